What follows belongs to an exercise in optimizing a design on an open flow for small area; a production flow would make more cautious choices.
At most, simulation tests tie the RTL to the original design; equivalence was not proved.
Runs are listed by start time; runs that overlapped did not see each other's results, and the first one shown may already differ from the original design.
The series may have gaps, and a smaller design here may also do less where the tests do not look.
No functional check of the RTL was part of runs 2, 15 and 17.
Power figures rest on the tool's default switching activity, not on a simulated workload.

===== flow/design.v =====
`timescale 1ns / 1ps
module rgb2YCbCr #(
parameter pix_per_clock = 4,
parameter data_width    = 8
)
(
input wire clk_in                                   ,
input wire reset                                    ,
input wire[(data_width*pix_per_clock*3)-1 :0] rdata ,
input wire rlast                                    ,
output reg rready                                   ,
input wire ruser                                    ,
input wire rvalid                                   ,
output reg[(data_width*pix_per_clock*3)-1 :0] tdata ,
output reg tlast                                    ,
input wire tready                                   ,
output reg tuser                                    ,
output reg tvalid                                   
);
localparam para_0183_10b = 10'd47;  
localparam para_0614_10b = 10'd157;
localparam para_0062_10b = 10'd16;
localparam para_0101_10b = 10'd26;
localparam para_0338_10b = 10'd86;
localparam para_0439_10b = 10'd112;
localparam para_0399_10b = 10'd102;
localparam para_0040_10b = 10'd10;
localparam para_16_18b   = 18'd4096;
localparam para_128_18b  = 18'd32768;
wire[pix_per_clock-1:0] sign_cb;
wire[pix_per_clock-1:0] sign_cr;
wire[data_width-1:0] R[pix_per_clock-1:0];
wire[data_width-1:0] G[pix_per_clock-1:0];
wire[data_width-1:0] B[pix_per_clock-1:0];
reg[data_width+9:0] M0[pix_per_clock-1:0];
reg[data_width+9:0] M1[pix_per_clock-1:0];
reg[data_width+9:0] M2[pix_per_clock-1:0];
reg[data_width+9:0] M3[pix_per_clock-1:0];
reg[data_width+9:0] M4[pix_per_clock-1:0];
reg[data_width+9:0] M5[pix_per_clock-1:0];
reg[data_width+9:0] M6[pix_per_clock-1:0];
reg[data_width+9:0] M7[pix_per_clock-1:0];
reg[data_width+9:0] M8[pix_per_clock-1:0];
reg[data_width+9:0] A0[pix_per_clock-1:0];
reg[data_width+9:0] A1[pix_per_clock-1:0];
reg[data_width+9:0] A2[pix_per_clock-1:0];  
reg[data_width+9:0] A3[pix_per_clock-1:0];
reg[data_width+9:0] A4[pix_per_clock-1:0];
reg[data_width+9:0] A5[pix_per_clock-1:0];
reg[data_width+9:0] Y[pix_per_clock-1:0];
reg[data_width+9:0] Cb[pix_per_clock-1:0];
reg[data_width+9:0] Cr[pix_per_clock-1:0];
genvar i;
generate 
    for (i = 1; i < (pix_per_clock + 1); i = i + 1)
    begin
        assign R[i-1] = rdata[(data_width*3*i-1)              -: data_width];
        assign G[i-1] = rdata[(data_width*3*i-1-data_width)   -: data_width];
        assign B[i-1] = rdata[(data_width*3*i-1-2*data_width) -: data_width];
    end
endgenerate
generate
    for (i = 0; i < pix_per_clock; i = i + 1)
    begin:convert
        always @ (posedge clk_in)
        begin
            M0[i] <= para_0183_10b * R[i];
            M1[i] <= para_0614_10b * G[i];
            M2[i] <= para_0062_10b * B[i];
            M3[i] <= para_0101_10b * R[i];
            M4[i] <= para_0338_10b * G[i];
            M5[i] <= para_0439_10b * B[i];
            M6[i] <= para_0439_10b * R[i];
            M7[i] <= para_0399_10b * G[i];
            M8[i] <= para_0040_10b * B[i];
        end
        always @ (posedge clk_in)
        begin
            A0[i] <= M0[i] + M1[i];
            A1[i] <= M2[i] + para_16_18b;
            A2[i] <= M5[i] + para_128_18b;
            A3[i] <= M3[i] + M4[i];
            A4[i] <= M6[i] + para_128_18b;
            A5[i] <= M7[i] + M8[i];
        end
        assign sign_cb[i] = (A2[i] >= A3[i]);
        assign sign_cr[i] = (A4[i] >= A5[i]);
        always @ (posedge clk_in)
        begin
            Y[i]    <= A0[i] + A1[i];
            Cb[i]   <= sign_cb[i] ? (A2[i] - A3[i]) : 18'd0;
            Cr[i]   <= sign_cr[i] ? (A4[i] - A5[i]) : 18'd0;
        end
    end
endgenerate
generate
    for (i = 1; i < (pix_per_clock + 1); i = i + 1)
    begin
        always @ (posedge clk_in)
        begin
            tdata[(data_width*3*i-1)              -: data_width] <= Cr[i-1][data_width+9:8];
            tdata[(data_width*3*i-1-data_width)   -: data_width] <= Cb[i-1][data_width+9:8];
            tdata[(data_width*3*i-1-2*data_width) -: data_width] <= Y[i-1][data_width+9:8];
        end
    end
endgenerate
reg     rlast_dly1;
reg     rlast_dly2;
reg     rlast_dly3;
reg     ruser_dly1;
reg     ruser_dly2;
reg     ruser_dly3;
reg     rvalid_dly1;
reg     rvalid_dly2;
reg     rvalid_dly3;
always @ (posedge clk_in)
begin
    rlast_dly1  <= rlast;
    rlast_dly2  <= rlast_dly1;
    rlast_dly3  <= rlast_dly2;
    ruser_dly1  <= ruser;
    ruser_dly2  <= ruser_dly1;
    ruser_dly3  <= ruser_dly2;
    rvalid_dly1 <= rvalid;
    rvalid_dly2 <= rvalid_dly1;
    rvalid_dly3 <= rvalid_dly2;
end
always @ (posedge clk_in)
begin
    tlast   <= rlast_dly3  ;
    rready  <= tready ;
    tuser   <= ruser_dly3  ;
    tvalid  <= rvalid_dly3 ;
end
endmodule

===== flow/run.sh =====
#!/bin/bash
# synth_recipe.tcl (not shown) runs the flow's synth.tcl, then flattens the netlist and writes it again
# the make line also repeats each setting of config.mk as NAME=value (left out here)
make -C /OpenROAD-flow-scripts/flow DESIGN_CONFIG=/design/flow/config.mk WORK_HOME=/design/flow/orfs CLKGATE_MAP_FILE= SYNTH_SCRIPT=/design/flow/synth_recipe.tcl finish

===== flow/config.mk =====
export PLATFORM = sky130hd
export DESIGN_NAME = rgb2YCbCr
export DESIGN_NICKNAME = rgb2YCbCr
export VERILOG_FILES = /design/flow/design.v
export SDC_FILE = /design/flow/constraint.sdc
export NUM_CORES = 4
export LEC_CHECK = 0
export CAP_MARGIN = 20
export CORE_MARGIN = 2
export CORE_UTILIZATION = 40
export SLEW_MARGIN = 20

===== flow/constraint.sdc =====
create_clock -name core_clock -period 5.0 [get_ports {clk_in}]
set_input_delay 1.0000 -clock core_clock [delete_from_list [all_inputs] [get_ports {clk_in}]]
set_output_delay 1.0000 -clock core_clock [all_outputs]
set_load 0.01 [all_outputs]

==> flow_metrics.py, run 1 <==
metrics = {
    "timing": {
        "period_minus_slack_ps": 4598,
        "slew_headroom_pct": 44.57,
        "worst_pin_slew_ps": 810.4,
        "drv_slew": 0,
        "fin_crit_sh_pct": 91.95,
        "fin_worst_skew_ps": 22.27,
        "hold_viol": 0,
        "rsz0062_at_grt": "false",
        "fmaxAchievable_mhz": 217.5,
        "setup_viol": 0,
    },
    "cts": {
        "clock_latency_ps": 690,
        "clk_pin_slew_worst_paths_ps": 60,
        "ctsResizeCount": 0,
        "htreeDepth": 3,
        "cts_tree": "yes",
        "cts_setup_buffers": 0,
        "root_buffer": "clkbuf_16",
        "clockBufferDepth": 3,
        "cts.hold.buffers_added": 0,
        "clkSinkCount": 889,
        "numCtsBuffers": 98,
    },
    "drt": {
        "postRouteAntennaNets": 0,
        "viasPerCell": 4.685,
        "vias": 33294,
        "dr.pass1.iters": 5,
        "routed_wl_um": 100200,
        "drc": 0,
        "dr.first_iter.drc_count": 1212,
        "routedWlPerCell_um": 14.11,
    },
    "worst_setup_path": {
        "cp.arrival_ps": 5210,
        "crit_chain": "clkdlybuf4s50_1 > inv_1 > fa_1 > inv_1 > ha_1 > inv_1 > fa_1 > inv_1 > ha_1 > a21o_1 > a21oi_1 > nand2b_1 > a21boi_0 > o41ai_1 > or4b_2 > o211ai_1",
        "slowest_delay_ps": 620,
        "startpoint_type": "primary input",
        "path_class": "primary input to register",
        "crit_top_cell": "inv_1",
        "slowest_stage": "or4b_2",
        "cp.required_ps": 5610,
        "end_kind": "register",
        "path_delay_family": "adder cells",
        "cp_max_fo": 2,
        "worst-path-buf-inv": 5,
    },
    "placement": {
        "dpl-instance-area_mm2": 0.05577,
        "dp_cells": 6918,
        "portBuffers": 200,
        "dp_hpwl_um": 82460,
        "finalWeightedCongestion": 0.8611,
    },
    "yosys": {
        "synth-edff-count": 0,
        "ys_warn_count": 19,
        "yosys_most_used_dff": "dfxtp_1",
        "avgSynthCellArea_um2": 10.30,
        "synth_fp_nets": 6144,
        "synthCells": 4876,
        "synth_area_mm2": 0.05025,
        "yosysSeqAreaShare_pct": 35.42,
        "ys_seq_elements": 889,
        "synth_cell_types": 77,
        "async_flop_share_pct": 0,
        "synth_top_area_cell": "dfxtp_1",
        "synth_top_cell_area_share_pct": 35.42,
        "synthTopCellsByArea": "dfxtp_1 (35%), ha_1 (23%), fa_1 (10%)",
    },
    "die": {
        "start_util_pct": 40.17,
        "io_pins": 202,
        "die_height_um": 358.4,
        "dieArea_mm2": 0.1285,
        "die_x_um": 358.4,
        "num_rows": 130,
        "coreArea_mm2": 0.1251,
    },
    "power_and_ir_drop": {
        "vdd_drop_max_mv": 0.4381,
        "p_leak_nw": 29.01,
        "powerDensity_mw_per_mm2": 599.3,
    },
    "outcome": {
        "status": "no timing/DRC/antenna violations",
    },
    "layout": {
        "fin_area_mm2": 0.05933,
        "nets": 6636,
        "drive_gt1_share_pct": 7.650,
        "area_delta_synth_final_pct": 18.08,
        "final_cell_count_no_fill": 7106,
    },
    "grt": {
        "overflow": 0,
        "grt_pass1_wl_um": 165200,
        "grt_usage_pct": 15.92,
        "antenna_found_initial": 5,
        "grt_max_degree": 15,
        "grt_pass1_vias": 33159,
    },
    "run": {
        "max-cap-violations": 0,
    },
    "worst_hold_path": {
        "holdCritPathClass": "register to register",
    },
}
==> synth_stat cells, types with 39 or more instances <==
master and count:
a21o_1 85, ha_1 905, and3_1 40, nor3_1 71
a21oi_1 254, o21a_1 62, xnor2_1 309, o21ai_0 152
nor2_1 239, dfxtp_1 889, nand3_1 56, nor2b_1 68
xor2_1 91, nand2_1 111, a21boi_0 41, inv_1 824
or3_1 39, fa_1 261
==> flip-flops by register name, indices dropped and copies added, names as in the netlist, 36 cells and up <==
register  count
M8           36
M3           44
A4           44
M0           56
A3           56
A0           52
M1           64
M4           44
M5           40
A2           40
tdata        96
M7           52
A5           60
==> worst register-to-register path, cell delays in order (launching register included) <==
cell and delay (ps):
dfxtp_1 340, ha_1 280, nor4b_1 540, o22ai_1 220, o221ai_1 440, a221o_1 290, a21boi_1 180, nor2_1 490
==> cell families (layout without fill, tap and decap cells) <==
family	after synthesis	after routing	share of synthesized area, %
fa+ha+maj	1166	1166	32.93
flops	889	889	35.42
compound gates	830	830	10.78
buf+inv	828	1403	6.185
simple gates	755	755	7.547
xor+xnor	400	400	6.972
mux	8	8	0.1643
other cells	0	5	0
==> cell usage in the layout, fill, tap and decap left out, drive strengths merged, types with 56 or more instances in the layout <==
cell type        n
clkdlybuf4s50  200
nand3           56
nor2b           68
dfxtp          889
a21o            86
inv            829
buf            196
xor2            91
a21oi          255
nor2           239
clkbuf         136
fa             261
nor3            72
o21ai          153
ha             905
xnor2          309
o21a            62
nand2          111
==> through the flow <==
stage | setup slack (ps) | TNS (ps) | power, mW | util, % | hold slack [ps]
final | 402.5 | 0 | 35.56 | 47.43 | 317.1
after global routing | 285.1 | 0 | 38.73 | 47.43 | 326.4
after CTS | 496.5 | 0 | 36.11 | 47.42 | 315.6
after detailed placement | -188.7 | -935.1 | 28.13 | 44.59 | 312.1
after global placement | -176.7 | -661.4 | 27.89 | 44.59 | 309.8
after floorplan | 438.8 | 0 | 23.25 | - | 309.6
==> layer usage <==
layer | vias up | global-route usage (%) | wire, um
met5 | - | 0 | 0
met4 | 0 | 4.703 | 2238
met3 | 127 | 2.320 | 3041
met2 | 356 | 26.45 | 45790
met1 | 15428 | 21.39 | 49170
li1 | 17383 | - | -
==> worst paths after layout <==
| path | start | to | slack, ps | depth (start not counted) |
|---|---|---|---|---|
| setup / recovery | rdata[42] | M0[1][12] | 400 | 16 |
| setup reg to reg | A1[1][4] | Cb[1][10] | 2060 | 7 |
| hold / removal | Y[0][12] | tdata[4] | 320 | 0 |
| hold reg to reg | Y[0][12] | tdata[4] | 320 | 0 |
==> area by class of cell <==
type / instances / area (um2)
Multi-Input combinational cell: 3159 / 29340
Inverter: 824 / 3093
Sequential cell: 889 / 17800
Clock buffer: 136 / 2855
Timing Repair Buffer: 396 / 3473
Antenna cell: 5 / 12.51
Tap cell: 1650 / 2064
Clock inverter: 47 / 694.4
Fill cell: 11637 / 65750
==> where the power goes <==
group | total (mW) | internal [mW] | leakage [nW] | switching, mW
Combinational | 16.7 | 8.10 | 19.8 | 8.65
Clock | 7.66 | 4.69 | 1.73 | 2.97
Sequential | 11.2 | 10.1 | 7.49 | 1.02
Total | 35.6 | 22.9 | 29.0 | 12.6
==> inputs of run 2 (changes only) <==
==> flow/design.v (replaced) <==
`timescale 1ns / 1ps
module rgb2YCbCr #(
parameter pix_per_clock = 4,
parameter data_width    = 8
)
(
input wire clk_in,
input wire reset,
input wire [(data_width*pix_per_clock*3)-1:0] rdata,
input wire rlast,
output reg rready,
input wire ruser,
input wire rvalid,
output reg [(data_width*pix_per_clock*3)-1:0] tdata,
output reg tlast,
input wire tready,
output reg tuser,
output reg tvalid
);
reg [95:0] pix_d1, pix_d2;
reg [7:0] g_d3 [0:3];
reg [8:0] u_d3 [0:3];
reg [8:0] v_d3 [0:3];
always @(posedge clk_in) begin
    pix_d1 <= rdata;
    pix_d2 <= pix_d1;
end
genvar i;
generate for (i = 0; i < 4; i = i + 1) begin : px
    wire [7:0] r = pix_d2[24*i+16 +: 8];
    wire [7:0] g = pix_d2[24*i+8  +: 8];
    wire [7:0] b = pix_d2[24*i    +: 8];
    wire [8:0] u, v;
    wire [7:0] y, cb, cr;
    rgb2ycc_diff du (.a(r), .g(g), .d(u));
    rgb2ycc_diff dv (.a(b), .g(g), .d(v));
    always @(posedge clk_in) begin
        g_d3[i] <= g;
        u_d3[i] <= u;
        v_d3[i] <= v;
    end
    rgb2ycc_sum cs (.g(g_d3[i]), .u(u_d3[i]), .v(v_d3[i]), .y(y), .cb(cb), .cr(cr));
    always @(posedge clk_in)
        tdata[24*i +: 24] <= {cr, cb, y};
end endgenerate
reg rlast_d1, rlast_d2, rlast_d3;
reg ruser_d1, ruser_d2, ruser_d3;
reg rvalid_d1, rvalid_d2, rvalid_d3;
always @(posedge clk_in) begin
    rlast_d1  <= rlast;  rlast_d2  <= rlast_d1;  rlast_d3  <= rlast_d2;  tlast  <= rlast_d3;
    ruser_d1  <= ruser;  ruser_d2  <= ruser_d1;  ruser_d3  <= ruser_d2;  tuser  <= ruser_d3;
    rvalid_d1 <= rvalid; rvalid_d2 <= rvalid_d1; rvalid_d3 <= rvalid_d2; tvalid <= rvalid_d3;
    rready    <= tready;
end
endmodule
module rgb2ycc_diff (input wire [7:0] a, input wire [7:0] g, output wire [8:0] d);
  wire [8:0] c;
  assign c[0] = 1'b1;
  genvar k;
  generate for (k = 0; k < 8; k = k + 1) begin : bit_
    assign d[k]   = a[k] ^ ~g[k] ^ c[k];
    assign c[k+1] = (a[k] & ~g[k]) | (c[k] & (a[k] ^ ~g[k]));
  end endgenerate
  assign d[8] = c[8];
endmodule
module rgb2ycc_sum (input wire [7:0] g, input wire [8:0] u, input wire [8:0] v,
  output wire [7:0] y, output wire [7:0] cb, output wire [7:0] cr);
  wire n1;
  wire n2;
  wire n3;
  wire n4;
  wire n5;
  wire n6;
  wire n7;
  wire n8;
  wire n9;
  wire n10;
  wire n11;
  wire n12;
  wire n13;
  wire n14;
  wire n15;
  wire n16;
  wire n17;
  wire n18;
  wire n19;
  wire n20;
  wire n21;
  wire n22;
  wire n23;
  wire n24;
  wire n25;
  wire n26;
  wire n27;
  wire n28;
  wire n29;
  wire n30;
  wire n31;
  wire n32;
  wire n33;
  wire n34;
  wire n35;
  wire n36;
  wire n37;
  wire n38;
  wire n39;
  wire n40;
  wire n41;
  wire n42;
  wire n43;
  wire n44;
  wire n45;
  wire n46;
  wire n47;
  wire n48;
  wire n49;
  wire n50;
  wire n51;
  wire n52;
  wire n53;
  wire n54;
  wire n55;
  wire n56;
  wire n57;
  wire n58;
  wire n59;
  wire n60;
  wire n61;
  wire n62;
  wire n63;
  wire n64;
  wire n65;
  wire n66;
  wire n67;
  wire n68;
  wire n69;
  wire n70;
  wire n71;
  wire n72;
  wire n73;
  wire n74;
  wire n75;
  wire n76;
  wire n77;
  wire n78;
  wire n79;
  wire n80;
  wire n81;
  wire n82;
  wire n83;
  wire n84;
  wire n85;
  wire n86;
  wire n87;
  wire n88;
  wire n89;
  wire n90;
  wire n91;
  wire n92;
  wire n93;
  wire n94;
  wire n95;
  wire n96;
  wire n97;
  wire n98;
  wire n99;
  wire n100;
  wire n101;
  wire n102;
  wire n103;
  wire n104;
  wire n105;
  wire n106;
  wire n107;
  wire n108;
  wire n109;
  wire n110;
  wire n111;
  wire n112;
  wire n113;
  wire n114;
  wire n115;
  wire n116;
  wire n117;
  wire n118;
  wire n119;
  wire n120;
  wire n121;
  wire n122;
  wire n123;
  wire n124;
  wire n125;
  wire n126;
  wire n127;
  wire n128;
  wire n129;
  wire n130;
  wire n131;
  wire n132;
  wire n133;
  wire n134;
  wire n135;
  wire n136;
  wire n137;
  wire n138;
  wire n139;
  wire n140;
  wire n141;
  wire n142;
  wire n143;
  wire n144;
  wire n145;
  wire n146;
  wire n147;
  wire n148;
  wire n149;
  wire n150;
  wire n151;
  wire n152;
  wire n153;
  wire n154;
  wire n155;
  wire n156;
  wire n157;
  wire n158;
  wire n159;
  wire n160;
  wire n161;
  wire n162;
  wire n163;
  wire n164;
  wire n165;
  wire n166;
  wire n167;
  wire n168;
  wire n169;
  wire n170;
  wire n171;
  wire n172;
  wire n173;
  wire n174;
  wire n175;
  wire n176;
  wire n177;
  wire n178;
  wire n179;
  wire n180;
  wire n181;
  wire n182;
  wire n183;
  wire n184;
  wire n185;
  wire n186;
  wire n187;
  wire n188;
  wire n189;
  wire n190;
  wire n191;
  wire n192;
  wire n193;
  wire n194;
  wire n195;
  wire n196;
  wire n197;
  wire n198;
  wire n199;
  wire n200;
  wire n201;
  wire n202;
  wire n203;
  wire n204;
  wire n205;
  wire n206;
  wire n207;
  wire n208;
  wire n209;
  wire n210;
  wire n211;
  wire n212;
  wire n213;
  wire n214;
  wire n215;
  wire n216;
  wire n217;
  wire n218;
  wire n219;
  wire n220;
  wire n221;
  wire n222;
  wire n223;
  wire n224;
  wire n225;
  wire n226;
  wire n227;
  wire n228;
  wire n229;
  wire n230;
  wire n231;
  wire n232;
  wire n233;
  wire n234;
  wire n235;
  wire n236;
  wire n237;
  wire n238;
  wire n239;
  wire n240;
  wire n241;
  wire n242;
  wire n243;
  wire n244;
  wire n245;
  wire n246;
  wire n247;
  wire n248;
  wire n249;
  wire n250;
  wire n251;
  wire n252;
  wire n253;
  wire n254;
  wire n255;
  wire n256;
  assign n1 = ~u[1] & ~u[0];
  assign n2 = ~g[0] | ~u[2];
  assign n3 = ~(~g[0] ^ ~u[2]);
  assign n4 = n3 & n1;
  assign n5 = ~g[1] ^ ~u[3] ^ n2;
  assign n6 = (~g[1] & ~u[3]) | (n2 & (~g[1] ^ ~u[3]));
  assign n7 = n4 & n5;
  assign n8 = ~g[2] | ~u[4];
  assign n9 = ~(~g[2] ^ ~u[4]);
  assign n10 = ~u[0] ^ v[0] ^ n9;
  assign n11 = (~u[0] & v[0]) | (n9 & (~u[0] ^ v[0]));
  assign n12 = (n10 & n6) | (n7 & (n10 | n6));
  assign n13 = ~g[3] | ~g[0];
  assign n14 = ~(~g[3] ^ ~g[0]);
  assign n15 = ~u[5] ^ ~u[1] ^ v[1];
  assign n16 = (~u[5] & ~u[1]) | (v[1] & (~u[5] ^ ~u[1]));
  assign n17 = n14 ^ n8 ^ n15;
  assign n18 = (n14 & n8) | (n15 & (n14 ^ n8));
  assign n19 = (n11 & n17) | (n12 & (n11 | n17));
  assign n20 = ~g[4] ^ ~g[1] ^ ~u[6];
  assign n21 = (~g[4] & ~g[1]) | (~u[6] & (~g[4] ^ ~g[1]));
  assign n22 = ~u[2] ^ u[0] ^ v[2];
  assign n23 = (~u[2] & u[0]) | (v[2] & (~u[2] ^ u[0]));
  assign n24 = n13 ^ n16 ^ n20;
  assign n25 = (n13 & n16) | (n20 & (n13 ^ n16));
  assign n26 = n22 ^ n18 ^ n24;
  assign n27 = (n22 & n18) | (n24 & (n22 ^ n18));
  assign n28 = n26 & n19;
  assign n29 = ~g[5] ^ ~g[2] ^ ~u[7];
  assign n30 = (~g[5] & ~g[2]) | (~u[7] & (~g[5] ^ ~g[2]));
  assign n31 = ~u[3] ^ u[1] ^ v[3];
  assign n32 = (~u[3] & u[1]) | (v[3] & (~u[3] ^ u[1]));
  assign n33 = n21 ^ n23 ^ n29;
  assign n34 = (n21 & n23) | (n29 & (n21 ^ n23));
  assign n35 = n31 ^ n25 ^ n33;
  assign n36 = (n31 & n25) | (n33 & (n31 ^ n25));
  assign n37 = (n27 & n35) | (n28 & (n27 | n35));
  assign n38 = ~g[6] | ~g[3];
  assign n39 = ~(~g[6] ^ ~g[3]);
  assign n40 = g[0] ^ ~u[8] ^ ~u[4];
  assign n41 = (g[0] & ~u[8]) | (~u[4] & (g[0] ^ ~u[8]));
  assign n42 = u[2] ^ v[4] ^ n39;
  assign n43 = (u[2] & v[4]) | (n39 & (u[2] ^ v[4]));
  assign n44 = n30 ^ n32 ^ n40;
  assign n45 = (n30 & n32) | (n40 & (n30 ^ n32));
  assign n46 = n42 ^ n34 ^ n44;
  assign n47 = (n42 & n34) | (n44 & (n42 ^ n34));
  assign n48 = n36 ^ n46 ^ n37;
  assign n49 = (n36 & n46) | (n37 & (n36 ^ n46));
  assign n50 = ~g[7] | ~g[4];
  assign n51 = ~(~g[7] ^ ~g[4]);
  assign n52 = g[1] ^ ~u[5] ^ u[3];
  assign n53 = (g[1] & ~u[5]) | (u[3] & (g[1] ^ ~u[5]));
  assign n54 = v[5] ^ n51 ^ n38;
  assign n55 = (v[5] & n51) | (n38 & (v[5] ^ n51));
  assign n56 = n41 ^ n52 ^ n43;
  assign n57 = (n41 & n52) | (n43 & (n41 ^ n52));
  assign n58 = n54 ^ n45 ^ n56;
  assign n59 = (n54 & n45) | (n56 & (n54 ^ n45));
  assign n60 = n47 ^ n58 ^ n49;
  assign n61 = (n47 & n58) | (n49 & (n47 ^ n58));
  assign n62 = ~g[5] ^ g[2] ^ ~u[6];
  assign n63 = (~g[5] & g[2]) | (~u[6] & (~g[5] ^ g[2]));
  assign n64 = u[4] ^ v[6] ^ n50;
  assign n65 = (u[4] & v[6]) | (n50 & (u[4] ^ v[6]));
  assign n66 = n53 ^ n62 ^ n55;
  assign n67 = (n53 & n62) | (n55 & (n53 ^ n62));
  assign n68 = n64 ^ n57 ^ n66;
  assign n69 = (n64 & n57) | (n66 & (n64 ^ n57));
  assign n70 = n59 ^ n68 ^ n61;
  assign n71 = (n59 & n68) | (n61 & (n59 ^ n68));
  assign n72 = ~g[6] | g[3];
  assign n73 = ~(~g[6] ^ g[3]);
  assign n74 = ~u[7] ^ u[5] ^ v[7];
  assign n75 = (~u[7] & u[5]) | (v[7] & (~u[7] ^ u[5]));
  assign n76 = n73 ^ n63 ^ n74;
  assign n77 = (n73 & n63) | (n74 & (n73 ^ n63));
  assign n78 = n65 ^ n76 ^ n67;
  assign n79 = (n65 & n76) | (n67 & (n65 ^ n76));
  assign n80 = n69 ^ n78 ^ n71;
  assign n81 = (n69 & n78) | (n71 & (n69 ^ n78));
  assign n82 = ~g[7] ^ g[4] ^ ~u[8];
  assign n83 = (~g[7] & g[4]) | (~u[8] & (~g[7] ^ g[4]));
  assign n84 = u[6] ^ v[8] ^ n72;
  assign n85 = (u[6] & v[8]) | (n72 & (u[6] ^ v[8]));
  assign n86 = n75 ^ n82 ^ n84;
  assign n87 = (n75 & n82) | (n84 & (n75 ^ n82));
  assign n88 = n77 ^ n86 ^ n79;
  assign n89 = (n77 & n86) | (n79 & (n77 ^ n86));
  assign n90 = n88 ^ n81;
  assign n91 = n88 & n81;
  assign n92 = g[5] ^ u[7] ^ n83;
  assign n93 = (g[5] & u[7]) | (n83 & (g[5] ^ u[7]));
  assign n94 = n85 ^ n92 ^ n87;
  assign n95 = (n85 & n92) | (n87 & (n85 ^ n92));
  assign n96 = n94 ^ n89 ^ n91;
  assign n97 = (n94 & n89) | (n91 & (n94 ^ n89));
  assign n98 = g[6] ^ u[8] ^ n93;
  assign n99 = (g[6] & u[8]) | (n93 & (g[6] ^ u[8]));
  assign n100 = n98 ^ n95 ^ n97;
  assign n101 = (n98 & n95) | (n97 & (n98 ^ n95));
  assign n102 = g[7] | n99;
  assign n103 = ~(g[7] ^ n99);
  assign n104 = n103 ^ n101;
  assign n105 = ~u[1] & ~u[0];
  assign n106 = ~u[2] | ~u[0];
  assign n107 = ~(~u[2] ^ ~u[0]);
  assign n108 = n107 & n105;
  assign n109 = ~u[3] ^ ~u[1] ^ ~u[0];
  assign n110 = (~u[3] & ~u[1]) | (~u[0] & (~u[3] ^ ~u[1]));
  assign n111 = ~v[0] ^ n106 ^ n108;
  assign n112 = (~v[0] & n106) | (n108 & (~v[0] ^ n106));
  assign n113 = n109 & n111;
  assign n114 = ~u[4] | ~u[2];
  assign n115 = ~(~u[4] ^ ~u[2]);
  assign n116 = ~u[1] ^ ~v[1] ^ n115;
  assign n117 = (~u[1] & ~v[1]) | (n115 & (~u[1] ^ ~v[1]));
  assign n118 = n110 ^ n116 ^ n112;
  assign n119 = (n110 & n116) | (n112 & (n110 ^ n116));
  assign n120 = n113 & n118;
  assign n121 = ~u[5] ^ ~u[3] ^ ~u[2];
  assign n122 = (~u[5] & ~u[3]) | (~u[2] & (~u[5] ^ ~u[3]));
  assign n123 = ~v[2] ^ n114 ^ n121;
  assign n124 = (~v[2] & n114) | (n121 & (~v[2] ^ n114));
  assign n125 = n117 ^ n123 ^ n119;
  assign n126 = (n117 & n123) | (n119 & (n117 ^ n123));
  assign n127 = n120 & n125;
  assign n128 = ~u[6] ^ ~u[4] ^ ~u[3];
  assign n129 = (~u[6] & ~u[4]) | (~u[3] & (~u[6] ^ ~u[4]));
  assign n130 = ~v[3] ^ v[0] ^ n122;
  assign n131 = (~v[3] & v[0]) | (n122 & (~v[3] ^ v[0]));
  assign n132 = n128 ^ n124 ^ n130;
  assign n133 = (n128 & n124) | (n130 & (n128 ^ n124));
  assign n134 = (n132 & n126) | (n127 & (n132 | n126));
  assign n135 = ~u[7] ^ ~u[5] ^ ~u[4];
  assign n136 = (~u[7] & ~u[5]) | (~u[4] & (~u[7] ^ ~u[5]));
  assign n137 = ~v[4] ^ v[1] ^ n129;
  assign n138 = (~v[4] & v[1]) | (n129 & (~v[4] ^ v[1]));
  assign n139 = n135 ^ n131 ^ n137;
  assign n140 = (n135 & n131) | (n137 & (n135 ^ n131));
  assign n141 = n133 ^ n139 ^ n134;
  assign n142 = (n133 & n139) | (n134 & (n133 ^ n139));
  assign n143 = ~u[8] | ~u[6];
  assign n144 = ~(~u[8] ^ ~u[6]);
  assign n145 = ~u[5] ^ ~v[5] ^ v[2];
  assign n146 = (~u[5] & ~v[5]) | (v[2] & (~u[5] ^ ~v[5]));
  assign n147 = n144 ^ n136 ^ n145;
  assign n148 = (n144 & n136) | (n145 & (n144 ^ n136));
  assign n149 = n138 ^ n147 ^ n140;
  assign n150 = (n138 & n147) | (n140 & (n138 ^ n147));
  assign n151 = n149 ^ n142;
  assign n152 = n149 & n142;
  assign n153 = ~u[7] | ~u[6];
  assign n154 = ~(~u[7] ^ ~u[6]);
  assign n155 = ~v[6] ^ v[3] ^ n154;
  assign n156 = (~v[6] & v[3]) | (n154 & (~v[6] ^ v[3]));
  assign n157 = n143 ^ n146 ^ n155;
  assign n158 = (n143 & n146) | (n155 & (n143 ^ n146));
  assign n159 = n148 ^ n157 ^ n150;
  assign n160 = (n148 & n157) | (n150 & (n148 ^ n157));
  assign n161 = n159 ^ n152;
  assign n162 = n159 & n152;
  assign n163 = ~u[8] ^ ~u[7] ^ ~v[7];
  assign n164 = (~u[8] & ~u[7]) | (~v[7] & (~u[8] ^ ~u[7]));
  assign n165 = v[4] ^ n153 ^ n163;
  assign n166 = (v[4] & n153) | (n163 & (v[4] ^ n153));
  assign n167 = n156 ^ n165 ^ n158;
  assign n168 = (n156 & n165) | (n158 & (n156 ^ n165));
  assign n169 = n167 ^ n160 ^ n162;
  assign n170 = (n167 & n160) | (n162 & (n167 ^ n160));
  assign n171 = ~u[8] | ~v[8];
  assign n172 = ~(~u[8] ^ ~v[8]);
  assign n173 = v[5] ^ n172 ^ n164;
  assign n174 = (v[5] & n172) | (n164 & (v[5] ^ n172));
  assign n175 = n166 ^ n173 ^ n168;
  assign n176 = (n166 & n173) | (n168 & (n166 ^ n173));
  assign n177 = n175 ^ n170;
  assign n178 = n175 & n170;
  assign n179 = v[6] ^ n171 ^ n174;
  assign n180 = (v[6] & n171) | (n174 & (v[6] ^ n171));
  assign n181 = n179 ^ n176 ^ n178;
  assign n182 = (n179 & n176) | (n178 & (n179 ^ n176));
  assign n183 = v[7] | n180;
  assign n184 = ~(v[7] ^ n180);
  assign n185 = n184 ^ n182;
  assign n186 = n184 & n182;
  assign n187 = v[8] | n183;
  assign n188 = ~(v[8] ^ n183);
  assign n189 = n188 ^ n186;
  assign n190 = ~v[1] & ~v[0];
  assign n191 = ~v[2] | ~v[0];
  assign n192 = ~(~v[2] ^ ~v[0]);
  assign n193 = n192 & n190;
  assign n194 = ~u[0] | ~v[3];
  assign n195 = ~(~u[0] ^ ~v[3]);
  assign n196 = ~v[1] ^ n195 ^ n191;
  assign n197 = (~v[1] & n195) | (n191 & (~v[1] ^ n195));
  assign n198 = n193 & n196;
  assign n199 = ~u[1] ^ ~v[4] ^ ~v[2];
  assign n200 = (~u[1] & ~v[4]) | (~v[2] & (~u[1] ^ ~v[4]));
  assign n201 = n194 ^ n199 ^ n197;
  assign n202 = (n194 & n199) | (n197 & (n194 ^ n199));
  assign n203 = n198 & n201;
  assign n204 = ~u[2] ^ ~v[5] ^ ~v[3];
  assign n205 = (~u[2] & ~v[5]) | (~v[3] & (~u[2] ^ ~v[5]));
  assign n206 = n200 ^ n204 ^ n202;
  assign n207 = (n200 & n204) | (n202 & (n200 ^ n204));
  assign n208 = n203 & n206;
  assign n209 = ~u[3] ^ u[0] ^ ~v[6];
  assign n210 = (~u[3] & u[0]) | (~v[6] & (~u[3] ^ u[0]));
  assign n211 = ~v[4] ^ n205 ^ n209;
  assign n212 = (~v[4] & n205) | (n209 & (~v[4] ^ n205));
  assign n213 = (n211 & n207) | (n208 & (n211 | n207));
  assign n214 = ~u[4] ^ u[1] ^ ~v[7];
  assign n215 = (~u[4] & u[1]) | (~v[7] & (~u[4] ^ u[1]));
  assign n216 = ~v[5] ^ n210 ^ n214;
  assign n217 = (~v[5] & n210) | (n214 & (~v[5] ^ n210));
  assign n218 = n212 ^ n216 ^ n213;
  assign n219 = (n212 & n216) | (n213 & (n212 ^ n216));
  assign n220 = ~u[5] | u[2];
  assign n221 = ~(~u[5] ^ u[2]);
  assign n222 = ~v[8] ^ ~v[6] ^ n221;
  assign n223 = (~v[8] & ~v[6]) | (n221 & (~v[8] ^ ~v[6]));
  assign n224 = n215 ^ n222 ^ n217;
  assign n225 = (n215 & n222) | (n217 & (n215 ^ n222));
  assign n226 = n224 ^ n219;
  assign n227 = n224 & n219;
  assign n228 = ~u[6] | u[3];
  assign n229 = ~(~u[6] ^ u[3]);
  assign n230 = ~v[7] ^ n229 ^ n220;
  assign n231 = (~v[7] & n229) | (n220 & (~v[7] ^ n229));
  assign n232 = n223 ^ n230 ^ n225;
  assign n233 = (n223 & n230) | (n225 & (n223 ^ n230));
  assign n234 = n232 ^ n227;
  assign n235 = n232 & n227;
  assign n236 = ~u[7] ^ u[4] ^ ~v[8];
  assign n237 = (~u[7] & u[4]) | (~v[8] & (~u[7] ^ u[4]));
  assign n238 = n228 ^ n236 ^ n231;
  assign n239 = (n228 & n236) | (n231 & (n228 ^ n236));
  assign n240 = n238 ^ n233 ^ n235;
  assign n241 = (n238 & n233) | (n235 & (n238 ^ n233));
  assign n242 = ~u[8] ^ u[5] ^ n237;
  assign n243 = (~u[8] & u[5]) | (n237 & (~u[8] ^ u[5]));
  assign n244 = n242 ^ n239 ^ n241;
  assign n245 = (n242 & n239) | (n241 & (n242 ^ n239));
  assign n246 = u[6] | n243;
  assign n247 = ~(u[6] ^ n243);
  assign n248 = n247 ^ n245;
  assign n249 = n247 & n245;
  assign n250 = u[7] | n246;
  assign n251 = ~(u[7] ^ n246);
  assign n252 = n251 ^ n249;
  assign n253 = n251 & n249;
  assign n254 = u[8] | n250;
  assign n255 = ~(u[8] ^ n250);
  assign n256 = n255 ^ n253;
  assign y[0] = n48;
  assign y[1] = n60;
  assign y[2] = n70;
  assign y[3] = n80;
  assign y[4] = n90;
  assign y[5] = n96;
  assign y[6] = n100;
  assign y[7] = n104;
  assign cb[0] = n141;
  assign cb[1] = n151;
  assign cb[2] = n161;
  assign cb[3] = n169;
  assign cb[4] = n177;
  assign cb[5] = n181;
  assign cb[6] = n185;
  assign cb[7] = n189;
  assign cr[0] = n218;
  assign cr[1] = n226;
  assign cr[2] = n234;
  assign cr[3] = n240;
  assign cr[4] = n244;
  assign cr[5] = n248;
  assign cr[6] = n252;
  assign cr[7] = n256;
endmodule
==> flow_metrics.py, run 2 <==
metrics = {
    "yosys": {
        "synth_fp_nets": 2202,
        "post-synth-top-count-cell": "inv_1",
        "ys_warn_count": 7,
        "ys_seq_elements": 405,
        "synthTopCellsByArea": "dfxtp_1 (40%), fa_1 (40%), inv_1 (10%)",
        "avgSynthCellArea_um2": 13.01,
        "synthCells": 1572,
        "async_flop_share_pct": 0,
        "synth_cell_types": 25,
        "synth_top_area_cell": "dfxtp_1",
        "yosys_most_used_dff": "dfxtp_1",
        "synth_area_mm2": 0.02045,
        "synth_commonest_cells": "inv_1 (558), dfxtp_1 (405), fa_1 (404)",
        "synth-edff-count": 0,
        "synth_top_cell_area_share_pct": 39.64,
        "yosysSeqAreaShare_pct": 39.64,
    },
    "timing": {
        "rsz0062_at_grt": "true",
        "period_minus_slack_ps": 5056,
        "slew_headroom_pct": 74.77,
        "fmaxAchievable_mhz": 197.8,
        "drv_slew": 0,
        "fin_crit_sh_pct": 101.1,
        "setup_viol": 1,
        "worst_pin_slew_ps": 378.0,
        "fin_worst_skew_ps": 16.19,
        "setup_ws_ps": -55.74,
        "hold_viol": 0,
    },
    "layout": {
        "largest_registers": "pix_d1 (96), pix_d2 (96), tdata (96)",
        "regArea_mm2": 0.008132,
        "insertedDiodeCount": 0,
        "n_fill_cell": 4367,
        "multiInputGateArea_mm2": 0.01039,
        "layout_common_cells": "inv_1 (551), dfxtp_1 (392), fa_1 (380), clkdlybuf4s50_1 (200), ha_1 (117)",
        "area_delta_synth_final_pct": 25.78,
        "final_common_cell": "inv_1",
        "drive_gt1_share_pct": 12.29,
        "fin_area_mm2": 0.02573,
        "nets": 2551,
    },
    "cts": {
        "clock_latency_ps": 560,
        "clk_pin_slew_worst_paths_ps": 60,
        "numCtsBuffers": 42,
        "cts_tree": "yes",
        "clkSinkCount": 405,
        "root_buffer": "clkbuf_16",
        "htreeDepth": 2,
        "clockBufferDepth": 3,
    },
    "grt": {
        "grt_max_degree": 15,
        "overflow": 0,
        "grt_pass1_vias": 12575,
        "grt_usage_pct": 15.09,
        "antenna_found_initial": 0,
        "grt_pass1_wl_um": 62810,
    },
    "die": {
        "dieArea_mm2": 0.05296,
        "die_x_um": 230.1,
        "coreArea_mm2": 0.05027,
        "num_rows": 82,
        "start_util_pct": 40.68,
        "io_pins": 202,
        "die_height_um": 230.1,
    },
    "worst_setup_path": {
        "path_class": "register to register",
        "cp_max_fo": 2,
        "end_kind": "register",
        "slowest_delay_ps": 530,
        "crit_chain": "inv_2 > fa_1 > inv_1 > fa_1 > fa_1 > a221o_1 > o32ai_1 > maj3_2 > fa_2 > fa_2 > fa_2 > fa_2 > ha_2 > fa_2 > fa_2 > xor2_1 > xnor2_1",
        "startpoint_type": "register",
        "critPathLaunch": "g_d3[2][1]",
        "cp.required_ps": 5440,
        "ff2ff_path_depth": 17,
        "crit_top_cell": "fa_2",
        "r2r_start": "g_d3[2][1]",
        "cp.arrival_ps": 5500,
        "slowest_stage": "fa_1",
    },
    "placement": {
        "post-place-ws_ps": -173.8,
        "dp_hpwl_um": 31100,
        "portBuffers": 200,
        "dpl-instance-area_mm2": 0.02410,
        "finalWeightedCongestion": 0.8495,
    },
    "run": {
        "max-cap-violations": 0,
    },
    "drt": {
        "dr.first_iter.drc_count": 261,
        "viasPerCell": 4.106,
        "dr.pass1.iters": 4,
        "drc": 0,
        "routed_wl_um": 37070,
        "vias": 10779,
        "routedWlPerCell_um": 14.12,
        "postRouteAntennaNets": 0,
    },
    "power_and_ir_drop": {
        "powerDensity_mw_per_mm2": 641.4,
        "p_leak_nw": 12.44,
        "vdd_drop_max_mv": 0.4474,
    },
    "worst_hold_path": {
        "min_from": "pix_d1[22]",
        "whs_path_depth": 0,
        "holdCritPathClass": "register to register",
    },
    "outcome": {
        "violations": "setup timing",
        "status": "finished with violations",
    },
}
run 2: area by class of cell:
| type | instances | share of cell area, % |
|---|---|---|
| clock buffer | 57 | 4.713 |
| clock inverter | 19 | 0.9533 |
| inverter | 558 | 8.156 |
| multi-input combinational | 609 | 40.38 |
| sequential | 405 | 31.61 |
| tap | 672 | 3.268 |
| timing repair buffer | 305 | 10.92 |
run 2: worst paths after layout:
path                            slack [ps]    endpoint
worst min-delay path                   320  pix_d2[22]
worst max register to register         -60   tdata[55]
worst min register to register         320  pix_d2[22]
worst max-delay path                   -60   tdata[55]
run 2: metal layers:
layer / share of wire [%] / GRT usage, % / wire, um / vias to the layer above
li1: - / - / - / 5082
met1: 43 / 19.02 / 15790 / 5472
met2: 51 / 26.38 / 19090 / 176
met3: 3.9 / 2.691 / 1436 / 49
met4: 2.0 / 4.657 / 757 / 0
met5: 0 / 0 / 0 / -
run 2: power by group:
group	switching [mW]	internal, mW
Clock	1.28	1.97
Combinational	4.51	4.33
Sequential	0.320	4.10
Total	6.11	10.4
run 2: stage by stage:
step	setup TNS, ps	hold WS [ps]	utilization, %	cells	power [mW]
finish	-55.74	318.8	51.17	2625	16.50
global route	-554.6	316.8	51.17	2625	18.49
CTS	-86.26	323.3	50.89	2622	16.82
detailed placement	-566.4	312.1	47.94	2546	13.35
global placement	-283.9	309.6	47.94	2546	13.22
floorplan	-23.42	309.6	-	1572	9.957
run 2: cell families after synthesis:
kind of cell | synth area share [%]
AO/OA/AOI/OAI | 0.5261
XOR/XNOR | 1.028
adder cells (fa/ha/maj) | 47.57
buffers and inverters | 10.24
flip-flops | 39.64
AND/OR/NAND/NOR | 0.9970
run 2: timing repair:
| action | 4_1_cts | 5_1_grt |
|---|---|---|
| hold buffers | 0 | 0 |
| setup endpoints to repair | 7 | 12 |
| setup buffers | 0 | 3 |
| pin swaps | 6 | 8 |
| resized for setup | 12 | 29 |
run 2: critical path: cells and delay by family, from the launching register on:
family                   cells  cell delay, ps
XOR/XNOR                     2             280
flip-flops                   1             330
buffers and inverters        2             110
AO/OA/AOI/OAI                2             190
adder cells (fa/ha/maj)     11            4040
==> inputs of run 3 (changes only) <==
==> flow/design.v (replaced) <==
`timescale 1ns / 1ps
module rgb2YCbCr #(
parameter pix_per_clock = 4,
parameter data_width    = 8
)
(
input wire clk_in,
input wire reset,
input wire [(data_width*pix_per_clock*3)-1:0] rdata,
input wire rlast,
output reg rready,
input wire ruser,
input wire rvalid,
output reg [(data_width*pix_per_clock*3)-1:0] tdata,
output reg tlast,
input wire tready,
output reg tuser,
output reg tvalid
);
reg [95:0] pix_d1, pix_d2;
reg [7:0] g_d3 [0:3];
reg [8:0] u_d3 [0:3];
reg [8:0] v_d3 [0:3];
always @(posedge clk_in) begin
    pix_d1 <= rdata;
    pix_d2 <= pix_d1;
end
genvar i;
generate for (i = 0; i < 4; i = i + 1) begin : px
    wire [7:0] r = pix_d2[24*i+16 +: 8];
    wire [7:0] g = pix_d2[24*i+8  +: 8];
    wire [7:0] b = pix_d2[24*i    +: 8];
    wire [8:0] u, v;
    wire [7:0] y, cb, cr;
    rgb2ycc_diff du (.a(r), .g(g), .d(u));
    rgb2ycc_diff dv (.a(b), .g(g), .d(v));
    always @(posedge clk_in) begin
        g_d3[i] <= g;
        u_d3[i] <= u;
        v_d3[i] <= v;
    end
    rgb2ycc_sum cs (.g(g_d3[i]), .u(u_d3[i]), .v(v_d3[i]), .y(y), .cb(cb), .cr(cr));
    always @(posedge clk_in)
        tdata[24*i +: 24] <= {cr, cb, y};
end endgenerate
reg rlast_d1, rlast_d2, rlast_d3;
reg ruser_d1, ruser_d2, ruser_d3;
reg rvalid_d1, rvalid_d2, rvalid_d3;
always @(posedge clk_in) begin
    rlast_d1  <= rlast;  rlast_d2  <= rlast_d1;  rlast_d3  <= rlast_d2;  tlast  <= rlast_d3;
    ruser_d1  <= ruser;  ruser_d2  <= ruser_d1;  ruser_d3  <= ruser_d2;  tuser  <= ruser_d3;
    rvalid_d1 <= rvalid; rvalid_d2 <= rvalid_d1; rvalid_d3 <= rvalid_d2; tvalid <= rvalid_d3;
    rready    <= tready;
end
endmodule
module rgb2ycc_diff (input wire [7:0] a, input wire [7:0] g, output wire [8:0] d);
  wire [8:0] c;
  assign c[0] = 1'b1;
  genvar k;
  generate for (k = 0; k < 8; k = k + 1) begin : bit_
    wire gn = ~g[k];
    rgb2ycc_fa f (.a(a[k]), .b(gn), .c(c[k]), .s(d[k]), .co(c[k+1]));
  end endgenerate
  assign d[8] = c[8];
endmodule
module rgb2ycc_fa (input wire a, input wire b, input wire c, output wire s, output wire co);
  assign s  = a ^ b ^ c;
  assign co = (a & b) | (c & (a ^ b));
endmodule
module rgb2ycc_ha (input wire a, input wire b, output wire s, output wire co);
  assign s  = a ^ b;
  assign co = a & b;
endmodule
module rgb2ycc_sum (input wire [7:0] g, input wire [8:0] u, input wire [8:0] v,
  output wire [7:0] y, output wire [7:0] cb, output wire [7:0] cr);
  wire n1;
  wire n2;
  wire n3;
  wire n4;
  wire n5;
  wire n6;
  wire n7;
  wire n8;
  wire n9;
  wire n10;
  wire n11;
  wire n12;
  wire n13;
  wire n14;
  wire n15;
  wire n16;
  wire n17;
  wire n18;
  wire n19;
  wire n20;
  wire n21;
  wire n22;
  wire n23;
  wire n24;
  wire n25;
  wire n26;
  wire n27;
  wire n28;
  wire n29;
  wire n30;
  wire n31;
  wire n32;
  wire n33;
  wire n34;
  wire n35;
  wire n36;
  wire n37;
  wire n38;
  wire n39;
  wire n40;
  wire n41;
  wire n42;
  wire n43;
  wire n44;
  wire n45;
  wire n46;
  wire n47;
  wire n48;
  wire n49;
  wire n50;
  wire n51;
  wire n52;
  wire n53;
  wire n54;
  wire n55;
  wire n56;
  wire n57;
  wire n58;
  wire n59;
  wire n60;
  wire n61;
  wire n62;
  wire n63;
  wire n64;
  wire n65;
  wire n66;
  wire n67;
  wire n68;
  wire n69;
  wire n70;
  wire n71;
  wire n72;
  wire n73;
  wire n74;
  wire n75;
  wire n76;
  wire n77;
  wire n78;
  wire n79;
  wire n80;
  wire n81;
  wire n82;
  wire n83;
  wire n84;
  wire n85;
  wire n86;
  wire n87;
  wire n88;
  wire n89;
  wire n90;
  wire n91;
  wire n92;
  wire n93;
  wire n94;
  wire n95;
  wire n96;
  wire n97;
  wire n98;
  wire n99;
  wire n100;
  wire n101;
  wire n102;
  wire n103;
  wire n104;
  wire n105;
  wire n106;
  wire n107;
  wire n108;
  wire n109;
  wire n110;
  wire n111;
  wire n112;
  wire n113;
  wire n114;
  wire n115;
  wire n116;
  wire n117;
  wire n118;
  wire n119;
  wire n120;
  wire n121;
  wire n122;
  wire n123;
  wire n124;
  wire n125;
  wire n126;
  wire n127;
  wire n128;
  wire n129;
  wire n130;
  wire n131;
  wire n132;
  wire n133;
  wire n134;
  wire n135;
  wire n136;
  wire n137;
  wire n138;
  wire n139;
  wire n140;
  wire n141;
  wire n142;
  wire n143;
  wire n144;
  wire n145;
  wire n146;
  wire n147;
  wire n148;
  wire n149;
  wire n150;
  wire n151;
  wire n152;
  wire n153;
  wire n154;
  wire n155;
  wire n156;
  wire n157;
  wire n158;
  wire n159;
  wire n160;
  wire n161;
  wire n162;
  wire n163;
  wire n164;
  wire n165;
  wire n166;
  wire n167;
  wire n168;
  wire n169;
  wire n170;
  wire n171;
  wire n172;
  wire n173;
  wire n174;
  wire n175;
  wire n176;
  wire n177;
  wire n178;
  wire n179;
  wire n180;
  wire n181;
  wire n182;
  wire n183;
  wire n184;
  wire n185;
  wire n186;
  wire n187;
  wire n188;
  wire n189;
  wire n190;
  wire n191;
  wire n192;
  wire n193;
  wire n194;
  wire n195;
  wire n196;
  wire n197;
  wire n198;
  wire n199;
  wire n200;
  wire n201;
  wire n202;
  wire n203;
  wire n204;
  wire n205;
  wire n206;
  wire n207;
  wire n208;
  wire n209;
  wire n210;
  wire n211;
  wire n212;
  wire n213;
  wire n214;
  wire n215;
  wire n216;
  wire n217;
  wire n218;
  wire n219;
  wire n220;
  wire n221;
  wire n222;
  wire n223;
  wire n224;
  wire n225;
  wire n226;
  wire n227;
  wire n228;
  wire n229;
  wire n230;
  wire n231;
  wire n232;
  wire n233;
  wire n234;
  wire n235;
  wire n236;
  wire n237;
  wire n238;
  wire n239;
  wire n240;
  wire n241;
  wire n242;
  wire n243;
  wire n244;
  wire n245;
  wire n246;
  wire n247;
  wire n248;
  wire n249;
  wire n250;
  wire n251;
  wire n252;
  wire n253;
  wire n254;
  wire n255;
  wire n256;
  assign n1 = ~u[1] & ~u[0];
  assign n2 = ~g[0] | ~u[2];
  assign n3 = ~(~g[0] ^ ~u[2]);
  assign n4 = n3 & n1;
  rgb2ycc_fa fa_n5 (.a(~g[1]), .b(~u[3]), .c(n2), .s(n5), .co(n6));
  assign n7 = n4 & n5;
  assign n8 = ~g[2] | ~u[4];
  assign n9 = ~(~g[2] ^ ~u[4]);
  rgb2ycc_fa fa_n10 (.a(~u[0]), .b(v[0]), .c(n9), .s(n10), .co(n11));
  assign n12 = (n10 & n6) | (n7 & (n10 | n6));
  assign n13 = ~g[3] | ~g[0];
  assign n14 = ~(~g[3] ^ ~g[0]);
  rgb2ycc_fa fa_n15 (.a(~u[5]), .b(~u[1]), .c(v[1]), .s(n15), .co(n16));
  rgb2ycc_fa fa_n17 (.a(n14), .b(n8), .c(n15), .s(n17), .co(n18));
  assign n19 = (n11 & n17) | (n12 & (n11 | n17));
  rgb2ycc_fa fa_n20 (.a(~g[4]), .b(~g[1]), .c(~u[6]), .s(n20), .co(n21));
  rgb2ycc_fa fa_n22 (.a(~u[2]), .b(u[0]), .c(v[2]), .s(n22), .co(n23));
  rgb2ycc_fa fa_n24 (.a(n13), .b(n16), .c(n20), .s(n24), .co(n25));
  rgb2ycc_fa fa_n26 (.a(n22), .b(n18), .c(n24), .s(n26), .co(n27));
  assign n28 = n26 & n19;
  rgb2ycc_fa fa_n29 (.a(~g[5]), .b(~g[2]), .c(~u[7]), .s(n29), .co(n30));
  rgb2ycc_fa fa_n31 (.a(~u[3]), .b(u[1]), .c(v[3]), .s(n31), .co(n32));
  rgb2ycc_fa fa_n33 (.a(n21), .b(n23), .c(n29), .s(n33), .co(n34));
  rgb2ycc_fa fa_n35 (.a(n31), .b(n25), .c(n33), .s(n35), .co(n36));
  assign n37 = (n27 & n35) | (n28 & (n27 | n35));
  assign n38 = ~g[6] | ~g[3];
  assign n39 = ~(~g[6] ^ ~g[3]);
  rgb2ycc_fa fa_n40 (.a(g[0]), .b(~u[8]), .c(~u[4]), .s(n40), .co(n41));
  rgb2ycc_fa fa_n42 (.a(u[2]), .b(v[4]), .c(n39), .s(n42), .co(n43));
  rgb2ycc_fa fa_n44 (.a(n30), .b(n32), .c(n40), .s(n44), .co(n45));
  rgb2ycc_fa fa_n46 (.a(n42), .b(n34), .c(n44), .s(n46), .co(n47));
  rgb2ycc_fa fa_n48 (.a(n36), .b(n46), .c(n37), .s(n48), .co(n49));
  assign n50 = ~g[7] | ~g[4];
  assign n51 = ~(~g[7] ^ ~g[4]);
  rgb2ycc_fa fa_n52 (.a(g[1]), .b(~u[5]), .c(u[3]), .s(n52), .co(n53));
  rgb2ycc_fa fa_n54 (.a(v[5]), .b(n51), .c(n38), .s(n54), .co(n55));
  rgb2ycc_fa fa_n56 (.a(n41), .b(n52), .c(n43), .s(n56), .co(n57));
  rgb2ycc_fa fa_n58 (.a(n54), .b(n45), .c(n56), .s(n58), .co(n59));
  rgb2ycc_fa fa_n60 (.a(n47), .b(n58), .c(n49), .s(n60), .co(n61));
  rgb2ycc_fa fa_n62 (.a(~g[5]), .b(g[2]), .c(~u[6]), .s(n62), .co(n63));
  rgb2ycc_fa fa_n64 (.a(u[4]), .b(v[6]), .c(n50), .s(n64), .co(n65));
  rgb2ycc_fa fa_n66 (.a(n53), .b(n62), .c(n55), .s(n66), .co(n67));
  rgb2ycc_fa fa_n68 (.a(n64), .b(n57), .c(n66), .s(n68), .co(n69));
  rgb2ycc_fa fa_n70 (.a(n59), .b(n68), .c(n61), .s(n70), .co(n71));
  assign n72 = ~g[6] | g[3];
  assign n73 = ~(~g[6] ^ g[3]);
  rgb2ycc_fa fa_n74 (.a(~u[7]), .b(u[5]), .c(v[7]), .s(n74), .co(n75));
  rgb2ycc_fa fa_n76 (.a(n73), .b(n63), .c(n74), .s(n76), .co(n77));
  rgb2ycc_fa fa_n78 (.a(n65), .b(n76), .c(n67), .s(n78), .co(n79));
  rgb2ycc_fa fa_n80 (.a(n69), .b(n78), .c(n71), .s(n80), .co(n81));
  rgb2ycc_fa fa_n82 (.a(~g[7]), .b(g[4]), .c(~u[8]), .s(n82), .co(n83));
  rgb2ycc_fa fa_n84 (.a(u[6]), .b(v[8]), .c(n72), .s(n84), .co(n85));
  rgb2ycc_fa fa_n86 (.a(n75), .b(n82), .c(n84), .s(n86), .co(n87));
  rgb2ycc_fa fa_n88 (.a(n77), .b(n86), .c(n79), .s(n88), .co(n89));
  rgb2ycc_ha ha_n90 (.a(n88), .b(n81), .s(n90), .co(n91));
  rgb2ycc_fa fa_n92 (.a(g[5]), .b(u[7]), .c(n83), .s(n92), .co(n93));
  rgb2ycc_fa fa_n94 (.a(n85), .b(n92), .c(n87), .s(n94), .co(n95));
  rgb2ycc_fa fa_n96 (.a(n94), .b(n89), .c(n91), .s(n96), .co(n97));
  rgb2ycc_fa fa_n98 (.a(g[6]), .b(u[8]), .c(n93), .s(n98), .co(n99));
  rgb2ycc_fa fa_n100 (.a(n98), .b(n95), .c(n97), .s(n100), .co(n101));
  assign n102 = g[7] | n99;
  assign n103 = ~(g[7] ^ n99);
  assign n104 = n103 ^ n101;
  assign n105 = ~u[1] & ~u[0];
  assign n106 = ~u[2] | ~u[0];
  assign n107 = ~(~u[2] ^ ~u[0]);
  assign n108 = n107 & n105;
  rgb2ycc_fa fa_n109 (.a(~u[3]), .b(~u[1]), .c(~u[0]), .s(n109), .co(n110));
  rgb2ycc_fa fa_n111 (.a(~v[0]), .b(n106), .c(n108), .s(n111), .co(n112));
  assign n113 = n109 & n111;
  assign n114 = ~u[4] | ~u[2];
  assign n115 = ~(~u[4] ^ ~u[2]);
  rgb2ycc_fa fa_n116 (.a(~u[1]), .b(~v[1]), .c(n115), .s(n116), .co(n117));
  rgb2ycc_fa fa_n118 (.a(n110), .b(n116), .c(n112), .s(n118), .co(n119));
  assign n120 = n113 & n118;
  rgb2ycc_fa fa_n121 (.a(~u[5]), .b(~u[3]), .c(~u[2]), .s(n121), .co(n122));
  rgb2ycc_fa fa_n123 (.a(~v[2]), .b(n114), .c(n121), .s(n123), .co(n124));
  rgb2ycc_fa fa_n125 (.a(n117), .b(n123), .c(n119), .s(n125), .co(n126));
  assign n127 = n120 & n125;
  rgb2ycc_fa fa_n128 (.a(~u[6]), .b(~u[4]), .c(~u[3]), .s(n128), .co(n129));
  rgb2ycc_fa fa_n130 (.a(~v[3]), .b(v[0]), .c(n122), .s(n130), .co(n131));
  rgb2ycc_fa fa_n132 (.a(n128), .b(n124), .c(n130), .s(n132), .co(n133));
  assign n134 = (n132 & n126) | (n127 & (n132 | n126));
  rgb2ycc_fa fa_n135 (.a(~u[7]), .b(~u[5]), .c(~u[4]), .s(n135), .co(n136));
  rgb2ycc_fa fa_n137 (.a(~v[4]), .b(v[1]), .c(n129), .s(n137), .co(n138));
  rgb2ycc_fa fa_n139 (.a(n135), .b(n131), .c(n137), .s(n139), .co(n140));
  rgb2ycc_fa fa_n141 (.a(n133), .b(n139), .c(n134), .s(n141), .co(n142));
  assign n143 = ~u[8] | ~u[6];
  assign n144 = ~(~u[8] ^ ~u[6]);
  rgb2ycc_fa fa_n145 (.a(~u[5]), .b(~v[5]), .c(v[2]), .s(n145), .co(n146));
  rgb2ycc_fa fa_n147 (.a(n144), .b(n136), .c(n145), .s(n147), .co(n148));
  rgb2ycc_fa fa_n149 (.a(n138), .b(n147), .c(n140), .s(n149), .co(n150));
  rgb2ycc_ha ha_n151 (.a(n149), .b(n142), .s(n151), .co(n152));
  assign n153 = ~u[7] | ~u[6];
  assign n154 = ~(~u[7] ^ ~u[6]);
  rgb2ycc_fa fa_n155 (.a(~v[6]), .b(v[3]), .c(n154), .s(n155), .co(n156));
  rgb2ycc_fa fa_n157 (.a(n143), .b(n146), .c(n155), .s(n157), .co(n158));
  rgb2ycc_fa fa_n159 (.a(n148), .b(n157), .c(n150), .s(n159), .co(n160));
  rgb2ycc_ha ha_n161 (.a(n159), .b(n152), .s(n161), .co(n162));
  rgb2ycc_fa fa_n163 (.a(~u[8]), .b(~u[7]), .c(~v[7]), .s(n163), .co(n164));
  rgb2ycc_fa fa_n165 (.a(v[4]), .b(n153), .c(n163), .s(n165), .co(n166));
  rgb2ycc_fa fa_n167 (.a(n156), .b(n165), .c(n158), .s(n167), .co(n168));
  rgb2ycc_fa fa_n169 (.a(n167), .b(n160), .c(n162), .s(n169), .co(n170));
  assign n171 = ~u[8] | ~v[8];
  assign n172 = ~(~u[8] ^ ~v[8]);
  rgb2ycc_fa fa_n173 (.a(v[5]), .b(n172), .c(n164), .s(n173), .co(n174));
  rgb2ycc_fa fa_n175 (.a(n166), .b(n173), .c(n168), .s(n175), .co(n176));
  rgb2ycc_ha ha_n177 (.a(n175), .b(n170), .s(n177), .co(n178));
  rgb2ycc_fa fa_n179 (.a(v[6]), .b(n171), .c(n174), .s(n179), .co(n180));
  rgb2ycc_fa fa_n181 (.a(n179), .b(n176), .c(n178), .s(n181), .co(n182));
  assign n183 = v[7] | n180;
  assign n184 = ~(v[7] ^ n180);
  rgb2ycc_ha ha_n185 (.a(n184), .b(n182), .s(n185), .co(n186));
  assign n187 = v[8] | n183;
  assign n188 = ~(v[8] ^ n183);
  assign n189 = n188 ^ n186;
  assign n190 = ~v[1] & ~v[0];
  assign n191 = ~v[2] | ~v[0];
  assign n192 = ~(~v[2] ^ ~v[0]);
  assign n193 = n192 & n190;
  assign n194 = ~u[0] | ~v[3];
  assign n195 = ~(~u[0] ^ ~v[3]);
  rgb2ycc_fa fa_n196 (.a(~v[1]), .b(n195), .c(n191), .s(n196), .co(n197));
  assign n198 = n193 & n196;
  rgb2ycc_fa fa_n199 (.a(~u[1]), .b(~v[4]), .c(~v[2]), .s(n199), .co(n200));
  rgb2ycc_fa fa_n201 (.a(n194), .b(n199), .c(n197), .s(n201), .co(n202));
  assign n203 = n198 & n201;
  rgb2ycc_fa fa_n204 (.a(~u[2]), .b(~v[5]), .c(~v[3]), .s(n204), .co(n205));
  rgb2ycc_fa fa_n206 (.a(n200), .b(n204), .c(n202), .s(n206), .co(n207));
  assign n208 = n203 & n206;
  rgb2ycc_fa fa_n209 (.a(~u[3]), .b(u[0]), .c(~v[6]), .s(n209), .co(n210));
  rgb2ycc_fa fa_n211 (.a(~v[4]), .b(n205), .c(n209), .s(n211), .co(n212));
  assign n213 = (n211 & n207) | (n208 & (n211 | n207));
  rgb2ycc_fa fa_n214 (.a(~u[4]), .b(u[1]), .c(~v[7]), .s(n214), .co(n215));
  rgb2ycc_fa fa_n216 (.a(~v[5]), .b(n210), .c(n214), .s(n216), .co(n217));
  rgb2ycc_fa fa_n218 (.a(n212), .b(n216), .c(n213), .s(n218), .co(n219));
  assign n220 = ~u[5] | u[2];
  assign n221 = ~(~u[5] ^ u[2]);
  rgb2ycc_fa fa_n222 (.a(~v[8]), .b(~v[6]), .c(n221), .s(n222), .co(n223));
  rgb2ycc_fa fa_n224 (.a(n215), .b(n222), .c(n217), .s(n224), .co(n225));
  rgb2ycc_ha ha_n226 (.a(n224), .b(n219), .s(n226), .co(n227));
  assign n228 = ~u[6] | u[3];
  assign n229 = ~(~u[6] ^ u[3]);
  rgb2ycc_fa fa_n230 (.a(~v[7]), .b(n229), .c(n220), .s(n230), .co(n231));
  rgb2ycc_fa fa_n232 (.a(n223), .b(n230), .c(n225), .s(n232), .co(n233));
  rgb2ycc_ha ha_n234 (.a(n232), .b(n227), .s(n234), .co(n235));
  rgb2ycc_fa fa_n236 (.a(~u[7]), .b(u[4]), .c(~v[8]), .s(n236), .co(n237));
  rgb2ycc_fa fa_n238 (.a(n228), .b(n236), .c(n231), .s(n238), .co(n239));
  rgb2ycc_fa fa_n240 (.a(n238), .b(n233), .c(n235), .s(n240), .co(n241));
  rgb2ycc_fa fa_n242 (.a(~u[8]), .b(u[5]), .c(n237), .s(n242), .co(n243));
  rgb2ycc_fa fa_n244 (.a(n242), .b(n239), .c(n241), .s(n244), .co(n245));
  assign n246 = u[6] | n243;
  assign n247 = ~(u[6] ^ n243);
  rgb2ycc_ha ha_n248 (.a(n247), .b(n245), .s(n248), .co(n249));
  assign n250 = u[7] | n246;
  assign n251 = ~(u[7] ^ n246);
  rgb2ycc_ha ha_n252 (.a(n251), .b(n249), .s(n252), .co(n253));
  assign n254 = u[8] | n250;
  assign n255 = ~(u[8] ^ n250);
  assign n256 = n255 ^ n253;
  assign y[0] = n48;
  assign y[1] = n60;
  assign y[2] = n70;
  assign y[3] = n80;
  assign y[4] = n90;
  assign y[5] = n96;
  assign y[6] = n100;
  assign y[7] = n104;
  assign cb[0] = n141;
  assign cb[1] = n151;
  assign cb[2] = n161;
  assign cb[3] = n169;
  assign cb[4] = n177;
  assign cb[5] = n181;
  assign cb[6] = n185;
  assign cb[7] = n189;
  assign cr[0] = n218;
  assign cr[1] = n226;
  assign cr[2] = n234;
  assign cr[3] = n240;
  assign cr[4] = n244;
  assign cr[5] = n248;
  assign cr[6] = n252;
  assign cr[7] = n256;
endmodule
--- a/flow/config.mk
+++ b/flow/config.mk
@@ -9,3 +9,5 @@
 export CORE_MARGIN = 2
 export CORE_UTILIZATION = 40
 export SLEW_MARGIN = 20
+export SYNTH_HIERARCHICAL = 1
+export SYNTH_MINIMUM_KEEP_SIZE = 0
==> flow_metrics.py, run 3 <==
metrics = {
    "cts": {
        "clock_latency_ps": 550,
        "cts.hold.buffers_added": 0,
        "htreeDepth": 2,
        "numCtsBuffers": 42,
        "clkSinkCount": 405,
        "clk_pin_slew_worst_paths_ps": 60,
        "cts_tree": "yes",
        "clockBufferDepth": 3,
        "root_buffer": "clkbuf_16",
    },
    "worst_setup_path": {
        "slowest_delay_ps": 560,
        "cp_max_fo": 3,
        "cp.arrival_ps": 5380,
        "ff2ff_path_depth": 15,
        "startpoint_type": "register",
        "r2r_start": "u_d3[1][7]",
        "cp.required_ps": 5430,
        "end_kind": "register",
        "crit_chain": "inv_4 > fa_1 > fa_1 > fa_1 > o2111ai_1 > nand3_2 > fa_2 > fa_2 > fa_2 > fa_2 > ha_4 > fa_2 > fa_2 > xnor2_2 > xnor2_1",
        "reg2reg_slack_ps": 50,
        "path_class": "register to register",
        "reg2reg_to": "tdata[31]",
        "slowest_stage": "fa_1",
        "critPathLaunch": "u_d3[1][7]",
        "crit_top_cell": "fa_2",
    },
    "drt": {
        "dr.pass1.iters": 5,
        "dr.first_iter.drc_count": 225,
        "drt-met1-wl_um": 14410,
        "drc": 0,
        "routed-wl-met2_um": 18360,
        "wl_met3_um": 1368,
        "vias": 9874,
        "postRouteAntennaNets": 0,
        "viasPerCell": 4.180,
        "routedWlPerCell_um": 14.90,
        "topRoutingLayerUsed": "met4",
        "routed_wl_um": 35190,
    },
    "grt": {
        "grt_pass1_vias": 11794,
        "antenna_found_initial": 0,
        "grt_max_degree": 15,
        "overflow": 0,
        "grt_usage_pct": 14.43,
        "grt_pass1_wl_um": 58730,
    },
    "worst_hold_path": {
        "hold_end": "pix_d2[47]",
        "whs_path_depth": 0,
        "min_from": "pix_d1[47]",
        "holdCritPathClass": "register to register",
    },
    "placement": {
        "dp_cells": 2282,
        "dp_hpwl_um": 29760,
        "dpl-instance-area_mm2": 0.02319,
        "post-place-ws_ps": -91.61,
        "portBuffers": 200,
        "finalWeightedCongestion": 0.8369,
    },
    "layout": {
        "nets": 2281,
        "final_common_cell": "fa_1",
        "drive_gt1_share_pct": 18.99,
        "fin_area_mm2": 0.02493,
        "final_cell_count_no_fill": 2362,
        "largest_registers": "pix_d1 (96), pix_d2 (96), tdata (96)",
        "n_fill_cell": 4405,
        "area_delta_synth_final_pct": 23.38,
        "insertedDiodeCount": 0,
        "layout_common_cells": "fa_1 (372), dfxtp_1 (363), inv_1 (256), clkdlybuf4s50_1 (200), buf_4 (112)",
    },
    "yosys": {
        "async_flop_share_pct": 0,
        "ys_seq_elements": 405,
        "yosys_most_used_dff": "dfxtp_1",
        "synthTopCellsByArea": "fa_1 (41%), dfxtp_1 (40%), ha_1 (6.7%)",
        "synth_commonest_cells": "fa_1 (412), dfxtp_1 (405), inv_1 (284)",
        "ys_warn_count": 13,
        "yosysSeqAreaShare_pct": 40.13,
        "synth_top_area_cell": "fa_1",
        "synth_cell_types": 17,
        "avgSynthCellArea_um2": 14.38,
        "synth_top_cell_area_share_pct": 40.82,
        "synth_area_mm2": 0.02020,
        "synth_fp_nets": 2027,
        "synthCells": 1405,
        "post-synth-top-count-cell": "fa_1",
        "synth-edff-count": 0,
    },
    "run": {
        "max-cap-violations": 0,
    },
    "die": {
        "start_util_pct": 40.44,
        "coreArea_mm2": 0.04997,
        "num_rows": 82,
        "dieArea_mm2": 0.05232,
        "io_pins": 202,
        "die_x_um": 228.7,
        "die_height_um": 228.7,
    },
    "timing": {
        "hold_viol": 0,
        "fin_crit_sh_pct": 98.97,
        "fmaxAchievable_mhz": 202.1,
        "fin_setup_tns_ps": 0,
        "period_minus_slack_ps": 4949,
        "whs_ps": 322.7,
        "drv_slew": 0,
        "fin_worst_skew_ps": 10.39,
        "setup_viol": 0,
        "setup_ws_ps": 51.30,
        "rsz0062_at_grt": "true",
    },
    "power_and_ir_drop": {
        "powerDensity_mw_per_mm2": 686.6,
        "vdd_drop_max_mv": 0.3561,
        "p_leak_nw": 10.85,
    },
    "outcome": {
        "status": "no timing/DRC/antenna violations",
    },
}
run 3: cell types whose count changed in the layout (fill, tap and decap cells not counted), moves of 16 or more:
cell     change
dfxtp_1     -29
dfxtp_2     +26
fa_2        +16
ha_1        -17
inv_1      -295
inv_2       +17
run 3: final cells by class:
type	instances	area, um2	area share [%]
Multi-Input combinational cell	612	10490	42.08
Sequential cell	405	8175	32.80
Timing Repair Buffer	314	2883	11.56
Clock buffer	60	1260	5.054
Inverter	284	1080	4.332
Tap cell	672	840.8	3.373
Clock inverter	15	198.9	0.7981
run 3: worst max path at each step:
| stage | end | slack [ps] | depth (start not counted) |
|---|---|---|---|
| floorplan | tdata[31] | 30 | 16 |
| global placement | tdata[7] | -50 | 15 |
| detailed placement | tdata[55] | -90 | 15 |
| CTS | tdata[39] | 4 | 16 |
| global route | tdata[31] | -170 | 15 |
| finish | tdata[31] | 50 | 15 |
run 3: repair_timing:
item / in CTS / in global routing
pin swaps: 17 / 33
setup endpoints to repair: 7 / 12
resized for setup: 21 / 55
buffers inserted: 0 / 5
run 3: worst max-delay path, delay by kind of cell (launching register included):
kind / cells / cell delay [ps]
AO/OA/AOI/OAI: 1 / 240
flip-flops: 1 / 350
XOR/XNOR: 2 / 260
buffers and inverters: 1 / 40
adder cells (fa/ha/maj): 10 / 3820
AND/OR/NAND/NOR: 1 / 110
run 3: where the power goes:
group	internal [mW]	switching [mW]
clock	1.96	1.24
sequential	4.12	0.320
combinational	4.87	4.60
total	11.0	6.16
run 3: cell families after synthesis:
| logic type | count (synthesis) | synth area share (%) |
|---|---|---|
| adders and majority gates | 528 | 47.91 |
| DFF | 405 | 40.13 |
| buffers and inverters | 388 | 9.140 |
| and+or+nand+nor | 40 | 1.139 |
| xor gates and xnor gates | 24 | 1.040 |
| AOI/OAI and AO/OA | 12 | 0.4954 |
| other | 8 | 0.1486 |
run 3: routing by layer:
metal | GRT usage, % | vias up
met4 | 5.699 | 0
li1 | - | 4553
met2 | 25.66 | 189
met5 | 0 | -
met3 | 2.408 | 66
met1 | 17.45 | 5066
run 3: modules after synthesis (local to each module, per instance):
module        flops+latches  times used  cells
rgb2ycc_diff              0           8     10
rgb2ycc_fa                0         412      1
rgb2YCbCr               405           1    405
rgb2ycc_ha                0          36      1
rgb2ycc_sum               0           4    118
run 3: stage by stage:
step / util [%] / power, mW
6_report: 49.89 / 17.12
5_1_grt: 49.89 / 18.95
4_1_cts: 49.49 / 17.37
3_5_place_dp: 46.42 / 13.84
3_3_place_gp: 46.42 / 13.75
2_1_floorplan: - / 13.67
==> inputs of run 4 (changes only) <==
==> flow/design.v (replaced) <==
`timescale 1ns / 1ps
module rgb2YCbCr #(
parameter pix_per_clock = 4,
parameter data_width    = 8
)
(
input wire clk_in,
input wire reset,
input wire [(data_width*pix_per_clock*3)-1:0] rdata,
input wire rlast,
output reg rready,
input wire ruser,
input wire rvalid,
output reg [(data_width*pix_per_clock*3)-1:0] tdata,
output reg tlast,
input wire tready,
output reg tuser,
output reg tvalid
);
reg [95:0] pix_d1, pix_d2;
reg [7:0] g_d3 [0:3];
reg [8:0] u_d3 [0:3];
reg [8:0] v_d3 [0:3];
always @(posedge clk_in) begin
    pix_d1 <= rdata;
    pix_d2 <= pix_d1;
end
genvar i;
generate for (i = 0; i < 4; i = i + 1) begin : px
    wire [7:0] r = pix_d2[24*i+16 +: 8];
    wire [7:0] g = pix_d2[24*i+8  +: 8];
    wire [7:0] b = pix_d2[24*i    +: 8];
    wire [7:0] gn = ~g;
    wire [8:0] u, v;
    wire [7:0] y, cb, cr;
    rgb2ycc_diff_u du (.a(r), .g(g), .gn(gn), .d(u));
    rgb2ycc_diff_v dv (.a(b), .g(g), .gn(gn), .d(v));
    always @(posedge clk_in) begin
        g_d3[i] <= g;
        u_d3[i] <= u;
        v_d3[i] <= v;
    end
    rgb2ycc_sum cs (.g(g_d3[i]), .u(u_d3[i]), .v(v_d3[i]), .y(y), .cb(cb), .cr(cr));
    always @(posedge clk_in)
        tdata[24*i +: 24] <= {cr, cb, y};
end endgenerate
reg rlast_d1, rlast_d2, rlast_d3;
reg ruser_d1, ruser_d2, ruser_d3;
reg rvalid_d1, rvalid_d2, rvalid_d3;
always @(posedge clk_in) begin
    rlast_d1  <= rlast;  rlast_d2  <= rlast_d1;  rlast_d3  <= rlast_d2;  tlast  <= rlast_d3;
    ruser_d1  <= ruser;  ruser_d2  <= ruser_d1;  ruser_d3  <= ruser_d2;  tuser  <= ruser_d3;
    rvalid_d1 <= rvalid; rvalid_d2 <= rvalid_d1; rvalid_d3 <= rvalid_d2; tvalid <= rvalid_d3;
    rready    <= tready;
end
endmodule
module rgb2ycc_fa (input wire a, input wire b, input wire c, output wire s, output wire co);
  assign s  = a ^ b ^ c;
  assign co = (a & b) | (c & (a ^ b));
endmodule
module rgb2ycc_ha (input wire a, input wire b, output wire s, output wire co);
  assign s  = a ^ b;
  assign co = a & b;
endmodule
module rgb2ycc_maj (input wire a, input wire b, input wire c, output wire co);
  assign co = (a & b) | (c & (a | b));
endmodule
module rgb2ycc_xor (input wire a, input wire b, output wire s);
  assign s = a ^ b;
endmodule
module rgb2ycc_xnor (input wire a, input wire b, output wire s);
  assign s = ~(a ^ b);
endmodule
module rgb2ycc_or (input wire a, input wire b, output wire co);
  assign co = a | b;
endmodule
module rgb2ycc_and (input wire a, input wire b, output wire co);
  assign co = a & b;
endmodule
module rgb2ycc_diff_u (input wire [7:0] a, input wire [7:0] g, input wire [7:0] gn, output wire [8:0] d);
  wire [7:0] an = ~a;
  wire [8:0] c;
  rgb2ycc_ha   h0 (.a(a[0]), .b(gn[0]), .s(d[0]), .co(c[1]));
  genvar k;
  generate for (k = 1; k < 8; k = k + 1) begin : bit_
    rgb2ycc_fa f (.a(a[k]), .b(gn[k]), .c(c[k]), .s(d[k]), .co(c[k+1]));
  end endgenerate
  assign d[8] = c[8];
endmodule
module rgb2ycc_diff_v (input wire [7:0] a, input wire [7:0] g, input wire [7:0] gn, output wire [8:0] d);
  wire [7:0] an = ~a;
  wire [8:0] c;
  rgb2ycc_ha   h0 (.a(a[0]), .b(gn[0]), .s(d[0]), .co(c[1]));
  genvar k;
  generate for (k = 1; k < 8; k = k + 1) begin : bit_
    rgb2ycc_fa f (.a(a[k]), .b(gn[k]), .c(c[k]), .s(d[k]), .co(c[k+1]));
  end endgenerate
  assign d[8] = c[8];
endmodule
module rgb2ycc_sum (input wire [7:0] g, input wire [8:0] u, input wire [8:0] v,
  output wire [7:0] y, output wire [7:0] cb, output wire [7:0] cr);
  wire [7:0] g_n = ~g;
  wire [8:0] u_n = ~u;
  wire [8:0] v_n = ~v;
  wire n1;
  wire n2;
  wire n3, n4;
  wire n5;
  wire n6;
  wire n7;
  wire n8, n9;
  wire n10, n11;
  wire n12;
  wire n13;
  wire n14;
  wire n15, n16;
  wire n17, n18;
  wire n19, n20;
  wire n21;
  wire n22, n23;
  wire n24, n25;
  wire n26, n27;
  wire n28, n29;
  wire n30;
  wire n31;
  wire n32;
  wire n33, n34;
  wire n35, n36;
  wire n37, n38;
  wire n39, n40;
  wire n41, n42;
  wire n43;
  wire n44;
  wire n45, n46;
  wire n47, n48;
  wire n49, n50;
  wire n51, n52;
  wire n53, n54;
  wire n55, n56;
  wire n57, n58;
  wire n59, n60;
  wire n61, n62;
  wire n63, n64;
  wire n65;
  wire n66;
  wire n67, n68;
  wire n69, n70;
  wire n71, n72;
  wire n73, n74;
  wire n75, n76;
  wire n77, n78;
  wire n79, n80;
  wire n81, n82;
  wire n83, n84;
  wire n85;
  wire n86;
  wire n87, n88;
  wire n89, n90;
  wire n91, n92;
  wire n93, n94;
  wire n95, n96;
  wire n97;
  wire n98;
  wire n99;
  wire n100, n101;
  wire n102;
  wire n103, n104;
  wire n105, n106;
  wire n107;
  wire n108, n109;
  wire n110, n111;
  wire n112;
  wire n113;
  wire n114;
  wire n115, n116;
  wire n117, n118;
  wire n119;
  wire n120, n121;
  wire n122, n123;
  wire n124, n125;
  wire n126, n127;
  wire n128;
  wire n129;
  wire n130, n131;
  wire n132, n133;
  wire n134, n135;
  wire n136, n137;
  wire n138;
  wire n139;
  wire n140, n141;
  wire n142, n143;
  wire n144, n145;
  wire n146, n147;
  wire n148, n149;
  wire n150, n151;
  wire n152, n153;
  wire n154, n155;
  wire n156, n157;
  wire n158, n159;
  wire n160, n161;
  wire n162, n163;
  wire n164, n165;
  wire n166;
  wire n167;
  wire n168, n169;
  wire n170;
  wire n171;
  wire n172;
  wire n173, n174;
  wire n175;
  wire n176, n177;
  wire n178;
  wire n179, n180;
  wire n181;
  wire n182;
  wire n183;
  wire n184, n185;
  wire n186;
  wire n187, n188;
  wire n189, n190;
  wire n191, n192;
  wire n193;
  wire n194;
  wire n195, n196;
  wire n197, n198;
  wire n199, n200;
  wire n201;
  wire n202;
  wire n203, n204;
  wire n205, n206;
  wire n207, n208;
  wire n209, n210;
  wire n211, n212;
  wire n213, n214;
  wire n215, n216;
  wire n217, n218;
  wire n219;
  wire n220;
  wire n221, n222;
  wire n223;
  wire n224;
  wire n225, n226;
  wire n227;
  wire n228;
  rgb2ycc_or  cn1 (.a(g_n[0]), .b(u_n[2]), .co(n1));
  rgb2ycc_maj cn2 (.a(g_n[1]), .b(u_n[3]), .c(n1), .co(n2));
  rgb2ycc_fa  cn3 (.a(g_n[2]), .b(u_n[4]), .c(u[0]), .s(n3), .co(n4));
  rgb2ycc_maj cn5 (.a(v[0]), .b(n3), .c(n2), .co(n5));
  rgb2ycc_or  cn6 (.a(g_n[3]), .b(g_n[0]), .co(n6));
  rgb2ycc_xnor cn7 (.a(g_n[3]), .b(g_n[0]), .s(n7));
  rgb2ycc_fa  cn8 (.a(u_n[5]), .b(u[1]), .c(u[0]), .s(n8), .co(n9));
  rgb2ycc_fa  cn10 (.a(v[1]), .b(n7), .c(n4), .s(n10), .co(n11));
  rgb2ycc_maj cn12 (.a(n8), .b(n10), .c(n5), .co(n12));
  rgb2ycc_or  cn13 (.a(g_n[4]), .b(g_n[1]), .co(n13));
  rgb2ycc_xnor cn14 (.a(g_n[4]), .b(g_n[1]), .s(n14));
  rgb2ycc_fa  cn15 (.a(u_n[6]), .b(u[2]), .c(u[1]), .s(n15), .co(n16));
  rgb2ycc_fa  cn17 (.a(v[2]), .b(n14), .c(n6), .s(n17), .co(n18));
  rgb2ycc_fa  cn19 (.a(n9), .b(n15), .c(n17), .s(n19), .co(n20));
  rgb2ycc_maj cn21 (.a(n11), .b(n19), .c(n12), .co(n21));
  rgb2ycc_fa  cn22 (.a(g_n[5]), .b(g_n[2]), .c(u_n[7]), .s(n22), .co(n23));
  rgb2ycc_fa  cn24 (.a(u[3]), .b(u[2]), .c(v[3]), .s(n24), .co(n25));
  rgb2ycc_fa  cn26 (.a(n13), .b(n16), .c(n22), .s(n26), .co(n27));
  rgb2ycc_fa  cn28 (.a(n24), .b(n18), .c(n26), .s(n28), .co(n29));
  rgb2ycc_maj cn30 (.a(n20), .b(n28), .c(n21), .co(n30));
  rgb2ycc_or  cn31 (.a(g_n[6]), .b(g_n[3]), .co(n31));
  rgb2ycc_xnor cn32 (.a(g_n[6]), .b(g_n[3]), .s(n32));
  rgb2ycc_fa  cn33 (.a(g[0]), .b(u_n[8]), .c(u[4]), .s(n33), .co(n34));
  rgb2ycc_fa  cn35 (.a(u[3]), .b(v[4]), .c(n32), .s(n35), .co(n36));
  rgb2ycc_fa  cn37 (.a(n23), .b(n25), .c(n33), .s(n37), .co(n38));
  rgb2ycc_fa  cn39 (.a(n35), .b(n27), .c(n37), .s(n39), .co(n40));
  rgb2ycc_fa  cn41 (.a(n29), .b(n39), .c(n30), .s(n41), .co(n42));
  rgb2ycc_or  cn43 (.a(g_n[7]), .b(g_n[4]), .co(n43));
  rgb2ycc_xnor cn44 (.a(g_n[7]), .b(g_n[4]), .s(n44));
  rgb2ycc_fa  cn45 (.a(g[1]), .b(u[5]), .c(u[4]), .s(n45), .co(n46));
  rgb2ycc_fa  cn47 (.a(v[5]), .b(n44), .c(n31), .s(n47), .co(n48));
  rgb2ycc_fa  cn49 (.a(n34), .b(n45), .c(n36), .s(n49), .co(n50));
  rgb2ycc_fa  cn51 (.a(n47), .b(n38), .c(n49), .s(n51), .co(n52));
  rgb2ycc_fa  cn53 (.a(n40), .b(n51), .c(n42), .s(n53), .co(n54));
  rgb2ycc_fa  cn55 (.a(g_n[5]), .b(g[2]), .c(u[6]), .s(n55), .co(n56));
  rgb2ycc_fa  cn57 (.a(u[5]), .b(v[6]), .c(n43), .s(n57), .co(n58));
  rgb2ycc_fa  cn59 (.a(n46), .b(n55), .c(n48), .s(n59), .co(n60));
  rgb2ycc_fa  cn61 (.a(n57), .b(n50), .c(n59), .s(n61), .co(n62));
  rgb2ycc_fa  cn63 (.a(n52), .b(n61), .c(n54), .s(n63), .co(n64));
  rgb2ycc_or  cn65 (.a(g_n[6]), .b(g[3]), .co(n65));
  rgb2ycc_xnor cn66 (.a(g_n[6]), .b(g[3]), .s(n66));
  rgb2ycc_fa  cn67 (.a(u[7]), .b(u[6]), .c(v[7]), .s(n67), .co(n68));
  rgb2ycc_fa  cn69 (.a(n66), .b(n56), .c(n67), .s(n69), .co(n70));
  rgb2ycc_fa  cn71 (.a(n58), .b(n69), .c(n60), .s(n71), .co(n72));
  rgb2ycc_fa  cn73 (.a(n62), .b(n71), .c(n64), .s(n73), .co(n74));
  rgb2ycc_fa  cn75 (.a(g_n[7]), .b(g[4]), .c(u[8]), .s(n75), .co(n76));
  rgb2ycc_fa  cn77 (.a(u[7]), .b(v[8]), .c(n65), .s(n77), .co(n78));
  rgb2ycc_fa  cn79 (.a(n68), .b(n75), .c(n77), .s(n79), .co(n80));
  rgb2ycc_fa  cn81 (.a(n70), .b(n79), .c(n72), .s(n81), .co(n82));
  rgb2ycc_ha  cn83 (.a(n81), .b(n74), .s(n83), .co(n84));
  rgb2ycc_or  cn85 (.a(g[5]), .b(u[8]), .co(n85));
  rgb2ycc_xnor cn86 (.a(g[5]), .b(u[8]), .s(n86));
  rgb2ycc_fa  cn87 (.a(n86), .b(n76), .c(n78), .s(n87), .co(n88));
  rgb2ycc_fa  cn89 (.a(n80), .b(n87), .c(n82), .s(n89), .co(n90));
  rgb2ycc_ha  cn91 (.a(n89), .b(n84), .s(n91), .co(n92));
  rgb2ycc_fa  cn93 (.a(g[6]), .b(n85), .c(n88), .s(n93), .co(n94));
  rgb2ycc_fa  cn95 (.a(n93), .b(n90), .c(n92), .s(n95), .co(n96));
  rgb2ycc_xnor cn97 (.a(g[7]), .b(n94), .s(n97));
  rgb2ycc_xor cn98 (.a(n97), .b(n96), .s(n98));
  rgb2ycc_or  cn99 (.a(u_n[2]), .b(u[0]), .co(n99));
  rgb2ycc_fa  cn100 (.a(u_n[3]), .b(u[1]), .c(v_n[0]), .s(n100), .co(n101));
  rgb2ycc_and cn102 (.a(n99), .b(n100), .co(n102));
  rgb2ycc_fa  cn103 (.a(u_n[4]), .b(u[2]), .c(u_n[0]), .s(n103), .co(n104));
  rgb2ycc_fa  cn105 (.a(v_n[1]), .b(n101), .c(n103), .s(n105), .co(n106));
  rgb2ycc_and cn107 (.a(n102), .b(n105), .co(n107));
  rgb2ycc_fa  cn108 (.a(u_n[5]), .b(u[3]), .c(u_n[1]), .s(n108), .co(n109));
  rgb2ycc_fa  cn110 (.a(v_n[2]), .b(n104), .c(n108), .s(n110), .co(n111));
  rgb2ycc_maj cn112 (.a(n106), .b(n110), .c(n107), .co(n112));
  rgb2ycc_or  cn113 (.a(u_n[6]), .b(u[4]), .co(n113));
  rgb2ycc_xnor cn114 (.a(u_n[6]), .b(u[4]), .s(n114));
  rgb2ycc_fa  cn115 (.a(u_n[2]), .b(v_n[3]), .c(v[0]), .s(n115), .co(n116));
  rgb2ycc_fa  cn117 (.a(n114), .b(n109), .c(n115), .s(n117), .co(n118));
  rgb2ycc_maj cn119 (.a(n111), .b(n117), .c(n112), .co(n119));
  rgb2ycc_fa  cn120 (.a(u_n[7]), .b(u[5]), .c(u_n[3]), .s(n120), .co(n121));
  rgb2ycc_fa  cn122 (.a(v_n[4]), .b(v[1]), .c(n113), .s(n122), .co(n123));
  rgb2ycc_fa  cn124 (.a(n116), .b(n120), .c(n122), .s(n124), .co(n125));
  rgb2ycc_fa  cn126 (.a(n118), .b(n124), .c(n119), .s(n126), .co(n127));
  rgb2ycc_or  cn128 (.a(u_n[8]), .b(u[6]), .co(n128));
  rgb2ycc_xnor cn129 (.a(u_n[8]), .b(u[6]), .s(n129));
  rgb2ycc_fa  cn130 (.a(u_n[4]), .b(v_n[5]), .c(v[2]), .s(n130), .co(n131));
  rgb2ycc_fa  cn132 (.a(n129), .b(n121), .c(n130), .s(n132), .co(n133));
  rgb2ycc_fa  cn134 (.a(n123), .b(n132), .c(n125), .s(n134), .co(n135));
  rgb2ycc_ha  cn136 (.a(n134), .b(n127), .s(n136), .co(n137));
  rgb2ycc_or  cn138 (.a(u[7]), .b(u_n[5]), .co(n138));
  rgb2ycc_xnor cn139 (.a(u[7]), .b(u_n[5]), .s(n139));
  rgb2ycc_fa  cn140 (.a(v_n[6]), .b(v[3]), .c(n139), .s(n140), .co(n141));
  rgb2ycc_fa  cn142 (.a(n128), .b(n131), .c(n140), .s(n142), .co(n143));
  rgb2ycc_fa  cn144 (.a(n133), .b(n142), .c(n135), .s(n144), .co(n145));
  rgb2ycc_ha  cn146 (.a(n144), .b(n137), .s(n146), .co(n147));
  rgb2ycc_fa  cn148 (.a(u[8]), .b(u_n[6]), .c(v_n[7]), .s(n148), .co(n149));
  rgb2ycc_fa  cn150 (.a(v[4]), .b(n138), .c(n148), .s(n150), .co(n151));
  rgb2ycc_fa  cn152 (.a(n141), .b(n150), .c(n143), .s(n152), .co(n153));
  rgb2ycc_fa  cn154 (.a(n152), .b(n145), .c(n147), .s(n154), .co(n155));
  rgb2ycc_fa  cn156 (.a(u_n[7]), .b(v_n[8]), .c(v[5]), .s(n156), .co(n157));
  rgb2ycc_fa  cn158 (.a(n149), .b(n156), .c(n151), .s(n158), .co(n159));
  rgb2ycc_fa  cn160 (.a(n158), .b(n153), .c(n155), .s(n160), .co(n161));
  rgb2ycc_fa  cn162 (.a(u_n[8]), .b(v[6]), .c(n157), .s(n162), .co(n163));
  rgb2ycc_fa  cn164 (.a(n162), .b(n159), .c(n161), .s(n164), .co(n165));
  rgb2ycc_or  cn166 (.a(v[7]), .b(n163), .co(n166));
  rgb2ycc_xnor cn167 (.a(v[7]), .b(n163), .s(n167));
  rgb2ycc_ha  cn168 (.a(n167), .b(n165), .s(n168), .co(n169));
  rgb2ycc_xnor cn170 (.a(v[8]), .b(n166), .s(n170));
  rgb2ycc_xor cn171 (.a(n170), .b(n169), .s(n171));
  rgb2ycc_and cn172 (.a(v_n[2]), .b(v_n[0]), .co(n172));
  rgb2ycc_fa  cn173 (.a(u_n[0]), .b(v_n[3]), .c(v_n[1]), .s(n173), .co(n174));
  rgb2ycc_and cn175 (.a(n172), .b(n173), .co(n175));
  rgb2ycc_fa  cn176 (.a(u_n[1]), .b(v_n[4]), .c(v_n[2]), .s(n176), .co(n177));
  rgb2ycc_maj cn178 (.a(n174), .b(n176), .c(n175), .co(n178));
  rgb2ycc_fa  cn179 (.a(u_n[2]), .b(v_n[5]), .c(v_n[3]), .s(n179), .co(n180));
  rgb2ycc_maj cn181 (.a(n177), .b(n179), .c(n178), .co(n181));
  rgb2ycc_or  cn182 (.a(u_n[3]), .b(u[0]), .co(n182));
  rgb2ycc_xnor cn183 (.a(u_n[3]), .b(u[0]), .s(n183));
  rgb2ycc_fa  cn184 (.a(v_n[6]), .b(v_n[4]), .c(n183), .s(n184), .co(n185));
  rgb2ycc_maj cn186 (.a(n180), .b(n184), .c(n181), .co(n186));
  rgb2ycc_fa  cn187 (.a(u_n[4]), .b(u[1]), .c(v_n[7]), .s(n187), .co(n188));
  rgb2ycc_fa  cn189 (.a(v_n[5]), .b(n182), .c(n187), .s(n189), .co(n190));
  rgb2ycc_fa  cn191 (.a(n185), .b(n189), .c(n186), .s(n191), .co(n192));
  rgb2ycc_or  cn193 (.a(u_n[5]), .b(u[2]), .co(n193));
  rgb2ycc_xnor cn194 (.a(u_n[5]), .b(u[2]), .s(n194));
  rgb2ycc_fa  cn195 (.a(v_n[8]), .b(v_n[6]), .c(n194), .s(n195), .co(n196));
  rgb2ycc_fa  cn197 (.a(n188), .b(n195), .c(n190), .s(n197), .co(n198));
  rgb2ycc_ha  cn199 (.a(n197), .b(n192), .s(n199), .co(n200));
  rgb2ycc_or  cn201 (.a(u_n[6]), .b(u[3]), .co(n201));
  rgb2ycc_xnor cn202 (.a(u_n[6]), .b(u[3]), .s(n202));
  rgb2ycc_fa  cn203 (.a(v_n[7]), .b(n202), .c(n193), .s(n203), .co(n204));
  rgb2ycc_fa  cn205 (.a(n196), .b(n203), .c(n198), .s(n205), .co(n206));
  rgb2ycc_ha  cn207 (.a(n205), .b(n200), .s(n207), .co(n208));
  rgb2ycc_fa  cn209 (.a(u_n[7]), .b(u[4]), .c(v_n[8]), .s(n209), .co(n210));
  rgb2ycc_fa  cn211 (.a(n201), .b(n209), .c(n204), .s(n211), .co(n212));
  rgb2ycc_fa  cn213 (.a(n211), .b(n206), .c(n208), .s(n213), .co(n214));
  rgb2ycc_fa  cn215 (.a(u_n[8]), .b(u[5]), .c(n210), .s(n215), .co(n216));
  rgb2ycc_fa  cn217 (.a(n215), .b(n212), .c(n214), .s(n217), .co(n218));
  rgb2ycc_or  cn219 (.a(u[6]), .b(n216), .co(n219));
  rgb2ycc_xnor cn220 (.a(u[6]), .b(n216), .s(n220));
  rgb2ycc_ha  cn221 (.a(n220), .b(n218), .s(n221), .co(n222));
  rgb2ycc_or  cn223 (.a(u[7]), .b(n219), .co(n223));
  rgb2ycc_xnor cn224 (.a(u[7]), .b(n219), .s(n224));
  rgb2ycc_ha  cn225 (.a(n224), .b(n222), .s(n225), .co(n226));
  rgb2ycc_xnor cn227 (.a(u[8]), .b(n223), .s(n227));
  rgb2ycc_xor cn228 (.a(n227), .b(n226), .s(n228));
  assign y[0] = n41;
  assign y[1] = n53;
  assign y[2] = n63;
  assign y[3] = n73;
  assign y[4] = n83;
  assign y[5] = n91;
  assign y[6] = n95;
  assign y[7] = n98;
  assign cb[0] = n126;
  assign cb[1] = n136;
  assign cb[2] = n146;
  assign cb[3] = n154;
  assign cb[4] = n160;
  assign cb[5] = n164;
  assign cb[6] = n168;
  assign cb[7] = n171;
  assign cr[0] = n191;
  assign cr[1] = n199;
  assign cr[2] = n207;
  assign cr[3] = n213;
  assign cr[4] = n217;
  assign cr[5] = n221;
  assign cr[6] = n225;
  assign cr[7] = n228;
endmodule
==> flow_metrics.py, run 4 <==
metrics = {
    "outcome": {
        "status": "no timing/DRC/antenna violations",
    },
    "timing": {
        "worst_pin_slew_ps": 371.6,
        "fin_worst_skew_ps": 10.78,
        "drv_slew": 0,
        "setup_viol": 0,
        "fin_crit_sh_pct": 97.18,
        "fin_setup_tns_ps": 0,
        "setup_ws_ps": 140.9,
        "slew_headroom_pct": 75.19,
        "period_minus_slack_ps": 4859,
        "hold_viol": 0,
        "fmaxAchievable_mhz": 205.8,
    },
    "grt": {
        "antenna_found_initial": 1,
        "grt_pass1_vias": 10490,
        "overflow": 0,
        "grt_max_degree": 15,
        "grt_usage_pct": 13.78,
        "grt_pass1_wl_um": 52990,
    },
    "power_and_ir_drop": {
        "p_leak_nw": 9.448,
        "internal_power_mw": 9.994,
        "powerDensity_mw_per_mm2": 661.3,
        "clkPwrFrac_pct": 21.1,
        "p_sw_mw": 5.202,
        "vdd_drop_max_mv": 0.3582,
        "p_seq_share_pct": 28.9,
        "netSwitchingFraction_pct": 34.23,
        "comb_power_share_pct": 50.0,
    },
    "yosys": {
        "ys_warn_count": 13,
        "synthTopCellsByArea": "dfxtp_1 (42%), fa_1 (39%), buf_4 (4.1%)",
        "post-synth-top-count-cell": "dfxtp_1",
        "synth_commonest_cells": "dfxtp_1 (405), fa_1 (372), inv_1 (136)",
        "async_flop_share_pct": 0,
        "yosys_most_used_dff": "dfxtp_1",
        "ys_seq_elements": 405,
        "yosysSeqAreaShare_pct": 42.43,
        "synth_top_cell_area_share_pct": 42.43,
        "synth_fp_nets": 1787,
        "avgSynthCellArea_um2": 15.06,
        "synth_top_area_cell": "dfxtp_1",
        "synth_area_mm2": 0.01911,
        "synth_cell_types": 10,
        "synth-edff-count": 0,
        "synthCells": 1269,
    },
    "cts": {
        "cts.hold.buffers_added": 0,
        "clk_pin_slew_worst_paths_ps": 60,
        "clockBufferDepth": 3,
        "root_buffer": "clkbuf_16",
        "cts_tree": "yes",
        "htreeDepth": 2,
        "clkSinkCount": 405,
        "numCtsBuffers": 42,
        "clock_latency_ps": 540,
    },
    "worst_setup_path": {
        "r2r_start": "g_d3[0][0]",
        "cp.required_ps": 5430,
        "reg2reg_to": "tdata[7]",
        "ff2ff_path_depth": 14,
        "cp_max_fo": 3,
        "cp.arrival_ps": 5290,
        "startpoint_type": "register",
        "path_class": "register to register",
        "end_kind": "register",
        "reg2reg_slack_ps": 140,
    },
    "worst_hold_path": {
        "hold_end": "pix_d2[66]",
        "whs_path_depth": 0,
        "holdCritPathClass": "register to register",
        "min_from": "pix_d1[66]",
    },
    "die": {
        "num_rows": 80,
        "start_util_pct": 40.27,
        "coreArea_mm2": 0.04745,
        "die_x_um": 222.6,
        "io_pins": 202,
        "dieArea_mm2": 0.04954,
        "die_height_um": 222.6,
    },
    "placement": {
        "dpl-instance-area_mm2": 0.02148,
        "portBuffers": 200,
        "post-place-ws_ps": 52.24,
        "dp_cells": 2031,
        "dp_hpwl_um": 26840,
        "finalWeightedCongestion": 0.8264,
    },
    "layout": {
        "layout_common_cells": "dfxtp_1 (395), fa_1 (368), clkdlybuf4s50_1 (200), inv_1 (126), xnor2_1 (69)",
        "nets": 1978,
        "utilization_pct": 48.43,
        "area_delta_synth_final_pct": 20.25,
        "fin_area_mm2": 0.02298,
        "insertedDiodeCount": 0,
        "final_cell_count_no_fill": 2105,
        "drive_gt1_share_pct": 12.48,
        "final_common_cell": "dfxtp_1",
        "largest_registers": "pix_d1 (96), pix_d2 (96), tdata (96)",
    },
    "drt": {
        "vias": 8855,
        "routedWlPerCell_um": 15.22,
        "routed_wl_um": 32030,
        "dr.first_iter.drc_count": 209,
        "postRouteAntennaNets": 0,
        "drc": 0,
        "viasPerCell": 4.207,
        "dr.pass1.iters": 4,
    },
    "run": {
        "max-cap-violations": 0,
    },
}
[run 4: timing repair]
item / 4_1_cts / 5_1_grt
setup endpoints to repair: 0 / 5
setup buffers: 0 / 0
gates resized for setup: 0 / 24
[run 4: power by group through the flow]
stage          logic (mW)  clock network, mW  registers, mW
4_1_cts              7.93               3.33           4.41
3_3_place_gp         7.83                  0           4.46
3_5_place_dp         7.86                  0           4.48
6_report             7.60               3.21           4.39
2_1_floorplan        7.97                  0           4.68
5_1_grt              8.87               3.45           4.46
[run 4: layer usage]
layer,wire (um),vias to the layer above,global-route usage (%)
met5,13,-,0
met4,639,2,3.659
met3,1443,45,3.240
met2,16710,165,24.33
met1,13230,4558,16.93
li1,-,4085,-
[run 4: layout make-up]
| cell class | count | area (um2) |
|---|---|---|
| Inverter | 136 | 513.0 |
| Fill cell | 4146 | 24470 |
| Multi-Input combinational cell | 624 | 9742 |
| Tap cell | 615 | 769.5 |
| Sequential cell | 405 | 8120 |
| Clock inverter | 18 | 254.0 |
| Timing Repair Buffer | 251 | 2385 |
| Clock buffer | 56 | 1195 |
[run 4: kinds of logic after synthesis]
logic type,synth area share [%]
fa+ha+maj,44.21
flops,42.43
buf+inv,6.757
xor+xnor,3.850
simple gates,2.750
[run 4: worst max-delay path by stage]
stage / from / endpoint / slack (ps)
after floorplan: u_d3[1][2] / tdata[31] / 1
after global placement: g_d3[2][3] / tdata[55] / 90
after CTS: g_d3[2][3] / tdata[55] / 30
after global routing: g_d3[0][0] / tdata[7] / -20
final: g_d3[0][0] / tdata[7] / 140
after detailed placement: g_d3[0][2] / tdata[7] / 50
[run 4: critical path, cell delays in order, from the launching register on]
cell and delay [ps]:
dfxtp_1 370, inv_1 100, or2_1 250, fa_1 500, fa_1 420, maj3_2 320, maj3_2 320, fa_1 380
fa_1 390, fa_1 390, fa_1 370, ha_1 190, ha_1 200, fa_1 370, xor2_1 170
[run 4: metrics by stage]
step	hold slack, ps	total power, mW
after floorplan	309.6	12.65
after global placement	310.4	12.29
after detailed placement	312.1	12.33
after CTS	321.1	15.67
after global routing	326.2	16.79
final	320.6	15.20
[run 4: per-module statistics from Yosys, one instance, submodules excluded, a selection]
| module | cell area (um2) | flops+latches | times used |
|---|---|---|---|
| rgb2ycc_or | 6.256 | 0 | 68 |
| rgb2ycc_ha | 12.51 | 0 | 44 |
| rgb2ycc_sum | 277.8 | 0 | 4 |
| rgb2YCbCr | 8228 | 405 | 1 |
| rgb2ycc_and | 6.256 | 0 | 16 |
| rgb2ycc_maj | 11.26 | 0 | 40 |
| rgb2ycc_xor | 8.758 | 0 | 12 |
| rgb2ycc_xnor | 8.758 | 0 | 72 |
==> inputs of run 5 (changes only) <==
--- a/flow/config.mk
+++ b/flow/config.mk
@@ -8,6 +8,8 @@
 export CAP_MARGIN = 20
 export CORE_MARGIN = 2
 export CORE_UTILIZATION = 40
+export CTS_BUF_LIST = sky130_fd_sc_hd__clkbuf_4
+export CTS_CLUSTER_SIZE = 30
 export SLEW_MARGIN = 20
 export SYNTH_HIERARCHICAL = 1
 export SYNTH_MINIMUM_KEEP_SIZE = 0
==> flow_metrics.py, run 5 <==
metrics = {
    "outcome": {
        "status": "no timing/DRC/antenna violations",
    },
    "placement": {
        "dpl-instance-area_mm2": 0.02148,
        "finalWeightedCongestion": 0.8264,
        "dp_cells": 2031,
        "post-place-ws_ps": 52.24,
        "dp_hpwl_um": 26840,
        "portBuffers": 200,
    },
    "cts": {
        "htreeDepth": 3,
        "cts_setup_buffers": 0,
        "cts_tree": "yes",
        "clockBufferDepth": 3,
        "root_buffer": "clkbuf_4",
        "ctsResizeCount": 0,
        "numCtsBuffers": 101,
        "clock_latency_ps": 860,
        "clk_pin_slew_worst_paths_ps": 70,
        "clkSinkCount": 405,
        "cts.hold.buffers_added": 0,
    },
    "timing": {
        "setup_viol": 0,
        "whs_ps": 301.3,
        "drv_slew": 0,
        "fin_worst_skew_ps": 68.50,
        "hold_viol": 0,
        "rsz0062_at_grt": "false",
        "fmaxAchievable_mhz": 205.9,
        "slew_headroom_pct": 75.37,
        "period_minus_slack_ps": 4856,
        "fin_setup_tns_ps": 0,
        "setup_ws_ps": 144.1,
        "fin_crit_sh_pct": 97.12,
        "worst_pin_slew_ps": 369.0,
    },
    "drt": {
        "dr.pass1.iters": 4,
        "dr.first_iter.drc_count": 179,
        "vias": 9187,
        "routedWlPerCell_um": 14.74,
        "postRouteAntennaNets": 0,
        "viasPerCell": 4.151,
        "drc": 0,
        "routed_wl_um": 32630,
    },
    "yosys": {
        "synth_commonest_cells": "dfxtp_1 (405), fa_1 (372), inv_1 (136)",
        "synthTopCellsByArea": "dfxtp_1 (42%), fa_1 (39%), buf_4 (4.1%)",
        "synth_top_cell_area_share_pct": 42.43,
        "synth_top_area_cell": "dfxtp_1",
        "synth-edff-count": 0,
        "post-synth-top-count-cell": "dfxtp_1",
        "yosys_most_used_dff": "dfxtp_1",
        "synth_area_mm2": 0.01911,
        "synth_fp_nets": 1787,
        "yosysSeqAreaShare_pct": 42.43,
        "ys_seq_elements": 405,
        "synth_cell_types": 10,
        "async_flop_share_pct": 0,
        "ys_warn_count": 13,
        "avgSynthCellArea_um2": 15.06,
        "synthCells": 1269,
    },
    "worst_setup_path": {
        "ff2ff_path_depth": 14,
        "startpoint_type": "register",
        "cp.arrival_ps": 5580,
        "reg2reg_to": "tdata[55]",
        "reg2reg_slack_ps": 140,
        "cp.required_ps": 5730,
        "path_class": "register to register",
        "r2r_start": "g_d3[2][3]",
        "cp_max_fo": 4,
        "end_kind": "register",
    },
    "power_and_ir_drop": {
        "p_seq_share_pct": 29.8,
        "netSwitchingFraction_pct": 35.68,
        "internal_power_mw": 9.467,
        "comb_power_share_pct": 51.6,
        "finalPower_mw": 14.72,
        "powerDensity_mw_per_mm2": 644.6,
        "p_sw_mw": 5.251,
        "p_leak_nw": 9.490,
        "clkPwrFrac_pct": 18.6,
        "vdd_drop_max_mv": 0.3070,
    },
    "layout": {
        "area_delta_synth_final_pct": 19.48,
        "regArea_mm2": 0.008118,
        "n_fill_cell": 4227,
        "largest_registers": "pix_d1 (96), pix_d2 (96), tdata (96)",
        "utilization_pct": 48.12,
        "multiInputGateArea_mm2": 0.009734,
        "layout_common_cells": "dfxtp_1 (397), fa_1 (368), clkdlybuf4s50_1 (200), clkbuf_4 (141), inv_1 (126)",
        "drive_gt1_share_pct": 17.02,
        "fin_area_mm2": 0.02283,
        "final_common_cell": "dfxtp_1",
        "final_cell_count_no_fill": 2213,
        "nets": 2037,
    },
    "die": {
        "io_pins": 202,
        "num_rows": 80,
        "die_x_um": 222.6,
        "start_util_pct": 40.27,
        "coreArea_mm2": 0.04745,
        "dieArea_mm2": 0.04954,
        "die_height_um": 222.6,
    },
    "worst_hold_path": {
        "whs_path_depth": 0,
        "holdCritPathClass": "register to register",
        "hold_end": "g_d3[1][0]",
        "min_from": "pix_d2[32]",
    },
    "grt": {
        "use_met3_pct": 3.756,
        "use_met1_pct": 16.77,
        "grtUsageMet2_pct": 24.26,
        "grt_pass1_vias": 10933,
        "grt_usage_pct": 14.17,
        "grt_pass1_wl_um": 53940,
        "antenna_found_initial": 3,
        "grt_max_degree": 16,
        "grt.busiest_layer": "met2",
        "overflow": 0,
    },
    "run": {
        "max-cap-violations": 0,
    },
}
## run 5: worst max path at each step
stage	start	endpoint	depth (start not counted)
3_3_place_gp	g_d3[2][3]	tdata[55]	14
5_1_grt	u_d3[0][2]	tdata[7]	15
2_1_floorplan	u_d3[1][2]	tdata[31]	16
3_5_place_dp	g_d3[0][2]	tdata[7]	14
6_report	g_d3[2][3]	tdata[55]	14
4_1_cts	g_d3[0][2]	tdata[7]	14
## run 5: power by group through the flow
stage               Combinational (mW)  Clock, mW  Sequential, mW
finish                            7.59       2.74            4.38
detailed placement                7.86          0            4.48
global route                      8.87       3.05            4.46
floorplan                         7.97          0            4.68
CTS                               7.93       2.89            4.41
global placement                  7.83          0            4.46
## run 5: critical path: stages, from the launching register on
cell and delay [ps]:
dfxtp_2 350, inv_1 100, or2_1 230, fa_1 510
fa_1 430, maj3_2 320, maj3_2 310, fa_1 390
fa_1 400, fa_1 390, fa_1 400, ha_1 200
ha_1 190, fa_1 380, xor2_1 170
## run 5: kinds of logic after synthesis
family / after synthesis / synth area share [%]
simple gates: 84 / 2.750
flops: 405 / 42.43
buf+inv: 240 / 6.757
fa+ha+maj: 456 / 44.21
xor+xnor: 84 / 3.850
## run 5: routing by layer
| metal | wire, um | share of wire (%) |
|---|---|---|
| met1 | 13290 | 41 |
| met3 | 1544 | 4.7 |
| met2 | 17020 | 52 |
| met5 | 13 | 0.040 |
| met4 | 755 | 2.3 |
## run 5: layout make-up
type / instances / share of cell area, %
clock buffers: 141 / 4.636
diodes: 6 / 0.06576
well taps: 615 / 3.370
multi-input cells: 624 / 42.64
clock inverters: 35 / 1.052
flip-flops and latches: 405 / 35.56
inverters: 136 / 2.236
repair buffers: 251 / 10.45
## run 5: modules after synthesis, one instance, submodules excluded
module | times used | cells inside | area [um2] | flops+latches
rgb2ycc_xnor | 72 | 1 | 8.758 | 0
rgb2ycc_ha | 44 | 1 | 12.51 | 0
rgb2ycc_diff_u | 4 | 1 | 7.507 | 0
rgb2ycc_maj | 40 | 1 | 11.26 | 0
rgb2YCbCr | 1 | 437 | 8228 | 405
rgb2ycc_sum | 4 | 50 | 277.8 | 0
rgb2ycc_or | 68 | 1 | 6.256 | 0
rgb2ycc_xor | 12 | 1 | 8.758 | 0
rgb2ycc_diff_v | 4 | 1 | 7.507 | 0
rgb2ycc_fa | 372 | 1 | 20.02 | 0
rgb2ycc_and | 16 | 1 | 6.256 | 0
==> inputs of run 6 (changes only) <==
==> flow/flow/run.sh (new file) <==
#!/bin/bash
# Standard layout (standard.sh, unchanged synthesis and floorplan) with two
# knobs passed through the environment:
#  - ports are buffered with the smallest buffer (buf_1) instead of the default choice;
#  - clock tree synthesis clusters more sinks per buffer and adds no dummy loads.
set -euo pipefail
cd "$(dirname "$0")/.."
export BUFFER_PORTS_ARGS="-buffer_cell sky130_fd_sc_hd__buf_1"
export CTS_ARGS="-sink_clustering_enable -repair_clock_nets -dont_use_dummy_load -sink_clustering_size 30 -buf_list sky130_fd_sc_hd__clkbuf_4"
bash standard.sh > standard.log 2>&1
==> flow/standard.sh (new file) <==
#!/bin/bash
# synth_recipe.tcl (not shown) runs the flow's synth.tcl, then flattens the netlist and writes it again
# the make line also repeats each setting of config.mk as NAME=value (left out here)
make -C /OpenROAD-flow-scripts/flow DESIGN_CONFIG=/design/flow/config.mk WORK_HOME=/design/flow/orfs CLKGATE_MAP_FILE= SYNTH_SCRIPT=/design/flow/synth_recipe.tcl "${@:-finish}"
--- a/flow/config.mk
+++ b/flow/config.mk
@@ -8,8 +8,6 @@
 export CAP_MARGIN = 20
 export CORE_MARGIN = 2
 export CORE_UTILIZATION = 40
-export CTS_BUF_LIST = sky130_fd_sc_hd__clkbuf_4
-export CTS_CLUSTER_SIZE = 30
 export SLEW_MARGIN = 20
 export SYNTH_HIERARCHICAL = 1
 export SYNTH_MINIMUM_KEEP_SIZE = 0
removed: flow/run.sh
==> flow_metrics.py, run 6 <==
metrics = {
    "timing": {
        "fmaxAchievable_mhz": 206.3,
        "setup_viol": 0,
        "worst_pin_slew_ps": 363.6,
        "slew_headroom_pct": 75.73,
        "setup_ws_ps": 152.3,
        "drv_slew": 0,
        "fin_worst_skew_ps": 52.12,
        "fin_crit_sh_pct": 96.95,
        "period_minus_slack_ps": 4848,
        "hold_viol": 0,
        "whs_ps": 287.3,
    },
    "die": {
        "die_height_um": 222.6,
        "coreArea_mm2": 0.04745,
        "die_x_um": 222.6,
        "io_pins": 202,
        "num_rows": 80,
        "start_util_pct": 40.27,
        "dieArea_mm2": 0.04954,
    },
    "layout": {
        "final_common_cell": "dfxtp_1",
        "largest_registers": "pix_d1 (96), pix_d2 (96), tdata (96)",
        "area_delta_synth_final_pct": 10.05,
        "drive_gt1_share_pct": 14.66,
        "nets": 2034,
        "n_fill_cell": 4427,
        "regArea_mm2": 0.008128,
        "multiInputGateArea_mm2": 0.009744,
        "layout_common_cells": "dfxtp_1 (389), fa_1 (367), buf_1 (200), inv_1 (127), clkbuf_4 (98)",
    },
    "yosys": {
        "synthCells": 1269,
        "synth_commonest_cells": "dfxtp_1 (405), fa_1 (372), inv_1 (136)",
        "synth_fp_nets": 1787,
        "yosys_most_used_dff": "dfxtp_1",
        "synth_top_area_cell": "dfxtp_1",
        "synthTopCellsByArea": "dfxtp_1 (42%), fa_1 (39%), buf_4 (4.1%)",
        "synth_top_cell_area_share_pct": 42.43,
        "ys_seq_elements": 405,
        "ys_warn_count": 13,
        "avgSynthCellArea_um2": 15.06,
        "yosysSeqAreaShare_pct": 42.43,
        "synth-edff-count": 0,
        "synth_area_mm2": 0.01911,
        "synth_cell_types": 10,
        "post-synth-top-count-cell": "dfxtp_1",
        "async_flop_share_pct": 0,
    },
    "worst_hold_path": {
        "holdCritPathClass": "primary input to register",
        "whs_path_depth": 1,
        "hold_end": "pix_d1[26]",
        "min_from": "rdata[26]",
    },
    "worst_setup_path": {
        "r2r_start": "g_d3[1][3]",
        "reg2reg_to": "tdata[31]",
        "startpoint_type": "register",
        "cp_max_fo": 3,
        "path_class": "register to register",
        "cp.required_ps": 5680,
        "end_kind": "register",
        "cp.arrival_ps": 5520,
        "reg2reg_slack_ps": 150,
        "ff2ff_path_depth": 14,
    },
    "power_and_ir_drop": {
        "p_seq_share_pct": 32.8,
        "powerDensity_mw_per_mm2": 635.5,
        "finalPower_mw": 13.36,
        "vdd_drop_max_mv": 0.2958,
        "comb_power_share_pct": 52.7,
        "p_sw_mw": 5.026,
        "clkPwrFrac_pct": 14.5,
        "p_leak_nw": 8.636,
        "internal_power_mw": 8.338,
        "netSwitchingFraction_pct": 37.61,
    },
    "drt": {
        "dr.pass1.iters": 4,
        "vias": 9069,
        "drc": 0,
        "dr.first_iter.drc_count": 204,
        "postRouteAntennaNets": 0,
        "viasPerCell": 4.256,
        "routedWlPerCell_um": 14.87,
        "routed_wl_um": 31700,
    },
    "placement": {
        "finalWeightedCongestion": 0.8549,
        "post-place-ws_ps": 69.47,
        "portBuffers": 200,
        "dp_hpwl_um": 26660,
    },
    "grt": {
        "grt_max_degree": 16,
        "grt_pass1_wl_um": 53100,
        "overflow": 0,
        "grt_usage_pct": 13.89,
        "grt_pass1_vias": 10915,
        "antenna_found_initial": 2,
    },
    "cts": {
        "clkSinkCount": 405,
        "numCtsBuffers": 98,
        "clock_latency_ps": 800,
        "clk_pin_slew_worst_paths_ps": 60,
        "root_buffer": "clkbuf_4",
        "clockBufferDepth": 3,
        "htreeDepth": 3,
        "cts_setup_buffers": 0,
        "cts_tree": "yes",
    },
    "run": {
        "max-cap-violations": 0,
    },
    "outcome": {
        "status": "no timing/DRC/antenna violations",
    },
}
run 6: cell counts after synthesis:
Identical to the previous run, type by type.
run 6: kinds of logic (layout without fill, tap and decap cells):
kind of cell | Yosys count | count (layout) | synth area share [%]
and+or+nand+nor | 84 | 84 | 2.750
other | 0 | 2 | 0
DFF | 405 | 405 | 42.43
adders and majority gates | 456 | 456 | 44.21
buffers and inverters | 240 | 485 | 6.757
xor gates and xnor gates | 84 | 84 | 3.850
run 6: repair_timing:
item	in CTS	in global routing
setup endpoints to repair	0	5
hold buffers	0	0
gates resized for setup	0	30
run 6: stage by stage:
stage / cell area [um2] / std cells / TNS (ps) / util [%]
after floorplan: 19110 / 1269 / 0 / -
after global placement: 20230 / 2031 / 0 / 42.64
after detailed placement: 20230 / 2031 / 0 / 42.64
after CTS: 20970 / 2129 / 0 / 44.19
after global routing: 21030 / 2131 / -8.334 / 44.32
final: 21030 / 2131 / 0 / 44.32
run 6: metal layers:
metal | global-route usage [%] | share of wire (%) | vias up
met5 | 0 | 0 | -
met4 | 6.408 | 2.6 | 0
met3 | 3.769 | 4.8 | 56
met2 | 23.54 | 52 | 204
met1 | 16.49 | 41 | 4624
li1 | - | - | 4185
run 6: layout make-up:
class	count	area share (%)
multi-input combinational	624	46.34
antenna	2	0.02380
tap	615	3.659
timing repair buffer	251	5.391
clock buffer	98	3.499
inverter	136	2.439
sequential	405	38.65
run 6: power groups by stage:
stage / logic, mW / registers (mW) / clock network, mW
final: 7.05 / 4.38 / 1.93
after global routing: 8.33 / 4.45 / 2.22
after floorplan: 7.97 / 4.68 / 0
after CTS: 7.37 / 4.40 / 2.08
after global placement: 7.24 / 4.46 / 0
after detailed placement: 7.30 / 4.47 / 0
run 6: critical path, stage by stage, from the launching register on:
cell	delay (ps)
dfxtp_1	410
inv_1	80
or2_1	230
fa_1	510
fa_1	430
maj3_2	320
maj3_2	320
fa_1	380
fa_1	400
fa_2	350
fa_1	390
ha_1	200
ha_1	190
fa_1	370
xor2_1	160
run 6: modules after synthesis, one instance, submodules excluded, excerpt:
module          cell area, um2  copies in the design  flip-flops and latches
rgb2ycc_and              6.256                    16                       0
rgb2ycc_xor              8.758                    12                       0
rgb2ycc_sum              277.8                     4                       0
rgb2YCbCr                 8228                     1                     405
rgb2ycc_diff_v           7.507                     4                       0
rgb2ycc_diff_u           7.507                     4                       0
rgb2ycc_xnor             8.758                    72                       0
rgb2ycc_ha               12.51                    44                       0
rgb2ycc_maj              11.26                    40                       0
run 6: how the worst max path moves through the flow:
stage                           from         to  slack, ps  depth (start not counted)
after detailed placement  g_d3[1][2]  tdata[31]         70                         14
final                     g_d3[1][3]  tdata[31]        150                         14
after floorplan           u_d3[1][2]  tdata[31]          1                         16
after global routing      g_d3[2][1]  tdata[55]         -8                         14
after CTS                 g_d3[0][2]   tdata[7]         50                         14
after global placement    g_d3[1][4]  tdata[31]         90                         14
==> inputs of run 7 (changes only) <==
--- a/flow/flow/run.sh
+++ b/flow/flow/run.sh
@@ -6,5 +6,5 @@
 set -euo pipefail
 cd "$(dirname "$0")/.."
 export BUFFER_PORTS_ARGS="-buffer_cell sky130_fd_sc_hd__buf_1"
-export CTS_ARGS="-sink_clustering_enable -repair_clock_nets -dont_use_dummy_load -sink_clustering_size 30 -buf_list sky130_fd_sc_hd__clkbuf_4"
+export CTS_ARGS="-sink_clustering_enable -repair_clock_nets -dont_use_dummy_load -sink_clustering_size 35 -sink_clustering_max_diameter 80 -buf_list sky130_fd_sc_hd__clkbuf_16"
 bash standard.sh > standard.log 2>&1
==> flow_metrics.py, run 7 <==
metrics = {
    "layout": {
        "insertedDiodeCount": 0,
        "final_common_cell": "dfxtp_1",
        "drive_gt1_share_pct": 10.08,
        "largest_registers": "pix_d1 (96), pix_d2 (96), tdata (96)",
        "nets": 1958,
        "area_delta_synth_final_pct": 8.977,
        "layout_common_cells": "dfxtp_1 (387), fa_1 (366), buf_1 (200), inv_1 (131), xnor2_1 (69)",
    },
    "timing": {
        "fin_worst_skew_ps": 52.63,
        "drv_slew": 0,
        "hold_viol": 0,
        "fin_setup_tns_ps": 0,
        "slew_headroom_pct": 75.77,
        "fin_crit_sh_pct": 96.84,
        "worst_pin_slew_ps": 363.0,
        "rsz0062_at_grt": "false",
        "period_minus_slack_ps": 4842,
        "whs_ps": 304.3,
        "setup_viol": 0,
        "fmaxAchievable_mhz": 206.5,
    },
    "worst_setup_path": {
        "crit_chain": "inv_1 > or2_1 > fa_1 > fa_1 > maj3_2 > maj3_2 > fa_1 > fa_1 > fa_1 > fa_1 > ha_1 > ha_1 > fa_1 > xor2_1",
        "slowest_delay_ps": 500,
        "path_class": "register to register",
        "startpoint_type": "register",
        "path_delay_family": "adder cells",
        "worst-path-buf-inv": 1,
        "cp.required_ps": 5440,
        "end_kind": "register",
        "slowest_stage": "fa_1",
        "cp_max_fo": 3,
        "crit_top_cell": "fa_1",
        "cp.arrival_ps": 5290,
    },
    "power_and_ir_drop": {
        "vdd_drop_max_mv": 0.3851,
        "powerDensity_mw_per_mm2": 629.0,
        "comb_power_share_pct": 53.8,
        "netSwitchingFraction_pct": 37.37,
        "p_sw_mw": 4.894,
        "internal_power_mw": 8.204,
        "clkPwrFrac_pct": 12.8,
        "p_leak_nw": 8.452,
        "p_seq_share_pct": 33.4,
    },
    "yosys": {
        "synth_cell_types": 10,
        "synth-edff-count": 0,
        "ys_seq_elements": 405,
        "async_flop_share_pct": 0,
        "avgSynthCellArea_um2": 15.06,
        "synthCells": 1269,
        "synthTopCellsByArea": "dfxtp_1 (42%), fa_1 (39%), buf_4 (4.1%)",
        "post-synth-top-count-cell": "dfxtp_1",
        "ys_warn_count": 13,
        "synth_commonest_cells": "dfxtp_1 (405), fa_1 (372), inv_1 (136)",
        "synth_top_cell_area_share_pct": 42.43,
        "synth_top_area_cell": "dfxtp_1",
        "synth_fp_nets": 1787,
        "synth_area_mm2": 0.01911,
        "yosysSeqAreaShare_pct": 42.43,
        "yosys_most_used_dff": "dfxtp_1",
    },
    "grt": {
        "grt_usage_pct": 13.14,
        "antenna_found_initial": 1,
        "grt_max_degree": 36,
        "overflow": 0,
        "grt_pass1_wl_um": 51270,
        "grt_pass1_vias": 10192,
    },
    "die": {
        "start_util_pct": 40.27,
        "dieArea_mm2": 0.04954,
        "die_height_um": 222.6,
        "die_x_um": 222.6,
        "coreArea_mm2": 0.04745,
        "io_pins": 202,
        "num_rows": 80,
    },
    "outcome": {
        "status": "no timing/DRC/antenna violations",
    },
    "drt": {
        "routed_wl_um": 30800,
        "routedWlPerCell_um": 15.00,
        "postRouteAntennaNets": 0,
        "dr.pass1.iters": 4,
        "dr.first_iter.drc_count": 242,
        "viasPerCell": 4.223,
        "drc": 0,
        "vias": 8670,
    },
    "placement": {
        "portBuffers": 200,
        "dp_hpwl_um": 26660,
        "finalWeightedCongestion": 0.8549,
    },
    "cts": {
        "clock_latency_ps": 550,
        "clockBufferDepth": 3,
        "cts_tree": "yes",
        "clkSinkCount": 405,
        "htreeDepth": 1,
        "numCtsBuffers": 21,
        "clk_pin_slew_worst_paths_ps": 110,
        "root_buffer": "clkbuf_16",
        "cts.hold.buffers_added": 0,
    },
    "run": {
        "max-cap-violations": 0,
    },
    "worst_hold_path": {
        "holdCritPathClass": "register to register",
    },
}
-- run 7: cell counts after synthesis --
Identical to the previous run, type by type.
-- run 7: metrics by stage --
stage	std cells	worst slack [ps]	power, mW	util (%)	area [um2]
3_5_place_dp	2031	69.47	11.77	42.64	20230
3_3_place_gp	2031	89.25	11.70	42.64	20230
6_report	2053	158.1	13.10	43.89	20820
2_1_floorplan	1269	0.9668	12.65	-	19110
5_1_grt	2053	8.438	14.66	43.89	20820
4_1_cts	2052	1.587	13.54	43.75	20760
-- run 7: metal layers --
layer	track usage, %	part of all wire (%)	wire length [um]
met5	0	0	0
met4	3.053	2.2	663
met3	2.182	3.6	1113
met2	23.31	52	15960
met1	16.83	42	13060
-- run 7: repair_timing --
item                       in CTS  in global routing
gates resized for setup         0                 28
buffers inserted                0                  1
setup endpoints to repair       0                  7
-- run 7: final cells by class --
cell class                 count  area (um2)
inverter                     136       510.5
sequential                   405        8130
timing repair buffer         252        1141
fill                        4393       26620
clock buffer                  21       525.5
tap                          615       769.5
multi-input combinational    624        9747
-- run 7: final timing paths --
kind | from | to | slack (ps) | depth (start not counted)
worst min register to register | pix_d2[14] | g_d3[0][6] | 300 | 0
worst min-delay path | pix_d2[14] | g_d3[0][6] | 300 | 0
worst max-delay path | g_d3[2][0] | tdata[55] | 160 | 14
worst max register to register | g_d3[2][0] | tdata[55] | 160 | 14
-- run 7: logic make-up after synthesis --
logic type / count (synthesis) / share of synthesized area (%)
adders and majority gates: 456 / 44.21
DFF: 405 / 42.43
and+or+nand+nor: 84 / 2.750
xor gates and xnor gates: 84 / 3.850
buffers and inverters: 240 / 6.757
-- run 7: worst reg2reg max path: stages (launching register included) --
cell and delay (ps):
dfxtp_1 380, inv_1 90, or2_1 240, fa_1 500, fa_1 410, maj3_2 320, maj3_2 320, fa_1 380
fa_1 400, fa_1 390, fa_1 390, ha_1 200, ha_1 190, fa_1 370, xor2_1 170
-- run 7: power groups by stage --
stage	Sequential [mW]	Combinational, mW	Clock, mW
after floorplan	4.68	7.97	0
after global placement	4.46	7.24	0
after detailed placement	4.47	7.30	0
after CTS	4.40	7.37	1.77
after global routing	4.45	8.34	1.87
final	4.37	7.05	1.67
-- run 7: per-module statistics from Yosys (local to each module, per instance), a selection --
module	flip-flops and latches	times used
rgb2ycc_xor	0	12
rgb2YCbCr	405	1
rgb2ycc_and	0	16
rgb2ycc_or	0	68
rgb2ycc_ha	0	44
rgb2ycc_sum	0	4
rgb2ycc_xnor	0	72
rgb2ycc_diff_u	0	4
==> inputs of run 8 (changes only) <==
--- a/flow/flow/run.sh
+++ b/flow/flow/run.sh
@@ -6,5 +6,5 @@
 set -euo pipefail
 cd "$(dirname "$0")/.."
 export BUFFER_PORTS_ARGS="-buffer_cell sky130_fd_sc_hd__buf_1"
-export CTS_ARGS="-sink_clustering_enable -repair_clock_nets -dont_use_dummy_load -sink_clustering_size 35 -sink_clustering_max_diameter 80 -buf_list sky130_fd_sc_hd__clkbuf_16"
+export CTS_ARGS="-sink_clustering_enable -repair_clock_nets -dont_use_dummy_load -sink_clustering_size 20 -sink_clustering_max_diameter 60 -buf_list sky130_fd_sc_hd__clkbuf_8"
 bash standard.sh > standard.log 2>&1
==> flow_metrics.py, run 8 <==
metrics = {
    "outcome": {
        "status": "no timing/DRC/antenna violations",
    },
    "drt": {
        "routed_wl_um": 31150,
        "routedWlPerCell_um": 15.09,
        "dr.pass1.iters": 4,
        "viasPerCell": 4.251,
        "dr.first_iter.drc_count": 190,
        "postRouteAntennaNets": 0,
        "drc": 0,
        "vias": 8774,
    },
    "yosys": {
        "synth_top_cell_area_share_pct": 42.43,
        "ys_seq_elements": 405,
        "synth_top_area_cell": "dfxtp_1",
        "yosys_most_used_dff": "dfxtp_1",
        "synth_cell_types": 10,
        "post-synth-top-count-cell": "dfxtp_1",
        "yosysSeqAreaShare_pct": 42.43,
        "avgSynthCellArea_um2": 15.06,
        "synth_area_mm2": 0.01911,
        "synthCells": 1269,
        "synthTopCellsByArea": "dfxtp_1 (42%), fa_1 (39%), buf_4 (4.1%)",
        "synth_fp_nets": 1787,
        "async_flop_share_pct": 0,
        "synth-edff-count": 0,
        "ys_warn_count": 13,
        "synth_commonest_cells": "dfxtp_1 (405), fa_1 (372), inv_1 (136)",
    },
    "cts": {
        "root_buffer": "clkbuf_8",
        "htreeDepth": 1,
        "clock_latency_ps": 650,
        "clk_pin_slew_worst_paths_ps": 110,
        "clkSinkCount": 405,
        "numCtsBuffers": 31,
        "cts_tree": "yes",
        "clockBufferDepth": 3,
    },
    "grt": {
        "grtUsageMet2_pct": 23.39,
        "antenna_found_initial": 1,
        "grt_pass1_wl_um": 51590,
        "grt_pass1_vias": 10278,
        "grt_max_degree": 21,
        "overflow": 0,
        "grt.busiest_layer": "met2",
        "use_met3_pct": 2.248,
        "use_met1_pct": 16.82,
        "grt_usage_pct": 13.19,
    },
    "worst_hold_path": {
        "min_from": "pix_d1[94]",
        "holdCritPathClass": "register to register",
    },
    "worst_setup_path": {
        "end_kind": "register",
        "cp.arrival_ps": 5350,
        "r2r_start": "g_d3[1][3]",
        "cp_max_fo": 3,
        "path_class": "register to register",
        "critPathLaunch": "g_d3[1][3]",
        "startpoint_type": "register",
        "cp.required_ps": 5500,
    },
    "timing": {
        "fin_setup_tns_ps": 0,
        "rsz0062_at_grt": "false",
        "slew_headroom_pct": 75.77,
        "setup_viol": 0,
        "whs_ps": 273.8,
        "drv_slew": 0,
        "period_minus_slack_ps": 4845,
        "fmaxAchievable_mhz": 206.4,
        "hold_viol": 0,
        "worst_pin_slew_ps": 363.1,
        "fin_crit_sh_pct": 96.91,
        "fin_worst_skew_ps": 75.10,
    },
    "layout": {
        "fin_area_mm2": 0.02074,
        "area_delta_synth_final_pct": 8.532,
        "insertedDiodeCount": 0,
        "layout_common_cells": "dfxtp_1 (388), fa_1 (366), buf_1 (200), inv_1 (128)",
        "final_common_cell": "dfxtp_1",
        "nets": 1969,
        "utilization_pct": 43.71,
        "largest_registers": "pix_d1 (96), pix_d2 (96), tdata (96)",
        "drive_gt1_share_pct": 10.97,
    },
    "die": {
        "num_rows": 80,
        "die_height_um": 222.6,
        "dieArea_mm2": 0.04954,
        "die_x_um": 222.6,
        "start_util_pct": 40.27,
        "io_pins": 202,
        "coreArea_mm2": 0.04745,
    },
    "placement": {
        "dpl-instance-area_mm2": 0.02023,
        "dp_hpwl_um": 26660,
        "portBuffers": 200,
        "finalWeightedCongestion": 0.8549,
    },
    "power_and_ir_drop": {
        "finalPower_mw": 12.91,
        "p_leak_nw": 8.424,
        "powerDensity_mw_per_mm2": 622.6,
        "vdd_drop_max_mv": 0.3324,
    },
    "run": {
        "max-cap-violations": 0,
    },
}
-- run 8: cell count changes in the layout (fill, tap and decap cells not counted), sizes merged --
cell / before / now
buf: 252 / 253
clkbuf: 21 / 31
-- run 8: worst max-delay path, stage by stage, from the launching register on --
cell     delay (ps)
dfxtp_1         420
inv_1            80
or2_1           230
fa_1            510
fa_1            420
maj3_2          320
maj3_2          320
fa_1            380
fa_1            400
fa_2            350
fa_1            380
ha_1            200
ha_1            200
fa_1            370
xor2_1          160
-- run 8: final timing paths --
path / cells past startpoint / to / slack [ps]
max: 14 / tdata[31] / 150
min: 0 / pix_d2[94] / 270
max reg2reg: 14 / tdata[31] / 150
min reg2reg: 0 / pix_d2[94] / 270
-- run 8: per-layer routing --
metal / part of all wire, % / vias to the layer above / wire (um)
met5: 0 / - / 0
met4: 2.3 / 0 / 729
met3: 4.1 / 47 / 1292
met2: 52 / 173 / 16100
met1: 42 / 4535 / 13030
li1: - / 4019 / -
-- run 8: through the flow --
step,std cells,setup WS (ps)
after floorplan,1269,0.9668
after global placement,2031,89.25
after detailed placement,2031,69.47
after CTS,2062,16.11
after global routing,2064,9.027
final,2064,154.6
-- run 8: cells by family (layout without fill, tap and decap cells) --
| logic type | count (synthesis) | after routing | share of synthesized area, % |
|---|---|---|---|
| XOR/XNOR | 84 | 84 | 3.850 |
| buffers and inverters | 240 | 420 | 6.757 |
| flip-flops | 405 | 405 | 42.43 |
| adder cells (fa/ha/maj) | 456 | 456 | 44.21 |
| AND/OR/NAND/NOR | 84 | 84 | 2.750 |
-- run 8: area by class of cell --
cell class,count,area (um2)
Inverter,136,510.5
Multi-Input combinational cell,624,9754
Clock buffer,31,426.7
Sequential cell,405,8129
Tap cell,615,769.5
Fill cell,4400,26710
Timing Repair Buffer,253,1149
-- run 8: timing repair --
action                                  4_1_cts  5_1_grt
hold buffers                                  0        0
setup buffers                                 0        2
endpoints found under the setup margin        0        5
gates resized for setup                       0       31
-- run 8: per-module statistics from Yosys, one instance, submodules excluded --
module,cells inside,flip-flops and latches,copies in the design,area [um2]
rgb2ycc_and,1,0,16,6.256
rgb2ycc_ha,1,0,44,12.51
rgb2ycc_or,1,0,68,6.256
rgb2ycc_maj,1,0,40,11.26
rgb2YCbCr,437,405,1,8228
rgb2ycc_diff_v,1,0,4,7.507
rgb2ycc_xor,1,0,12,8.758
rgb2ycc_sum,50,0,4,277.8
rgb2ycc_xnor,1,0,72,8.758
rgb2ycc_diff_u,1,0,4,7.507
rgb2ycc_fa,1,0,372,20.02
-- run 8: power by group --
group / total, mW / internal (mW) / switching (mW)
clock: 1.48 / 0.549 / 0.931
combinational: 7.06 / 3.37 / 3.68
sequential: 4.37 / 4.08 / 0.293
total: 12.9 / 8.00 / 4.91
==> inputs of run 9 (changes only) <==
--- a/flow/config.mk
+++ b/flow/config.mk
@@ -7,7 +7,7 @@
 export LEC_CHECK = 0
 export CAP_MARGIN = 20
 export CORE_MARGIN = 2
-export CORE_UTILIZATION = 40
+export CORE_UTILIZATION = 60
 export SLEW_MARGIN = 20
 export SYNTH_HIERARCHICAL = 1
 export SYNTH_MINIMUM_KEEP_SIZE = 0
==> flow_metrics.py, run 9 <==
metrics = {
    "outcome": {
        "status": "no timing/DRC/antenna violations",
    },
    "yosys": {
        "avgSynthCellArea_um2": 15.06,
        "yosys_most_used_dff": "dfxtp_1",
        "synth_top_cell_area_share_pct": 42.43,
        "synthCells": 1269,
        "synth_area_mm2": 0.01911,
        "synthTopCellsByArea": "dfxtp_1 (42%), fa_1 (39%), buf_4 (4.1%)",
        "synth_cell_types": 10,
        "synth_commonest_cells": "dfxtp_1 (405), fa_1 (372), inv_1 (136)",
        "synth-edff-count": 0,
        "synth_top_area_cell": "dfxtp_1",
        "async_flop_share_pct": 0,
        "ys_warn_count": 13,
        "ys_seq_elements": 405,
        "synth_fp_nets": 1787,
        "yosysSeqAreaShare_pct": 42.43,
        "post-synth-top-count-cell": "dfxtp_1",
    },
    "layout": {
        "layout_common_cells": "dfxtp_1 (383), fa_1 (366), buf_1 (200), inv_1 (131), xnor2_1 (69)",
        "n_fill_cell": 2419,
        "nets": 1962,
        "final_cell_count_no_fill": 1846,
        "fin_area_mm2": 0.02041,
        "largest_registers": "pix_d1 (96), pix_d2 (96), tdata (96)",
        "regArea_mm2": 0.008135,
        "drive_gt1_share_pct": 10.61,
        "area_delta_synth_final_pct": 6.816,
        "utilization_pct": 64.85,
        "final_common_cell": "dfxtp_1",
        "multiInputGateArea_mm2": 0.009747,
    },
    "power_and_ir_drop": {
        "powerDensity_mw_per_mm2": 620.9,
        "finalPower_mw": 12.67,
        "p_leak_nw": 8.383,
        "vdd_drop_max_mv": 0.3869,
    },
    "timing": {
        "fin_crit_sh_pct": 96.80,
        "setup_viol": 0,
        "worst_pin_slew_ps": 380.8,
        "fin_worst_skew_ps": 58.07,
        "slew_headroom_pct": 74.58,
        "fin_setup_tns_ps": 0,
        "period_minus_slack_ps": 4840,
        "setup_ws_ps": 160.0,
        "fmaxAchievable_mhz": 206.6,
        "rsz0062_at_grt": "false",
        "whs_ps": 309.0,
        "drv_slew": 0,
        "hold_viol": 0,
    },
    "grt": {
        "overflow": 0,
        "grt_pass1_wl_um": 48360,
        "grt_pass1_vias": 9835,
        "grt_max_degree": 21,
        "grt_usage_pct": 19.02,
        "antenna_found_initial": 3,
    },
    "die": {
        "io_pins": 202,
        "die_x_um": 182.5,
        "start_util_pct": 60.71,
        "die_height_um": 182.5,
        "num_rows": 65,
        "coreArea_mm2": 0.03147,
        "dieArea_mm2": 0.03329,
    },
    "drt": {
        "routedWlPerCell_um": 15.90,
        "dr.first_iter.drc_count": 230,
        "viasPerCell": 4.598,
        "routed_wl_um": 29340,
        "postRouteAntennaNets": 0,
        "drc": 0,
        "vias": 8488,
        "dr.pass1.iters": 4,
    },
    "cts": {
        "clock_latency_ps": 610,
        "htreeDepth": 1,
        "cts_tree": "yes",
        "cts.hold.buffers_added": 0,
        "clk_pin_slew_worst_paths_ps": 110,
        "root_buffer": "clkbuf_8",
        "clockBufferDepth": 3,
        "numCtsBuffers": 29,
        "clkSinkCount": 405,
    },
    "worst_hold_path": {
        "whs_path_depth": 0,
        "hold_end": "pix_d2[86]",
        "min_from": "pix_d1[86]",
        "holdCritPathClass": "register to register",
    },
    "worst_setup_path": {
        "startpoint_type": "register",
        "r2r_start": "g_d3[2][2]",
        "reg2reg_to": "tdata[55]",
        "slowest_delay_ps": 450,
        "cp_max_fo": 2,
        "cp.arrival_ps": 5320,
        "reg2reg_slack_ps": 160,
        "slowest_stage": "fa_1",
        "path_class": "register to register",
        "crit_top_cell": "fa_1",
        "cp.required_ps": 5480,
        "end_kind": "register",
        "ff2ff_path_depth": 14,
        "crit_chain": "inv_1 > fa_1 > fa_1 > maj3_2 > maj3_2 > maj3_2 > fa_1 > fa_1 > fa_1 > fa_2 > ha_1 > ha_1 > fa_1 > xor2_1",
    },
    "placement": {
        "dp_cells": 1814,
        "dp_hpwl_um": 24980,
        "dpl-instance-area_mm2": 0.01993,
        "portBuffers": 200,
        "post-place-ws_ps": 44.99,
        "finalWeightedCongestion": 0.8177,
    },
    "run": {
        "max-cap-violations": 0,
    },
}
[run 9: cell counts after synthesis]
Identical to the previous run, type by type.
[run 9: critical path: cells and delay by family, from the launching register on]
kind	cells	cell delay (ps)
buf+inv	1	90
xor+xnor	1	170
flops	1	350
fa+ha+maj	12	4090
[run 9: modules after synthesis, one instance, submodules excluded, a selection]
module	flip-flops and latches	copies in the design	cells	area, um2
rgb2ycc_diff_v	0	4	1	7.507
rgb2ycc_xnor	0	72	1	8.758
rgb2YCbCr	405	1	437	8228
rgb2ycc_xor	0	12	1	8.758
rgb2ycc_sum	0	4	50	277.8
rgb2ycc_and	0	16	1	6.256
rgb2ycc_maj	0	40	1	11.26
rgb2ycc_diff_u	0	4	1	7.507
rgb2ycc_ha	0	44	1	12.51
[run 9: logic make-up (layout without fill, tap and decap cells)]
| kind of cell | count (synthesis) | after routing | share of synthesized area, % |
|---|---|---|---|
| xor gates and xnor gates | 84 | 84 | 3.850 |
| other | 0 | 2 | 0 |
| buffers and inverters | 240 | 413 | 6.757 |
| DFF | 405 | 405 | 42.43 |
| adders and majority gates | 456 | 456 | 44.21 |
| and+or+nand+nor | 84 | 84 | 2.750 |
[run 9: where the power goes]
group,leakage [nW],internal (mW),switching (mW)
registers,3.42,4.08,0.284
clock network,0.209,0.515,0.902
logic,4.76,3.31,3.58
[run 9: cell type report]
class                           instances  share of cell area, %
Clock buffer                           29                  1.955
Multi-Input combinational cell        624                  47.75
Sequential cell                       405                  39.86
Timing Repair Buffer                  248                  5.444
Antenna cell                            2                0.02452
Tap cell                              402                  2.464
Inverter                              136                  2.501
[run 9: metal layers]
metal	track usage [%]	share of wire [%]	wire [um]	vias up
met5	0	0.044	13	-
met4	6.452	3.5	1026	2
met3	2.834	3.2	937	52
met2	34.37	53	15420	149
met1	23.53	41	11940	4279
li1	-	-	-	4006
[run 9: how the worst max path moves through the flow]
stage | from | endpoint | slack, ps | cells past startpoint
6_report | g_d3[2][2] | tdata[55] | 160 | 14
2_1_floorplan | u_d3[1][2] | tdata[31] | 1 | 16
3_3_place_gp | g_d3[1][2] | tdata[31] | 80 | 14
3_5_place_dp | g_d3[1][2] | tdata[31] | 40 | 14
4_1_cts | g_d3[0][2] | tdata[7] | 3 | 14
5_1_grt | g_d3[0][2] | tdata[7] | 9 | 14
[run 9: timing repair]
item	4_1_cts	5_1_grt
buffers inserted	0	1
resized for setup	0	32
endpoints found under the setup margin	0	7
==> inputs of run 10 (changes only) <==
--- a/flow/flow/run.sh
+++ b/flow/flow/run.sh
@@ -6,5 +6,5 @@
 set -euo pipefail
 cd "$(dirname "$0")/.."
 export BUFFER_PORTS_ARGS="-buffer_cell sky130_fd_sc_hd__buf_1"
-export CTS_ARGS="-sink_clustering_enable -repair_clock_nets -dont_use_dummy_load -sink_clustering_size 20 -sink_clustering_max_diameter 60 -buf_list sky130_fd_sc_hd__clkbuf_8"
+export CTS_ARGS="-sink_clustering_enable -repair_clock_nets -dont_use_dummy_load -sink_clustering_size 20 -sink_clustering_max_diameter 60 -buf_list {sky130_fd_sc_hd__clkbuf_4 sky130_fd_sc_hd__clkbuf_8}"
 bash standard.sh > standard.log 2>&1
--- a/flow/config.mk
+++ b/flow/config.mk
@@ -7,7 +7,7 @@
 export LEC_CHECK = 0
 export CAP_MARGIN = 20
 export CORE_MARGIN = 2
-export CORE_UTILIZATION = 60
+export CORE_UTILIZATION = 40
 export SLEW_MARGIN = 20
 export SYNTH_HIERARCHICAL = 1
 export SYNTH_MINIMUM_KEEP_SIZE = 0
==> flow_metrics.py, run 10 <==
metrics = {
    "outcome": {
        "status": "no timing/DRC/antenna violations",
    },
    "worst_setup_path": {
        "startpoint_type": "register",
        "path_class": "register to register",
        "end_kind": "register",
        "cp.arrival_ps": 5350,
        "cp_max_fo": 3,
        "cp.required_ps": 5500,
    },
    "run": {
        "max-cap-violations": 0,
    },
    "cts": {
        "clock_latency_ps": 650,
        "clockBufferDepth": 3,
        "clkSinkCount": 405,
        "cts.hold.buffers_added": 0,
        "cts_tree": "yes",
        "root_buffer": "clkbuf_8",
        "clk_pin_slew_worst_paths_ps": 110,
        "htreeDepth": 1,
        "numCtsBuffers": 31,
    },
    "yosys": {
        "post-synth-top-count-cell": "dfxtp_1",
        "synth_cell_types": 10,
        "synth_commonest_cells": "dfxtp_1 (405), fa_1 (372), inv_1 (136)",
        "synth-edff-count": 0,
        "synth_top_cell_area_share_pct": 42.43,
        "async_flop_share_pct": 0,
        "synthCells": 1269,
        "synthTopCellsByArea": "dfxtp_1 (42%), fa_1 (39%), buf_4 (4.1%)",
        "yosys_most_used_dff": "dfxtp_1",
        "avgSynthCellArea_um2": 15.06,
        "yosysSeqAreaShare_pct": 42.43,
        "synth_area_mm2": 0.01911,
        "synth_fp_nets": 1787,
        "ys_seq_elements": 405,
        "synth_top_area_cell": "dfxtp_1",
        "ys_warn_count": 13,
    },
    "power_and_ir_drop": {
        "internal_power_mw": 8.002,
        "vdd_drop_max_mv": 0.3324,
        "p_seq_share_pct": 33.9,
        "comb_power_share_pct": 54.7,
        "p_sw_mw": 4.909,
        "clkPwrFrac_pct": 11.5,
        "p_leak_nw": 8.424,
        "netSwitchingFraction_pct": 38.02,
        "powerDensity_mw_per_mm2": 622.6,
    },
    "grt": {
        "antenna_found_initial": 1,
        "grt_max_degree": 21,
        "grt_pass1_vias": 10278,
        "overflow": 0,
        "grt_pass1_wl_um": 51590,
        "grt_usage_pct": 13.19,
    },
    "layout": {
        "insertedDiodeCount": 0,
        "n_fill_cell": 4400,
        "final_common_cell": "dfxtp_1",
        "largest_registers": "pix_d1 (96), pix_d2 (96), tdata (96)",
        "drive_gt1_share_pct": 10.97,
        "area_delta_synth_final_pct": 8.532,
        "nets": 1969,
        "layout_common_cells": "dfxtp_1 (388), fa_1 (366), buf_1 (200), inv_1 (128)",
    },
    "drt": {
        "viasPerCell": 4.251,
        "routed_wl_um": 31150,
        "routedWlPerCell_um": 15.09,
        "drc": 0,
        "postRouteAntennaNets": 0,
        "vias": 8774,
        "dr.first_iter.drc_count": 190,
        "dr.pass1.iters": 4,
    },
    "timing": {
        "fin_worst_skew_ps": 75.10,
        "fmaxAchievable_mhz": 206.4,
        "period_minus_slack_ps": 4845,
        "drv_slew": 0,
        "worst_pin_slew_ps": 363.1,
        "fin_setup_tns_ps": 0,
        "whs_ps": 273.8,
        "rsz0062_at_grt": "false",
        "hold_viol": 0,
        "fin_crit_sh_pct": 96.91,
        "slew_headroom_pct": 75.77,
        "setup_viol": 0,
    },
    "die": {
        "die_height_um": 222.6,
        "num_rows": 80,
        "die_x_um": 222.6,
        "io_pins": 202,
        "coreArea_mm2": 0.04745,
        "start_util_pct": 40.27,
        "dieArea_mm2": 0.04954,
    },
    "placement": {
        "dp_hpwl_um": 26660,
        "finalWeightedCongestion": 0.8549,
        "portBuffers": 200,
    },
    "worst_hold_path": {
        "holdCritPathClass": "register to register",
    },
}
==> run 10: final timing paths <==
check                   from    endpoint  slack [ps]  cells past startpoint
setup reg to reg  g_d3[1][3]   tdata[31]         150                     14
hold / removal    pix_d1[94]  pix_d2[94]         270                      0
hold reg to reg   pix_d1[94]  pix_d2[94]         270                      0
setup / recovery  g_d3[1][3]   tdata[31]         150                     14
==> run 10: worst max-delay path, cell delays in order, from the launching register on <==
cell and delay [ps]:
dfxtp_1 420, inv_1 80, or2_1 230, fa_1 510, fa_1 420, maj3_2 320, maj3_2 320, fa_1 380
fa_1 400, fa_2 350, fa_1 380, ha_1 200, ha_1 200, fa_1 370, xor2_1 160
==> run 10: cell families (layout without fill, tap and decap cells) <==
family | after synthesis | count (layout) | synth area share (%)
adder cells (fa/ha/maj) | 456 | 456 | 44.21
flip-flops | 405 | 405 | 42.43
AND/OR/NAND/NOR | 84 | 84 | 2.750
buffers and inverters | 240 | 420 | 6.757
XOR/XNOR | 84 | 84 | 3.850
==> run 10: modules after synthesis (local to each module, per instance), a selection <==
module	cell area, um2	times used	cells inside	flip-flops and latches
rgb2YCbCr	8228	1	437	405
rgb2ycc_and	6.256	16	1	0
rgb2ycc_diff_v	7.507	4	1	0
rgb2ycc_fa	20.02	372	1	0
rgb2ycc_ha	12.51	44	1	0
rgb2ycc_maj	11.26	40	1	0
rgb2ycc_or	6.256	68	1	0
rgb2ycc_sum	277.8	4	50	0
rgb2ycc_xor	8.758	12	1	0
==> run 10: repair_timing <==
action | 4_1_cts | 5_1_grt
endpoints found under the hold margin | 0 | 0
gates resized for setup | 0 | 31
buffers inserted | 0 | 2
setup endpoints to repair | 0 | 5
==> run 10: cell type report <==
| class | instances | area, um2 | area share, % |
|---|---|---|---|
| repair buffers | 253 | 1149 | 5.538 |
| multi-input cells | 624 | 9754 | 47.03 |
| flip-flops and latches | 405 | 8129 | 39.20 |
| inverters | 136 | 510.5 | 2.462 |
| clock buffers | 31 | 426.7 | 2.057 |
| well taps | 615 | 769.5 | 3.710 |
==> run 10: routing by layer <==
| layer | up-vias | global-route usage [%] | wire, um |
|---|---|---|---|
| li1 | 4019 | - | - |
| met1 | 4535 | 16.82 | 13030 |
| met2 | 173 | 23.39 | 16100 |
| met3 | 47 | 2.248 | 1292 |
| met4 | 0 | 3.226 | 729 |
| met5 | - | 0 | 0 |
==> run 10: metrics by stage <==
stage / utilization (%) / cell area (um2) / cells / power, mW / setup slack, ps
finish: 43.71 / 20740 / 2064 / 12.91 / 154.6
global placement: 42.64 / 20230 / 2031 / 11.70 / 89.25
detailed placement: 42.64 / 20230 / 2031 / 11.77 / 69.47
floorplan: - / 19110 / 1269 / 12.65 / 0.9668
global route: 43.71 / 20740 / 2064 / 14.46 / 9.027
CTS: 43.54 / 20660 / 2062 / 13.33 / 16.11
==> run 10: power by group through the flow <==
stage / combinational, mW / clock [mW] / sequential [mW]
after floorplan: 7.97 / 0 / 4.68
after global placement: 7.24 / 0 / 4.46
after detailed placement: 7.30 / 0 / 4.47
after CTS: 7.37 / 1.57 / 4.40
after global routing: 8.34 / 1.67 / 4.44
final: 7.06 / 1.48 / 4.37
==> inputs of run 11 (changes only) <==
--- a/flow/flow/run.sh
+++ b/flow/flow/run.sh
@@ -6,5 +6,6 @@
 set -euo pipefail
 cd "$(dirname "$0")/.."
 export BUFFER_PORTS_ARGS="-buffer_cell sky130_fd_sc_hd__buf_1"
-export CTS_ARGS="-sink_clustering_enable -repair_clock_nets -dont_use_dummy_load -sink_clustering_size 20 -sink_clustering_max_diameter 60 -buf_list {sky130_fd_sc_hd__clkbuf_4 sky130_fd_sc_hd__clkbuf_8}"
+export GPL_KEEP_OVERFLOW=0
+export CTS_ARGS="-sink_clustering_enable -repair_clock_nets -dont_use_dummy_load -sink_clustering_size 20 -sink_clustering_max_diameter 60 -buf_list sky130_fd_sc_hd__clkbuf_8"
 bash standard.sh > standard.log 2>&1
==> flow_metrics.py, run 11 <==
metrics = {
    "die": {
        "dieArea_mm2": 0.04954,
        "num_rows": 80,
        "coreArea_mm2": 0.04745,
        "die_x_um": 222.6,
        "start_util_pct": 40.27,
        "die_height_um": 222.6,
        "io_pins": 202,
    },
    "worst_setup_path": {
        "cp.arrival_ps": 5400,
        "cp_max_fo": 4,
        "path_class": "register to register",
        "worst-path-buf-inv": 1,
        "path_delay_family": "adder cells",
        "end_kind": "register",
        "cp.required_ps": 5540,
        "slowest_stage": "fa_1",
        "crit_top_cell": "fa_1",
        "crit_chain": "inv_2 > fa_1 > fa_1 > maj3_2 > maj3_2 > maj3_2 > fa_1 > fa_2 > fa_1 > fa_1 > ha_1 > ha_1 > fa_1 > xor2_1",
        "startpoint_type": "register",
        "slowest_delay_ps": 440,
    },
    "placement": {
        "portBuffers": 200,
        "dpl-instance-area_mm2": 0.01985,
        "finalWeightedCongestion": 0.8131,
        "dp_hpwl_um": 25730,
    },
    "drt": {
        "dr.first_iter.drc_count": 210,
        "viasPerCell": 4.230,
        "routedWlPerCell_um": 14.86,
        "vias": 8785,
        "routed_wl_um": 30860,
        "postRouteAntennaNets": 0,
        "drc": 0,
        "dr.pass1.iters": 6,
    },
    "timing": {
        "period_minus_slack_ps": 4866,
        "worst_pin_slew_ps": 376.4,
        "drv_slew": 0,
        "fmaxAchievable_mhz": 205.5,
        "fin_crit_sh_pct": 97.32,
        "fin_setup_tns_ps": 0,
        "setup_viol": 0,
        "slew_headroom_pct": 74.87,
        "fin_worst_skew_ps": 65.29,
        "hold_viol": 0,
        "whs_ps": 267.3,
    },
    "power_and_ir_drop": {
        "p_leak_nw": 8.401,
        "comb_power_share_pct": 54.1,
        "finalPower_mw": 12.98,
        "p_sw_mw": 4.910,
        "powerDensity_mw_per_mm2": 617.8,
        "netSwitchingFraction_pct": 37.84,
        "vdd_drop_max_mv": 0.3155,
        "clkPwrFrac_pct": 11.4,
        "p_seq_share_pct": 34.5,
        "internal_power_mw": 8.066,
    },
    "yosys": {
        "synth_top_area_cell": "dfxtp_1",
        "post-synth-top-count-cell": "dfxtp_1",
        "synth-edff-count": 0,
        "avgSynthCellArea_um2": 15.06,
        "synth_top_cell_area_share_pct": 42.43,
        "synthCells": 1269,
        "synth_area_mm2": 0.01911,
        "yosysSeqAreaShare_pct": 42.43,
        "ys_warn_count": 13,
        "synthTopCellsByArea": "dfxtp_1 (42%), fa_1 (39%), buf_4 (4.1%)",
        "synth_cell_types": 10,
        "synth_fp_nets": 1787,
        "async_flop_share_pct": 0,
        "ys_seq_elements": 405,
        "synth_commonest_cells": "dfxtp_1 (405), fa_1 (372), inv_1 (136)",
        "yosys_most_used_dff": "dfxtp_1",
    },
    "grt": {
        "grt_pass1_wl_um": 50470,
        "grt_usage_pct": 12.85,
        "grt_pass1_vias": 10136,
        "antenna_found_initial": 1,
        "grt_max_degree": 21,
        "overflow": 0,
    },
    "worst_hold_path": {
        "holdCritPathClass": "register to register",
    },
    "run": {
        "max-cap-violations": 0,
    },
    "cts": {
        "numCtsBuffers": 31,
        "htreeDepth": 1,
        "clockBufferDepth": 3,
        "root_buffer": "clkbuf_8",
        "clock_latency_ps": 640,
        "cts_tree": "yes",
        "clkSinkCount": 405,
        "clk_pin_slew_worst_paths_ps": 110,
        "cts.hold.buffers_added": 0,
    },
    "layout": {
        "regArea_mm2": 0.008227,
        "fin_area_mm2": 0.02100,
        "n_fill_cell": 4434,
        "insertedDiodeCount": 0,
        "utilization_pct": 44.27,
        "final_common_cell": "fa_1",
        "area_delta_synth_final_pct": 9.913,
        "drive_gt1_share_pct": 14.98,
        "multiInputGateArea_mm2": 0.009754,
        "largest_registers": "pix_d1 (96), pix_d2 (96), tdata (96)",
        "layout_common_cells": "fa_1 (363), dfxtp_1 (358), buf_1 (200), inv_1 (113), xnor2_1 (69)",
        "nets": 1982,
    },
    "outcome": {
        "status": "no timing/DRC/antenna violations",
    },
}
## run 11: final timing paths
kind,cells past startpoint,start,endpoint,slack (ps)
setup / recovery,14,u_d3[2][4],tdata[55],130
hold / removal,0,pix_d1[67],pix_d2[67],270
setup reg to reg,14,u_d3[2][4],tdata[55],130
hold reg to reg,0,pix_d1[67],pix_d2[67],270
## run 11: repair_timing
action,4_1_cts,5_1_grt
hold endpoints to repair,0,0
buffers inserted,11,55
pin swaps,0,0
gates resized for setup,56,48
setup endpoints to repair,10,9
## run 11: layout make-up
class                           count  area share (%)
Clock buffer                       31           2.031
Timing Repair Buffer              266           5.934
Tap cell                          615           3.664
Sequential cell                   405           39.17
Multi-Input combinational cell    624           46.44
Inverter                          136           2.758
## run 11: cells by family after synthesis
kind of cell / count (synthesis) / synth area share (%)
buf+inv: 240 / 6.757
simple gates: 84 / 2.750
fa+ha+maj: 456 / 44.21
flops: 405 / 42.43
xor+xnor: 84 / 3.850
## run 11: per-module statistics from Yosys (local to each module, per instance)
module / cells inside / copies in the design
rgb2ycc_diff_v: 1 / 4
rgb2ycc_ha: 1 / 44
rgb2ycc_maj: 1 / 40
rgb2ycc_fa: 1 / 372
rgb2ycc_and: 1 / 16
rgb2YCbCr: 437 / 1
rgb2ycc_diff_u: 1 / 4
rgb2ycc_sum: 50 / 4
rgb2ycc_xnor: 1 / 72
rgb2ycc_xor: 1 / 12
rgb2ycc_or: 1 / 68
## run 11: worst reg2reg max path: stages (launching register included)
cell,delay (ps)
dfxtp_4,380
inv_2,90
fa_1,420
fa_1,440
maj3_2,320
maj3_2,320
maj3_2,320
fa_1,400
fa_2,360
fa_1,390
fa_1,380
ha_1,200
ha_1,200
fa_1,380
xor2_1,170
## run 11: per-stage QoR
step | worst slack (ps) | std cells
2_1_floorplan | 0.9668 | 1269
3_3_place_gp | -270.4 | 1980
3_5_place_dp | -294.4 | 1980
4_1_cts | 0.4343 | 2022
5_1_grt | -6.829 | 2077
6_report | 133.8 | 2077
## run 11: power groups by stage
stage               Combinational (mW)  Sequential (mW)  Clock [mW]
finish                            7.03             4.47        1.48
global route                      8.28             4.55        1.69
CTS                               7.16             4.53        1.59
detailed placement                7.02             4.59           0
global placement                  7.03             4.58           0
floorplan                         7.97             4.68           0
## run 11: per-layer routing
metal | routed length (um) | global-route usage (%) | vias up
li1 | - | - | 4052
met1 | 12880 | 16.00 | 4525
met2 | 16030 | 22.92 | 163
met3 | 1285 | 2.156 | 45
met4 | 655 | 3.767 | 0
met5 | 0 | 0 | -
==> inputs of run 12 (changes only) <==
--- a/flow/config.mk
+++ b/flow/config.mk
@@ -7,7 +7,7 @@
 export LEC_CHECK = 0
 export CAP_MARGIN = 20
 export CORE_MARGIN = 2
-export CORE_UTILIZATION = 40
+export CORE_UTILIZATION = 60
 export SLEW_MARGIN = 20
 export SYNTH_HIERARCHICAL = 1
 export SYNTH_MINIMUM_KEEP_SIZE = 0
==> flow_metrics.py, run 12 <==
metrics = {
    "worst_setup_path": {
        "path_class": "register to register",
        "ff2ff_path_depth": 14,
        "end_kind": "register",
        "cp.arrival_ps": 5340,
        "cp_max_fo": 5,
        "startpoint_type": "register",
        "slowest_stage": "fa_1",
        "path_delay_family": "adder cells",
        "cp.required_ps": 5480,
        "slowest_delay_ps": 570,
        "worst-path-buf-inv": 2,
        "crit_cells": 14,
        "crit_top_cell": "fa_1",
        "crit_chain": "clkinvlp_4 > buf_4 > fa_1 > fa_1 > maj3_2 > maj3_2 > fa_1 > ha_1 > ha_1 > fa_1 > fa_1 > fa_1 > ha_1 > xor2_1",
    },
    "cts": {
        "cts.hold.buffers_added": 0,
        "clkSinkCount": 405,
        "numCtsBuffers": 29,
        "clk_pin_slew_worst_paths_ps": 110,
        "cts_tree": "yes",
        "htreeDepth": 1,
        "root_buffer": "clkbuf_8",
        "clockBufferDepth": 3,
        "clock_latency_ps": 610,
    },
    "drt": {
        "dr.first_iter.drc_count": 219,
        "routed_wl_um": 29080,
        "drc": 0,
        "postRouteAntennaNets": 0,
        "dr.pass1.iters": 4,
        "vias": 8580,
        "routedWlPerCell_um": 15.79,
        "viasPerCell": 4.661,
    },
    "yosys": {
        "post-synth-top-count-cell": "dfxtp_1",
        "synthTopCellsByArea": "dfxtp_1 (42%), fa_1 (39%), buf_4 (4.1%)",
        "yosys_most_used_dff": "dfxtp_1",
        "synth_commonest_cells": "dfxtp_1 (405), fa_1 (372), inv_1 (136)",
        "synth_top_area_cell": "dfxtp_1",
        "synth_top_cell_area_share_pct": 42.43,
        "avgSynthCellArea_um2": 15.06,
        "async_flop_share_pct": 0,
        "synth-edff-count": 0,
        "ys_warn_count": 13,
        "synth_cell_types": 10,
        "yosysSeqAreaShare_pct": 42.43,
        "synth_fp_nets": 1787,
        "ys_seq_elements": 405,
        "synthCells": 1269,
        "synth_area_mm2": 0.01911,
    },
    "timing": {
        "fmaxAchievable_mhz": 205.8,
        "period_minus_slack_ps": 4860,
        "fin_worst_skew_ps": 49.27,
        "slew_headroom_pct": 76.45,
        "hold_viol": 0,
        "drv_slew": 0,
        "setup_viol": 0,
        "worst_pin_slew_ps": 352.8,
        "rsz0062_at_grt": "false",
        "fin_crit_sh_pct": 97.20,
        "whs_ps": 305.0,
    },
    "power_and_ir_drop": {
        "vdd_drop_max_mv": 0.3386,
        "powerDensity_mw_per_mm2": 619.9,
        "finalPower_mw": 12.72,
        "p_leak_nw": 8.292,
    },
    "die": {
        "coreArea_mm2": 0.03147,
        "start_util_pct": 60.71,
        "num_rows": 65,
        "dieArea_mm2": 0.03329,
        "io_pins": 202,
        "die_x_um": 182.5,
        "die_height_um": 182.5,
    },
    "worst_hold_path": {
        "whs_path_depth": 0,
        "holdCritPathClass": "register to register",
    },
    "layout": {
        "final_cell_count_no_fill": 1841,
        "final_common_cell": "fa_1",
        "n_fill_cell": 2419,
        "area_delta_synth_final_pct": 7.412,
        "layout_common_cells": "fa_1 (367), dfxtp_1 (364), buf_1 (200), inv_1 (112)",
        "drive_gt1_share_pct": 13.00,
        "largest_registers": "pix_d1 (96), pix_d2 (96), tdata (96)",
        "nets": 1958,
    },
    "placement": {
        "dp_cells": 1767,
        "dp_hpwl_um": 24270,
        "finalWeightedCongestion": 0.8106,
        "portBuffers": 200,
    },
    "outcome": {
        "status": "no timing/DRC/antenna violations",
    },
    "grt": {
        "grt.busiest_layer": "met2",
        "use_met1_pct": 22.24,
        "grt_pass1_vias": 9777,
        "antenna_found_initial": 2,
        "grtUsageMet2_pct": 33.89,
        "grt_max_degree": 21,
        "use_met3_pct": 2.993,
        "grt_usage_pct": 18.55,
        "grt_pass1_wl_um": 47740,
        "overflow": 0,
    },
    "run": {
        "max-cap-violations": 0,
    },
}
-- run 12: cell count changes in the layout (fill, tap and decap cells not counted), moves of 2 or more --
| cell | change |
|---|---|
| dfxtp_4 | -3 |
| dfxtp_2 | -3 |
| dfxtp_1 | +6 |
| inv_2 | +2 |
| fa_2 | -4 |
| fa_1 | +4 |
| buf_4 | -22 |
| clkbuf_8 | -2 |
-- run 12: final timing paths --
kind              startpoint    endpoint  slack, ps
setup reg to reg  u_d3[1][5]   tdata[39]        140
hold reg to reg   pix_d1[86]  pix_d2[86]        300
setup / recovery  u_d3[1][5]   tdata[39]        140
hold / removal    pix_d1[86]  pix_d2[86]        300
-- run 12: metrics by stage --
step / worst slack, ps / cell area [um2] / utilization, % / TNS (ps)
detailed placement: -269.6 / 19580 / 62.21 / -1536
global placement: -256.8 / 19580 / 62.21 / -1361
finish: 139.9 / 20520 / 65.21 / 0
CTS: 0.5440 / 20150 / 64.02 / 0
global route: 9.750 / 20520 / 65.20 / 0
floorplan: 0.9668 / 19110 / - / 0
-- run 12: kinds of logic after synthesis --
kind of cell             count (synthesis)  share of synthesized area, %
flip-flops                             405                         42.43
AND/OR/NAND/NOR                         84                         2.750
adder cells (fa/ha/maj)                456                         44.21
buffers and inverters                  240                         6.757
XOR/XNOR                                84                         3.850
-- run 12: metal layers --
| layer | up-vias | part of all wire [%] |
|---|---|---|
| met5 | - | 0.034 |
| met4 | 2 | 3.8 |
| met3 | 58 | 3.8 |
| met2 | 173 | 54 |
| met1 | 4343 | 39 |
| li1 | 4004 | - |
-- run 12: cell type report --
| class | instances | area, um2 | share of cell area (%) |
|---|---|---|---|
| Multi-Input combinational cell | 624 | 9752 | 47.51 |
| Sequential cell | 405 | 8212 | 40.01 |
| Inverter | 136 | 575.6 | 2.804 |
| Timing Repair Buffer | 244 | 1081 | 5.267 |
| Clock buffer | 29 | 399.1 | 1.945 |
| Antenna cell | 1 | 2.502 | 0.01219 |
| Tap cell | 402 | 503.0 | 2.451 |
-- run 12: what timing repair did --
item | CTS | global route
endpoints found under the setup margin | 9 | 7
resized for setup | 45 | 48
cloned | 0 | 0
buffers inserted | 10 | 34
-- run 12: power by group --
| part | leakage, nW | internal (mW) | switching [mW] |
|---|---|---|---|
| registers | 3.42 | 4.10 | 0.369 |
| clock network | 0.209 | 0.516 | 0.906 |
| logic | 4.66 | 3.33 | 3.50 |
-- run 12: Yosys stat by module (local to each module, per instance) --
module,cells inside,cell area (um2),flip-flops and latches,times used
rgb2ycc_xnor,1,8.758,0,72
rgb2ycc_diff_u,1,7.507,0,4
rgb2ycc_xor,1,8.758,0,12
rgb2ycc_maj,1,11.26,0,40
rgb2ycc_and,1,6.256,0,16
rgb2ycc_fa,1,20.02,0,372
rgb2ycc_diff_v,1,7.507,0,4
rgb2YCbCr,437,8228,405,1
rgb2ycc_ha,1,12.51,0,44
rgb2ycc_or,1,6.256,0,68
rgb2ycc_sum,50,277.8,0,4
==> inputs of run 13 (changes only) <==
==> flow/flow/run.sh (replaced) <==
#!/bin/bash
# Standard layout (standard.sh, unchanged synthesis and floorplan) with two
# knobs passed through the environment:
#  - ports are buffered with the smallest buffer (buf_1) instead of the default choice;
#  - clock tree synthesis uses clkbuf_8 on clusters of up to 20 sinks and adds no dummy loads.
set -euo pipefail
cd "$(dirname "$0")/.."
export BUFFER_PORTS_ARGS="-buffer_cell sky130_fd_sc_hd__buf_1"
export CTS_ARGS="-sink_clustering_enable -repair_clock_nets -dont_use_dummy_load -sink_clustering_size 20 -sink_clustering_max_diameter 60 -buf_list sky130_fd_sc_hd__clkbuf_8"
bash standard.sh > standard.log 2>&1
==> flow_metrics.py, run 13 <==
metrics = {
    "outcome": {
        "status": "no timing/DRC/antenna violations",
    },
    "drt": {
        "routed_wl_um": 29340,
        "routedWlPerCell_um": 15.90,
        "vias": 8488,
        "drc": 0,
        "dr.pass1.iters": 4,
        "postRouteAntennaNets": 0,
        "viasPerCell": 4.598,
        "dr.first_iter.drc_count": 230,
    },
    "cts": {
        "cts_tree": "yes",
        "numCtsBuffers": 29,
        "clkSinkCount": 405,
        "root_buffer": "clkbuf_8",
        "clock_latency_ps": 610,
        "clockBufferDepth": 3,
        "htreeDepth": 1,
        "clk_pin_slew_worst_paths_ps": 110,
    },
    "timing": {
        "worst_pin_slew_ps": 380.8,
        "fmaxAchievable_mhz": 206.6,
        "setup_viol": 0,
        "slew_headroom_pct": 74.58,
        "fin_setup_tns_ps": 0,
        "rsz0062_at_grt": "false",
        "fin_crit_sh_pct": 96.80,
        "period_minus_slack_ps": 4840,
        "drv_slew": 0,
        "hold_viol": 0,
        "fin_worst_skew_ps": 58.07,
    },
    "layout": {
        "largest_registers": "pix_d1 (96), pix_d2 (96), tdata (96)",
        "fin_area_mm2": 0.02041,
        "n_fill_cell": 2419,
        "multiInputGateArea_mm2": 0.009747,
        "regArea_mm2": 0.008135,
        "drive_gt1_share_pct": 10.61,
        "nets": 1962,
        "layout_common_cells": "dfxtp_1 (383), fa_1 (366), buf_1 (200), inv_1 (131), xnor2_1 (69)",
        "final_common_cell": "dfxtp_1",
        "area_delta_synth_final_pct": 6.816,
    },
    "placement": {
        "finalWeightedCongestion": 0.8177,
        "dp_hpwl_um": 24980,
        "portBuffers": 200,
        "dpl-instance-area_mm2": 0.01993,
    },
    "yosys": {
        "ys_warn_count": 13,
        "synth_fp_nets": 1787,
        "synthTopCellsByArea": "dfxtp_1 (42%), fa_1 (39%), buf_4 (4.1%)",
        "ys_seq_elements": 405,
        "synth_area_mm2": 0.01911,
        "synth_commonest_cells": "dfxtp_1 (405), fa_1 (372), inv_1 (136)",
        "yosysSeqAreaShare_pct": 42.43,
        "synth-edff-count": 0,
        "post-synth-top-count-cell": "dfxtp_1",
        "synth_top_area_cell": "dfxtp_1",
        "synth_cell_types": 10,
        "avgSynthCellArea_um2": 15.06,
        "async_flop_share_pct": 0,
        "yosys_most_used_dff": "dfxtp_1",
        "synth_top_cell_area_share_pct": 42.43,
        "synthCells": 1269,
    },
    "power_and_ir_drop": {
        "p_sw_mw": 4.764,
        "clkPwrFrac_pct": 11.2,
        "comb_power_share_pct": 54.4,
        "netSwitchingFraction_pct": 37.59,
        "p_leak_nw": 8.383,
        "internal_power_mw": 7.910,
        "vdd_drop_max_mv": 0.3869,
        "powerDensity_mw_per_mm2": 620.9,
        "p_seq_share_pct": 34.4,
    },
    "run": {
        "max-cap-violations": 0,
    },
    "grt": {
        "overflow": 0,
        "grt_pass1_vias": 9835,
        "grt.busiest_layer": "met2",
        "grt_max_degree": 21,
        "grt_usage_pct": 19.02,
        "grt_pass1_wl_um": 48360,
        "use_met3_pct": 2.834,
        "use_met1_pct": 23.53,
        "grtUsageMet2_pct": 34.37,
        "antenna_found_initial": 3,
    },
    "worst_hold_path": {
        "holdCritPathClass": "register to register",
    },
    "worst_setup_path": {
        "cp.required_ps": 5480,
        "slowest_delay_ps": 450,
        "end_kind": "register",
        "crit_chain": "inv_1 > fa_1 > fa_1 > maj3_2 > maj3_2 > maj3_2 > fa_1 > fa_1 > fa_1 > fa_2 > ha_1 > ha_1 > fa_1 > xor2_1",
        "cp.arrival_ps": 5320,
        "path_class": "register to register",
        "cp_max_fo": 2,
        "startpoint_type": "register",
        "slowest_stage": "fa_1",
        "crit_top_cell": "fa_1",
    },
    "die": {
        "die_x_um": 182.5,
        "start_util_pct": 60.71,
        "num_rows": 65,
        "die_height_um": 182.5,
        "dieArea_mm2": 0.03329,
        "coreArea_mm2": 0.03147,
        "io_pins": 202,
    },
}
[run 13: cell count changes in the layout (fill, tap and decap cells not counted), moves of 2 or more]
cell        delta
dfxtp_4       -21
clkinvlp_4    -16
inv_1         +19
inv_4          -2
dfxtp_1       +19
dfxtp_2        +2
buf_4          +4
[run 13: logic make-up after synthesis]
logic type | after synthesis | synth area share, %
adders and majority gates | 456 | 44.21
DFF | 405 | 42.43
buffers and inverters | 240 | 6.757
xor gates and xnor gates | 84 | 3.850
and+or+nand+nor | 84 | 2.750
[run 13: critical path: cells and delay by family (launching register included)]
family	cells	cell delay (ps)
xor+xnor	1	170
fa+ha+maj	12	4090
buf+inv	1	90
flops	1	350
[run 13: what timing repair did]
| item | 4_1_cts | 5_1_grt |
|---|---|---|
| endpoints found under the setup margin | 0 | 7 |
| resized for setup | 0 | 32 |
| setup buffers | 0 | 1 |
| hold buffers | 0 | 0 |
[run 13: path summary, 6_finish.rpt]
kind	endpoint	slack, ps	cells past startpoint	start
setup reg to reg	tdata[55]	160	14	g_d3[2][2]
hold / removal	pix_d2[86]	310	0	pix_d1[86]
setup / recovery	tdata[55]	160	14	g_d3[2][2]
hold reg to reg	pix_d2[86]	310	0	pix_d1[86]
[run 13: per-stage QoR]
stage	setup WS [ps]	hold slack (ps)	utilization (%)	power, mW	instances
floorplan	0.9668	309.6	-	12.65	1269
global placement	75.97	309.6	63.34	11.44	1814
detailed placement	44.99	312.1	63.34	11.58	1814
CTS	2.923	296.3	64.60	13.06	1843
global route	8.683	313.5	64.85	14.26	1846
finish	160.0	309.0	64.85	12.67	1846
[run 13: modules after synthesis, one instance, submodules excluded]
| module | cells inside | flip-flops and latches | times used |
|---|---|---|---|
| rgb2YCbCr | 437 | 405 | 1 |
| rgb2ycc_and | 1 | 0 | 16 |
| rgb2ycc_diff_u | 1 | 0 | 4 |
| rgb2ycc_diff_v | 1 | 0 | 4 |
| rgb2ycc_fa | 1 | 0 | 372 |
| rgb2ycc_ha | 1 | 0 | 44 |
| rgb2ycc_maj | 1 | 0 | 40 |
| rgb2ycc_or | 1 | 0 | 68 |
| rgb2ycc_sum | 50 | 0 | 4 |
| rgb2ycc_xnor | 1 | 0 | 72 |
| rgb2ycc_xor | 1 | 0 | 12 |
[run 13: area by class of cell]
type / instances / share of cell area (%)
antenna: 2 / 0.02452
clock buffer: 29 / 1.955
inverter: 136 / 2.501
multi-input combinational: 624 / 47.75
sequential: 405 / 39.86
tap: 402 / 2.464
timing repair buffer: 248 / 5.444
[run 13: power by group through the flow]
| stage | clock [mW] | sequential (mW) | combinational (mW) |
|---|---|---|---|
| after floorplan | 0 | 4.68 | 7.97 |
| after global placement | 0 | 4.44 | 7.00 |
| after detailed placement | 0 | 4.45 | 7.13 |
| after CTS | 1.50 | 4.38 | 7.18 |
| after global routing | 1.61 | 4.43 | 8.22 |
| final | 1.42 | 4.36 | 6.89 |
[run 13: metal layers]
metal	wire, um	share of wire [%]
met4	1026	3.5
met3	937	3.2
met1	11940	41
met5	13	0.044
met2	15420	53
==> inputs of run 14 (changes only) <==
--- a/flow/flow/run.sh
+++ b/flow/flow/run.sh
@@ -6,5 +6,5 @@
 set -euo pipefail
 cd "$(dirname "$0")/.."
 export BUFFER_PORTS_ARGS="-buffer_cell sky130_fd_sc_hd__buf_1"
-export CTS_ARGS="-sink_clustering_enable -repair_clock_nets -dont_use_dummy_load -sink_clustering_size 20 -sink_clustering_max_diameter 60 -buf_list sky130_fd_sc_hd__clkbuf_8"
+export CTS_ARGS="-sink_clustering_enable -repair_clock_nets -dont_use_dummy_load -sink_clustering_size 10 -sink_clustering_max_diameter 40 -buf_list sky130_fd_sc_hd__clkbuf_4"
 bash standard.sh > standard.log 2>&1
==> flow_metrics.py, run 14 <==
metrics = {
    "outcome": {
        "status": "no timing/DRC/antenna violations",
    },
    "yosys": {
        "ys_seq_elements": 405,
        "ys_warn_count": 13,
        "synth_compound_area_share_pct": 0,
        "async_flop_share_pct": 0,
        "synthCells": 1269,
        "yosys_most_used_dff": "dfxtp_1",
        "avgSynthCellArea_um2": 15.06,
        "post-synth-top-count-cell": "dfxtp_1",
        "synth_cell_types": 10,
        "synth_top_area_cell": "dfxtp_1",
        "synth.area.mux_share_pct": 0,
        "synth_commonest_cells": "dfxtp_1 (405), fa_1 (372), inv_1 (136)",
        "synth_top_family_by_area": "adder cells",
        "synth_top_cell_area_share_pct": 42.43,
        "synthAdderAreaFrac_pct": 44.21,
        "synth-xor-area-share_pct": 3.850,
        "yosysSeqAreaShare_pct": 42.43,
        "yosys.area_share.simple_pct": 2.750,
        "synth_fp_nets": 1787,
        "synthTopCellsByArea": "dfxtp_1 (42%), fa_1 (39%), buf_4 (4.1%)",
        "synth-edff-count": 0,
        "synth_area_mm2": 0.01911,
    },
    "placement": {
        "dp_hpwl_um": 24980,
        "dpl-instance-area_mm2": 0.01993,
        "portBuffers": 200,
        "finalWeightedCongestion": 0.8177,
    },
    "grt": {
        "antenna_found_initial": 3,
        "overflow": 0,
        "use_met1_pct": 23.49,
        "grt_pass1_vias": 10077,
        "grtUsageMet2_pct": 34.56,
        "grt_usage_pct": 19.50,
        "grt_pass1_wl_um": 49020,
        "grt.busiest_layer": "met2",
        "use_met3_pct": 3.333,
        "grt_max_degree": 13,
    },
    "timing": {
        "slew_headroom_pct": 74.63,
        "drv_slew": 0,
        "rsz0062_at_grt": "false",
        "fmaxAchievable_mhz": 204.9,
        "period_minus_slack_ps": 4880,
        "hold_viol": 0,
        "setup_viol": 0,
        "fin_worst_skew_ps": 66.88,
        "worst_pin_slew_ps": 380.1,
        "fin_setup_tns_ps": 0,
        "fin_crit_sh_pct": 97.60,
    },
    "cts": {
        "clock_latency_ps": 750,
        "htreeDepth": 2,
        "root_buffer": "clkbuf_4",
        "clkSinkCount": 405,
        "numCtsBuffers": 52,
        "clockBufferDepth": 3,
        "clk_pin_slew_worst_paths_ps": 90,
        "cts_tree": "yes",
    },
    "power_and_ir_drop": {
        "p_leak_nw": 8.404,
        "vdd_drop_max_mv": 0.3336,
        "powerDensity_mw_per_mm2": 622.0,
    },
    "worst_setup_path": {
        "ff2ff_path_depth": 14,
        "cp.required_ps": 5640,
        "crit_top_cell": "fa_1",
        "startpoint_type": "register",
        "end_kind": "register",
        "path_class": "register to register",
        "cp.arrival_ps": 5520,
        "slowest_delay_ps": 460,
        "cp_max_fo": 2,
        "crit_chain": "inv_1 > fa_1 > fa_1 > maj3_2 > maj3_2 > maj3_2 > fa_1 > fa_1 > fa_1 > fa_1 > ha_1 > ha_1 > fa_1 > xor2_1",
        "slowest_stage": "fa_1",
    },
    "drt": {
        "drc": 0,
        "dr.pass1.iters": 4,
        "postRouteAntennaNets": 0,
        "routed_wl_um": 29650,
        "viasPerCell": 4.635,
        "dr.first_iter.drc_count": 237,
        "routedWlPerCell_um": 15.87,
        "vias": 8662,
    },
    "run": {
        "max-cap-violations": 0,
    },
    "die": {
        "num_rows": 65,
        "start_util_pct": 60.71,
        "dieArea_mm2": 0.03329,
        "io_pins": 202,
        "coreArea_mm2": 0.03147,
        "die_height_um": 182.5,
        "die_x_um": 182.5,
    },
    "worst_hold_path": {
        "whs_path_depth": 0,
        "holdCritPathClass": "register to register",
    },
    "layout": {
        "layout_common_cells": "dfxtp_1 (389), fa_1 (369), buf_1 (200), inv_1 (130), xnor2_1 (70)",
        "utilization_pct": 64.73,
        "fin_area_mm2": 0.02037,
        "largest_registers": "pix_d1 (96), pix_d2 (96), tdata (96)",
        "drive_gt1_share_pct": 11.34,
        "nets": 1984,
        "final_common_cell": "dfxtp_1",
        "area_delta_synth_final_pct": 6.626,
    },
}
==> run 14: cell counts after synthesis <==
Identical to the previous run, type by type.
==> run 14: cell families (layout without fill, tap and decap cells) <==
family                     after synthesis  after routing
and+or+nand+nor                         84             84
xor gates and xnor gates                84             84
buffers and inverters                  240            435
other                                    0              3
adders and majority gates              456            456
DFF                                    405            405
==> run 14: worst paths after layout <==
check | from | end | slack, ps
worst max-delay path | g_d3[3][2] | tdata[79] | 120
worst min-delay path | pix_d1[61] | pix_d2[61] | 290
worst max register to register | g_d3[3][2] | tdata[79] | 120
worst min register to register | pix_d1[61] | pix_d2[61] | 290
==> run 14: timing repair <==
action	CTS	global route
setup endpoints to repair	0	7
hold buffers	0	0
buffers inserted	0	0
resized for setup	0	23
==> run 14: worst max-delay path, delay by kind of cell (launching register included) <==
family	cells	cell delay, ps
adder cells (fa/ha/maj)	12	4170
XOR/XNOR	1	180
buffers and inverters	1	90
flip-flops	1	350
==> run 14: through the flow <==
stage,total power [mW],std cells,worst slack [ps],hold slack [ps]
after floorplan,12.65,1269,0.9668,309.6
after global placement,11.44,1814,75.97,309.6
after detailed placement,11.58,1814,44.99,312.1
after CTS,13.06,1866,12.07,213.6
after global routing,14.28,1869,0.9748,230.0
final,12.67,1869,120.2,292.1
==> run 14: final cells by class <==
type                            count  area (um2)
Clock buffer                       52       390.4
Tap cell                          402       503.0
Antenna cell                        3       7.507
Inverter                          136       510.5
Timing Repair Buffer              247        1104
Multi-Input combinational cell    624        9732
Fill cell                        2447       11100
Sequential cell                   405        8128
==> run 14: power breakdown <==
part	switching (mW)	internal, mW	total (mW)
sequential	0.285	4.08	4.36
combinational	3.59	3.31	6.90
clock	0.930	0.475	1.41
total	4.81	7.87	12.7
==> run 14: modules after synthesis, one instance, submodules excluded, excerpt <==
| module | flip-flops and latches | copies in the design | area, um2 |
|---|---|---|---|
| rgb2YCbCr | 405 | 1 | 8228 |
| rgb2ycc_sum | 0 | 4 | 277.8 |
| rgb2ycc_ha | 0 | 44 | 12.51 |
| rgb2ycc_maj | 0 | 40 | 11.26 |
| rgb2ycc_xor | 0 | 12 | 8.758 |
| rgb2ycc_diff_v | 0 | 4 | 7.507 |
| rgb2ycc_and | 0 | 16 | 6.256 |
| rgb2ycc_or | 0 | 68 | 6.256 |
==> run 14: routing by layer <==
| layer | wire [um] | vias to the layer above |
|---|---|---|
| met5 | 0 | - |
| met4 | 1023 | 0 |
| met3 | 1060 | 60 |
| met2 | 15660 | 179 |
| met1 | 11910 | 4350 |
| li1 | - | 4073 |
==> inputs of run 15 (changes only) <==
--- a/flow/design.v
+++ b/flow/design.v
@@ -106,13 +106,11 @@
   wire n2;
   wire n3, n4;
   wire n5;
-  wire n6;
-  wire n7;
+  wire n6, n7;
   wire n8, n9;
   wire n10, n11;
   wire n12;
-  wire n13;
-  wire n14;
+  wire n13, n14;
   wire n15, n16;
   wire n17, n18;
   wire n19, n20;
@@ -122,15 +120,13 @@
   wire n26, n27;
   wire n28, n29;
   wire n30;
-  wire n31;
-  wire n32;
+  wire n31, n32;
   wire n33, n34;
   wire n35, n36;
   wire n37, n38;
   wire n39, n40;
   wire n41, n42;
-  wire n43;
-  wire n44;
+  wire n43, n44;
   wire n45, n46;
   wire n47, n48;
   wire n49, n50;
@@ -141,13 +137,13 @@
   wire n59, n60;
   wire n61, n62;
   wire n63, n64;
-  wire n65;
-  wire n66;
+  wire n65, n66;
   wire n67, n68;
   wire n69, n70;
   wire n71, n72;
   wire n73, n74;
-  wire n75, n76;
+  wire n75;
+  wire n76;
   wire n77, n78;
   wire n79, n80;
   wire n81, n82;
@@ -242,64 +238,60 @@
   wire n225, n226;
   wire n227;
   wire n228;
-  rgb2ycc_or  cn1 (.a(g_n[0]), .b(u_n[2]), .co(n1));
-  rgb2ycc_maj cn2 (.a(g_n[1]), .b(u_n[3]), .c(n1), .co(n2));
-  rgb2ycc_fa  cn3 (.a(g_n[2]), .b(u_n[4]), .c(u[0]), .s(n3), .co(n4));
-  rgb2ycc_maj cn5 (.a(v[0]), .b(n3), .c(n2), .co(n5));
-  rgb2ycc_or  cn6 (.a(g_n[3]), .b(g_n[0]), .co(n6));
-  rgb2ycc_xnor cn7 (.a(g_n[3]), .b(g_n[0]), .s(n7));
-  rgb2ycc_fa  cn8 (.a(u_n[5]), .b(u[1]), .c(u[0]), .s(n8), .co(n9));
-  rgb2ycc_fa  cn10 (.a(v[1]), .b(n7), .c(n4), .s(n10), .co(n11));
-  rgb2ycc_maj cn12 (.a(n8), .b(n10), .c(n5), .co(n12));
-  rgb2ycc_or  cn13 (.a(g_n[4]), .b(g_n[1]), .co(n13));
-  rgb2ycc_xnor cn14 (.a(g_n[4]), .b(g_n[1]), .s(n14));
-  rgb2ycc_fa  cn15 (.a(u_n[6]), .b(u[2]), .c(u[1]), .s(n15), .co(n16));
-  rgb2ycc_fa  cn17 (.a(v[2]), .b(n14), .c(n6), .s(n17), .co(n18));
-  rgb2ycc_fa  cn19 (.a(n9), .b(n15), .c(n17), .s(n19), .co(n20));
-  rgb2ycc_maj cn21 (.a(n11), .b(n19), .c(n12), .co(n21));
-  rgb2ycc_fa  cn22 (.a(g_n[5]), .b(g_n[2]), .c(u_n[7]), .s(n22), .co(n23));
-  rgb2ycc_fa  cn24 (.a(u[3]), .b(u[2]), .c(v[3]), .s(n24), .co(n25));
-  rgb2ycc_fa  cn26 (.a(n13), .b(n16), .c(n22), .s(n26), .co(n27));
+  rgb2ycc_and cn1 (.a(g[0]), .b(u[2]), .co(n1));
+  rgb2ycc_maj cn2 (.a(g[1]), .b(u[3]), .c(n1), .co(n2));
+  rgb2ycc_fa  cn3 (.a(g[2]), .b(u[4]), .c(u_n[0]), .s(n3), .co(n4));
+  rgb2ycc_maj cn5 (.a(v_n[0]), .b(n3), .c(n2), .co(n5));
+  rgb2ycc_fa  cn6 (.a(g[3]), .b(g[0]), .c(u[5]), .s(n6), .co(n7));
+  rgb2ycc_fa  cn8 (.a(u_n[1]), .b(u_n[0]), .c(v_n[1]), .s(n8), .co(n9));
+  rgb2ycc_fa  cn10 (.a(n4), .b(n6), .c(n8), .s(n10), .co(n11));
+  rgb2ycc_and cn12 (.a(n5), .b(n10), .co(n12));
+  rgb2ycc_fa  cn13 (.a(g[4]), .b(g[1]), .c(u[6]), .s(n13), .co(n14));
+  rgb2ycc_fa  cn15 (.a(u_n[2]), .b(u_n[1]), .c(v_n[2]), .s(n15), .co(n16));
+  rgb2ycc_fa  cn17 (.a(n7), .b(n9), .c(n13), .s(n17), .co(n18));
+  rgb2ycc_fa  cn19 (.a(n15), .b(n11), .c(n17), .s(n19), .co(n20));
+  rgb2ycc_and cn21 (.a(n12), .b(n19), .co(n21));
+  rgb2ycc_fa  cn22 (.a(g[5]), .b(g[2]), .c(u[7]), .s(n22), .co(n23));
+  rgb2ycc_fa  cn24 (.a(u_n[3]), .b(u_n[2]), .c(v_n[3]), .s(n24), .co(n25));
+  rgb2ycc_fa  cn26 (.a(n14), .b(n16), .c(n22), .s(n26), .co(n27));
   rgb2ycc_fa  cn28 (.a(n24), .b(n18), .c(n26), .s(n28), .co(n29));
   rgb2ycc_maj cn30 (.a(n20), .b(n28), .c(n21), .co(n30));
-  rgb2ycc_or  cn31 (.a(g_n[6]), .b(g_n[3]), .co(n31));
-  rgb2ycc_xnor cn32 (.a(g_n[6]), .b(g_n[3]), .s(n32));
-  rgb2ycc_fa  cn33 (.a(g[0]), .b(u_n[8]), .c(u[4]), .s(n33), .co(n34));
-  rgb2ycc_fa  cn35 (.a(u[3]), .b(v[4]), .c(n32), .s(n35), .co(n36));
-  rgb2ycc_fa  cn37 (.a(n23), .b(n25), .c(n33), .s(n37), .co(n38));
-  rgb2ycc_fa  cn39 (.a(n35), .b(n27), .c(n37), .s(n39), .co(n40));
-  rgb2ycc_fa  cn41 (.a(n29), .b(n39), .c(n30), .s(n41), .co(n42));
-  rgb2ycc_or  cn43 (.a(g_n[7]), .b(g_n[4]), .co(n43));
-  rgb2ycc_xnor cn44 (.a(g_n[7]), .b(g_n[4]), .s(n44));
-  rgb2ycc_fa  cn45 (.a(g[1]), .b(u[5]), .c(u[4]), .s(n45), .co(n46));
-  rgb2ycc_fa  cn47 (.a(v[5]), .b(n44), .c(n31), .s(n47), .co(n48));
-  rgb2ycc_fa  cn49 (.a(n34), .b(n45), .c(n36), .s(n49), .co(n50));
-  rgb2ycc_fa  cn51 (.a(n47), .b(n38), .c(n49), .s(n51), .co(n52));
-  rgb2ycc_fa  cn53 (.a(n40), .b(n51), .c(n42), .s(n53), .co(n54));
-  rgb2ycc_fa  cn55 (.a(g_n[5]), .b(g[2]), .c(u[6]), .s(n55), .co(n56));
-  rgb2ycc_fa  cn57 (.a(u[5]), .b(v[6]), .c(n43), .s(n57), .co(n58));
-  rgb2ycc_fa  cn59 (.a(n46), .b(n55), .c(n48), .s(n59), .co(n60));
-  rgb2ycc_fa  cn61 (.a(n57), .b(n50), .c(n59), .s(n61), .co(n62));
-  rgb2ycc_fa  cn63 (.a(n52), .b(n61), .c(n54), .s(n63), .co(n64));
-  rgb2ycc_or  cn65 (.a(g_n[6]), .b(g[3]), .co(n65));
-  rgb2ycc_xnor cn66 (.a(g_n[6]), .b(g[3]), .s(n66));
-  rgb2ycc_fa  cn67 (.a(u[7]), .b(u[6]), .c(v[7]), .s(n67), .co(n68));
-  rgb2ycc_fa  cn69 (.a(n66), .b(n56), .c(n67), .s(n69), .co(n70));
-  rgb2ycc_fa  cn71 (.a(n58), .b(n69), .c(n60), .s(n71), .co(n72));
-  rgb2ycc_fa  cn73 (.a(n62), .b(n71), .c(n64), .s(n73), .co(n74));
-  rgb2ycc_fa  cn75 (.a(g_n[7]), .b(g[4]), .c(u[8]), .s(n75), .co(n76));
-  rgb2ycc_fa  cn77 (.a(u[7]), .b(v[8]), .c(n65), .s(n77), .co(n78));
-  rgb2ycc_fa  cn79 (.a(n68), .b(n75), .c(n77), .s(n79), .co(n80));
-  rgb2ycc_fa  cn81 (.a(n70), .b(n79), .c(n72), .s(n81), .co(n82));
-  rgb2ycc_ha  cn83 (.a(n81), .b(n74), .s(n83), .co(n84));
-  rgb2ycc_or  cn85 (.a(g[5]), .b(u[8]), .co(n85));
-  rgb2ycc_xnor cn86 (.a(g[5]), .b(u[8]), .s(n86));
-  rgb2ycc_fa  cn87 (.a(n86), .b(n76), .c(n78), .s(n87), .co(n88));
+  rgb2ycc_fa  cn31 (.a(g[6]), .b(g[3]), .c(g_n[0]), .s(n31), .co(n32));
+  rgb2ycc_fa  cn33 (.a(u[8]), .b(u_n[4]), .c(u_n[3]), .s(n33), .co(n34));
+  rgb2ycc_fa  cn35 (.a(v_n[4]), .b(n31), .c(n23), .s(n35), .co(n36));
+  rgb2ycc_fa  cn37 (.a(n25), .b(n33), .c(n27), .s(n37), .co(n38));
+  rgb2ycc_fa  cn39 (.a(n35), .b(n29), .c(n37), .s(n39), .co(n40));
+  rgb2ycc_ha  cn41 (.a(n39), .b(n30), .s(n41), .co(n42));
+  rgb2ycc_fa  cn43 (.a(g[7]), .b(g[4]), .c(g_n[1]), .s(n43), .co(n44));
+  rgb2ycc_fa  cn45 (.a(u_n[5]), .b(u_n[4]), .c(v_n[5]), .s(n45), .co(n46));
+  rgb2ycc_fa  cn47 (.a(n32), .b(n43), .c(n34), .s(n47), .co(n48));
+  rgb2ycc_fa  cn49 (.a(n45), .b(n36), .c(n47), .s(n49), .co(n50));
+  rgb2ycc_fa  cn51 (.a(n38), .b(n49), .c(n40), .s(n51), .co(n52));
+  rgb2ycc_ha  cn53 (.a(n42), .b(n51), .s(n53), .co(n54));
+  rgb2ycc_fa  cn55 (.a(g[5]), .b(g_n[2]), .c(u_n[6]), .s(n55), .co(n56));
+  rgb2ycc_fa  cn57 (.a(u_n[5]), .b(v_n[6]), .c(n44), .s(n57), .co(n58));
+  rgb2ycc_fa  cn59 (.a(n46), .b(n55), .c(n57), .s(n59), .co(n60));
+  rgb2ycc_fa  cn61 (.a(n48), .b(n59), .c(n50), .s(n61), .co(n62));
+  rgb2ycc_fa  cn63 (.a(n61), .b(n52), .c(n54), .s(n63), .co(n64));
+  rgb2ycc_fa  cn65 (.a(g[6]), .b(g_n[3]), .c(u_n[7]), .s(n65), .co(n66));
+  rgb2ycc_fa  cn67 (.a(u_n[6]), .b(v_n[7]), .c(n56), .s(n67), .co(n68));
+  rgb2ycc_fa  cn69 (.a(n65), .b(n58), .c(n67), .s(n69), .co(n70));
+  rgb2ycc_fa  cn71 (.a(n60), .b(n69), .c(n62), .s(n71), .co(n72));
+  rgb2ycc_ha  cn73 (.a(n71), .b(n64), .s(n73), .co(n74));
+  rgb2ycc_or  cn75 (.a(g[7]), .b(g_n[4]), .co(n75));
+  rgb2ycc_xnor cn76 (.a(g[7]), .b(g_n[4]), .s(n76));
+  rgb2ycc_fa  cn77 (.a(u_n[8]), .b(u_n[7]), .c(v_n[8]), .s(n77), .co(n78));
+  rgb2ycc_fa  cn79 (.a(n76), .b(n66), .c(n77), .s(n79), .co(n80));
+  rgb2ycc_fa  cn81 (.a(n68), .b(n79), .c(n70), .s(n81), .co(n82));
+  rgb2ycc_fa  cn83 (.a(n81), .b(n72), .c(n74), .s(n83), .co(n84));
+  rgb2ycc_or  cn85 (.a(g_n[5]), .b(u_n[8]), .co(n85));
+  rgb2ycc_xnor cn86 (.a(g_n[5]), .b(u_n[8]), .s(n86));
+  rgb2ycc_fa  cn87 (.a(n75), .b(n86), .c(n78), .s(n87), .co(n88));
   rgb2ycc_fa  cn89 (.a(n80), .b(n87), .c(n82), .s(n89), .co(n90));
   rgb2ycc_ha  cn91 (.a(n89), .b(n84), .s(n91), .co(n92));
-  rgb2ycc_fa  cn93 (.a(g[6]), .b(n85), .c(n88), .s(n93), .co(n94));
+  rgb2ycc_fa  cn93 (.a(g_n[6]), .b(n85), .c(n88), .s(n93), .co(n94));
   rgb2ycc_fa  cn95 (.a(n93), .b(n90), .c(n92), .s(n95), .co(n96));
-  rgb2ycc_xnor cn97 (.a(g[7]), .b(n94), .s(n97));
+  rgb2ycc_xnor cn97 (.a(g_n[7]), .b(n94), .s(n97));
   rgb2ycc_xor cn98 (.a(n97), .b(n96), .s(n98));
   rgb2ycc_or  cn99 (.a(u_n[2]), .b(u[0]), .co(n99));
   rgb2ycc_fa  cn100 (.a(u_n[3]), .b(u[1]), .c(v_n[0]), .s(n100), .co(n101));
@@ -382,14 +374,14 @@
   rgb2ycc_ha  cn225 (.a(n224), .b(n222), .s(n225), .co(n226));
   rgb2ycc_xnor cn227 (.a(u[8]), .b(n223), .s(n227));
   rgb2ycc_xor cn228 (.a(n227), .b(n226), .s(n228));
-  assign y[0] = n41;
-  assign y[1] = n53;
-  assign y[2] = n63;
-  assign y[3] = n73;
-  assign y[4] = n83;
-  assign y[5] = n91;
-  assign y[6] = n95;
-  assign y[7] = n98;
+  assign y[0] = ~n41;
+  assign y[1] = ~n53;
+  assign y[2] = ~n63;
+  assign y[3] = ~n73;
+  assign y[4] = ~n83;
+  assign y[5] = ~n91;
+  assign y[6] = ~n95;
+  assign y[7] = ~n98;
   assign cb[0] = n126;
   assign cb[1] = n136;
   assign cb[2] = n146;
--- a/flow/flow/run.sh
+++ b/flow/flow/run.sh
@@ -6,5 +6,5 @@
 set -euo pipefail
 cd "$(dirname "$0")/.."
 export BUFFER_PORTS_ARGS="-buffer_cell sky130_fd_sc_hd__buf_1"
-export CTS_ARGS="-sink_clustering_enable -repair_clock_nets -dont_use_dummy_load -sink_clustering_size 10 -sink_clustering_max_diameter 40 -buf_list sky130_fd_sc_hd__clkbuf_4"
+export CTS_ARGS="-sink_clustering_enable -repair_clock_nets -dont_use_dummy_load -sink_clustering_size 20 -sink_clustering_max_diameter 60 -buf_list sky130_fd_sc_hd__clkbuf_8"
 bash standard.sh > standard.log 2>&1
==> flow_metrics.py, run 15 <==
metrics = {
    "outcome": {
        "status": "no timing/DRC/antenna violations",
    },
    "worst_setup_path": {
        "slowest_delay_ps": 440,
        "end_kind": "register",
        "cp.required_ps": 5480,
        "cp.arrival_ps": 5270,
        "path_class": "register to register",
        "crit_top_cell": "fa_1",
        "startpoint_type": "register",
        "path_delay_family": "adder cells",
        "cp_max_fo": 4,
        "crit_chain": "inv_1 > fa_1 > fa_1 > fa_1 > fa_1 > fa_1 > ha_1 > fa_1 > ha_1 > fa_1 > ha_1 > fa_1 > xor2_1 > inv_1",
        "worst-path-buf-inv": 2,
        "slowest_stage": "fa_1",
    },
    "cts": {
        "root_buffer": "clkbuf_8",
        "cts_tree": "yes",
        "numCtsBuffers": 29,
        "cts.hold.buffers_added": 0,
        "cts_setup_buffers": 0,
        "clock_latency_ps": 610,
        "clockBufferDepth": 3,
        "clkSinkCount": 405,
        "clk_pin_slew_worst_paths_ps": 110,
        "htreeDepth": 1,
    },
    "drt": {
        "drc": 0,
        "viasPerCell": 4.654,
        "routedWlPerCell_um": 16.59,
        "routed_wl_um": 30870,
        "dr.first_iter.drc_count": 215,
        "vias": 8661,
        "dr.pass1.iters": 5,
        "postRouteAntennaNets": 0,
    },
    "grt": {
        "grt_max_degree": 21,
        "use_met1_pct": 26.66,
        "antenna_found_initial": 0,
        "use_met3_pct": 2.748,
        "overflow": 0,
        "grtUsageMet2_pct": 37.10,
        "grt.busiest_layer": "met2",
        "grt_usage_pct": 20.54,
        "grt_pass1_vias": 10227,
        "grt_pass1_wl_um": 51740,
    },
    "power_and_ir_drop": {
        "vdd_drop_max_mv": 0.4556,
        "powerDensity_mw_per_mm2": 650.8,
        "p_leak_nw": 8.649,
    },
    "timing": {
        "drv_slew": 0,
        "fin_setup_tns_ps": 0,
        "fin_worst_skew_ps": 64.49,
        "fin_crit_sh_pct": 95.81,
        "hold_viol": 0,
        "rsz0062_at_grt": "false",
        "worst_pin_slew_ps": 411.7,
        "setup_viol": 0,
        "fmaxAchievable_mhz": 208.8,
        "period_minus_slack_ps": 4790,
        "slew_headroom_pct": 72.52,
        "setup_ws_ps": 209.7,
    },
    "die": {
        "die_x_um": 181.8,
        "io_pins": 202,
        "coreArea_mm2": 0.03131,
        "start_util_pct": 60.58,
        "dieArea_mm2": 0.03305,
        "num_rows": 65,
        "die_height_um": 181.8,
    },
    "yosys": {
        "synth_top_area_cell": "dfxtp_1",
        "synth_commonest_cells": "dfxtp_1 (405), fa_1 (380), inv_1 (168)",
        "synth_area_mm2": 0.01897,
        "synth-edff-count": 0,
        "ys_warn_count": 13,
        "yosys_most_used_dff": "dfxtp_1",
        "async_flop_share_pct": 0,
        "post-synth-top-count-cell": "dfxtp_1",
        "yosysSeqAreaShare_pct": 42.74,
        "ys_seq_elements": 405,
        "synth_cell_types": 10,
        "synth_top_cell_area_share_pct": 42.74,
        "avgSynthCellArea_um2": 15.14,
        "synth_fp_nets": 1787,
        "synthCells": 1253,
        "synthTopCellsByArea": "dfxtp_1 (43%), fa_1 (40%), ha_1 (3.4%)",
    },
    "layout": {
        "nets": 1994,
        "area_delta_synth_final_pct": 7.797,
        "final_cell_count_no_fill": 1861,
        "layout_common_cells": "dfxtp_1 (402), fa_1 (380), buf_1 (200), inv_1 (167), xnor2_1 (56)",
        "largest_registers": "pix_d1 (96), pix_d2 (96), tdata (96)",
        "drive_gt1_share_pct": 7.750,
        "final_common_cell": "dfxtp_1",
        "fin_area_mm2": 0.02045,
        "utilization_pct": 65.30,
    },
    "placement": {
        "finalWeightedCongestion": 0.8888,
        "dp_hpwl_um": 26370,
        "portBuffers": 200,
        "dp_cells": 1831,
        "dpl-instance-area_mm2": 0.02004,
        "post-place-ws_ps": 159.5,
    },
    "run": {
        "max-cap-violations": 0,
    },
    "worst_hold_path": {
        "holdCritPathClass": "register to register",
    },
}
-- run 15: what timing repair did --
item,in CTS,in global routing
setup endpoints to repair,0,3
resized for setup,0,4
hold endpoints to repair,0,0
-- run 15: final cells by class --
| type | count | area [um2] |
|---|---|---|
| Antenna cell | 1 | 2.502 |
| Clock buffer | 29 | 399.1 |
| Fill cell | 2392 | 10860 |
| Inverter | 168 | 630.6 |
| Multi-Input combinational cell | 608 | 9689 |
| Sequential cell | 405 | 8112 |
| Tap cell | 402 | 503.0 |
| Timing Repair Buffer | 248 | 1111 |
-- run 15: stage by stage --
| stage | hold WS [ps] | total power [mW] |
|---|---|---|
| after floorplan | 309.6 | 11.79 |
| after global placement | 309.7 | 12.01 |
| after detailed placement | 312.1 | 12.19 |
| after CTS | 272.3 | 13.71 |
| after global routing | 258.6 | 15.05 |
| final | 269.3 | 13.31 |
-- run 15: cell families (layout without fill, tap and decap cells) --
family / after synthesis / count (layout) / share of synthesized area, %
simple gates: 76 / 76 / 2.507
fa+ha+maj: 464 / 464 / 45.44
flops: 405 / 405 / 42.74
buf+inv: 240 / 445 / 6.174
xor+xnor: 68 / 68 / 3.140
other cells: 0 / 1 / 0
-- run 15: where the power goes --
part	switching [mW]	internal [mW]
registers	0.287	4.09
logic	3.96	3.53
clock network	0.917	0.516
-- run 15: final timing paths --
| path | from | endpoint | slack [ps] | cells after the start |
|---|---|---|---|---|
| max reg2reg | u_d3[0][0] | tdata[7] | 210 | 14 |
| min reg2reg | pix_d1[3] | pix_d2[3] | 270 | 0 |
| min | pix_d1[3] | pix_d2[3] | 270 | 0 |
| max | u_d3[0][0] | tdata[7] | 210 | 14 |
-- run 15: modules after synthesis, one instance, submodules excluded, a selection --
| module | area, um2 | cells |
|---|---|---|
| rgb2YCbCr | 8228 | 437 |
| rgb2ycc_ha | 12.51 | 1 |
| rgb2ycc_maj | 11.26 | 1 |
| rgb2ycc_or | 6.256 | 1 |
| rgb2ycc_sum | 247.7 | 50 |
| rgb2ycc_xor | 8.758 | 1 |
-- run 15: layer usage --
metal,part of all wire [%],wire length (um),vias up
li1,-,-,4029
met1,41,12620,4420
met2,53,16320,173
met3,3.9,1211,39
met4,2.3,711,0
met5,0,0,-
==> inputs of run 16 (changes only) <==
==> flow/design.v: back to that of run 4 <==
--- a/flow/config.mk
+++ b/flow/config.mk
@@ -8,6 +8,7 @@
 export CAP_MARGIN = 20
 export CORE_MARGIN = 2
 export CORE_UTILIZATION = 60
+export GPL_TIMING_DRIVEN = 0
 export SLEW_MARGIN = 20
 export SYNTH_HIERARCHICAL = 1
 export SYNTH_MINIMUM_KEEP_SIZE = 0
==> flow_metrics.py, run 16 <==
metrics = {
    "worst_setup_path": {
        "cp.required_ps": 5510,
        "cp_max_fo": 4,
        "path_class": "register to register",
        "cp.arrival_ps": 5370,
        "reg2reg_slack_ps": 140,
        "critPathLaunch": "u_d3[1][2]",
        "reg2reg_to": "tdata[31]",
        "ff2ff_path_depth": 16,
        "end_kind": "register",
        "startpoint_type": "register",
        "r2r_start": "u_d3[1][2]",
        "worstSetupEndpoint": "tdata[31]",
    },
    "yosys": {
        "yosysSeqAreaShare_pct": 42.43,
        "synth_area_mm2": 0.01911,
        "ys_warn_count": 13,
        "synth_commonest_cells": "dfxtp_1 (405), fa_1 (372), inv_1 (136)",
        "ys_seq_elements": 405,
        "yosys_most_used_dff": "dfxtp_1",
        "synthCells": 1269,
        "post-synth-top-count-cell": "dfxtp_1",
        "synth-edff-count": 0,
        "synth_fp_nets": 1787,
        "synth_top_area_cell": "dfxtp_1",
        "avgSynthCellArea_um2": 15.06,
        "synth_top_cell_area_share_pct": 42.43,
        "synth_cell_types": 10,
        "async_flop_share_pct": 0,
        "synthTopCellsByArea": "dfxtp_1 (42%), fa_1 (39%), buf_4 (4.1%)",
    },
    "power_and_ir_drop": {
        "vdd_drop_max_mv": 0.4615,
        "p_leak_nw": 8.898,
        "powerDensity_mw_per_mm2": 756.3,
    },
    "drt": {
        "drc": 0,
        "postRouteAntennaNets": 0,
        "viasPerCell": 4.599,
        "vias": 9055,
        "dr.first_iter.drc_count": 210,
        "routedWlPerCell_um": 14.86,
        "dr.pass1.iters": 6,
        "routed_wl_um": 29260,
    },
    "grt": {
        "grt_pass1_vias": 10077,
        "grt_max_degree": 21,
        "grt_pass1_wl_um": 48560,
        "antenna_found_initial": 2,
        "overflow": 0,
        "grt_usage_pct": 18.90,
    },
    "cts": {
        "cts_tree": "yes",
        "clk_pin_slew_worst_paths_ps": 110,
        "cts.hold.buffers_added": 0,
        "root_buffer": "clkbuf_8",
        "clkSinkCount": 405,
        "numCtsBuffers": 29,
        "clock_latency_ps": 600,
        "clockBufferDepth": 3,
        "htreeDepth": 1,
    },
    "timing": {
        "fmaxAchievable_mhz": 206.0,
        "hold_viol": 0,
        "setup_viol": 0,
        "slew_headroom_pct": 76.09,
        "whs_ps": 263.5,
        "rsz0062_at_grt": "true",
        "period_minus_slack_ps": 4855,
        "setup_ws_ps": 144.8,
        "fin_crit_sh_pct": 97.10,
        "worst_pin_slew_ps": 358.2,
        "drv_slew": 0,
        "fin_worst_skew_ps": 56.11,
    },
    "placement": {
        "finalWeightedCongestion": 0.8375,
        "dp_hpwl_um": 24430,
        "portBuffers": 200,
        "dpl-instance-area_mm2": 0.02036,
        "post-place-ws_ps": -381.2,
    },
    "outcome": {
        "status": "no timing/DRC/antenna violations",
    },
    "die": {
        "io_pins": 202,
        "die_x_um": 182.5,
        "die_height_um": 182.5,
        "num_rows": 65,
        "coreArea_mm2": 0.03147,
        "start_util_pct": 60.71,
        "dieArea_mm2": 0.03329,
    },
    "worst_hold_path": {
        "whs_path_depth": 0,
        "holdCritPathClass": "register to register",
    },
    "layout": {
        "layout_common_cells": "fa_1 (356), dfxtp_1 (352), buf_1 (200), buf_4 (172), inv_1 (112)",
        "final_common_cell": "fa_1",
        "nets": 2086,
        "fin_area_mm2": 0.02153,
        "largest_registers": "pix_d1 (96), pix_d2 (96), tdata (96)",
        "drive_gt1_share_pct": 21.58,
        "area_delta_synth_final_pct": 12.68,
    },
    "run": {
        "max-cap-violations": 0,
    },
}
==> run 16: worst max-delay path, cell delays in order (launching register included) <==
cell	delay, ps
dfxtp_4	380
clkinvlp_4	100
or2_1	240
maj3_2	310
maj3_2	310
maj3_2	310
maj3_2	320
maj3_2	320
fa_2	360
fa_2	350
fa_2	350
fa_1	370
ha_1	190
ha_1	190
fa_1	370
xor2_1	170
buf_4	130
==> run 16: cell type report <==
type	count	area [um2]
tap	402	503.0
timing repair buffer	268	1261
inverter	136	570.5
fill	2311	9943
antenna	1	2.502
buffer	104	780.7
sequential	405	8234
clock buffer	29	399.1
multi-input combinational	624	9779
==> run 16: what timing repair did <==
action	CTS	global route
endpoints found under the setup margin	13	13
buffers inserted	30	38
resized for setup	80	37
==> run 16: per-module statistics from Yosys, one instance, submodules excluded <==
module          cells  area [um2]
rgb2ycc_diff_u      1       7.507
rgb2YCbCr         437        8228
rgb2ycc_maj         1       11.26
rgb2ycc_diff_v      1       7.507
rgb2ycc_or          1       6.256
rgb2ycc_xor         1       8.758
rgb2ycc_xnor        1       8.758
rgb2ycc_fa          1       20.02
rgb2ycc_and         1       6.256
rgb2ycc_ha          1       12.51
rgb2ycc_sum        50       277.8
==> run 16: worst min-delay path by stage <==
stage	slack, ps	to	startpoint
4_1_cts	260	pix_d2[79]	pix_d1[79]
3_3_place_gp	310	rvalid_d2	rvalid_d1
5_1_grt	260	pix_d2[79]	pix_d1[79]
6_report	260	pix_d2[79]	pix_d1[79]
3_5_place_dp	310	pix_d2[15]	pix_d1[15]
2_1_floorplan	310	pix_d2[0]	pix_d1[0]
==> run 16: power breakdown <==
part / total (mW) / switching [mW] / leakage, nW / internal (mW)
Combinational: 10.4 / 4.16 / 5.26 / 6.27
Sequential: 4.45 / 0.337 / 3.43 / 4.11
Clock: 1.41 / 0.895 / 0.209 / 0.516
==> run 16: per-stage QoR <==
stage	std cells	total power, mW	util [%]	setup TNS (ps)
3_3_place_gp	1871	14.76	64.69	-2370
5_1_grt	1969	18.02	68.41	-15.15
6_report	1969	16.28	68.41	0
3_5_place_dp	1871	14.91	64.69	-2480
2_1_floorplan	1269	12.65	-	0
4_1_cts	1930	16.52	67.22	-16.48
==> run 16: kinds of logic (layout without fill, tap and decap cells) <==
kind of cell             Yosys count  after routing  share of synthesized area (%)
other                              0              1                              0
adder cells (fa/ha/maj)          456            456                          44.21
buffers and inverters            240            537                          6.757
XOR/XNOR                          84             84                          3.850
flip-flops                       405            405                          42.43
AND/OR/NAND/NOR                   84             84                          2.750
==> run 16: layer usage <==
| layer | global-route usage, % | wire length, um | part of all wire, % |
|---|---|---|---|
| met5 | 0 | 13 | 0.044 |
| met4 | 5.387 | 690 | 2.4 |
| met3 | 2.954 | 1165 | 4.0 |
| met2 | 34.95 | 16010 | 55 |
| met1 | 23.01 | 11380 | 39 |
==> inputs of run 17 (changes only) <==
==> flow/design.v: back to that of run 15 <==
==> flow_metrics.py, run 17 <==
metrics = {
    "outcome": {
        "status": "no timing/DRC/antenna violations",
    },
    "timing": {
        "whs_ps": 246.5,
        "rsz0062_at_grt": "true",
        "worst_pin_slew_ps": 406.5,
        "period_minus_slack_ps": 4870,
        "fin_crit_sh_pct": 97.39,
        "drv_slew": 0,
        "fin_worst_skew_ps": 64.26,
        "fin_setup_tns_ps": 0,
        "hold_viol": 0,
        "slew_headroom_pct": 72.87,
        "fmaxAchievable_mhz": 205.4,
        "setup_viol": 0,
    },
    "worst_setup_path": {
        "cp.arrival_ps": 5380,
        "reg2reg_slack_ps": 130,
        "critPathLaunch": "u_d3[0][4]",
        "r2r_start": "u_d3[0][4]",
        "reg2reg_to": "tdata[15]",
        "startpoint_type": "register",
        "cp.required_ps": 5510,
        "cp_max_fo": 5,
        "end_kind": "register",
        "path_class": "register to register",
        "ff2ff_path_depth": 15,
    },
    "cts": {
        "numCtsBuffers": 28,
        "root_buffer": "clkbuf_8",
        "clockBufferDepth": 3,
        "cts_tree": "yes",
        "clock_latency_ps": 600,
        "htreeDepth": 1,
        "cts.hold.buffers_added": 0,
        "clk_pin_slew_worst_paths_ps": 110,
        "clkSinkCount": 405,
    },
    "layout": {
        "fin_area_mm2": 0.02086,
        "nets": 2039,
        "area_delta_synth_final_pct": 9.967,
        "largest_registers": "pix_d1 (96), pix_d2 (96), tdata (96)",
        "final_common_cell": "dfxtp_1",
        "final_cell_count_no_fill": 1905,
        "n_fill_cell": 2388,
        "insertedDiodeCount": 0,
        "drive_gt1_share_pct": 13.04,
        "layout_common_cells": "dfxtp_1 (383), fa_1 (379), buf_1 (200), inv_1 (149), buf_4 (94)",
    },
    "yosys": {
        "synthCells": 1253,
        "synth_fp_nets": 1787,
        "synth_top_cell_area_share_pct": 42.74,
        "yosys_most_used_dff": "dfxtp_1",
        "post-synth-top-count-cell": "dfxtp_1",
        "synth_cell_types": 10,
        "synthTopCellsByArea": "dfxtp_1 (43%), fa_1 (40%), ha_1 (3.4%)",
        "synth_area_mm2": 0.01897,
        "async_flop_share_pct": 0,
        "ys_seq_elements": 405,
        "synth_commonest_cells": "dfxtp_1 (405), fa_1 (380), inv_1 (168)",
        "synth_top_area_cell": "dfxtp_1",
        "avgSynthCellArea_um2": 15.14,
        "synth-edff-count": 0,
        "ys_warn_count": 13,
        "yosysSeqAreaShare_pct": 42.74,
    },
    "drt": {
        "routedWlPerCell_um": 16.07,
        "postRouteAntennaNets": 0,
        "vias": 8879,
        "routed_wl_um": 30610,
        "viasPerCell": 4.661,
        "dr.first_iter.drc_count": 296,
        "drc": 0,
        "dr.pass1.iters": 4,
    },
    "die": {
        "dieArea_mm2": 0.03305,
        "start_util_pct": 60.58,
        "die_height_um": 181.8,
        "die_x_um": 181.8,
        "io_pins": 202,
        "num_rows": 65,
        "coreArea_mm2": 0.03131,
    },
    "grt": {
        "grt_max_degree": 21,
        "grt_pass1_vias": 10075,
        "antenna_found_initial": 0,
        "overflow": 0,
        "grt_usage_pct": 19.96,
        "grt_pass1_wl_um": 50450,
    },
    "worst_hold_path": {
        "min_from": "pix_d1[19]",
        "hold_end": "pix_d2[19]",
        "holdCritPathClass": "register to register",
        "whs_path_depth": 0,
    },
    "placement": {
        "dp_hpwl_um": 25480,
        "finalWeightedCongestion": 0.8307,
        "dp_cells": 1855,
        "portBuffers": 200,
        "dpl-instance-area_mm2": 0.02022,
    },
    "power_and_ir_drop": {
        "p_leak_nw": 8.800,
        "vdd_drop_max_mv": 0.4709,
        "powerDensity_mw_per_mm2": 735.7,
    },
    "run": {
        "max-cap-violations": 0,
    },
}
## run 17: layer usage
metal  up-vias  share of wire, %  wire length [um]  global-route usage, %
met3        42               3.5              1079                  2.607
met1      4540                43             13140                  26.98
met5         -                 0                 0                      0
met2       177                51             15590                  34.47
li1       4120                 -                 -                      -
met4         0               2.6               797                  5.398
## run 17: report_power, final
part           total (mW)  switching [mW]  internal (mW)
combinational        9.48            4.27           5.21
sequential           4.46           0.354           4.11
clock                1.41           0.907          0.500
## run 17: repair_timing
| action | in CTS | in global routing |
|---|---|---|
| setup buffers | 4 | 18 |
| endpoints found under the setup margin | 12 | 15 |
| resized for setup | 17 | 31 |
## run 17: worst max-delay path: stages (launching register included)
cell        delay [ps]
dfxtp_4            430
clkinvlp_4         130
fa_1               560
fa_1               400
and2_1             150
maj3_2             310
maj3_2             320
fa_1               370
ha_1               200
ha_1               200
fa_1               400
fa_1               390
fa_1               380
ha_1               200
xor2_1             170
buf_4              140
## run 17: final cells by class
type                       count  area [um2]  share of cell area [%]
buffer                        72       540.5                   2.591
clock buffer                  28       385.4                   1.848
inverter                     168       671.9                   3.221
multi-input combinational    608        9692                   46.46
sequential                   405        8150                   39.07
tap                          402       503.0                   2.411
timing repair buffer         222       915.9                   4.391
## run 17: cell families (layout without fill, tap and decap cells)
group,count (synthesis),in the layout,share of synthesized area [%]
flip-flops,405,405,42.74
adder cells (fa/ha/maj),464,464,45.44
XOR/XNOR,68,68,3.140
AND/OR/NAND/NOR,76,76,2.507
buffers and inverters,240,490,6.174
## run 17: stage by stage
step	utilization (%)	setup slack, ps	power [mW]
final	66.62	130.4	15.35
after global routing	66.62	-29.95	17.23
after CTS	65.99	-38.22	15.65
after detailed placement	64.58	-186.5	14.12
after global placement	64.58	-161.3	14.01
after floorplan	-	263.5	11.79
## run 17: how the worst max path moves through the flow
stage	cells after the start	slack [ps]	end
5_1_grt	14	-30	tdata[55]
3_5_place_dp	15	-190	tdata[63]
2_1_floorplan	15	260	tdata[15]
6_report	15	130	tdata[15]
4_1_cts	14	-40	tdata[15]
3_3_place_gp	15	-160	tdata[63]
## run 17: modules after synthesis, one instance, submodules excluded
module          times used  cells  flops+latches  cell area [um2]
rgb2YCbCr                1    437            405             8228
rgb2ycc_and             28      1              0            6.256
rgb2ycc_diff_u           4      1              0            7.507
rgb2ycc_diff_v           4      1              0            7.507
rgb2ycc_fa             380      1              0            20.02
rgb2ycc_ha              52      1              0            12.51
rgb2ycc_maj             32      1              0            11.26
rgb2ycc_or              48      1              0            6.256
rgb2ycc_sum              4     50              0            247.7
rgb2ycc_xnor            56      1              0            8.758
rgb2ycc_xor             12      1              0            8.758
==> inputs of run 18 (changes only) <==
==> flow/design.v: back to that of run 4 <==
--- a/flow/config.mk
+++ b/flow/config.mk
@@ -8,7 +8,7 @@
 export CAP_MARGIN = 20
 export CORE_MARGIN = 2
 export CORE_UTILIZATION = 60
-export GPL_TIMING_DRIVEN = 0
+export PLACE_DENSITY = 0.75
 export SLEW_MARGIN = 20
 export SYNTH_HIERARCHICAL = 1
 export SYNTH_MINIMUM_KEEP_SIZE = 0
==> flow_metrics.py, run 18 <==
metrics = {
    "worst_setup_path": {
        "worst-path-buf-inv": 1,
        "critPathLaunch": "g_d3[0][5]",
        "slowest_delay_ps": 570,
        "path_class": "register to register",
        "slowest_stage": "fa_1",
        "cp_max_fo": 3,
        "reg2reg_slack_ps": 130,
        "startpoint_type": "register",
        "cp.arrival_ps": 5360,
        "path_delay_family": "adder cells",
        "cp.required_ps": 5490,
        "r2r_start": "g_d3[0][5]",
        "end_kind": "register",
        "crit_top_cell": "fa_1",
        "crit_chain": "inv_1 > fa_1 > fa_1 > fa_1 > maj3_2 > fa_1 > fa_1 > fa_1 > fa_1 > ha_1 > ha_1 > fa_1 > xor2_1",
    },
    "yosys": {
        "synth_commonest_cells": "dfxtp_1 (405), fa_1 (372), inv_1 (136)",
        "synth_top_area_cell": "dfxtp_1",
        "ys_warn_count": 13,
        "synth-edff-count": 0,
        "synthCells": 1269,
        "async_flop_share_pct": 0,
        "yosysSeqAreaShare_pct": 42.43,
        "synthTopCellsByArea": "dfxtp_1 (42%), fa_1 (39%), buf_4 (4.1%)",
        "avgSynthCellArea_um2": 15.06,
        "ys_seq_elements": 405,
        "yosys_most_used_dff": "dfxtp_1",
        "synth_cell_types": 10,
        "synth_top_cell_area_share_pct": 42.43,
        "synth_fp_nets": 1787,
        "post-synth-top-count-cell": "dfxtp_1",
        "synth_area_mm2": 0.01911,
    },
    "timing": {
        "fin_worst_skew_ps": 64.70,
        "rsz0062_at_grt": "true",
        "setup_ws_ps": 131.3,
        "fin_crit_sh_pct": 97.37,
        "whs_ps": 285.8,
        "hold_viol": 0,
        "period_minus_slack_ps": 4869,
        "drv_slew": 0,
        "worst_pin_slew_ps": 356.8,
        "slew_headroom_pct": 76.18,
        "fmaxAchievable_mhz": 205.4,
        "setup_viol": 0,
    },
    "cts": {
        "clockBufferDepth": 3,
        "htreeDepth": 1,
        "root_buffer": "clkbuf_8",
        "clk_pin_slew_worst_paths_ps": 110,
        "numCtsBuffers": 28,
        "cts.hold.buffers_added": 0,
        "clkSinkCount": 405,
        "cts_tree": "yes",
        "clock_latency_ps": 610,
    },
    "placement": {
        "post-place-ws_ps": 48.80,
        "dp_hpwl_um": 25260,
        "portBuffers": 200,
        "finalWeightedCongestion": 0.8689,
        "dp_cells": 1813,
    },
    "layout": {
        "largest_registers": "pix_d1 (96), pix_d2 (96), tdata (96)",
        "final_common_cell": "dfxtp_1",
        "nets": 1963,
        "utilization_pct": 64.86,
        "area_delta_synth_final_pct": 6.829,
        "insertedDiodeCount": 0,
        "drive_gt1_share_pct": 10.81,
        "layout_common_cells": "dfxtp_1 (384), fa_1 (366), buf_1 (200), inv_1 (129)",
        "final_cell_count_no_fill": 1845,
    },
    "die": {
        "start_util_pct": 60.71,
        "dieArea_mm2": 0.03329,
        "die_height_um": 182.5,
        "die_x_um": 182.5,
        "io_pins": 202,
        "coreArea_mm2": 0.03147,
        "num_rows": 65,
    },
    "grt": {
        "grt_max_degree": 21,
        "overflow": 0,
        "antenna_found_initial": 0,
        "grt_usage_pct": 19.33,
        "grt_pass1_wl_um": 49810,
        "grt_pass1_vias": 10381,
    },
    "drt": {
        "routed_wl_um": 29730,
        "dr.pass1.iters": 4,
        "vias": 8682,
        "postRouteAntennaNets": 0,
        "viasPerCell": 4.706,
        "drc": 0,
        "routedWlPerCell_um": 16.11,
        "dr.first_iter.drc_count": 261,
    },
    "worst_hold_path": {
        "min_from": "pix_d1[50]",
        "holdCritPathClass": "register to register",
    },
    "power_and_ir_drop": {
        "powerDensity_mw_per_mm2": 624.6,
        "vdd_drop_max_mv": 0.4205,
        "p_leak_nw": 8.389,
    },
    "outcome": {
        "status": "no timing/DRC/antenna violations",
    },
    "run": {
        "max-cap-violations": 0,
    },
}
==> run 18: changes by cell type in the layout (fill, tap and decap cells not counted), sizes merged <==
cell / before / now
inv: 157 / 136
xnor2: 56 / 72
clkinvlp: 11 / 0
and2: 28 / 16
ha: 52 / 44
or2: 48 / 68
maj3: 32 / 40
fa: 380 / 372
buf: 294 / 250
==> run 18: cells by family (layout without fill, tap and decap cells) <==
logic type                 Yosys count  after routing  share of synthesized area (%)
xor gates and xnor gates            84             84                          3.850
adders and majority gates          456            456                          44.21
buffers and inverters              240            414                          6.757
DFF                                405            405                          42.43
and+or+nand+nor                     84             84                          2.750
==> run 18: through the flow <==
stage / area [um2] / power [mW] / TNS, ps
after floorplan: 19110 / 12.65 / 0
after global placement: 19930 / 11.28 / 0
after detailed placement: 19930 / 11.54 / 0
after CTS: 20310 / 13.04 / 0
after global routing: 20410 / 14.23 / -6.239
final: 20410 / 12.75 / 0
==> run 18: cell type report <==
| class | count | area (um2) |
|---|---|---|
| fillers | 2294 | 11060 |
| multi-input cells | 624 | 9754 |
| flip-flops and latches | 405 | 8134 |
| repair buffers | 250 | 1126 |
| inverters | 136 | 510.5 |
| well taps | 402 | 503.0 |
| clock buffers | 28 | 385.4 |
==> run 18: modules after synthesis (local to each module, per instance) <==
module	cells inside	cell area (um2)	copies in the design	flip-flops and latches
rgb2ycc_sum	50	277.8	4	0
rgb2ycc_xor	1	8.758	12	0
rgb2ycc_maj	1	11.26	40	0
rgb2ycc_diff_v	1	7.507	4	0
rgb2ycc_ha	1	12.51	44	0
rgb2ycc_xnor	1	8.758	72	0
rgb2ycc_diff_u	1	7.507	4	0
rgb2ycc_and	1	6.256	16	0
rgb2ycc_or	1	6.256	68	0
rgb2YCbCr	437	8228	1	405
rgb2ycc_fa	1	20.02	372	0
==> run 18: path summary, 6_finish.rpt <==
| path | depth (start not counted) | endpoint |
|---|---|---|
| worst max-delay path | 13 | tdata[7] |
| worst min-delay path | 0 | pix_d2[50] |
| worst max register to register | 13 | tdata[7] |
| worst min register to register | 0 | pix_d2[50] |
==> run 18: layer usage <==
metal / up-vias / track usage [%] / share of wire [%]
li1: 4010 / - / -
met1: 4469 / 23.56 / 40
met2: 160 / 35.97 / 55
met3: 43 / 2.814 / 3.7
met4: 0 / 5.323 / 2.0
met5: - / 0 / 0
==> run 18: report_power, final <==
part	switching, mW	internal (mW)	leakage (nW)	total, mW
registers	0.285	4.08	3.42	4.37
clock network	0.896	0.499	0.201	1.40
logic	3.64	3.35	4.77	6.99
==> run 18: repair_timing <==
item,in CTS,in global routing
setup endpoints to repair,1,7
gates resized for setup,1,33
setup buffers,0,4
hold endpoints to repair,0,0
==> inputs of run 19 (changes only) <==
--- a/flow/flow/run.sh
+++ b/flow/flow/run.sh
@@ -6,5 +6,5 @@
 set -euo pipefail
 cd "$(dirname "$0")/.."
 export BUFFER_PORTS_ARGS="-buffer_cell sky130_fd_sc_hd__buf_1"
-export CTS_ARGS="-sink_clustering_enable -repair_clock_nets -dont_use_dummy_load -sink_clustering_size 20 -sink_clustering_max_diameter 60 -buf_list sky130_fd_sc_hd__clkbuf_8"
+export CTS_ARGS="-sink_clustering_enable -repair_clock_nets -dont_use_dummy_load -sink_clustering_size 10 -sink_clustering_max_diameter 40 -buf_list sky130_fd_sc_hd__clkbuf_4"
 bash standard.sh > standard.log 2>&1
--- a/flow/config.mk
+++ b/flow/config.mk
@@ -7,8 +7,7 @@
 export LEC_CHECK = 0
 export CAP_MARGIN = 20
 export CORE_MARGIN = 2
-export CORE_UTILIZATION = 60
-export PLACE_DENSITY = 0.75
+export CORE_UTILIZATION = 75
 export SLEW_MARGIN = 20
 export SYNTH_HIERARCHICAL = 1
 export SYNTH_MINIMUM_KEEP_SIZE = 0
==> flow_metrics.py, run 19 <==
metrics = {
    "timing": {
        "fin_setup_tns_ps": 0,
        "fin_crit_sh_pct": 97.60,
        "worst_pin_slew_ps": 354.6,
        "period_minus_slack_ps": 4880,
        "hold_viol": 0,
        "fin_worst_skew_ps": 54.24,
        "setup_viol": 0,
        "whs_ps": 307.5,
        "fmaxAchievable_mhz": 204.9,
        "setup_ws_ps": 119.8,
        "drv_slew": 0,
        "slew_headroom_pct": 76.33,
    },
    "worst_setup_path": {
        "crit_top_cell": "fa_1",
        "end_kind": "register",
        "slowest_stage": "fa_1",
        "ff2ff_path_depth": 13,
        "cp_max_fo": 3,
        "cp.required_ps": 5550,
        "startpoint_type": "register",
        "path_class": "register to register",
        "cp.arrival_ps": 5430,
        "crit_chain": "inv_1 > fa_1 > fa_1 > fa_1 > maj3_2 > fa_1 > fa_2 > fa_1 > fa_2 > ha_1 > ha_1 > fa_1 > xor2_1",
        "slowest_delay_ps": 560,
    },
    "placement": {
        "dpl-instance-area_mm2": 0.01984,
        "portBuffers": 200,
        "post-place-ws_ps": -24.06,
        "finalWeightedCongestion": 0.8557,
        "dp_hpwl_um": 26560,
    },
    "drt": {
        "routed_wl_um": 31220,
        "routedWlPerCell_um": 17.38,
        "dr.pass1.iters": 4,
        "drc": 0,
        "vias": 9024,
        "dr.first_iter.drc_count": 303,
        "postRouteAntennaNets": 0,
        "viasPerCell": 5.024,
    },
    "die": {
        "start_util_pct": 76.10,
        "die_height_um": 163.6,
        "num_rows": 58,
        "io_pins": 202,
        "coreArea_mm2": 0.02511,
        "dieArea_mm2": 0.02677,
        "die_x_um": 163.6,
    },
    "grt": {
        "overflow": 0,
        "grt_max_degree": 13,
        "grt_usage_pct": 25.15,
        "grt_pass1_wl_um": 50690,
        "antenna_found_initial": 4,
        "grt_pass1_vias": 10639,
    },
    "cts": {
        "clock_latency_ps": 660,
        "clockBufferDepth": 3,
        "htreeDepth": 2,
        "cts_tree": "yes",
        "numCtsBuffers": 51,
        "cts.hold.buffers_added": 0,
        "clkSinkCount": 405,
        "clk_pin_slew_worst_paths_ps": 90,
        "root_buffer": "clkbuf_4",
        "cts_setup_buffers": 0,
    },
    "yosys": {
        "async_flop_share_pct": 0,
        "synth_fp_nets": 1787,
        "synth.area.mux_share_pct": 0,
        "ys_seq_elements": 405,
        "synth_compound_area_share_pct": 0,
        "yosys.area_share.simple_pct": 2.750,
        "synthCells": 1269,
        "synth_top_family_by_area": "adder cells",
        "synth_top_area_cell": "dfxtp_1",
        "ys_warn_count": 13,
        "post-synth-top-count-cell": "dfxtp_1",
        "synth_commonest_cells": "dfxtp_1 (405), fa_1 (372), inv_1 (136)",
        "synthAdderAreaFrac_pct": 44.21,
        "synth-edff-count": 0,
        "synth-xor-area-share_pct": 3.850,
        "synthTopCellsByArea": "dfxtp_1 (42%), fa_1 (39%), buf_4 (4.1%)",
        "synth_top_cell_area_share_pct": 42.43,
        "synth_area_mm2": 0.01911,
        "yosysSeqAreaShare_pct": 42.43,
        "synth_cell_types": 10,
        "yosys_most_used_dff": "dfxtp_1",
        "avgSynthCellArea_um2": 15.06,
    },
    "power_and_ir_drop": {
        "internal_power_mw": 7.936,
        "netSwitchingFraction_pct": 38.18,
        "powerDensity_mw_per_mm2": 632.2,
        "finalPower_mw": 12.84,
        "comb_power_share_pct": 55.2,
        "vdd_drop_max_mv": 0.4341,
        "p_seq_share_pct": 34.0,
        "clkPwrFrac_pct": 10.8,
        "p_sw_mw": 4.900,
        "p_leak_nw": 8.400,
    },
    "layout": {
        "fin_area_mm2": 0.02030,
        "final_common_cell": "dfxtp_1",
        "area_delta_synth_final_pct": 6.260,
        "nets": 1982,
        "layout_common_cells": "dfxtp_1 (387), fa_1 (363), buf_1 (200), inv_1 (129)",
        "drive_gt1_share_pct": 11.97,
        "largest_registers": "pix_d1 (96), pix_d2 (96), tdata (96)",
    },
    "run": {
        "max-cap-violations": 0,
    },
    "outcome": {
        "status": "no timing/DRC/antenna violations",
    },
    "worst_hold_path": {
        "whs_path_depth": 0,
        "holdCritPathClass": "register to register",
    },
}
==> run 19: per-module statistics from Yosys (local to each module, per instance) <==
module,cells inside,copies in the design,flip-flops and latches,area [um2]
rgb2YCbCr,437,1,405,8228
rgb2ycc_diff_u,1,4,0,7.507
rgb2ycc_xor,1,12,0,8.758
rgb2ycc_sum,50,4,0,277.8
rgb2ycc_diff_v,1,4,0,7.507
rgb2ycc_fa,1,372,0,20.02
rgb2ycc_maj,1,40,0,11.26
rgb2ycc_and,1,16,0,6.256
rgb2ycc_ha,1,44,0,12.51
rgb2ycc_or,1,68,0,6.256
rgb2ycc_xnor,1,72,0,8.758
==> run 19: cell families (layout without fill, tap and decap cells) <==
family | Yosys count | in the layout
xor+xnor | 84 | 84
fa+ha+maj | 456 | 456
buf+inv | 240 | 433
flops | 405 | 405
other cells | 0 | 4
simple gates | 84 | 84
==> run 19: cell type report <==
class | count | area (um2)
diodes | 4 | 10.01
clock buffers | 51 | 382.9
fillers | 1456 | 4805
inverters | 136 | 510.5
multi-input cells | 624 | 9762
flip-flops and latches | 405 | 8130
well taps | 330 | 412.9
repair buffers | 246 | 1096
==> run 19: worst max-delay path, delay by kind of cell, from the launching register on <==
family     cells  cell delay, ps
xor+xnor       1             180
fa+ha+maj     11            4080
buf+inv        1             120
flops          1             400
==> run 19: final timing paths <==
| kind | startpoint | to | slack [ps] |
|---|---|---|---|
| hold / removal | pix_d1[68] | pix_d2[68] | 310 |
| setup / recovery | g_d3[0][5] | tdata[7] | 120 |
| hold reg to reg | pix_d1[68] | pix_d2[68] | 310 |
| setup reg to reg | g_d3[0][5] | tdata[7] | 120 |
==> run 19: power by group through the flow <==
stage,Combinational (mW),Clock [mW],Sequential [mW]
finish,7.08,1.39,4.36
detailed placement,7.22,0,4.45
CTS,7.27,1.45,4.37
global route,8.23,1.59,4.43
floorplan,7.97,0,4.68
global placement,6.82,0,4.42
==> run 19: repair_timing <==
action	4_1_cts	5_1_grt
setup endpoints to repair	2	5
gates resized for setup	8	26
pin swaps	0	0
==> run 19: through the flow <==
stage / util [%] / std cells
floorplan: - / 1269
global placement: 79.00 / 1741
detailed placement: 79.00 / 1741
CTS: 80.58 / 1792
global route: 80.87 / 1796
finish: 80.87 / 1796
==> run 19: layer usage <==
metal	part of all wire (%)	GRT usage, %	routed length, um
met1	36	28.33	11350
met2	57	47.67	17640
met3	3.6	3.758	1128
met4	3.5	10.13	1096
met5	0	0	0
==> inputs of run 20 (changes only) <==
--- a/flow/flow/run.sh
+++ b/flow/flow/run.sh
@@ -6,5 +6,5 @@
 set -euo pipefail
 cd "$(dirname "$0")/.."
 export BUFFER_PORTS_ARGS="-buffer_cell sky130_fd_sc_hd__buf_1"
-export CTS_ARGS="-sink_clustering_enable -repair_clock_nets -dont_use_dummy_load -sink_clustering_size 10 -sink_clustering_max_diameter 40 -buf_list sky130_fd_sc_hd__clkbuf_4"
+export CTS_ARGS="-sink_clustering_enable -repair_clock_nets -dont_use_dummy_load -sink_clustering_size 12 -sink_clustering_max_diameter 45 -buf_list sky130_fd_sc_hd__clkbuf_4"
 bash standard.sh > standard.log 2>&1
==> flow_metrics.py, run 20 <==
metrics = {
    "grt": {
        "grt_usage_pct": 24.71,
        "overflow": 0,
        "grt_pass1_vias": 10487,
        "grt_max_degree": 13,
        "antenna_found_initial": 3,
        "grt_pass1_wl_um": 49850,
    },
    "worst_setup_path": {
        "cp.required_ps": 5540,
        "ff2ff_path_depth": 14,
        "startpoint_type": "register",
        "cp.arrival_ps": 5410,
        "path_class": "register to register",
        "r2r_start": "g_d3[1][2]",
        "cp_max_fo": 2,
        "reg2reg_to": "tdata[31]",
        "path_delay_family": "adder cells",
        "crit_chain": "inv_1 > fa_1 > fa_1 > maj3_2 > maj3_2 > maj3_2 > fa_1 > fa_2 > fa_1 > fa_1 > ha_1 > ha_1 > fa_2 > xor2_1",
        "crit_cells": 14,
        "worst-path-buf-inv": 1,
        "reg2reg_slack_ps": 120,
        "slowest_delay_ps": 450,
        "crit_top_cell": "fa_1",
        "slowest_stage": "fa_1",
        "end_kind": "register",
    },
    "drt": {
        "viasPerCell": 4.973,
        "dr.pass1.iters": 4,
        "routedWlPerCell_um": 17.19,
        "vias": 8892,
        "dr.first_iter.drc_count": 329,
        "routed_wl_um": 30730,
        "drc": 0,
        "postRouteAntennaNets": 0,
    },
    "layout": {
        "n_fill_cell": 1470,
        "final_cell_count_no_fill": 1788,
        "drive_gt1_share_pct": 11.13,
        "final_common_cell": "dfxtp_1",
        "layout_common_cells": "dfxtp_1 (388), fa_1 (365), buf_1 (200), inv_1 (130), xnor2_1 (70)",
        "nets": 1975,
        "largest_registers": "pix_d1 (96), pix_d2 (96), tdata (96)",
        "fin_area_mm2": 0.02023,
        "area_delta_synth_final_pct": 5.861,
    },
    "timing": {
        "fin_crit_sh_pct": 97.56,
        "drv_slew": 0,
        "slew_headroom_pct": 76.32,
        "rsz0062_at_grt": "false",
        "period_minus_slack_ps": 4878,
        "fin_worst_skew_ps": 53.99,
        "whs_ps": 313.9,
        "setup_ws_ps": 121.9,
        "hold_viol": 0,
        "worst_pin_slew_ps": 354.6,
        "fmaxAchievable_mhz": 205.0,
        "setup_viol": 0,
    },
    "cts": {
        "htreeDepth": 2,
        "root_buffer": "clkbuf_4",
        "numCtsBuffers": 42,
        "clock_latency_ps": 650,
        "clk_pin_slew_worst_paths_ps": 120,
        "clockBufferDepth": 3,
        "cts_tree": "yes",
        "clkSinkCount": 405,
    },
    "worst_hold_path": {
        "whs_path_depth": 0,
        "min_from": "rvalid_d1",
        "hold_end": "rvalid_d2",
        "holdCritPathClass": "register to register",
    },
    "yosys": {
        "synth_fp_nets": 1787,
        "synth_top_cell_area_share_pct": 42.43,
        "yosys_most_used_dff": "dfxtp_1",
        "post-synth-top-count-cell": "dfxtp_1",
        "synth_top_area_cell": "dfxtp_1",
        "ys_warn_count": 13,
        "synthTopCellsByArea": "dfxtp_1 (42%), fa_1 (39%), buf_4 (4.1%)",
        "yosysSeqAreaShare_pct": 42.43,
        "avgSynthCellArea_um2": 15.06,
        "ys_seq_elements": 405,
        "synth_commonest_cells": "dfxtp_1 (405), fa_1 (372), inv_1 (136)",
        "async_flop_share_pct": 0,
        "synthCells": 1269,
        "synth-edff-count": 0,
        "synth_area_mm2": 0.01911,
        "synth_cell_types": 10,
    },
    "power_and_ir_drop": {
        "powerDensity_mw_per_mm2": 628.9,
        "p_leak_nw": 8.360,
        "netSwitchingFraction_pct": 38.27,
        "internal_power_mw": 7.853,
        "p_seq_share_pct": 34.3,
        "comb_power_share_pct": 55.7,
        "clkPwrFrac_pct": 10.0,
        "vdd_drop_max_mv": 0.4321,
        "p_sw_mw": 4.869,
    },
    "outcome": {
        "status": "no timing/DRC/antenna violations",
    },
    "run": {
        "max-cap-violations": 0,
    },
    "die": {
        "die_height_um": 163.6,
        "io_pins": 202,
        "dieArea_mm2": 0.02677,
        "die_x_um": 163.6,
        "start_util_pct": 76.10,
        "num_rows": 58,
        "coreArea_mm2": 0.02511,
    },
    "placement": {
        "dpl-instance-area_mm2": 0.01984,
        "dp_cells": 1741,
        "portBuffers": 200,
        "post-place-ws_ps": -24.06,
        "finalWeightedCongestion": 0.8557,
        "dp_hpwl_um": 26560,
    },
}
[run 20: worst max-delay path by stage]
| stage | from | to | slack, ps |
|---|---|---|---|
| 6_report | g_d3[1][2] | tdata[31] | 120 |
| 5_1_grt | g_d3[1][1] | tdata[31] | 6 |
| 4_1_cts | g_d3[1][2] | tdata[31] | 10 |
| 3_5_place_dp | g_d3[1][2] | tdata[31] | -20 |
| 3_3_place_gp | g_d3[0][2] | tdata[7] | 70 |
| 2_1_floorplan | u_d3[1][2] | tdata[31] | 1 |
[run 20: timing repair]
item,4_1_cts,5_1_grt
setup endpoints to repair,2,4
gates resized for setup,6,22
setup buffers,0,2
hold buffers,0,0
[run 20: worst reg2reg max path: cells and delay by family, from the launching register on]
| family | cells | cell delay [ps] |
|---|---|---|
| xor gates and xnor gates | 1 | 180 |
| adders and majority gates | 12 | 4130 |
| buffers and inverters | 1 | 100 |
| DFF | 1 | 360 |
[run 20: kinds of logic (layout without fill, tap and decap cells)]
logic type,Yosys count,count (layout),share of synthesized area (%)
DFF,405,405,42.43
buffers and inverters,240,426,6.757
other,0,3,0
and+or+nand+nor,84,84,2.750
adders and majority gates,456,456,44.21
xor gates and xnor gates,84,84,3.850
[run 20: stage by stage]
step	TNS, ps	utilization [%]	total power [mW]
CTS	0	80.29	12.97
finish	0	80.56	12.72
floorplan	0	-	12.65
global placement	0	79.00	11.24
detailed placement	-35.41	79.00	11.67
global route	0	80.56	14.12
[run 20: final cells by class]
class                   count  area (um2)  area share [%]
multi-input cells         624        9742           48.16
flip-flops and latches    405        8129           40.19
repair buffers            248        1111           5.493
inverters                 136       510.5           2.524
well taps                 330       412.9           2.041
clock buffers              42       315.3           1.559
diodes                      3       7.507         0.03711
[run 20: power by group through the flow]
stage	logic [mW]	clock network, mW	registers [mW]
finish	7.09	1.28	4.36
floorplan	7.97	0	4.68
CTS	7.27	1.34	4.37
global route	8.23	1.47	4.43
global placement	6.82	0	4.42
detailed placement	7.22	0	4.45
[run 20: metal layers]
layer  GRT usage [%]  vias up  share of wire (%)
met1           28.18     4575                 37
li1                -     4046                  -
met3           3.504       69                3.4
met4           9.609        0                3.5
met2           46.77      202                 56
met5               0        -                  0
[run 20: Yosys stat by module, one instance, submodules excluded]
module,flip-flops and latches,cells,copies in the design
rgb2YCbCr,405,437,1
rgb2ycc_sum,0,50,4
rgb2ycc_fa,0,1,372
rgb2ycc_ha,0,1,44
rgb2ycc_maj,0,1,40
rgb2ycc_xnor,0,1,72
rgb2ycc_xor,0,1,12
rgb2ycc_diff_u,0,1,4
rgb2ycc_diff_v,0,1,4
rgb2ycc_and,0,1,16
rgb2ycc_or,0,1,68
==> inputs of run 21 (changes only) <==
--- a/flow/flow/run.sh
+++ b/flow/flow/run.sh
@@ -6,5 +6,5 @@
 set -euo pipefail
 cd "$(dirname "$0")/.."
 export BUFFER_PORTS_ARGS="-buffer_cell sky130_fd_sc_hd__buf_1"
-export CTS_ARGS="-sink_clustering_enable -repair_clock_nets -dont_use_dummy_load -sink_clustering_size 12 -sink_clustering_max_diameter 45 -buf_list sky130_fd_sc_hd__clkbuf_4"
+export CTS_ARGS="-sink_clustering_enable -repair_clock_nets -dont_use_dummy_load -sink_clustering_size 20 -sink_clustering_max_diameter 60 -buf_list sky130_fd_sc_hd__clkbuf_8"
 bash standard.sh > standard.log 2>&1
==> flow_metrics.py, run 21 <==
metrics = {
    "outcome": {
        "status": "no timing/DRC/antenna violations",
    },
    "yosys": {
        "synth_top_area_cell": "dfxtp_1",
        "yosysSeqAreaShare_pct": 42.43,
        "yosys_most_used_dff": "dfxtp_1",
        "synth_fp_nets": 1787,
        "avgSynthCellArea_um2": 15.06,
        "synthTopCellsByArea": "dfxtp_1 (42%), fa_1 (39%), buf_4 (4.1%)",
        "post-synth-top-count-cell": "dfxtp_1",
        "ys_seq_elements": 405,
        "synth_area_mm2": 0.01911,
        "async_flop_share_pct": 0,
        "synth-edff-count": 0,
        "synth_commonest_cells": "dfxtp_1 (405), fa_1 (372), inv_1 (136)",
        "synth_top_cell_area_share_pct": 42.43,
        "ys_warn_count": 13,
        "synthCells": 1269,
        "synth_cell_types": 10,
    },
    "layout": {
        "n_fill_cell": 1452,
        "area_delta_synth_final_pct": 6.116,
        "layout_common_cells": "dfxtp_1 (388), fa_1 (364), buf_1 (200), inv_1 (129), xnor2_1 (70)",
        "regArea_mm2": 0.008129,
        "drive_gt1_share_pct": 10.28,
        "multiInputGateArea_mm2": 0.009744,
        "largest_registers": "pix_d1 (96), pix_d2 (96), tdata (96)",
        "nets": 1959,
        "final_cell_count_no_fill": 1771,
        "final_common_cell": "dfxtp_1",
    },
    "worst_setup_path": {
        "reg2reg_to": "tdata[31]",
        "worstSetupEndpoint": "tdata[31]",
        "cp.required_ps": 5480,
        "end_kind": "register",
        "cp.arrival_ps": 5340,
        "r2r_start": "g_d3[1][1]",
        "path_class": "register to register",
        "reg2reg_slack_ps": 140,
        "startpoint_type": "register",
        "cp_max_fo": 3,
        "ff2ff_path_depth": 14,
        "critPathLaunch": "g_d3[1][1]",
    },
    "power_and_ir_drop": {
        "finalPower_mw": 12.81,
        "vdd_drop_max_mv": 0.4171,
        "powerDensity_mw_per_mm2": 631.6,
        "p_leak_nw": 8.354,
    },
    "run": {
        "max-cap-violations": 0,
    },
    "cts": {
        "clk_pin_slew_worst_paths_ps": 110,
        "htreeDepth": 1,
        "root_buffer": "clkbuf_8",
        "clkSinkCount": 405,
        "clock_latency_ps": 580,
        "numCtsBuffers": 27,
        "clockBufferDepth": 3,
        "cts.hold.buffers_added": 0,
        "cts_tree": "yes",
    },
    "timing": {
        "period_minus_slack_ps": 4859,
        "setup_viol": 0,
        "worst_pin_slew_ps": 349.3,
        "fin_crit_sh_pct": 97.19,
        "fin_setup_tns_ps": 0,
        "fin_worst_skew_ps": 41.12,
        "drv_slew": 0,
        "whs_ps": 294.2,
        "slew_headroom_pct": 76.68,
        "hold_viol": 0,
        "setup_ws_ps": 140.6,
        "fmaxAchievable_mhz": 205.8,
    },
    "grt": {
        "grt_max_degree": 21,
        "grt_usage_pct": 24.45,
        "grt_pass1_wl_um": 49490,
        "grt_pass1_vias": 10337,
        "antenna_found_initial": 2,
        "overflow": 0,
    },
    "die": {
        "start_util_pct": 76.10,
        "coreArea_mm2": 0.02511,
        "io_pins": 202,
        "dieArea_mm2": 0.02677,
        "die_x_um": 163.6,
        "die_height_um": 163.6,
        "num_rows": 58,
    },
    "drt": {
        "dr.first_iter.drc_count": 327,
        "vias": 8824,
        "viasPerCell": 4.982,
        "drc": 0,
        "postRouteAntennaNets": 0,
        "routed_wl_um": 30540,
        "dr.pass1.iters": 4,
        "routedWlPerCell_um": 17.24,
    },
    "worst_hold_path": {
        "holdCritPathClass": "register to register",
        "min_from": "pix_d1[79]",
    },
    "placement": {
        "dp_cells": 1741,
        "post-place-ws_ps": -24.06,
        "portBuffers": 200,
        "dp_hpwl_um": 26560,
        "finalWeightedCongestion": 0.8557,
    },
}
## run 21: cell counts after synthesis
Identical to the previous run, type by type.
## run 21: final cells by class
class / instances / share of cell area (%)
diodes: 2 / 0.02468
well taps: 330 / 2.036
repair buffers: 247 / 5.442
flip-flops and latches: 405 / 40.09
inverters: 136 / 2.518
multi-input cells: 624 / 48.06
clock buffers: 27 / 1.833
## run 21: kinds of logic after synthesis
kind of cell,Yosys count,share of synthesized area (%)
adder cells (fa/ha/maj),456,44.21
flip-flops,405,42.43
buffers and inverters,240,6.757
XOR/XNOR,84,3.850
AND/OR/NAND/NOR,84,2.750
## run 21: how the worst min path moves through the flow
stage / end / depth (start not counted)
floorplan: pix_d2[0] / 0
global placement: pix_d2[37] / 0
detailed placement: pix_d2[15] / 0
CTS: pix_d2[79] / 0
global route: rvalid_d2 / 0
finish: pix_d2[79] / 0
## run 21: what timing repair did
action	CTS	global route
gates resized for setup	7	23
buffers inserted	0	1
setup endpoints to repair	2	5
## run 21: where the power goes
part / internal (mW) / total [mW] / switching, mW
Combinational: 3.39 / 7.08 / 3.69
Sequential: 4.08 / 4.36 / 0.281
Clock: 0.483 / 1.36 / 0.881
Total: 7.95 / 12.8 / 4.86
## run 21: layer usage
metal	up-vias	wire length [um]	track usage, %
li1	4006	-	-
met1	4566	11250	28.43
met2	190	17250	46.37
met3	62	1091	2.946
met4	0	943	8.931
met5	-	0	0
## run 21: per-stage QoR
step                area, um2  util [%]
floorplan               19110         -
global placement        19840     79.00
detailed placement      19840     79.00
CTS                     20220     80.53
global route            20280     80.76
finish                  20280     80.76
## run 21: critical path, cell delays in order, from the launching register on
cell and delay [ps]:
dfxtp_1 390, inv_1 100, xnor2_1 230, fa_1 470
fa_1 440, maj3_2 320, maj3_2 320, fa_1 400
fa_2 350, fa_1 380, fa_1 390, ha_1 210
ha_1 210, fa_2 360, xor2_1 180
## run 21: Yosys stat by module (local to each module, per instance), a selection
module | times used | cells | cell area, um2
rgb2ycc_ha | 44 | 1 | 12.51
rgb2YCbCr | 1 | 437 | 8228
rgb2ycc_diff_u | 4 | 1 | 7.507
rgb2ycc_diff_v | 4 | 1 | 7.507
rgb2ycc_sum | 4 | 50 | 277.8
rgb2ycc_xor | 12 | 1 | 8.758
rgb2ycc_and | 16 | 1 | 6.256
==> inputs of run 22 (changes only) <==
--- a/flow/design.v
+++ b/flow/design.v
@@ -77,6 +77,12 @@
 module rgb2ycc_and (input wire a, input wire b, output wire co);
   assign co = a & b;
 endmodule
+module rgb2ycc_nand (input wire a, input wire b, output wire co);
+  assign co = ~(a & b);
+endmodule
+module rgb2ycc_nor (input wire a, input wire b, output wire co);
+  assign co = ~(a | b);
+endmodule
 module rgb2ycc_diff_u (input wire [7:0] a, input wire [7:0] g, input wire [7:0] gn, output wire [8:0] d);
   wire [7:0] an = ~a;
   wire [8:0] c;
@@ -242,16 +248,16 @@
   wire n225, n226;
   wire n227;
   wire n228;
-  rgb2ycc_or  cn1 (.a(g_n[0]), .b(u_n[2]), .co(n1));
+  rgb2ycc_nand cn1 (.a(g[0]), .b(u[2]), .co(n1));
   rgb2ycc_maj cn2 (.a(g_n[1]), .b(u_n[3]), .c(n1), .co(n2));
   rgb2ycc_fa  cn3 (.a(g_n[2]), .b(u_n[4]), .c(u[0]), .s(n3), .co(n4));
   rgb2ycc_maj cn5 (.a(v[0]), .b(n3), .c(n2), .co(n5));
-  rgb2ycc_or  cn6 (.a(g_n[3]), .b(g_n[0]), .co(n6));
+  rgb2ycc_nand cn6 (.a(g[3]), .b(g[0]), .co(n6));
   rgb2ycc_xnor cn7 (.a(g_n[3]), .b(g_n[0]), .s(n7));
   rgb2ycc_fa  cn8 (.a(u_n[5]), .b(u[1]), .c(u[0]), .s(n8), .co(n9));
   rgb2ycc_fa  cn10 (.a(v[1]), .b(n7), .c(n4), .s(n10), .co(n11));
   rgb2ycc_maj cn12 (.a(n8), .b(n10), .c(n5), .co(n12));
-  rgb2ycc_or  cn13 (.a(g_n[4]), .b(g_n[1]), .co(n13));
+  rgb2ycc_nand cn13 (.a(g[4]), .b(g[1]), .co(n13));
   rgb2ycc_xnor cn14 (.a(g_n[4]), .b(g_n[1]), .s(n14));
   rgb2ycc_fa  cn15 (.a(u_n[6]), .b(u[2]), .c(u[1]), .s(n15), .co(n16));
   rgb2ycc_fa  cn17 (.a(v[2]), .b(n14), .c(n6), .s(n17), .co(n18));
@@ -262,14 +268,14 @@
   rgb2ycc_fa  cn26 (.a(n13), .b(n16), .c(n22), .s(n26), .co(n27));
   rgb2ycc_fa  cn28 (.a(n24), .b(n18), .c(n26), .s(n28), .co(n29));
   rgb2ycc_maj cn30 (.a(n20), .b(n28), .c(n21), .co(n30));
-  rgb2ycc_or  cn31 (.a(g_n[6]), .b(g_n[3]), .co(n31));
+  rgb2ycc_nand cn31 (.a(g[6]), .b(g[3]), .co(n31));
   rgb2ycc_xnor cn32 (.a(g_n[6]), .b(g_n[3]), .s(n32));
   rgb2ycc_fa  cn33 (.a(g[0]), .b(u_n[8]), .c(u[4]), .s(n33), .co(n34));
   rgb2ycc_fa  cn35 (.a(u[3]), .b(v[4]), .c(n32), .s(n35), .co(n36));
   rgb2ycc_fa  cn37 (.a(n23), .b(n25), .c(n33), .s(n37), .co(n38));
   rgb2ycc_fa  cn39 (.a(n35), .b(n27), .c(n37), .s(n39), .co(n40));
   rgb2ycc_fa  cn41 (.a(n29), .b(n39), .c(n30), .s(n41), .co(n42));
-  rgb2ycc_or  cn43 (.a(g_n[7]), .b(g_n[4]), .co(n43));
+  rgb2ycc_nand cn43 (.a(g[7]), .b(g[4]), .co(n43));
   rgb2ycc_xnor cn44 (.a(g_n[7]), .b(g_n[4]), .s(n44));
   rgb2ycc_fa  cn45 (.a(g[1]), .b(u[5]), .c(u[4]), .s(n45), .co(n46));
   rgb2ycc_fa  cn47 (.a(v[5]), .b(n44), .c(n31), .s(n47), .co(n48));
@@ -281,7 +287,7 @@
   rgb2ycc_fa  cn59 (.a(n46), .b(n55), .c(n48), .s(n59), .co(n60));
   rgb2ycc_fa  cn61 (.a(n57), .b(n50), .c(n59), .s(n61), .co(n62));
   rgb2ycc_fa  cn63 (.a(n52), .b(n61), .c(n54), .s(n63), .co(n64));
-  rgb2ycc_or  cn65 (.a(g_n[6]), .b(g[3]), .co(n65));
+  rgb2ycc_nand cn65 (.a(g[6]), .b(g_n[3]), .co(n65));
   rgb2ycc_xnor cn66 (.a(g_n[6]), .b(g[3]), .s(n66));
   rgb2ycc_fa  cn67 (.a(u[7]), .b(u[6]), .c(v[7]), .s(n67), .co(n68));
   rgb2ycc_fa  cn69 (.a(n66), .b(n56), .c(n67), .s(n69), .co(n70));
@@ -292,7 +298,7 @@
   rgb2ycc_fa  cn79 (.a(n68), .b(n75), .c(n77), .s(n79), .co(n80));
   rgb2ycc_fa  cn81 (.a(n70), .b(n79), .c(n72), .s(n81), .co(n82));
   rgb2ycc_ha  cn83 (.a(n81), .b(n74), .s(n83), .co(n84));
-  rgb2ycc_or  cn85 (.a(g[5]), .b(u[8]), .co(n85));
+  rgb2ycc_nand cn85 (.a(g_n[5]), .b(u_n[8]), .co(n85));
   rgb2ycc_xnor cn86 (.a(g[5]), .b(u[8]), .s(n86));
   rgb2ycc_fa  cn87 (.a(n86), .b(n76), .c(n78), .s(n87), .co(n88));
   rgb2ycc_fa  cn89 (.a(n80), .b(n87), .c(n82), .s(n89), .co(n90));
@@ -301,7 +307,7 @@
   rgb2ycc_fa  cn95 (.a(n93), .b(n90), .c(n92), .s(n95), .co(n96));
   rgb2ycc_xnor cn97 (.a(g[7]), .b(n94), .s(n97));
   rgb2ycc_xor cn98 (.a(n97), .b(n96), .s(n98));
-  rgb2ycc_or  cn99 (.a(u_n[2]), .b(u[0]), .co(n99));
+  rgb2ycc_nand cn99 (.a(u[2]), .b(u_n[0]), .co(n99));
   rgb2ycc_fa  cn100 (.a(u_n[3]), .b(u[1]), .c(v_n[0]), .s(n100), .co(n101));
   rgb2ycc_and cn102 (.a(n99), .b(n100), .co(n102));
   rgb2ycc_fa  cn103 (.a(u_n[4]), .b(u[2]), .c(u_n[0]), .s(n103), .co(n104));
@@ -310,7 +316,7 @@
   rgb2ycc_fa  cn108 (.a(u_n[5]), .b(u[3]), .c(u_n[1]), .s(n108), .co(n109));
   rgb2ycc_fa  cn110 (.a(v_n[2]), .b(n104), .c(n108), .s(n110), .co(n111));
   rgb2ycc_maj cn112 (.a(n106), .b(n110), .c(n107), .co(n112));
-  rgb2ycc_or  cn113 (.a(u_n[6]), .b(u[4]), .co(n113));
+  rgb2ycc_nand cn113 (.a(u[6]), .b(u_n[4]), .co(n113));
   rgb2ycc_xnor cn114 (.a(u_n[6]), .b(u[4]), .s(n114));
   rgb2ycc_fa  cn115 (.a(u_n[2]), .b(v_n[3]), .c(v[0]), .s(n115), .co(n116));
   rgb2ycc_fa  cn117 (.a(n114), .b(n109), .c(n115), .s(n117), .co(n118));
@@ -319,13 +325,13 @@
   rgb2ycc_fa  cn122 (.a(v_n[4]), .b(v[1]), .c(n113), .s(n122), .co(n123));
   rgb2ycc_fa  cn124 (.a(n116), .b(n120), .c(n122), .s(n124), .co(n125));
   rgb2ycc_fa  cn126 (.a(n118), .b(n124), .c(n119), .s(n126), .co(n127));
-  rgb2ycc_or  cn128 (.a(u_n[8]), .b(u[6]), .co(n128));
+  rgb2ycc_nand cn128 (.a(u[8]), .b(u_n[6]), .co(n128));
   rgb2ycc_xnor cn129 (.a(u_n[8]), .b(u[6]), .s(n129));
   rgb2ycc_fa  cn130 (.a(u_n[4]), .b(v_n[5]), .c(v[2]), .s(n130), .co(n131));
   rgb2ycc_fa  cn132 (.a(n129), .b(n121), .c(n130), .s(n132), .co(n133));
   rgb2ycc_fa  cn134 (.a(n123), .b(n132), .c(n125), .s(n134), .co(n135));
   rgb2ycc_ha  cn136 (.a(n134), .b(n127), .s(n136), .co(n137));
-  rgb2ycc_or  cn138 (.a(u[7]), .b(u_n[5]), .co(n138));
+  rgb2ycc_nand cn138 (.a(u_n[7]), .b(u[5]), .co(n138));
   rgb2ycc_xnor cn139 (.a(u[7]), .b(u_n[5]), .s(n139));
   rgb2ycc_fa  cn140 (.a(v_n[6]), .b(v[3]), .c(n139), .s(n140), .co(n141));
   rgb2ycc_fa  cn142 (.a(n128), .b(n131), .c(n140), .s(n142), .co(n143));
@@ -345,26 +351,26 @@
   rgb2ycc_ha  cn168 (.a(n167), .b(n165), .s(n168), .co(n169));
   rgb2ycc_xnor cn170 (.a(v[8]), .b(n166), .s(n170));
   rgb2ycc_xor cn171 (.a(n170), .b(n169), .s(n171));
-  rgb2ycc_and cn172 (.a(v_n[2]), .b(v_n[0]), .co(n172));
+  rgb2ycc_nor cn172 (.a(v[2]), .b(v[0]), .co(n172));
   rgb2ycc_fa  cn173 (.a(u_n[0]), .b(v_n[3]), .c(v_n[1]), .s(n173), .co(n174));
   rgb2ycc_and cn175 (.a(n172), .b(n173), .co(n175));
   rgb2ycc_fa  cn176 (.a(u_n[1]), .b(v_n[4]), .c(v_n[2]), .s(n176), .co(n177));
   rgb2ycc_maj cn178 (.a(n174), .b(n176), .c(n175), .co(n178));
   rgb2ycc_fa  cn179 (.a(u_n[2]), .b(v_n[5]), .c(v_n[3]), .s(n179), .co(n180));
   rgb2ycc_maj cn181 (.a(n177), .b(n179), .c(n178), .co(n181));
-  rgb2ycc_or  cn182 (.a(u_n[3]), .b(u[0]), .co(n182));
+  rgb2ycc_nand cn182 (.a(u[3]), .b(u_n[0]), .co(n182));
   rgb2ycc_xnor cn183 (.a(u_n[3]), .b(u[0]), .s(n183));
   rgb2ycc_fa  cn184 (.a(v_n[6]), .b(v_n[4]), .c(n183), .s(n184), .co(n185));
   rgb2ycc_maj cn186 (.a(n180), .b(n184), .c(n181), .co(n186));
   rgb2ycc_fa  cn187 (.a(u_n[4]), .b(u[1]), .c(v_n[7]), .s(n187), .co(n188));
   rgb2ycc_fa  cn189 (.a(v_n[5]), .b(n182), .c(n187), .s(n189), .co(n190));
   rgb2ycc_fa  cn191 (.a(n185), .b(n189), .c(n186), .s(n191), .co(n192));
-  rgb2ycc_or  cn193 (.a(u_n[5]), .b(u[2]), .co(n193));
+  rgb2ycc_nand cn193 (.a(u[5]), .b(u_n[2]), .co(n193));
   rgb2ycc_xnor cn194 (.a(u_n[5]), .b(u[2]), .s(n194));
   rgb2ycc_fa  cn195 (.a(v_n[8]), .b(v_n[6]), .c(n194), .s(n195), .co(n196));
   rgb2ycc_fa  cn197 (.a(n188), .b(n195), .c(n190), .s(n197), .co(n198));
   rgb2ycc_ha  cn199 (.a(n197), .b(n192), .s(n199), .co(n200));
-  rgb2ycc_or  cn201 (.a(u_n[6]), .b(u[3]), .co(n201));
+  rgb2ycc_nand cn201 (.a(u[6]), .b(u_n[3]), .co(n201));
   rgb2ycc_xnor cn202 (.a(u_n[6]), .b(u[3]), .s(n202));
   rgb2ycc_fa  cn203 (.a(v_n[7]), .b(n202), .c(n193), .s(n203), .co(n204));
   rgb2ycc_fa  cn205 (.a(n196), .b(n203), .c(n198), .s(n205), .co(n206));
==> flow_metrics.py, run 22 <==
metrics = {
    "outcome": {
        "status": "no timing/DRC/antenna violations",
    },
    "die": {
        "coreArea_mm2": 0.02496,
        "start_util_pct": 75.94,
        "die_x_um": 163.0,
        "die_height_um": 163.0,
        "io_pins": 202,
        "dieArea_mm2": 0.02657,
        "num_rows": 58,
    },
    "timing": {
        "rsz0062_at_grt": "false",
        "drv_slew": 0,
        "fin_worst_skew_ps": 36.14,
        "fmaxAchievable_mhz": 206.5,
        "worst_pin_slew_ps": 342.0,
        "fin_crit_sh_pct": 96.86,
        "hold_viol": 0,
        "slew_headroom_pct": 77.17,
        "fin_setup_tns_ps": 0,
        "period_minus_slack_ps": 4843,
        "setup_viol": 0,
        "setup_ws_ps": 156.8,
    },
    "placement": {
        "post-place-ws_ps": 17.71,
        "finalWeightedCongestion": 0.8726,
        "dp_hpwl_um": 26160,
        "portBuffers": 200,
        "dp_cells": 1747,
    },
    "layout": {
        "drive_gt1_share_pct": 9.286,
        "area_delta_synth_final_pct": 6.131,
        "largest_registers": "pix_d1 (96), pix_d2 (96), tdata (96)",
        "nets": 1963,
        "final_common_cell": "dfxtp_1",
        "utilization_pct": 80.60,
        "layout_common_cells": "dfxtp_1 (400), fa_1 (366), buf_1 (200), inv_1 (132), xnor2_1 (71)",
        "n_fill_cell": 1438,
        "final_cell_count_no_fill": 1774,
    },
    "yosys": {
        "ys_warn_count": 13,
        "synth-edff-count": 0,
        "ys_seq_elements": 405,
        "post-synth-top-count-cell": "dfxtp_1",
        "synth_fp_nets": 1787,
        "async_flop_share_pct": 0,
        "synth_commonest_cells": "dfxtp_1 (405), fa_1 (372), inv_1 (136)",
        "synth_top_cell_area_share_pct": 42.77,
        "synth_area_mm2": 0.01896,
        "synth_top_area_cell": "dfxtp_1",
        "yosys_most_used_dff": "dfxtp_1",
        "avgSynthCellArea_um2": 14.94,
        "synth_cell_types": 12,
        "yosysSeqAreaShare_pct": 42.77,
        "synthTopCellsByArea": "dfxtp_1 (43%), fa_1 (39%), buf_4 (4.1%)",
        "synthCells": 1269,
    },
    "grt": {
        "overflow": 0,
        "grt_pass1_wl_um": 51550,
        "grt_max_degree": 21,
        "grt_pass1_vias": 10653,
        "grt_usage_pct": 25.70,
        "antenna_found_initial": 1,
    },
    "worst_setup_path": {
        "path_class": "register to register",
        "critPathLaunch": "g_d3[0][2]",
        "cp.arrival_ps": 5290,
        "cp.required_ps": 5440,
        "startpoint_type": "register",
        "end_kind": "register",
        "cp_max_fo": 2,
        "r2r_start": "g_d3[0][2]",
    },
    "cts": {
        "cts_tree": "yes",
        "clock_latency_ps": 590,
        "clockBufferDepth": 3,
        "numCtsBuffers": 26,
        "clk_pin_slew_worst_paths_ps": 110,
        "htreeDepth": 1,
        "root_buffer": "clkbuf_8",
        "clkSinkCount": 405,
        "cts_setup_buffers": 0,
    },
    "power_and_ir_drop": {
        "vdd_drop_max_mv": 0.4211,
        "finalPower_mw": 12.67,
        "p_leak_nw": 8.383,
        "powerDensity_mw_per_mm2": 629.5,
    },
    "drt": {
        "viasPerCell": 5.036,
        "vias": 8933,
        "routedWlPerCell_um": 17.80,
        "postRouteAntennaNets": 0,
        "dr.first_iter.drc_count": 381,
        "dr.pass1.iters": 4,
        "routed_wl_um": 31590,
        "drc": 0,
    },
    "worst_hold_path": {
        "min_from": "pix_d1[53]",
        "holdCritPathClass": "register to register",
    },
    "run": {
        "max-cap-violations": 0,
    },
}
## run 22: final timing paths
check,slack [ps],depth (start not counted),end
worst max-delay path,160,14,tdata[7]
worst min register to register,290,0,pix_d2[53]
worst min-delay path,290,0,pix_d2[53]
worst max register to register,160,14,tdata[7]
## run 22: cell type report
cell class | count | area, um2 | area share (%)
multi-input cells | 624 | 9582 | 47.62
flip-flops and latches | 405 | 8114 | 40.33
repair buffers | 252 | 1141 | 5.671
inverters | 136 | 510.5 | 2.537
well taps | 330 | 412.9 | 2.052
clock buffers | 26 | 357.8 | 1.778
diodes | 1 | 2.502 | 0.01244
## run 22: critical path, cell delays in order, from the launching register on
cell,delay (ps)
dfxtp_2,360
inv_1,90
fa_1,440
fa_1,440
maj3_2,320
maj3_2,320
maj3_2,320
fa_1,380
fa_2,350
fa_1,380
fa_1,370
ha_1,190
ha_1,190
fa_1,370
xor2_1,170
## run 22: timing repair
action                     CTS  global route
setup endpoints to repair    0             6
hold endpoints to repair     0             0
gates resized for setup      0            12
hold buffers                 0             0
## run 22: per-layer routing
layer / vias up / GRT usage, % / part of all wire [%]
met2: 232 / 48.25 / 56
met1: 4621 / 30.01 / 36
met3: 72 / 3.412 / 3.8
li1: 4008 / - / -
met5: - / 0 / 0
met4: 0 / 9.855 / 4.0
## run 22: kinds of logic (layout without fill, tap and decap cells)
family	Yosys count	after routing	share of synthesized area, %
flip-flops	405	405	42.77
other	0	1	0
AND/OR/NAND/NOR	84	84	1.980
XOR/XNOR	84	84	3.881
buffers and inverters	240	414	6.811
adder cells (fa/ha/maj)	456	456	44.56
## run 22: modules after synthesis, one instance, submodules excluded
module / cells inside / flip-flops and latches
rgb2ycc_maj: 1 / 0
rgb2ycc_xor: 1 / 0
rgb2ycc_nor: 1 / 0
rgb2ycc_diff_u: 1 / 0
rgb2ycc_xnor: 1 / 0
rgb2ycc_nand: 1 / 0
rgb2ycc_fa: 1 / 0
rgb2YCbCr: 437 / 405
rgb2ycc_ha: 1 / 0
rgb2ycc_or: 1 / 0
rgb2ycc_diff_v: 1 / 0
rgb2ycc_sum: 50 / 0
rgb2ycc_and: 1 / 0
## run 22: power by group
part / internal (mW) / switching (mW)
clock network: 0.466 / 0.900
registers: 4.08 / 0.299
logic: 3.32 / 3.61
total: 7.86 / 4.80
## run 22: stage by stage
stage	hold slack (ps)	cell area, um2
CTS	294.8	20090
global placement	309.7	19730
global route	299.9	20120
finish	288.2	20120
floorplan	309.6	18960
detailed placement	312.1	19730
==> inputs of run 23 (changes only) <==
==> flow/flow/run.sh (replaced) <==
#!/bin/bash
# Standard layout (standard.sh, unchanged synthesis and floorplan) with two
# knobs passed through the environment:
#  - ports are buffered with the smallest buffer (buf_1) instead of the default choice;
#  - clock tree synthesis uses clkbuf_4 on clusters of up to 10 sinks and adds no dummy loads.
set -euo pipefail
cd "$(dirname "$0")/.."
export BUFFER_PORTS_ARGS="-buffer_cell sky130_fd_sc_hd__buf_1"
export CTS_ARGS="-sink_clustering_enable -repair_clock_nets -dont_use_dummy_load -sink_clustering_size 10 -sink_clustering_max_diameter 40 -buf_list sky130_fd_sc_hd__clkbuf_4"
bash standard.sh > standard.log 2>&1
--- a/flow/config.mk
+++ b/flow/config.mk
@@ -7,7 +7,7 @@
 export LEC_CHECK = 0
 export CAP_MARGIN = 20
 export CORE_MARGIN = 2
-export CORE_UTILIZATION = 75
+export CORE_UTILIZATION = 85
 export SLEW_MARGIN = 20
 export SYNTH_HIERARCHICAL = 1
 export SYNTH_MINIMUM_KEEP_SIZE = 0
==> flow_metrics.py, run 23 <==
metrics = {
    "placement": {
        "finalWeightedCongestion": 0.8811,
        "dp_hpwl_um": 30210,
        "portBuffers": 200,
    },
    "timing": {
        "fin_worst_skew_ps": 68.60,
        "worst_pin_slew_ps": 515.2,
        "period_minus_slack_ps": 5189,
        "drv_slew": 0,
        "setup_viol": 3,
        "slew_headroom_pct": 65.60,
        "setup_ws_ps": -189.4,
        "fmaxAchievable_mhz": 192.7,
        "hold_viol": 0,
        "fin_setup_tns_ps": -331.8,
        "fin_crit_sh_pct": 103.8,
    },
    "cts": {
        "clockBufferDepth": 3,
        "root_buffer": "clkbuf_4",
        "cts_tree": "yes",
        "clkSinkCount": 405,
        "clk_pin_slew_worst_paths_ps": 100,
        "numCtsBuffers": 49,
        "htreeDepth": 2,
        "clock_latency_ps": 700,
    },
    "drt": {
        "routedWlPerCell_um": 28.87,
        "postRouteAntennaNets": 0,
        "routed_wl_um": 50460,
        "dr.first_iter.drc_count": 996,
        "drc": 0,
        "vias": 10890,
        "dr.pass1.iters": 5,
        "viasPerCell": 6.230,
    },
    "yosys": {
        "synthTopCellsByArea": "dfxtp_1 (43%), fa_1 (39%), buf_4 (4.1%)",
        "synth_top_area_cell": "dfxtp_1",
        "synth_commonest_cells": "dfxtp_1 (405), fa_1 (372), inv_1 (136)",
        "yosysSeqAreaShare_pct": 42.77,
        "synth_top_family_by_area": "adder cells",
        "synth_fp_nets": 1787,
        "post-synth-top-count-cell": "dfxtp_1",
        "avgSynthCellArea_um2": 14.94,
        "yosys_most_used_dff": "dfxtp_1",
        "synth_cell_types": 12,
        "synthCells": 1269,
        "ys_seq_elements": 405,
        "synth_compound_area_share_pct": 0,
        "synth_top_cell_area_share_pct": 42.77,
        "synth_area_mm2": 0.01896,
        "ys_warn_count": 13,
        "synthAdderAreaFrac_pct": 44.56,
        "synth.area.mux_share_pct": 0,
        "async_flop_share_pct": 0,
        "synth-xor-area-share_pct": 3.881,
        "synth-edff-count": 0,
        "yosys.area_share.simple_pct": 1.980,
    },
    "worst_setup_path": {
        "cp.required_ps": 5580,
        "cp_max_fo": 3,
        "critPathLaunch": "g_d3[2][1]",
        "crit_chain": "inv_1 > xnor2_2 > fa_1 > fa_1 > maj3_2 > maj3_2 > fa_1 > fa_1 > fa_1 > fa_2 > ha_1 > ha_1 > fa_2 > xor2_1",
        "cp.arrival_ps": 5770,
        "crit_top_cell": "fa_1",
        "path_class": "register to register",
        "slowest_stage": "fa_1",
        "end_kind": "register",
        "reg2reg_to": "tdata[55]",
        "startpoint_type": "register",
        "slowest_delay_ps": 520,
        "r2r_start": "g_d3[2][1]",
        "reg2reg_slack_ps": -190,
        "ff2ff_path_depth": 14,
    },
    "die": {
        "die_x_um": 153.3,
        "die_height_um": 153.3,
        "io_pins": 202,
        "num_rows": 54,
        "coreArea_mm2": 0.02189,
        "dieArea_mm2": 0.02351,
        "start_util_pct": 86.60,
    },
    "worst_hold_path": {
        "whs_path_depth": 0,
        "holdCritPathClass": "register to register",
        "min_from": "pix_d1[60]",
        "hold_end": "pix_d2[60]",
    },
    "grt": {
        "grt_max_degree": 13,
        "grt_usage_pct": 42.24,
        "antenna_found_initial": 3,
        "overflow": 0,
        "grt_pass1_vias": 12797,
        "grt_pass1_wl_um": 72220,
    },
    "layout": {
        "regArea_mm2": 0.008139,
        "n_fill_cell": 656,
        "final_common_cell": "dfxtp_1",
        "multiInputGateArea_mm2": 0.009679,
        "layout_common_cells": "dfxtp_1 (382), fa_1 (350), buf_1 (200), inv_1 (127), xnor2_1 (64)",
        "largest_registers": "pix_d1 (96), pix_d2 (96), tdata (96)",
        "area_delta_synth_final_pct": 6.474,
        "nets": 1984,
        "drive_gt1_share_pct": 13.87,
    },
    "outcome": {
        "violations": "setup timing",
        "status": "finished with violations",
    },
    "power_and_ir_drop": {
        "p_leak_nw": 8.428,
        "finalPower_mw": 14.37,
        "powerDensity_mw_per_mm2": 712.1,
        "vdd_drop_max_mv": 0.4976,
    },
    "run": {
        "max-cap-violations": 0,
    },
}
-- run 23: cell counts after synthesis --
No cell type changed its count.
-- run 23: where the power goes --
part           switching, mW  internal (mW)
clock network           1.03          0.451
registers              0.355           4.08
logic                   4.64           3.82
-- run 23: layout make-up --
class | count | area share [%]
Inverter | 136 | 2.541
Sequential cell | 405 | 40.32
Clock buffer | 49 | 1.822
Tap cell | 280 | 1.736
Antenna cell | 4 | 0.04959
Multi-Input combinational cell | 624 | 47.95
Timing Repair Buffer | 250 | 5.579
-- run 23: logic make-up after synthesis --
logic type / count (synthesis)
flip-flops: 405
buffers and inverters: 240
XOR/XNOR: 84
adder cells (fa/ha/maj): 456
AND/OR/NAND/NOR: 84
-- run 23: worst max path at each step --
stage                      endpoint  cells past startpoint  slack [ps]
after CTS                 tdata[31]                     14           3
after global placement    tdata[79]                     14         110
final                     tdata[55]                     14        -190
after detailed placement  tdata[31]                     14         -40
after floorplan           tdata[31]                     14          10
after global routing      tdata[55]                     14        -210
-- run 23: routing by layer --
metal | vias to the layer above | share of wire [%] | global-route usage, %
met1 | 5431 | 29 | 44.51
li1 | 4070 | - | -
met5 | - | 0 | 0
met4 | 0 | 11 | 31.98
met3 | 414 | 8.5 | 9.073
met2 | 975 | 52 | 74.17
-- run 23: stage by stage --
stage | cell area, um2 | cells | hold WS, ps | util, % | setup WS [ps]
after floorplan | 18960 | 1269 | 309.6 | - | 11.74
after global placement | 19640 | 1693 | 309.7 | 89.71 | 111.5
after detailed placement | 19640 | 1693 | 312.1 | 89.71 | -37.73
after CTS | 20080 | 1742 | 292.4 | 91.72 | 2.825
after global routing | 20190 | 1748 | 302.0 | 92.21 | -207.0
final | 20190 | 1748 | 311.0 | 92.21 | -189.4
-- run 23: repair_timing --
item	4_1_cts	5_1_grt
buffers inserted	0	2
pin swaps	2	8
hold buffers	0	0
resized for setup	27	35
endpoints found under the setup margin	6	9
-- run 23: per-module statistics from Yosys (local to each module, per instance), excerpt --
module / flops+latches / cells inside / area [um2]
rgb2YCbCr: 405 / 437 / 8228
rgb2ycc_fa: 0 / 1 / 20.02
rgb2ycc_maj: 0 / 1 / 11.26
rgb2ycc_xnor: 0 / 1 / 8.758
rgb2ycc_xor: 0 / 1 / 8.758
rgb2ycc_diff_u: 0 / 1 / 7.507
rgb2ycc_diff_v: 0 / 1 / 7.507
rgb2ycc_and: 0 / 1 / 6.256
rgb2ycc_nand: 0 / 1 / 3.754
-- run 23: worst max-delay path: cells and delay by family, from the launching register on --
| family | cells | cell delay, ps |
|---|---|---|
| XOR/XNOR | 2 | 510 |
| buffers and inverters | 1 | 130 |
| flip-flops | 1 | 390 |
| adder cells (fa/ha/maj) | 11 | 4030 |
==> inputs of run 24 (changes only) <==
--- a/flow/config.mk
+++ b/flow/config.mk
@@ -7,7 +7,8 @@
 export LEC_CHECK = 0
 export CAP_MARGIN = 20
 export CORE_MARGIN = 2
-export CORE_UTILIZATION = 85
+export CORE_UTILIZATION = 75
+export GPL_ROUTABILITY_DRIVEN = 0
 export SLEW_MARGIN = 20
 export SYNTH_HIERARCHICAL = 1
 export SYNTH_MINIMUM_KEEP_SIZE = 0
==> flow_metrics.py, run 24 <==
metrics = {
    "timing": {
        "fin_setup_tns_ps": 0,
        "hold_viol": 0,
        "slew_headroom_pct": 76.85,
        "drv_slew": 0,
        "fin_crit_sh_pct": 96.51,
        "period_minus_slack_ps": 4826,
        "setup_viol": 0,
        "rsz0062_at_grt": "false",
        "worst_pin_slew_ps": 346.8,
        "fin_worst_skew_ps": 40.32,
        "fmaxAchievable_mhz": 207.2,
    },
    "yosys": {
        "synth-edff-count": 0,
        "synthCells": 1269,
        "async_flop_share_pct": 0,
        "yosys_most_used_dff": "dfxtp_1",
        "synthTopCellsByArea": "dfxtp_1 (43%), fa_1 (39%), buf_4 (4.1%)",
        "post-synth-top-count-cell": "dfxtp_1",
        "ys_warn_count": 13,
        "ys_seq_elements": 405,
        "synth_top_area_cell": "dfxtp_1",
        "synth_commonest_cells": "dfxtp_1 (405), fa_1 (372), inv_1 (136)",
        "avgSynthCellArea_um2": 14.94,
        "yosysSeqAreaShare_pct": 42.77,
        "synth_cell_types": 12,
        "synth_area_mm2": 0.01896,
        "synth_fp_nets": 1787,
        "synth_top_cell_area_share_pct": 42.77,
    },
    "drt": {
        "topRoutingLayerUsed": "met4",
        "routed_wl_um": 31140,
        "vias": 9029,
        "drc": 0,
        "dr.first_iter.drc_count": 358,
        "dr.pass1.iters": 4,
        "postRouteAntennaNets": 0,
        "drt-met1-wl_um": 11430,
        "viasPerCell": 5.022,
        "routed-wl-met2_um": 17340,
        "wl_met3_um": 1255,
        "routedWlPerCell_um": 17.32,
    },
    "cts": {
        "root_buffer": "clkbuf_4",
        "clockBufferDepth": 3,
        "clk_pin_slew_worst_paths_ps": 90,
        "clock_latency_ps": 690,
        "cts_setup_buffers": 0,
        "cts_tree": "yes",
        "clkSinkCount": 405,
        "htreeDepth": 2,
        "numCtsBuffers": 49,
    },
    "power_and_ir_drop": {
        "vdd_drop_max_mv": 0.4191,
        "p_leak_nw": 8.420,
        "powerDensity_mw_per_mm2": 630.2,
    },
    "worst_setup_path": {
        "cp.arrival_ps": 5380,
        "crit_chain": "inv_1 > fa_1 > fa_1 > maj3_2 > maj3_2 > maj3_2 > fa_2 > fa_1 > fa_2 > fa_1 > ha_1 > ha_1 > fa_1 > xor2_1",
        "slowest_stage": "fa_1",
        "crit_top_cell": "fa_1",
        "r2r_start": "g_d3[1][2]",
        "slowest_delay_ps": 450,
        "cp_max_fo": 2,
        "critPathLaunch": "g_d3[1][2]",
        "startpoint_type": "register",
        "cp.required_ps": 5560,
        "path_class": "register to register",
        "end_kind": "register",
    },
    "run": {
        "max-cap-violations": 0,
    },
    "grt": {
        "antenna_found_initial": 2,
        "grt_pass1_wl_um": 51120,
        "grt_usage_pct": 25.55,
        "grt_max_degree": 14,
        "grt_pass1_vias": 10785,
        "overflow": 0,
    },
    "layout": {
        "drive_gt1_share_pct": 10.85,
        "area_delta_synth_final_pct": 6.217,
        "n_fill_cell": 1447,
        "largest_registers": "pix_d1 (96), pix_d2 (96), tdata (96)",
        "final_common_cell": "dfxtp_1",
        "regArea_mm2": 0.008115,
        "multiInputGateArea_mm2": 0.009584,
        "layout_common_cells": "dfxtp_1 (399), fa_1 (365), buf_1 (200), inv_1 (132), xnor2_1 (71)",
        "nets": 1986,
        "utilization_pct": 80.66,
    },
    "placement": {
        "portBuffers": 200,
        "dp_hpwl_um": 26160,
    },
    "die": {
        "die_x_um": 163.0,
        "dieArea_mm2": 0.02657,
        "io_pins": 202,
        "coreArea_mm2": 0.02496,
        "num_rows": 58,
        "die_height_um": 163.0,
        "start_util_pct": 75.94,
    },
    "worst_hold_path": {
        "min_from": "rlast_d2",
        "holdCritPathClass": "register to register",
    },
    "outcome": {
        "status": "no timing/DRC/antenna violations",
    },
}
run 24: cell counts after synthesis:
Identical to the previous run, type by type.
run 24: path summary, 6_finish.rpt:
kind / endpoint / cells after the start / slack, ps
worst max-delay path: tdata[31] / 14 / 170
worst min-delay path: rlast_d3 / 0 / 290
worst max register to register: tdata[31] / 14 / 170
worst min register to register: rlast_d3 / 0 / 290
run 24: metrics by stage:
stage	area [um2]	cells	hold WS [ps]	worst slack, ps	power [mW]
after global placement	19730	1747	309.7	105.1	11.17
final	20140	1798	290.5	174.3	12.69
after global routing	20140	1798	293.3	36.81	14.07
after floorplan	18960	1269	309.6	11.74	12.64
after detailed placement	19730	1747	312.1	17.71	11.48
after CTS	20100	1796	288.4	17.84	12.88
run 24: layout make-up:
cell class                 count  share of cell area [%]
inverter                     136                   2.535
timing repair buffer         252                   5.667
clock buffer                  49                   1.827
sequential                   405                   40.30
tap                          330                   2.050
antenna                        2                 0.02485
multi-input combinational    624                   47.60
run 24: cell families (layout without fill, tap and decap cells):
group	count (synthesis)	count (layout)	share of synthesized area (%)
xor gates and xnor gates	84	84	3.881
buffers and inverters	240	437	6.811
and+or+nand+nor	84	84	1.980
DFF	405	405	42.77
other	0	2	0
adders and majority gates	456	456	44.56
run 24: repair_timing:
action | 4_1_cts | 5_1_grt
hold buffers | 0 | 0
resized for setup | 0 | 14
setup endpoints to repair | 0 | 4
run 24: report_power, final:
group | switching, mW | internal, mW
registers | 0.297 | 4.08
clock network | 0.920 | 0.450
logic | 3.61 | 3.33
total | 4.83 | 7.86
run 24: Yosys stat by module (local to each module, per instance), a selection:
module | flip-flops and latches | cell area, um2 | cells
rgb2ycc_and | 0 | 6.256 | 1
rgb2ycc_maj | 0 | 11.26 | 1
rgb2ycc_nor | 0 | 3.754 | 1
rgb2ycc_diff_v | 0 | 7.507 | 1
rgb2ycc_ha | 0 | 12.51 | 1
rgb2ycc_nand | 0 | 3.754 | 1
rgb2ycc_sum | 0 | 277.8 | 50
rgb2ycc_xor | 0 | 8.758 | 1
rgb2ycc_fa | 0 | 20.02 | 1
rgb2YCbCr | 405 | 8228 | 437
rgb2ycc_xnor | 0 | 8.758 | 1
run 24: metal layers:
layer | global-route usage (%) | vias to the layer above
met5 | 0 | -
met3 | 4.100 | 78
li1 | - | 4076
met2 | 47.36 | 232
met1 | 29.58 | 4643
met4 | 10.50 | 0
run 24: critical path, delay by kind of cell (launching register included):
family	cells	cell delay [ps]
XOR/XNOR	1	170
buffers and inverters	1	90
flip-flops	1	360
adder cells (fa/ha/maj)	12	4090
==> inputs of run 25 (changes only) <==
--- a/flow/config.mk
+++ b/flow/config.mk
@@ -8,7 +8,6 @@
 export CAP_MARGIN = 20
 export CORE_MARGIN = 2
 export CORE_UTILIZATION = 75
-export GPL_ROUTABILITY_DRIVEN = 0
 export SLEW_MARGIN = 20
 export SYNTH_HIERARCHICAL = 1
 export SYNTH_MINIMUM_KEEP_SIZE = 0
==> flow_metrics.py, run 25 <==
metrics = {
    "yosys": {
        "synthTopCellsByArea": "dfxtp_1 (43%), fa_1 (39%), buf_4 (4.1%)",
        "yosysSeqAreaShare_pct": 42.77,
        "yosys_most_used_dff": "dfxtp_1",
        "ys_seq_elements": 405,
        "async_flop_share_pct": 0,
        "synthCells": 1269,
        "synth_compound_area_share_pct": 0,
        "avgSynthCellArea_um2": 14.94,
        "ys_warn_count": 13,
        "synth-xor-area-share_pct": 3.881,
        "post-synth-top-count-cell": "dfxtp_1",
        "synth_cell_types": 12,
        "yosys.area_share.simple_pct": 1.980,
        "synth_top_area_cell": "dfxtp_1",
        "synth.area.mux_share_pct": 0,
        "synth-edff-count": 0,
        "synthAdderAreaFrac_pct": 44.56,
        "synth_top_family_by_area": "adder cells",
        "synth_fp_nets": 1787,
        "synth_top_cell_area_share_pct": 42.77,
        "synth_area_mm2": 0.01896,
        "synth_commonest_cells": "dfxtp_1 (405), fa_1 (372), inv_1 (136)",
    },
    "layout": {
        "largest_registers": "pix_d1 (96), pix_d2 (96), tdata (96)",
        "n_fill_cell": 1447,
        "utilization_pct": 80.66,
        "layout_common_cells": "dfxtp_1 (399), fa_1 (365), buf_1 (200), inv_1 (132), xnor2_1 (71)",
        "final_common_cell": "dfxtp_1",
        "fin_area_mm2": 0.02014,
        "nets": 1986,
        "area_delta_synth_final_pct": 6.217,
        "drive_gt1_share_pct": 10.85,
    },
    "grt": {
        "grt_pass1_vias": 10785,
        "grt_max_degree": 14,
        "overflow": 0,
        "grt_pass1_wl_um": 51120,
        "grt_usage_pct": 25.55,
        "antenna_found_initial": 2,
    },
    "die": {
        "io_pins": 202,
        "dieArea_mm2": 0.02657,
        "start_util_pct": 75.94,
        "die_x_um": 163.0,
        "coreArea_mm2": 0.02496,
        "die_height_um": 163.0,
        "num_rows": 58,
    },
    "cts": {
        "cts_tree": "yes",
        "htreeDepth": 2,
        "clk_pin_slew_worst_paths_ps": 90,
        "clockBufferDepth": 3,
        "numCtsBuffers": 49,
        "clock_latency_ps": 690,
        "cts.hold.buffers_added": 0,
        "cts_setup_buffers": 0,
        "clkSinkCount": 405,
        "ctsResizeCount": 0,
        "root_buffer": "clkbuf_4",
    },
    "timing": {
        "hold_viol": 0,
        "setup_viol": 0,
        "fin_crit_sh_pct": 96.51,
        "drv_slew": 0,
        "slew_headroom_pct": 76.85,
        "fmaxAchievable_mhz": 207.2,
        "rsz0062_at_grt": "false",
        "period_minus_slack_ps": 4826,
        "worst_pin_slew_ps": 346.8,
        "fin_setup_tns_ps": 0,
        "fin_worst_skew_ps": 40.32,
    },
    "power_and_ir_drop": {
        "p_leak_nw": 8.420,
        "vdd_drop_max_mv": 0.4191,
        "powerDensity_mw_per_mm2": 630.2,
    },
    "worst_setup_path": {
        "cp_max_fo": 2,
        "path_class": "register to register",
        "cp.arrival_ps": 5380,
        "cp.required_ps": 5560,
        "end_kind": "register",
        "startpoint_type": "register",
    },
    "worst_hold_path": {
        "holdCritPathClass": "register to register",
    },
    "placement": {
        "finalWeightedCongestion": 0.8726,
        "portBuffers": 200,
        "dpl-instance-area_mm2": 0.01973,
        "dp_hpwl_um": 26160,
    },
    "drt": {
        "vias": 9029,
        "viasPerCell": 5.022,
        "drc": 0,
        "routedWlPerCell_um": 17.32,
        "dr.pass1.iters": 4,
        "routed_wl_um": 31140,
        "dr.first_iter.drc_count": 358,
        "postRouteAntennaNets": 0,
    },
    "outcome": {
        "status": "no timing/DRC/antenna violations",
    },
    "run": {
        "max-cap-violations": 0,
    },
}
## run 25: cell counts in the layout (fill, tap and decap cells not counted)
No cell type changed its count.
## run 25: cell families (layout without fill, tap and decap cells)
| logic type | count (synthesis) | in the layout |
|---|---|---|
| adders and majority gates | 456 | 456 |
| other | 0 | 2 |
| and+or+nand+nor | 84 | 84 |
| DFF | 405 | 405 |
| xor gates and xnor gates | 84 | 84 |
| buffers and inverters | 240 | 437 |
## run 25: stage by stage
stage | setup WS [ps] | hold WS [ps] | power [mW] | std cells
after floorplan | 11.74 | 309.6 | 12.64 | 1269
after global placement | 105.1 | 309.7 | 11.17 | 1747
after detailed placement | 17.71 | 312.1 | 11.48 | 1747
after CTS | 17.84 | 288.4 | 12.88 | 1796
after global routing | 36.81 | 293.3 | 14.07 | 1798
final | 174.3 | 290.5 | 12.69 | 1798
## run 25: per-module statistics from Yosys (local to each module, per instance), a selection
module / flops+latches / cells
rgb2ycc_diff_u: 0 / 1
rgb2ycc_diff_v: 0 / 1
rgb2ycc_ha: 0 / 1
rgb2ycc_maj: 0 / 1
rgb2ycc_nand: 0 / 1
rgb2ycc_or: 0 / 1
rgb2ycc_xor: 0 / 1
## run 25: cell type report
class	count	area (um2)	area share [%]
antenna	2	5.005	0.02485
timing repair buffer	252	1141	5.667
clock buffer	49	367.9	1.827
tap	330	412.9	2.050
sequential	405	8115	40.30
multi-input combinational	624	9584	47.60
inverter	136	510.5	2.535
## run 25: worst paths after layout
kind               from         to  slack (ps)  depth (start not counted)
max          g_d3[1][2]  tdata[31]         170                         14
min            rlast_d2   rlast_d3         290                          0
max reg2reg  g_d3[1][2]  tdata[31]         170                         14
min reg2reg    rlast_d2   rlast_d3         290                          0
## run 25: where the power goes
group / leakage [nW] / switching [mW] / internal [mW] / total [mW]
Combinational: 4.78 / 3.61 / 3.33 / 6.95
Sequential: 3.42 / 0.297 / 4.08 / 4.37
Clock: 0.225 / 0.920 / 0.450 / 1.37
Total: 8.42 / 4.83 / 7.86 / 12.7
## run 25: critical path, stage by stage, from the launching register on
cell	delay (ps)
dfxtp_2	360
inv_1	90
fa_1	450
fa_1	450
maj3_2	320
maj3_2	310
maj3_2	320
fa_2	350
fa_1	410
fa_2	350
fa_1	370
ha_1	190
ha_1	190
fa_1	380
xor2_1	170
## run 25: layer usage
metal | part of all wire [%] | GRT usage (%) | routed length (um)
met4 | 3.6 | 10.50 | 1116
met3 | 4.0 | 4.100 | 1255
met5 | 0 | 0 | 0
met2 | 56 | 47.36 | 17340
met1 | 37 | 29.58 | 11430
==> inputs of run 26 (changes only) <==
--- a/flow/flow/run.sh
+++ b/flow/flow/run.sh
@@ -6,5 +6,6 @@
 set -euo pipefail
 cd "$(dirname "$0")/.."
 export BUFFER_PORTS_ARGS="-buffer_cell sky130_fd_sc_hd__buf_1"
+export GLOBAL_PLACEMENT_ARGS="-timing_driven_repair_tns_end_percent 0"
 export CTS_ARGS="-sink_clustering_enable -repair_clock_nets -dont_use_dummy_load -sink_clustering_size 10 -sink_clustering_max_diameter 40 -buf_list sky130_fd_sc_hd__clkbuf_4"
 bash standard.sh > standard.log 2>&1
==> flow_metrics.py, run 26 <==
metrics = {
    "layout": {
        "area_delta_synth_final_pct": 6.217,
        "final_common_cell": "dfxtp_1",
        "multiInputGateArea_mm2": 0.009584,
        "n_fill_cell": 1447,
        "final_cell_count_no_fill": 1798,
        "largest_registers": "pix_d1 (96), pix_d2 (96), tdata (96)",
        "drive_gt1_share_pct": 10.85,
        "utilization_pct": 80.66,
        "layout_common_cells": "dfxtp_1 (399), fa_1 (365), buf_1 (200), inv_1 (132), xnor2_1 (71)",
        "nets": 1986,
        "regArea_mm2": 0.008115,
    },
    "cts": {
        "clockBufferDepth": 3,
        "clk_pin_slew_worst_paths_ps": 90,
        "ctsResizeCount": 0,
        "root_buffer": "clkbuf_4",
        "numCtsBuffers": 49,
        "htreeDepth": 2,
        "cts_setup_buffers": 0,
        "clkSinkCount": 405,
        "clock_latency_ps": 690,
        "cts.hold.buffers_added": 0,
        "cts_tree": "yes",
    },
    "yosys": {
        "yosysSeqAreaShare_pct": 42.77,
        "synth_area_mm2": 0.01896,
        "synth_fp_nets": 1787,
        "synth_top_cell_area_share_pct": 42.77,
        "synthTopCellsByArea": "dfxtp_1 (43%), fa_1 (39%), buf_4 (4.1%)",
        "yosys_most_used_dff": "dfxtp_1",
        "ys_seq_elements": 405,
        "synth-edff-count": 0,
        "synthCells": 1269,
        "synth_top_area_cell": "dfxtp_1",
        "post-synth-top-count-cell": "dfxtp_1",
        "async_flop_share_pct": 0,
        "avgSynthCellArea_um2": 14.94,
        "ys_warn_count": 13,
        "synth_cell_types": 12,
        "synth_commonest_cells": "dfxtp_1 (405), fa_1 (372), inv_1 (136)",
    },
    "grt": {
        "grt_pass1_wl_um": 51120,
        "grt_max_degree": 14,
        "overflow": 0,
        "grt_usage_pct": 25.55,
        "grt_pass1_vias": 10785,
        "antenna_found_initial": 2,
    },
    "worst_setup_path": {
        "cp.arrival_ps": 5380,
        "end_kind": "register",
        "slowest_stage": "fa_1",
        "path_delay_family": "adder cells",
        "slowest_delay_ps": 450,
        "cp_max_fo": 2,
        "reg2reg_slack_ps": 170,
        "path_class": "register to register",
        "crit_top_cell": "fa_1",
        "cp.required_ps": 5560,
        "startpoint_type": "register",
        "crit_chain": "inv_1 > fa_1 > fa_1 > maj3_2 > maj3_2 > maj3_2 > fa_2 > fa_1 > fa_2 > fa_1 > ha_1 > ha_1 > fa_1 > xor2_1",
        "worst-path-buf-inv": 1,
    },
    "drt": {
        "vias": 9029,
        "routed_wl_um": 31140,
        "dr.first_iter.drc_count": 358,
        "postRouteAntennaNets": 0,
        "drc": 0,
        "routedWlPerCell_um": 17.32,
        "dr.pass1.iters": 4,
        "viasPerCell": 5.022,
    },
    "placement": {
        "dp_cells": 1747,
        "dp_hpwl_um": 26160,
        "finalWeightedCongestion": 0.8726,
        "portBuffers": 200,
        "post-place-ws_ps": 17.71,
    },
    "die": {
        "num_rows": 58,
        "coreArea_mm2": 0.02496,
        "dieArea_mm2": 0.02657,
        "io_pins": 202,
        "die_height_um": 163.0,
        "start_util_pct": 75.94,
        "die_x_um": 163.0,
    },
    "power_and_ir_drop": {
        "vdd_drop_max_mv": 0.4191,
        "p_leak_nw": 8.420,
        "finalPower_mw": 12.69,
        "powerDensity_mw_per_mm2": 630.2,
    },
    "timing": {
        "fin_setup_tns_ps": 0,
        "period_minus_slack_ps": 4826,
        "fmaxAchievable_mhz": 207.2,
        "setup_ws_ps": 174.3,
        "fin_crit_sh_pct": 96.51,
        "rsz0062_at_grt": "false",
        "setup_viol": 0,
        "fin_worst_skew_ps": 40.32,
        "worst_pin_slew_ps": 346.8,
        "hold_viol": 0,
        "slew_headroom_pct": 76.85,
        "drv_slew": 0,
    },
    "worst_hold_path": {
        "holdCritPathClass": "register to register",
    },
    "run": {
        "max-cap-violations": 0,
    },
    "outcome": {
        "status": "no timing/DRC/antenna violations",
    },
}
==> run 26: cell counts after synthesis <==
Identical to the previous run, type by type.
==> run 26: metal layers <==
layer	vias to the layer above	track usage [%]	routed length (um)
li1	4076	-	-
met5	-	0	0
met2	232	47.36	17340
met3	78	4.100	1255
met1	4643	29.58	11430
met4	0	10.50	1116
==> run 26: worst reg2reg max path, stage by stage, from the launching register on <==
cell     delay [ps]
dfxtp_2         360
inv_1            90
fa_1            450
fa_1            450
maj3_2          320
maj3_2          310
maj3_2          320
fa_2            350
fa_1            410
fa_2            350
fa_1            370
ha_1            190
ha_1            190
fa_1            380
xor2_1          170
==> run 26: layout make-up <==
cell class	count	area share, %
multi-input combinational	624	47.60
tap	330	2.050
inverter	136	2.535
sequential	405	40.30
timing repair buffer	252	5.667
antenna	2	0.02485
clock buffer	49	1.827
==> run 26: metrics by stage <==
stage / hold WS (ps) / instance area [um2]
finish: 290.5 / 20140
global route: 293.3 / 20140
CTS: 288.4 / 20100
detailed placement: 312.1 / 19730
global placement: 309.7 / 19730
floorplan: 309.6 / 18960
==> run 26: worst paths after layout <==
kind,end,depth (start not counted),from
worst min-delay path,rlast_d3,0,rlast_d2
worst max register to register,tdata[31],14,g_d3[1][2]
worst min register to register,rlast_d3,0,rlast_d2
worst max-delay path,tdata[31],14,g_d3[1][2]
==> run 26: cells by family after synthesis <==
family,count (synthesis),share of synthesized area [%]
flops,405,42.77
buf+inv,240,6.811
simple gates,84,1.980
xor+xnor,84,3.881
fa+ha+maj,456,44.56
==> run 26: power by group <==
| part | total [mW] | internal (mW) | switching (mW) |
|---|---|---|---|
| Sequential | 4.37 | 4.08 | 0.297 |
| Clock | 1.37 | 0.450 | 0.920 |
| Combinational | 6.95 | 3.33 | 3.61 |
| Total | 12.7 | 7.86 | 4.83 |
==> run 26: per-module statistics from Yosys, one instance, submodules excluded, a selection <==
module          flops+latches  times used
rgb2YCbCr                 405           1
rgb2ycc_and                 0          12
rgb2ycc_diff_u              0           4
rgb2ycc_diff_v              0           4
rgb2ycc_nor                 0           4
rgb2ycc_or                  0          12
rgb2ycc_sum                 0           4
rgb2ycc_xor                 0          12
==> inputs of run 27 (changes only) <==
--- a/flow/flow/run.sh
+++ b/flow/flow/run.sh
@@ -6,6 +6,5 @@
 set -euo pipefail
 cd "$(dirname "$0")/.."
 export BUFFER_PORTS_ARGS="-buffer_cell sky130_fd_sc_hd__buf_1"
-export GLOBAL_PLACEMENT_ARGS="-timing_driven_repair_tns_end_percent 0"
 export CTS_ARGS="-sink_clustering_enable -repair_clock_nets -dont_use_dummy_load -sink_clustering_size 10 -sink_clustering_max_diameter 40 -buf_list sky130_fd_sc_hd__clkbuf_4"
 bash standard.sh > standard.log 2>&1
--- a/flow/config.mk
+++ b/flow/config.mk
@@ -5,9 +5,9 @@
 export SDC_FILE = /design/flow/constraint.sdc
 export NUM_CORES = 4
 export LEC_CHECK = 0
-export CAP_MARGIN = 20
+export CAP_MARGIN = 0
 export CORE_MARGIN = 2
 export CORE_UTILIZATION = 75
-export SLEW_MARGIN = 20
+export SLEW_MARGIN = 0
 export SYNTH_HIERARCHICAL = 1
 export SYNTH_MINIMUM_KEEP_SIZE = 0
==> flow_metrics.py, run 27 <==
metrics = {
    "worst_setup_path": {
        "end_kind": "register",
        "r2r_start": "g_d3[1][2]",
        "crit_chain": "inv_1 > fa_1 > fa_1 > maj3_2 > maj3_2 > maj3_2 > fa_2 > fa_1 > fa_2 > fa_1 > ha_1 > ha_1 > fa_1 > xor2_1",
        "path_class": "register to register",
        "worst-path-buf-inv": 1,
        "reg2reg_to": "tdata[31]",
        "ff2ff_path_depth": 14,
        "startpoint_type": "register",
        "cp.arrival_ps": 5380,
        "reg2reg_slack_ps": 170,
        "crit_top_cell": "fa_1",
        "path_delay_family": "adder cells",
        "cp_max_fo": 2,
        "slowest_stage": "fa_1",
        "slowest_delay_ps": 450,
        "cp.required_ps": 5560,
    },
    "timing": {
        "hold_viol": 0,
        "period_minus_slack_ps": 4826,
        "fmaxAchievable_mhz": 207.2,
        "fin_worst_skew_ps": 40.32,
        "rsz0062_at_grt": "false",
        "fin_setup_tns_ps": 0,
        "setup_viol": 0,
        "slew_headroom_pct": 76.85,
        "worst_pin_slew_ps": 346.8,
        "fin_crit_sh_pct": 96.51,
        "setup_ws_ps": 174.3,
        "drv_slew": 0,
    },
    "placement": {
        "finalWeightedCongestion": 0.8726,
        "portBuffers": 200,
        "post-place-ws_ps": 17.71,
        "dp_hpwl_um": 26160,
    },
    "layout": {
        "final_common_cell": "dfxtp_1",
        "utilization_pct": 80.66,
        "area_delta_synth_final_pct": 6.217,
        "largest_registers": "pix_d1 (96), pix_d2 (96), tdata (96)",
        "drive_gt1_share_pct": 10.85,
        "layout_common_cells": "dfxtp_1 (399), fa_1 (365), buf_1 (200), inv_1 (132), xnor2_1 (71)",
        "nets": 1986,
    },
    "die": {
        "num_rows": 58,
        "coreArea_mm2": 0.02496,
        "die_x_um": 163.0,
        "dieArea_mm2": 0.02657,
        "die_height_um": 163.0,
        "start_util_pct": 75.94,
        "io_pins": 202,
    },
    "yosys": {
        "synth_top_family_by_area": "adder cells",
        "synth_top_area_cell": "dfxtp_1",
        "ys_warn_count": 13,
        "yosys_most_used_dff": "dfxtp_1",
        "async_flop_share_pct": 0,
        "post-synth-top-count-cell": "dfxtp_1",
        "synth_fp_nets": 1787,
        "synthAdderAreaFrac_pct": 44.56,
        "synth-edff-count": 0,
        "yosysSeqAreaShare_pct": 42.77,
        "avgSynthCellArea_um2": 14.94,
        "synth-xor-area-share_pct": 3.881,
        "synth_cell_types": 12,
        "synthCells": 1269,
        "synthTopCellsByArea": "dfxtp_1 (43%), fa_1 (39%), buf_4 (4.1%)",
        "yosys.area_share.simple_pct": 1.980,
        "synth_top_cell_area_share_pct": 42.77,
        "synth.area.mux_share_pct": 0,
        "synth_compound_area_share_pct": 0,
        "ys_seq_elements": 405,
        "synth_area_mm2": 0.01896,
        "synth_commonest_cells": "dfxtp_1 (405), fa_1 (372), inv_1 (136)",
    },
    "grt": {
        "grt_pass1_wl_um": 51120,
        "antenna_found_initial": 2,
        "overflow": 0,
        "grt_max_degree": 14,
        "grt_pass1_vias": 10785,
        "grt_usage_pct": 25.55,
    },
    "worst_hold_path": {
        "holdCritPathClass": "register to register",
        "min_from": "rlast_d2",
        "hold_end": "rlast_d3",
        "whs_path_depth": 0,
    },
    "drt": {
        "viasPerCell": 5.022,
        "routed_wl_um": 31140,
        "postRouteAntennaNets": 0,
        "dr.pass1.iters": 4,
        "routedWlPerCell_um": 17.32,
        "drc": 0,
        "dr.first_iter.drc_count": 358,
        "vias": 9029,
    },
    "cts": {
        "numCtsBuffers": 49,
        "cts.hold.buffers_added": 0,
        "clkSinkCount": 405,
        "clock_latency_ps": 690,
        "root_buffer": "clkbuf_4",
        "cts_tree": "yes",
        "clockBufferDepth": 3,
        "htreeDepth": 2,
        "clk_pin_slew_worst_paths_ps": 90,
    },
    "run": {
        "max-cap-violations": 0,
    },
    "power_and_ir_drop": {
        "powerDensity_mw_per_mm2": 630.2,
        "p_leak_nw": 8.420,
        "vdd_drop_max_mv": 0.4191,
    },
    "outcome": {
        "status": "no timing/DRC/antenna violations",
    },
}
-- run 27: per-module statistics from Yosys, one instance, submodules excluded, excerpt --
module,times used,area [um2]
rgb2ycc_sum,4,277.8
rgb2YCbCr,1,8228
rgb2ycc_diff_u,4,7.507
rgb2ycc_nand,56,3.754
rgb2ycc_xnor,72,8.758
rgb2ycc_maj,40,11.26
-- run 27: worst max path at each step --
stage,start,endpoint,cells after the start
after floorplan,u_d3[1][6],tdata[31],14
after global placement,g_d3[3][2],tdata[79],14
after detailed placement,g_d3[2][2],tdata[55],14
after CTS,g_d3[1][2],tdata[31],14
after global routing,g_d3[2][2],tdata[55],14
final,g_d3[1][2],tdata[31],14
-- run 27: per-layer routing --
metal,GRT usage (%),wire length (um),vias to the layer above
met5,0,0,-
met4,10.50,1116,0
met3,4.100,1255,78
met2,47.36,17340,232
met1,29.58,11430,4643
li1,-,-,4076
-- run 27: area by class of cell --
type / count / area (um2)
multi-input cells: 624 / 9584
well taps: 330 / 412.9
repair buffers: 252 / 1141
flip-flops and latches: 405 / 8115
diodes: 2 / 5.005
clock buffers: 49 / 367.9
fillers: 1447 / 4827
inverters: 136 / 510.5
-- run 27: cell families (layout without fill, tap and decap cells) --
family / Yosys count / count (layout)
buffers and inverters: 240 / 437
other: 0 / 2
and+or+nand+nor: 84 / 84
adders and majority gates: 456 / 456
xor gates and xnor gates: 84 / 84
DFF: 405 / 405
-- run 27: what timing repair did --
action,in CTS,in global routing
endpoints found under the setup margin,0,4
buffers inserted,0,0
endpoints found under the hold margin,0,0
resized for setup,0,14
-- run 27: through the flow --
step	power [mW]	instance area, um2	std cells	hold slack [ps]
after floorplan	12.64	18960	1269	309.6
after global placement	11.17	19730	1747	309.7
after detailed placement	11.48	19730	1747	312.1
after CTS	12.88	20100	1796	288.4
after global routing	14.07	20140	1798	293.3
final	12.69	20140	1798	290.5
-- run 27: worst reg2reg max path: stages (launching register included) --
cell and delay [ps]:
dfxtp_2 360, inv_1 90, fa_1 450, fa_1 450, maj3_2 320, maj3_2 310, maj3_2 320, fa_2 350
fa_1 410, fa_2 350, fa_1 370, ha_1 190, ha_1 190, fa_1 380, xor2_1 170
-- run 27: report_power, final --
group          leakage (nW)  internal, mW  switching, mW  total, mW
Clock                 0.225         0.450          0.920       1.37
Sequential             3.42          4.08          0.297       4.37
Combinational          4.78          3.33           3.61       6.95
==> inputs of run 28 (changes only) <==
--- a/flow/flow/run.sh
+++ b/flow/flow/run.sh
@@ -6,5 +6,6 @@
 set -euo pipefail
 cd "$(dirname "$0")/.."
 export BUFFER_PORTS_ARGS="-buffer_cell sky130_fd_sc_hd__buf_1"
+export GPL_KEEP_OVERFLOW=0.3
 export CTS_ARGS="-sink_clustering_enable -repair_clock_nets -dont_use_dummy_load -sink_clustering_size 10 -sink_clustering_max_diameter 40 -buf_list sky130_fd_sc_hd__clkbuf_4"
 bash standard.sh > standard.log 2>&1
--- a/flow/config.mk
+++ b/flow/config.mk
@@ -5,9 +5,9 @@
 export SDC_FILE = /design/flow/constraint.sdc
 export NUM_CORES = 4
 export LEC_CHECK = 0
-export CAP_MARGIN = 0
+export CAP_MARGIN = 20
 export CORE_MARGIN = 2
 export CORE_UTILIZATION = 75
-export SLEW_MARGIN = 0
+export SLEW_MARGIN = 20
 export SYNTH_HIERARCHICAL = 1
 export SYNTH_MINIMUM_KEEP_SIZE = 0
==> flow_metrics.py, run 28 <==
metrics = {
    "drt": {
        "drc": 0,
        "dr.pass1.iters": 4,
        "dr.first_iter.drc_count": 356,
        "routedWlPerCell_um": 17.17,
        "viasPerCell": 4.974,
        "routed_wl_um": 31050,
        "vias": 8998,
        "postRouteAntennaNets": 0,
    },
    "layout": {
        "fin_area_mm2": 0.02022,
        "final_common_cell": "dfxtp_1",
        "largest_registers": "pix_d1 (96), pix_d2 (96), tdata (96)",
        "nets": 1995,
        "layout_common_cells": "dfxtp_1 (398), fa_1 (365), buf_1 (200), inv_1 (131), xnor2_1 (70)",
        "n_fill_cell": 1441,
        "area_delta_synth_final_pct": 6.646,
        "drive_gt1_share_pct": 11.59,
        "final_cell_count_no_fill": 1809,
    },
    "cts": {
        "clock_latency_ps": 660,
        "clockBufferDepth": 3,
        "htreeDepth": 2,
        "clkSinkCount": 405,
        "cts_tree": "yes",
        "numCtsBuffers": 51,
        "root_buffer": "clkbuf_4",
        "clk_pin_slew_worst_paths_ps": 100,
        "cts.hold.buffers_added": 0,
    },
    "worst_hold_path": {
        "whs_path_depth": 0,
        "hold_end": "pix_d2[60]",
        "holdCritPathClass": "register to register",
        "min_from": "pix_d1[60]",
    },
    "die": {
        "die_height_um": 163.0,
        "dieArea_mm2": 0.02657,
        "num_rows": 58,
        "io_pins": 202,
        "die_x_um": 163.0,
        "start_util_pct": 75.94,
        "coreArea_mm2": 0.02496,
    },
    "grt": {
        "grt_max_degree": 14,
        "grt_usage_pct": 25.47,
        "grt_pass1_wl_um": 51250,
        "overflow": 0,
        "antenna_found_initial": 4,
        "grt_pass1_vias": 10546,
    },
    "worst_setup_path": {
        "cp.required_ps": 5560,
        "ff2ff_path_depth": 14,
        "path_class": "register to register",
        "reg2reg_to": "tdata[31]",
        "cp_max_fo": 2,
        "cp.arrival_ps": 5420,
        "startpoint_type": "register",
        "r2r_start": "g_d3[1][2]",
        "reg2reg_slack_ps": 140,
        "end_kind": "register",
    },
    "timing": {
        "setup_viol": 0,
        "rsz0062_at_grt": "false",
        "slew_headroom_pct": 74.57,
        "hold_viol": 0,
        "drv_slew": 0,
        "period_minus_slack_ps": 4861,
        "whs_ps": 283.6,
        "fmaxAchievable_mhz": 205.7,
        "fin_setup_tns_ps": 0,
        "worst_pin_slew_ps": 380.9,
        "fin_worst_skew_ps": 56.13,
        "fin_crit_sh_pct": 97.21,
    },
    "yosys": {
        "yosysSeqAreaShare_pct": 42.77,
        "ys_warn_count": 13,
        "synthTopCellsByArea": "dfxtp_1 (43%), fa_1 (39%), buf_4 (4.1%)",
        "synth-edff-count": 0,
        "synth_area_mm2": 0.01896,
        "ys_seq_elements": 405,
        "synth_cell_types": 12,
        "synth_top_cell_area_share_pct": 42.77,
        "async_flop_share_pct": 0,
        "synth_fp_nets": 1787,
        "avgSynthCellArea_um2": 14.94,
        "yosys_most_used_dff": "dfxtp_1",
        "synth_top_area_cell": "dfxtp_1",
        "post-synth-top-count-cell": "dfxtp_1",
        "synth_commonest_cells": "dfxtp_1 (405), fa_1 (372), inv_1 (136)",
        "synthCells": 1269,
    },
    "placement": {
        "dpl-instance-area_mm2": 0.01978,
        "finalWeightedCongestion": 0.8584,
        "portBuffers": 200,
        "dp_hpwl_um": 26290,
        "dp_cells": 1754,
    },
    "power_and_ir_drop": {
        "powerDensity_mw_per_mm2": 628.3,
        "comb_power_share_pct": 54.7,
        "vdd_drop_max_mv": 0.4724,
        "p_sw_mw": 4.833,
        "p_seq_share_pct": 34.4,
        "internal_power_mw": 7.870,
        "p_leak_nw": 8.468,
        "finalPower_mw": 12.70,
        "clkPwrFrac_pct": 10.9,
        "netSwitchingFraction_pct": 38.05,
    },
    "run": {
        "max-cap-violations": 0,
    },
    "outcome": {
        "status": "no timing/DRC/antenna violations",
    },
}
[run 28: power groups by stage]
stage	Sequential [mW]	Combinational [mW]	Clock [mW]
floorplan	4.69	7.95	0
global placement	4.43	6.78	0
detailed placement	4.45	7.08	0
CTS	4.37	7.11	1.45
global route	4.44	8.12	1.58
finish	4.36	6.95	1.39
[run 28: metal layers]
layer / vias to the layer above / GRT usage, % / part of all wire [%]
li1: 4103 / - / -
met1: 4578 / 30.72 / 38
met2: 232 / 46.32 / 55
met3: 85 / 3.514 / 3.5
met4: 0 / 10.54 / 4.0
met5: - / 0 / 0
[run 28: Yosys stat by module (local to each module, per instance), a selection]
module	flip-flops and latches	cells inside	times used	cell area, um2
rgb2ycc_nor	0	1	4	3.754
rgb2ycc_xnor	0	1	72	8.758
rgb2ycc_diff_u	0	1	4	7.507
rgb2ycc_nand	0	1	56	3.754
rgb2ycc_sum	0	50	4	277.8
rgb2ycc_ha	0	1	44	12.51
rgb2ycc_maj	0	1	40	11.26
rgb2ycc_fa	0	1	372	20.02
rgb2YCbCr	405	437	1	8228
rgb2ycc_or	0	1	12	6.256
rgb2ycc_diff_v	0	1	4	7.507
[run 28: worst max-delay path, stage by stage (launching register included)]
cell     delay (ps)
dfxtp_2         360
inv_1            90
fa_1            450
fa_1            440
maj3_2          320
maj3_2          310
maj3_2          320
fa_1            390
fa_1            400
fa_2            350
fa_1            370
ha_1            190
ha_1            210
fa_1            380
xor2_1          160
[run 28: worst max path at each step]
stage,endpoint,start,slack (ps)
after floorplan,tdata[31],u_d3[1][6],10
after global placement,tdata[55],g_d3[2][2],120
after detailed placement,tdata[55],g_d3[2][2],40
after CTS,tdata[79],g_d3[3][2],20
after global routing,tdata[79],g_d3[3][2],10
final,tdata[31],g_d3[1][2],140
[run 28: per-stage QoR]
step	util (%)	worst slack [ps]
2_1_floorplan	-	11.74
3_3_place_gp	79.25	117.3
3_5_place_dp	79.25	41.92
4_1_cts	80.78	18.58
5_1_grt	80.99	9.520
6_report	80.99	139.3
[run 28: area by class of cell]
cell class                      instances  area [um2]  share of cell area (%)
Antenna cell                            4       10.01                 0.04951
Clock buffer                           51       382.9                   1.894
Inverter                              136       510.5                   2.525
Multi-Input combinational cell        624        9592                   47.44
Sequential cell                       405        8117                   40.14
Tap cell                              330       412.9                   2.042
Timing Repair Buffer                  259        1194                   5.904
[run 28: kinds of logic (layout without fill, tap and decap cells)]
logic type | after synthesis | after routing | synth area share (%)
xor+xnor | 84 | 84 | 3.881
buf+inv | 240 | 446 | 6.811
flops | 405 | 405 | 42.77
simple gates | 84 | 84 | 1.980
other cells | 0 | 4 | 0
fa+ha+maj | 456 | 456 | 44.56
[run 28: repair_timing]
action / in CTS / in global routing
hold endpoints to repair: 0 / 0
setup endpoints to repair: 0 / 5
setup buffers: 0 / 0
gates resized for setup: 0 / 17
==> inputs of run 29 (changes only) <==
--- a/flow/flow/run.sh
+++ b/flow/flow/run.sh
@@ -6,6 +6,5 @@
 set -euo pipefail
 cd "$(dirname "$0")/.."
 export BUFFER_PORTS_ARGS="-buffer_cell sky130_fd_sc_hd__buf_1"
-export GPL_KEEP_OVERFLOW=0.3
 export CTS_ARGS="-sink_clustering_enable -repair_clock_nets -dont_use_dummy_load -sink_clustering_size 10 -sink_clustering_max_diameter 40 -buf_list sky130_fd_sc_hd__clkbuf_4"
 bash standard.sh > standard.log 2>&1
--- a/flow/config.mk
+++ b/flow/config.mk
@@ -7,7 +7,7 @@
 export LEC_CHECK = 0
 export CAP_MARGIN = 20
 export CORE_MARGIN = 2
-export CORE_UTILIZATION = 75
+export CORE_UTILIZATION = 80
 export SLEW_MARGIN = 20
 export SYNTH_HIERARCHICAL = 1
 export SYNTH_MINIMUM_KEEP_SIZE = 0
==> flow_metrics.py, run 29 <==
metrics = {
    "layout": {
        "final_common_cell": "dfxtp_1",
        "n_fill_cell": 1112,
        "area_delta_synth_final_pct": 6.224,
        "drive_gt1_share_pct": 10.99,
        "largest_registers": "pix_d1 (96), pix_d2 (96), tdata (96)",
        "layout_common_cells": "dfxtp_1 (399), fa_1 (365), buf_1 (200), inv_1 (132), xnor2_1 (68)",
        "final_cell_count_no_fill": 1786,
        "nets": 1985,
    },
    "worst_hold_path": {
        "hold_end": "pix_d2[89]",
        "whs_path_depth": 0,
        "min_from": "pix_d1[89]",
        "holdCritPathClass": "register to register",
    },
    "cts": {
        "htreeDepth": 2,
        "cts_tree": "yes",
        "numCtsBuffers": 48,
        "clk_pin_slew_worst_paths_ps": 110,
        "cts.hold.buffers_added": 0,
        "clockBufferDepth": 3,
        "clkSinkCount": 405,
        "clock_latency_ps": 700,
        "root_buffer": "clkbuf_4",
    },
    "yosys": {
        "synth_top_cell_area_share_pct": 42.77,
        "ys_seq_elements": 405,
        "synthTopCellsByArea": "dfxtp_1 (43%), fa_1 (39%), buf_4 (4.1%)",
        "synth_cell_types": 12,
        "synth_fp_nets": 1787,
        "synth_top_area_cell": "dfxtp_1",
        "synth_area_mm2": 0.01896,
        "post-synth-top-count-cell": "dfxtp_1",
        "synth-edff-count": 0,
        "yosysSeqAreaShare_pct": 42.77,
        "synth_commonest_cells": "dfxtp_1 (405), fa_1 (372), inv_1 (136)",
        "async_flop_share_pct": 0,
        "yosys_most_used_dff": "dfxtp_1",
        "avgSynthCellArea_um2": 14.94,
        "ys_warn_count": 13,
        "synthCells": 1269,
    },
    "drt": {
        "dr.pass1.iters": 5,
        "dr.first_iter.drc_count": 396,
        "routed_wl_um": 35470,
        "viasPerCell": 5.232,
        "postRouteAntennaNets": 0,
        "vias": 9344,
        "routedWlPerCell_um": 19.86,
        "drc": 0,
    },
    "outcome": {
        "status": "finished with violations",
        "violations": "setup timing",
    },
    "grt": {
        "antenna_found_initial": 1,
        "grt_pass1_vias": 11059,
        "overflow": 0,
        "grt_pass1_wl_um": 52760,
        "grt_max_degree": 13,
        "grt_usage_pct": 28.46,
    },
    "timing": {
        "hold_viol": 0,
        "fmaxAchievable_mhz": 199.7,
        "period_minus_slack_ps": 5008,
        "drv_slew": 0,
        "fin_crit_sh_pct": 100.2,
        "setup_ws_ps": -7.662,
        "fin_worst_skew_ps": 77.74,
        "slew_headroom_pct": 76.44,
        "worst_pin_slew_ps": 350.9,
        "setup_viol": 1,
    },
    "worst_setup_path": {
        "startpoint_type": "register",
        "reg2reg_to": "tdata[7]",
        "cp.arrival_ps": 5560,
        "reg2reg_slack_ps": -8,
        "cp_max_fo": 3,
        "ff2ff_path_depth": 14,
        "path_class": "register to register",
        "r2r_start": "g_d3[0][1]",
        "end_kind": "register",
        "cp.required_ps": 5550,
    },
    "placement": {
        "post-place-ws_ps": -48.76,
        "portBuffers": 200,
        "dp_hpwl_um": 28150,
        "dp_cells": 1735,
        "finalWeightedCongestion": 0.8858,
    },
    "run": {
        "max-cap-violations": 0,
    },
    "die": {
        "die_height_um": 157.9,
        "io_pins": 202,
        "start_util_pct": 81.01,
        "coreArea_mm2": 0.02340,
        "die_x_um": 157.9,
        "num_rows": 56,
        "dieArea_mm2": 0.02495,
    },
    "power_and_ir_drop": {
        "vdd_drop_max_mv": 0.3872,
        "finalPower_mw": 13.01,
        "p_leak_nw": 8.433,
        "powerDensity_mw_per_mm2": 646.2,
    },
}
==> run 29: cell counts after synthesis <==
No cell type changed its count.
==> run 29: logic make-up (layout without fill, tap and decap cells) <==
group,Yosys count,count (layout),share of synthesized area [%]
fa+ha+maj,456,456,44.56
flops,405,405,42.77
buf+inv,240,436,6.811
xor+xnor,84,84,3.881
simple gates,84,84,1.980
other cells,0,2,0
==> run 29: per-stage QoR <==
step / hold slack (ps) / utilization [%] / area, um2 / TNS (ps)
floorplan: 309.6 / - / 18960 / 0
global placement: 309.8 / 84.22 / 19710 / 0
detailed placement: 312.1 / 84.22 / 19710 / -80.05
CTS: 298.9 / 85.83 / 20090 / 0
global route: 304.7 / 86.04 / 20140 / -109.1
finish: 307.4 / 86.05 / 20140 / -7.662
==> run 29: where the power goes <==
group | internal (mW) | switching, mW | total (mW)
Clock | 0.442 | 0.928 | 1.37
Sequential | 4.08 | 0.303 | 4.38
Combinational | 3.42 | 3.84 | 7.26
==> run 29: routing by layer <==
| layer | GRT usage, % | vias up | wire length (um) |
|---|---|---|---|
| met4 | 10.85 | 0 | 1405 |
| met3 | 5.092 | 102 | 1644 |
| met1 | 31.39 | 4825 | 12140 |
| li1 | - | 4074 | - |
| met2 | 54.45 | 343 | 20270 |
| met5 | 0 | - | 0 |
==> run 29: timing repair <==
| action | CTS | global route |
|---|---|---|
| pin swaps | 1 | 0 |
| cloned | 0 | 0 |
| gates resized for setup | 5 | 12 |
| endpoints found under the setup margin | 2 | 5 |
| buffers inserted | 0 | 1 |
==> run 29: per-module statistics from Yosys (local to each module, per instance) <==
module,area [um2],flip-flops and latches,cells inside,times used
rgb2YCbCr,8228,405,437,1
rgb2ycc_diff_v,7.507,0,1,4
rgb2ycc_or,6.256,0,1,12
rgb2ycc_nand,3.754,0,1,56
rgb2ycc_xnor,8.758,0,1,72
rgb2ycc_ha,12.51,0,1,44
rgb2ycc_sum,277.8,0,50,4
rgb2ycc_xor,8.758,0,1,12
rgb2ycc_maj,11.26,0,1,40
rgb2ycc_nor,3.754,0,1,4
rgb2ycc_and,6.256,0,1,12
rgb2ycc_diff_u,7.507,0,1,4
rgb2ycc_fa,20.02,0,1,372
==> run 29: worst max path at each step <==
stage                from  cells after the start         to  slack (ps)
2_1_floorplan  u_d3[1][6]                     14  tdata[31]          10
3_3_place_gp   g_d3[1][2]                     14  tdata[31]          90
3_5_place_dp   g_d3[0][2]                     14   tdata[7]         -50
4_1_cts        g_d3[3][1]                     14  tdata[79]           5
5_1_grt        g_d3[1][1]                     14  tdata[31]         -80
6_report       g_d3[0][1]                     14   tdata[7]          -8
==> run 29: final cells by class <==
type	instances	area (um2)	share of cell area, %
Multi-Input combinational cell	624	9607	47.70
Antenna cell	2	5.005	0.02485
Sequential cell	405	8115	40.30
Clock buffer	48	360.3	1.789
Tap cell	319	399.1	1.982
Inverter	136	510.5	2.535
Timing Repair Buffer	252	1141	5.666
==> run 29: worst max-delay path, stage by stage (launching register included) <==
cell,delay [ps]
dfxtp_1,410
inv_1,120
xnor2_2,170
fa_1,550
fa_1,440
maj3_2,340
maj3_2,320
fa_1,400
fa_2,360
fa_2,350
fa_1,380
ha_1,220
ha_1,210
fa_1,380
xor2_1,250
==> inputs of run 30 (changes only) <==
--- a/flow/config.mk
+++ b/flow/config.mk
@@ -7,7 +7,7 @@
 export LEC_CHECK = 0
 export CAP_MARGIN = 20
 export CORE_MARGIN = 2
-export CORE_UTILIZATION = 80
+export CORE_UTILIZATION = 70
 export SLEW_MARGIN = 20
 export SYNTH_HIERARCHICAL = 1
 export SYNTH_MINIMUM_KEEP_SIZE = 0
==> flow_metrics.py, run 30 <==
metrics = {
    "outcome": {
        "status": "no timing/DRC/antenna violations",
    },
    "power_and_ir_drop": {
        "p_seq_share_pct": 34.7,
        "p_leak_nw": 8.413,
        "p_sw_mw": 4.759,
        "comb_power_share_pct": 54.4,
        "powerDensity_mw_per_mm2": 624.6,
        "netSwitchingFraction_pct": 37.83,
        "vdd_drop_max_mv": 0.4331,
        "finalPower_mw": 12.58,
        "clkPwrFrac_pct": 10.9,
        "internal_power_mw": 7.823,
    },
    "yosys": {
        "ys_warn_count": 13,
        "yosys_most_used_dff": "dfxtp_1",
        "synth_cell_types": 12,
        "synthCells": 1269,
        "avgSynthCellArea_um2": 14.94,
        "synth.area.mux_share_pct": 0,
        "synth-xor-area-share_pct": 3.881,
        "synth_commonest_cells": "dfxtp_1 (405), fa_1 (372), inv_1 (136)",
        "ys_seq_elements": 405,
        "synth_area_mm2": 0.01896,
        "synthAdderAreaFrac_pct": 44.56,
        "synth_compound_area_share_pct": 0,
        "yosys.area_share.simple_pct": 1.980,
        "synth_top_area_cell": "dfxtp_1",
        "yosysSeqAreaShare_pct": 42.77,
        "post-synth-top-count-cell": "dfxtp_1",
        "synth_fp_nets": 1787,
        "synthTopCellsByArea": "dfxtp_1 (43%), fa_1 (39%), buf_4 (4.1%)",
        "async_flop_share_pct": 0,
        "synth_top_family_by_area": "adder cells",
        "synth-edff-count": 0,
        "synth_top_cell_area_share_pct": 42.77,
    },
    "grt": {
        "grt_pass1_wl_um": 49650,
        "antenna_found_initial": 2,
        "use_met1_pct": 27.11,
        "overflow": 0,
        "grt_pass1_vias": 10331,
        "grt_usage_pct": 22.88,
        "grtUsageMet2_pct": 41.99,
        "grt_max_degree": 13,
        "grt.busiest_layer": "met2",
        "use_met3_pct": 4.372,
    },
    "die": {
        "io_pins": 202,
        "die_height_um": 168.6,
        "dieArea_mm2": 0.02842,
        "die_x_um": 168.6,
        "num_rows": 60,
        "coreArea_mm2": 0.02680,
        "start_util_pct": 70.74,
    },
    "drt": {
        "routed_wl_um": 30070,
        "postRouteAntennaNets": 0,
        "dr.pass1.iters": 4,
        "routedWlPerCell_um": 16.61,
        "viasPerCell": 4.878,
        "drc": 0,
        "dr.first_iter.drc_count": 273,
        "vias": 8829,
    },
    "timing": {
        "drv_slew": 0,
        "slew_headroom_pct": 76.16,
        "period_minus_slack_ps": 4858,
        "fin_setup_tns_ps": 0,
        "fmaxAchievable_mhz": 205.8,
        "hold_viol": 0,
        "worst_pin_slew_ps": 357.1,
        "fin_crit_sh_pct": 97.17,
        "fin_worst_skew_ps": 67.06,
        "setup_viol": 0,
        "rsz0062_at_grt": "false",
    },
    "placement": {
        "finalWeightedCongestion": 0.8396,
        "portBuffers": 200,
        "dp_hpwl_um": 25350,
    },
    "cts": {
        "cts_tree": "yes",
        "numCtsBuffers": 50,
        "root_buffer": "clkbuf_4",
        "cts_setup_buffers": 0,
        "clockBufferDepth": 3,
        "clkSinkCount": 405,
        "clock_latency_ps": 670,
        "htreeDepth": 2,
        "clk_pin_slew_worst_paths_ps": 100,
    },
    "layout": {
        "final_common_cell": "dfxtp_1",
        "drive_gt1_share_pct": 10.85,
        "nets": 1986,
        "area_delta_synth_final_pct": 6.250,
        "layout_common_cells": "dfxtp_1 (399), fa_1 (366), buf_1 (200), inv_1 (130), xnor2_1 (72)",
        "n_fill_cell": 1735,
        "largest_registers": "pix_d1 (96), pix_d2 (96), tdata (96)",
    },
    "run": {
        "max-cap-violations": 0,
    },
    "worst_setup_path": {
        "end_kind": "register",
        "cp.arrival_ps": 5430,
        "startpoint_type": "register",
        "cp.required_ps": 5570,
        "cp_max_fo": 3,
        "path_class": "register to register",
    },
    "worst_hold_path": {
        "holdCritPathClass": "register to register",
    },
}
==> run 30: cell counts after synthesis <==
Identical to the previous run, type by type.
==> run 30: power groups by stage <==
stage	clock network, mW	logic (mW)	registers (mW)
final	1.37	6.85	4.36
after global placement	0	6.73	4.43
after CTS	1.45	7.03	4.37
after floorplan	0	7.95	4.69
after global routing	1.58	8.09	4.43
after detailed placement	0	7.00	4.45
==> run 30: layout make-up <==
type | instances | area, um2 | area share, %
Clock buffer | 50 | 375.4 | 1.863
Sequential cell | 405 | 8115 | 40.29
Inverter | 136 | 510.5 | 2.534
Multi-Input combinational cell | 624 | 9574 | 47.53
Tap cell | 341 | 426.7 | 2.118
Timing Repair Buffer | 251 | 1134 | 5.628
Antenna cell | 3 | 7.507 | 0.03727
==> run 30: per-module statistics from Yosys, one instance, submodules excluded <==
module / area, um2 / flip-flops and latches
rgb2ycc_ha: 12.51 / 0
rgb2ycc_xnor: 8.758 / 0
rgb2ycc_fa: 20.02 / 0
rgb2YCbCr: 8228 / 405
rgb2ycc_diff_v: 7.507 / 0
rgb2ycc_or: 6.256 / 0
rgb2ycc_nor: 3.754 / 0
rgb2ycc_xor: 8.758 / 0
rgb2ycc_diff_u: 7.507 / 0
rgb2ycc_nand: 3.754 / 0
rgb2ycc_maj: 11.26 / 0
rgb2ycc_sum: 277.8 / 0
rgb2ycc_and: 6.256 / 0
==> run 30: timing repair <==
action,in CTS,in global routing
setup endpoints to repair,0,7
gates resized for setup,0,14
hold buffers,0,0
==> run 30: kinds of logic after synthesis <==
logic type	after synthesis
XOR/XNOR	84
buffers and inverters	240
adder cells (fa/ha/maj)	456
flip-flops	405
AND/OR/NAND/NOR	84
==> run 30: path summary, 6_finish.rpt <==
path                            cells past startpoint          to        from  slack (ps)
worst max-delay path                               13   tdata[55]  g_d3[2][5]         140
worst max register to register                     13   tdata[55]  g_d3[2][5]         140
worst min-delay path                                0  pix_d2[73]  pix_d1[73]         270
worst min register to register                      0  pix_d2[73]  pix_d1[73]         270
==> run 30: metrics by stage <==
stage | hold slack (ps) | cell area (um2) | worst slack [ps] | utilization (%) | instances
2_1_floorplan | 309.6 | 18960 | 11.74 | - | 1269
3_3_place_gp | 309.5 | 19740 | 96.47 | 73.65 | 1757
3_5_place_dp | 312.1 | 19740 | 43.17 | 73.65 | 1757
4_1_cts | 250.5 | 20110 | 11.17 | 75.05 | 1807
5_1_grt | 261.3 | 20140 | 13.30 | 75.14 | 1808
6_report | 267.9 | 20140 | 141.6 | 75.16 | 1810
==> run 30: per-layer routing <==
| layer | routed length (um) | vias up | share of wire, % |
|---|---|---|---|
| met1 | 11400 | 4510 | 38 |
| met5 | 0 | - | 0 |
| met2 | 16540 | 178 | 55 |
| met3 | 1238 | 60 | 4.1 |
| li1 | - | 4081 | - |
| met4 | 884 | 0 | 2.9 |
==> run 30: critical path: stages (launching register included) <==
cell	delay [ps]
dfxtp_1	370
inv_2	80
fa_1	560
fa_1	440
fa_1	460
maj3_2	330
fa_1	380
fa_1	380
fa_1	410
fa_1	390
ha_1	190
ha_1	200
fa_1	390
xor2_1	170

## separate check: timing with driven ports
Ports are ideal in the flow. The routed layouts listed here were re-timed in OpenROAD. Step 1, drivers: a clkbuf_16 drives clk_in and a buf_2 each remaining input, both assumed. Step 2 moves the port delays by t, midway between the first and last clock arrival at a register: inputs arrive t later, outputs are due t later. That takes back most of the time a late clock gives input paths. Three values: ideal, step 1, step 2; two values: the first two.
run | shift t [ns] | slack for setup (ns) | latest minus earliest clock arrival (ns) | cell pins on the clock port's net
run 1 | 0.752 | 0.402 / 0.453 / -0.299 | 0.029 / 0.029 | 1
run 2 | 0.603 | -0.056 / -0.056 / -0.056 | 0.019 / 0.018 | 1
run 3 | 0.600 | 0.051 / 0.051 / 0.051 | 0.013 / 0.012 | 1
run 4 | 0.593 | 0.141 / 0.141 / 0.141 | 0.016 / 0.016 | 1
run 5 | 0.880 | 0.144 / 0.144 / 0.144 | 0.079 / 0.080 | 1
run 6 | 0.810 | 0.152 / 0.152 / 0.152 | 0.081 / 0.082 | 1
run 7 | 0.583 | 0.158 / 0.158 / 0.158 | 0.056 / 0.057 | 1
run 8 | 0.665 | 0.155 / 0.155 / 0.155 | 0.075 / 0.076 | 1
run 9 | 0.645 | 0.160 / 0.160 / 0.160 | 0.085 / 0.085 | 1
run 10 | 0.665 | 0.155 / 0.155 / 0.155 | 0.075 / 0.076 | 1
run 11 | 0.662 | 0.134 / 0.134 / 0.134 | 0.065 / 0.066 | 1
run 12 | 0.633 | 0.140 / 0.140 / 0.140 | 0.051 / 0.051 | 1
run 13 | 0.645 | 0.160 / 0.160 / 0.160 | 0.085 / 0.085 | 1
run 14 | 0.772 | 0.120 / 0.120 / 0.120 | 0.075 / 0.075 | 1
run 15 | 0.622 | 0.210 / 0.210 / 0.210 | 0.068 / 0.068 | 1
run 16 | 0.624 | 0.145 / 0.145 / 0.145 | 0.062 / 0.062 | 1
run 17 | 0.620 | 0.130 / 0.130 / 0.130 | 0.065 / 0.064 | 1
run 18 | 0.627 | 0.131 / 0.131 / 0.131 | 0.066 / 0.066 | 1
run 19 | 0.681 | 0.120 / 0.120 / 0.120 | 0.064 / 0.065 | 1
run 20 | 0.663 | 0.122 / 0.122 / 0.122 | 0.054 / 0.054 | 1
run 21 | 0.613 | 0.141 / 0.141 / 0.141 | 0.041 / 0.041 | 1
run 22 | 0.620 | 0.157 / 0.157 / 0.157 | 0.042 / 0.042 | 1
run 23 | 0.716 | -0.189 / -0.189 / -0.189 | 0.081 / 0.080 | 1
run 24 | 0.716 | 0.174 / 0.174 / 0.174 | 0.048 / 0.048 | 1
run 25 | 0.716 | 0.174 / 0.174 / 0.174 | 0.048 / 0.048 | 1
run 26 | 0.716 | 0.174 / 0.174 / 0.174 | 0.048 / 0.048 | 1
run 27 | 0.716 | 0.174 / 0.174 / 0.174 | 0.048 / 0.048 | 1
run 28 | 0.674 | 0.139 / 0.139 / 0.139 | 0.066 / 0.066 | 1
run 29 | 0.706 | -0.008 / -0.008 / -0.008 | 0.083 / 0.084 | 1
run 30 | 0.686 | 0.142 / 0.142 / 0.142 | 0.072 / 0.071 | 1
With both steps, setup timing fails in run 1, where it was met with ideal ports. For run 1, which loses most, drivers alone change the setup slack by +0.051 ns; drivers and shift together by -0.701 ns.
